Context: an optimization exercise on an open-source flow, tuned for small area and a short achievable clock period. The choices shown serve that exercise and are no tape-out recipe.
Where RTL was checked, it was by simulation tests only, not by an equivalence proof against the original.
Runs are listed by start time; runs that overlapped did not see each other's results, and the first one shown may already differ from the original design.
The series may have gaps, and a smaller design here may also do less where the tests do not look.
No functional check of the RTL was part of runs 2 to 6, 12, 15, 18 and 22.
The clock input has no modelled driver; a real chip could not lean on it and would need a root buffer or a full tree.

<file path="flow/design.v">
`timescale 1ns / 1ps
module alu(input wire [31:0] a, input wire [31:0] b, input wire [3:0] opcode, output reg [31:0] result,output reg zero_flag,
				output reg carry_flag, output reg sign_flag, output reg overflow_flag
    );
	 reg signed [31:0] multiplicand;
	 reg signed [31:0] multiplier;
	 reg signed [31:0] product_high;
	 reg signed [31:0] product_low;
	 wire [31:0] rst, produ,prods;
	 wire cst;
	 wire [31:0] left_shifted;
	 wire [31:0] right_shifted;
	 wire [31:0] input1;
	 wire [31:0] input2;
	 assign input1 = a;
	 assign input2 = b;
	 Hibrid_adder A(.a(input1), .b(input2), .sum(rst), .cout(cst));
	 array_multiplier M(.a(input1), .b(input2), .y(produ));
	 wire [31:0] input11;
	 wire [31:0] input22;
	 checkBit C(.a(a),.y(input11));
	 checkBit D(.a(b),.y(input22));
	 array_multiplier N(.a(input11), .b(input22), .y(prods));
		always @(*)
		begin
			carry_flag <= 0; 
			zero_flag <= 0;
			sign_flag <= 0;
			overflow_flag <= 0;
			case(opcode)
				4'b0000:
					begin
						result <= rst;
						carry_flag <= cst;  
						zero_flag <= (result == 32'd0)?1:0; 
						sign_flag <= result[31];  
						overflow_flag <= carry_flag^(result[31]^(a[31]^b[31]));  
					end
				4'b0001:
					begin
						result <= ~b+1; 
						zero_flag <= (result == 32'd0)?1:0; 
						sign_flag <= result[31];  
						overflow_flag <= carry_flag^(result[31]^(a[31]^b[31]));  
					end
				4'b0010:
					begin
						result <= produ; 
						zero_flag <= (result == 32'd0)?1:0; 
						sign_flag <= result[31];  
						overflow_flag <= carry_flag^(result[31]^(a[31]^b[31]));  
					end
				4'b0011: 
					begin
						 if(a[31]!=b[31])
						 begin
								result <= ~prods + 1;
								sign_flag <= result[31];
						 end
						 else
						 begin
								result <= prods;
								sign_flag <= result[31]; 
						 end
						 zero_flag <= (result == 32'd0)?1:0; 
						 overflow_flag <= carry_flag^(result[31]^(a[31]^b[31]));  
					end
				4'b0100:
					begin
						result <= rst;
						carry_flag <= cst;  
						zero_flag <= (result == 32'd0)?1:0; 
						sign_flag <= result[31];  
						overflow_flag <= carry_flag^(result[31]^(a[31]^b[31]));  
					end
				4'b0101:
					begin
						result <= ~b+1; 
						zero_flag <= (result == 32'd0)?1:0; 
						sign_flag <= result[31];  
						overflow_flag <= carry_flag^(result[31]^(a[31]^b[31]));  
					end
				4'b0110: result <= a&b; 
				4'b0111: result <= a^b; 
				4'b1010: result <= a<<b; 
				4'b1011: result <= a>>b; 
				4'b1100: result <= a<<b; 
				4'b1101: result <= a>>b; 
				4'b1110: result <= a<<<b; 
				4'b1111: result <= a>>>b; 
				default:
					begin
							result <= 32'd0;  
							zero_flag <= 0;
							sign_flag <= 0;
							overflow_flag <= 0;
							carry_flag <= 0;
					end
			endcase
	end
endmodule
module Hibrid_adder( 
		input [31:0] a,
		input [31:0] b,
		output [31:0] sum,
		output cout
    );
	 wire cin = 0;
	 wire [6:0] c;
	 fourBitAdder Add1(.a(a[3:0]), .b(b[3:0]), .cin(cin) ,.sum(sum[3:0]), .cout(c[0]));
	 fourBitAdder Add2(.a(a[7:4]), .b(b[7:4]), .cin(c[0]) ,.sum(sum[7:4]), .cout(c[1]));
	 fourBitAdder Add3(.a(a[11:8]), .b(b[11:8]), .cin(c[1]) ,.sum(sum[11:8]), .cout(c[2]));
	 fourBitAdder Add4(.a(a[15:12]), .b(b[15:12]), .cin(c[2]) ,.sum(sum[15:12]), .cout(c[3]));
	 fourBitAdder Add5(.a(a[19:16]), .b(b[19:16]), .cin(c[3]) ,.sum(sum[19:16]), .cout(c[4]));
	 fourBitAdder Add6(.a(a[23:20]), .b(b[23:20]), .cin(c[4]) ,.sum(sum[23:20]), .cout(c[5]));
	 fourBitAdder Add7(.a(a[27:24]), .b(b[27:24]), .cin(c[5]) ,.sum(sum[27:24]), .cout(c[6]));
	 fourBitAdder Add8(.a(a[31:28]), .b(b[31:28]), .cin(c[6]) ,.sum(sum[31:28]), .cout(cout));
endmodule
module fourBitAdder(input [3:0] a, input [3:0] b, input cin, output [3:0] sum, output cout);
	 wire [3:0] G,P,C;
	 assign G = a&b;
	 assign P = a^b;
	 assign C[0] = cin;
	 assign C[1] = G[0] + (P[0]&C[0]);
	 assign C[2] = G[1] + (P[1]&G[0]) + (P[1]&P[0]&cin);
	 assign C[3] = G[2] + (P[2]&G[1]) + (P[2]&P[1]&G[0]) +  (P[2]&P[1]&P[0]&cin);
	 assign cout = G[3]+ (P[3]&G[2]) + (P[3]&P[2]&G[1]) +  (P[3]&P[2]&P[1]&G[0]) + (P[3]&P[2]&P[1]&P[0]&cin);	 
	 assign sum = {cout,P^C};
endmodule
module array_multiplier(a, b, y);
		parameter width = 32;
		input [width-1:0] a, b;
		output [2*width-1:0] y;
		wire [width*width-1:0] partials;
		genvar i;
		assign partials[width-1 : 0] = a[0] ? b : 0;
		generate for (i = 1; i < width; i = i+1) 
		begin:gen
			 assign partials[width*(i+1)-1 : width*i] = (a[i] ? b << i : 0) + partials[width*i-1 : width*(i-1)];
		end endgenerate
		assign y = partials[width*width-1 : width*(width-1)];
endmodule
module checkBit(a, y);
		input [31:0] a;
		output reg [31:0] y;
		always @(*)
		begin
			if(a[31] == 1)
			begin
				y <= ~a + 1;
			end
			else
			begin
				y <= a;
			end
		end
endmodule
module alu_top (
    input  wire        clk,
    input  wire [31:0] a,
    input  wire [31:0] b,
    input  wire [3:0]  opcode,
    output reg  [31:0] result,
    output reg         zero_flag,
    output reg         carry_flag,
    output reg         sign_flag,
    output reg         overflow_flag
);
    reg [31:0] a_q, b_q;
    reg [3:0]  op_q;
    wire [31:0] res_w;
    wire        z_w, c_w, s_w, v_w;
    alu u_alu (
        .a(a_q), .b(b_q), .opcode(op_q),
        .result(res_w), .zero_flag(z_w), .carry_flag(c_w),
        .sign_flag(s_w), .overflow_flag(v_w)
    );
    always @(posedge clk) begin
        a_q           <= a;
        b_q           <= b;
        op_q          <= opcode;
        result        <= res_w;
        zero_flag     <= z_w;
        carry_flag    <= c_w;
        sign_flag     <= s_w;
        overflow_flag <= v_w;
    end
endmodule
</file>
<file path="flow/run.sh">
#!/bin/bash
# synth_recipe.tcl (not shown) runs the flow's synth.tcl, then flattens the netlist and writes it again
# the make line also repeats each setting of config.mk as NAME=value (left out here)
make -C /OpenROAD-flow-scripts/flow DESIGN_CONFIG=/design/flow/config.mk WORK_HOME=/design/flow/orfs CLKGATE_MAP_FILE= SYNTH_SCRIPT=/design/flow/synth_recipe.tcl finish
</file>
<file path="flow/config.mk">
export PLATFORM = sky130hd
export DESIGN_NAME = alu_top
export DESIGN_NICKNAME = alu_top
export VERILOG_FILES = /design/flow/design.v
export SDC_FILE = /design/flow/constraint.sdc
export NUM_CORES = 4
export LEC_CHECK = 0
export CAP_MARGIN = 20
export CORE_MARGIN = 2
export CORE_UTILIZATION = 40
export SLEW_MARGIN = 20
</file>
<file path="flow/constraint.sdc">
create_clock -name core_clock -period 12.0 [get_ports {clk}]
set_input_delay 2.4000 -clock core_clock [delete_from_list [all_inputs] [get_ports {clk}]]
set_output_delay 2.4000 -clock core_clock [all_outputs]
set_load 0.01 [all_outputs]
</file>
==> results of run 1 <==
[metal layers]
| metal | vias to the layer above | global-route usage [%] |
|---|---|---|
| li1 | 15100 | - |
| met1 | 18300 | 43.9 |
| met2 | 2135 | 49.0 |
| met3 | 441 | 9.70 |
| met4 | 12 | 14.7 |
| met5 | - | 0 |
[how the worst max path moves through the flow]
stage,startpoint,to,slack (ns),depth (start not counted)
floorplan,b_q[1]$_DFF_P_,zero_flag$_SDFF_PN0_,0.25,44
global placement,b_q[6]$_DFF_P_,zero_flag$_SDFF_PN0_,0.67,40
detailed placement,b_q[6]$_DFF_P_,zero_flag$_SDFF_PN0_,0.40,40
CTS,b_q[6]$_DFF_P_,zero_flag$_SDFF_PN0_,0.36,40
global route,a_q[5]$_DFF_P_,zero_flag$_SDFF_PN0_,0.04,37
finish,a_q[5]$_DFF_P_,zero_flag$_SDFF_PN0_,0.91,37
[kinds of logic after synthesis]
| group | count (synthesis) | share of synthesized area, % |
|---|---|---|
| flops | 104 | 5.09 |
| compound gates | 577 | 9.24 |
| buf+inv | 1118 | 10.4 |
| xor+xnor | 326 | 7.02 |
| simple gates | 1649 | 18.1 |
| mux | 39 | 1.01 |
| fa+ha+maj | 1106 | 49.2 |
[placed cells by master (no fill, tap or decap), types with 23 or more instances in the layout]
cell	Yosys	final
inv_1	803	802
clkdlybuf4s50_1	0	104
xor2_1	84	82
a21oi_1	149	149
nand2_1	890	890
nand3_1	37	37
fa_1	836	836
o31ai_1	29	28
dfxtp_1	104	96
and2_1	209	209
nor2_1	304	303
xnor2_1	241	222
buf_4	2	153
a211oi_1	23	23
nor3_1	39	35
mux2i_1	31	31
ha_1	270	270
o21ai_0	152	151
nand2b_1	27	27
[cell usage after synthesis, drive strengths merged (7+ instances only)]
master     n  area (um2)
xnor2    241        2110
o21ai    155         776
nor2b     10        65.1
mux2i     31         310
nand2b    27         169
nand4      8        50.1
a222oi    21         210
o211ai    17         128
fa       836       16700
clkbuf   250         938
nor4      14        93.8
nand3     37         185
and3      13        81.3
o221ai    13         120
a21oi    149         746
xor2      84         736
dfxtp    104        2080
a221oi    13         114
o41ai      8        70.1
o22ai     14        87.6
mux2       7        78.8
a22oi      9        72.6
nand3b    10        75.1
a211oi    23         173
o31ai     29         218
o21a       7        52.6
or2       14        87.6
ha       270        3380
a21boi    18         135
nor3      39         195
buf       59         241
o2111ai    7        61.3
nor4b      7        61.3
nor2     304        1140
or3       18         113
a31oi     18         113
a21o      16         121
and2     211        1320
inv      803        3010
or4       23         180
nand2    890        3340
[cell type report]
type / instances / area [um2]
Multi-Input combinational cell: 3697 / 34800
Sequential cell: 104 / 2100
Tap cell: 1368 / 1710
Clock buffer: 10 / 229
Antenna cell: 7 / 17.5
Clock inverter: 6 / 62.6
Fill cell: 10300 / 57400
Inverter: 806 / 3030
Timing Repair Buffer: 259 / 2220
[state kept, by name (all words and copies together) (netlist names)]
signal	flops
a_q	32
b_q	32
result	32
op_q	4
carry_flag	1
overflow_flag	1
sign_flag	1
zero_flag	1
[metrics by stage]
| step | utilization [%] | std cells |
|---|---|---|
| after global placement | 43.1 | 6233 |
| after floorplan | - | 4919 |
| final | 43.5 | 6257 |
| after detailed placement | 43.2 | 6234 |
| after global routing | 43.5 | 6254 |
| after CTS | 43.5 | 6250 |
[worst max-delay path, delay by kind of cell, from the launching register on]
kind                     cells  cell delay, ns
adder cells (fa/ha/maj)      9            3.66
AND/OR/NAND/NOR             10            3.35
AO/OA/AOI/OAI               13            3.04
XOR/XNOR                     2            0.47
flip-flops                   1            0.33
buffers and inverters        3            0.15
==> run notes, run 1 <==
clk buf depth 2; share of cells above drive strength 1 5.22%; Synth Net Count 6094; Final period util 92.4%; Post-DP HPWL 134000 um; post_cts resized 0; largest net degree at the start of global routing 95; Worst setup EP type flop; status timing/DRC/antenna clean; first-pass GRT wire length 248000 um; Reg-to-Reg End zero_flag$_SDFF_PN0_; Avg Cell Area, Syn 8.31 um2; # DRC 0; port buffer count 104; WS Path Type reg -> reg; Slew HR 22.9%; total wire length 169000 um; Hold Startpoint op_q[3]$_DFF_P_; maximum clock rate 90.2 MHz; #FFs+latches synth 104; DP Worst Slack 0.401 ns; Worst-path clk slew 0.11 ns; Synth warnings 5; r2r startpoint a_q[5]$_DFF_P_; r2r setup slk 0.91 ns; critical path's largest stage delay 0.72 ns; CTS root buf clkbuf_16; Top cell by count, worst path o21ai_0; post-route ant nets 0; max-cap violation count 0; metal2 WL 71600 um; Via density 5.75; Hold Slack 0.857 ns; GRT Overall Usage 32.8%; clock sinks 104; vias in the first global route 36700; core area 102000 um2; Final nets 6052; Post-CTS Setup Bufs 0; DP Area 43900 um2; worst hold path depth 2; met1 WL 67400 um; Worst path slowest cell or4b_2; die area 105000 um2; gpl congestion 1.04; Die Y 324 um; Final Skew 0.0322 ns; initial antenna violation count 17; CTS tree done; CP Launch Type flop; cts hold-fix bufs 0; Clock Latency Late Sink 0.43 ns; Hold Violations, Final 0; Worst Path Required 12.35 ns; Post-synth EDFFs 0; Seq/Total Area, Yosys 5.09%; die width 324 um; R2R depth 37; setup tns final 0 ns; hold endpoint overflow_flag$_SDFF_PN0_; gr ovfl total 0; DR vias 36000; Top Layer Used met5; effective utilization at floorplan 40.2%; Row Count 117; Main synth FF type dfxtp_1; Cell variety after synth 91; Ports 105; post-synthesis cell count 4919; Avg WL per Cell 27.0 um; Num CTS Buffers 9; H-Tree Depth 3; Worst Hold Class reg -> reg; unrepaired setup endpoints after global routing false; Tightest Pin Transition 1.15 ns; PnR worst setup slack 0.909 ns; Tmin final 11.09 ns; metal3 WL 20600 um; crit-path max FO 21; Area Growth Syn to Fin 8.13%; design area 44200 um2; post-synthesis instance area 40900 um2; # setup viols final 0; asr flop ratio synth 0%; drt pass-1 iters 8; critical path arrival 11.44 ns; Slew Limit Fails 0; Iter 0 DRT Violations 4595
Power of run 1 is left out: the tool's default activity adds up to more than one toggle a clock period on the data nets, which glitch-free logic cannot reach.
==> inputs of run 2 (changes only) <==
==> flow/design.v (replaced) <==
module mul32lo (input wire [31:0] x, input wire [31:0] y, output wire [31:0] p);
  wire neg0 = y[1];
  wire one0 = y[0] ^ 1'b0;
  wire two0 = (y[1] & ~y[0] & ~1'b0) | (~y[1] & y[0] & 1'b0);
  wire neg1 = y[3];
  wire one1 = y[2] ^ y[1];
  wire two1 = (y[3] & ~y[2] & ~y[1]) | (~y[3] & y[2] & y[1]);
  wire neg2 = y[5];
  wire one2 = y[4] ^ y[3];
  wire two2 = (y[5] & ~y[4] & ~y[3]) | (~y[5] & y[4] & y[3]);
  wire neg3 = y[7];
  wire one3 = y[6] ^ y[5];
  wire two3 = (y[7] & ~y[6] & ~y[5]) | (~y[7] & y[6] & y[5]);
  wire neg4 = y[9];
  wire one4 = y[8] ^ y[7];
  wire two4 = (y[9] & ~y[8] & ~y[7]) | (~y[9] & y[8] & y[7]);
  wire neg5 = y[11];
  wire one5 = y[10] ^ y[9];
  wire two5 = (y[11] & ~y[10] & ~y[9]) | (~y[11] & y[10] & y[9]);
  wire neg6 = y[13];
  wire one6 = y[12] ^ y[11];
  wire two6 = (y[13] & ~y[12] & ~y[11]) | (~y[13] & y[12] & y[11]);
  wire neg7 = y[15];
  wire one7 = y[14] ^ y[13];
  wire two7 = (y[15] & ~y[14] & ~y[13]) | (~y[15] & y[14] & y[13]);
  wire neg8 = y[17];
  wire one8 = y[16] ^ y[15];
  wire two8 = (y[17] & ~y[16] & ~y[15]) | (~y[17] & y[16] & y[15]);
  wire neg9 = y[19];
  wire one9 = y[18] ^ y[17];
  wire two9 = (y[19] & ~y[18] & ~y[17]) | (~y[19] & y[18] & y[17]);
  wire neg10 = y[21];
  wire one10 = y[20] ^ y[19];
  wire two10 = (y[21] & ~y[20] & ~y[19]) | (~y[21] & y[20] & y[19]);
  wire neg11 = y[23];
  wire one11 = y[22] ^ y[21];
  wire two11 = (y[23] & ~y[22] & ~y[21]) | (~y[23] & y[22] & y[21]);
  wire neg12 = y[25];
  wire one12 = y[24] ^ y[23];
  wire two12 = (y[25] & ~y[24] & ~y[23]) | (~y[25] & y[24] & y[23]);
  wire neg13 = y[27];
  wire one13 = y[26] ^ y[25];
  wire two13 = (y[27] & ~y[26] & ~y[25]) | (~y[27] & y[26] & y[25]);
  wire neg14 = y[29];
  wire one14 = y[28] ^ y[27];
  wire two14 = (y[29] & ~y[28] & ~y[27]) | (~y[29] & y[28] & y[27]);
  wire neg15 = y[31];
  wire one15 = y[30] ^ y[29];
  wire two15 = (y[31] & ~y[30] & ~y[29]) | (~y[31] & y[30] & y[29]);
  wire pp0_0 = (one0 & x[0]) ^ neg0;
  wire pp0_1 = ((one0 & x[1]) | (two0 & x[0])) ^ neg0;
  wire pp0_2 = ((one0 & x[2]) | (two0 & x[1])) ^ neg0;
  wire pp0_3 = ((one0 & x[3]) | (two0 & x[2])) ^ neg0;
  wire pp0_4 = ((one0 & x[4]) | (two0 & x[3])) ^ neg0;
  wire pp0_5 = ((one0 & x[5]) | (two0 & x[4])) ^ neg0;
  wire pp0_6 = ((one0 & x[6]) | (two0 & x[5])) ^ neg0;
  wire pp0_7 = ((one0 & x[7]) | (two0 & x[6])) ^ neg0;
  wire pp0_8 = ((one0 & x[8]) | (two0 & x[7])) ^ neg0;
  wire pp0_9 = ((one0 & x[9]) | (two0 & x[8])) ^ neg0;
  wire pp0_10 = ((one0 & x[10]) | (two0 & x[9])) ^ neg0;
  wire pp0_11 = ((one0 & x[11]) | (two0 & x[10])) ^ neg0;
  wire pp0_12 = ((one0 & x[12]) | (two0 & x[11])) ^ neg0;
  wire pp0_13 = ((one0 & x[13]) | (two0 & x[12])) ^ neg0;
  wire pp0_14 = ((one0 & x[14]) | (two0 & x[13])) ^ neg0;
  wire pp0_15 = ((one0 & x[15]) | (two0 & x[14])) ^ neg0;
  wire pp0_16 = ((one0 & x[16]) | (two0 & x[15])) ^ neg0;
  wire pp0_17 = ((one0 & x[17]) | (two0 & x[16])) ^ neg0;
  wire pp0_18 = ((one0 & x[18]) | (two0 & x[17])) ^ neg0;
  wire pp0_19 = ((one0 & x[19]) | (two0 & x[18])) ^ neg0;
  wire pp0_20 = ((one0 & x[20]) | (two0 & x[19])) ^ neg0;
  wire pp0_21 = ((one0 & x[21]) | (two0 & x[20])) ^ neg0;
  wire pp0_22 = ((one0 & x[22]) | (two0 & x[21])) ^ neg0;
  wire pp0_23 = ((one0 & x[23]) | (two0 & x[22])) ^ neg0;
  wire pp0_24 = ((one0 & x[24]) | (two0 & x[23])) ^ neg0;
  wire pp0_25 = ((one0 & x[25]) | (two0 & x[24])) ^ neg0;
  wire pp0_26 = ((one0 & x[26]) | (two0 & x[25])) ^ neg0;
  wire pp0_27 = ((one0 & x[27]) | (two0 & x[26])) ^ neg0;
  wire pp0_28 = ((one0 & x[28]) | (two0 & x[27])) ^ neg0;
  wire pp0_29 = ((one0 & x[29]) | (two0 & x[28])) ^ neg0;
  wire pp0_30 = ((one0 & x[30]) | (two0 & x[29])) ^ neg0;
  wire pp0_31 = ((one0 & x[31]) | (two0 & x[30])) ^ neg0;
  wire pp1_0 = (one1 & x[0]) ^ neg1;
  wire pp1_1 = ((one1 & x[1]) | (two1 & x[0])) ^ neg1;
  wire pp1_2 = ((one1 & x[2]) | (two1 & x[1])) ^ neg1;
  wire pp1_3 = ((one1 & x[3]) | (two1 & x[2])) ^ neg1;
  wire pp1_4 = ((one1 & x[4]) | (two1 & x[3])) ^ neg1;
  wire pp1_5 = ((one1 & x[5]) | (two1 & x[4])) ^ neg1;
  wire pp1_6 = ((one1 & x[6]) | (two1 & x[5])) ^ neg1;
  wire pp1_7 = ((one1 & x[7]) | (two1 & x[6])) ^ neg1;
  wire pp1_8 = ((one1 & x[8]) | (two1 & x[7])) ^ neg1;
  wire pp1_9 = ((one1 & x[9]) | (two1 & x[8])) ^ neg1;
  wire pp1_10 = ((one1 & x[10]) | (two1 & x[9])) ^ neg1;
  wire pp1_11 = ((one1 & x[11]) | (two1 & x[10])) ^ neg1;
  wire pp1_12 = ((one1 & x[12]) | (two1 & x[11])) ^ neg1;
  wire pp1_13 = ((one1 & x[13]) | (two1 & x[12])) ^ neg1;
  wire pp1_14 = ((one1 & x[14]) | (two1 & x[13])) ^ neg1;
  wire pp1_15 = ((one1 & x[15]) | (two1 & x[14])) ^ neg1;
  wire pp1_16 = ((one1 & x[16]) | (two1 & x[15])) ^ neg1;
  wire pp1_17 = ((one1 & x[17]) | (two1 & x[16])) ^ neg1;
  wire pp1_18 = ((one1 & x[18]) | (two1 & x[17])) ^ neg1;
  wire pp1_19 = ((one1 & x[19]) | (two1 & x[18])) ^ neg1;
  wire pp1_20 = ((one1 & x[20]) | (two1 & x[19])) ^ neg1;
  wire pp1_21 = ((one1 & x[21]) | (two1 & x[20])) ^ neg1;
  wire pp1_22 = ((one1 & x[22]) | (two1 & x[21])) ^ neg1;
  wire pp1_23 = ((one1 & x[23]) | (two1 & x[22])) ^ neg1;
  wire pp1_24 = ((one1 & x[24]) | (two1 & x[23])) ^ neg1;
  wire pp1_25 = ((one1 & x[25]) | (two1 & x[24])) ^ neg1;
  wire pp1_26 = ((one1 & x[26]) | (two1 & x[25])) ^ neg1;
  wire pp1_27 = ((one1 & x[27]) | (two1 & x[26])) ^ neg1;
  wire pp1_28 = ((one1 & x[28]) | (two1 & x[27])) ^ neg1;
  wire pp1_29 = ((one1 & x[29]) | (two1 & x[28])) ^ neg1;
  wire pp2_0 = (one2 & x[0]) ^ neg2;
  wire pp2_1 = ((one2 & x[1]) | (two2 & x[0])) ^ neg2;
  wire pp2_2 = ((one2 & x[2]) | (two2 & x[1])) ^ neg2;
  wire pp2_3 = ((one2 & x[3]) | (two2 & x[2])) ^ neg2;
  wire pp2_4 = ((one2 & x[4]) | (two2 & x[3])) ^ neg2;
  wire pp2_5 = ((one2 & x[5]) | (two2 & x[4])) ^ neg2;
  wire pp2_6 = ((one2 & x[6]) | (two2 & x[5])) ^ neg2;
  wire pp2_7 = ((one2 & x[7]) | (two2 & x[6])) ^ neg2;
  wire pp2_8 = ((one2 & x[8]) | (two2 & x[7])) ^ neg2;
  wire pp2_9 = ((one2 & x[9]) | (two2 & x[8])) ^ neg2;
  wire pp2_10 = ((one2 & x[10]) | (two2 & x[9])) ^ neg2;
  wire pp2_11 = ((one2 & x[11]) | (two2 & x[10])) ^ neg2;
  wire pp2_12 = ((one2 & x[12]) | (two2 & x[11])) ^ neg2;
  wire pp2_13 = ((one2 & x[13]) | (two2 & x[12])) ^ neg2;
  wire pp2_14 = ((one2 & x[14]) | (two2 & x[13])) ^ neg2;
  wire pp2_15 = ((one2 & x[15]) | (two2 & x[14])) ^ neg2;
  wire pp2_16 = ((one2 & x[16]) | (two2 & x[15])) ^ neg2;
  wire pp2_17 = ((one2 & x[17]) | (two2 & x[16])) ^ neg2;
  wire pp2_18 = ((one2 & x[18]) | (two2 & x[17])) ^ neg2;
  wire pp2_19 = ((one2 & x[19]) | (two2 & x[18])) ^ neg2;
  wire pp2_20 = ((one2 & x[20]) | (two2 & x[19])) ^ neg2;
  wire pp2_21 = ((one2 & x[21]) | (two2 & x[20])) ^ neg2;
  wire pp2_22 = ((one2 & x[22]) | (two2 & x[21])) ^ neg2;
  wire pp2_23 = ((one2 & x[23]) | (two2 & x[22])) ^ neg2;
  wire pp2_24 = ((one2 & x[24]) | (two2 & x[23])) ^ neg2;
  wire pp2_25 = ((one2 & x[25]) | (two2 & x[24])) ^ neg2;
  wire pp2_26 = ((one2 & x[26]) | (two2 & x[25])) ^ neg2;
  wire pp2_27 = ((one2 & x[27]) | (two2 & x[26])) ^ neg2;
  wire pp3_0 = (one3 & x[0]) ^ neg3;
  wire pp3_1 = ((one3 & x[1]) | (two3 & x[0])) ^ neg3;
  wire pp3_2 = ((one3 & x[2]) | (two3 & x[1])) ^ neg3;
  wire pp3_3 = ((one3 & x[3]) | (two3 & x[2])) ^ neg3;
  wire pp3_4 = ((one3 & x[4]) | (two3 & x[3])) ^ neg3;
  wire pp3_5 = ((one3 & x[5]) | (two3 & x[4])) ^ neg3;
  wire pp3_6 = ((one3 & x[6]) | (two3 & x[5])) ^ neg3;
  wire pp3_7 = ((one3 & x[7]) | (two3 & x[6])) ^ neg3;
  wire pp3_8 = ((one3 & x[8]) | (two3 & x[7])) ^ neg3;
  wire pp3_9 = ((one3 & x[9]) | (two3 & x[8])) ^ neg3;
  wire pp3_10 = ((one3 & x[10]) | (two3 & x[9])) ^ neg3;
  wire pp3_11 = ((one3 & x[11]) | (two3 & x[10])) ^ neg3;
  wire pp3_12 = ((one3 & x[12]) | (two3 & x[11])) ^ neg3;
  wire pp3_13 = ((one3 & x[13]) | (two3 & x[12])) ^ neg3;
  wire pp3_14 = ((one3 & x[14]) | (two3 & x[13])) ^ neg3;
  wire pp3_15 = ((one3 & x[15]) | (two3 & x[14])) ^ neg3;
  wire pp3_16 = ((one3 & x[16]) | (two3 & x[15])) ^ neg3;
  wire pp3_17 = ((one3 & x[17]) | (two3 & x[16])) ^ neg3;
  wire pp3_18 = ((one3 & x[18]) | (two3 & x[17])) ^ neg3;
  wire pp3_19 = ((one3 & x[19]) | (two3 & x[18])) ^ neg3;
  wire pp3_20 = ((one3 & x[20]) | (two3 & x[19])) ^ neg3;
  wire pp3_21 = ((one3 & x[21]) | (two3 & x[20])) ^ neg3;
  wire pp3_22 = ((one3 & x[22]) | (two3 & x[21])) ^ neg3;
  wire pp3_23 = ((one3 & x[23]) | (two3 & x[22])) ^ neg3;
  wire pp3_24 = ((one3 & x[24]) | (two3 & x[23])) ^ neg3;
  wire pp3_25 = ((one3 & x[25]) | (two3 & x[24])) ^ neg3;
  wire pp4_0 = (one4 & x[0]) ^ neg4;
  wire pp4_1 = ((one4 & x[1]) | (two4 & x[0])) ^ neg4;
  wire pp4_2 = ((one4 & x[2]) | (two4 & x[1])) ^ neg4;
  wire pp4_3 = ((one4 & x[3]) | (two4 & x[2])) ^ neg4;
  wire pp4_4 = ((one4 & x[4]) | (two4 & x[3])) ^ neg4;
  wire pp4_5 = ((one4 & x[5]) | (two4 & x[4])) ^ neg4;
  wire pp4_6 = ((one4 & x[6]) | (two4 & x[5])) ^ neg4;
  wire pp4_7 = ((one4 & x[7]) | (two4 & x[6])) ^ neg4;
  wire pp4_8 = ((one4 & x[8]) | (two4 & x[7])) ^ neg4;
  wire pp4_9 = ((one4 & x[9]) | (two4 & x[8])) ^ neg4;
  wire pp4_10 = ((one4 & x[10]) | (two4 & x[9])) ^ neg4;
  wire pp4_11 = ((one4 & x[11]) | (two4 & x[10])) ^ neg4;
  wire pp4_12 = ((one4 & x[12]) | (two4 & x[11])) ^ neg4;
  wire pp4_13 = ((one4 & x[13]) | (two4 & x[12])) ^ neg4;
  wire pp4_14 = ((one4 & x[14]) | (two4 & x[13])) ^ neg4;
  wire pp4_15 = ((one4 & x[15]) | (two4 & x[14])) ^ neg4;
  wire pp4_16 = ((one4 & x[16]) | (two4 & x[15])) ^ neg4;
  wire pp4_17 = ((one4 & x[17]) | (two4 & x[16])) ^ neg4;
  wire pp4_18 = ((one4 & x[18]) | (two4 & x[17])) ^ neg4;
  wire pp4_19 = ((one4 & x[19]) | (two4 & x[18])) ^ neg4;
  wire pp4_20 = ((one4 & x[20]) | (two4 & x[19])) ^ neg4;
  wire pp4_21 = ((one4 & x[21]) | (two4 & x[20])) ^ neg4;
  wire pp4_22 = ((one4 & x[22]) | (two4 & x[21])) ^ neg4;
  wire pp4_23 = ((one4 & x[23]) | (two4 & x[22])) ^ neg4;
  wire pp5_0 = (one5 & x[0]) ^ neg5;
  wire pp5_1 = ((one5 & x[1]) | (two5 & x[0])) ^ neg5;
  wire pp5_2 = ((one5 & x[2]) | (two5 & x[1])) ^ neg5;
  wire pp5_3 = ((one5 & x[3]) | (two5 & x[2])) ^ neg5;
  wire pp5_4 = ((one5 & x[4]) | (two5 & x[3])) ^ neg5;
  wire pp5_5 = ((one5 & x[5]) | (two5 & x[4])) ^ neg5;
  wire pp5_6 = ((one5 & x[6]) | (two5 & x[5])) ^ neg5;
  wire pp5_7 = ((one5 & x[7]) | (two5 & x[6])) ^ neg5;
  wire pp5_8 = ((one5 & x[8]) | (two5 & x[7])) ^ neg5;
  wire pp5_9 = ((one5 & x[9]) | (two5 & x[8])) ^ neg5;
  wire pp5_10 = ((one5 & x[10]) | (two5 & x[9])) ^ neg5;
  wire pp5_11 = ((one5 & x[11]) | (two5 & x[10])) ^ neg5;
  wire pp5_12 = ((one5 & x[12]) | (two5 & x[11])) ^ neg5;
  wire pp5_13 = ((one5 & x[13]) | (two5 & x[12])) ^ neg5;
  wire pp5_14 = ((one5 & x[14]) | (two5 & x[13])) ^ neg5;
  wire pp5_15 = ((one5 & x[15]) | (two5 & x[14])) ^ neg5;
  wire pp5_16 = ((one5 & x[16]) | (two5 & x[15])) ^ neg5;
  wire pp5_17 = ((one5 & x[17]) | (two5 & x[16])) ^ neg5;
  wire pp5_18 = ((one5 & x[18]) | (two5 & x[17])) ^ neg5;
  wire pp5_19 = ((one5 & x[19]) | (two5 & x[18])) ^ neg5;
  wire pp5_20 = ((one5 & x[20]) | (two5 & x[19])) ^ neg5;
  wire pp5_21 = ((one5 & x[21]) | (two5 & x[20])) ^ neg5;
  wire pp6_0 = (one6 & x[0]) ^ neg6;
  wire pp6_1 = ((one6 & x[1]) | (two6 & x[0])) ^ neg6;
  wire pp6_2 = ((one6 & x[2]) | (two6 & x[1])) ^ neg6;
  wire pp6_3 = ((one6 & x[3]) | (two6 & x[2])) ^ neg6;
  wire pp6_4 = ((one6 & x[4]) | (two6 & x[3])) ^ neg6;
  wire pp6_5 = ((one6 & x[5]) | (two6 & x[4])) ^ neg6;
  wire pp6_6 = ((one6 & x[6]) | (two6 & x[5])) ^ neg6;
  wire pp6_7 = ((one6 & x[7]) | (two6 & x[6])) ^ neg6;
  wire pp6_8 = ((one6 & x[8]) | (two6 & x[7])) ^ neg6;
  wire pp6_9 = ((one6 & x[9]) | (two6 & x[8])) ^ neg6;
  wire pp6_10 = ((one6 & x[10]) | (two6 & x[9])) ^ neg6;
  wire pp6_11 = ((one6 & x[11]) | (two6 & x[10])) ^ neg6;
  wire pp6_12 = ((one6 & x[12]) | (two6 & x[11])) ^ neg6;
  wire pp6_13 = ((one6 & x[13]) | (two6 & x[12])) ^ neg6;
  wire pp6_14 = ((one6 & x[14]) | (two6 & x[13])) ^ neg6;
  wire pp6_15 = ((one6 & x[15]) | (two6 & x[14])) ^ neg6;
  wire pp6_16 = ((one6 & x[16]) | (two6 & x[15])) ^ neg6;
  wire pp6_17 = ((one6 & x[17]) | (two6 & x[16])) ^ neg6;
  wire pp6_18 = ((one6 & x[18]) | (two6 & x[17])) ^ neg6;
  wire pp6_19 = ((one6 & x[19]) | (two6 & x[18])) ^ neg6;
  wire pp7_0 = (one7 & x[0]) ^ neg7;
  wire pp7_1 = ((one7 & x[1]) | (two7 & x[0])) ^ neg7;
  wire pp7_2 = ((one7 & x[2]) | (two7 & x[1])) ^ neg7;
  wire pp7_3 = ((one7 & x[3]) | (two7 & x[2])) ^ neg7;
  wire pp7_4 = ((one7 & x[4]) | (two7 & x[3])) ^ neg7;
  wire pp7_5 = ((one7 & x[5]) | (two7 & x[4])) ^ neg7;
  wire pp7_6 = ((one7 & x[6]) | (two7 & x[5])) ^ neg7;
  wire pp7_7 = ((one7 & x[7]) | (two7 & x[6])) ^ neg7;
  wire pp7_8 = ((one7 & x[8]) | (two7 & x[7])) ^ neg7;
  wire pp7_9 = ((one7 & x[9]) | (two7 & x[8])) ^ neg7;
  wire pp7_10 = ((one7 & x[10]) | (two7 & x[9])) ^ neg7;
  wire pp7_11 = ((one7 & x[11]) | (two7 & x[10])) ^ neg7;
  wire pp7_12 = ((one7 & x[12]) | (two7 & x[11])) ^ neg7;
  wire pp7_13 = ((one7 & x[13]) | (two7 & x[12])) ^ neg7;
  wire pp7_14 = ((one7 & x[14]) | (two7 & x[13])) ^ neg7;
  wire pp7_15 = ((one7 & x[15]) | (two7 & x[14])) ^ neg7;
  wire pp7_16 = ((one7 & x[16]) | (two7 & x[15])) ^ neg7;
  wire pp7_17 = ((one7 & x[17]) | (two7 & x[16])) ^ neg7;
  wire pp8_0 = (one8 & x[0]) ^ neg8;
  wire pp8_1 = ((one8 & x[1]) | (two8 & x[0])) ^ neg8;
  wire pp8_2 = ((one8 & x[2]) | (two8 & x[1])) ^ neg8;
  wire pp8_3 = ((one8 & x[3]) | (two8 & x[2])) ^ neg8;
  wire pp8_4 = ((one8 & x[4]) | (two8 & x[3])) ^ neg8;
  wire pp8_5 = ((one8 & x[5]) | (two8 & x[4])) ^ neg8;
  wire pp8_6 = ((one8 & x[6]) | (two8 & x[5])) ^ neg8;
  wire pp8_7 = ((one8 & x[7]) | (two8 & x[6])) ^ neg8;
  wire pp8_8 = ((one8 & x[8]) | (two8 & x[7])) ^ neg8;
  wire pp8_9 = ((one8 & x[9]) | (two8 & x[8])) ^ neg8;
  wire pp8_10 = ((one8 & x[10]) | (two8 & x[9])) ^ neg8;
  wire pp8_11 = ((one8 & x[11]) | (two8 & x[10])) ^ neg8;
  wire pp8_12 = ((one8 & x[12]) | (two8 & x[11])) ^ neg8;
  wire pp8_13 = ((one8 & x[13]) | (two8 & x[12])) ^ neg8;
  wire pp8_14 = ((one8 & x[14]) | (two8 & x[13])) ^ neg8;
  wire pp8_15 = ((one8 & x[15]) | (two8 & x[14])) ^ neg8;
  wire pp9_0 = (one9 & x[0]) ^ neg9;
  wire pp9_1 = ((one9 & x[1]) | (two9 & x[0])) ^ neg9;
  wire pp9_2 = ((one9 & x[2]) | (two9 & x[1])) ^ neg9;
  wire pp9_3 = ((one9 & x[3]) | (two9 & x[2])) ^ neg9;
  wire pp9_4 = ((one9 & x[4]) | (two9 & x[3])) ^ neg9;
  wire pp9_5 = ((one9 & x[5]) | (two9 & x[4])) ^ neg9;
  wire pp9_6 = ((one9 & x[6]) | (two9 & x[5])) ^ neg9;
  wire pp9_7 = ((one9 & x[7]) | (two9 & x[6])) ^ neg9;
  wire pp9_8 = ((one9 & x[8]) | (two9 & x[7])) ^ neg9;
  wire pp9_9 = ((one9 & x[9]) | (two9 & x[8])) ^ neg9;
  wire pp9_10 = ((one9 & x[10]) | (two9 & x[9])) ^ neg9;
  wire pp9_11 = ((one9 & x[11]) | (two9 & x[10])) ^ neg9;
  wire pp9_12 = ((one9 & x[12]) | (two9 & x[11])) ^ neg9;
  wire pp9_13 = ((one9 & x[13]) | (two9 & x[12])) ^ neg9;
  wire pp10_0 = (one10 & x[0]) ^ neg10;
  wire pp10_1 = ((one10 & x[1]) | (two10 & x[0])) ^ neg10;
  wire pp10_2 = ((one10 & x[2]) | (two10 & x[1])) ^ neg10;
  wire pp10_3 = ((one10 & x[3]) | (two10 & x[2])) ^ neg10;
  wire pp10_4 = ((one10 & x[4]) | (two10 & x[3])) ^ neg10;
  wire pp10_5 = ((one10 & x[5]) | (two10 & x[4])) ^ neg10;
  wire pp10_6 = ((one10 & x[6]) | (two10 & x[5])) ^ neg10;
  wire pp10_7 = ((one10 & x[7]) | (two10 & x[6])) ^ neg10;
  wire pp10_8 = ((one10 & x[8]) | (two10 & x[7])) ^ neg10;
  wire pp10_9 = ((one10 & x[9]) | (two10 & x[8])) ^ neg10;
  wire pp10_10 = ((one10 & x[10]) | (two10 & x[9])) ^ neg10;
  wire pp10_11 = ((one10 & x[11]) | (two10 & x[10])) ^ neg10;
  wire pp11_0 = (one11 & x[0]) ^ neg11;
  wire pp11_1 = ((one11 & x[1]) | (two11 & x[0])) ^ neg11;
  wire pp11_2 = ((one11 & x[2]) | (two11 & x[1])) ^ neg11;
  wire pp11_3 = ((one11 & x[3]) | (two11 & x[2])) ^ neg11;
  wire pp11_4 = ((one11 & x[4]) | (two11 & x[3])) ^ neg11;
  wire pp11_5 = ((one11 & x[5]) | (two11 & x[4])) ^ neg11;
  wire pp11_6 = ((one11 & x[6]) | (two11 & x[5])) ^ neg11;
  wire pp11_7 = ((one11 & x[7]) | (two11 & x[6])) ^ neg11;
  wire pp11_8 = ((one11 & x[8]) | (two11 & x[7])) ^ neg11;
  wire pp11_9 = ((one11 & x[9]) | (two11 & x[8])) ^ neg11;
  wire pp12_0 = (one12 & x[0]) ^ neg12;
  wire pp12_1 = ((one12 & x[1]) | (two12 & x[0])) ^ neg12;
  wire pp12_2 = ((one12 & x[2]) | (two12 & x[1])) ^ neg12;
  wire pp12_3 = ((one12 & x[3]) | (two12 & x[2])) ^ neg12;
  wire pp12_4 = ((one12 & x[4]) | (two12 & x[3])) ^ neg12;
  wire pp12_5 = ((one12 & x[5]) | (two12 & x[4])) ^ neg12;
  wire pp12_6 = ((one12 & x[6]) | (two12 & x[5])) ^ neg12;
  wire pp12_7 = ((one12 & x[7]) | (two12 & x[6])) ^ neg12;
  wire pp13_0 = (one13 & x[0]) ^ neg13;
  wire pp13_1 = ((one13 & x[1]) | (two13 & x[0])) ^ neg13;
  wire pp13_2 = ((one13 & x[2]) | (two13 & x[1])) ^ neg13;
  wire pp13_3 = ((one13 & x[3]) | (two13 & x[2])) ^ neg13;
  wire pp13_4 = ((one13 & x[4]) | (two13 & x[3])) ^ neg13;
  wire pp13_5 = ((one13 & x[5]) | (two13 & x[4])) ^ neg13;
  wire pp14_0 = (one14 & x[0]) ^ neg14;
  wire pp14_1 = ((one14 & x[1]) | (two14 & x[0])) ^ neg14;
  wire pp14_2 = ((one14 & x[2]) | (two14 & x[1])) ^ neg14;
  wire pp14_3 = ((one14 & x[3]) | (two14 & x[2])) ^ neg14;
  wire r15_0 = one15 & x[0];
  wire r15_1 = (one15 & x[1]) | (two15 & x[0]);
  wire pp15_0 = r15_0;
  wire pp15_1 = r15_1 ^ (neg15 & r15_0);
  wire s1 = neg12 ^ pp0_24;
  wire c2 = neg12 & pp0_24;
  wire s3 = pp0_25 ^ pp10_5;
  wire c4 = pp0_25 & pp10_5;
  wire s5 = neg13 ^ pp0_26 ^ pp10_6;
  wire c6 = (neg13 & pp0_26) | (neg13 & pp10_6) | (pp0_26 & pp10_6);
  wire s7 = pp11_4 ^ pp12_2;
  wire c8 = pp11_4 & pp12_2;
  wire s9 = pp0_27 ^ pp10_7 ^ pp11_5;
  wire c10 = (pp0_27 & pp10_7) | (pp0_27 & pp11_5) | (pp10_7 & pp11_5);
  wire s11 = pp12_3 ^ pp13_1;
  wire c12 = pp12_3 & pp13_1;
  wire s13 = neg14 ^ pp0_28 ^ pp10_8;
  wire c14 = (neg14 & pp0_28) | (neg14 & pp10_8) | (pp0_28 & pp10_8);
  wire s15 = pp11_6 ^ pp12_4 ^ pp13_2;
  wire c16 = (pp11_6 & pp12_4) | (pp11_6 & pp13_2) | (pp12_4 & pp13_2);
  wire s17 = pp14_0 ^ pp1_26;
  wire c18 = pp14_0 & pp1_26;
  wire s19 = pp0_29 ^ pp10_9 ^ pp11_7;
  wire c20 = (pp0_29 & pp10_9) | (pp0_29 & pp11_7) | (pp10_9 & pp11_7);
  wire s21 = pp12_5 ^ pp13_3 ^ pp14_1;
  wire c22 = (pp12_5 & pp13_3) | (pp12_5 & pp14_1) | (pp13_3 & pp14_1);
  wire s23 = pp1_27 ^ pp2_25;
  wire c24 = pp1_27 & pp2_25;
  wire s25 = pp0_30 ^ pp10_10 ^ pp11_8;
  wire c26 = (pp0_30 & pp10_10) | (pp0_30 & pp11_8) | (pp10_10 & pp11_8);
  wire s27 = pp12_6 ^ pp13_4 ^ pp14_2;
  wire c28 = (pp12_6 & pp13_4) | (pp12_6 & pp14_2) | (pp13_4 & pp14_2);
  wire s29 = pp15_0 ^ pp1_28 ^ pp2_26;
  wire c30 = (pp15_0 & pp1_28) | (pp15_0 & pp2_26) | (pp1_28 & pp2_26);
  wire s31 = pp0_31 ^ pp10_11 ^ pp11_9;
  wire s33 = pp12_7 ^ pp13_5 ^ pp14_3;
  wire s35 = pp1_29 ^ pp2_27 ^ pp3_25;
  wire s37 = neg8 ^ pp0_16;
  wire c38 = neg8 & pp0_16;
  wire s39 = pp0_17 ^ pp1_15;
  wire c40 = pp0_17 & pp1_15;
  wire s41 = neg9 ^ pp0_18 ^ pp1_16;
  wire c42 = (neg9 & pp0_18) | (neg9 & pp1_16) | (pp0_18 & pp1_16);
  wire s43 = pp2_14 ^ pp3_12;
  wire c44 = pp2_14 & pp3_12;
  wire s45 = pp0_19 ^ pp1_17 ^ pp2_15;
  wire c46 = (pp0_19 & pp1_17) | (pp0_19 & pp2_15) | (pp1_17 & pp2_15);
  wire s47 = pp3_13 ^ pp4_11;
  wire c48 = pp3_13 & pp4_11;
  wire s49 = neg10 ^ pp0_20 ^ pp10_0;
  wire c50 = (neg10 & pp0_20) | (neg10 & pp10_0) | (pp0_20 & pp10_0);
  wire s51 = pp1_18 ^ pp2_16 ^ pp3_14;
  wire c52 = (pp1_18 & pp2_16) | (pp1_18 & pp3_14) | (pp2_16 & pp3_14);
  wire s53 = pp4_12 ^ pp5_10;
  wire c54 = pp4_12 & pp5_10;
  wire s55 = pp0_21 ^ pp10_1 ^ pp1_19;
  wire c56 = (pp0_21 & pp10_1) | (pp0_21 & pp1_19) | (pp10_1 & pp1_19);
  wire s57 = pp2_17 ^ pp3_15 ^ pp4_13;
  wire c58 = (pp2_17 & pp3_15) | (pp2_17 & pp4_13) | (pp3_15 & pp4_13);
  wire s59 = pp5_11 ^ pp6_9;
  wire c60 = pp5_11 & pp6_9;
  wire s61 = neg11 ^ pp0_22 ^ pp10_2;
  wire c62 = (neg11 & pp0_22) | (neg11 & pp10_2) | (pp0_22 & pp10_2);
  wire s63 = pp11_0 ^ pp1_20 ^ pp2_18;
  wire c64 = (pp11_0 & pp1_20) | (pp11_0 & pp2_18) | (pp1_20 & pp2_18);
  wire s65 = pp3_16 ^ pp4_14 ^ pp5_12;
  wire c66 = (pp3_16 & pp4_14) | (pp3_16 & pp5_12) | (pp4_14 & pp5_12);
  wire s67 = pp6_10 ^ pp7_8;
  wire c68 = pp6_10 & pp7_8;
  wire s69 = pp0_23 ^ pp10_3 ^ pp11_1;
  wire c70 = (pp0_23 & pp10_3) | (pp0_23 & pp11_1) | (pp10_3 & pp11_1);
  wire s71 = pp1_21 ^ pp2_19 ^ pp3_17;
  wire c72 = (pp1_21 & pp2_19) | (pp1_21 & pp3_17) | (pp2_19 & pp3_17);
  wire s73 = pp4_15 ^ pp5_13 ^ pp6_11;
  wire c74 = (pp4_15 & pp5_13) | (pp4_15 & pp6_11) | (pp5_13 & pp6_11);
  wire s75 = pp7_9 ^ pp8_7;
  wire c76 = pp7_9 & pp8_7;
  wire s77 = pp10_4 ^ pp11_2 ^ pp12_0;
  wire c78 = (pp10_4 & pp11_2) | (pp10_4 & pp12_0) | (pp11_2 & pp12_0);
  wire s79 = pp1_22 ^ pp2_20 ^ pp3_18;
  wire c80 = (pp1_22 & pp2_20) | (pp1_22 & pp3_18) | (pp2_20 & pp3_18);
  wire s81 = pp4_16 ^ pp5_14 ^ pp6_12;
  wire c82 = (pp4_16 & pp5_14) | (pp4_16 & pp6_12) | (pp5_14 & pp6_12);
  wire s83 = pp7_10 ^ pp8_8 ^ pp9_6;
  wire c84 = (pp7_10 & pp8_8) | (pp7_10 & pp9_6) | (pp8_8 & pp9_6);
  wire s85 = pp11_3 ^ pp12_1 ^ pp1_23;
  wire c86 = (pp11_3 & pp12_1) | (pp11_3 & pp1_23) | (pp12_1 & pp1_23);
  wire s87 = pp2_21 ^ pp3_19 ^ pp4_17;
  wire c88 = (pp2_21 & pp3_19) | (pp2_21 & pp4_17) | (pp3_19 & pp4_17);
  wire s89 = pp5_15 ^ pp6_13 ^ pp7_11;
  wire c90 = (pp5_15 & pp6_13) | (pp5_15 & pp7_11) | (pp6_13 & pp7_11);
  wire s91 = pp8_9 ^ pp9_7 ^ c2;
  wire c92 = (pp8_9 & pp9_7) | (pp8_9 & c2) | (pp9_7 & c2);
  wire s93 = pp13_0 ^ pp1_24 ^ pp2_22;
  wire c94 = (pp13_0 & pp1_24) | (pp13_0 & pp2_22) | (pp1_24 & pp2_22);
  wire s95 = pp3_20 ^ pp4_18 ^ pp5_16;
  wire c96 = (pp3_20 & pp4_18) | (pp3_20 & pp5_16) | (pp4_18 & pp5_16);
  wire s97 = pp6_14 ^ pp7_12 ^ pp8_10;
  wire c98 = (pp6_14 & pp7_12) | (pp6_14 & pp8_10) | (pp7_12 & pp8_10);
  wire s99 = pp9_8 ^ c4 ^ s7;
  wire c100 = (pp9_8 & c4) | (pp9_8 & s7) | (c4 & s7);
  wire s101 = pp1_25 ^ pp2_23 ^ pp3_21;
  wire c102 = (pp1_25 & pp2_23) | (pp1_25 & pp3_21) | (pp2_23 & pp3_21);
  wire s103 = pp4_19 ^ pp5_17 ^ pp6_15;
  wire c104 = (pp4_19 & pp5_17) | (pp4_19 & pp6_15) | (pp5_17 & pp6_15);
  wire s105 = pp7_13 ^ pp8_11 ^ pp9_9;
  wire c106 = (pp7_13 & pp8_11) | (pp7_13 & pp9_9) | (pp8_11 & pp9_9);
  wire s107 = c8 ^ s11 ^ c6;
  wire c108 = (c8 & s11) | (c8 & c6) | (s11 & c6);
  wire s109 = pp2_24 ^ pp3_22 ^ pp4_20;
  wire c110 = (pp2_24 & pp3_22) | (pp2_24 & pp4_20) | (pp3_22 & pp4_20);
  wire s111 = pp5_18 ^ pp6_16 ^ pp7_14;
  wire c112 = (pp5_18 & pp6_16) | (pp5_18 & pp7_14) | (pp6_16 & pp7_14);
  wire s113 = pp8_12 ^ pp9_10 ^ c12;
  wire c114 = (pp8_12 & pp9_10) | (pp8_12 & c12) | (pp9_10 & c12);
  wire s115 = s17 ^ c10 ^ s13;
  wire c116 = (s17 & c10) | (s17 & s13) | (c10 & s13);
  wire s117 = pp3_23 ^ pp4_21 ^ pp5_19;
  wire c118 = (pp3_23 & pp4_21) | (pp3_23 & pp5_19) | (pp4_21 & pp5_19);
  wire s119 = pp6_17 ^ pp7_15 ^ pp8_13;
  wire c120 = (pp6_17 & pp7_15) | (pp6_17 & pp8_13) | (pp7_15 & pp8_13);
  wire s121 = pp9_11 ^ c18 ^ s23;
  wire c122 = (pp9_11 & c18) | (pp9_11 & s23) | (c18 & s23);
  wire s123 = c14 ^ c16 ^ s19;
  wire c124 = (c14 & c16) | (c14 & s19) | (c16 & s19);
  wire s125 = pp3_24 ^ pp4_22 ^ pp5_20;
  wire c126 = (pp3_24 & pp4_22) | (pp3_24 & pp5_20) | (pp4_22 & pp5_20);
  wire s127 = pp6_18 ^ pp7_16 ^ pp8_14;
  wire c128 = (pp6_18 & pp7_16) | (pp6_18 & pp8_14) | (pp7_16 & pp8_14);
  wire s129 = pp9_12 ^ c24 ^ c20;
  wire c130 = (pp9_12 & c24) | (pp9_12 & c20) | (c24 & c20);
  wire s131 = c22 ^ s25 ^ s27;
  wire c132 = (c22 & s25) | (c22 & s27) | (s25 & s27);
  wire s133 = pp4_23 ^ pp5_21 ^ pp6_19;
  wire s135 = pp7_17 ^ pp8_15 ^ pp9_13;
  wire s137 = pp15_1 ^ c26 ^ c28;
  wire s139 = c30 ^ s31 ^ s33;
  wire s141 = neg5 ^ pp0_10;
  wire c142 = neg5 & pp0_10;
  wire s143 = pp0_11 ^ pp1_9;
  wire c144 = pp0_11 & pp1_9;
  wire s145 = neg6 ^ pp0_12 ^ pp1_10;
  wire c146 = (neg6 & pp0_12) | (neg6 & pp1_10) | (pp0_12 & pp1_10);
  wire s147 = pp2_8 ^ pp3_6;
  wire c148 = pp2_8 & pp3_6;
  wire s149 = pp0_13 ^ pp1_11 ^ pp2_9;
  wire c150 = (pp0_13 & pp1_11) | (pp0_13 & pp2_9) | (pp1_11 & pp2_9);
  wire s151 = pp3_7 ^ pp4_5;
  wire c152 = pp3_7 & pp4_5;
  wire s153 = neg7 ^ pp0_14 ^ pp1_12;
  wire c154 = (neg7 & pp0_14) | (neg7 & pp1_12) | (pp0_14 & pp1_12);
  wire s155 = pp2_10 ^ pp3_8 ^ pp4_6;
  wire c156 = (pp2_10 & pp3_8) | (pp2_10 & pp4_6) | (pp3_8 & pp4_6);
  wire s157 = pp5_4 ^ pp6_2;
  wire c158 = pp5_4 & pp6_2;
  wire s159 = pp0_15 ^ pp1_13 ^ pp2_11;
  wire c160 = (pp0_15 & pp1_13) | (pp0_15 & pp2_11) | (pp1_13 & pp2_11);
  wire s161 = pp3_9 ^ pp4_7 ^ pp5_5;
  wire c162 = (pp3_9 & pp4_7) | (pp3_9 & pp5_5) | (pp4_7 & pp5_5);
  wire s163 = pp6_3 ^ pp7_1;
  wire c164 = pp6_3 & pp7_1;
  wire s165 = pp1_14 ^ pp2_12 ^ pp3_10;
  wire c166 = (pp1_14 & pp2_12) | (pp1_14 & pp3_10) | (pp2_12 & pp3_10);
  wire s167 = pp4_8 ^ pp5_6 ^ pp6_4;
  wire c168 = (pp4_8 & pp5_6) | (pp4_8 & pp6_4) | (pp5_6 & pp6_4);
  wire s169 = pp7_2 ^ pp8_0 ^ s37;
  wire c170 = (pp7_2 & pp8_0) | (pp7_2 & s37) | (pp8_0 & s37);
  wire s171 = pp2_13 ^ pp3_11 ^ pp4_9;
  wire c172 = (pp2_13 & pp3_11) | (pp2_13 & pp4_9) | (pp3_11 & pp4_9);
  wire s173 = pp5_7 ^ pp6_5 ^ pp7_3;
  wire c174 = (pp5_7 & pp6_5) | (pp5_7 & pp7_3) | (pp6_5 & pp7_3);
  wire s175 = pp8_1 ^ c38 ^ s39;
  wire c176 = (pp8_1 & c38) | (pp8_1 & s39) | (c38 & s39);
  wire s177 = pp4_10 ^ pp5_8 ^ pp6_6;
  wire c178 = (pp4_10 & pp5_8) | (pp4_10 & pp6_6) | (pp5_8 & pp6_6);
  wire s179 = pp7_4 ^ pp8_2 ^ pp9_0;
  wire c180 = (pp7_4 & pp8_2) | (pp7_4 & pp9_0) | (pp8_2 & pp9_0);
  wire s181 = c40 ^ s43 ^ s41;
  wire c182 = (c40 & s43) | (c40 & s41) | (s43 & s41);
  wire s183 = pp5_9 ^ pp6_7 ^ pp7_5;
  wire c184 = (pp5_9 & pp6_7) | (pp5_9 & pp7_5) | (pp6_7 & pp7_5);
  wire s185 = pp8_3 ^ pp9_1 ^ c44;
  wire c186 = (pp8_3 & pp9_1) | (pp8_3 & c44) | (pp9_1 & c44);
  wire s187 = s47 ^ c42 ^ s45;
  wire c188 = (s47 & c42) | (s47 & s45) | (c42 & s45);
  wire s189 = pp6_8 ^ pp7_6 ^ pp8_4;
  wire c190 = (pp6_8 & pp7_6) | (pp6_8 & pp8_4) | (pp7_6 & pp8_4);
  wire s191 = pp9_2 ^ c48 ^ s53;
  wire c192 = (pp9_2 & c48) | (pp9_2 & s53) | (c48 & s53);
  wire s193 = c46 ^ s49 ^ s51;
  wire c194 = (c46 & s49) | (c46 & s51) | (s49 & s51);
  wire s195 = pp7_7 ^ pp8_5 ^ pp9_3;
  wire c196 = (pp7_7 & pp8_5) | (pp7_7 & pp9_3) | (pp8_5 & pp9_3);
  wire s197 = c54 ^ s59 ^ c50;
  wire c198 = (c54 & s59) | (c54 & c50) | (s59 & c50);
  wire s199 = c52 ^ s55 ^ s57;
  wire c200 = (c52 & s55) | (c52 & s57) | (s55 & s57);
  wire s201 = pp8_6 ^ pp9_4 ^ c60;
  wire c202 = (pp8_6 & pp9_4) | (pp8_6 & c60) | (pp9_4 & c60);
  wire s203 = s67 ^ c56 ^ c58;
  wire c204 = (s67 & c56) | (s67 & c58) | (c56 & c58);
  wire s205 = s61 ^ s63 ^ s65;
  wire c206 = (s61 & s63) | (s61 & s65) | (s63 & s65);
  wire s207 = pp9_5 ^ c68 ^ s75;
  wire c208 = (pp9_5 & c68) | (pp9_5 & s75) | (c68 & s75);
  wire s209 = c62 ^ c64 ^ c66;
  wire c210 = (c62 & c64) | (c62 & c66) | (c64 & c66);
  wire s211 = s69 ^ s71 ^ s73;
  wire c212 = (s69 & s71) | (s69 & s73) | (s71 & s73);
  wire s213 = c76 ^ s1 ^ c70;
  wire c214 = (c76 & s1) | (c76 & c70) | (s1 & c70);
  wire s215 = c72 ^ c74 ^ s77;
  wire c216 = (c72 & c74) | (c72 & s77) | (c74 & s77);
  wire s217 = s79 ^ s81 ^ s83;
  wire c218 = (s79 & s81) | (s79 & s83) | (s81 & s83);
  wire s219 = s3 ^ c78 ^ c80;
  wire c220 = (s3 & c78) | (s3 & c80) | (c78 & c80);
  wire s221 = c82 ^ c84 ^ s85;
  wire c222 = (c82 & c84) | (c82 & s85) | (c84 & s85);
  wire s223 = s87 ^ s89 ^ s91;
  wire c224 = (s87 & s89) | (s87 & s91) | (s89 & s91);
  wire s225 = c86 ^ c88 ^ c90;
  wire c226 = (c86 & c88) | (c86 & c90) | (c88 & c90);
  wire s227 = s5 ^ s93 ^ s95;
  wire c228 = (s5 & s93) | (s5 & s95) | (s93 & s95);
  wire s229 = s97 ^ c92 ^ s99;
  wire c230 = (s97 & c92) | (s97 & s99) | (c92 & s99);
  wire s231 = c94 ^ c96 ^ c98;
  wire c232 = (c94 & c96) | (c94 & c98) | (c96 & c98);
  wire s233 = s101 ^ s103 ^ s105;
  wire c234 = (s101 & s103) | (s101 & s105) | (s103 & s105);
  wire s235 = s9 ^ c100 ^ s107;
  wire c236 = (s9 & c100) | (s9 & s107) | (c100 & s107);
  wire s237 = c102 ^ c104 ^ c106;
  wire c238 = (c102 & c104) | (c102 & c106) | (c104 & c106);
  wire s239 = s109 ^ s111 ^ s15;
  wire c240 = (s109 & s111) | (s109 & s15) | (s111 & s15);
  wire s241 = s113 ^ c108 ^ s115;
  wire c242 = (s113 & c108) | (s113 & s115) | (c108 & s115);
  wire s243 = c110 ^ c112 ^ s117;
  wire c244 = (c110 & c112) | (c110 & s117) | (c112 & s117);
  wire s245 = s119 ^ s21 ^ c114;
  wire c246 = (s119 & s21) | (s119 & c114) | (s21 & c114);
  wire s247 = s121 ^ c116 ^ s123;
  wire c248 = (s121 & c116) | (s121 & s123) | (c116 & s123);
  wire s249 = c118 ^ c120 ^ s125;
  wire c250 = (c118 & c120) | (c118 & s125) | (c120 & s125);
  wire s251 = s127 ^ s29 ^ c122;
  wire c252 = (s127 & s29) | (s127 & c122) | (s29 & c122);
  wire s253 = c124 ^ s129 ^ s131;
  wire c254 = (c124 & s129) | (c124 & s131) | (s129 & s131);
  wire s255 = c126 ^ c128 ^ s133;
  wire s257 = s135 ^ s35 ^ c130;
  wire s259 = c132 ^ s137 ^ s139;
  wire s261 = neg3 ^ pp0_6;
  wire c262 = neg3 & pp0_6;
  wire s263 = pp0_7 ^ pp1_5;
  wire c264 = pp0_7 & pp1_5;
  wire s265 = neg4 ^ pp0_8 ^ pp1_6;
  wire c266 = (neg4 & pp0_8) | (neg4 & pp1_6) | (pp0_8 & pp1_6);
  wire s267 = pp2_4 ^ pp3_2;
  wire c268 = pp2_4 & pp3_2;
  wire s269 = pp0_9 ^ pp1_7 ^ pp2_5;
  wire c270 = (pp0_9 & pp1_7) | (pp0_9 & pp2_5) | (pp1_7 & pp2_5);
  wire s271 = pp3_3 ^ pp4_1;
  wire c272 = pp3_3 & pp4_1;
  wire s273 = pp1_8 ^ pp2_6 ^ pp3_4;
  wire c274 = (pp1_8 & pp2_6) | (pp1_8 & pp3_4) | (pp2_6 & pp3_4);
  wire s275 = pp4_2 ^ pp5_0 ^ s141;
  wire c276 = (pp4_2 & pp5_0) | (pp4_2 & s141) | (pp5_0 & s141);
  wire s277 = pp2_7 ^ pp3_5 ^ pp4_3;
  wire c278 = (pp2_7 & pp3_5) | (pp2_7 & pp4_3) | (pp3_5 & pp4_3);
  wire s279 = pp5_1 ^ c142 ^ s143;
  wire c280 = (pp5_1 & c142) | (pp5_1 & s143) | (c142 & s143);
  wire s281 = pp4_4 ^ pp5_2 ^ pp6_0;
  wire c282 = (pp4_4 & pp5_2) | (pp4_4 & pp6_0) | (pp5_2 & pp6_0);
  wire s283 = c144 ^ s147 ^ s145;
  wire c284 = (c144 & s147) | (c144 & s145) | (s147 & s145);
  wire s285 = pp5_3 ^ pp6_1 ^ c148;
  wire c286 = (pp5_3 & pp6_1) | (pp5_3 & c148) | (pp6_1 & c148);
  wire s287 = s151 ^ c146 ^ s149;
  wire c288 = (s151 & c146) | (s151 & s149) | (c146 & s149);
  wire s289 = pp7_0 ^ c152 ^ s157;
  wire c290 = (pp7_0 & c152) | (pp7_0 & s157) | (c152 & s157);
  wire s291 = c150 ^ s153 ^ s155;
  wire c292 = (c150 & s153) | (c150 & s155) | (s153 & s155);
  wire s293 = c158 ^ s163 ^ c154;
  wire c294 = (c158 & s163) | (c158 & c154) | (s163 & c154);
  wire s295 = c156 ^ s159 ^ s161;
  wire c296 = (c156 & s159) | (c156 & s161) | (s159 & s161);
  wire s297 = c164 ^ c160 ^ c162;
  wire c298 = (c164 & c160) | (c164 & c162) | (c160 & c162);
  wire s299 = s165 ^ s167 ^ s169;
  wire c300 = (s165 & s167) | (s165 & s169) | (s167 & s169);
  wire s301 = c166 ^ c168 ^ s171;
  wire c302 = (c166 & c168) | (c166 & s171) | (c168 & s171);
  wire s303 = s173 ^ c170 ^ s175;
  wire c304 = (s173 & c170) | (s173 & s175) | (c170 & s175);
  wire s305 = c172 ^ c174 ^ s177;
  wire c306 = (c172 & c174) | (c172 & s177) | (c174 & s177);
  wire s307 = s179 ^ c176 ^ s181;
  wire c308 = (s179 & c176) | (s179 & s181) | (c176 & s181);
  wire s309 = c178 ^ c180 ^ s183;
  wire c310 = (c178 & c180) | (c178 & s183) | (c180 & s183);
  wire s311 = s185 ^ c182 ^ s187;
  wire c312 = (s185 & c182) | (s185 & s187) | (c182 & s187);
  wire s313 = c184 ^ s189 ^ c186;
  wire c314 = (c184 & s189) | (c184 & c186) | (s189 & c186);
  wire s315 = s191 ^ c188 ^ s193;
  wire c316 = (s191 & c188) | (s191 & s193) | (c188 & s193);
  wire s317 = c190 ^ s195 ^ c192;
  wire c318 = (c190 & s195) | (c190 & c192) | (s195 & c192);
  wire s319 = c194 ^ s197 ^ s199;
  wire c320 = (c194 & s197) | (c194 & s199) | (s197 & s199);
  wire s321 = c196 ^ s201 ^ c198;
  wire c322 = (c196 & s201) | (c196 & c198) | (s201 & c198);
  wire s323 = c200 ^ s203 ^ s205;
  wire c324 = (c200 & s203) | (c200 & s205) | (s203 & s205);
  wire s325 = c202 ^ s207 ^ c204;
  wire c326 = (c202 & s207) | (c202 & c204) | (s207 & c204);
  wire s327 = c206 ^ s209 ^ s211;
  wire c328 = (c206 & s209) | (c206 & s211) | (s209 & s211);
  wire s329 = c208 ^ c210 ^ c212;
  wire c330 = (c208 & c210) | (c208 & c212) | (c210 & c212);
  wire s331 = s213 ^ s215 ^ s217;
  wire c332 = (s213 & s215) | (s213 & s217) | (s215 & s217);
  wire s333 = c214 ^ c216 ^ c218;
  wire c334 = (c214 & c216) | (c214 & c218) | (c216 & c218);
  wire s335 = s219 ^ s221 ^ s223;
  wire c336 = (s219 & s221) | (s219 & s223) | (s221 & s223);
  wire s337 = c220 ^ c222 ^ s225;
  wire c338 = (c220 & c222) | (c220 & s225) | (c222 & s225);
  wire s339 = s227 ^ c224 ^ s229;
  wire c340 = (s227 & c224) | (s227 & s229) | (c224 & s229);
  wire s341 = c226 ^ c228 ^ s231;
  wire c342 = (c226 & c228) | (c226 & s231) | (c228 & s231);
  wire s343 = s233 ^ c230 ^ s235;
  wire c344 = (s233 & c230) | (s233 & s235) | (c230 & s235);
  wire s345 = c232 ^ c234 ^ s237;
  wire c346 = (c232 & c234) | (c232 & s237) | (c234 & s237);
  wire s347 = s239 ^ c236 ^ s241;
  wire c348 = (s239 & c236) | (s239 & s241) | (c236 & s241);
  wire s349 = c238 ^ c240 ^ s243;
  wire c350 = (c238 & c240) | (c238 & s243) | (c240 & s243);
  wire s351 = s245 ^ c242 ^ s247;
  wire c352 = (s245 & c242) | (s245 & s247) | (c242 & s247);
  wire s353 = c244 ^ s249 ^ c246;
  wire c354 = (c244 & s249) | (c244 & c246) | (s249 & c246);
  wire s355 = s251 ^ c248 ^ s253;
  wire c356 = (s251 & c248) | (s251 & s253) | (c248 & s253);
  wire s357 = c250 ^ s255 ^ c252;
  wire s359 = s257 ^ c254 ^ s259;
  wire s361 = neg2 ^ pp0_4;
  wire c362 = neg2 & pp0_4;
  wire s363 = pp0_5 ^ pp1_3;
  wire c364 = pp0_5 & pp1_3;
  wire s365 = pp1_4 ^ pp2_2 ^ pp3_0;
  wire c366 = (pp1_4 & pp2_2) | (pp1_4 & pp3_0) | (pp2_2 & pp3_0);
  wire s367 = pp2_3 ^ pp3_1 ^ c262;
  wire c368 = (pp2_3 & pp3_1) | (pp2_3 & c262) | (pp3_1 & c262);
  wire s369 = pp4_0 ^ c264 ^ s267;
  wire c370 = (pp4_0 & c264) | (pp4_0 & s267) | (c264 & s267);
  wire s371 = c268 ^ s271 ^ c266;
  wire c372 = (c268 & s271) | (c268 & c266) | (s271 & c266);
  wire s373 = c272 ^ c270 ^ s273;
  wire c374 = (c272 & c270) | (c272 & s273) | (c270 & s273);
  wire s375 = c274 ^ s277 ^ c276;
  wire c376 = (c274 & s277) | (c274 & c276) | (s277 & c276);
  wire s377 = c278 ^ s281 ^ c280;
  wire c378 = (c278 & s281) | (c278 & c280) | (s281 & c280);
  wire s379 = c282 ^ s285 ^ c284;
  wire c380 = (c282 & s285) | (c282 & c284) | (s285 & c284);
  wire s381 = c286 ^ s289 ^ c288;
  wire c382 = (c286 & s289) | (c286 & c288) | (s289 & c288);
  wire s383 = c290 ^ c292 ^ s293;
  wire c384 = (c290 & c292) | (c290 & s293) | (c292 & s293);
  wire s385 = c294 ^ c296 ^ s297;
  wire c386 = (c294 & c296) | (c294 & s297) | (c296 & s297);
  wire s387 = c298 ^ s301 ^ c300;
  wire c388 = (c298 & s301) | (c298 & c300) | (s301 & c300);
  wire s389 = c302 ^ s305 ^ c304;
  wire c390 = (c302 & s305) | (c302 & c304) | (s305 & c304);
  wire s391 = c306 ^ s309 ^ c308;
  wire c392 = (c306 & s309) | (c306 & c308) | (s309 & c308);
  wire s393 = c310 ^ s313 ^ c312;
  wire c394 = (c310 & s313) | (c310 & c312) | (s313 & c312);
  wire s395 = c314 ^ s317 ^ c316;
  wire c396 = (c314 & s317) | (c314 & c316) | (s317 & c316);
  wire s397 = c318 ^ s321 ^ c320;
  wire c398 = (c318 & s321) | (c318 & c320) | (s321 & c320);
  wire s399 = c322 ^ s325 ^ c324;
  wire c400 = (c322 & s325) | (c322 & c324) | (s325 & c324);
  wire s401 = c326 ^ c328 ^ s329;
  wire c402 = (c326 & c328) | (c326 & s329) | (c328 & s329);
  wire s403 = c330 ^ c332 ^ s333;
  wire c404 = (c330 & c332) | (c330 & s333) | (c332 & s333);
  wire s405 = c334 ^ s337 ^ c336;
  wire c406 = (c334 & s337) | (c334 & c336) | (s337 & c336);
  wire s407 = c338 ^ s341 ^ c340;
  wire c408 = (c338 & s341) | (c338 & c340) | (s341 & c340);
  wire s409 = c342 ^ s345 ^ c344;
  wire c410 = (c342 & s345) | (c342 & c344) | (s345 & c344);
  wire s411 = c346 ^ s349 ^ c348;
  wire c412 = (c346 & s349) | (c346 & c348) | (s349 & c348);
  wire s413 = c350 ^ s353 ^ c352;
  wire c414 = (c350 & s353) | (c350 & c352) | (s353 & c352);
  wire s415 = c354 ^ s357 ^ c356;
  wire s417 = neg1 ^ pp0_2;
  wire c418 = neg1 & pp0_2;
  wire s419 = pp0_3 ^ pp1_1;
  wire c420 = pp0_3 & pp1_1;
  wire s421 = pp1_2 ^ pp2_0 ^ s361;
  wire c422 = (pp1_2 & pp2_0) | (pp1_2 & s361) | (pp2_0 & s361);
  wire s423 = pp2_1 ^ c362 ^ s363;
  wire c424 = (pp2_1 & c362) | (pp2_1 & s363) | (c362 & s363);
  wire s425 = c364 ^ s261 ^ s365;
  wire c426 = (c364 & s261) | (c364 & s365) | (s261 & s365);
  wire s427 = s263 ^ c366 ^ s367;
  wire c428 = (s263 & c366) | (s263 & s367) | (c366 & s367);
  wire s429 = s265 ^ c368 ^ s369;
  wire c430 = (s265 & c368) | (s265 & s369) | (c368 & s369);
  wire s431 = s269 ^ c370 ^ s371;
  wire c432 = (s269 & c370) | (s269 & s371) | (c370 & s371);
  wire s433 = s275 ^ c372 ^ s373;
  wire c434 = (s275 & c372) | (s275 & s373) | (c372 & s373);
  wire s435 = s279 ^ c374 ^ s375;
  wire c436 = (s279 & c374) | (s279 & s375) | (c374 & s375);
  wire s437 = s283 ^ c376 ^ s377;
  wire c438 = (s283 & c376) | (s283 & s377) | (c376 & s377);
  wire s439 = s287 ^ c378 ^ s379;
  wire c440 = (s287 & c378) | (s287 & s379) | (c378 & s379);
  wire s441 = s291 ^ c380 ^ s381;
  wire c442 = (s291 & c380) | (s291 & s381) | (c380 & s381);
  wire s443 = s295 ^ c382 ^ s383;
  wire c444 = (s295 & c382) | (s295 & s383) | (c382 & s383);
  wire s445 = s299 ^ c384 ^ s385;
  wire c446 = (s299 & c384) | (s299 & s385) | (c384 & s385);
  wire s447 = s303 ^ c386 ^ s387;
  wire c448 = (s303 & c386) | (s303 & s387) | (c386 & s387);
  wire s449 = s307 ^ c388 ^ s389;
  wire c450 = (s307 & c388) | (s307 & s389) | (c388 & s389);
  wire s451 = s311 ^ c390 ^ s391;
  wire c452 = (s311 & c390) | (s311 & s391) | (c390 & s391);
  wire s453 = s315 ^ c392 ^ s393;
  wire c454 = (s315 & c392) | (s315 & s393) | (c392 & s393);
  wire s455 = s319 ^ c394 ^ s395;
  wire c456 = (s319 & c394) | (s319 & s395) | (c394 & s395);
  wire s457 = s323 ^ c396 ^ s397;
  wire c458 = (s323 & c396) | (s323 & s397) | (c396 & s397);
  wire s459 = s327 ^ c398 ^ s399;
  wire c460 = (s327 & c398) | (s327 & s399) | (c398 & s399);
  wire s461 = s331 ^ c400 ^ s401;
  wire c462 = (s331 & c400) | (s331 & s401) | (c400 & s401);
  wire s463 = s335 ^ c402 ^ s403;
  wire c464 = (s335 & c402) | (s335 & s403) | (c402 & s403);
  wire s465 = s339 ^ c404 ^ s405;
  wire c466 = (s339 & c404) | (s339 & s405) | (c404 & s405);
  wire s467 = s343 ^ c406 ^ s407;
  wire c468 = (s343 & c406) | (s343 & s407) | (c406 & s407);
  wire s469 = s347 ^ c408 ^ s409;
  wire c470 = (s347 & c408) | (s347 & s409) | (c408 & s409);
  wire s471 = s351 ^ c410 ^ s411;
  wire c472 = (s351 & c410) | (s351 & s411) | (c410 & s411);
  wire s473 = s355 ^ c412 ^ s413;
  wire c474 = (s355 & c412) | (s355 & s413) | (c412 & s413);
  wire s475 = s359 ^ c414 ^ s415;
  wire [31:0] ra = {c474, c472, c470, c468, c466, c464, c462, c460, c458, c456, c454, c452, c450, c448, c446, c444, c442, c440, c438, c436, c434, c432, c430, c428, c426, c424, c422, c420, c418, pp1_0, pp0_1, neg0};
  wire [31:0] rb = {s475, s473, s471, s469, s467, s465, s463, s461, s459, s457, s455, s453, s451, s449, s447, s445, s443, s441, s439, s437, s435, s433, s431, s429, s427, s425, s423, s421, s419, s417, 1'b0, pp0_0};
  assign p = ra + rb;
endmodule
module alu_top (
    input  wire        clk,
    input  wire [31:0] a,
    input  wire [31:0] b,
    input  wire [3:0]  opcode,
    output wire [31:0] result,
    output wire        zero_flag,
    output wire        carry_flag,
    output wire        sign_flag,
    output wire        overflow_flag
);
    wire op_add = ~opcode[3] & ~opcode[1] & ~opcode[0];              
    wire op_neg = ~opcode[3] & ~opcode[1] &  opcode[0];              
    wire op_mul = ~opcode[3] & ~opcode[2] &  opcode[1];              
    wire op_and = ~opcode[3] &  opcode[2] &  opcode[1] & ~opcode[0];  
    wire op_xor = ~opcode[3] &  opcode[2] &  opcode[1] &  opcode[0];  
    wire op_sh  =  opcode[3] & (opcode[2] | opcode[1]);              
    wire op_shl = op_sh & ~opcode[0];
    wire op_shr = op_sh &  opcode[0];
    wire op_ari = ~opcode[3] & ~(opcode[2] & opcode[1]);             
    wire big = |b[31:5];
    wire [31:0] onehot = big ? 32'd0 : (32'd1 << b[4:0]);
    wire [31:0] a_rev;
    genvar i;
    generate for (i = 0; i < 32; i = i + 1) begin : g_ra
        assign a_rev[i] = a[31-i];
    end endgenerate
    wire [31:0] x_d = op_shr ? a_rev : a;
    wire [31:0] y_d = op_sh ? onehot : b;
    reg [31:0] x_q, y_q;
    reg s_add, s_neg, s_mul, s_rev, s_and, s_xor, s_ari;
    always @(posedge clk) begin
        x_q   <= x_d;
        y_q   <= y_d;
        s_add <= op_add;
        s_neg <= op_neg;
        s_mul <= op_mul | op_shl;
        s_rev <= op_shr;
        s_and <= op_and;
        s_xor <= op_xor;
        s_ari <= op_ari;
    end
    wire [32:0] sum = {1'b0, x_q} + {1'b0, y_q};
    wire [31:0] neg = -y_q;
    wire [31:0] prod;
    mul32lo u_mul (.x(x_q), .y(y_q), .p(prod));
    wire [31:0] prod_rev;
    generate for (i = 0; i < 32; i = i + 1) begin : g_rp
        assign prod_rev[i] = prod[31-i];
    end endgenerate
    wire [31:0] res = ({32{s_add}} & sum[31:0])
                    | ({32{s_neg}} & neg)
                    | ({32{s_mul}} & prod)
                    | ({32{s_rev}} & prod_rev)
                    | ({32{s_and}} & (x_q & y_q))
                    | ({32{s_xor}} & (x_q ^ y_q));
    wire cy  = s_add & sum[32];
    wire ovp = s_ari & (cy ^ x_q[31] ^ y_q[31]);
    reg [31:0] res_q;
    reg cy_q, ovp_q, ari_q;
    always @(posedge clk) begin
        res_q <= res;
        cy_q  <= cy;
        ovp_q <= ovp;
        ari_q <= s_ari;
    end
    assign result        = res_q;
    assign carry_flag    = cy_q;
    assign sign_flag     = ari_q & res_q[31];
    assign zero_flag     = ari_q & ~|res_q;
    assign overflow_flag = ovp_q ^ sign_flag;
endmodule
==> run notes, run 2 <==
#FFs+latches synth 106 (+1.9%); CTS tree done; total wire length 74200 um (-56%); asr flop ratio synth 0% (unchanged); effective utilization at floorplan 40.3% (+0.056 points); Avg WL per Cell 26.1 um (-3.3%); WS Path Type reg -> reg; drt pass-1 iters 8 (unchanged); r2r setup slk 3.96 ns (+3.06 ns); cts hold-fix bufs 0 (unchanged); # diodes 0 (-7); Worst path slowest cell clkinv_1; Synth warnings 1 (-4); gr ovfl total 0 (unchanged); area leader, netlist fa_1; post-synthesis instance area 19100 um2 (-53%); Synth Net Count 2626 (-57%); crit path cell chain buf_4 -> clkinv_1 -> ha_1 -> buf_4 -> a22oi_1 -> xnor2_1 -> fa_1 -> fa_1 -> inv_1 -> fa_1 -> fa_1 -> ha_1 -> a211oi_1 -> nor2_1 -> o31ai_1 -> o311ai_4 -> a31oi_4 -> nor2_1 -> a31o_1 -> xor2_1 -> a221o_1; CP top delay family adder cells; Post-CTS Setup Bufs 0 (unchanged); unrepaired setup endpoints after global routing false; top-count cell post-synth xnor2_1; Die Y 223 um (-31%); crit-path max FO 27 (+29%); Iter 0 DRT Violations 2207 (-52%); status timing/DRC/antenna clean; Synth top area share 20.5% (-20 points); commonest cells after routing, fill and taps aside xnor2_1, a22oi_1, inv_1, nand2_1, fa_1; H-Tree Depth 3 (unchanged); top flop regs res_q x32, x_q x32, y_q x32; Seq/Total Area, Yosys 11.1% (+6.0 points); post-synthesis cell count 2253 (-54%); Cell variety after synth 88 (-3.3%); list of most frequent post-synthesis cells xnor2_1, a22oi_1, inv_1; Avg Cell Area, Syn 8.48 um2 (+2.1%); CTS root buf clkbuf_16; commonest non-fill, non-tap cell in the layout xnor2_1; design area 20700 um2 (-53%); Worst-path clk slew 0.07 ns (-0.04 ns); setup tns final 0 ns (unchanged); Ports 105 (unchanged); Main synth FF type dfxtp_1; first-pass GRT wire length 111000 um (-55%); Worst Hold Class reg -> reg; Top cell by count, worst path fa_1; clk buf depth 2 (unchanged); Post-DP HPWL 53300 um (-60%); Worst setup EP type flop; Filler cells 4773 (-53%); post_cts resized 0 (unchanged); Worst Path Required 12.22 ns (-0.13 ns); DR vias 18100 (-50%); CP Launch Type flop; Hold Violations, Final 0 (unchanged); Final Skew 0.00888 ns (-0.0233 ns); maximum clock rate 124 MHz (+38%); # setup viols final 0 (unchanged); Final nets 2593 (-57%); core area 47400 um2 (-53%); Slew Limit Fails 0 (unchanged); Num CTS Buffers 9 (unchanged); Final period util 67.0% (-25 points); DP Area 20400 um2 (-53%); max-cap violation count 0 (unchanged); die width 223 um (-31%); gpl congestion 0.946 (-9.3%); synth top area cells fa_1, xnor2_1, dfxtp_1; GRT Overall Usage 29.4% (-3.5 points); clock sinks 106 (+1.9%); Post-synth EDFFs 0 (unchanged); critical path arrival 8.26 ns (-3.18 ns); port buffer count 104 (unchanged); share of cells above drive strength 1 4.81% (-0.41 points); Tightest Pin Transition 1.11 ns (-0.0360 ns); Tmin final 8.04 ns (-3.06 ns); Slew HR 26.0% (+3.1 points); post-route ant nets 0 (unchanged); Area Growth Syn to Fin 8.39%; die area 49500 um2 (-53%); Via density 6.37 (+11%); vias in the first global route 17700 (-52%); Register Area 2130 um2 (+1.1%); crit path buf inv count 4 (+1); Clock Latency Late Sink 0.36 ns (-0.07 ns); # DRC 0 (unchanged); largest net degree at the start of global routing 45 (-53%); area of the multi-input gates 15200 um2 (-56%); critical path's largest stage delay 1.00 ns (+0.28 ns); Row Count 80 (-32%); initial antenna violation count 1 (-16)
[run 2: changes by cell type in the layout (fill, tap and decap cells not counted), sizes merged, moves of 26 or more]
cell,previous run,this run
a21oi,149,68
a22o,4,36
a22oi,9,244
and2,211,7
buf,155,52
fa,836,196
ha,270,108
inv,806,224
mux2i,31,5
nand2,890,205
nor2,304,54
o21ai,155,51
xnor2,241,328
xor2,84,30
[run 2: kinds of logic after synthesis]
| group | after synthesis | synth area share (%) |
|---|---|---|
| muxes | 5 | 0.281 |
| DFF | 106 | 11.1 |
| buffers and inverters | 428 | 9.17 |
| adders and majority gates | 304 | 27.6 |
| xor gates and xnor gates | 360 | 16.7 |
| AOI/OAI and AO/OA | 626 | 24.4 |
| and+or+nand+nor | 424 | 10.8 |
[run 2: routing by layer]
metal / global-route usage, % / share of wire [%] / vias up
li1: - / - / 7806
met1: 38.9 / 40 / 8938
met2: 47.0 / 45 / 1133
met3: 5.99 / 11 / 200
met4: 11.3 / 4.1 / 0
met5: 0 / 0 / -
[run 2: final timing paths]
kind / cells after the start / startpoint / endpoint
max reg2reg: 21 / y_q[3]$_DFF_P_ / res_q[25]$_DFF_P_
min reg2reg: 0 / s_ari$_DFF_P_ / ari_q$_DFF_P_
min: 0 / s_ari$_DFF_P_ / ari_q$_DFF_P_
max: 21 / y_q[3]$_DFF_P_ / res_q[25]$_DFF_P_
[run 2: metrics by stage]
| step | std cells | util (%) | setup WS [ns] | hold slack [ns] |
|---|---|---|---|---|
| 2_1_floorplan | 2253 | - | 5.00 | 0.323 |
| 3_3_place_gp | 2824 | 43.1 | 4.25 | 0.336 |
| 3_5_place_dp | 2824 | 43.1 | 4.16 | 0.338 |
| 4_1_cts | 2840 | 43.7 | 4.15 | 0.359 |
| 5_1_grt | 2840 | 43.7 | 3.79 | 0.366 |
| 6_report | 2840 | 43.7 | 3.96 | 0.352 |
[run 2: area by class of cell]
cell class | instances | area share [%]
multi-input cells | 1719 | 73.6
inverters | 228 | 4.13
flip-flops and latches | 106 | 10.3
clock inverters | 5 | 0.205
well taps | 615 | 3.71
clock buffers | 11 | 1.17
repair buffers | 156 | 6.91
Power of run 2 is left out for the same reason.
==> inputs of run 3 (changes only) <==
--- a/flow/design.v
+++ b/flow/design.v
@@ -1,52 +1,53 @@
-module mul32lo (input wire [31:0] x, input wire [31:0] y, output wire [31:0] p);
-  wire neg0 = y[1];
-  wire one0 = y[0] ^ 1'b0;
-  wire two0 = (y[1] & ~y[0] & ~1'b0) | (~y[1] & y[0] & 1'b0);
-  wire neg1 = y[3];
-  wire one1 = y[2] ^ y[1];
-  wire two1 = (y[3] & ~y[2] & ~y[1]) | (~y[3] & y[2] & y[1]);
-  wire neg2 = y[5];
-  wire one2 = y[4] ^ y[3];
-  wire two2 = (y[5] & ~y[4] & ~y[3]) | (~y[5] & y[4] & y[3]);
-  wire neg3 = y[7];
-  wire one3 = y[6] ^ y[5];
-  wire two3 = (y[7] & ~y[6] & ~y[5]) | (~y[7] & y[6] & y[5]);
-  wire neg4 = y[9];
-  wire one4 = y[8] ^ y[7];
-  wire two4 = (y[9] & ~y[8] & ~y[7]) | (~y[9] & y[8] & y[7]);
-  wire neg5 = y[11];
-  wire one5 = y[10] ^ y[9];
-  wire two5 = (y[11] & ~y[10] & ~y[9]) | (~y[11] & y[10] & y[9]);
-  wire neg6 = y[13];
-  wire one6 = y[12] ^ y[11];
-  wire two6 = (y[13] & ~y[12] & ~y[11]) | (~y[13] & y[12] & y[11]);
-  wire neg7 = y[15];
-  wire one7 = y[14] ^ y[13];
-  wire two7 = (y[15] & ~y[14] & ~y[13]) | (~y[15] & y[14] & y[13]);
-  wire neg8 = y[17];
-  wire one8 = y[16] ^ y[15];
-  wire two8 = (y[17] & ~y[16] & ~y[15]) | (~y[17] & y[16] & y[15]);
-  wire neg9 = y[19];
-  wire one9 = y[18] ^ y[17];
-  wire two9 = (y[19] & ~y[18] & ~y[17]) | (~y[19] & y[18] & y[17]);
-  wire neg10 = y[21];
-  wire one10 = y[20] ^ y[19];
-  wire two10 = (y[21] & ~y[20] & ~y[19]) | (~y[21] & y[20] & y[19]);
-  wire neg11 = y[23];
-  wire one11 = y[22] ^ y[21];
-  wire two11 = (y[23] & ~y[22] & ~y[21]) | (~y[23] & y[22] & y[21]);
-  wire neg12 = y[25];
-  wire one12 = y[24] ^ y[23];
-  wire two12 = (y[25] & ~y[24] & ~y[23]) | (~y[25] & y[24] & y[23]);
-  wire neg13 = y[27];
-  wire one13 = y[26] ^ y[25];
-  wire two13 = (y[27] & ~y[26] & ~y[25]) | (~y[27] & y[26] & y[25]);
-  wire neg14 = y[29];
-  wire one14 = y[28] ^ y[27];
-  wire two14 = (y[29] & ~y[28] & ~y[27]) | (~y[29] & y[28] & y[27]);
-  wire neg15 = y[31];
-  wire one15 = y[30] ^ y[29];
-  wire two15 = (y[31] & ~y[30] & ~y[29]) | (~y[31] & y[30] & y[29]);
+module mul32lo (input wire [31:0] x, input wire [15:0] one, input wire [15:0] two,
+    input wire [15:0] neg, output wire [31:0] p);
+  wire neg0 = neg[0];
+  wire one0 = one[0];
+  wire two0 = two[0];
+  wire neg1 = neg[1];
+  wire one1 = one[1];
+  wire two1 = two[1];
+  wire neg2 = neg[2];
+  wire one2 = one[2];
+  wire two2 = two[2];
+  wire neg3 = neg[3];
+  wire one3 = one[3];
+  wire two3 = two[3];
+  wire neg4 = neg[4];
+  wire one4 = one[4];
+  wire two4 = two[4];
+  wire neg5 = neg[5];
+  wire one5 = one[5];
+  wire two5 = two[5];
+  wire neg6 = neg[6];
+  wire one6 = one[6];
+  wire two6 = two[6];
+  wire neg7 = neg[7];
+  wire one7 = one[7];
+  wire two7 = two[7];
+  wire neg8 = neg[8];
+  wire one8 = one[8];
+  wire two8 = two[8];
+  wire neg9 = neg[9];
+  wire one9 = one[9];
+  wire two9 = two[9];
+  wire neg10 = neg[10];
+  wire one10 = one[10];
+  wire two10 = two[10];
+  wire neg11 = neg[11];
+  wire one11 = one[11];
+  wire two11 = two[11];
+  wire neg12 = neg[12];
+  wire one12 = one[12];
+  wire two12 = two[12];
+  wire neg13 = neg[13];
+  wire one13 = one[13];
+  wire two13 = two[13];
+  wire neg14 = neg[14];
+  wire one14 = one[14];
+  wire two14 = two[14];
+  wire neg15 = neg[15];
+  wire one15 = one[15];
+  wire two15 = two[15];
   wire pp0_0 = (one0 & x[0]) ^ neg0;
   wire pp0_1 = ((one0 & x[1]) | (two0 & x[0])) ^ neg0;
   wire pp0_2 = ((one0 & x[2]) | (two0 & x[1])) ^ neg0;
@@ -807,6 +808,13 @@
     wire op_shl = op_sh & ~opcode[0];
     wire op_shr = op_sh &  opcode[0];
     wire op_ari = ~opcode[3] & ~(opcode[2] & opcode[1]);             
+    wire [32:0] sum = {1'b0, a} + {1'b0, b};
+    wire [31:0] oth = ({32{op_add}} & sum[31:0])
+                    | ({32{op_neg}} & (-b))
+                    | ({32{op_and}} & (a & b))
+                    | ({32{op_xor}} & (a ^ b));
+    wire cy  = op_add & sum[32];
+    wire ovp = op_ari & (cy ^ a[31] ^ b[31]);
     wire big = |b[31:5];
     wire [31:0] onehot = big ? 32'd0 : (32'd1 << b[4:0]);
     wire [31:0] a_rev;
@@ -816,46 +824,47 @@
     end endgenerate
     wire [31:0] x_d = op_shr ? a_rev : a;
     wire [31:0] y_d = op_sh ? onehot : b;
-    reg [31:0] x_q, y_q;
-    reg s_add, s_neg, s_mul, s_rev, s_and, s_xor, s_ari;
+    wire [32:0] ye = {y_d, 1'b0};
+    wire [15:0] one_d, two_d, neg_d;
+    generate for (i = 0; i < 16; i = i + 1) begin : g_be
+        assign neg_d[i] = ye[2*i+2];
+        assign one_d[i] = ye[2*i+1] ^ ye[2*i];
+        assign two_d[i] = (ye[2*i+2] & ~ye[2*i+1] & ~ye[2*i])
+                        | (~ye[2*i+2] & ye[2*i+1] & ye[2*i]);
+    end endgenerate
+    reg [31:0] x_q, oth_q;
+    reg [15:0] one_q, two_q, neg_q;
+    reg s_mul, s_rev, cy_q, ovp_q, ari_q;
     always @(posedge clk) begin
         x_q   <= x_d;
-        y_q   <= y_d;
-        s_add <= op_add;
-        s_neg <= op_neg;
+        one_q <= one_d;
+        two_q <= two_d;
+        neg_q <= neg_d;
+        oth_q <= oth;
         s_mul <= op_mul | op_shl;
         s_rev <= op_shr;
-        s_and <= op_and;
-        s_xor <= op_xor;
-        s_ari <= op_ari;
+        cy_q  <= cy;
+        ovp_q <= ovp;
+        ari_q <= op_ari;
     end
-    wire [32:0] sum = {1'b0, x_q} + {1'b0, y_q};
-    wire [31:0] neg = -y_q;
     wire [31:0] prod;
-    mul32lo u_mul (.x(x_q), .y(y_q), .p(prod));
+    mul32lo u_mul (.x(x_q), .one(one_q), .two(two_q), .neg(neg_q), .p(prod));
     wire [31:0] prod_rev;
     generate for (i = 0; i < 32; i = i + 1) begin : g_rp
         assign prod_rev[i] = prod[31-i];
     end endgenerate
-    wire [31:0] res = ({32{s_add}} & sum[31:0])
-                    | ({32{s_neg}} & neg)
-                    | ({32{s_mul}} & prod)
-                    | ({32{s_rev}} & prod_rev)
-                    | ({32{s_and}} & (x_q & y_q))
-                    | ({32{s_xor}} & (x_q ^ y_q));
-    wire cy  = s_add & sum[32];
-    wire ovp = s_ari & (cy ^ x_q[31] ^ y_q[31]);
+    wire [31:0] res = oth_q | ({32{s_mul}} & prod) | ({32{s_rev}} & prod_rev);
     reg [31:0] res_q;
-    reg cy_q, ovp_q, ari_q;
+    reg cy_q2, ovp_q2, ari_q2;
     always @(posedge clk) begin
-        res_q <= res;
-        cy_q  <= cy;
-        ovp_q <= ovp;
-        ari_q <= s_ari;
+        res_q  <= res;
+        cy_q2  <= cy_q;
+        ovp_q2 <= ovp_q;
+        ari_q2 <= ari_q;
     end
     assign result        = res_q;
-    assign carry_flag    = cy_q;
-    assign sign_flag     = ari_q & res_q[31];
-    assign zero_flag     = ari_q & ~|res_q;
-    assign overflow_flag = ovp_q ^ sign_flag;
+    assign carry_flag    = cy_q2;
+    assign sign_flag     = ari_q2 & res_q[31];
+    assign zero_flag     = ari_q2 & ~|res_q;
+    assign overflow_flag = ovp_q2 ^ sign_flag;
 endmodule
--- a/flow/config.mk
+++ b/flow/config.mk
@@ -8,4 +8,5 @@
 export CAP_MARGIN = 20
 export CORE_MARGIN = 2
 export CORE_UTILIZATION = 40
+export SETUP_SLACK_MARGIN = 5
 export SLEW_MARGIN = 20
==> run notes, run 3 <==
total wire length 68200 um (-8.2%); initial antenna violation count 1 (unchanged); commonest cells after routing, fill and taps aside a22oi_1, xnor2_1, nand2_1, inv_1, fa_1; Worst Path Required 12.30 ns (+0.08 ns); drt pass-1 iters 9 (+1); largest net degree at the start of global routing 36 (-20%); Hold Violations, Final 0 (unchanged); Post-synth EDFFs 0 (unchanged); commonest non-fill, non-tap cell in the layout a22oi_1; CTS tree done; # diodes 0 (unchanged); die area 49700 um2 (+0.27%); Final nets 2551 (-1.6%); Worst setup EP type flop; top flop regs oth_q x32, res_q x32, x_q x32; setup tns final 0 ns (unchanged); Die Y 223 um (+0.13%); Via density 6.06 (-4.8%); DR vias 17100 (-5.6%); gr ovfl total 0 (unchanged); post_cts resized 0 (unchanged); vias in the first global route 16600 (-6.4%); asr flop ratio synth 0% (unchanged); clock sinks 152 (+43%); # DRC 0 (unchanged); synth top area cells fa_1, dfxtp_1, a22oi_1; post-synthesis cell count 2197 (-2.5%); Synth Net Count 2559 (-2.6%); gpl congestion 0.961 (+1.5%); clk buf depth 2 (unchanged); first-pass GRT wire length 103000 um (-7.2%); Seq/Total Area, Yosys 15.9% (+4.8 points); list of most frequent post-synthesis cells a22oi_1, xnor2_1, nand2_1; post-route ant nets 0 (unchanged); Tightest Pin Transition 1.07 ns (-0.0362 ns); # setup viols final 0 (unchanged); H-Tree Depth 4 (+1); Avg Cell Area, Syn 8.72 um2 (+2.8%); #FFs+latches synth 152 (+43%); WS Path Type reg -> reg; Cell variety after synth 70 (-20%); Num CTS Buffers 17 (+8); Worst-path clk slew 0.08 ns (about the same); cts hold-fix bufs 0 (unchanged); Tmin final 6.42 ns (-1.62 ns); Final period util 53.5% (-13 points); port buffer count 104 (unchanged); maximum clock rate 156 MHz (+25%); r2r setup slk 5.58 ns (+1.62 ns); Iter 0 DRT Violations 1934 (-12%); Area Growth Syn to Fin 10.8%; Worst Hold Class reg -> reg; Clock Latency Late Sink 0.42 ns (+0.06 ns); Slew Limit Fails 0 (unchanged); CTS root buf clkbuf_16; Slew HR 28.2% (+2.2 points); share of cells above drive strength 1 4.72% (-0.086 points); die width 223 um (+0.13%); Synth warnings 1 (unchanged); crit-path max FO 17 (-37%); Avg WL per Cell 24.2 um (-7.4%); Final Skew 0.0198 ns (+0.0109 ns); area leader, netlist fa_1; post-synthesis instance area 19200 um2 (+0.27%); Row Count 80 (unchanged); Post-CTS Setup Bufs 0 (unchanged); top-count cell post-synth a22oi_1; core area 47500 um2 (+0.21%); status timing/DRC/antenna clean; effective utilization at floorplan 40.3% (about the same); Post-DP HPWL 51300 um (-3.9%); Ports 105 (unchanged); critical path arrival 6.72 ns (-1.54 ns); CP Launch Type flop; GRT Overall Usage 27.1% (-2.2 points); Synth top area share 20.5% (-0.056 points); Main synth FF type dfxtp_1; unrepaired setup endpoints after global routing false; max-cap violation count 0 (unchanged)
run 3: changes by cell type after synthesis, sizes merged, moves of 28 or more:
cell and delta:
xor2 +116, a31oi -29, dfxtp +46, a22o -31, a22oi +28, xnor2 -100
run 3: final timing paths:
check / cells after the start / start / endpoint
setup reg to reg: 19 / one_q[1]$_DFF_P_ / res_q[31]$_DFF_P_
setup / recovery: 19 / one_q[1]$_DFF_P_ / res_q[31]$_DFF_P_
hold reg to reg: 0 / ovp_q$_DFF_P_ / ovp_q2$_DFF_P_
hold / removal: 0 / ovp_q$_DFF_P_ / ovp_q2$_DFF_P_
run 3: layer usage:
metal / track usage, % / part of all wire, % / vias up
li1: - / - / 7599
met1: 37.7 / 42 / 8327
met2: 42.5 / 45 / 988
met3: 3.61 / 8.4 / 149
met4: 11.2 / 4.6 / 0
met5: 0 / 0 / -
run 3: logic make-up (layout without fill, tap and decap cells):
kind of cell    after synthesis  count (layout)  synth area share (%)
simple gates                404             404                  10.1
flops                       152             152                  15.9
buf+inv                     378             383                  7.48
mux                           4               4                 0.209
xor+xnor                    375             375                  17.2
fa+ha+maj                   293             293                  26.8
compound gates              591             591                  22.3
run 3: per-stage QoR:
stage	area, um2	utilization, %	hold slack [ns]	std cells	worst slack [ns]
2_1_floorplan	19200	-	0.310	2197	5.81
3_3_place_gp	20700	43.5	0.311	2785	5.67
3_5_place_dp	20700	43.5	0.312	2785	5.62
4_1_cts	21200	44.6	0.329	2817	5.58
5_1_grt	21200	44.7	0.348	2817	5.29
6_report	21200	44.7	0.330	2817	5.58
run 3: critical path: stages (launching register included):
cell	delay (ns)
dfxtp_1	0.72
buf_4	0.36
a22oi_1	0.14
xor2_1	0.20
fa_1	0.53
fa_1	0.44
fa_1	0.42
inv_1	0.09
fa_1	0.42
fa_1	0.45
ha_1	0.37
nand2_1	0.16
o21ai_0	0.15
a221o_1	0.35
a31o_2	0.28
a22o_1	0.22
a211o_1	0.28
a31oi_1	0.21
xnor2_1	0.11
a221o_1	0.36
run 3: final cells by class:
| cell class | instances | area [um2] |
|---|---|---|
| fillers | 4630 | 26300 |
| clock buffers | 18 | 429 |
| flip-flops and latches | 152 | 3050 |
| clock inverters | 14 | 131 |
| multi-input cells | 1667 | 14700 |
| repair buffers | 150 | 1390 |
| well taps | 615 | 769 |
| inverters | 201 | 754 |
Power of run 3 is left out for the same reason.
==> inputs of run 4 (changes only) <==
--- a/flow/config.mk
+++ b/flow/config.mk
@@ -8,5 +8,4 @@
 export CAP_MARGIN = 20
 export CORE_MARGIN = 2
 export CORE_UTILIZATION = 40
-export SETUP_SLACK_MARGIN = 5
 export SLEW_MARGIN = 20
==> run notes, run 4 <==
top-count cell post-synth a22oi_1; post_cts resized 0 (unchanged); Worst setup EP type flop; Hold Violations, Final 0 (unchanged); clock sinks 152 (unchanged); Avg WL per Cell 24.2 um (unchanged); GRT Overall Usage 27.1% (unchanged); core area 47500 um2 (unchanged); Row Count 80 (unchanged); clk buf depth 2 (unchanged); Worst Hold Class reg -> reg; status timing/DRC/antenna clean; effective utilization at floorplan 40.3% (unchanged); Ports 105 (unchanged); Via density 6.06 (unchanged); port buffer count 104 (unchanged); total wire length 68200 um (unchanged); Register Area 3050 um2 (unchanged); setup tns final 0 ns (unchanged); Main synth FF type dfxtp_1; post-synthesis instance area 19200 um2 (unchanged); Worst Path Required 12.30 ns (about the same); CTS root buf clkbuf_16; Die Y 223 um (unchanged); Num CTS Buffers 17 (unchanged); share of cells above drive strength 1 4.72% (unchanged); Filler cells 4630 (unchanged); largest net degree at the start of global routing 36 (unchanged); cts hold-fix bufs 0 (unchanged); Tmin final 6.42 ns (unchanged); Iter 0 DRT Violations 1934 (unchanged); first-pass GRT wire length 103000 um (unchanged); commonest cells after routing, fill and taps aside a22oi_1, xnor2_1, nand2_1, inv_1, fa_1; Synth top area share 20.5% (unchanged); list of most frequent post-synthesis cells a22oi_1, xnor2_1, nand2_1; gr ovfl total 0 (unchanged); Cell variety after synth 70 (unchanged); Synth Net Count 2559 (unchanged); Post-synth EDFFs 0 (unchanged); commonest non-fill, non-tap cell in the layout a22oi_1; crit-path max FO 17 (unchanged); area of the multi-input gates 14700 um2 (unchanged); Worst-path clk slew 0.08 ns (about the same); WS Path Type reg -> reg; die width 223 um (unchanged); synth top area cells fa_1, dfxtp_1, a22oi_1; #FFs+latches synth 152 (unchanged); post-synthesis cell count 2197 (unchanged); Area Growth Syn to Fin 10.8% (unchanged); die area 49700 um2 (unchanged); Avg Cell Area, Syn 8.72 um2 (unchanged); Slew HR 28.2% (unchanged); Hold Startpoint ovp_q$_DFF_P_; # DRC 0 (unchanged); Slew Limit Fails 0 (unchanged); critical path arrival 6.72 ns (about the same); CTS tree done; # setup viols final 0 (unchanged); maximum clock rate 156 MHz (unchanged); Post-CTS Setup Bufs 0 (unchanged); critical path startpoint one_q[1]$_DFF_P_; Final period util 53.5% (unchanged); unrepaired setup endpoints after global routing false; Tightest Pin Transition 1.07 ns (unchanged); # diodes 0 (unchanged); top flop regs oth_q x32, res_q x32, x_q x32; Clock Latency Late Sink 0.42 ns (about the same); Synth warnings 1 (unchanged); drt pass-1 iters 9 (unchanged); vias in the first global route 16600 (unchanged); Final nets 2551 (unchanged); r2r startpoint one_q[1]$_DFF_P_; Seq/Total Area, Yosys 15.9% (unchanged); initial antenna violation count 1 (unchanged); Post-DP HPWL 51300 um (unchanged); asr flop ratio synth 0% (unchanged); DR vias 17100 (unchanged); max-cap violation count 0 (unchanged); gpl congestion 0.961 (unchanged); H-Tree Depth 4 (unchanged); post-route ant nets 0 (unchanged); CP Launch Type flop; Final Skew 0.0198 ns (unchanged); area leader, netlist fa_1
-- run 4: cell counts after synthesis --
Identical to the previous run, type by type.
-- run 4: layout make-up --
type | instances | area share, %
inverter | 201 | 3.55
multi-input combinational | 1667 | 69.3
sequential | 152 | 14.4
clock buffer | 18 | 2.02
tap | 615 | 3.62
clock inverter | 14 | 0.619
timing repair buffer | 150 | 6.53
-- run 4: metrics by stage --
step	worst slack (ns)	cell area, um2	std cells	hold slack [ns]	util (%)
floorplan	5.81	19200	2197	0.310	-
detailed placement	5.62	20700	2785	0.312	43.5
global placement	5.67	20700	2785	0.311	43.5
finish	5.58	21200	2817	0.330	44.7
CTS	5.58	21200	2817	0.329	44.6
global route	5.29	21200	2817	0.348	44.7
-- run 4: final timing paths --
kind	endpoint	slack, ns	depth (start not counted)
setup / recovery	res_q[31]$_DFF_P_	5.58	19
hold / removal	ovp_q2$_DFF_P_	0.33	0
setup reg to reg	res_q[31]$_DFF_P_	5.58	19
hold reg to reg	ovp_q2$_DFF_P_	0.33	0
-- run 4: cells by family (layout without fill, tap and decap cells) --
family / count (synthesis) / in the layout / synth area share (%)
adders and majority gates: 293 / 293 / 26.8
DFF: 152 / 152 / 15.9
muxes: 4 / 4 / 0.209
buffers and inverters: 378 / 383 / 7.48
AOI/OAI and AO/OA: 591 / 591 / 22.3
and+or+nand+nor: 404 / 404 / 10.1
xor gates and xnor gates: 375 / 375 / 17.2
-- run 4: per-layer routing --
layer,routed length [um],share of wire (%),GRT usage (%)
met1,28600,42,37.7
met2,30600,45,42.5
met3,5750,8.4,3.61
met4,3150,4.6,11.2
met5,0,0,0
-- run 4: critical path, stage by stage, from the launching register on --
cell	delay, ns
dfxtp_1	0.72
buf_4	0.36
a22oi_1	0.14
xor2_1	0.20
fa_1	0.53
fa_1	0.44
fa_1	0.42
inv_1	0.09
fa_1	0.42
fa_1	0.45
ha_1	0.37
nand2_1	0.16
o21ai_0	0.15
a221o_1	0.35
a31o_2	0.28
a22o_1	0.22
a211o_1	0.28
a31oi_1	0.21
xnor2_1	0.11
a221o_1	0.36
Power of run 4 is left out for the same reason.
==> inputs of run 5 (changes only) <==
--- a/flow/design.v
+++ b/flow/design.v
@@ -786,7 +786,169 @@
   wire s475 = s359 ^ c414 ^ s415;
   wire [31:0] ra = {c474, c472, c470, c468, c466, c464, c462, c460, c458, c456, c454, c452, c450, c448, c446, c444, c442, c440, c438, c436, c434, c432, c430, c428, c426, c424, c422, c420, c418, pp1_0, pp0_1, neg0};
   wire [31:0] rb = {s475, s473, s471, s469, s467, s465, s463, s461, s459, s457, s455, s453, s451, s449, s447, s445, s443, s441, s439, s437, s435, s433, s431, s429, s427, s425, s423, s421, s419, s417, 1'b0, pp0_0};
-  assign p = ra + rb;
+  wire [31:0] g0 = ra & rb;
+  wire [31:0] p0 = ra ^ rb;
+  wire G1_1 = g0[1] | (p0[1] & g0[0]);
+  wire P1_1 = p0[1] & p0[0];
+  wire G1_3 = g0[3] | (p0[3] & g0[2]);
+  wire P1_3 = p0[3] & p0[2];
+  wire G1_5 = g0[5] | (p0[5] & g0[4]);
+  wire P1_5 = p0[5] & p0[4];
+  wire G1_7 = g0[7] | (p0[7] & g0[6]);
+  wire P1_7 = p0[7] & p0[6];
+  wire G1_9 = g0[9] | (p0[9] & g0[8]);
+  wire P1_9 = p0[9] & p0[8];
+  wire G1_11 = g0[11] | (p0[11] & g0[10]);
+  wire P1_11 = p0[11] & p0[10];
+  wire G1_13 = g0[13] | (p0[13] & g0[12]);
+  wire P1_13 = p0[13] & p0[12];
+  wire G1_15 = g0[15] | (p0[15] & g0[14]);
+  wire P1_15 = p0[15] & p0[14];
+  wire G1_17 = g0[17] | (p0[17] & g0[16]);
+  wire P1_17 = p0[17] & p0[16];
+  wire G1_19 = g0[19] | (p0[19] & g0[18]);
+  wire P1_19 = p0[19] & p0[18];
+  wire G1_21 = g0[21] | (p0[21] & g0[20]);
+  wire P1_21 = p0[21] & p0[20];
+  wire G1_23 = g0[23] | (p0[23] & g0[22]);
+  wire P1_23 = p0[23] & p0[22];
+  wire G1_25 = g0[25] | (p0[25] & g0[24]);
+  wire P1_25 = p0[25] & p0[24];
+  wire G1_27 = g0[27] | (p0[27] & g0[26]);
+  wire P1_27 = p0[27] & p0[26];
+  wire G1_29 = g0[29] | (p0[29] & g0[28]);
+  wire P1_29 = p0[29] & p0[28];
+  wire G1_31 = g0[31] | (p0[31] & g0[30]);
+  wire P1_31 = p0[31] & p0[30];
+  wire G2_2 = g0[2] | (p0[2] & G1_1);
+  wire P2_2 = p0[2] & P1_1;
+  wire G2_3 = G1_3 | (P1_3 & G1_1);
+  wire P2_3 = P1_3 & P1_1;
+  wire G2_6 = g0[6] | (p0[6] & G1_5);
+  wire P2_6 = p0[6] & P1_5;
+  wire G2_7 = G1_7 | (P1_7 & G1_5);
+  wire P2_7 = P1_7 & P1_5;
+  wire G2_10 = g0[10] | (p0[10] & G1_9);
+  wire P2_10 = p0[10] & P1_9;
+  wire G2_11 = G1_11 | (P1_11 & G1_9);
+  wire P2_11 = P1_11 & P1_9;
+  wire G2_14 = g0[14] | (p0[14] & G1_13);
+  wire P2_14 = p0[14] & P1_13;
+  wire G2_15 = G1_15 | (P1_15 & G1_13);
+  wire P2_15 = P1_15 & P1_13;
+  wire G2_18 = g0[18] | (p0[18] & G1_17);
+  wire P2_18 = p0[18] & P1_17;
+  wire G2_19 = G1_19 | (P1_19 & G1_17);
+  wire P2_19 = P1_19 & P1_17;
+  wire G2_22 = g0[22] | (p0[22] & G1_21);
+  wire P2_22 = p0[22] & P1_21;
+  wire G2_23 = G1_23 | (P1_23 & G1_21);
+  wire P2_23 = P1_23 & P1_21;
+  wire G2_26 = g0[26] | (p0[26] & G1_25);
+  wire P2_26 = p0[26] & P1_25;
+  wire G2_27 = G1_27 | (P1_27 & G1_25);
+  wire P2_27 = P1_27 & P1_25;
+  wire G2_30 = g0[30] | (p0[30] & G1_29);
+  wire P2_30 = p0[30] & P1_29;
+  wire G2_31 = G1_31 | (P1_31 & G1_29);
+  wire P2_31 = P1_31 & P1_29;
+  wire G3_4 = g0[4] | (p0[4] & G2_3);
+  wire P3_4 = p0[4] & P2_3;
+  wire G3_5 = G1_5 | (P1_5 & G2_3);
+  wire P3_5 = P1_5 & P2_3;
+  wire G3_6 = G2_6 | (P2_6 & G2_3);
+  wire P3_6 = P2_6 & P2_3;
+  wire G3_7 = G2_7 | (P2_7 & G2_3);
+  wire P3_7 = P2_7 & P2_3;
+  wire G3_12 = g0[12] | (p0[12] & G2_11);
+  wire P3_12 = p0[12] & P2_11;
+  wire G3_13 = G1_13 | (P1_13 & G2_11);
+  wire P3_13 = P1_13 & P2_11;
+  wire G3_14 = G2_14 | (P2_14 & G2_11);
+  wire P3_14 = P2_14 & P2_11;
+  wire G3_15 = G2_15 | (P2_15 & G2_11);
+  wire P3_15 = P2_15 & P2_11;
+  wire G3_20 = g0[20] | (p0[20] & G2_19);
+  wire P3_20 = p0[20] & P2_19;
+  wire G3_21 = G1_21 | (P1_21 & G2_19);
+  wire P3_21 = P1_21 & P2_19;
+  wire G3_22 = G2_22 | (P2_22 & G2_19);
+  wire P3_22 = P2_22 & P2_19;
+  wire G3_23 = G2_23 | (P2_23 & G2_19);
+  wire P3_23 = P2_23 & P2_19;
+  wire G3_28 = g0[28] | (p0[28] & G2_27);
+  wire P3_28 = p0[28] & P2_27;
+  wire G3_29 = G1_29 | (P1_29 & G2_27);
+  wire P3_29 = P1_29 & P2_27;
+  wire G3_30 = G2_30 | (P2_30 & G2_27);
+  wire P3_30 = P2_30 & P2_27;
+  wire G3_31 = G2_31 | (P2_31 & G2_27);
+  wire P3_31 = P2_31 & P2_27;
+  wire G4_8 = g0[8] | (p0[8] & G3_7);
+  wire P4_8 = p0[8] & P3_7;
+  wire G4_9 = G1_9 | (P1_9 & G3_7);
+  wire P4_9 = P1_9 & P3_7;
+  wire G4_10 = G2_10 | (P2_10 & G3_7);
+  wire P4_10 = P2_10 & P3_7;
+  wire G4_11 = G2_11 | (P2_11 & G3_7);
+  wire P4_11 = P2_11 & P3_7;
+  wire G4_12 = G3_12 | (P3_12 & G3_7);
+  wire P4_12 = P3_12 & P3_7;
+  wire G4_13 = G3_13 | (P3_13 & G3_7);
+  wire P4_13 = P3_13 & P3_7;
+  wire G4_14 = G3_14 | (P3_14 & G3_7);
+  wire P4_14 = P3_14 & P3_7;
+  wire G4_15 = G3_15 | (P3_15 & G3_7);
+  wire P4_15 = P3_15 & P3_7;
+  wire G4_24 = g0[24] | (p0[24] & G3_23);
+  wire P4_24 = p0[24] & P3_23;
+  wire G4_25 = G1_25 | (P1_25 & G3_23);
+  wire P4_25 = P1_25 & P3_23;
+  wire G4_26 = G2_26 | (P2_26 & G3_23);
+  wire P4_26 = P2_26 & P3_23;
+  wire G4_27 = G2_27 | (P2_27 & G3_23);
+  wire P4_27 = P2_27 & P3_23;
+  wire G4_28 = G3_28 | (P3_28 & G3_23);
+  wire P4_28 = P3_28 & P3_23;
+  wire G4_29 = G3_29 | (P3_29 & G3_23);
+  wire P4_29 = P3_29 & P3_23;
+  wire G4_30 = G3_30 | (P3_30 & G3_23);
+  wire P4_30 = P3_30 & P3_23;
+  wire G4_31 = G3_31 | (P3_31 & G3_23);
+  wire P4_31 = P3_31 & P3_23;
+  wire G5_16 = g0[16] | (p0[16] & G4_15);
+  wire P5_16 = p0[16] & P4_15;
+  wire G5_17 = G1_17 | (P1_17 & G4_15);
+  wire P5_17 = P1_17 & P4_15;
+  wire G5_18 = G2_18 | (P2_18 & G4_15);
+  wire P5_18 = P2_18 & P4_15;
+  wire G5_19 = G2_19 | (P2_19 & G4_15);
+  wire P5_19 = P2_19 & P4_15;
+  wire G5_20 = G3_20 | (P3_20 & G4_15);
+  wire P5_20 = P3_20 & P4_15;
+  wire G5_21 = G3_21 | (P3_21 & G4_15);
+  wire P5_21 = P3_21 & P4_15;
+  wire G5_22 = G3_22 | (P3_22 & G4_15);
+  wire P5_22 = P3_22 & P4_15;
+  wire G5_23 = G3_23 | (P3_23 & G4_15);
+  wire P5_23 = P3_23 & P4_15;
+  wire G5_24 = G4_24 | (P4_24 & G4_15);
+  wire P5_24 = P4_24 & P4_15;
+  wire G5_25 = G4_25 | (P4_25 & G4_15);
+  wire P5_25 = P4_25 & P4_15;
+  wire G5_26 = G4_26 | (P4_26 & G4_15);
+  wire P5_26 = P4_26 & P4_15;
+  wire G5_27 = G4_27 | (P4_27 & G4_15);
+  wire P5_27 = P4_27 & P4_15;
+  wire G5_28 = G4_28 | (P4_28 & G4_15);
+  wire P5_28 = P4_28 & P4_15;
+  wire G5_29 = G4_29 | (P4_29 & G4_15);
+  wire P5_29 = P4_29 & P4_15;
+  wire G5_30 = G4_30 | (P4_30 & G4_15);
+  wire P5_30 = P4_30 & P4_15;
+  wire G5_31 = G4_31 | (P4_31 & G4_15);
+  wire P5_31 = P4_31 & P4_15;
+  assign p = p0 ^ {G5_30, G5_29, G5_28, G5_27, G5_26, G5_25, G5_24, G5_23, G5_22, G5_21, G5_20, G5_19, G5_18, G5_17, G5_16, G4_15, G4_14, G4_13, G4_12, G4_11, G4_10, G4_9, G4_8, G3_7, G3_6, G3_5, G3_4, G2_3, G2_2, G1_1, g0[0], 1'b0};
 endmodule
 module alu_top (
     input  wire        clk,
==> flow/flow/run.sh (new file) <==
#!/bin/bash
cp standard.sh standard_sh.txt
export SETUP_SLACK_MARGIN=${MARGIN:-7}
bash standard.sh > standard.log 2>&1
==> flow/standard.sh (new file) <==
#!/bin/bash
# synth_recipe.tcl (not shown) runs the flow's synth.tcl, then flattens the netlist and writes it again
# the make line also repeats each setting of config.mk as NAME=value (left out here)
make -C /OpenROAD-flow-scripts/flow DESIGN_CONFIG=/design/flow/config.mk WORK_HOME=/design/flow/orfs CLKGATE_MAP_FILE= SYNTH_SCRIPT=/design/flow/synth_recipe.tcl "${@:-finish}"
removed: flow/run.sh
==> run notes, run 5 <==
WS Path Type reg -> reg; Main synth FF type dfxtp_1; Worst setup EP type flop; Avg WL per Cell 26.5 um (+9.4%); critical path arrival 5.87 ns (-0.85 ns); simple-gate share of the synthesized area 9.33% (-0.77 points); Hold Violations, Final 0 (unchanged); Post-synth EDFFs 0 (unchanged); Worst Path Required 12.31 ns (about the same); core area 46700 um2 (-1.9%); max-cap violation count 0 (unchanged); post-synthesis cell count 2157 (-1.8%); Synth Area in XOR/XNOR 17.0% (-0.18 points); Cell variety after synth 76 (+8.6%); CP Launch Type flop; maximum clock rate 180 MHz (+16%); top-count cell post-synth a22oi_1; die width 222 um (-0.53%); H-Tree Depth 4 (unchanged); post-synthesis instance area 19000 um2 (-1.1%); Slew HR 26.9% (-1.3 points); unrepaired setup endpoints after global routing true; initial antenna violation count 2 (+1); drt pass-1 iters 7 (-2); gr ovfl total 0 (unchanged); area of the multi-input gates 15500 um2 (+5.2%); multiplexer area fraction after synthesis 0.106% (-0.10 points); Final Skew 0.0272 ns (+0.00742 ns); die area 49200 um2 (-1.1%); clk buf depth 2 (unchanged); port buffer count 104 (unchanged); total wire length 75700 um (+11%); first-pass GRT wire length 112000 um (+9.5%); Worst-path clk slew 0.08 ns (about the same); Area Growth Syn to Fin 24.6%; Die Y 222 um (-0.53%); GRT Overall Usage 30.1% (+3.0 points); adder-cell share of the synthesized area 27.5% (+0.67 points); Worst Hold Class reg -> reg; clock sinks 152 (unchanged); area leader, netlist fa_1; top flop regs oth_q x32, res_q x32, x_q x32; commonest non-fill, non-tap cell in the layout a22oi_1; post-route ant nets 0 (unchanged); Register Area 3150 um2 (+3.4%); # setup viols final 0 (unchanged); Synth top area share 21.0% (+0.54 points); Avg Cell Area, Syn 8.79 um2 (+0.76%); Synth warnings 1 (unchanged); Tightest Pin Transition 1.09 ns (+0.0214 ns); Final nets 2605 (+2.1%); status timing/DRC/antenna clean; #FFs+latches synth 152 (unchanged); Synth Net Count 2523 (-1.4%); share of cells above drive strength 1 17.9% (+13 points); Iter 0 DRT Violations 2075 (+7.3%); # DRC 0 (unchanged); Filler cells 4290 (-7.3%); largest net degree at the start of global routing 41 (+14%); main combinational cell family by area after synthesis adder cells; commonest cells after routing, fill and taps aside a22oi_1, xnor2_1, inv_1, nand2_1, fa_1; Clock Latency Late Sink 0.44 ns (+0.02 ns); synth top area cells fa_1, dfxtp_1, a22oi_1; compound-gate portion of the synthesized area 22.1% (-0.25 points); Ports 105 (unchanged); list of most frequent post-synthesis cells a22oi_1, xnor2_1, inv_1; gpl congestion 0.944 (-1.7%); Post-DP HPWL 51200 um (-0.16%); crit-path max FO 8 (-9); CTS tree done; Via density 6.26 (+3.3%); vias in the first global route 17700 (+6.6%); Num CTS Buffers 17 (unchanged); cts hold-fix bufs 0 (unchanged); Final period util 46.3% (-7.2 points); effective utilization at floorplan 40.6% (+0.33 points); Seq/Total Area, Yosys 16.1% (+0.17 points); Tmin final 5.56 ns (-0.863 ns); Slew Limit Fails 0 (unchanged); asr flop ratio synth 0% (unchanged); setup tns final 0 ns (unchanged); Row Count 79 (-1.3%); CTS root buf clkbuf_16; DR vias 17900 (+5.0%)
==> run 5: worst max-delay path, stage by stage, from the launching register on <==
cell and delay [ns]:
dfxtp_4 0.38, buf_12 0.15, buf_4 0.15, a22oi_2 0.15
xor2_1 0.20, fa_1 0.48, fa_2 0.36, fa_1 0.53
inv_2 0.04, fa_1 0.56, fa_1 0.47, ha_4 0.33
a21oi_4 0.07, a21boi_4 0.22, nor3_2 0.07, a2111o_1 0.45
o311ai_4 0.08, o21a_1 0.18, nor2_2 0.06, xnor2_2 0.13
a221o_1 0.33
==> run 5: cell type report <==
class,count,share of cell area (%)
clock inverter,14,0.736
inverter,208,3.34
sequential,152,13.3
clock buffer,18,1.82
tap,607,3.21
multi-input combinational,1611,65.5
antenna,2,0.0212
timing repair buffer,249,12.0
==> run 5: repair_timing <==
item / in CTS / in global routing
cloned: 9 / 0
setup buffers: 70 / 19
pin swaps: 65 / 51
setup endpoints to repair: 89 / 73
resized for setup: 270 / 94
==> run 5: cells by family after synthesis <==
group	Yosys count
AO/OA/AOI/OAI	566
XOR/XNOR	367
adder cells (fa/ha/maj)	297
buffers and inverters	394
flip-flops	152
multiplexers	2
AND/OR/NAND/NOR	379
==> run 5: final timing paths <==
check | from | to | slack, ns | depth (start not counted)
worst min-delay path | ari_q$_DFF_P_ | ari_q2$_DFF_P_ | 0.33 | 0
worst max register to register | x_q[6]$_DFF_P_ | res_q[31]$_DFF_P_ | 6.44 | 20
worst max-delay path | x_q[6]$_DFF_P_ | res_q[31]$_DFF_P_ | 6.44 | 20
worst min register to register | ari_q$_DFF_P_ | ari_q2$_DFF_P_ | 0.33 | 0
==> run 5: metal layers <==
metal	up-vias	part of all wire, %	global-route usage (%)
met3	279	10	7.26
met2	1139	45	47.1
li1	7652	-	-
met1	8840	39	39.4
met4	0	5.6	14.0
met5	-	0	0
==> run 5: metrics by stage <==
stage	util [%]	hold slack [ns]	std cells	setup WS, ns	area [um2]
after floorplan	-	0.310	2157	6.73	19500
after CTS	49.5	0.330	2840	6.45	23100
final	50.6	0.327	2861	6.44	23600
after global routing	50.6	0.334	2859	6.29	23600
after detailed placement	44.2	0.315	2729	5.75	20600
after global placement	44.2	0.313	2729	5.89	20600
Power of run 5 is left out for the same reason.
==> inputs of run 6 (changes only) <==
==> flow/run.sh (new file) <==
#!/bin/bash
# synth_recipe.tcl (not shown) runs the flow's synth.tcl, then flattens the netlist and writes it again
# the make line also repeats each setting of config.mk as NAME=value (left out here)
make -C /OpenROAD-flow-scripts/flow DESIGN_CONFIG=/design/flow/config.mk WORK_HOME=/design/flow/orfs CLKGATE_MAP_FILE= SYNTH_SCRIPT=/design/flow/synth_recipe.tcl finish
removed: flow/flow/run.sh
removed: flow/standard.sh
==> run notes, run 6 <==
WS Path Type reg -> reg; first-pass GRT wire length 105000 um (-6.7%); top-count cell post-synth a22oi_1; core area 46700 um2 (unchanged); maximum clock rate 158 MHz (-12%); Die Y 222 um (unchanged); Seq/Total Area, Yosys 16.1% (unchanged); Cell variety after synth 76 (unchanged); Synth Area in XOR/XNOR 17.0% (unchanged); Hold Slack 0.334 ns (+0.00624 ns); crit-path max FO 17 (+9); Area Growth Syn to Fin 10.6%; worst hold path depth 0 (unchanged); Avg WL per Cell 25.2 um (-4.8%); R2R depth 19 (-5.0%); Synth top area share 21.0% (unchanged); Worst setup EP type flop; share of cells above drive strength 1 4.69% (-13 points); Iter 0 DRT Violations 2079 (+0.19%); Main synth FF type dfxtp_1; setup tns final 0 ns (unchanged); Worst Path Required 12.30 ns (about the same); gpl congestion 0.929 (-1.6%); Worst-path clk slew 0.08 ns (about the same); Tightest Pin Transition 1.11 ns (+0.0107 ns); Synth Net Count 2523 (unchanged); clk buf depth 2 (unchanged); critical path's largest stage delay 0.77 ns (+0.21 ns); CTS tree done; Post-DP HPWL 50400 um (-1.4%); list of most frequent post-synthesis cells a22oi_1, xnor2_1, inv_1; Hold Startpoint cy_q$_DFF_P_; Final period util 52.8% (+6.4 points); GRT Overall Usage 27.9% (-2.3 points); crit path cell chain buf_4 -> a22oi_1 -> xnor2_1 -> ha_1 -> xnor2_1 -> fa_1 -> fa_1 -> inv_1 -> fa_1 -> fa_1 -> ha_1 -> a21o_1 -> a221o_1 -> a31oi_1 -> nand2_1 -> a21oi_1 -> o21ai_0 -> xor2_1 -> a221o_1; clock sinks 152 (unchanged); die width 222 um (unchanged); adder-cell share of the synthesized area 27.5% (unchanged); Reg-to-Reg End res_q[5]$_DFF_P_; Avg Cell Area, Syn 8.79 um2 (unchanged); critical path arrival 6.63 ns (+0.76 ns); port buffer count 104 (unchanged); Synth warnings 1 (unchanged); post-synthesis cell count 2157 (unchanged); Hold Violations, Final 0 (unchanged); CTS root buf clkbuf_16; effective utilization at floorplan 40.6% (unchanged); #FFs+latches synth 152 (unchanged); commonest cells after routing, fill and taps aside a22oi_1, xnor2_1, inv_1, fa_1, nand2_1; max-cap violation count 0 (unchanged); CP Launch Type flop; asr flop ratio synth 0% (unchanged); # setup viols final 0 (unchanged); status timing/DRC/antenna clean; post_cts resized 0 (-100%); DR vias 16900 (-5.5%); H-Tree Depth 4 (unchanged); drt pass-1 iters 6 (-1); synth top area cells fa_1, dfxtp_1, a22oi_1; design area 21000 um2 (-11%); Row Count 79 (unchanged); largest net degree at the start of global routing 41 (unchanged); die area 49200 um2 (unchanged); # diodes 0 (-2); Ports 105 (unchanged); total wire length 69600 um (-8.1%); r2r setup slk 5.67 ns (-0.77 ns); Slew Limit Fails 0 (unchanged); commonest non-fill, non-tap cell in the layout a22oi_1; simple-gate share of the synthesized area 9.33% (unchanged); Clock Latency Late Sink 0.43 ns (about the same); multiplexer area fraction after synthesis 0.106% (unchanged); Post-CTS Setup Bufs 0 (-100%); hold endpoint cy_q2$_DFF_P_; Via density 6.12 (-2.2%); Top cell by count, worst path fa_1; Slew HR 26.2% (-0.72 points); post-synthesis instance area 19000 um2 (unchanged); r2r startpoint one_q[2]$_DFF_P_; unrepaired setup endpoints after global routing false; initial antenna violation count 2 (unchanged); main combinational cell family by area after synthesis adder cells; gr ovfl total 0 (unchanged); Worst Hold Class reg -> reg; Final nets 2508 (-3.7%); cts hold-fix bufs 0 (unchanged); compound-gate portion of the synthesized area 22.1% (unchanged); Tmin final 6.33 ns (+0.773 ns); area leader, netlist fa_1; vias in the first global route 17100 (-3.4%); # DRC 0 (unchanged); final cell count without fillers 2762 (-3.5%); placed instance count 2730 (+0.037%); top flop regs oth_q x32, res_q x32, x_q x32; Num CTS Buffers 17 (unchanged); post-route ant nets 0 (unchanged); Worst path slowest cell dfxtp_1; Post-synth EDFFs 0 (unchanged); Final Skew 0.0192 ns (-0.00802 ns); DP Area 20400 um2 (-0.91%)
run 6: final cells by class:
class	count	area, um2
Clock buffer	18	429
Clock inverter	14	125
Fill cell	4566	25700
Inverter	208	781
Multi-Input combinational cell	1611	14400
Sequential cell	152	3050
Tap cell	607	759
Timing Repair Buffer	152	1400
run 6: worst max-delay path by stage:
stage / endpoint / slack [ns] / from / cells after the start
floorplan: res_q[0]$_DFF_P_ / 5.90 / neg_q[0]$_DFF_P_ / 21
global placement: res_q[0]$_DFF_P_ / 5.66 / two_q[1]$_DFF_P_ / 19
detailed placement: res_q[26]$_DFF_P_ / 5.61 / two_q[1]$_DFF_P_ / 18
CTS: res_q[5]$_DFF_P_ / 5.59 / two_q[1]$_DFF_P_ / 18
global route: res_q[0]$_DFF_P_ / 5.34 / one_q[2]$_DFF_P_ / 20
finish: res_q[5]$_DFF_P_ / 5.67 / one_q[2]$_DFF_P_ / 19
run 6: kinds of logic after synthesis:
logic type               Yosys count
multiplexers                       2
AND/OR/NAND/NOR                  379
buffers and inverters            394
adder cells (fa/ha/maj)          297
AO/OA/AOI/OAI                    566
flip-flops                       152
XOR/XNOR                         367
run 6: metal layers:
metal | up-vias | track usage (%) | routed length [um]
met5 | - | 0 | 16
met4 | 2 | 12.6 | 3220
met3 | 196 | 4.59 | 6120
met2 | 935 | 44.5 | 31800
met1 | 8347 | 37.1 | 28400
li1 | 7437 | - | -
run 6: through the flow:
step	utilization [%]	worst slack, ns
detailed placement	43.8	5.61
CTS	44.9	5.59
global placement	43.8	5.66
floorplan	-	5.90
finish	45.0	5.67
global route	45.0	5.34
run 6: critical path, delay by kind of cell (launching register included):
family / cells / cell delay, ns
flip-flops: 1 / 0.77
buffers and inverters: 2 / 0.44
XOR/XNOR: 3 / 0.62
AND/OR/NAND/NOR: 1 / 0.21
adder cells (fa/ha/maj): 6 / 2.31
AO/OA/AOI/OAI: 7 / 1.86
Power of run 6 is left out for the same reason.
==> inputs of run 7 (changes only) <==
--- a/flow/design.v
+++ b/flow/design.v
@@ -970,13 +970,6 @@
     wire op_shl = op_sh & ~opcode[0];
     wire op_shr = op_sh &  opcode[0];
     wire op_ari = ~opcode[3] & ~(opcode[2] & opcode[1]);             
-    wire [32:0] sum = {1'b0, a} + {1'b0, b};
-    wire [31:0] oth = ({32{op_add}} & sum[31:0])
-                    | ({32{op_neg}} & (-b))
-                    | ({32{op_and}} & (a & b))
-                    | ({32{op_xor}} & (a ^ b));
-    wire cy  = op_add & sum[32];
-    wire ovp = op_ari & (cy ^ a[31] ^ b[31]);
     wire big = |b[31:5];
     wire [31:0] onehot = big ? 32'd0 : (32'd1 << b[4:0]);
     wire [31:0] a_rev;
@@ -994,39 +987,56 @@
         assign two_d[i] = (ye[2*i+2] & ~ye[2*i+1] & ~ye[2*i])
                         | (~ye[2*i+2] & ye[2*i+1] & ye[2*i]);
     end endgenerate
-    reg [31:0] x_q, oth_q;
+    reg [31:0] x_q;
     reg [15:0] one_q, two_q, neg_q;
-    reg s_mul, s_rev, cy_q, ovp_q, ari_q;
+    reg s_add, s_neg, s_and, s_xor, s_mul, s_rev, s_ari;
     always @(posedge clk) begin
         x_q   <= x_d;
         one_q <= one_d;
         two_q <= two_d;
         neg_q <= neg_d;
-        oth_q <= oth;
+        s_add <= op_add;
+        s_neg <= op_neg;
+        s_and <= op_and;
+        s_xor <= op_xor;
         s_mul <= op_mul | op_shl;
         s_rev <= op_shr;
-        cy_q  <= cy;
-        ovp_q <= ovp;
-        ari_q <= op_ari;
+        s_ari <= op_ari;
     end
+    wire [31:0] y_q;
+    generate for (i = 0; i < 16; i = i + 1) begin : g_bd
+        assign y_q[2*i+1] = neg_q[i];
+        if (i == 0) begin : g_lo
+            assign y_q[0] = one_q[0];
+        end else begin : g_hi
+            assign y_q[2*i] = one_q[i] ^ neg_q[i-1];
+        end
+    end endgenerate
+    wire [32:0] sum = {1'b0, x_q} + {1'b0, y_q};
+    wire [31:0] oth = ({32{s_add}} & sum[31:0])
+                    | ({32{s_neg}} & (-y_q))
+                    | ({32{s_and}} & (x_q & y_q))
+                    | ({32{s_xor}} & (x_q ^ y_q));
+    wire cy  = s_add & sum[32];
+    wire ovp = s_ari & (cy ^ x_q[31] ^ y_q[31]);
     wire [31:0] prod;
     mul32lo u_mul (.x(x_q), .one(one_q), .two(two_q), .neg(neg_q), .p(prod));
     wire [31:0] prod_rev;
     generate for (i = 0; i < 32; i = i + 1) begin : g_rp
         assign prod_rev[i] = prod[31-i];
     end endgenerate
-    wire [31:0] res = oth_q | ({32{s_mul}} & prod) | ({32{s_rev}} & prod_rev);
+    wire [31:0] res = oth | ({32{s_mul}} & prod) | ({32{s_rev}} & prod_rev);
     reg [31:0] res_q;
-    reg cy_q2, ovp_q2, ari_q2;
+    reg cy_q, ovp_q, ari_q;
     always @(posedge clk) begin
-        res_q  <= res;
-        cy_q2  <= cy_q;
-        ovp_q2 <= ovp_q;
-        ari_q2 <= ari_q;
+        res_q <= res;
+        cy_q  <= cy;
+        ovp_q <= ovp;
+        ari_q <= s_ari;
     end
     assign result        = res_q;
-    assign carry_flag    = cy_q2;
-    assign sign_flag     = ari_q2 & res_q[31];
-    assign zero_flag     = ari_q2 & ~|res_q;
-    assign overflow_flag = ovp_q2 ^ sign_flag;
+    assign carry_flag    = cy_q;
+    assign sign_flag     = ari_q & res_q[31];
+    assign zero_flag     = ari_q & ~|res_q;
+    assign overflow_flag = ovp_q ^ sign_flag;
 endmodule
==> flow/flow/run.sh (new file) <==
#!/bin/bash
cp standard.sh standard_sh.txt
export SETUP_SLACK_MARGIN=${MARGIN:-7}
bash standard.sh > standard.log 2>&1
==> flow/standard.sh (new file) <==
#!/bin/bash
# synth_recipe.tcl (not shown) runs the flow's synth.tcl, then flattens the netlist and writes it again
# the make line also repeats each setting of config.mk as NAME=value (left out here)
make -C /OpenROAD-flow-scripts/flow DESIGN_CONFIG=/design/flow/config.mk WORK_HOME=/design/flow/orfs CLKGATE_MAP_FILE= SYNTH_SCRIPT=/design/flow/synth_recipe.tcl "${@:-finish}"
removed: flow/run.sh
==> run notes, run 7 <==
status timing/DRC/antenna clean; Worst Hold Class reg -> reg; #FFs+latches synth 122 (-20%); Die Y 221 um (-0.46%); Num CTS Buffers 17 (unchanged); Clock Latency Late Sink 0.48 ns (+0.05 ns); list of most frequent post-synthesis cells xnor2_1, a22oi_1, inv_1; Synth top area share 21.2% (+0.20 points); port buffer count 104 (unchanged); Synth warnings 1 (unchanged); H-Tree Depth 4 (unchanged); Worst-path clk slew 0.07 ns (about the same); Slew HR 50.0% (+24 points); # DRC 0 (unchanged); Avg WL per Cell 28.8 um (+14%); M3 GR Usage 8.22% (+3.6 points); Area Growth Syn to Fin 30.2%; Post-DP HPWL 52800 um (+4.6%); final cell count without fillers 2915 (+5.5%); global routing's busiest layer met2; critical path arrival 5.92 ns (-0.71 ns); top flop regs res_q x32, x_q x32; synth top area cells fa_1, xnor2_1, dfxtp_1; Seq/Total Area, Yosys 13.0% (-3.0 points); post-route ant nets 0 (unchanged); crit-path max FO 7 (-10); # diodes 0 (unchanged); post-synthesis instance area 18800 um2 (-0.92%); Post-synth EDFFs 0 (unchanged); die width 221 um (-0.46%); Cell variety after synth 71 (-6.6%); gr ovfl total 0 (unchanged); clk buf depth 2 (unchanged); Slew Limit Fails 0 (unchanged); Tightest Pin Transition 0.749 ns (-0.356 ns); setup tns final 0 ns (unchanged); Iter 0 DRT Violations 2880 (+39%); effective utilization at floorplan 40.4% (-0.20 points); Final nets 2671 (+6.5%); Final Skew 0.0351 ns (+0.0159 ns); met2 Use GR 50.5% (+5.9 points); share of cells above drive strength 1 23.0% (+18 points); DR vias 18800 (+11%); Avg Cell Area, Syn 8.82 um2 (+0.38%); Worst Path Required 12.34 ns (+0.04 ns); Main synth FF type dfxtp_1; drt pass-1 iters 10 (+4); first-pass GRT wire length 119000 um (+14%); Final Util 52.6% (+7.7 points); initial antenna violation count 0 (-2); commonest non-fill, non-tap cell in the layout xnor2_1; cts hold-fix bufs 0 (unchanged); Via density 6.44 (+5.1%); commonest cells after routing, fill and taps aside xnor2_1, a22oi_1, inv_1, fa_1, buf_4; Ports 105 (unchanged); design area 24500 um2 (+17%); asr flop ratio synth 0% (unchanged); CTS root buf clkbuf_16; met1 Use GR 43.6% (+6.5 points); maximum clock rate 179 MHz (+14%); CTS tree done; unrepaired setup endpoints after global routing true; clock sinks 122 (-20%); largest net degree at the start of global routing 34 (-17%); core area 46500 um2 (-0.42%); area leader, netlist fa_1; Row Count 79 (unchanged); # setup viols final 0 (unchanged); CP Launch Type flop; max-cap violation count 0 (unchanged); WS Path Type reg -> reg; Tmin final 5.58 ns (-0.753 ns); total wire length 84100 um (+21%); Final period util 46.5% (-6.3 points); gpl congestion 0.947 (+1.9%); DP Area 20500 um2 (+0.29%); GRT Overall Usage 33.7% (+5.8 points); Synth Net Count 2505 (-0.71%); vias in the first global route 18400 (+7.5%); Hold Violations, Final 0 (unchanged); Worst setup EP type flop; post-synthesis cell count 2129 (-1.3%); die area 48700 um2 (-0.91%); top-count cell post-synth xnor2_1; placed instance count 2716 (-0.51%)
==> run 7: what timing repair did <==
action,in CTS,in global routing
cloned,18,3
buffers inserted,118,28
gates resized for setup,301,88
setup endpoints to repair,32,30
pin swaps,101,78
==> run 7: cells by family after synthesis <==
group                      count (synthesis)  synth area share, %
buffers and inverters                    408                 8.23
muxes                                     43                 2.51
AOI/OAI and AO/OA                        565                 21.8
DFF                                      122                 13.0
and+or+nand+nor                          300                 8.05
xor gates and xnor gates                 384                 18.0
adders and majority gates                307                 28.4
==> run 7: path summary, 6_finish.rpt <==
path,end,cells after the start,startpoint,slack [ns]
worst max-delay path,res_q[30]$_DFF_P_,20,x_q[17]$_DFF_P_,6.42
worst min register to register,ari_q$_DFF_P_,0,s_ari$_DFF_P_,0.35
worst max register to register,res_q[30]$_DFF_P_,20,x_q[17]$_DFF_P_,6.42
worst min-delay path,ari_q$_DFF_P_,0,s_ari$_DFF_P_,0.35
==> run 7: critical path, stage by stage (launching register included) <==
cell	delay, ns
dfxtp_4	0.41
buf_6	0.14
a22oi_2	0.23
xnor2_2	0.16
fa_2	0.51
fa_1	0.52
fa_2	0.41
inv_2	0.07
fa_1	0.44
fa_1	0.53
ha_4	0.34
and4_4	0.23
buf_6	0.13
nand4_1	0.17
inv_1	0.11
a22oi_2	0.06
o211ai_1	0.16
buf_4	0.23
a21oi_2	0.06
a311o_1	0.29
a221o_1	0.26
==> run 7: layer usage <==
metal	vias to the layer above	part of all wire, %
li1	7778	-
met4	0	7.3
met5	-	0
met1	9072	37
met3	408	13
met2	1512	43
==> run 7: cell type report <==
cell class | count | area, um2
Multi-Input combinational cell | 1599 | 15900
Timing Repair Buffer | 311 | 3610
Inverter | 244 | 976
Clock inverter | 14 | 171
Sequential cell | 122 | 2620
Fill cell | 4160 | 22000
Tap cell | 607 | 759
Clock buffer | 18 | 439
==> run 7: through the flow <==
step | hold slack (ns) | setup WS, ns
after floorplan | 0.323 | 6.74
after CTS | 0.343 | 6.62
after global placement | 0.331 | 5.75
after detailed placement | 0.331 | 5.67
final | 0.345 | 6.42
after global routing | 0.359 | 6.37
Power of run 7 is left out for the same reason.
==> inputs of run 8 (changes only) <==
==> flow/flow/run.sh (replaced) <==
#!/bin/bash
# Standard layout (standard.sh, unchanged synthesis), with
#  - the smallest buffer cell for the port buffers.
# The SDC and the clock period are the standard flow's.
cp standard.sh standard_sh.txt
bash standard.sh SETUP_SLACK_MARGIN=7 "BUFFER_PORTS_ARGS=-buffer_cell sky130_fd_sc_hd__buf_1" finish > standard.log 2>&1
==> run notes, run 8 <==
Avg WL per Cell 28.8 um (about the same); clk buf depth 2 (unchanged); Synth top area share 21.2% (unchanged); commonest cells after routing, fill and taps aside xnor2_1, a22oi_1, inv_1, fa_1, buf_1; crit path cell chain a22oi_2 -> xnor2_1 -> fa_1 -> fa_1 -> fa_2 -> inv_2 -> fa_1 -> fa_1 -> ha_4 -> and4_4 -> a211o_4 -> nor2_4 -> nand3b_1 -> and2_4 -> a311o_1 -> or3b_4; Via density 6.41 (-0.46%); # setup viols final 0 (unchanged); Synth warnings 1 (unchanged); die area 48700 um2 (unchanged); Tightest Pin Transition 0.765 ns (+0.0156 ns); Worst Path Required 12.34 ns (about the same); hold endpoint ari_q$_DFF_P_; Post-DP HPWL 51700 um (-2.1%); Hold Startpoint s_ari$_DFF_P_; vias in the first global route 18300 (-0.071%); Clock Latency Late Sink 0.48 ns (about the same); clock sinks 122 (unchanged); die width 221 um (unchanged); main combinational cell family by area after synthesis adder cells; synth top area cells fa_1, xnor2_1, dfxtp_1; asr flop ratio synth 0% (unchanged); total wire length 83100 um (-1.1%); unrepaired setup endpoints after global routing true; Tmin final 5.56 ns (-0.0197 ns); Slew HR 48.9% (-1.0 points); H-Tree Depth 4 (unchanged); drt pass-1 iters 9 (-1); initial antenna violation count 2 (+2); multiplexer area fraction after synthesis 2.51% (unchanged); Area Growth Syn to Fin 23.9%; share of cells above drive strength 1 20.3% (-2.6 points); crit-path max FO 13 (+6); R2R depth 16 (-20%); Main synth FF type dfxtp_1; Post-synth EDFFs 0 (unchanged); Iter 0 DRT Violations 2704 (-6.1%); first-pass GRT wire length 119000 um (-0.18%); top-count cell post-synth xnor2_1; worst hold path depth 0 (unchanged); post-synthesis cell count 2129 (unchanged); list of most frequent post-synthesis cells xnor2_1, a22oi_1, inv_1; setup tns final 0 ns (unchanged); met1 Use GR 43.5% (-0.12 points); r2r startpoint x_q[20]$_DFF_P_; DR vias 18500 (-1.6%); Seq/Total Area, Yosys 13.0% (unchanged); Hold Violations, Final 0 (unchanged); Top cell by count, worst path fa_1; # DRC 0 (unchanged); compound-gate portion of the synthesized area 21.8% (unchanged); simple-gate share of the synthesized area 8.05% (unchanged); gpl congestion 0.951 (+0.48%); M3 GR Usage 10.4% (+2.2 points); Final nets 2637 (-1.3%); CP top delay family adder cells; post-synthesis instance area 18800 um2 (unchanged); top flop regs res_q x32, x_q x32; WS Path Type reg -> reg; critical path arrival 5.90 ns (-0.02 ns); Hold Slack 0.353 ns (+0.00798 ns); Final period util 46.3% (-0.16 points); core area 46500 um2 (unchanged); Worst-path clk slew 0.06 ns (about the same); Synth Net Count 2505 (unchanged); port buffer count 104 (unchanged); Final Skew 0.0195 ns (-0.0155 ns); adder-cell share of the synthesized area 28.4% (unchanged); effective utilization at floorplan 40.4% (unchanged); Die Y 221 um (unchanged); crit path buf inv count 1 (-4); maximum clock rate 180 MHz (+0.35%); Reg-to-Reg End res_q[28]$_DFF_P_; critical path's largest stage delay 0.68 ns (+0.15 ns); Filler cells 4334 (+4.2%); Num CTS Buffers 17 (unchanged); Slew Limit Fails 0 (unchanged); largest net degree at the start of global routing 34 (unchanged); cts hold-fix bufs 0 (unchanged); Worst path slowest cell dfxtp_2; Avg Cell Area, Syn 8.82 um2 (unchanged); #FFs+latches synth 122 (unchanged); commonest non-fill, non-tap cell in the layout xnor2_1; Cell variety after synth 71 (unchanged); Ports 105 (unchanged); CP Launch Type flop; global routing's busiest layer met2; max-cap violation count 0 (unchanged); CTS root buf clkbuf_16; Worst setup EP type flop; status timing/DRC/antenna clean; gr ovfl total 0 (unchanged); CTS tree done; met2 Use GR 48.9% (-1.6 points); GRT Overall Usage 33.6% (-0.038 points); Worst Hold Class reg -> reg; post-route ant nets 0 (unchanged); Synth Area in XOR/XNOR 18.0% (unchanged); r2r setup slk 6.44 ns (+0.02 ns); area leader, netlist fa_1; Row Count 79 (unchanged)
## run 8: cell counts after synthesis
Identical to the previous run, type by type.
## run 8: worst reg2reg max path, stage by stage, from the launching register on
cell and delay (ns):
dfxtp_2 0.68, a22oi_2 0.14, xnor2_1 0.20, fa_1 0.58
fa_1 0.45, fa_2 0.37, inv_2 0.06, fa_1 0.42
fa_1 0.57, ha_4 0.23, and4_4 0.21, a211o_4 0.36
nor2_4 0.17, nand3b_1 0.13, and2_4 0.17, a311o_1 0.32
or3b_4 0.37
## run 8: cell type report
| class | count | area (um2) | share of cell area [%] |
|---|---|---|---|
| well taps | 607 | 759 | 3.26 |
| clock buffers | 22 | 474 | 2.04 |
| inverters | 244 | 967 | 4.16 |
| clock inverters | 10 | 164 | 0.704 |
| multi-input cells | 1599 | 15700 | 67.6 |
| diodes | 1 | 2.50 | 0.0108 |
| flip-flops and latches | 122 | 2590 | 11.1 |
| repair buffers | 277 | 2590 | 11.1 |
## run 8: logic make-up (layout without fill, tap and decap cells)
| group | Yosys count | after routing |
|---|---|---|
| and+or+nand+nor | 300 | 300 |
| other | 0 | 1 |
| adders and majority gates | 307 | 307 |
| buffers and inverters | 408 | 553 |
| DFF | 122 | 122 |
| xor gates and xnor gates | 384 | 384 |
| muxes | 43 | 43 |
| AOI/OAI and AO/OA | 565 | 565 |
## run 8: worst max-delay path by stage
stage	start	end	slack [ns]	cells after the start
after global routing	two_q[0]$_DFF_P_	res_q[30]$_DFF_P_	6.32	23
after floorplan	x_q[12]$_DFF_P_	res_q[28]$_DFF_P_	6.74	18
after detailed placement	neg_q[7]$_DFF_P_	res_q[30]$_DFF_P_	5.49	15
after CTS	x_q[7]$_DFF_P_	res_q[30]$_DFF_P_	6.49	19
final	x_q[20]$_DFF_P_	res_q[28]$_DFF_P_	6.44	16
after global placement	neg_q[7]$_DFF_P_	res_q[28]$_DFF_P_	5.49	16
## run 8: through the flow
step | util, % | area, um2 | std cells | setup slack, ns
floorplan | - | 19400 | 2129 | 6.74
global placement | 42.7 | 19800 | 2717 | 5.49
detailed placement | 42.7 | 19800 | 2717 | 5.49
CTS | 48.9 | 22700 | 2857 | 6.49
global route | 50.1 | 23300 | 2882 | 6.32
finish | 50.1 | 23300 | 2882 | 6.44
## run 8: layer usage
layer | wire length [um] | up-vias
met4 | 5710 | 0
li1 | - | 7700
met2 | 34900 | 1469
met1 | 30800 | 8954
met5 | 0 | -
met3 | 11700 | 349
## run 8: repair_timing
action | CTS | global route
gates cloned | 13 | 3
setup endpoints to repair | 32 | 29
endpoints found under the hold margin | 0 | 0
resized for setup | 257 | 64
pin swaps | 77 | 49
setup buffers | 95 | 21
Power of run 8 is left out for the same reason.
==> inputs of run 9 (changes only) <==
==> flow/flow/run.sh (replaced) <==
#!/bin/bash
# Standard layout (standard.sh, unchanged synthesis), with
#  - the smallest buffer cell for the port buffers.
# The SDC and the clock period are the standard flow's.
cp standard.sh standard_sh.txt
bash standard.sh SETUP_SLACK_MARGIN=6 "BUFFER_PORTS_ARGS=-buffer_cell sky130_fd_sc_hd__buf_1" finish > standard.log 2>&1
==> run notes, run 9 <==
status timing/DRC/antenna clean; design area 20900 um2 (-10%); Synth Net Count 2505 (unchanged); H-Tree Depth 4 (unchanged); Num CTS Buffers 17 (unchanged); vias in the first global route 17900 (-2.2%); share of cells above drive strength 1 9.22% (-11 points); Hold Violations, Final 0 (unchanged); Worst Hold Class reg -> reg; Area Growth Syn to Fin 11.5%; R2R depth 18 (+2); crit-path max FO 8 (-5); area leader, netlist fa_1; first-pass GRT wire length 112000 um (-6.2%); Synth warnings 1 (unchanged); CP Launch Type flop; setup tns final 0 ns (unchanged); DR vias 17900 (-3.3%); Avg WL per Cell 27.4 um (-5.2%); top-count cell post-synth xnor2_1; WS Path Type reg -> reg; Cell variety after synth 71 (unchanged); top flop regs res_q x32, x_q x32; clk buf depth 2 (unchanged); drt pass-1 iters 9 (unchanged); DP Area 19700 um2 (-0.62%); gr ovfl total 0 (unchanged); die width 221 um (unchanged); post-synthesis instance area 18800 um2 (unchanged); Final Skew 0.0144 ns (-0.00517 ns); Main synth FF type dfxtp_1; Worst-path clk slew 0.07 ns (about the same); max-cap violation count 0 (unchanged); list of most frequent post-synthesis cells xnor2_1, a22oi_1, inv_1; Ports 105 (unchanged); effective utilization at floorplan 40.4% (unchanged); Tightest Pin Transition 0.770 ns (+0.00510 ns); Worst Path Required 12.34 ns (about the same); critical path arrival 6.25 ns (+0.35 ns); Worst setup EP type flop; unrepaired setup endpoints after global routing false; Die Y 221 um (unchanged); #FFs+latches synth 122 (unchanged); CTS tree done; Final nets 2542 (-3.6%); Row Count 79 (unchanged); Post-synth EDFFs 0 (unchanged); worst hold path depth 0 (unchanged); commonest non-fill, non-tap cell in the layout xnor2_1; Iter 0 DRT Violations 2710 (+0.22%); Avg Cell Area, Syn 8.82 um2 (unchanged); Seq/Total Area, Yosys 13.0% (unchanged); die area 48700 um2 (unchanged); Clock Latency Late Sink 0.46 ns (-0.02 ns); # setup viols final 0 (unchanged); Post-DP HPWL 51600 um (-0.19%); gpl congestion 0.952 (about the same); Slew HR 48.6% (-0.35 points); asr flop ratio synth 0% (unchanged); port buffer count 104 (unchanged); synth top area cells fa_1, xnor2_1, dfxtp_1; GRT Overall Usage 31.1% (-2.5 points); cts hold-fix bufs 0 (unchanged); commonest cells after routing, fill and taps aside xnor2_1, a22oi_1, inv_1, fa_1, ha_1; # DRC 0 (unchanged); clock sinks 122 (unchanged); total wire length 76300 um (-8.3%); Tmin final 5.91 ns (+0.350 ns); post-synthesis cell count 2129 (unchanged); maximum clock rate 169 MHz (-5.9%); core area 46500 um2 (unchanged); post-route ant nets 0 (unchanged); initial antenna violation count 0 (-2); largest net degree at the start of global routing 37 (+8.8%); Slew Limit Fails 0 (unchanged); Synth top area share 21.2% (unchanged); CTS root buf clkbuf_16; Final period util 49.2% (+2.9 points); Via density 6.41 (about the same)
==> run 9: cell count changes in the layout (fill, tap and decap cells not counted), sizes merged <==
| cell | before | now |
|---|---|---|
| bufinv | 4 | 1 |
| bufbuf | 13 | 0 |
| diode | 1 | 2 |
| inv | 240 | 249 |
| clkinv | 6 | 5 |
| clkbuf | 25 | 21 |
| buf | 261 | 178 |
==> run 9: final cells by class <==
type                            instances  area [um2]
Fill cell                            4586       25500
Multi-Input combinational cell       1599       14900
Sequential cell                       122        2500
Timing Repair Buffer                  182        1290
Inverter                              244         943
Tap cell                              607         759
Clock buffer                           17         425
Clock inverter                         15         156
Antenna cell                            2        5.00
==> run 9: final timing paths <==
kind,from,to,slack (ns)
setup / recovery,neg_q[1]$_DFF_P_,res_q[28]$_DFF_P_,6.09
hold / removal,s_ari$_DFF_P_,ari_q$_DFF_P_,0.36
setup reg to reg,neg_q[1]$_DFF_P_,res_q[28]$_DFF_P_,6.09
hold reg to reg,s_ari$_DFF_P_,ari_q$_DFF_P_,0.36
==> run 9: stage by stage <==
stage / worst slack, ns / hold slack [ns] / std cells / utilization [%]
after floorplan: 6.03 / 0.323 / 2129 / -
after global placement: 5.56 / 0.330 / 2728 / 42.4
after detailed placement: 5.39 / 0.343 / 2728 / 42.4
after CTS: 5.98 / 0.359 / 2769 / 44.0
after global routing: 5.99 / 0.359 / 2786 / 45.1
final: 6.09 / 0.356 / 2788 / 45.1
==> run 9: per-layer routing <==
metal,track usage [%],part of all wire (%)
met1,40.9,38
met2,47.7,43
met3,7.88,13
met4,14.8,5.6
met5,0,0
==> run 9: kinds of logic after synthesis <==
logic type	after synthesis	share of synthesized area, %
adders and majority gates	307	28.4
DFF	122	13.0
AOI/OAI and AO/OA	565	21.8
and+or+nand+nor	300	8.05
buffers and inverters	408	8.23
xor gates and xnor gates	384	18.0
muxes	43	2.51
==> run 9: timing repair <==
action / CTS / global route
pin swaps: 1 / 2
buffers inserted: 9 / 13
gates cloned: 0 / 4
gates resized for setup: 27 / 96
setup endpoints to repair: 26 / 20
==> run 9: critical path: stages, from the launching register on <==
cell and delay (ns):
dfxtp_4 0.42, buf_12 0.16, buf_4 0.23, xnor2_1 0.17, fa_1 0.48, fa_1 0.50, inv_1 0.05, fa_1 0.36
inv_1 0.10, fa_1 0.43, fa_1 0.48, ha_1 0.36, and4_2 0.32, a211o_4 0.38, nor2_2 0.16, nand3b_1 0.16
and2_1 0.23, a311o_1 0.36, or3b_2 0.43
Power of run 9 is left out for the same reason.
==> inputs of run 10 (changes only) <==
==> flow/design.v (replaced) <==
module mul32lo (input wire [31:0] x, input wire [15:0] one, input wire [15:0] two,
    input wire [15:0] neg, output wire [31:0] p);
  wire pp0_0 = (one[0] & x[0]) ^ neg[0];
  wire pp0_1 = ((one[0] & x[1]) | (two[0] & x[0])) ^ neg[0];
  wire pp0_2 = ((one[0] & x[2]) | (two[0] & x[1])) ^ neg[0];
  wire pp0_3 = ((one[0] & x[3]) | (two[0] & x[2])) ^ neg[0];
  wire pp0_4 = ((one[0] & x[4]) | (two[0] & x[3])) ^ neg[0];
  wire pp0_5 = ((one[0] & x[5]) | (two[0] & x[4])) ^ neg[0];
  wire pp0_6 = ((one[0] & x[6]) | (two[0] & x[5])) ^ neg[0];
  wire pp0_7 = ((one[0] & x[7]) | (two[0] & x[6])) ^ neg[0];
  wire pp0_8 = ((one[0] & x[8]) | (two[0] & x[7])) ^ neg[0];
  wire pp0_9 = ((one[0] & x[9]) | (two[0] & x[8])) ^ neg[0];
  wire pp0_10 = ((one[0] & x[10]) | (two[0] & x[9])) ^ neg[0];
  wire pp0_11 = ((one[0] & x[11]) | (two[0] & x[10])) ^ neg[0];
  wire pp0_12 = ((one[0] & x[12]) | (two[0] & x[11])) ^ neg[0];
  wire pp0_13 = ((one[0] & x[13]) | (two[0] & x[12])) ^ neg[0];
  wire pp0_14 = ((one[0] & x[14]) | (two[0] & x[13])) ^ neg[0];
  wire pp0_15 = ((one[0] & x[15]) | (two[0] & x[14])) ^ neg[0];
  wire pp0_16 = ((one[0] & x[16]) | (two[0] & x[15])) ^ neg[0];
  wire pp0_17 = ((one[0] & x[17]) | (two[0] & x[16])) ^ neg[0];
  wire pp0_18 = ((one[0] & x[18]) | (two[0] & x[17])) ^ neg[0];
  wire pp0_19 = ((one[0] & x[19]) | (two[0] & x[18])) ^ neg[0];
  wire pp0_20 = ((one[0] & x[20]) | (two[0] & x[19])) ^ neg[0];
  wire pp0_21 = ((one[0] & x[21]) | (two[0] & x[20])) ^ neg[0];
  wire pp0_22 = ((one[0] & x[22]) | (two[0] & x[21])) ^ neg[0];
  wire pp0_23 = ((one[0] & x[23]) | (two[0] & x[22])) ^ neg[0];
  wire pp0_24 = ((one[0] & x[24]) | (two[0] & x[23])) ^ neg[0];
  wire pp0_25 = ((one[0] & x[25]) | (two[0] & x[24])) ^ neg[0];
  wire pp0_26 = ((one[0] & x[26]) | (two[0] & x[25])) ^ neg[0];
  wire pp0_27 = ((one[0] & x[27]) | (two[0] & x[26])) ^ neg[0];
  wire pp0_28 = ((one[0] & x[28]) | (two[0] & x[27])) ^ neg[0];
  wire pp0_29 = ((one[0] & x[29]) | (two[0] & x[28])) ^ neg[0];
  wire pp0_30 = ((one[0] & x[30]) | (two[0] & x[29])) ^ neg[0];
  wire pp0_31 = ((one[0] & x[31]) | (two[0] & x[30])) ^ neg[0];
  wire pp1_0 = (one[1] & x[0]) ^ neg[1];
  wire pp1_1 = ((one[1] & x[1]) | (two[1] & x[0])) ^ neg[1];
  wire pp1_2 = ((one[1] & x[2]) | (two[1] & x[1])) ^ neg[1];
  wire pp1_3 = ((one[1] & x[3]) | (two[1] & x[2])) ^ neg[1];
  wire pp1_4 = ((one[1] & x[4]) | (two[1] & x[3])) ^ neg[1];
  wire pp1_5 = ((one[1] & x[5]) | (two[1] & x[4])) ^ neg[1];
  wire pp1_6 = ((one[1] & x[6]) | (two[1] & x[5])) ^ neg[1];
  wire pp1_7 = ((one[1] & x[7]) | (two[1] & x[6])) ^ neg[1];
  wire pp1_8 = ((one[1] & x[8]) | (two[1] & x[7])) ^ neg[1];
  wire pp1_9 = ((one[1] & x[9]) | (two[1] & x[8])) ^ neg[1];
  wire pp1_10 = ((one[1] & x[10]) | (two[1] & x[9])) ^ neg[1];
  wire pp1_11 = ((one[1] & x[11]) | (two[1] & x[10])) ^ neg[1];
  wire pp1_12 = ((one[1] & x[12]) | (two[1] & x[11])) ^ neg[1];
  wire pp1_13 = ((one[1] & x[13]) | (two[1] & x[12])) ^ neg[1];
  wire pp1_14 = ((one[1] & x[14]) | (two[1] & x[13])) ^ neg[1];
  wire pp1_15 = ((one[1] & x[15]) | (two[1] & x[14])) ^ neg[1];
  wire pp1_16 = ((one[1] & x[16]) | (two[1] & x[15])) ^ neg[1];
  wire pp1_17 = ((one[1] & x[17]) | (two[1] & x[16])) ^ neg[1];
  wire pp1_18 = ((one[1] & x[18]) | (two[1] & x[17])) ^ neg[1];
  wire pp1_19 = ((one[1] & x[19]) | (two[1] & x[18])) ^ neg[1];
  wire pp1_20 = ((one[1] & x[20]) | (two[1] & x[19])) ^ neg[1];
  wire pp1_21 = ((one[1] & x[21]) | (two[1] & x[20])) ^ neg[1];
  wire pp1_22 = ((one[1] & x[22]) | (two[1] & x[21])) ^ neg[1];
  wire pp1_23 = ((one[1] & x[23]) | (two[1] & x[22])) ^ neg[1];
  wire pp1_24 = ((one[1] & x[24]) | (two[1] & x[23])) ^ neg[1];
  wire pp1_25 = ((one[1] & x[25]) | (two[1] & x[24])) ^ neg[1];
  wire pp1_26 = ((one[1] & x[26]) | (two[1] & x[25])) ^ neg[1];
  wire pp1_27 = ((one[1] & x[27]) | (two[1] & x[26])) ^ neg[1];
  wire pp1_28 = ((one[1] & x[28]) | (two[1] & x[27])) ^ neg[1];
  wire pp1_29 = ((one[1] & x[29]) | (two[1] & x[28])) ^ neg[1];
  wire pp2_0 = (one[2] & x[0]) ^ neg[2];
  wire pp2_1 = ((one[2] & x[1]) | (two[2] & x[0])) ^ neg[2];
  wire pp2_2 = ((one[2] & x[2]) | (two[2] & x[1])) ^ neg[2];
  wire pp2_3 = ((one[2] & x[3]) | (two[2] & x[2])) ^ neg[2];
  wire pp2_4 = ((one[2] & x[4]) | (two[2] & x[3])) ^ neg[2];
  wire pp2_5 = ((one[2] & x[5]) | (two[2] & x[4])) ^ neg[2];
  wire pp2_6 = ((one[2] & x[6]) | (two[2] & x[5])) ^ neg[2];
  wire pp2_7 = ((one[2] & x[7]) | (two[2] & x[6])) ^ neg[2];
  wire pp2_8 = ((one[2] & x[8]) | (two[2] & x[7])) ^ neg[2];
  wire pp2_9 = ((one[2] & x[9]) | (two[2] & x[8])) ^ neg[2];
  wire pp2_10 = ((one[2] & x[10]) | (two[2] & x[9])) ^ neg[2];
  wire pp2_11 = ((one[2] & x[11]) | (two[2] & x[10])) ^ neg[2];
  wire pp2_12 = ((one[2] & x[12]) | (two[2] & x[11])) ^ neg[2];
  wire pp2_13 = ((one[2] & x[13]) | (two[2] & x[12])) ^ neg[2];
  wire pp2_14 = ((one[2] & x[14]) | (two[2] & x[13])) ^ neg[2];
  wire pp2_15 = ((one[2] & x[15]) | (two[2] & x[14])) ^ neg[2];
  wire pp2_16 = ((one[2] & x[16]) | (two[2] & x[15])) ^ neg[2];
  wire pp2_17 = ((one[2] & x[17]) | (two[2] & x[16])) ^ neg[2];
  wire pp2_18 = ((one[2] & x[18]) | (two[2] & x[17])) ^ neg[2];
  wire pp2_19 = ((one[2] & x[19]) | (two[2] & x[18])) ^ neg[2];
  wire pp2_20 = ((one[2] & x[20]) | (two[2] & x[19])) ^ neg[2];
  wire pp2_21 = ((one[2] & x[21]) | (two[2] & x[20])) ^ neg[2];
  wire pp2_22 = ((one[2] & x[22]) | (two[2] & x[21])) ^ neg[2];
  wire pp2_23 = ((one[2] & x[23]) | (two[2] & x[22])) ^ neg[2];
  wire pp2_24 = ((one[2] & x[24]) | (two[2] & x[23])) ^ neg[2];
  wire pp2_25 = ((one[2] & x[25]) | (two[2] & x[24])) ^ neg[2];
  wire pp2_26 = ((one[2] & x[26]) | (two[2] & x[25])) ^ neg[2];
  wire pp2_27 = ((one[2] & x[27]) | (two[2] & x[26])) ^ neg[2];
  wire pp3_0 = (one[3] & x[0]) ^ neg[3];
  wire pp3_1 = ((one[3] & x[1]) | (two[3] & x[0])) ^ neg[3];
  wire pp3_2 = ((one[3] & x[2]) | (two[3] & x[1])) ^ neg[3];
  wire pp3_3 = ((one[3] & x[3]) | (two[3] & x[2])) ^ neg[3];
  wire pp3_4 = ((one[3] & x[4]) | (two[3] & x[3])) ^ neg[3];
  wire pp3_5 = ((one[3] & x[5]) | (two[3] & x[4])) ^ neg[3];
  wire pp3_6 = ((one[3] & x[6]) | (two[3] & x[5])) ^ neg[3];
  wire pp3_7 = ((one[3] & x[7]) | (two[3] & x[6])) ^ neg[3];
  wire pp3_8 = ((one[3] & x[8]) | (two[3] & x[7])) ^ neg[3];
  wire pp3_9 = ((one[3] & x[9]) | (two[3] & x[8])) ^ neg[3];
  wire pp3_10 = ((one[3] & x[10]) | (two[3] & x[9])) ^ neg[3];
  wire pp3_11 = ((one[3] & x[11]) | (two[3] & x[10])) ^ neg[3];
  wire pp3_12 = ((one[3] & x[12]) | (two[3] & x[11])) ^ neg[3];
  wire pp3_13 = ((one[3] & x[13]) | (two[3] & x[12])) ^ neg[3];
  wire pp3_14 = ((one[3] & x[14]) | (two[3] & x[13])) ^ neg[3];
  wire pp3_15 = ((one[3] & x[15]) | (two[3] & x[14])) ^ neg[3];
  wire pp3_16 = ((one[3] & x[16]) | (two[3] & x[15])) ^ neg[3];
  wire pp3_17 = ((one[3] & x[17]) | (two[3] & x[16])) ^ neg[3];
  wire pp3_18 = ((one[3] & x[18]) | (two[3] & x[17])) ^ neg[3];
  wire pp3_19 = ((one[3] & x[19]) | (two[3] & x[18])) ^ neg[3];
  wire pp3_20 = ((one[3] & x[20]) | (two[3] & x[19])) ^ neg[3];
  wire pp3_21 = ((one[3] & x[21]) | (two[3] & x[20])) ^ neg[3];
  wire pp3_22 = ((one[3] & x[22]) | (two[3] & x[21])) ^ neg[3];
  wire pp3_23 = ((one[3] & x[23]) | (two[3] & x[22])) ^ neg[3];
  wire pp3_24 = ((one[3] & x[24]) | (two[3] & x[23])) ^ neg[3];
  wire pp3_25 = ((one[3] & x[25]) | (two[3] & x[24])) ^ neg[3];
  wire pp4_0 = (one[4] & x[0]) ^ neg[4];
  wire pp4_1 = ((one[4] & x[1]) | (two[4] & x[0])) ^ neg[4];
  wire pp4_2 = ((one[4] & x[2]) | (two[4] & x[1])) ^ neg[4];
  wire pp4_3 = ((one[4] & x[3]) | (two[4] & x[2])) ^ neg[4];
  wire pp4_4 = ((one[4] & x[4]) | (two[4] & x[3])) ^ neg[4];
  wire pp4_5 = ((one[4] & x[5]) | (two[4] & x[4])) ^ neg[4];
  wire pp4_6 = ((one[4] & x[6]) | (two[4] & x[5])) ^ neg[4];
  wire pp4_7 = ((one[4] & x[7]) | (two[4] & x[6])) ^ neg[4];
  wire pp4_8 = ((one[4] & x[8]) | (two[4] & x[7])) ^ neg[4];
  wire pp4_9 = ((one[4] & x[9]) | (two[4] & x[8])) ^ neg[4];
  wire pp4_10 = ((one[4] & x[10]) | (two[4] & x[9])) ^ neg[4];
  wire pp4_11 = ((one[4] & x[11]) | (two[4] & x[10])) ^ neg[4];
  wire pp4_12 = ((one[4] & x[12]) | (two[4] & x[11])) ^ neg[4];
  wire pp4_13 = ((one[4] & x[13]) | (two[4] & x[12])) ^ neg[4];
  wire pp4_14 = ((one[4] & x[14]) | (two[4] & x[13])) ^ neg[4];
  wire pp4_15 = ((one[4] & x[15]) | (two[4] & x[14])) ^ neg[4];
  wire pp4_16 = ((one[4] & x[16]) | (two[4] & x[15])) ^ neg[4];
  wire pp4_17 = ((one[4] & x[17]) | (two[4] & x[16])) ^ neg[4];
  wire pp4_18 = ((one[4] & x[18]) | (two[4] & x[17])) ^ neg[4];
  wire pp4_19 = ((one[4] & x[19]) | (two[4] & x[18])) ^ neg[4];
  wire pp4_20 = ((one[4] & x[20]) | (two[4] & x[19])) ^ neg[4];
  wire pp4_21 = ((one[4] & x[21]) | (two[4] & x[20])) ^ neg[4];
  wire pp4_22 = ((one[4] & x[22]) | (two[4] & x[21])) ^ neg[4];
  wire pp4_23 = ((one[4] & x[23]) | (two[4] & x[22])) ^ neg[4];
  wire pp5_0 = (one[5] & x[0]) ^ neg[5];
  wire pp5_1 = ((one[5] & x[1]) | (two[5] & x[0])) ^ neg[5];
  wire pp5_2 = ((one[5] & x[2]) | (two[5] & x[1])) ^ neg[5];
  wire pp5_3 = ((one[5] & x[3]) | (two[5] & x[2])) ^ neg[5];
  wire pp5_4 = ((one[5] & x[4]) | (two[5] & x[3])) ^ neg[5];
  wire pp5_5 = ((one[5] & x[5]) | (two[5] & x[4])) ^ neg[5];
  wire pp5_6 = ((one[5] & x[6]) | (two[5] & x[5])) ^ neg[5];
  wire pp5_7 = ((one[5] & x[7]) | (two[5] & x[6])) ^ neg[5];
  wire pp5_8 = ((one[5] & x[8]) | (two[5] & x[7])) ^ neg[5];
  wire pp5_9 = ((one[5] & x[9]) | (two[5] & x[8])) ^ neg[5];
  wire pp5_10 = ((one[5] & x[10]) | (two[5] & x[9])) ^ neg[5];
  wire pp5_11 = ((one[5] & x[11]) | (two[5] & x[10])) ^ neg[5];
  wire pp5_12 = ((one[5] & x[12]) | (two[5] & x[11])) ^ neg[5];
  wire pp5_13 = ((one[5] & x[13]) | (two[5] & x[12])) ^ neg[5];
  wire pp5_14 = ((one[5] & x[14]) | (two[5] & x[13])) ^ neg[5];
  wire pp5_15 = ((one[5] & x[15]) | (two[5] & x[14])) ^ neg[5];
  wire pp5_16 = ((one[5] & x[16]) | (two[5] & x[15])) ^ neg[5];
  wire pp5_17 = ((one[5] & x[17]) | (two[5] & x[16])) ^ neg[5];
  wire pp5_18 = ((one[5] & x[18]) | (two[5] & x[17])) ^ neg[5];
  wire pp5_19 = ((one[5] & x[19]) | (two[5] & x[18])) ^ neg[5];
  wire pp5_20 = ((one[5] & x[20]) | (two[5] & x[19])) ^ neg[5];
  wire pp5_21 = ((one[5] & x[21]) | (two[5] & x[20])) ^ neg[5];
  wire pp6_0 = (one[6] & x[0]) ^ neg[6];
  wire pp6_1 = ((one[6] & x[1]) | (two[6] & x[0])) ^ neg[6];
  wire pp6_2 = ((one[6] & x[2]) | (two[6] & x[1])) ^ neg[6];
  wire pp6_3 = ((one[6] & x[3]) | (two[6] & x[2])) ^ neg[6];
  wire pp6_4 = ((one[6] & x[4]) | (two[6] & x[3])) ^ neg[6];
  wire pp6_5 = ((one[6] & x[5]) | (two[6] & x[4])) ^ neg[6];
  wire pp6_6 = ((one[6] & x[6]) | (two[6] & x[5])) ^ neg[6];
  wire pp6_7 = ((one[6] & x[7]) | (two[6] & x[6])) ^ neg[6];
  wire pp6_8 = ((one[6] & x[8]) | (two[6] & x[7])) ^ neg[6];
  wire pp6_9 = ((one[6] & x[9]) | (two[6] & x[8])) ^ neg[6];
  wire pp6_10 = ((one[6] & x[10]) | (two[6] & x[9])) ^ neg[6];
  wire pp6_11 = ((one[6] & x[11]) | (two[6] & x[10])) ^ neg[6];
  wire pp6_12 = ((one[6] & x[12]) | (two[6] & x[11])) ^ neg[6];
  wire pp6_13 = ((one[6] & x[13]) | (two[6] & x[12])) ^ neg[6];
  wire pp6_14 = ((one[6] & x[14]) | (two[6] & x[13])) ^ neg[6];
  wire pp6_15 = ((one[6] & x[15]) | (two[6] & x[14])) ^ neg[6];
  wire pp6_16 = ((one[6] & x[16]) | (two[6] & x[15])) ^ neg[6];
  wire pp6_17 = ((one[6] & x[17]) | (two[6] & x[16])) ^ neg[6];
  wire pp6_18 = ((one[6] & x[18]) | (two[6] & x[17])) ^ neg[6];
  wire pp6_19 = ((one[6] & x[19]) | (two[6] & x[18])) ^ neg[6];
  wire pp7_0 = (one[7] & x[0]) ^ neg[7];
  wire pp7_1 = ((one[7] & x[1]) | (two[7] & x[0])) ^ neg[7];
  wire pp7_2 = ((one[7] & x[2]) | (two[7] & x[1])) ^ neg[7];
  wire pp7_3 = ((one[7] & x[3]) | (two[7] & x[2])) ^ neg[7];
  wire pp7_4 = ((one[7] & x[4]) | (two[7] & x[3])) ^ neg[7];
  wire pp7_5 = ((one[7] & x[5]) | (two[7] & x[4])) ^ neg[7];
  wire pp7_6 = ((one[7] & x[6]) | (two[7] & x[5])) ^ neg[7];
  wire pp7_7 = ((one[7] & x[7]) | (two[7] & x[6])) ^ neg[7];
  wire pp7_8 = ((one[7] & x[8]) | (two[7] & x[7])) ^ neg[7];
  wire pp7_9 = ((one[7] & x[9]) | (two[7] & x[8])) ^ neg[7];
  wire pp7_10 = ((one[7] & x[10]) | (two[7] & x[9])) ^ neg[7];
  wire pp7_11 = ((one[7] & x[11]) | (two[7] & x[10])) ^ neg[7];
  wire pp7_12 = ((one[7] & x[12]) | (two[7] & x[11])) ^ neg[7];
  wire pp7_13 = ((one[7] & x[13]) | (two[7] & x[12])) ^ neg[7];
  wire pp7_14 = ((one[7] & x[14]) | (two[7] & x[13])) ^ neg[7];
  wire pp7_15 = ((one[7] & x[15]) | (two[7] & x[14])) ^ neg[7];
  wire pp7_16 = ((one[7] & x[16]) | (two[7] & x[15])) ^ neg[7];
  wire pp7_17 = ((one[7] & x[17]) | (two[7] & x[16])) ^ neg[7];
  wire pp8_0 = (one[8] & x[0]) ^ neg[8];
  wire pp8_1 = ((one[8] & x[1]) | (two[8] & x[0])) ^ neg[8];
  wire pp8_2 = ((one[8] & x[2]) | (two[8] & x[1])) ^ neg[8];
  wire pp8_3 = ((one[8] & x[3]) | (two[8] & x[2])) ^ neg[8];
  wire pp8_4 = ((one[8] & x[4]) | (two[8] & x[3])) ^ neg[8];
  wire pp8_5 = ((one[8] & x[5]) | (two[8] & x[4])) ^ neg[8];
  wire pp8_6 = ((one[8] & x[6]) | (two[8] & x[5])) ^ neg[8];
  wire pp8_7 = ((one[8] & x[7]) | (two[8] & x[6])) ^ neg[8];
  wire pp8_8 = ((one[8] & x[8]) | (two[8] & x[7])) ^ neg[8];
  wire pp8_9 = ((one[8] & x[9]) | (two[8] & x[8])) ^ neg[8];
  wire pp8_10 = ((one[8] & x[10]) | (two[8] & x[9])) ^ neg[8];
  wire pp8_11 = ((one[8] & x[11]) | (two[8] & x[10])) ^ neg[8];
  wire pp8_12 = ((one[8] & x[12]) | (two[8] & x[11])) ^ neg[8];
  wire pp8_13 = ((one[8] & x[13]) | (two[8] & x[12])) ^ neg[8];
  wire pp8_14 = ((one[8] & x[14]) | (two[8] & x[13])) ^ neg[8];
  wire pp8_15 = ((one[8] & x[15]) | (two[8] & x[14])) ^ neg[8];
  wire pp9_0 = (one[9] & x[0]) ^ neg[9];
  wire pp9_1 = ((one[9] & x[1]) | (two[9] & x[0])) ^ neg[9];
  wire pp9_2 = ((one[9] & x[2]) | (two[9] & x[1])) ^ neg[9];
  wire pp9_3 = ((one[9] & x[3]) | (two[9] & x[2])) ^ neg[9];
  wire pp9_4 = ((one[9] & x[4]) | (two[9] & x[3])) ^ neg[9];
  wire pp9_5 = ((one[9] & x[5]) | (two[9] & x[4])) ^ neg[9];
  wire pp9_6 = ((one[9] & x[6]) | (two[9] & x[5])) ^ neg[9];
  wire pp9_7 = ((one[9] & x[7]) | (two[9] & x[6])) ^ neg[9];
  wire pp9_8 = ((one[9] & x[8]) | (two[9] & x[7])) ^ neg[9];
  wire pp9_9 = ((one[9] & x[9]) | (two[9] & x[8])) ^ neg[9];
  wire pp9_10 = ((one[9] & x[10]) | (two[9] & x[9])) ^ neg[9];
  wire pp9_11 = ((one[9] & x[11]) | (two[9] & x[10])) ^ neg[9];
  wire pp9_12 = ((one[9] & x[12]) | (two[9] & x[11])) ^ neg[9];
  wire pp9_13 = ((one[9] & x[13]) | (two[9] & x[12])) ^ neg[9];
  wire pp10_0 = (one[10] & x[0]) ^ neg[10];
  wire pp10_1 = ((one[10] & x[1]) | (two[10] & x[0])) ^ neg[10];
  wire pp10_2 = ((one[10] & x[2]) | (two[10] & x[1])) ^ neg[10];
  wire pp10_3 = ((one[10] & x[3]) | (two[10] & x[2])) ^ neg[10];
  wire pp10_4 = ((one[10] & x[4]) | (two[10] & x[3])) ^ neg[10];
  wire pp10_5 = ((one[10] & x[5]) | (two[10] & x[4])) ^ neg[10];
  wire pp10_6 = ((one[10] & x[6]) | (two[10] & x[5])) ^ neg[10];
  wire pp10_7 = ((one[10] & x[7]) | (two[10] & x[6])) ^ neg[10];
  wire pp10_8 = ((one[10] & x[8]) | (two[10] & x[7])) ^ neg[10];
  wire pp10_9 = ((one[10] & x[9]) | (two[10] & x[8])) ^ neg[10];
  wire pp10_10 = ((one[10] & x[10]) | (two[10] & x[9])) ^ neg[10];
  wire pp10_11 = ((one[10] & x[11]) | (two[10] & x[10])) ^ neg[10];
  wire pp11_0 = (one[11] & x[0]) ^ neg[11];
  wire pp11_1 = ((one[11] & x[1]) | (two[11] & x[0])) ^ neg[11];
  wire pp11_2 = ((one[11] & x[2]) | (two[11] & x[1])) ^ neg[11];
  wire pp11_3 = ((one[11] & x[3]) | (two[11] & x[2])) ^ neg[11];
  wire pp11_4 = ((one[11] & x[4]) | (two[11] & x[3])) ^ neg[11];
  wire pp11_5 = ((one[11] & x[5]) | (two[11] & x[4])) ^ neg[11];
  wire pp11_6 = ((one[11] & x[6]) | (two[11] & x[5])) ^ neg[11];
  wire pp11_7 = ((one[11] & x[7]) | (two[11] & x[6])) ^ neg[11];
  wire pp11_8 = ((one[11] & x[8]) | (two[11] & x[7])) ^ neg[11];
  wire pp11_9 = ((one[11] & x[9]) | (two[11] & x[8])) ^ neg[11];
  wire pp12_0 = (one[12] & x[0]) ^ neg[12];
  wire pp12_1 = ((one[12] & x[1]) | (two[12] & x[0])) ^ neg[12];
  wire pp12_2 = ((one[12] & x[2]) | (two[12] & x[1])) ^ neg[12];
  wire pp12_3 = ((one[12] & x[3]) | (two[12] & x[2])) ^ neg[12];
  wire pp12_4 = ((one[12] & x[4]) | (two[12] & x[3])) ^ neg[12];
  wire pp12_5 = ((one[12] & x[5]) | (two[12] & x[4])) ^ neg[12];
  wire pp12_6 = ((one[12] & x[6]) | (two[12] & x[5])) ^ neg[12];
  wire pp12_7 = ((one[12] & x[7]) | (two[12] & x[6])) ^ neg[12];
  wire pp13_0 = (one[13] & x[0]) ^ neg[13];
  wire pp13_1 = ((one[13] & x[1]) | (two[13] & x[0])) ^ neg[13];
  wire pp13_2 = ((one[13] & x[2]) | (two[13] & x[1])) ^ neg[13];
  wire pp13_3 = ((one[13] & x[3]) | (two[13] & x[2])) ^ neg[13];
  wire pp13_4 = ((one[13] & x[4]) | (two[13] & x[3])) ^ neg[13];
  wire pp13_5 = ((one[13] & x[5]) | (two[13] & x[4])) ^ neg[13];
  wire pp14_0 = (one[14] & x[0]) ^ neg[14];
  wire pp14_1 = ((one[14] & x[1]) | (two[14] & x[0])) ^ neg[14];
  wire pp14_2 = ((one[14] & x[2]) | (two[14] & x[1])) ^ neg[14];
  wire pp14_3 = ((one[14] & x[3]) | (two[14] & x[2])) ^ neg[14];
  wire r15_0 = one[15] & x[0];
  wire r15_1 = (one[15] & x[1]) | (two[15] & x[0]);
  wire pp15_0 = r15_0;
  wire pp15_1 = r15_1 ^ (neg[15] & r15_0);
  wire s1 = neg[12] ^ pp0_24;
  wire c2 = neg[12] & pp0_24;
  wire s3 = pp0_25 ^ pp10_5;
  wire c4 = pp0_25 & pp10_5;
  wire s5 = neg[13] ^ pp0_26 ^ pp10_6;
  wire c6 = (neg[13] & pp0_26) | (neg[13] & pp10_6) | (pp0_26 & pp10_6);
  wire s7 = pp11_4 ^ pp12_2;
  wire c8 = pp11_4 & pp12_2;
  wire s9 = pp0_27 ^ pp10_7 ^ pp11_5;
  wire c10 = (pp0_27 & pp10_7) | (pp0_27 & pp11_5) | (pp10_7 & pp11_5);
  wire s11 = pp12_3 ^ pp13_1;
  wire c12 = pp12_3 & pp13_1;
  wire s13 = neg[14] ^ pp0_28 ^ pp10_8;
  wire c14 = (neg[14] & pp0_28) | (neg[14] & pp10_8) | (pp0_28 & pp10_8);
  wire s15 = pp11_6 ^ pp12_4 ^ pp13_2;
  wire c16 = (pp11_6 & pp12_4) | (pp11_6 & pp13_2) | (pp12_4 & pp13_2);
  wire s17 = pp14_0 ^ pp1_26;
  wire c18 = pp14_0 & pp1_26;
  wire s19 = pp0_29 ^ pp10_9 ^ pp11_7;
  wire c20 = (pp0_29 & pp10_9) | (pp0_29 & pp11_7) | (pp10_9 & pp11_7);
  wire s21 = pp12_5 ^ pp13_3 ^ pp14_1;
  wire c22 = (pp12_5 & pp13_3) | (pp12_5 & pp14_1) | (pp13_3 & pp14_1);
  wire s23 = pp1_27 ^ pp2_25;
  wire c24 = pp1_27 & pp2_25;
  wire s25 = pp0_30 ^ pp10_10 ^ pp11_8;
  wire c26 = (pp0_30 & pp10_10) | (pp0_30 & pp11_8) | (pp10_10 & pp11_8);
  wire s27 = pp12_6 ^ pp13_4 ^ pp14_2;
  wire c28 = (pp12_6 & pp13_4) | (pp12_6 & pp14_2) | (pp13_4 & pp14_2);
  wire s29 = pp15_0 ^ pp1_28 ^ pp2_26;
  wire c30 = (pp15_0 & pp1_28) | (pp15_0 & pp2_26) | (pp1_28 & pp2_26);
  wire s31 = pp0_31 ^ pp10_11 ^ pp11_9;
  wire s33 = pp12_7 ^ pp13_5 ^ pp14_3;
  wire s35 = pp1_29 ^ pp2_27 ^ pp3_25;
  wire s37 = neg[8] ^ pp0_16;
  wire c38 = neg[8] & pp0_16;
  wire s39 = pp0_17 ^ pp1_15;
  wire c40 = pp0_17 & pp1_15;
  wire s41 = neg[9] ^ pp0_18 ^ pp1_16;
  wire c42 = (neg[9] & pp0_18) | (neg[9] & pp1_16) | (pp0_18 & pp1_16);
  wire s43 = pp2_14 ^ pp3_12;
  wire c44 = pp2_14 & pp3_12;
  wire s45 = pp0_19 ^ pp1_17 ^ pp2_15;
  wire c46 = (pp0_19 & pp1_17) | (pp0_19 & pp2_15) | (pp1_17 & pp2_15);
  wire s47 = pp3_13 ^ pp4_11;
  wire c48 = pp3_13 & pp4_11;
  wire s49 = neg[10] ^ pp0_20 ^ pp10_0;
  wire c50 = (neg[10] & pp0_20) | (neg[10] & pp10_0) | (pp0_20 & pp10_0);
  wire s51 = pp1_18 ^ pp2_16 ^ pp3_14;
  wire c52 = (pp1_18 & pp2_16) | (pp1_18 & pp3_14) | (pp2_16 & pp3_14);
  wire s53 = pp4_12 ^ pp5_10;
  wire c54 = pp4_12 & pp5_10;
  wire s55 = pp0_21 ^ pp10_1 ^ pp1_19;
  wire c56 = (pp0_21 & pp10_1) | (pp0_21 & pp1_19) | (pp10_1 & pp1_19);
  wire s57 = pp2_17 ^ pp3_15 ^ pp4_13;
  wire c58 = (pp2_17 & pp3_15) | (pp2_17 & pp4_13) | (pp3_15 & pp4_13);
  wire s59 = pp5_11 ^ pp6_9;
  wire c60 = pp5_11 & pp6_9;
  wire s61 = neg[11] ^ pp0_22 ^ pp10_2;
  wire c62 = (neg[11] & pp0_22) | (neg[11] & pp10_2) | (pp0_22 & pp10_2);
  wire s63 = pp11_0 ^ pp1_20 ^ pp2_18;
  wire c64 = (pp11_0 & pp1_20) | (pp11_0 & pp2_18) | (pp1_20 & pp2_18);
  wire s65 = pp3_16 ^ pp4_14 ^ pp5_12;
  wire c66 = (pp3_16 & pp4_14) | (pp3_16 & pp5_12) | (pp4_14 & pp5_12);
  wire s67 = pp6_10 ^ pp7_8;
  wire c68 = pp6_10 & pp7_8;
  wire s69 = pp0_23 ^ pp10_3 ^ pp11_1;
  wire c70 = (pp0_23 & pp10_3) | (pp0_23 & pp11_1) | (pp10_3 & pp11_1);
  wire s71 = pp1_21 ^ pp2_19 ^ pp3_17;
  wire c72 = (pp1_21 & pp2_19) | (pp1_21 & pp3_17) | (pp2_19 & pp3_17);
  wire s73 = pp4_15 ^ pp5_13 ^ pp6_11;
  wire c74 = (pp4_15 & pp5_13) | (pp4_15 & pp6_11) | (pp5_13 & pp6_11);
  wire s75 = pp7_9 ^ pp8_7;
  wire c76 = pp7_9 & pp8_7;
  wire s77 = pp10_4 ^ pp11_2 ^ pp12_0;
  wire c78 = (pp10_4 & pp11_2) | (pp10_4 & pp12_0) | (pp11_2 & pp12_0);
  wire s79 = pp1_22 ^ pp2_20 ^ pp3_18;
  wire c80 = (pp1_22 & pp2_20) | (pp1_22 & pp3_18) | (pp2_20 & pp3_18);
  wire s81 = pp4_16 ^ pp5_14 ^ pp6_12;
  wire c82 = (pp4_16 & pp5_14) | (pp4_16 & pp6_12) | (pp5_14 & pp6_12);
  wire s83 = pp7_10 ^ pp8_8 ^ pp9_6;
  wire c84 = (pp7_10 & pp8_8) | (pp7_10 & pp9_6) | (pp8_8 & pp9_6);
  wire s85 = pp11_3 ^ pp12_1 ^ pp1_23;
  wire c86 = (pp11_3 & pp12_1) | (pp11_3 & pp1_23) | (pp12_1 & pp1_23);
  wire s87 = pp2_21 ^ pp3_19 ^ pp4_17;
  wire c88 = (pp2_21 & pp3_19) | (pp2_21 & pp4_17) | (pp3_19 & pp4_17);
  wire s89 = pp5_15 ^ pp6_13 ^ pp7_11;
  wire c90 = (pp5_15 & pp6_13) | (pp5_15 & pp7_11) | (pp6_13 & pp7_11);
  wire s91 = pp8_9 ^ pp9_7 ^ c2;
  wire c92 = (pp8_9 & pp9_7) | (pp8_9 & c2) | (pp9_7 & c2);
  wire s93 = pp13_0 ^ pp1_24 ^ pp2_22;
  wire c94 = (pp13_0 & pp1_24) | (pp13_0 & pp2_22) | (pp1_24 & pp2_22);
  wire s95 = pp3_20 ^ pp4_18 ^ pp5_16;
  wire c96 = (pp3_20 & pp4_18) | (pp3_20 & pp5_16) | (pp4_18 & pp5_16);
  wire s97 = pp6_14 ^ pp7_12 ^ pp8_10;
  wire c98 = (pp6_14 & pp7_12) | (pp6_14 & pp8_10) | (pp7_12 & pp8_10);
  wire s99 = pp9_8 ^ c4 ^ s7;
  wire c100 = (pp9_8 & c4) | (pp9_8 & s7) | (c4 & s7);
  wire s101 = pp1_25 ^ pp2_23 ^ pp3_21;
  wire c102 = (pp1_25 & pp2_23) | (pp1_25 & pp3_21) | (pp2_23 & pp3_21);
  wire s103 = pp4_19 ^ pp5_17 ^ pp6_15;
  wire c104 = (pp4_19 & pp5_17) | (pp4_19 & pp6_15) | (pp5_17 & pp6_15);
  wire s105 = pp7_13 ^ pp8_11 ^ pp9_9;
  wire c106 = (pp7_13 & pp8_11) | (pp7_13 & pp9_9) | (pp8_11 & pp9_9);
  wire s107 = c8 ^ s11 ^ c6;
  wire c108 = (c8 & s11) | (c8 & c6) | (s11 & c6);
  wire s109 = pp2_24 ^ pp3_22 ^ pp4_20;
  wire c110 = (pp2_24 & pp3_22) | (pp2_24 & pp4_20) | (pp3_22 & pp4_20);
  wire s111 = pp5_18 ^ pp6_16 ^ pp7_14;
  wire c112 = (pp5_18 & pp6_16) | (pp5_18 & pp7_14) | (pp6_16 & pp7_14);
  wire s113 = pp8_12 ^ pp9_10 ^ c12;
  wire c114 = (pp8_12 & pp9_10) | (pp8_12 & c12) | (pp9_10 & c12);
  wire s115 = s17 ^ c10 ^ s13;
  wire c116 = (s17 & c10) | (s17 & s13) | (c10 & s13);
  wire s117 = pp3_23 ^ pp4_21 ^ pp5_19;
  wire c118 = (pp3_23 & pp4_21) | (pp3_23 & pp5_19) | (pp4_21 & pp5_19);
  wire s119 = pp6_17 ^ pp7_15 ^ pp8_13;
  wire c120 = (pp6_17 & pp7_15) | (pp6_17 & pp8_13) | (pp7_15 & pp8_13);
  wire s121 = pp9_11 ^ c18 ^ s23;
  wire c122 = (pp9_11 & c18) | (pp9_11 & s23) | (c18 & s23);
  wire s123 = c14 ^ c16 ^ s19;
  wire c124 = (c14 & c16) | (c14 & s19) | (c16 & s19);
  wire s125 = pp3_24 ^ pp4_22 ^ pp5_20;
  wire c126 = (pp3_24 & pp4_22) | (pp3_24 & pp5_20) | (pp4_22 & pp5_20);
  wire s127 = pp6_18 ^ pp7_16 ^ pp8_14;
  wire c128 = (pp6_18 & pp7_16) | (pp6_18 & pp8_14) | (pp7_16 & pp8_14);
  wire s129 = pp9_12 ^ c24 ^ c20;
  wire c130 = (pp9_12 & c24) | (pp9_12 & c20) | (c24 & c20);
  wire s131 = c22 ^ s25 ^ s27;
  wire c132 = (c22 & s25) | (c22 & s27) | (s25 & s27);
  wire s133 = pp4_23 ^ pp5_21 ^ pp6_19;
  wire s135 = pp7_17 ^ pp8_15 ^ pp9_13;
  wire s137 = pp15_1 ^ c26 ^ c28;
  wire s139 = c30 ^ s31 ^ s33;
  wire s141 = neg[5] ^ pp0_10;
  wire c142 = neg[5] & pp0_10;
  wire s143 = pp0_11 ^ pp1_9;
  wire c144 = pp0_11 & pp1_9;
  wire s145 = neg[6] ^ pp0_12 ^ pp1_10;
  wire c146 = (neg[6] & pp0_12) | (neg[6] & pp1_10) | (pp0_12 & pp1_10);
  wire s147 = pp2_8 ^ pp3_6;
  wire c148 = pp2_8 & pp3_6;
  wire s149 = pp0_13 ^ pp1_11 ^ pp2_9;
  wire c150 = (pp0_13 & pp1_11) | (pp0_13 & pp2_9) | (pp1_11 & pp2_9);
  wire s151 = pp3_7 ^ pp4_5;
  wire c152 = pp3_7 & pp4_5;
  wire s153 = neg[7] ^ pp0_14 ^ pp1_12;
  wire c154 = (neg[7] & pp0_14) | (neg[7] & pp1_12) | (pp0_14 & pp1_12);
  wire s155 = pp2_10 ^ pp3_8 ^ pp4_6;
  wire c156 = (pp2_10 & pp3_8) | (pp2_10 & pp4_6) | (pp3_8 & pp4_6);
  wire s157 = pp5_4 ^ pp6_2;
  wire c158 = pp5_4 & pp6_2;
  wire s159 = pp0_15 ^ pp1_13 ^ pp2_11;
  wire c160 = (pp0_15 & pp1_13) | (pp0_15 & pp2_11) | (pp1_13 & pp2_11);
  wire s161 = pp3_9 ^ pp4_7 ^ pp5_5;
  wire c162 = (pp3_9 & pp4_7) | (pp3_9 & pp5_5) | (pp4_7 & pp5_5);
  wire s163 = pp6_3 ^ pp7_1;
  wire c164 = pp6_3 & pp7_1;
  wire s165 = pp1_14 ^ pp2_12 ^ pp3_10;
  wire c166 = (pp1_14 & pp2_12) | (pp1_14 & pp3_10) | (pp2_12 & pp3_10);
  wire s167 = pp4_8 ^ pp5_6 ^ pp6_4;
  wire c168 = (pp4_8 & pp5_6) | (pp4_8 & pp6_4) | (pp5_6 & pp6_4);
  wire s169 = pp7_2 ^ pp8_0 ^ s37;
  wire c170 = (pp7_2 & pp8_0) | (pp7_2 & s37) | (pp8_0 & s37);
  wire s171 = pp2_13 ^ pp3_11 ^ pp4_9;
  wire c172 = (pp2_13 & pp3_11) | (pp2_13 & pp4_9) | (pp3_11 & pp4_9);
  wire s173 = pp5_7 ^ pp6_5 ^ pp7_3;
  wire c174 = (pp5_7 & pp6_5) | (pp5_7 & pp7_3) | (pp6_5 & pp7_3);
  wire s175 = pp8_1 ^ c38 ^ s39;
  wire c176 = (pp8_1 & c38) | (pp8_1 & s39) | (c38 & s39);
  wire s177 = pp4_10 ^ pp5_8 ^ pp6_6;
  wire c178 = (pp4_10 & pp5_8) | (pp4_10 & pp6_6) | (pp5_8 & pp6_6);
  wire s179 = pp7_4 ^ pp8_2 ^ pp9_0;
  wire c180 = (pp7_4 & pp8_2) | (pp7_4 & pp9_0) | (pp8_2 & pp9_0);
  wire s181 = c40 ^ s43 ^ s41;
  wire c182 = (c40 & s43) | (c40 & s41) | (s43 & s41);
  wire s183 = pp5_9 ^ pp6_7 ^ pp7_5;
  wire c184 = (pp5_9 & pp6_7) | (pp5_9 & pp7_5) | (pp6_7 & pp7_5);
  wire s185 = pp8_3 ^ pp9_1 ^ c44;
  wire c186 = (pp8_3 & pp9_1) | (pp8_3 & c44) | (pp9_1 & c44);
  wire s187 = s47 ^ c42 ^ s45;
  wire c188 = (s47 & c42) | (s47 & s45) | (c42 & s45);
  wire s189 = pp6_8 ^ pp7_6 ^ pp8_4;
  wire c190 = (pp6_8 & pp7_6) | (pp6_8 & pp8_4) | (pp7_6 & pp8_4);
  wire s191 = pp9_2 ^ c48 ^ s53;
  wire c192 = (pp9_2 & c48) | (pp9_2 & s53) | (c48 & s53);
  wire s193 = c46 ^ s49 ^ s51;
  wire c194 = (c46 & s49) | (c46 & s51) | (s49 & s51);
  wire s195 = pp7_7 ^ pp8_5 ^ pp9_3;
  wire c196 = (pp7_7 & pp8_5) | (pp7_7 & pp9_3) | (pp8_5 & pp9_3);
  wire s197 = c54 ^ s59 ^ c50;
  wire c198 = (c54 & s59) | (c54 & c50) | (s59 & c50);
  wire s199 = c52 ^ s55 ^ s57;
  wire c200 = (c52 & s55) | (c52 & s57) | (s55 & s57);
  wire s201 = pp8_6 ^ pp9_4 ^ c60;
  wire c202 = (pp8_6 & pp9_4) | (pp8_6 & c60) | (pp9_4 & c60);
  wire s203 = s67 ^ c56 ^ c58;
  wire c204 = (s67 & c56) | (s67 & c58) | (c56 & c58);
  wire s205 = s61 ^ s63 ^ s65;
  wire c206 = (s61 & s63) | (s61 & s65) | (s63 & s65);
  wire s207 = pp9_5 ^ c68 ^ s75;
  wire c208 = (pp9_5 & c68) | (pp9_5 & s75) | (c68 & s75);
  wire s209 = c62 ^ c64 ^ c66;
  wire c210 = (c62 & c64) | (c62 & c66) | (c64 & c66);
  wire s211 = s69 ^ s71 ^ s73;
  wire c212 = (s69 & s71) | (s69 & s73) | (s71 & s73);
  wire s213 = c76 ^ s1 ^ c70;
  wire c214 = (c76 & s1) | (c76 & c70) | (s1 & c70);
  wire s215 = c72 ^ c74 ^ s77;
  wire c216 = (c72 & c74) | (c72 & s77) | (c74 & s77);
  wire s217 = s79 ^ s81 ^ s83;
  wire c218 = (s79 & s81) | (s79 & s83) | (s81 & s83);
  wire s219 = s3 ^ c78 ^ c80;
  wire c220 = (s3 & c78) | (s3 & c80) | (c78 & c80);
  wire s221 = c82 ^ c84 ^ s85;
  wire c222 = (c82 & c84) | (c82 & s85) | (c84 & s85);
  wire s223 = s87 ^ s89 ^ s91;
  wire c224 = (s87 & s89) | (s87 & s91) | (s89 & s91);
  wire s225 = c86 ^ c88 ^ c90;
  wire c226 = (c86 & c88) | (c86 & c90) | (c88 & c90);
  wire s227 = s5 ^ s93 ^ s95;
  wire c228 = (s5 & s93) | (s5 & s95) | (s93 & s95);
  wire s229 = s97 ^ c92 ^ s99;
  wire c230 = (s97 & c92) | (s97 & s99) | (c92 & s99);
  wire s231 = c94 ^ c96 ^ c98;
  wire c232 = (c94 & c96) | (c94 & c98) | (c96 & c98);
  wire s233 = s101 ^ s103 ^ s105;
  wire c234 = (s101 & s103) | (s101 & s105) | (s103 & s105);
  wire s235 = s9 ^ c100 ^ s107;
  wire c236 = (s9 & c100) | (s9 & s107) | (c100 & s107);
  wire s237 = c102 ^ c104 ^ c106;
  wire c238 = (c102 & c104) | (c102 & c106) | (c104 & c106);
  wire s239 = s109 ^ s111 ^ s15;
  wire c240 = (s109 & s111) | (s109 & s15) | (s111 & s15);
  wire s241 = s113 ^ c108 ^ s115;
  wire c242 = (s113 & c108) | (s113 & s115) | (c108 & s115);
  wire s243 = c110 ^ c112 ^ s117;
  wire c244 = (c110 & c112) | (c110 & s117) | (c112 & s117);
  wire s245 = s119 ^ s21 ^ c114;
  wire c246 = (s119 & s21) | (s119 & c114) | (s21 & c114);
  wire s247 = s121 ^ c116 ^ s123;
  wire c248 = (s121 & c116) | (s121 & s123) | (c116 & s123);
  wire s249 = c118 ^ c120 ^ s125;
  wire c250 = (c118 & c120) | (c118 & s125) | (c120 & s125);
  wire s251 = s127 ^ s29 ^ c122;
  wire c252 = (s127 & s29) | (s127 & c122) | (s29 & c122);
  wire s253 = c124 ^ s129 ^ s131;
  wire c254 = (c124 & s129) | (c124 & s131) | (s129 & s131);
  wire s255 = c126 ^ c128 ^ s133;
  wire s257 = s135 ^ s35 ^ c130;
  wire s259 = c132 ^ s137 ^ s139;
  wire s261 = neg[3] ^ pp0_6;
  wire c262 = neg[3] & pp0_6;
  wire s263 = pp0_7 ^ pp1_5;
  wire c264 = pp0_7 & pp1_5;
  wire s265 = neg[4] ^ pp0_8 ^ pp1_6;
  wire c266 = (neg[4] & pp0_8) | (neg[4] & pp1_6) | (pp0_8 & pp1_6);
  wire s267 = pp2_4 ^ pp3_2;
  wire c268 = pp2_4 & pp3_2;
  wire s269 = pp0_9 ^ pp1_7 ^ pp2_5;
  wire c270 = (pp0_9 & pp1_7) | (pp0_9 & pp2_5) | (pp1_7 & pp2_5);
  wire s271 = pp3_3 ^ pp4_1;
  wire c272 = pp3_3 & pp4_1;
  wire s273 = pp1_8 ^ pp2_6 ^ pp3_4;
  wire c274 = (pp1_8 & pp2_6) | (pp1_8 & pp3_4) | (pp2_6 & pp3_4);
  wire s275 = pp4_2 ^ pp5_0 ^ s141;
  wire c276 = (pp4_2 & pp5_0) | (pp4_2 & s141) | (pp5_0 & s141);
  wire s277 = pp2_7 ^ pp3_5 ^ pp4_3;
  wire c278 = (pp2_7 & pp3_5) | (pp2_7 & pp4_3) | (pp3_5 & pp4_3);
  wire s279 = pp5_1 ^ c142 ^ s143;
  wire c280 = (pp5_1 & c142) | (pp5_1 & s143) | (c142 & s143);
  wire s281 = pp4_4 ^ pp5_2 ^ pp6_0;
  wire c282 = (pp4_4 & pp5_2) | (pp4_4 & pp6_0) | (pp5_2 & pp6_0);
  wire s283 = c144 ^ s147 ^ s145;
  wire c284 = (c144 & s147) | (c144 & s145) | (s147 & s145);
  wire s285 = pp5_3 ^ pp6_1 ^ c148;
  wire c286 = (pp5_3 & pp6_1) | (pp5_3 & c148) | (pp6_1 & c148);
  wire s287 = s151 ^ c146 ^ s149;
  wire c288 = (s151 & c146) | (s151 & s149) | (c146 & s149);
  wire s289 = pp7_0 ^ c152 ^ s157;
  wire c290 = (pp7_0 & c152) | (pp7_0 & s157) | (c152 & s157);
  wire s291 = c150 ^ s153 ^ s155;
  wire c292 = (c150 & s153) | (c150 & s155) | (s153 & s155);
  wire s293 = c158 ^ s163 ^ c154;
  wire c294 = (c158 & s163) | (c158 & c154) | (s163 & c154);
  wire s295 = c156 ^ s159 ^ s161;
  wire c296 = (c156 & s159) | (c156 & s161) | (s159 & s161);
  wire s297 = c164 ^ c160 ^ c162;
  wire c298 = (c164 & c160) | (c164 & c162) | (c160 & c162);
  wire s299 = s165 ^ s167 ^ s169;
  wire c300 = (s165 & s167) | (s165 & s169) | (s167 & s169);
  wire s301 = c166 ^ c168 ^ s171;
  wire c302 = (c166 & c168) | (c166 & s171) | (c168 & s171);
  wire s303 = s173 ^ c170 ^ s175;
  wire c304 = (s173 & c170) | (s173 & s175) | (c170 & s175);
  wire s305 = c172 ^ c174 ^ s177;
  wire c306 = (c172 & c174) | (c172 & s177) | (c174 & s177);
  wire s307 = s179 ^ c176 ^ s181;
  wire c308 = (s179 & c176) | (s179 & s181) | (c176 & s181);
  wire s309 = c178 ^ c180 ^ s183;
  wire c310 = (c178 & c180) | (c178 & s183) | (c180 & s183);
  wire s311 = s185 ^ c182 ^ s187;
  wire c312 = (s185 & c182) | (s185 & s187) | (c182 & s187);
  wire s313 = c184 ^ s189 ^ c186;
  wire c314 = (c184 & s189) | (c184 & c186) | (s189 & c186);
  wire s315 = s191 ^ c188 ^ s193;
  wire c316 = (s191 & c188) | (s191 & s193) | (c188 & s193);
  wire s317 = c190 ^ s195 ^ c192;
  wire c318 = (c190 & s195) | (c190 & c192) | (s195 & c192);
  wire s319 = c194 ^ s197 ^ s199;
  wire c320 = (c194 & s197) | (c194 & s199) | (s197 & s199);
  wire s321 = c196 ^ s201 ^ c198;
  wire c322 = (c196 & s201) | (c196 & c198) | (s201 & c198);
  wire s323 = c200 ^ s203 ^ s205;
  wire c324 = (c200 & s203) | (c200 & s205) | (s203 & s205);
  wire s325 = c202 ^ s207 ^ c204;
  wire c326 = (c202 & s207) | (c202 & c204) | (s207 & c204);
  wire s327 = c206 ^ s209 ^ s211;
  wire c328 = (c206 & s209) | (c206 & s211) | (s209 & s211);
  wire s329 = c208 ^ c210 ^ c212;
  wire c330 = (c208 & c210) | (c208 & c212) | (c210 & c212);
  wire s331 = s213 ^ s215 ^ s217;
  wire c332 = (s213 & s215) | (s213 & s217) | (s215 & s217);
  wire s333 = c214 ^ c216 ^ c218;
  wire c334 = (c214 & c216) | (c214 & c218) | (c216 & c218);
  wire s335 = s219 ^ s221 ^ s223;
  wire c336 = (s219 & s221) | (s219 & s223) | (s221 & s223);
  wire s337 = c220 ^ c222 ^ s225;
  wire c338 = (c220 & c222) | (c220 & s225) | (c222 & s225);
  wire s339 = s227 ^ c224 ^ s229;
  wire c340 = (s227 & c224) | (s227 & s229) | (c224 & s229);
  wire s341 = c226 ^ c228 ^ s231;
  wire c342 = (c226 & c228) | (c226 & s231) | (c228 & s231);
  wire s343 = s233 ^ c230 ^ s235;
  wire c344 = (s233 & c230) | (s233 & s235) | (c230 & s235);
  wire s345 = c232 ^ c234 ^ s237;
  wire c346 = (c232 & c234) | (c232 & s237) | (c234 & s237);
  wire s347 = s239 ^ c236 ^ s241;
  wire c348 = (s239 & c236) | (s239 & s241) | (c236 & s241);
  wire s349 = c238 ^ c240 ^ s243;
  wire c350 = (c238 & c240) | (c238 & s243) | (c240 & s243);
  wire s351 = s245 ^ c242 ^ s247;
  wire c352 = (s245 & c242) | (s245 & s247) | (c242 & s247);
  wire s353 = c244 ^ s249 ^ c246;
  wire c354 = (c244 & s249) | (c244 & c246) | (s249 & c246);
  wire s355 = s251 ^ c248 ^ s253;
  wire c356 = (s251 & c248) | (s251 & s253) | (c248 & s253);
  wire s357 = c250 ^ s255 ^ c252;
  wire s359 = s257 ^ c254 ^ s259;
  wire s361 = neg[2] ^ pp0_4;
  wire c362 = neg[2] & pp0_4;
  wire s363 = pp0_5 ^ pp1_3;
  wire c364 = pp0_5 & pp1_3;
  wire s365 = pp1_4 ^ pp2_2 ^ pp3_0;
  wire c366 = (pp1_4 & pp2_2) | (pp1_4 & pp3_0) | (pp2_2 & pp3_0);
  wire s367 = pp2_3 ^ pp3_1 ^ c262;
  wire c368 = (pp2_3 & pp3_1) | (pp2_3 & c262) | (pp3_1 & c262);
  wire s369 = pp4_0 ^ c264 ^ s267;
  wire c370 = (pp4_0 & c264) | (pp4_0 & s267) | (c264 & s267);
  wire s371 = c268 ^ s271 ^ c266;
  wire c372 = (c268 & s271) | (c268 & c266) | (s271 & c266);
  wire s373 = c272 ^ c270 ^ s273;
  wire c374 = (c272 & c270) | (c272 & s273) | (c270 & s273);
  wire s375 = c274 ^ s277 ^ c276;
  wire c376 = (c274 & s277) | (c274 & c276) | (s277 & c276);
  wire s377 = c278 ^ s281 ^ c280;
  wire c378 = (c278 & s281) | (c278 & c280) | (s281 & c280);
  wire s379 = c282 ^ s285 ^ c284;
  wire c380 = (c282 & s285) | (c282 & c284) | (s285 & c284);
  wire s381 = c286 ^ s289 ^ c288;
  wire c382 = (c286 & s289) | (c286 & c288) | (s289 & c288);
  wire s383 = c290 ^ c292 ^ s293;
  wire c384 = (c290 & c292) | (c290 & s293) | (c292 & s293);
  wire s385 = c294 ^ c296 ^ s297;
  wire c386 = (c294 & c296) | (c294 & s297) | (c296 & s297);
  wire s387 = c298 ^ s301 ^ c300;
  wire c388 = (c298 & s301) | (c298 & c300) | (s301 & c300);
  wire s389 = c302 ^ s305 ^ c304;
  wire c390 = (c302 & s305) | (c302 & c304) | (s305 & c304);
  wire s391 = c306 ^ s309 ^ c308;
  wire c392 = (c306 & s309) | (c306 & c308) | (s309 & c308);
  wire s393 = c310 ^ s313 ^ c312;
  wire c394 = (c310 & s313) | (c310 & c312) | (s313 & c312);
  wire s395 = c314 ^ s317 ^ c316;
  wire c396 = (c314 & s317) | (c314 & c316) | (s317 & c316);
  wire s397 = c318 ^ s321 ^ c320;
  wire c398 = (c318 & s321) | (c318 & c320) | (s321 & c320);
  wire s399 = c322 ^ s325 ^ c324;
  wire c400 = (c322 & s325) | (c322 & c324) | (s325 & c324);
  wire s401 = c326 ^ c328 ^ s329;
  wire c402 = (c326 & c328) | (c326 & s329) | (c328 & s329);
  wire s403 = c330 ^ c332 ^ s333;
  wire c404 = (c330 & c332) | (c330 & s333) | (c332 & s333);
  wire s405 = c334 ^ s337 ^ c336;
  wire c406 = (c334 & s337) | (c334 & c336) | (s337 & c336);
  wire s407 = c338 ^ s341 ^ c340;
  wire c408 = (c338 & s341) | (c338 & c340) | (s341 & c340);
  wire s409 = c342 ^ s345 ^ c344;
  wire c410 = (c342 & s345) | (c342 & c344) | (s345 & c344);
  wire s411 = c346 ^ s349 ^ c348;
  wire c412 = (c346 & s349) | (c346 & c348) | (s349 & c348);
  wire s413 = c350 ^ s353 ^ c352;
  wire c414 = (c350 & s353) | (c350 & c352) | (s353 & c352);
  wire s415 = c354 ^ s357 ^ c356;
  wire s417 = neg[1] ^ pp0_2;
  wire c418 = neg[1] & pp0_2;
  wire s419 = pp0_3 ^ pp1_1;
  wire c420 = pp0_3 & pp1_1;
  wire s421 = pp1_2 ^ pp2_0 ^ s361;
  wire c422 = (pp1_2 & pp2_0) | (pp1_2 & s361) | (pp2_0 & s361);
  wire s423 = pp2_1 ^ c362 ^ s363;
  wire c424 = (pp2_1 & c362) | (pp2_1 & s363) | (c362 & s363);
  wire s425 = c364 ^ s261 ^ s365;
  wire c426 = (c364 & s261) | (c364 & s365) | (s261 & s365);
  wire s427 = s263 ^ c366 ^ s367;
  wire c428 = (s263 & c366) | (s263 & s367) | (c366 & s367);
  wire s429 = s265 ^ c368 ^ s369;
  wire c430 = (s265 & c368) | (s265 & s369) | (c368 & s369);
  wire s431 = s269 ^ c370 ^ s371;
  wire c432 = (s269 & c370) | (s269 & s371) | (c370 & s371);
  wire s433 = s275 ^ c372 ^ s373;
  wire c434 = (s275 & c372) | (s275 & s373) | (c372 & s373);
  wire s435 = s279 ^ c374 ^ s375;
  wire c436 = (s279 & c374) | (s279 & s375) | (c374 & s375);
  wire s437 = s283 ^ c376 ^ s377;
  wire c438 = (s283 & c376) | (s283 & s377) | (c376 & s377);
  wire s439 = s287 ^ c378 ^ s379;
  wire c440 = (s287 & c378) | (s287 & s379) | (c378 & s379);
  wire s441 = s291 ^ c380 ^ s381;
  wire c442 = (s291 & c380) | (s291 & s381) | (c380 & s381);
  wire s443 = s295 ^ c382 ^ s383;
  wire c444 = (s295 & c382) | (s295 & s383) | (c382 & s383);
  wire s445 = s299 ^ c384 ^ s385;
  wire c446 = (s299 & c384) | (s299 & s385) | (c384 & s385);
  wire s447 = s303 ^ c386 ^ s387;
  wire c448 = (s303 & c386) | (s303 & s387) | (c386 & s387);
  wire s449 = s307 ^ c388 ^ s389;
  wire c450 = (s307 & c388) | (s307 & s389) | (c388 & s389);
  wire s451 = s311 ^ c390 ^ s391;
  wire c452 = (s311 & c390) | (s311 & s391) | (c390 & s391);
  wire s453 = s315 ^ c392 ^ s393;
  wire c454 = (s315 & c392) | (s315 & s393) | (c392 & s393);
  wire s455 = s319 ^ c394 ^ s395;
  wire c456 = (s319 & c394) | (s319 & s395) | (c394 & s395);
  wire s457 = s323 ^ c396 ^ s397;
  wire c458 = (s323 & c396) | (s323 & s397) | (c396 & s397);
  wire s459 = s327 ^ c398 ^ s399;
  wire c460 = (s327 & c398) | (s327 & s399) | (c398 & s399);
  wire s461 = s331 ^ c400 ^ s401;
  wire c462 = (s331 & c400) | (s331 & s401) | (c400 & s401);
  wire s463 = s335 ^ c402 ^ s403;
  wire c464 = (s335 & c402) | (s335 & s403) | (c402 & s403);
  wire s465 = c404 ^ s339 ^ s405;
  wire c466 = (c404 & s339) | (c404 & s405) | (s339 & s405);
  wire s467 = s343 ^ c406 ^ s407;
  wire c468 = (s343 & c406) | (s343 & s407) | (c406 & s407);
  wire s469 = s347 ^ c408 ^ s409;
  wire c470 = (s347 & c408) | (s347 & s409) | (c408 & s409);
  wire s471 = s351 ^ c410 ^ s411;
  wire c472 = (s351 & c410) | (s351 & s411) | (c410 & s411);
  wire s473 = s355 ^ c412 ^ s413;
  wire c474 = (s355 & c412) | (s355 & s413) | (c412 & s413);
  wire s475 = s359 ^ c414 ^ s415;
  wire [31:0] ma = {c474, c472, c470, c468, c466, c464, c462, c460, c458, c456, c454, c452, c450, c448, c446, c444, c442, c440, c438, c436, c434, c432, c430, c428, c426, c424, c422, c420, c418, pp1_0, pp0_1, neg[0]};
  wire [31:0] mb = {s475, s473, s471, s469, s467, s465, s463, s461, s459, s457, s455, s453, s451, s449, s447, s445, s443, s441, s439, s437, s435, s433, s431, s429, s427, s425, s423, s421, s419, s417, 1'b0, pp0_0};
  wire [31:0] kg0 = ma & mb;
  wire [31:0] kp0 = ma ^ mb;
  wire kG1_1 = kg0[1] | (kp0[1] & kg0[0]);
  wire kP1_1 = kp0[1] & kp0[0];
  wire kG1_3 = kg0[3] | (kp0[3] & kg0[2]);
  wire kP1_3 = kp0[3] & kp0[2];
  wire kG1_5 = kg0[5] | (kp0[5] & kg0[4]);
  wire kP1_5 = kp0[5] & kp0[4];
  wire kG1_7 = kg0[7] | (kp0[7] & kg0[6]);
  wire kP1_7 = kp0[7] & kp0[6];
  wire kG1_9 = kg0[9] | (kp0[9] & kg0[8]);
  wire kP1_9 = kp0[9] & kp0[8];
  wire kG1_11 = kg0[11] | (kp0[11] & kg0[10]);
  wire kP1_11 = kp0[11] & kp0[10];
  wire kG1_13 = kg0[13] | (kp0[13] & kg0[12]);
  wire kP1_13 = kp0[13] & kp0[12];
  wire kG1_15 = kg0[15] | (kp0[15] & kg0[14]);
  wire kP1_15 = kp0[15] & kp0[14];
  wire kG1_17 = kg0[17] | (kp0[17] & kg0[16]);
  wire kP1_17 = kp0[17] & kp0[16];
  wire kG1_19 = kg0[19] | (kp0[19] & kg0[18]);
  wire kP1_19 = kp0[19] & kp0[18];
  wire kG1_21 = kg0[21] | (kp0[21] & kg0[20]);
  wire kP1_21 = kp0[21] & kp0[20];
  wire kG1_23 = kg0[23] | (kp0[23] & kg0[22]);
  wire kP1_23 = kp0[23] & kp0[22];
  wire kG1_25 = kg0[25] | (kp0[25] & kg0[24]);
  wire kP1_25 = kp0[25] & kp0[24];
  wire kG1_27 = kg0[27] | (kp0[27] & kg0[26]);
  wire kP1_27 = kp0[27] & kp0[26];
  wire kG1_29 = kg0[29] | (kp0[29] & kg0[28]);
  wire kP1_29 = kp0[29] & kp0[28];
  wire kG1_31 = kg0[31] | (kp0[31] & kg0[30]);
  wire kP1_31 = kp0[31] & kp0[30];
  wire kG2_2 = kg0[2] | (kp0[2] & kG1_1);
  wire kP2_2 = kp0[2] & kP1_1;
  wire kG2_3 = kG1_3 | (kP1_3 & kG1_1);
  wire kP2_3 = kP1_3 & kP1_1;
  wire kG2_6 = kg0[6] | (kp0[6] & kG1_5);
  wire kP2_6 = kp0[6] & kP1_5;
  wire kG2_7 = kG1_7 | (kP1_7 & kG1_5);
  wire kP2_7 = kP1_7 & kP1_5;
  wire kG2_10 = kg0[10] | (kp0[10] & kG1_9);
  wire kP2_10 = kp0[10] & kP1_9;
  wire kG2_11 = kG1_11 | (kP1_11 & kG1_9);
  wire kP2_11 = kP1_11 & kP1_9;
  wire kG2_14 = kg0[14] | (kp0[14] & kG1_13);
  wire kP2_14 = kp0[14] & kP1_13;
  wire kG2_15 = kG1_15 | (kP1_15 & kG1_13);
  wire kP2_15 = kP1_15 & kP1_13;
  wire kG2_18 = kg0[18] | (kp0[18] & kG1_17);
  wire kP2_18 = kp0[18] & kP1_17;
  wire kG2_19 = kG1_19 | (kP1_19 & kG1_17);
  wire kP2_19 = kP1_19 & kP1_17;
  wire kG2_22 = kg0[22] | (kp0[22] & kG1_21);
  wire kP2_22 = kp0[22] & kP1_21;
  wire kG2_23 = kG1_23 | (kP1_23 & kG1_21);
  wire kP2_23 = kP1_23 & kP1_21;
  wire kG2_26 = kg0[26] | (kp0[26] & kG1_25);
  wire kP2_26 = kp0[26] & kP1_25;
  wire kG2_27 = kG1_27 | (kP1_27 & kG1_25);
  wire kP2_27 = kP1_27 & kP1_25;
  wire kG2_30 = kg0[30] | (kp0[30] & kG1_29);
  wire kP2_30 = kp0[30] & kP1_29;
  wire kG2_31 = kG1_31 | (kP1_31 & kG1_29);
  wire kP2_31 = kP1_31 & kP1_29;
  wire kG3_4 = kg0[4] | (kp0[4] & kG2_3);
  wire kP3_4 = kp0[4] & kP2_3;
  wire kG3_5 = kG1_5 | (kP1_5 & kG2_3);
  wire kP3_5 = kP1_5 & kP2_3;
  wire kG3_6 = kG2_6 | (kP2_6 & kG2_3);
  wire kP3_6 = kP2_6 & kP2_3;
  wire kG3_7 = kG2_7 | (kP2_7 & kG2_3);
  wire kP3_7 = kP2_7 & kP2_3;
  wire kG3_12 = kg0[12] | (kp0[12] & kG2_11);
  wire kP3_12 = kp0[12] & kP2_11;
  wire kG3_13 = kG1_13 | (kP1_13 & kG2_11);
  wire kP3_13 = kP1_13 & kP2_11;
  wire kG3_14 = kG2_14 | (kP2_14 & kG2_11);
  wire kP3_14 = kP2_14 & kP2_11;
  wire kG3_15 = kG2_15 | (kP2_15 & kG2_11);
  wire kP3_15 = kP2_15 & kP2_11;
  wire kG3_20 = kg0[20] | (kp0[20] & kG2_19);
  wire kP3_20 = kp0[20] & kP2_19;
  wire kG3_21 = kG1_21 | (kP1_21 & kG2_19);
  wire kP3_21 = kP1_21 & kP2_19;
  wire kG3_22 = kG2_22 | (kP2_22 & kG2_19);
  wire kP3_22 = kP2_22 & kP2_19;
  wire kG3_23 = kG2_23 | (kP2_23 & kG2_19);
  wire kP3_23 = kP2_23 & kP2_19;
  wire kG3_28 = kg0[28] | (kp0[28] & kG2_27);
  wire kP3_28 = kp0[28] & kP2_27;
  wire kG3_29 = kG1_29 | (kP1_29 & kG2_27);
  wire kP3_29 = kP1_29 & kP2_27;
  wire kG3_30 = kG2_30 | (kP2_30 & kG2_27);
  wire kP3_30 = kP2_30 & kP2_27;
  wire kG3_31 = kG2_31 | (kP2_31 & kG2_27);
  wire kP3_31 = kP2_31 & kP2_27;
  wire kG4_8 = kg0[8] | (kp0[8] & kG3_7);
  wire kP4_8 = kp0[8] & kP3_7;
  wire kG4_9 = kG1_9 | (kP1_9 & kG3_7);
  wire kP4_9 = kP1_9 & kP3_7;
  wire kG4_10 = kG2_10 | (kP2_10 & kG3_7);
  wire kP4_10 = kP2_10 & kP3_7;
  wire kG4_11 = kG2_11 | (kP2_11 & kG3_7);
  wire kP4_11 = kP2_11 & kP3_7;
  wire kG4_12 = kG3_12 | (kP3_12 & kG3_7);
  wire kP4_12 = kP3_12 & kP3_7;
  wire kG4_13 = kG3_13 | (kP3_13 & kG3_7);
  wire kP4_13 = kP3_13 & kP3_7;
  wire kG4_14 = kG3_14 | (kP3_14 & kG3_7);
  wire kP4_14 = kP3_14 & kP3_7;
  wire kG4_15 = kG3_15 | (kP3_15 & kG3_7);
  wire kP4_15 = kP3_15 & kP3_7;
  wire kG4_24 = kg0[24] | (kp0[24] & kG3_23);
  wire kP4_24 = kp0[24] & kP3_23;
  wire kG4_25 = kG1_25 | (kP1_25 & kG3_23);
  wire kP4_25 = kP1_25 & kP3_23;
  wire kG4_26 = kG2_26 | (kP2_26 & kG3_23);
  wire kP4_26 = kP2_26 & kP3_23;
  wire kG4_27 = kG2_27 | (kP2_27 & kG3_23);
  wire kP4_27 = kP2_27 & kP3_23;
  wire kG4_28 = kG3_28 | (kP3_28 & kG3_23);
  wire kP4_28 = kP3_28 & kP3_23;
  wire kG4_29 = kG3_29 | (kP3_29 & kG3_23);
  wire kP4_29 = kP3_29 & kP3_23;
  wire kG4_30 = kG3_30 | (kP3_30 & kG3_23);
  wire kP4_30 = kP3_30 & kP3_23;
  wire kG4_31 = kG3_31 | (kP3_31 & kG3_23);
  wire kP4_31 = kP3_31 & kP3_23;
  wire kG5_16 = kg0[16] | (kp0[16] & kG4_15);
  wire kP5_16 = kp0[16] & kP4_15;
  wire kG5_17 = kG1_17 | (kP1_17 & kG4_15);
  wire kP5_17 = kP1_17 & kP4_15;
  wire kG5_18 = kG2_18 | (kP2_18 & kG4_15);
  wire kP5_18 = kP2_18 & kP4_15;
  wire kG5_19 = kG2_19 | (kP2_19 & kG4_15);
  wire kP5_19 = kP2_19 & kP4_15;
  wire kG5_20 = kG3_20 | (kP3_20 & kG4_15);
  wire kP5_20 = kP3_20 & kP4_15;
  wire kG5_21 = kG3_21 | (kP3_21 & kG4_15);
  wire kP5_21 = kP3_21 & kP4_15;
  wire kG5_22 = kG3_22 | (kP3_22 & kG4_15);
  wire kP5_22 = kP3_22 & kP4_15;
  wire kG5_23 = kG3_23 | (kP3_23 & kG4_15);
  wire kP5_23 = kP3_23 & kP4_15;
  wire kG5_24 = kG4_24 | (kP4_24 & kG4_15);
  wire kP5_24 = kP4_24 & kP4_15;
  wire kG5_25 = kG4_25 | (kP4_25 & kG4_15);
  wire kP5_25 = kP4_25 & kP4_15;
  wire kG5_26 = kG4_26 | (kP4_26 & kG4_15);
  wire kP5_26 = kP4_26 & kP4_15;
  wire kG5_27 = kG4_27 | (kP4_27 & kG4_15);
  wire kP5_27 = kP4_27 & kP4_15;
  wire kG5_28 = kG4_28 | (kP4_28 & kG4_15);
  wire kP5_28 = kP4_28 & kP4_15;
  wire kG5_29 = kG4_29 | (kP4_29 & kG4_15);
  wire kP5_29 = kP4_29 & kP4_15;
  wire kG5_30 = kG4_30 | (kP4_30 & kG4_15);
  wire kP5_30 = kP4_30 & kP4_15;
  wire kG5_31 = kG4_31 | (kP4_31 & kG4_15);
  wire kP5_31 = kP4_31 & kP4_15;
  assign p = kp0 ^ {kG5_30, kG5_29, kG5_28, kG5_27, kG5_26, kG5_25, kG5_24, kG5_23, kG5_22, kG5_21, kG5_20, kG5_19, kG5_18, kG5_17, kG5_16, kG4_15, kG4_14, kG4_13, kG4_12, kG4_11, kG4_10, kG4_9, kG4_8, kG3_7, kG3_6, kG3_5, kG3_4, kG2_3, kG2_2, kG1_1, kg0[0], 1'b0};
endmodule
module add32bk (input wire [31:0] x, input wire [31:0] y, output wire [31:0] s, output wire co);
  wire [31:0] g0 = x & y;
  wire [31:0] p0 = x ^ y;
  wire G1_0 = g0[1] | (p0[1] & g0[0]);
  wire G3_2 = g0[3] | (p0[3] & g0[2]);
  wire P3_2 = p0[3] & p0[2];
  wire G5_4 = g0[5] | (p0[5] & g0[4]);
  wire P5_4 = p0[5] & p0[4];
  wire G7_6 = g0[7] | (p0[7] & g0[6]);
  wire P7_6 = p0[7] & p0[6];
  wire G9_8 = g0[9] | (p0[9] & g0[8]);
  wire P9_8 = p0[9] & p0[8];
  wire G11_10 = g0[11] | (p0[11] & g0[10]);
  wire P11_10 = p0[11] & p0[10];
  wire G13_12 = g0[13] | (p0[13] & g0[12]);
  wire P13_12 = p0[13] & p0[12];
  wire G15_14 = g0[15] | (p0[15] & g0[14]);
  wire P15_14 = p0[15] & p0[14];
  wire G17_16 = g0[17] | (p0[17] & g0[16]);
  wire P17_16 = p0[17] & p0[16];
  wire G19_18 = g0[19] | (p0[19] & g0[18]);
  wire P19_18 = p0[19] & p0[18];
  wire G21_20 = g0[21] | (p0[21] & g0[20]);
  wire P21_20 = p0[21] & p0[20];
  wire G23_22 = g0[23] | (p0[23] & g0[22]);
  wire P23_22 = p0[23] & p0[22];
  wire G25_24 = g0[25] | (p0[25] & g0[24]);
  wire P25_24 = p0[25] & p0[24];
  wire G27_26 = g0[27] | (p0[27] & g0[26]);
  wire P27_26 = p0[27] & p0[26];
  wire G29_28 = g0[29] | (p0[29] & g0[28]);
  wire P29_28 = p0[29] & p0[28];
  wire G31_30 = g0[31] | (p0[31] & g0[30]);
  wire P31_30 = p0[31] & p0[30];
  wire G3_0 = G3_2 | (P3_2 & G1_0);
  wire G7_4 = G7_6 | (P7_6 & G5_4);
  wire P7_4 = P7_6 & P5_4;
  wire G11_8 = G11_10 | (P11_10 & G9_8);
  wire P11_8 = P11_10 & P9_8;
  wire G15_12 = G15_14 | (P15_14 & G13_12);
  wire P15_12 = P15_14 & P13_12;
  wire G19_16 = G19_18 | (P19_18 & G17_16);
  wire P19_16 = P19_18 & P17_16;
  wire G23_20 = G23_22 | (P23_22 & G21_20);
  wire P23_20 = P23_22 & P21_20;
  wire G27_24 = G27_26 | (P27_26 & G25_24);
  wire P27_24 = P27_26 & P25_24;
  wire G31_28 = G31_30 | (P31_30 & G29_28);
  wire P31_28 = P31_30 & P29_28;
  wire G7_0 = G7_4 | (P7_4 & G3_0);
  wire G15_8 = G15_12 | (P15_12 & G11_8);
  wire P15_8 = P15_12 & P11_8;
  wire G23_16 = G23_20 | (P23_20 & G19_16);
  wire P23_16 = P23_20 & P19_16;
  wire G31_24 = G31_28 | (P31_28 & G27_24);
  wire P31_24 = P31_28 & P27_24;
  wire G15_0 = G15_8 | (P15_8 & G7_0);
  wire G31_16 = G31_24 | (P31_24 & G23_16);
  wire P31_16 = P31_24 & P23_16;
  wire G31_0 = G31_16 | (P31_16 & G15_0);
  wire G23_0 = G23_16 | (P23_16 & G15_0);
  wire G11_0 = G11_8 | (P11_8 & G7_0);
  wire G19_0 = G19_16 | (P19_16 & G15_0);
  wire G27_0 = G27_24 | (P27_24 & G23_0);
  wire G5_0 = G5_4 | (P5_4 & G3_0);
  wire G9_0 = G9_8 | (P9_8 & G7_0);
  wire G13_0 = G13_12 | (P13_12 & G11_0);
  wire G17_0 = G17_16 | (P17_16 & G15_0);
  wire G21_0 = G21_20 | (P21_20 & G19_0);
  wire G25_0 = G25_24 | (P25_24 & G23_0);
  wire G29_0 = G29_28 | (P29_28 & G27_0);
  wire G2_0 = g0[2] | (p0[2] & G1_0);
  wire G4_0 = g0[4] | (p0[4] & G3_0);
  wire G6_0 = g0[6] | (p0[6] & G5_0);
  wire G8_0 = g0[8] | (p0[8] & G7_0);
  wire G10_0 = g0[10] | (p0[10] & G9_0);
  wire G12_0 = g0[12] | (p0[12] & G11_0);
  wire G14_0 = g0[14] | (p0[14] & G13_0);
  wire G16_0 = g0[16] | (p0[16] & G15_0);
  wire G18_0 = g0[18] | (p0[18] & G17_0);
  wire G20_0 = g0[20] | (p0[20] & G19_0);
  wire G22_0 = g0[22] | (p0[22] & G21_0);
  wire G24_0 = g0[24] | (p0[24] & G23_0);
  wire G26_0 = g0[26] | (p0[26] & G25_0);
  wire G28_0 = g0[28] | (p0[28] & G27_0);
  wire G30_0 = g0[30] | (p0[30] & G29_0);
  assign s = p0 ^ {G30_0, G29_0, G28_0, G27_0, G26_0, G25_0, G24_0, G23_0, G22_0, G21_0, G20_0, G19_0, G18_0, G17_0, G16_0, G15_0, G14_0, G13_0, G12_0, G11_0, G10_0, G9_0, G8_0, G7_0, G6_0, G5_0, G4_0, G3_0, G2_0, G1_0, g0[0], 1'b0};
  assign co = G31_0;
endmodule
module alu_top (
    input  wire        clk,
    input  wire [31:0] a,
    input  wire [31:0] b,
    input  wire [3:0]  opcode,
    output wire [31:0] result,
    output wire        zero_flag,
    output wire        carry_flag,
    output wire        sign_flag,
    output wire        overflow_flag
);
    wire op_add = ~opcode[3] & ~opcode[1] & ~opcode[0];              
    wire op_neg = ~opcode[3] & ~opcode[1] &  opcode[0];              
    wire op_mul = ~opcode[3] & ~opcode[2] &  opcode[1];              
    wire op_and = ~opcode[3] &  opcode[2] &  opcode[1] & ~opcode[0];  
    wire op_xor = ~opcode[3] &  opcode[2] &  opcode[1] &  opcode[0];  
    wire op_sh  =  opcode[3] & (opcode[2] | opcode[1]);              
    wire op_shl = op_sh & ~opcode[0];
    wire op_shr = op_sh &  opcode[0];
    wire op_ari = ~opcode[3] & ~(opcode[2] & opcode[1]);             
    wire big = |b[31:5];
    wire [31:0] onehot = big ? 32'd0 : (32'd1 << b[4:0]);
    wire [31:0] a_rev;
    genvar i;
    generate for (i = 0; i < 32; i = i + 1) begin : g_ra
        assign a_rev[i] = a[31-i];
    end endgenerate
    wire [31:0] x_d = op_shr ? a_rev : (a | {32{op_neg}});
    wire [31:0] y_d = op_sh ? onehot : b;
    wire [32:0] ye = {y_d, 1'b0};
    wire [15:0] one_d, two_d, neg_d;
    generate for (i = 0; i < 16; i = i + 1) begin : g_be
        assign neg_d[i] = ye[2*i+2];
        assign one_d[i] = ye[2*i+1] ^ ye[2*i];
        assign two_d[i] = (ye[2*i+2] & ~ye[2*i+1] & ~ye[2*i])
                        | (~ye[2*i+2] & ye[2*i+1] & ye[2*i]);
    end endgenerate
    reg [31:0] x_q;
    reg [15:0] one_q, two_q, neg_q;
    reg s_add, s_and, s_xor, s_mul, s_rev, s_ari, axb31;
    always @(posedge clk) begin
        x_q   <= x_d;
        one_q <= one_d;
        two_q <= two_d;
        neg_q <= neg_d;
        s_add <= op_add;
        s_and <= op_and;
        s_xor <= op_xor;
        s_mul <= op_mul | op_shl | op_neg;
        s_rev <= op_shr;
        s_ari <= op_ari;
        axb31 <= a[31] ^ b[31];
    end
    wire [31:0] y_q;
    generate for (i = 0; i < 16; i = i + 1) begin : g_bd
        assign y_q[2*i+1] = neg_q[i];
        if (i == 0) begin : g_lo
            assign y_q[0] = one_q[0];
        end else begin : g_hi
            assign y_q[2*i] = one_q[i] ^ neg_q[i-1];
        end
    end endgenerate
    wire [32:0] sum;
    add32bk u_add (.x(x_q), .y(y_q), .s(sum[31:0]), .co(sum[32]));
    wire [31:0] oth = ({32{s_add}} & sum[31:0])
                    | ({32{s_and}} & (x_q & y_q))
                    | ({32{s_xor}} & (x_q ^ y_q));
    wire cy  = s_add & sum[32];
    wire ovp = s_ari & (cy ^ axb31);
    wire [31:0] prod;
    mul32lo u_mul (.x(x_q), .one(one_q), .two(two_q), .neg(neg_q), .p(prod));
    wire [31:0] prod_rev;
    generate for (i = 0; i < 32; i = i + 1) begin : g_rp
        assign prod_rev[i] = prod[31-i];
    end endgenerate
    wire [31:0] res = oth | ({32{s_mul}} & prod) | ({32{s_rev}} & prod_rev);
    reg [31:0] res_q;
    reg cy_q, ovp_q, ari_q;
    always @(posedge clk) begin
        res_q <= res;
        cy_q  <= cy;
        ovp_q <= ovp;
        ari_q <= s_ari;
    end
    assign result        = res_q;
    assign carry_flag    = cy_q;
    assign sign_flag     = ari_q & res_q[31];
    assign zero_flag     = ari_q & ~|res_q;
    assign overflow_flag = ovp_q ^ sign_flag;
endmodule
==> flow/flow/run.sh (replaced) <==
#!/bin/bash
# The standard layout (standard.sh), with these changes:
#  - synthesis without the early generic "abc -fast" pass, so that the full
#    adders written in the RTL reach extract_fa as written (no inverters
#    between adder cells); registers are unchanged,
#  - the smallest buffer cell for the port buffers.
# The SDC and the clock period are the standard flow's. Each tool's output goes to the
# ORFS logs under orfs/logs; make's own output to standard.log.
cp standard.sh standard_sh.txt
bash standard.sh SYNTH_ARGS=-noabc SETUP_SLACK_MARGIN=${MARGIN:-7} \
  "BUFFER_PORTS_ARGS=-buffer_cell sky130_fd_sc_hd__buf_1" finish > standard.log 2>&1
==> run notes, run 10 <==
Worst-path clk slew 0.06 ns (about the same); Worst setup EP type flop; Num CTS Buffers 17 (unchanged); Die Y 210 um (-5.0%); Final nets 2237 (-12%); drt pass-1 iters 8 (-1); gpl congestion 0.948 (-0.47%); top flop regs res_q x32, x_q x32; Post-DP HPWL 41300 um (-20%); CTS tree done; Area Growth Syn to Fin 24.4%; Filler cells 3731 (-19%); Synth warnings 1 (unchanged); final cell count without fillers 2412 (-13%); area leader, netlist fa_1; Final Util 50.3% (+5.2 points); gr ovfl total 0 (unchanged); Cell variety after synth 68 (-4.2%); # setup viols final 0 (unchanged); Row Count 75 (-5.1%); Ports 105 (unchanged); Register Area 2560 um2 (+2.1%); asr flop ratio synth 0% (unchanged); share of cells above drive strength 1 20.1% (+11 points); area of the multi-input gates 14600 um2 (-2.0%); Hold Slack 0.390 ns (+0.0349 ns); commonest non-fill, non-tap cell in the layout xnor2_1; Hold Violations, Final 0 (unchanged); die area 43900 um2 (-9.8%); Final period util 45.2% (-4.1 points); CTS root buf clkbuf_16; clk buf depth 2 (unchanged); core area 41900 um2 (-9.9%); DR vias 15900 (-11%); Post-synth EDFFs 0 (unchanged); status timing/DRC/antenna clean; Final Skew 0.0122 ns (-0.00223 ns); Seq/Total Area, Yosys 14.4% (+1.4 points); Tmin final 5.42 ns (-0.487 ns); unrepaired setup endpoints after global routing true; Main synth FF type dfxtp_1; list of most frequent post-synthesis cells xnor2_1, a22oi_1, fa_1; die width 210 um (-5.0%); commonest cells after routing, fill and taps aside xnor2_1, a22oi_1, fa_1, buf_1, nand2_1; clock sinks 122 (unchanged); crit-path max FO 15 (+7); # DRC 0 (unchanged); initial antenna violation count 1 (+1); effective utilization at floorplan 40.4% (about the same); critical path arrival 5.73 ns (-0.52 ns); Synth top area share 25.6% (+4.4 points); synth top area cells fa_1, xnor2_1, dfxtp_1; maximum clock rate 184 MHz (+9.0%); max-cap violation count 0 (unchanged); post-synthesis cell count 1770 (-17%); top-count cell post-synth xnor2_1; WS Path Type reg -> reg; Via density 6.60 (+2.9%); Synth Net Count 2148 (-14%); #FFs+latches synth 122 (unchanged); CP Launch Type flop; post-route ant nets 0 (unchanged); Iter 0 DRT Violations 2229 (-18%); Avg Cell Area, Syn 9.55 um2 (+8.3%); post-synthesis instance area 16900 um2 (-10%); first-pass GRT wire length 103000 um (-7.7%); Clock Latency Late Sink 0.44 ns (-0.02 ns); vias in the first global route 16300 (-9.2%); Slew Limit Fails 0 (unchanged); Avg WL per Cell 29.4 um (+7.4%); H-Tree Depth 4 (unchanged); GRT Overall Usage 31.6% (+0.53 points); largest net degree at the start of global routing 66 (+78%); placed instance count 2296 (-16%); Worst Hold Class reg -> reg; total wire length 70900 um (-7.1%); Tightest Pin Transition 0.775 ns (+0.00456 ns); Slew HR 48.3% (-0.30 points); port buffer count 104 (unchanged); cts hold-fix bufs 0 (unchanged); setup tns final 0 ns (unchanged); Worst Path Required 12.31 ns (-0.03 ns)
-- run 10: cell count changes after synthesis, moves of 12 or more --
| cell | change |
|---|---|
| mux2_2 | -31 |
| o21ai_0 | -50 |
| inv_1 | -205 |
| nor2_1 | +28 |
| a21oi_1 | +12 |
| buf_1 | +14 |
| fa_1 | +17 |
| xnor2_1 | -31 |
| a22oi_1 | +12 |
| ha_1 | -15 |
| clkbuf_1 | -13 |
| xor2_1 | +17 |
-- run 10: cells by family (layout without fill, tap and decap cells) --
group | after synthesis | count (layout) | synth area share [%]
AOI/OAI and AO/OA | 491 | 491 | 21.6
xor gates and xnor gates | 369 | 369 | 19.1
adders and majority gates | 309 | 309 | 32.5
and+or+nand+nor | 276 | 276 | 7.49
buffers and inverters | 199 | 301 | 4.59
DFF | 122 | 122 | 14.4
muxes | 4 | 4 | 0.252
other | 0 | 1 | 0
-- run 10: worst max-delay path, stage by stage (launching register included) --
cell and delay [ns]:
dfxtp_1 0.32, buf_6 0.24, ha_1 0.29, inv_1 0.09, fa_1 0.46, fa_1 0.50, fa_2 0.37, fa_1 0.49
fa_1 0.54, ha_4 0.21, a21o_1 0.18, a21oi_4 0.17, o211a_1 0.24, o32ai_2 0.11, a31oi_2 0.25, nand2b_1 0.14
a21oi_2 0.21, xnor2_2 0.10, a221o_1 0.36
-- run 10: through the flow --
step           area, um2  setup WS, ns
2_1_floorplan      17300          6.98
3_3_place_gp       17900          6.37
3_5_place_dp       17900          6.28
4_1_cts            20600          6.73
5_1_grt            21000          6.48
6_report           21000          6.58
-- run 10: final timing paths --
| check | startpoint | endpoint | slack (ns) | cells past startpoint |
|---|---|---|---|---|
| worst min-delay path | s_ari$_DFF_P_ | ari_q$_DFF_P_ | 0.39 | 0 |
| worst max-delay path | neg_q[10]$_DFF_P_ | res_q[29]$_DFF_P_ | 6.58 | 18 |
| worst max register to register | neg_q[10]$_DFF_P_ | res_q[29]$_DFF_P_ | 6.58 | 18 |
| worst min register to register | s_ari$_DFF_P_ | ari_q$_DFF_P_ | 0.39 | 0 |
-- run 10: cell type report --
class / count / area share [%]
repair buffers: 241 / 12.0
well taps: 539 / 3.21
diodes: 1 / 0.0119
clock inverters: 14 / 0.874
flip-flops and latches: 122 / 12.2
clock buffers: 18 / 2.04
multi-input cells: 1449 / 69.2
inverters: 28 / 0.500
-- run 10: layer usage --
metal / wire [um] / track usage, %
met5: 0 / 0.445
met4: 4840 / 19.3
met3: 8830 / 9.01
met2: 31400 / 49.2
met1: 25800 / 38.9
-- run 10: repair_timing --
item | in CTS | in global routing
endpoints found under the setup margin | 31 | 28
cloned | 21 | 1
pin swaps | 67 | 47
setup buffers | 46 | 14
gates resized for setup | 268 | 53
Power of run 10 is left out for the same reason.
==> inputs of run 11 (changes only) <==
==> flow/flow/run.sh (replaced) <==
#!/bin/bash
# The standard layout (standard.sh), with these changes:
#  - synthesis without the early generic "abc -fast" pass, so that the full
#    adders written in the RTL reach extract_fa as written (no inverters
#    between adder cells); registers are unchanged,
#  - after clock tree synthesis, flow/skew.tcl delays the clock of the second
#    register stage (useful skew for the paths between the two stages),
#  - the smallest buffer cell for the port buffers.
# The SDC and the clock period are the standard flow's. Each tool's output goes to the
# ORFS logs under orfs/logs; make's own output to standard.log.
cp standard.sh standard_sh.txt
bash standard.sh SYNTH_ARGS=-noabc SETUP_SLACK_MARGIN=6.8 \
  "BUFFER_PORTS_ARGS=-buffer_cell sky130_fd_sc_hd__buf_1" \
  POST_CTS_TCL=$PWD/flow/skew.tcl \
  "SKEW_CHAIN=sky130_fd_sc_hd__clkdlybuf4s50_1 sky130_fd_sc_hd__clkbuf_4" \
  finish > standard.log 2>&1
==> flow/flow/skew.tcl (new file) <==
# Sourced by ORFS after clock tree synthesis (POST_CTS_TCL).
# Delays the clock of the second register stage (the registers written from
# the multiplier and adder) by a short buffer chain, so that the paths between
# the two register stages get more of the cycle. The registers' clock stays a
# buffered branch of the same clock tree; input and output paths only lose
# time from this.
set stage2_re {^(res_q|cy_q|ovp_q|ari_q)(\[|\$)}
set chain $::env(SKEW_CHAIN)

set db [ord::get_db]
set block [ord::get_db_block]

set groups [dict create]
foreach inst [$block getInsts] {
  if { [regexp $stage2_re [$inst getName]] } {
    set it [$inst findITerm CLK]
    dict lappend groups [[$it getNet] getName] $inst
  }
}

set k 0
dict for {netname insts} $groups {
  set net [$block findNet $netname]
  set sx 0
  set sy 0
  foreach i $insts {
    set loc [$i getLocation]
    set sx [expr { $sx + [lindex $loc 0] }]
    set sy [expr { $sy + [lindex $loc 1] }]
  }
  set n [llength $insts]
  set cx [expr { int($sx / $n) }]
  set cy [expr { int($sy / $n) }]
  set prev $net
  set j 0
  foreach cell $chain {
    set m [$db findMaster $cell]
    set b [odb::dbInst_create $block $m "skewbuf_${k}_${j}"]
    set nn [odb::dbNet_create $block "skewclk_${k}_${j}"]
    $nn setSigType CLOCK
    [$b findITerm A] connect $prev
    [$b findITerm X] connect $nn
    $b setLocation $cx $cy
    $b setPlacementStatus PLACED
    set prev $nn
    incr j
  }
  foreach i $insts {
    set it [$i findITerm CLK]
    $it disconnect
    $it connect $prev
  }
  puts "skew: group $k on $netname: $n registers"
  incr k
}
global_connect

detailed_placement
estimate_parasitics -placement
report_worst_slack -max
report_worst_slack -min
repair_timing_helper
detailed_placement
check_placement -verbose
estimate_parasitics -placement
report_worst_slack -max
report_worst_slack -min
report_checks -from [all_inputs] -to [all_registers -data_pins] -format end
report_checks -from [all_registers -clock_pins] -to [all_registers -data_pins] -format end
report_checks -from [all_registers -clock_pins] -to [all_outputs] -format end
==> run notes, run 11 <==
area leader, netlist fa_1; Hold Slack 0.208 ns (-0.183 ns); DR vias 15700 (-1.6%); drt pass-1 iters 9 (+1); Row Count 75 (unchanged); top flop regs res_q x32, x_q x32; Slew Limit Fails 0 (unchanged); #FFs+latches synth 122 (unchanged); Clock Latency Late Sink 1.10 ns (+0.66 ns); compound-gate portion of the synthesized area 21.6% (unchanged); Filler cells 3773 (+1.1%); Post-DP HPWL 41600 um (+0.76%); synth top area cells fa_1, xnor2_1, dfxtp_1; adder-cell share of the synthesized area 32.5% (unchanged); critical path arrival 5.60 ns (-0.13 ns); Worst setup EP type flop; setup tns final 0 ns (unchanged); Final period util 44.1% (-1.1 points); Final Util 50.1% (-0.20 points); commonest cells after routing, fill and taps aside xnor2_1, a22oi_1, fa_1, buf_1, nand2_1; max-cap violation count 0 (unchanged); Worst Path Required 12.31 ns (about the same); Worst Hold Class reg -> reg; # setup viols final 0 (unchanged); Main synth FF type dfxtp_1; Hold Violations, Final 0 (unchanged); Cell variety after synth 68 (unchanged); post-synthesis instance area 16900 um2 (unchanged); Area Growth Syn to Fin 24.0%; Worst-path clk slew 0.06 ns (about the same); total wire length 68500 um (-3.3%); WS Path Type reg -> reg; Synth top area share 25.6% (unchanged); final cell count without fillers 2414 (+0.083%); simple-gate share of the synthesized area 7.49% (unchanged); Die Y 210 um (unchanged); Final nets 2239 (+0.089%); die area 43900 um2 (unchanged); Slew HR 31.9% (-16 points); maximum clock rate 189 MHz (+2.5%); core area 41900 um2 (unchanged); list of most frequent post-synthesis cells xnor2_1, a22oi_1, fa_1; Tightest Pin Transition 1.02 ns (+0.243 ns); post-synthesis cell count 1770 (unchanged); first-pass GRT wire length 100000 um (-3.0%); Avg Cell Area, Syn 9.55 um2 (unchanged); crit-path max FO 17 (+2); initial antenna violation count 0 (-1); post-route ant nets 0 (unchanged); CTS tree done; Avg WL per Cell 28.4 um (-3.4%); top-count cell post-synth xnor2_1; Synth warnings 1 (unchanged); commonest non-fill, non-tap cell in the layout xnor2_1; vias in the first global route 16000 (-2.0%); effective utilization at floorplan 40.4% (unchanged); gr ovfl total 0 (unchanged); GRT Overall Usage 30.7% (-0.90 points); die width 210 um (unchanged); Iter 0 DRT Violations 2079 (-6.7%); Post-synth EDFFs 0 (unchanged); main combinational cell family by area after synthesis adder cells; Synth Net Count 2148 (unchanged); Ports 105 (unchanged); Synth Area in XOR/XNOR 19.1% (unchanged); Via density 6.48 (-1.7%); largest net degree at the start of global routing 66 (unchanged); status timing/DRC/antenna clean; Seq/Total Area, Yosys 14.4% (unchanged); placed instance count 2297 (+0.044%); share of cells above drive strength 1 20.2% (+0.043 points); Tmin final 5.29 ns (-0.133 ns); CP Launch Type flop; port buffer count 104 (unchanged); asr flop ratio synth 0% (unchanged); clock sinks 122 (unchanged); gpl congestion 0.931 (-1.8%); Final Skew 0.667 ns (+0.655 ns); unrepaired setup endpoints after global routing true; multiplexer area fraction after synthesis 0.252% (unchanged); # DRC 0 (unchanged)
==> run 11: cell counts after synthesis <==
Identical to the previous run, type by type.
==> run 11: routing by layer <==
metal	GRT usage (%)	up-vias	part of all wire [%]
met5	0	-	0
met4	17.0	0	6.6
met3	7.87	283	11
met2	47.8	1130	44
met1	39.1	7782	38
li1	-	6458	-
==> run 11: area by class of cell, clock buffers not listed <==
cell class                      count  area [um2]  share of cell area (%)
Timing Repair Buffer              241        2470                    11.8
Tap cell                          539         674                    3.22
Sequential cell                   122        2570                    12.3
Inverter                           28         105                   0.502
Buffer                              2        17.5                  0.0836
Antenna cell                        2        5.00                  0.0239
Multi-Input combinational cell   1449       14500                    69.2
Clock inverter                     12         163                   0.776
==> run 11: kinds of logic (layout without fill, tap and decap cells) <==
kind of cell | count (synthesis) | count (layout)
AO/OA/AOI/OAI | 491 | 491
XOR/XNOR | 369 | 369
adder cells (fa/ha/maj) | 309 | 309
AND/OR/NAND/NOR | 276 | 276
buffers and inverters | 199 | 302
flip-flops | 122 | 122
multiplexers | 4 | 4
other | 0 | 2
==> run 11: final timing paths <==
check | start | endpoint | slack [ns] | cells after the start
setup / recovery | x_q[16]$_DFF_P_ | res_q[31]$_DFF_P_ | 6.71 | 19
hold reg to reg | x_q[30]$_DFF_P_ | cy_q$_DFF_P_ | 0.21 | 2
hold / removal | x_q[30]$_DFF_P_ | cy_q$_DFF_P_ | 0.21 | 2
setup reg to reg | x_q[16]$_DFF_P_ | res_q[31]$_DFF_P_ | 6.71 | 19
==> run 11: stage by stage <==
stage	setup slack (ns)	area [um2]
global route	6.58	20900
global placement	6.16	17800
floorplan	6.80	17000
detailed placement	6.05	17800
finish	6.71	21000
==> run 11: worst max-delay path, stage by stage (launching register included) <==
cell,delay [ns]
dfxtp_1,0.32
buf_12,0.16
a22oi_2,0.22
xnor2_1,0.13
fa_2,0.60
fa_2,0.44
fa_2,0.36
fa_2,0.56
fa_2,0.47
ha_4,0.33
and3_4,0.21
nor2_2,0.04
o2bb2ai_2,0.12
o32ai_2,0.30
a31oi_2,0.10
buf_4,0.17
a21oi_4,0.16
a21oi_2,0.09
xnor2_2,0.23
o211ai_1,0.13
Power of run 11 is left out for the same reason.
==> inputs of run 12 (changes only) <==
--- a/flow/design.v
+++ b/flow/design.v
@@ -1,5 +1,5 @@
 module mul32lo (input wire [31:0] x, input wire [15:0] one, input wire [15:0] two,
-    input wire [15:0] neg, output wire [31:0] p);
+    input wire [15:0] neg, output wire [31:0] p, output wire z);
   wire pp0_0 = (one[0] & x[0]) ^ neg[0];
   wire pp0_1 = ((one[0] & x[1]) | (two[0] & x[0])) ^ neg[0];
   wire pp0_2 = ((one[0] & x[2]) | (two[0] & x[1])) ^ neg[0];
@@ -901,6 +901,8 @@
   wire kG5_31 = kG4_31 | (kP4_31 & kG4_15);
   wire kP5_31 = kP4_31 & kP4_15;
   assign p = kp0 ^ {kG5_30, kG5_29, kG5_28, kG5_27, kG5_26, kG5_25, kG5_24, kG5_23, kG5_22, kG5_21, kG5_20, kG5_19, kG5_18, kG5_17, kG5_16, kG4_15, kG4_14, kG4_13, kG4_12, kG4_11, kG4_10, kG4_9, kG4_8, kG3_7, kG3_6, kG3_5, kG3_4, kG2_3, kG2_2, kG1_1, kg0[0], 1'b0};
+  wire [31:0] zk = ma | mb;
+  assign z = &(~((ma ^ mb) ^ {zk[30:0], 1'b0}));
 endmodule
 module add32bk (input wire [31:0] x, input wire [31:0] y, output wire [31:0] s, output wire co);
   wire [31:0] g0 = x & y;
@@ -1061,16 +1063,19 @@
     wire cy  = s_add & sum[32];
     wire ovp = s_ari & (cy ^ axb31);
     wire [31:0] prod;
-    mul32lo u_mul (.x(x_q), .one(one_q), .two(two_q), .neg(neg_q), .p(prod));
+    wire        prod_z;
+    mul32lo u_mul (.x(x_q), .one(one_q), .two(two_q), .neg(neg_q), .p(prod), .z(prod_z));
+    wire zf = s_ari & (s_add ? ~|sum[31:0] : prod_z);
     wire [31:0] prod_rev;
     generate for (i = 0; i < 32; i = i + 1) begin : g_rp
         assign prod_rev[i] = prod[31-i];
     end endgenerate
     wire [31:0] res = oth | ({32{s_mul}} & prod) | ({32{s_rev}} & prod_rev);
     reg [31:0] res_q;
-    reg cy_q, ovp_q, ari_q;
+    reg cy_q, ovp_q, ari_q, zf_q;
     always @(posedge clk) begin
         res_q <= res;
+        zf_q  <= zf;
         cy_q  <= cy;
         ovp_q <= ovp;
         ari_q <= s_ari;
@@ -1078,6 +1083,6 @@
     assign result        = res_q;
     assign carry_flag    = cy_q;
     assign sign_flag     = ari_q & res_q[31];
-    assign zero_flag     = ari_q & ~|res_q;
+    assign zero_flag     = zf_q;
     assign overflow_flag = ovp_q ^ sign_flag;
 endmodule
--- a/flow/flow/skew.tcl
+++ b/flow/flow/skew.tcl
@@ -4,7 +4,7 @@
 # the two register stages get more of the cycle. The registers' clock stays a
 # buffered branch of the same clock tree; input and output paths only lose
 # time from this.
-set stage2_re {^(res_q|cy_q|ovp_q|ari_q)(\[|\$)}
+set stage2_re {^(res_q|cy_q|ovp_q|ari_q|zf_q)(\\?\[|\$)}
 set chain $::env(SKEW_CHAIN)
 
 set db [ord::get_db]
==> run notes, run 12 <==
top-count cell post-synth xnor2_1; CP Launch Type flop; gr ovfl total 0 (unchanged); effective utilization at floorplan 40.6% (+0.17 points); Clock Latency Late Sink 1.08 ns (-0.02 ns); Slew Limit Fails 0 (unchanged); Die Y 216 um (+2.9%); Synth top area share 24.1% (-1.5 points); Synth warnings 1 (unchanged); Worst-path clk slew 0.06 ns (about the same); DR vias 16700 (+6.7%); Post-DP HPWL 45000 um (+8.1%); largest net degree at the start of global routing 66 (unchanged); crit-path max FO 29 (+12); r2r startpoint neg_q[3]$_DFF_P_; share of cells above drive strength 1 14.0% (-6.2 points); list of most frequent post-synthesis cells xnor2_1, a22oi_1, fa_1; maximum clock rate 202 MHz (+6.9%); Ports 105 (unchanged); commonest cells after routing, fill and taps aside xnor2_1, a22oi_1, fa_1, nand2_1, ha_1; # setup viols final 0 (unchanged); Area Growth Syn to Fin 19.1%; unrepaired setup endpoints after global routing false; post-synthesis cell count 1937 (+9.4%); Worst setup EP type flop; Avg Cell Area, Syn 9.26 um2 (-3.0%); GRT Overall Usage 31.1% (+0.32 points); gpl congestion 0.962 (+3.4%); critical path startpoint neg_q[3]$_DFF_P_; clock sinks 123 (+0.82%); Final Skew 0.652 ns (-0.0155 ns); multiplexer area fraction after synthesis 0.174% (-0.077 points); main combinational cell family by area after synthesis adder cells; first-pass GRT wire length 107000 um (+7.3%); setup tns final 0 ns (unchanged); post-route ant nets 0 (unchanged); CTS tree done; Iter 0 DRT Violations 2304 (+11%); Worst Path Required 12.92 ns (+0.61 ns); Seq/Total Area, Yosys 13.7% (-0.72 points); Row Count 77 (+2.7%); die width 216 um (+2.9%); Via density 6.39 (-1.5%); Slew HR 30.3% (-1.6 points); Synth Net Count 2345 (+9.2%); initial antenna violation count 0 (unchanged); compound-gate portion of the synthesized area 19.9% (-1.8 points); # diodes 0 (-2); post-synthesis instance area 17900 um2 (+6.1%); Tmin final 4.94 ns (-0.342 ns); asr flop ratio synth 0% (unchanged); Hold Startpoint axb31$_DFF_P_; Final nets 2416 (+7.9%); top flop regs res_q x32, x_q x32; total wire length 73100 um (+6.7%); Tightest Pin Transition 1.04 ns (+0.0236 ns); commonest non-fill, non-tap cell in the layout xnor2_1; simple-gate share of the synthesized area 8.61% (+1.1 points); # DRC 0 (unchanged); Cell variety after synth 64 (-5.9%); status timing/DRC/antenna clean; #FFs+latches synth 123 (+0.82%); die area 46600 um2 (+6.0%); Avg WL per Cell 28.0 um (-1.4%); Main synth FF type dfxtp_1; Synth Area in XOR/XNOR 19.4% (+0.32 points); Hold Violations, Final 0 (unchanged); Post-synth EDFFs 0 (unchanged); port buffer count 104 (unchanged); Worst Hold Class reg -> reg; synth top area cells fa_1, xnor2_1, dfxtp_1; core area 44200 um2 (+5.7%); Final period util 41.2% (-2.9 points); area leader, netlist fa_1; critical path arrival 5.87 ns (+0.27 ns); max-cap violation count 0 (unchanged); vias in the first global route 17000 (+6.5%); WS Path Type reg -> reg; adder-cell share of the synthesized area 32.7% (+0.22 points); drt pass-1 iters 8 (-1)
-- run 12: changes by cell type after synthesis, moves of 12 or more --
cell	change
a22oi_1	-27
ha_1	+30
inv_1	+52
nand2_1	+16
nand2b_1	+18
nand3b_1	+12
o21ai_0	+25
xor2_1	+30
-- run 12: final cells by class, clock buffers not listed --
type	instances	area, um2
sequential	123	2550
tap	592	741
inverter	80	300
timing repair buffer	214	2060
buffer	14	123
fill	4035	22900
multi-input combinational	1558	15000
clock inverter	14	184
-- run 12: final timing paths --
check	to	slack, ns	depth (start not counted)
max	res_q[0]$_DFF_P_	7.06	19
min	ovp_q$_DFF_P_	0.03	2
max reg2reg	res_q[0]$_DFF_P_	7.06	19
min reg2reg	ovp_q$_DFF_P_	0.03	2
-- run 12: critical path, stage by stage (launching register included) --
cell and delay (ns):
dfxtp_2 0.33, buf_8 0.35, xnor2_2 0.14, fa_1 0.62, fa_1 0.47, fa_2 0.36
fa_1 0.46, fa_1 0.56, inv_2 0.05, ha_4 0.22, a21oi_2 0.15, o211ai_1 0.14
a311oi_1 0.32, o21ai_1 0.11, a41o_2 0.30, a221oi_4 0.28, buf_4 0.18, o21ai_2 0.07
xnor2_2 0.19, o211ai_1 0.10
-- run 12: through the flow --
| stage | std cells | cell area (um2) | worst slack (ns) | utilization [%] | hold slack, ns |
|---|---|---|---|---|---|
| after global routing | 2613 | 21400 | 6.82 | 48.3 | 0.0177 |
| after global placement | 2507 | 18900 | 6.01 | 42.8 | 0.483 |
| after floorplan | 1937 | 18400 | 6.63 | - | 0.372 |
| after detailed placement | 2507 | 18900 | 5.91 | 42.8 | 0.492 |
| final | 2613 | 21400 | 7.06 | 48.3 | 0.0303 |
-- run 12: layer usage --
metal | part of all wire, % | track usage [%] | vias to the layer above
met4 | 7.5 | 20.5 | 0
met3 | 12 | 9.06 | 355
met1 | 37 | 38.3 | 8276
li1 | - | - | 6869
met5 | 0 | 0.417 | -
met2 | 44 | 47.1 | 1194
-- run 12: logic make-up (layout without fill, tap and decap cells) --
family,count (synthesis),after routing
AO/OA/AOI/OAI,491,491
buffers and inverters,256,340
flip-flops,123,123
AND/OR/NAND/NOR,327,327
adder cells (fa/ha/maj),339,339
XOR/XNOR,398,398
multiplexers,3,3
Power of run 12 is left out for the same reason.
==> inputs of run 13 (changes only) <==
--- a/flow/design.v
+++ b/flow/design.v
@@ -1,5 +1,5 @@
 module mul32lo (input wire [31:0] x, input wire [15:0] one, input wire [15:0] two,
-    input wire [15:0] neg, output wire [31:0] p, output wire z);
+    input wire [15:0] neg, output wire [31:0] p);
   wire pp0_0 = (one[0] & x[0]) ^ neg[0];
   wire pp0_1 = ((one[0] & x[1]) | (two[0] & x[0])) ^ neg[0];
   wire pp0_2 = ((one[0] & x[2]) | (two[0] & x[1])) ^ neg[0];
@@ -901,8 +901,6 @@
   wire kG5_31 = kG4_31 | (kP4_31 & kG4_15);
   wire kP5_31 = kP4_31 & kP4_15;
   assign p = kp0 ^ {kG5_30, kG5_29, kG5_28, kG5_27, kG5_26, kG5_25, kG5_24, kG5_23, kG5_22, kG5_21, kG5_20, kG5_19, kG5_18, kG5_17, kG5_16, kG4_15, kG4_14, kG4_13, kG4_12, kG4_11, kG4_10, kG4_9, kG4_8, kG3_7, kG3_6, kG3_5, kG3_4, kG2_3, kG2_2, kG1_1, kg0[0], 1'b0};
-  wire [31:0] zk = ma | mb;
-  assign z = &(~((ma ^ mb) ^ {zk[30:0], 1'b0}));
 endmodule
 module add32bk (input wire [31:0] x, input wire [31:0] y, output wire [31:0] s, output wire co);
   wire [31:0] g0 = x & y;
@@ -1063,19 +1061,16 @@
     wire cy  = s_add & sum[32];
     wire ovp = s_ari & (cy ^ axb31);
     wire [31:0] prod;
-    wire        prod_z;
-    mul32lo u_mul (.x(x_q), .one(one_q), .two(two_q), .neg(neg_q), .p(prod), .z(prod_z));
-    wire zf = s_ari & (s_add ? ~|sum[31:0] : prod_z);
+    mul32lo u_mul (.x(x_q), .one(one_q), .two(two_q), .neg(neg_q), .p(prod));
     wire [31:0] prod_rev;
     generate for (i = 0; i < 32; i = i + 1) begin : g_rp
         assign prod_rev[i] = prod[31-i];
     end endgenerate
     wire [31:0] res = oth | ({32{s_mul}} & prod) | ({32{s_rev}} & prod_rev);
     reg [31:0] res_q;
-    reg cy_q, ovp_q, ari_q, zf_q;
+    reg cy_q, ovp_q, ari_q;
     always @(posedge clk) begin
         res_q <= res;
-        zf_q  <= zf;
         cy_q  <= cy;
         ovp_q <= ovp;
         ari_q <= s_ari;
@@ -1083,6 +1078,6 @@
     assign result        = res_q;
     assign carry_flag    = cy_q;
     assign sign_flag     = ari_q & res_q[31];
-    assign zero_flag     = zf_q;
+    assign zero_flag     = ari_q & ~|res_q;
     assign overflow_flag = ovp_q ^ sign_flag;
 endmodule
--- a/flow/flow/skew.tcl
+++ b/flow/flow/skew.tcl
@@ -4,7 +4,7 @@
 # the two register stages get more of the cycle. The registers' clock stays a
 # buffered branch of the same clock tree; input and output paths only lose
 # time from this.
-set stage2_re {^(res_q|cy_q|ovp_q|ari_q|zf_q)(\\?\[|\$)}
+set stage2_re {^(res_q|cy_q|ovp_q|ari_q)(\\?\[|\$)}
 set chain $::env(SKEW_CHAIN)
 
 set db [ord::get_db]
==> run notes, run 13 <==
commonest cells after routing, fill and taps aside xnor2_1, a22oi_1, fa_1, buf_1, nand2_1; core area 41900 um2 (-5.4%); r2r startpoint x_q[14]$_DFF_P_; Avg Cell Area, Syn 9.55 um2 (+3.1%); post-route ant nets 0 (unchanged); WS Path Type reg -> out; die width 210 um (-2.9%); #FFs+latches synth 122 (-0.81%); clock sinks 122 (-0.81%); drt pass-1 iters 8 (unchanged); CTS tree done; Final nets 2223 (-8.0%); synth top area cells fa_1, xnor2_1, dfxtp_1; critical path's largest stage delay 0.61 ns (about the same); Hold Violations, Final 0 (unchanged); list of most frequent post-synthesis cells xnor2_1, a22oi_1, fa_1; max-cap violation count 0 (unchanged); Worst path depth 4 (-15); Worst Hold Class reg -> reg; Synth top area share 25.6% (+1.5 points); Cell variety after synth 68 (+6.3%); DR vias 15300 (-8.3%); gr ovfl total 0 (unchanged); asr flop ratio synth 0% (unchanged); Post-synth EDFFs 0 (unchanged); design area 20300 um2 (-5.2%); Via density 6.38 (about the same); final cell count without fillers 2397 (-8.3%); Final Skew 0.649 ns (-0.00295 ns); Final period util 42.4% (+1.2 points); effective utilization at floorplan 40.4% (-0.17 points); crit path cell chain nor4b_1 -> nand4_1 -> nor3_1 -> buf_1; total wire length 66300 um (-9.3%); critical path arrival 2.68 ns (-3.19 ns); CP top delay family simple AND/OR/NAND/NOR gates; post-synthesis instance area 16900 um2 (-5.8%); largest net degree at the start of global routing 66 (unchanged); setup tns final 0 ns (unchanged); DP Area 17800 um2 (-6.1%); crit path buf inv count 1 (-2); Slew HR 31.0% (+0.70 points); Setup crit end zero_flag; Tightest Pin Transition 1.03 ns (-0.0104 ns); area leader, netlist fa_1; share of cells above drive strength 1 14.8% (+0.86 points); crit-path max FO 2 (-93%); top-count cell post-synth xnor2_1; Seq/Total Area, Yosys 14.4% (+0.72 points); Row Count 75 (-2.6%); placed instance count 2297 (-8.4%); vias in the first global route 15900 (-6.3%); Worst path slowest cell nor4b_1; Filler cells 3849 (-4.6%); Area Growth Syn to Fin 19.8%; Synth Net Count 2148 (-8.4%); Reg-to-Reg End res_q[5]$_DFF_P_; GRT Overall Usage 30.2% (-0.83 points); die area 43900 um2 (-5.6%); Avg WL per Cell 27.6 um (-1.2%); maximum clock rate 197 MHz (-2.7%); R2R depth 18 (-1); gpl congestion 0.931 (-3.3%); port buffer count 104 (unchanged); top flop regs res_q x32, x_q x32; # setup viols final 0 (unchanged); Worst-path clk slew 0.11 ns (+0.05 ns); Tmin final 5.08 ns (+0.139 ns); Post-DP HPWL 41600 um (-7.5%); critical path startpoint res_q[9]$_DFF_P_; CP Launch Type flop; Synth warnings 1 (unchanged); unrepaired setup endpoints after global routing false; Worst Path Required 9.60 ns (-3.32 ns); Final Util 48.4% (+0.080 points); Clock Latency Late Sink 1.08 ns (about the same); commonest non-fill, non-tap cell in the layout xnor2_1; Main synth FF type dfxtp_1; status timing/DRC/antenna clean; Slew Limit Fails 0 (unchanged); # DRC 0 (unchanged); r2r setup slk 7.21 ns (+0.15 ns); post-synthesis cell count 1770 (-8.6%); first-pass GRT wire length 98700 um (-8.0%); Ports 105 (unchanged); initial antenna violation count 1 (+1); Die Y 210 um (-2.9%); Worst setup EP type output port; Iter 0 DRT Violations 1828 (-21%)
[run 13: changes by cell type in the layout (fill, tap and decap cells not counted), sizes merged, moves of 10 or more]
cell / before / now
inv: 86 / 33
o21ai: 64 / 30
ha: 123 / 93
xor2: 84 / 54
a22oi: 269 / 296
nand2b: 25 / 8
nand2: 109 / 93
nand3b: 15 / 3
a21oi: 53 / 63
[run 13: metrics by stage]
| step | hold WS [ns] | setup WS [ns] |
|---|---|---|
| finish | 0.0957 | 6.92 |
| global route | 0.109 | 6.80 |
| detailed placement | 0.367 | 6.05 |
| global placement | 0.362 | 6.16 |
| floorplan | 0.352 | 6.80 |
[run 13: cells by family (layout without fill, tap and decap cells)]
group,after synthesis,after routing,share of synthesized area (%)
buf+inv,199,286,4.59
fa+ha+maj,309,309,32.5
mux,4,4,0.252
xor+xnor,369,369,19.1
flops,122,122,14.4
compound gates,491,491,21.6
other cells,0,1,0
simple gates,276,276,7.49
[run 13: layout make-up, clock buffers not listed]
cell class / instances / area, um2 / area share [%]
repair buffers: 213 / 2100 / 10.4
flip-flops and latches: 122 / 2540 / 12.6
well taps: 539 / 674 / 3.33
plain buffers: 14 / 123 / 0.605
diodes: 1 / 2.50 / 0.0124
clock inverters: 12 / 163 / 0.803
inverters: 28 / 105 / 0.519
multi-input cells: 1449 / 14100 / 69.6
[run 13: worst min path at each step]
| stage | from | end | slack [ns] | cells past startpoint |
|---|---|---|---|---|
| after floorplan | s_ari$_DFF_P_ | ari_q$_DFF_P_ | 0.35 | 0 |
| after global placement | s_ari$_DFF_P_ | ari_q$_DFF_P_ | 0.36 | 0 |
| after detailed placement | s_ari$_DFF_P_ | ari_q$_DFF_P_ | 0.37 | 0 |
| after global routing | s_mul$_DFF_P_ | res_q[15]$_DFF_P_ | 0.11 | 3 |
| final | s_mul$_DFF_P_ | res_q[15]$_DFF_P_ | 0.1 | 3 |
[run 13: tightest hold or removal path, delay by kind of cell, from the launching register on]
| family | cells | cell delay [ns] |
|---|---|---|
| buffers and inverters | 1 | 0.24 |
| flip-flops | 1 | 0.30 |
| AND/OR/NAND/NOR | 2 | 0.15 |
[run 13: per-layer routing]
metal	vias up	wire length [um]	track usage, %
li1	6428	-	-
met1	7663	26100	38.1
met2	990	29900	47.5
met3	219	6850	8.57
met4	2	3410	15.1
met5	-	16	0
Power of run 13 is left out for the same reason.
==> inputs of run 14 (changes only) <==
--- a/flow/flow/run.sh
+++ b/flow/flow/run.sh
@@ -9,7 +9,7 @@
 # The SDC and the clock period are the standard flow's. Each tool's output goes to the
 # ORFS logs under orfs/logs; make's own output to standard.log.
 cp standard.sh standard_sh.txt
-bash standard.sh SYNTH_ARGS=-noabc SETUP_SLACK_MARGIN=6.8 \
+bash standard.sh SYNTH_ARGS=-noabc SETUP_SLACK_MARGIN=7.3 \
   "BUFFER_PORTS_ARGS=-buffer_cell sky130_fd_sc_hd__buf_1" \
   POST_CTS_TCL=$PWD/flow/skew.tcl \
   "SKEW_CHAIN=sky130_fd_sc_hd__clkdlybuf4s50_1 sky130_fd_sc_hd__clkbuf_4" \
==> run notes, run 14 <==
status timing/DRC/antenna clean; Worst-path clk slew 0.07 ns (-0.04 ns); Avg Cell Area, Syn 9.55 um2 (unchanged); Worst setup EP type flop; R2R depth 18 (unchanged); top-count cell post-synth xnor2_1; simple-gate share of the synthesized area 7.49% (unchanged); share of cells above drive strength 1 21.3% (+6.5 points); Tightest Pin Transition 1.06 ns (+0.0311 ns); asr flop ratio synth 0% (unchanged); Iter 0 DRT Violations 2165 (+18%); area leader, netlist fa_1; crit-path max FO 16 (+14); r2r setup slk 7.31 ns (+0.10 ns); worst hold path depth 2 (-1); post-route ant nets 0 (unchanged); unrepaired setup endpoints after global routing true; Area Growth Syn to Fin 25.4%; multiplexer area fraction after synthesis 0.252% (unchanged); #FFs+latches synth 122 (unchanged); CP Launch Type flop; Tmin final 4.69 ns (-0.394 ns); vias in the first global route 16300 (+2.2%); Hold Violations, Final 0 (unchanged); Post-synth EDFFs 0 (unchanged); Final Skew 0.643 ns (-0.00616 ns); hold endpoint ovp_q$_DFF_P_; Cell variety after synth 68 (unchanged); Final nets 2244 (+0.94%); adder-cell share of the synthesized area 32.5% (unchanged); Via density 6.63 (+3.9%); Synth Net Count 2148 (unchanged); total wire length 72700 um (+9.7%); port buffer count 104 (unchanged); GRT Overall Usage 32.5% (+2.3 points); Post-DP HPWL 41000 um (-1.5%); compound-gate portion of the synthesized area 21.6% (unchanged); commonest cells after routing, fill and taps aside xnor2_1, a22oi_1, fa_1, buf_1, nand2_1; critical path arrival 5.62 ns (+2.94 ns); largest net degree at the start of global routing 66 (unchanged); first-pass GRT wire length 105000 um (+6.2%); Synth Area in XOR/XNOR 19.1% (unchanged); top flop regs res_q x32, x_q x32; Slew Limit Fails 0 (unchanged); critical path's largest stage delay 0.57 ns (-0.04 ns); Die Y 210 um (unchanged); gr ovfl total 0 (unchanged); gpl congestion 0.957 (+2.8%); Synth top area share 25.6% (unchanged); setup tns final 0 ns (unchanged); Worst Hold Class reg -> reg; r2r startpoint one_q[0]$_DFF_P_; Worst path slowest cell fa_1; Avg WL per Cell 30.0 um (+8.7%); post-synthesis instance area 16900 um2 (unchanged); synth top area cells fa_1, xnor2_1, dfxtp_1; die area 43900 um2 (unchanged); die width 210 um (unchanged); Filler cells 3720 (-3.4%); Final period util 39.1% (-3.3 points); Clock Latency Late Sink 1.06 ns (-0.02 ns); WS Path Type reg -> reg; main combinational cell family by area after synthesis adder cells; maximum clock rate 213 MHz (+8.4%); Main synth FF type dfxtp_1; Slew HR 29.0% (-2.1 points); commonest non-fill, non-tap cell in the layout xnor2_1; # setup viols final 0 (unchanged); core area 41900 um2 (unchanged); drt pass-1 iters 9 (+1); # DRC 0 (unchanged); Seq/Total Area, Yosys 14.4% (unchanged); effective utilization at floorplan 40.4% (unchanged); Hold Startpoint axb31$_DFF_P_; Synth warnings 1 (unchanged); clock sinks 122 (unchanged); Ports 105 (unchanged); Top cell by count, worst path fa_1; crit path cell chain buf_12 -> a22oi_2 -> xnor2_1 -> fa_2 -> fa_1 -> fa_1 -> fa_1 -> fa_1 -> ha_4 -> and3_1 -> nor2_2 -> o2bb2ai_2 -> nor2_1 -> a21oi_2 -> o21bai_4 -> a21oi_2 -> xnor2_2 -> a221o_1; post-synthesis cell count 1770 (unchanged); Reg-to-Reg End res_q[26]$_DFF_P_; Row Count 75 (unchanged); max-cap violation count 0 (unchanged); DR vias 16000 (+4.9%); initial antenna violation count 1 (unchanged); CTS tree done; list of most frequent post-synthesis cells xnor2_1, a22oi_1, fa_1; Worst Path Required 12.93 ns (+3.33 ns)
run 14: cell types whose count changed in the layout (fill, tap and decap cells not counted), moves of 12 or more:
| cell | previous run | this run |
|---|---|---|
| dfxtp_1 | 84 | 71 |
| fa_1 | 197 | 185 |
| dfxtp_4 | 22 | 34 |
| a22oi_2 | 13 | 57 |
| a22oi_1 | 283 | 239 |
| fa_2 | 19 | 31 |
run 14: per-layer routing:
metal	global-route usage (%)	vias up	part of all wire [%]	wire length [um]
li1	-	6482	-	-
met1	38.7	7959	36	26100
met2	48.6	1242	43	31500
met3	11.7	364	13	9150
met4	23.6	0	8.0	5850
met5	0	-	0	0
run 14: area by class of cell, clock buffers not listed:
type                            count  area (um2)  share of cell area [%]
Multi-Input combinational cell   1449       14600                    68.8
Sequential cell                   122        2590                    12.2
Timing Repair Buffer              234        2480                    11.7
Tap cell                          539         674                    3.18
Clock inverter                     14         209                   0.985
Buffer                             14         123                   0.578
Inverter                           28         109                   0.513
Antenna cell                        2        5.00                  0.0236
run 14: critical path, delay by kind of cell, from the launching register on:
kind,cells,cell delay (ns)
XOR/XNOR,2,0.29
flip-flops,1,0.41
adder cells (fa/ha/maj),6,2.71
buffers and inverters,1,0.20
AO/OA/AOI/OAI,6,1.09
AND/OR/NAND/NOR,3,0.44
run 14: metrics by stage:
stage                     std cells  hold WS [ns]  worst slack, ns  instance area [um2]  utilization (%)
final                          2419        0.0570             7.31                21200             50.7
after global routing           2417        0.0847             7.25                21200             50.7
after detailed placement       2286         0.382             6.23                18000             43.0
after global placement         2286         0.380             6.32                18000             43.0
after floorplan                1770         0.352             7.07                17700                -
run 14: logic make-up after synthesis:
family / Yosys count
AOI/OAI and AO/OA: 491
xor gates and xnor gates: 369
adders and majority gates: 309
and+or+nand+nor: 276
buffers and inverters: 199
DFF: 122
muxes: 4
run 14: worst max path at each step:
stage / end / from / slack, ns / depth (start not counted)
6_report: res_q[26]$_DFF_P_ / one_q[0]$_DFF_P_ / 7.31 / 18
2_1_floorplan: res_q[29]$_DFF_P_ / x_q[0]$_DFF_P_ / 7.07 / 20
5_1_grt: res_q[26]$_DFF_P_ / one_q[1]$_DFF_P_ / 7.25 / 18
3_3_place_gp: res_q[29]$_DFF_P_ / two_q[5]$_DFF_P_ / 6.32 / 16
3_5_place_dp: res_q[29]$_DFF_P_ / two_q[5]$_DFF_P_ / 6.23 / 16
Power of run 14 is left out for the same reason.
==> inputs of run 15 (changes only) <==
--- a/flow/design.v
+++ b/flow/design.v
@@ -1011,23 +1011,34 @@
     wire op_shl = op_sh & ~opcode[0];
     wire op_shr = op_sh &  opcode[0];
     wire op_ari = ~opcode[3] & ~(opcode[2] & opcode[1]);             
-    wire big = |b[31:5];
-    wire [31:0] onehot = big ? 32'd0 : (32'd1 << b[4:0]);
     wire [31:0] a_rev;
     genvar i;
     generate for (i = 0; i < 32; i = i + 1) begin : g_ra
         assign a_rev[i] = a[31-i];
     end endgenerate
     wire [31:0] x_d = op_shr ? a_rev : (a | {32{op_neg}});
-    wire [31:0] y_d = op_sh ? onehot : b;
-    wire [32:0] ye = {y_d, 1'b0};
-    wire [15:0] one_d, two_d, neg_d;
+    wire [32:0] be = {b, 1'b0};
+    wire [15:0] b_one, b_two, b_neg;
     generate for (i = 0; i < 16; i = i + 1) begin : g_be
-        assign neg_d[i] = ye[2*i+2];
-        assign one_d[i] = ye[2*i+1] ^ ye[2*i];
-        assign two_d[i] = (ye[2*i+2] & ~ye[2*i+1] & ~ye[2*i])
-                        | (~ye[2*i+2] & ye[2*i+1] & ye[2*i]);
+        assign b_neg[i] = be[2*i+2];
+        assign b_one[i] = be[2*i+1] ^ be[2*i];
+        assign b_two[i] = (be[2*i+2] & ~be[2*i+1] & ~be[2*i])
+                        | (~be[2*i+2] & be[2*i+1] & be[2*i]);
     end endgenerate
+    wire [31:0] dec = 32'd1 << b[4:0];
+    wire [15:0] s_one, s_two;
+    generate for (i = 0; i < 16; i = i + 1) begin : g_se
+        assign s_two[i] = dec[2*i+1];
+        if (i == 0) begin : g_lo
+            assign s_one[i] = dec[0];
+        end else begin : g_hi
+            assign s_one[i] = dec[2*i] | dec[2*i-1];
+        end
+    end endgenerate
+    wire sh_ok = op_sh & ~|b[31:5];
+    wire [15:0] one_d = ({16{sh_ok}} & s_one) | ({16{~op_sh}} & b_one);
+    wire [15:0] two_d = ({16{sh_ok}} & s_two) | ({16{~op_sh}} & b_two);
+    wire [15:0] neg_d = ({16{sh_ok}} & s_two) | ({16{~op_sh}} & b_neg);
     reg [31:0] x_q;
     reg [15:0] one_q, two_q, neg_q;
     reg s_add, s_and, s_xor, s_mul, s_rev, s_ari, axb31;
==> run notes, run 15 <==
Final nets 2313 (+3.1%); # setup viols final 0 (unchanged); critical path's largest stage delay 0.54 ns (-0.03 ns); WS Path Type reg -> reg; synth top area cells fa_1, xnor2_1, dfxtp_1; CP top delay family adder cells; core area 42900 um2 (+2.5%); R2R depth 18 (unchanged); Synth Area in XOR/XNOR 17.8% (-1.4 points); post-synthesis cell count 1844 (+4.2%); GRT Overall Usage 32.3% (-0.23 points); Post-DP HPWL 43800 um (+6.8%); Worst path depth 18 (unchanged); max-cap violation count 0 (unchanged); Worst Path Required 12.93 ns (about the same); Synth warnings 1 (unchanged); Main synth FF type dfxtp_1; Setup crit end res_q[5]$_DFF_P_; Iter 0 DRT Violations 2519 (+16%); post-route ant nets 0 (unchanged); Slew HR 49.7% (+21 points); Worst setup EP type flop; commonest non-fill, non-tap cell in the layout xnor2_1; Tightest Pin Transition 0.754 ns (-0.308 ns); # DRC 0 (unchanged); Final Skew 0.643 ns (-0.000181 ns); #FFs+latches synth 122 (unchanged); compound-gate portion of the synthesized area 22.1% (+0.45 points); Avg Cell Area, Syn 9.37 um2 (-1.9%); Slew Limit Fails 0 (unchanged); Die Y 212 um (+1.1%); Post-synth EDFFs 0 (unchanged); Worst Hold Class reg -> reg; Row Count 76 (+1.3%); unrepaired setup endpoints after global routing true; die width 212 um (+1.1%); multiplexer area fraction after synthesis 0.355% (+0.10 points); Tmin final 4.69 ns (-0.00255 ns); Ports 105 (unchanged); main combinational cell family by area after synthesis adder cells; Cell variety after synth 71 (+4.4%); vias in the first global route 16700 (+2.4%); total wire length 72600 um (about the same); top-count cell post-synth xnor2_1; crit path cell chain buf_12 -> a22oi_2 -> xnor2_1 -> fa_2 -> fa_2 -> fa_2 -> fa_1 -> fa_1 -> ha_4 -> a21o_1 -> a21o_1 -> a21oi_2 -> nand2_1 -> o21a_1 -> buf_6 -> o21ai_4 -> mux2i_1 -> nand3_1; Filler cells 3858 (+3.7%); Synth Net Count 2235 (+4.1%); r2r setup slk 7.31 ns (about the same); Worst path slowest cell fa_1; status timing/DRC/antenna clean; Via density 6.53 (-1.6%); Clock Latency Late Sink 1.07 ns (about the same); first-pass GRT wire length 106000 um (+0.91%); asr flop ratio synth 0% (unchanged); adder-cell share of the synthesized area 32.7% (+0.23 points); commonest cells after routing, fill and taps aside xnor2_1, a22oi_1, fa_1, buf_1, nor2_1; maximum clock rate 213 MHz (about the same); list of most frequent post-synthesis cells xnor2_1, a22oi_1, fa_1; simple-gate share of the synthesized area 7.99% (+0.50 points); gr ovfl total 0 (unchanged); area leader, netlist fa_1; Synth top area share 25.0% (-0.56 points); gpl congestion 0.929 (-2.9%); post-synthesis instance area 17300 um2 (+2.2%); largest net degree at the start of global routing 66 (unchanged); initial antenna violation count 0 (-1); drt pass-1 iters 10 (+1); critical path arrival 5.61 ns (about the same); Hold Violations, Final 0 (unchanged); crit-path max FO 7 (-9); Worst-path clk slew 0.08 ns (about the same); effective utilization at floorplan 40.3% (-0.092 points); DR vias 16400 (+2.5%); Seq/Total Area, Yosys 14.1% (-0.32 points); CP Launch Type flop; Top cell by count, worst path fa_2; Final period util 39.1% (about the same); port buffer count 104 (unchanged); share of cells above drive strength 1 18.1% (-3.2 points); r2r startpoint one_q[1]$_DFF_P_; crit path buf inv count 2 (+1); clock sinks 122 (unchanged); setup tns final 0 ns (unchanged); CTS tree done; Area Growth Syn to Fin 23.2%; # diodes 0 (-2); Reg-to-Reg End res_q[5]$_DFF_P_; Avg WL per Cell 28.8 um (-4.1%); top flop regs res_q x32, x_q x32; critical path startpoint one_q[1]$_DFF_P_; die area 44900 um2 (+2.2%)
[run 15: worst min path at each step]
stage | start | endpoint | slack (ns) | depth (start not counted)
global placement | s_ari$_DFF_P_ | ari_q$_DFF_P_ | 0.37 | 0
detailed placement | s_ari$_DFF_P_ | ari_q$_DFF_P_ | 0.37 | 0
finish | axb31$_DFF_P_ | ovp_q$_DFF_P_ | 0.08 | 2
global route | s_mul$_DFF_P_ | res_q[7]$_DFF_P_ | 0.09 | 3
floorplan | s_ari$_DFF_P_ | ari_q$_DFF_P_ | 0.35 | 0
[run 15: area by class of cell, clock buffers not listed]
cell class	count	area (um2)	share of cell area (%)
multi-input combinational	1496	14800	69.5
sequential	122	2580	12.1
timing repair buffer	220	2260	10.6
tap	585	732	3.44
inverter	51	191	0.899
clock inverter	14	180	0.846
buffer	14	123	0.576
[run 15: metal layers]
metal / vias to the layer above / track usage (%) / share of wire, %
met1: 8040 / 40.4 / 37
met5: - / 0 / 0
met3: 324 / 9.72 / 13
li1: 6685 / - / -
met2: 1395 / 48.8 / 43
met4: 0 / 20.0 / 6.8
[run 15: tightest hold or removal path, cell delays in order (launching register included)]
cell	delay, ns
dfxtp_1	0.40
nand2b_1	0.12
mux2i_1	0.08
[run 15: cells by family (layout without fill, tap and decap cells)]
kind of cell / Yosys count / count (layout)
DFF: 122 / 122
and+or+nand+nor: 295 / 295
xor gates and xnor gates: 349 / 349
muxes: 6 / 6
AOI/OAI and AO/OA: 524 / 524
adders and majority gates: 322 / 322
buffers and inverters: 226 / 317
[run 15: metrics by stage]
step	hold WS (ns)	util (%)	area [um2]	setup slack (ns)	instances
after floorplan	0.352	-	17900	6.87	1844
after global placement	0.368	42.9	18400	6.24	2406
after detailed placement	0.373	42.9	18400	6.17	2406
after global routing	0.0863	49.6	21300	7.22	2520
final	0.0791	49.6	21300	7.31	2520
Power of run 15 is left out for the same reason.
==> inputs of run 16 (changes only) <==
--- a/flow/design.v
+++ b/flow/design.v
@@ -1011,34 +1011,23 @@
     wire op_shl = op_sh & ~opcode[0];
     wire op_shr = op_sh &  opcode[0];
     wire op_ari = ~opcode[3] & ~(opcode[2] & opcode[1]);             
+    wire big = |b[31:5];
+    wire [31:0] onehot = big ? 32'd0 : (32'd1 << b[4:0]);
     wire [31:0] a_rev;
     genvar i;
     generate for (i = 0; i < 32; i = i + 1) begin : g_ra
         assign a_rev[i] = a[31-i];
     end endgenerate
     wire [31:0] x_d = op_shr ? a_rev : (a | {32{op_neg}});
-    wire [32:0] be = {b, 1'b0};
-    wire [15:0] b_one, b_two, b_neg;
+    wire [31:0] y_d = op_sh ? onehot : b;
+    wire [32:0] ye = {y_d, 1'b0};
+    wire [15:0] one_d, two_d, neg_d;
     generate for (i = 0; i < 16; i = i + 1) begin : g_be
-        assign b_neg[i] = be[2*i+2];
-        assign b_one[i] = be[2*i+1] ^ be[2*i];
-        assign b_two[i] = (be[2*i+2] & ~be[2*i+1] & ~be[2*i])
-                        | (~be[2*i+2] & be[2*i+1] & be[2*i]);
+        assign neg_d[i] = ye[2*i+2];
+        assign one_d[i] = ye[2*i+1] ^ ye[2*i];
+        assign two_d[i] = (ye[2*i+2] & ~ye[2*i+1] & ~ye[2*i])
+                        | (~ye[2*i+2] & ye[2*i+1] & ye[2*i]);
     end endgenerate
-    wire [31:0] dec = 32'd1 << b[4:0];
-    wire [15:0] s_one, s_two;
-    generate for (i = 0; i < 16; i = i + 1) begin : g_se
-        assign s_two[i] = dec[2*i+1];
-        if (i == 0) begin : g_lo
-            assign s_one[i] = dec[0];
-        end else begin : g_hi
-            assign s_one[i] = dec[2*i] | dec[2*i-1];
-        end
-    end endgenerate
-    wire sh_ok = op_sh & ~|b[31:5];
-    wire [15:0] one_d = ({16{sh_ok}} & s_one) | ({16{~op_sh}} & b_one);
-    wire [15:0] two_d = ({16{sh_ok}} & s_two) | ({16{~op_sh}} & b_two);
-    wire [15:0] neg_d = ({16{sh_ok}} & s_two) | ({16{~op_sh}} & b_neg);
     reg [31:0] x_q;
     reg [15:0] one_q, two_q, neg_q;
     reg s_add, s_and, s_xor, s_mul, s_rev, s_ari, axb31;
--- a/flow/flow/run.sh
+++ b/flow/flow/run.sh
@@ -9,8 +9,8 @@
 # The SDC and the clock period are the standard flow's. Each tool's output goes to the
 # ORFS logs under orfs/logs; make's own output to standard.log.
 cp standard.sh standard_sh.txt
-bash standard.sh SYNTH_ARGS=-noabc SETUP_SLACK_MARGIN=7.3 \
+bash standard.sh SYNTH_ARGS=-noabc SETUP_SLACK_MARGIN=7.6 \
   "BUFFER_PORTS_ARGS=-buffer_cell sky130_fd_sc_hd__buf_1" \
   POST_CTS_TCL=$PWD/flow/skew.tcl \
-  "SKEW_CHAIN=sky130_fd_sc_hd__clkdlybuf4s50_1 sky130_fd_sc_hd__clkbuf_4" \
+  "SKEW_CHAIN=sky130_fd_sc_hd__clkdlybuf4s50_1 sky130_fd_sc_hd__clkbuf_2 sky130_fd_sc_hd__clkbuf_4" \
   finish > standard.log 2>&1
==> run notes, run 16 <==
top flop regs res_q x32, x_q x32; unrepaired setup endpoints after global routing true; final cell count without fillers 2437 (-3.3%); # diodes 0 (unchanged); Seq/Total Area, Yosys 14.4% (+0.32 points); Post-DP HPWL 40800 um (-6.9%); core area 41900 um2 (-2.4%); Ports 105 (unchanged); Avg WL per Cell 30.3 um (+5.0%); gr ovfl total 0 (unchanged); DR vias 16100 (-2.4%); Synth Net Count 2148 (-3.9%); Tmin final 4.67 ns (-0.0154 ns); Cell variety after synth 68 (-4.2%); setup tns final 0 ns (unchanged); post-synthesis instance area 16900 um2 (-2.2%); Avg Cell Area, Syn 9.55 um2 (+1.9%); Slew Limit Fails 0 (unchanged); Synth top area share 25.6% (+0.56 points); Worst-path clk slew 0.09 ns (about the same); Final nets 2263 (-2.2%); maximum clock rate 214 MHz (+0.33%); list of most frequent post-synthesis cells xnor2_1, a22oi_1, fa_1; # setup viols final 0 (unchanged); WS Path Type reg -> out; critical path arrival 2.27 ns (-3.34 ns); Hold Slack 0.0140 ns (-0.0652 ns); status timing/DRC/antenna clean; post-synthesis cell count 1770 (-4.0%); commonest cells after routing, fill and taps aside xnor2_1, a22oi_1, fa_1, buf_1, nand2_1; Worst Path Required 9.60 ns (-3.33 ns); met1 WL 26800 um (+0.55%); commonest non-fill, non-tap cell in the layout xnor2_1; design area 21500 um2 (+1.0%); clock sinks 122 (unchanged); metal3 WL 9270 um (-2.6%); DP Area 18000 um2 (-2.1%); # DRC 0 (unchanged); Synth warnings 1 (unchanged); crit-path max FO 2 (-5); Worst setup EP type output port; Die Y 210 um (-1.1%); die area 43900 um2 (-2.1%); Top Layer Used met5; post-route ant nets 0 (unchanged); Area Growth Syn to Fin 27.2%; metal2 WL 31900 um (+1.3%); CP Launch Type flop; largest net degree at the start of global routing 66 (unchanged); #FFs+latches synth 122 (unchanged); CTS tree done; Via density 6.59 (+0.96%); Tightest Pin Transition 1.05 ns (+0.294 ns); die width 210 um (-1.1%); Post-synth EDFFs 0 (unchanged); synth top area cells fa_1, xnor2_1, dfxtp_1; initial antenna violation count 6 (+6); port buffer count 104 (unchanged); Iter 0 DRT Violations 2389 (-5.2%); r2r setup slk 7.35 ns (+0.04 ns); max-cap violation count 0 (unchanged); Main synth FF type dfxtp_1; area leader, netlist fa_1; placed instance count 2285 (-5.0%); top-count cell post-synth xnor2_1; area of the multi-input gates 14800 um2 (-0.16%); effective utilization at floorplan 40.4% (+0.092 points); gpl congestion 0.929 (about the same); total wire length 73800 um (+1.6%); Filler cells 3643 (-5.6%); Clock Latency Late Sink 1.16 ns (+0.09 ns); Hold Violations, Final 0 (unchanged); Final period util 38.9% (-0.13 points); Register Area 2610 um2 (+0.97%); vias in the first global route 16700 (+0.072%); share of cells above drive strength 1 22.7% (+4.6 points); Slew HR 29.9% (-20 points); Row Count 75 (-1.3%); asr flop ratio synth 0% (unchanged); GRT Overall Usage 33.1% (+0.81 points); Worst Hold Class reg -> reg; first-pass GRT wire length 107000 um (+0.75%); drt pass-1 iters 8 (-2); Final Skew 0.738 ns (+0.0954 ns)
run 16: critical path, cell delays in order (launching register included):
cell and delay (ns):
dfxtp_2 0.35, nor4_4 0.34, nand4_1 0.12, nor3_1 0.16, buf_2 0.15
run 16: cell families (layout without fill, tap and decap cells):
kind of cell | Yosys count | in the layout | share of synthesized area [%]
AOI/OAI and AO/OA | 491 | 491 | 21.6
xor gates and xnor gates | 369 | 369 | 19.1
adders and majority gates | 309 | 309 | 32.5
buffers and inverters | 199 | 327 | 4.59
DFF | 122 | 122 | 14.4
muxes | 4 | 4 | 0.252
and+or+nand+nor | 276 | 276 | 7.49
run 16: per-stage QoR:
step           util (%)  setup slack, ns
2_1_floorplan         -             7.07
3_5_place_dp       43.0             6.19
3_3_place_gp       43.0             6.33
5_1_grt            51.4             7.23
6_report           51.4             7.33
run 16: worst paths after layout:
kind	start	to	depth (start not counted)
min reg2reg	s_mul$_DFF_P_	res_q[13]$_DFF_P_	3
max reg2reg	x_q[0]$_DFF_P_	res_q[29]$_DFF_P_	19
max	res_q[10]$_DFF_P_	zero_flag	4
min	s_mul$_DFF_P_	res_q[13]$_DFF_P_	3
run 16: cell type report, clock buffers not listed:
class | instances | area share (%)
multi-input cells | 1449 | 68.6
inverters | 28 | 0.489
plain buffers | 21 | 0.733
flip-flops and latches | 122 | 12.1
well taps | 539 | 3.14
clock inverters | 12 | 0.640
repair buffers | 246 | 12.1
run 16: routing by layer:
metal	up-vias	GRT usage, %
li1	6513	-
met1	7902	39.8
met2	1268	49.5
met3	368	11.3
met4	4	23.8
met5	-	0
Power of run 16 is left out for the same reason.
==> inputs of run 17 (changes only) <==
==> flow/flow/run.sh (replaced) <==
#!/bin/bash
# The standard layout (standard.sh), with these changes:
#  - synthesis without the early generic "abc -fast" pass, so that the full
#    adders written in the RTL reach extract_fa as written (no inverters
#    between adder cells); registers are unchanged,
#  - after clock tree synthesis, flow/skew.tcl delays the clock of the second
#    register stage (useful skew for the paths between the two stages),
#  - the smallest buffer cell for the port buffers,
#  - no gate cloning in timing repair.
# The SDC and the clock period are the standard flow's. Each tool's output goes to the
# ORFS logs under orfs/logs; make's own output to standard.log.
cp standard.sh standard_sh.txt
bash standard.sh SYNTH_ARGS=-noabc SETUP_SLACK_MARGIN=7.3 SKIP_GATE_CLONING=1 \
  "BUFFER_PORTS_ARGS=-buffer_cell sky130_fd_sc_hd__buf_1" \
  POST_CTS_TCL=$PWD/flow/skew.tcl \
  "SKEW_CHAIN=sky130_fd_sc_hd__clkdlybuf4s50_1 sky130_fd_sc_hd__clkbuf_4" \
  finish > standard.log 2>&1
==> run notes, run 17 <==
Post-synth EDFFs 0 (unchanged); Row Count 75 (unchanged); commonest cells after routing, fill and taps aside xnor2_1, a22oi_1, fa_1, buf_1, nand2_1; initial antenna violation count 1 (-5); critical path arrival 5.59 ns (+3.32 ns); core area 41900 um2 (unchanged); post-synthesis cell count 1770 (unchanged); critical path startpoint x_q[1]$_DFF_P_; Worst path slowest cell fa_1; port buffer count 104 (unchanged); Die Y 210 um (unchanged); max-cap violation count 0 (unchanged); first-pass GRT wire length 103000 um (-3.3%); Worst-path clk slew 0.07 ns (-0.02 ns); Worst Path Required 12.95 ns (+3.35 ns); CTS tree done; #FFs+latches synth 122 (unchanged); DP Area 18000 um2 (about the same); asr flop ratio synth 0% (unchanged); Final period util 38.7% (-0.22 points); unrepaired setup endpoints after global routing true; vias in the first global route 16200 (-3.0%); critical path's largest stage delay 0.60 ns (+0.25 ns); Main synth FF type dfxtp_1; Avg Cell Area, Syn 9.55 um2 (unchanged); Tmin final 4.64 ns (-0.0267 ns); Hold Startpoint axb31$_DFF_P_; synth top area cells fa_1, xnor2_1, dfxtp_1; crit path cell chain buf_12 -> buf_4 -> a22oi_2 -> xnor2_2 -> fa_1 -> fa_2 -> fa_2 -> fa_1 -> fa_1 -> ha_4 -> a21o_1 -> a21oi_2 -> o32ai_2 -> a31oi_2 -> nand2b_1 -> a21oi_2 -> xnor2_1 -> a221o_1; # setup viols final 0 (unchanged); Worst Hold Class reg -> reg; r2r startpoint x_q[1]$_DFF_P_; Worst setup EP type flop; CP top delay family adder cells; GRT Overall Usage 31.9% (-1.2 points); setup tns final 0 ns (unchanged); Synth warnings 1 (unchanged); Synth top area share 25.6% (unchanged); design area 21200 um2 (-1.4%); crit-path max FO 6 (+4); largest net degree at the start of global routing 66 (unchanged); DR vias 16000 (-0.11%); commonest non-fill, non-tap cell in the layout xnor2_1; Final Skew 0.643 ns (-0.0953 ns); Tightest Pin Transition 1.08 ns (+0.0312 ns); die width 210 um (unchanged); CP Launch Type flop; Post-DP HPWL 41000 um (+0.56%); gr ovfl total 0 (unchanged); list of most frequent post-synthesis cells xnor2_1, a22oi_1, fa_1; top flop regs res_q x32, x_q x32; Cell variety after synth 68 (unchanged); Slew Limit Fails 0 (unchanged); total wire length 71200 um (-3.5%); post-synthesis instance area 16900 um2 (unchanged); maximum clock rate 215 MHz (+0.58%); WS Path Type reg -> reg; top-count cell post-synth xnor2_1; # DRC 0 (unchanged); drt pass-1 iters 12 (+4); Clock Latency Late Sink 1.07 ns (-0.09 ns); Via density 6.56 (-0.40%); Area Growth Syn to Fin 25.4%; Final nets 2271 (+0.35%); gpl congestion 0.957 (+3.0%); Top cell by count, worst path fa_1; post-route ant nets 0 (unchanged); Hold Violations, Final 0 (unchanged); status timing/DRC/antenna clean; share of cells above drive strength 1 20.9% (-1.7 points); effective utilization at floorplan 40.4% (unchanged); Iter 0 DRT Violations 2330 (-2.5%); # diodes 0 (unchanged); Slew HR 27.8% (-2.1 points); crit path buf inv count 2 (+1); clock sinks 122 (unchanged); Avg WL per Cell 29.1 um (-3.8%); Seq/Total Area, Yosys 14.4% (unchanged); die area 43900 um2 (unchanged); Ports 105 (unchanged); area leader, netlist fa_1; Synth Net Count 2148 (unchanged)
-- run 17: cell counts after synthesis --
No cell type changed its count.
-- run 17: layout make-up, clock buffers not listed --
class / instances / area, um2
Fill cell: 3730 / 20600
Timing Repair Buffer: 261 / 2560
Buffer: 14 / 123
Sequential cell: 122 / 2540
Clock inverter: 14 / 209
Inverter: 28 / 105
Tap cell: 539 / 674
Multi-Input combinational cell: 1449 / 14600
-- run 17: tightest hold or removal path: stages (launching register included) --
cell and delay (ns):
dfxtp_1 0.36, nand2b_1 0.13, mux2i_1 0.09
-- run 17: cell families after synthesis --
| kind of cell | share of synthesized area [%] |
|---|---|
| DFF | 14.4 |
| xor gates and xnor gates | 19.1 |
| and+or+nand+nor | 7.49 |
| muxes | 0.252 |
| buffers and inverters | 4.59 |
| adders and majority gates | 32.5 |
| AOI/OAI and AO/OA | 21.6 |
-- run 17: stage by stage --
step	worst slack (ns)	instances	hold WS, ns	util (%)
after global placement	6.32	2286	0.380	43.0
after detailed placement	6.23	2286	0.382	43.0
final	7.36	2444	0.0295	50.7
after floorplan	7.07	1770	0.352	-
after global routing	7.28	2444	0.0742	50.7
-- run 17: routing by layer --
layer  wire length [um]  GRT usage, %
met2              31400          48.2
met3               8410          9.52
met5                 63             0
met1              25900          39.2
met4               5410          21.9
-- run 17: worst paths after layout --
| kind | endpoint | slack [ns] | depth (start not counted) |
|---|---|---|---|
| max | res_q[29]$_DFF_P_ | 7.36 | 18 |
| min | ovp_q$_DFF_P_ | 0.03 | 2 |
| max reg2reg | res_q[29]$_DFF_P_ | 7.36 | 18 |
| min reg2reg | ovp_q$_DFF_P_ | 0.03 | 2 |
Power of run 17 is left out for the same reason.
==> inputs of run 18 (changes only) <==
--- a/flow/design.v
+++ b/flow/design.v
@@ -274,470 +274,462 @@
   wire r15_1 = (one[15] & x[1]) | (two[15] & x[0]);
   wire pp15_0 = r15_0;
   wire pp15_1 = r15_1 ^ (neg[15] & r15_0);
-  wire s1 = neg[12] ^ pp0_24;
-  wire c2 = neg[12] & pp0_24;
-  wire s3 = pp0_25 ^ pp10_5;
-  wire c4 = pp0_25 & pp10_5;
-  wire s5 = neg[13] ^ pp0_26 ^ pp10_6;
-  wire c6 = (neg[13] & pp0_26) | (neg[13] & pp10_6) | (pp0_26 & pp10_6);
-  wire s7 = pp11_4 ^ pp12_2;
-  wire c8 = pp11_4 & pp12_2;
-  wire s9 = pp0_27 ^ pp10_7 ^ pp11_5;
-  wire c10 = (pp0_27 & pp10_7) | (pp0_27 & pp11_5) | (pp10_7 & pp11_5);
-  wire s11 = pp12_3 ^ pp13_1;
-  wire c12 = pp12_3 & pp13_1;
-  wire s13 = neg[14] ^ pp0_28 ^ pp10_8;
-  wire c14 = (neg[14] & pp0_28) | (neg[14] & pp10_8) | (pp0_28 & pp10_8);
-  wire s15 = pp11_6 ^ pp12_4 ^ pp13_2;
-  wire c16 = (pp11_6 & pp12_4) | (pp11_6 & pp13_2) | (pp12_4 & pp13_2);
-  wire s17 = pp14_0 ^ pp1_26;
-  wire c18 = pp14_0 & pp1_26;
-  wire s19 = pp0_29 ^ pp10_9 ^ pp11_7;
-  wire c20 = (pp0_29 & pp10_9) | (pp0_29 & pp11_7) | (pp10_9 & pp11_7);
-  wire s21 = pp12_5 ^ pp13_3 ^ pp14_1;
-  wire c22 = (pp12_5 & pp13_3) | (pp12_5 & pp14_1) | (pp13_3 & pp14_1);
-  wire s23 = pp1_27 ^ pp2_25;
-  wire c24 = pp1_27 & pp2_25;
-  wire s25 = pp0_30 ^ pp10_10 ^ pp11_8;
-  wire c26 = (pp0_30 & pp10_10) | (pp0_30 & pp11_8) | (pp10_10 & pp11_8);
-  wire s27 = pp12_6 ^ pp13_4 ^ pp14_2;
-  wire c28 = (pp12_6 & pp13_4) | (pp12_6 & pp14_2) | (pp13_4 & pp14_2);
-  wire s29 = pp15_0 ^ pp1_28 ^ pp2_26;
-  wire c30 = (pp15_0 & pp1_28) | (pp15_0 & pp2_26) | (pp1_28 & pp2_26);
-  wire s31 = pp0_31 ^ pp10_11 ^ pp11_9;
-  wire s33 = pp12_7 ^ pp13_5 ^ pp14_3;
-  wire s35 = pp1_29 ^ pp2_27 ^ pp3_25;
-  wire s37 = neg[8] ^ pp0_16;
-  wire c38 = neg[8] & pp0_16;
-  wire s39 = pp0_17 ^ pp1_15;
-  wire c40 = pp0_17 & pp1_15;
-  wire s41 = neg[9] ^ pp0_18 ^ pp1_16;
-  wire c42 = (neg[9] & pp0_18) | (neg[9] & pp1_16) | (pp0_18 & pp1_16);
-  wire s43 = pp2_14 ^ pp3_12;
-  wire c44 = pp2_14 & pp3_12;
-  wire s45 = pp0_19 ^ pp1_17 ^ pp2_15;
-  wire c46 = (pp0_19 & pp1_17) | (pp0_19 & pp2_15) | (pp1_17 & pp2_15);
-  wire s47 = pp3_13 ^ pp4_11;
-  wire c48 = pp3_13 & pp4_11;
-  wire s49 = neg[10] ^ pp0_20 ^ pp10_0;
-  wire c50 = (neg[10] & pp0_20) | (neg[10] & pp10_0) | (pp0_20 & pp10_0);
-  wire s51 = pp1_18 ^ pp2_16 ^ pp3_14;
-  wire c52 = (pp1_18 & pp2_16) | (pp1_18 & pp3_14) | (pp2_16 & pp3_14);
-  wire s53 = pp4_12 ^ pp5_10;
-  wire c54 = pp4_12 & pp5_10;
-  wire s55 = pp0_21 ^ pp10_1 ^ pp1_19;
-  wire c56 = (pp0_21 & pp10_1) | (pp0_21 & pp1_19) | (pp10_1 & pp1_19);
-  wire s57 = pp2_17 ^ pp3_15 ^ pp4_13;
-  wire c58 = (pp2_17 & pp3_15) | (pp2_17 & pp4_13) | (pp3_15 & pp4_13);
-  wire s59 = pp5_11 ^ pp6_9;
-  wire c60 = pp5_11 & pp6_9;
-  wire s61 = neg[11] ^ pp0_22 ^ pp10_2;
-  wire c62 = (neg[11] & pp0_22) | (neg[11] & pp10_2) | (pp0_22 & pp10_2);
-  wire s63 = pp11_0 ^ pp1_20 ^ pp2_18;
-  wire c64 = (pp11_0 & pp1_20) | (pp11_0 & pp2_18) | (pp1_20 & pp2_18);
-  wire s65 = pp3_16 ^ pp4_14 ^ pp5_12;
-  wire c66 = (pp3_16 & pp4_14) | (pp3_16 & pp5_12) | (pp4_14 & pp5_12);
-  wire s67 = pp6_10 ^ pp7_8;
-  wire c68 = pp6_10 & pp7_8;
-  wire s69 = pp0_23 ^ pp10_3 ^ pp11_1;
-  wire c70 = (pp0_23 & pp10_3) | (pp0_23 & pp11_1) | (pp10_3 & pp11_1);
-  wire s71 = pp1_21 ^ pp2_19 ^ pp3_17;
-  wire c72 = (pp1_21 & pp2_19) | (pp1_21 & pp3_17) | (pp2_19 & pp3_17);
-  wire s73 = pp4_15 ^ pp5_13 ^ pp6_11;
-  wire c74 = (pp4_15 & pp5_13) | (pp4_15 & pp6_11) | (pp5_13 & pp6_11);
-  wire s75 = pp7_9 ^ pp8_7;
-  wire c76 = pp7_9 & pp8_7;
-  wire s77 = pp10_4 ^ pp11_2 ^ pp12_0;
-  wire c78 = (pp10_4 & pp11_2) | (pp10_4 & pp12_0) | (pp11_2 & pp12_0);
-  wire s79 = pp1_22 ^ pp2_20 ^ pp3_18;
-  wire c80 = (pp1_22 & pp2_20) | (pp1_22 & pp3_18) | (pp2_20 & pp3_18);
-  wire s81 = pp4_16 ^ pp5_14 ^ pp6_12;
-  wire c82 = (pp4_16 & pp5_14) | (pp4_16 & pp6_12) | (pp5_14 & pp6_12);
-  wire s83 = pp7_10 ^ pp8_8 ^ pp9_6;
-  wire c84 = (pp7_10 & pp8_8) | (pp7_10 & pp9_6) | (pp8_8 & pp9_6);
-  wire s85 = pp11_3 ^ pp12_1 ^ pp1_23;
-  wire c86 = (pp11_3 & pp12_1) | (pp11_3 & pp1_23) | (pp12_1 & pp1_23);
-  wire s87 = pp2_21 ^ pp3_19 ^ pp4_17;
-  wire c88 = (pp2_21 & pp3_19) | (pp2_21 & pp4_17) | (pp3_19 & pp4_17);
-  wire s89 = pp5_15 ^ pp6_13 ^ pp7_11;
-  wire c90 = (pp5_15 & pp6_13) | (pp5_15 & pp7_11) | (pp6_13 & pp7_11);
-  wire s91 = pp8_9 ^ pp9_7 ^ c2;
-  wire c92 = (pp8_9 & pp9_7) | (pp8_9 & c2) | (pp9_7 & c2);
-  wire s93 = pp13_0 ^ pp1_24 ^ pp2_22;
-  wire c94 = (pp13_0 & pp1_24) | (pp13_0 & pp2_22) | (pp1_24 & pp2_22);
-  wire s95 = pp3_20 ^ pp4_18 ^ pp5_16;
-  wire c96 = (pp3_20 & pp4_18) | (pp3_20 & pp5_16) | (pp4_18 & pp5_16);
-  wire s97 = pp6_14 ^ pp7_12 ^ pp8_10;
-  wire c98 = (pp6_14 & pp7_12) | (pp6_14 & pp8_10) | (pp7_12 & pp8_10);
-  wire s99 = pp9_8 ^ c4 ^ s7;
-  wire c100 = (pp9_8 & c4) | (pp9_8 & s7) | (c4 & s7);
-  wire s101 = pp1_25 ^ pp2_23 ^ pp3_21;
-  wire c102 = (pp1_25 & pp2_23) | (pp1_25 & pp3_21) | (pp2_23 & pp3_21);
-  wire s103 = pp4_19 ^ pp5_17 ^ pp6_15;
-  wire c104 = (pp4_19 & pp5_17) | (pp4_19 & pp6_15) | (pp5_17 & pp6_15);
-  wire s105 = pp7_13 ^ pp8_11 ^ pp9_9;
-  wire c106 = (pp7_13 & pp8_11) | (pp7_13 & pp9_9) | (pp8_11 & pp9_9);
-  wire s107 = c8 ^ s11 ^ c6;
-  wire c108 = (c8 & s11) | (c8 & c6) | (s11 & c6);
-  wire s109 = pp2_24 ^ pp3_22 ^ pp4_20;
-  wire c110 = (pp2_24 & pp3_22) | (pp2_24 & pp4_20) | (pp3_22 & pp4_20);
-  wire s111 = pp5_18 ^ pp6_16 ^ pp7_14;
-  wire c112 = (pp5_18 & pp6_16) | (pp5_18 & pp7_14) | (pp6_16 & pp7_14);
-  wire s113 = pp8_12 ^ pp9_10 ^ c12;
-  wire c114 = (pp8_12 & pp9_10) | (pp8_12 & c12) | (pp9_10 & c12);
-  wire s115 = s17 ^ c10 ^ s13;
-  wire c116 = (s17 & c10) | (s17 & s13) | (c10 & s13);
-  wire s117 = pp3_23 ^ pp4_21 ^ pp5_19;
-  wire c118 = (pp3_23 & pp4_21) | (pp3_23 & pp5_19) | (pp4_21 & pp5_19);
-  wire s119 = pp6_17 ^ pp7_15 ^ pp8_13;
-  wire c120 = (pp6_17 & pp7_15) | (pp6_17 & pp8_13) | (pp7_15 & pp8_13);
-  wire s121 = pp9_11 ^ c18 ^ s23;
-  wire c122 = (pp9_11 & c18) | (pp9_11 & s23) | (c18 & s23);
-  wire s123 = c14 ^ c16 ^ s19;
-  wire c124 = (c14 & c16) | (c14 & s19) | (c16 & s19);
-  wire s125 = pp3_24 ^ pp4_22 ^ pp5_20;
-  wire c126 = (pp3_24 & pp4_22) | (pp3_24 & pp5_20) | (pp4_22 & pp5_20);
-  wire s127 = pp6_18 ^ pp7_16 ^ pp8_14;
-  wire c128 = (pp6_18 & pp7_16) | (pp6_18 & pp8_14) | (pp7_16 & pp8_14);
-  wire s129 = pp9_12 ^ c24 ^ c20;
-  wire c130 = (pp9_12 & c24) | (pp9_12 & c20) | (c24 & c20);
-  wire s131 = c22 ^ s25 ^ s27;
-  wire c132 = (c22 & s25) | (c22 & s27) | (s25 & s27);
-  wire s133 = pp4_23 ^ pp5_21 ^ pp6_19;
-  wire s135 = pp7_17 ^ pp8_15 ^ pp9_13;
-  wire s137 = pp15_1 ^ c26 ^ c28;
-  wire s139 = c30 ^ s31 ^ s33;
-  wire s141 = neg[5] ^ pp0_10;
-  wire c142 = neg[5] & pp0_10;
-  wire s143 = pp0_11 ^ pp1_9;
-  wire c144 = pp0_11 & pp1_9;
-  wire s145 = neg[6] ^ pp0_12 ^ pp1_10;
-  wire c146 = (neg[6] & pp0_12) | (neg[6] & pp1_10) | (pp0_12 & pp1_10);
-  wire s147 = pp2_8 ^ pp3_6;
-  wire c148 = pp2_8 & pp3_6;
-  wire s149 = pp0_13 ^ pp1_11 ^ pp2_9;
-  wire c150 = (pp0_13 & pp1_11) | (pp0_13 & pp2_9) | (pp1_11 & pp2_9);
-  wire s151 = pp3_7 ^ pp4_5;
-  wire c152 = pp3_7 & pp4_5;
-  wire s153 = neg[7] ^ pp0_14 ^ pp1_12;
-  wire c154 = (neg[7] & pp0_14) | (neg[7] & pp1_12) | (pp0_14 & pp1_12);
-  wire s155 = pp2_10 ^ pp3_8 ^ pp4_6;
-  wire c156 = (pp2_10 & pp3_8) | (pp2_10 & pp4_6) | (pp3_8 & pp4_6);
-  wire s157 = pp5_4 ^ pp6_2;
-  wire c158 = pp5_4 & pp6_2;
-  wire s159 = pp0_15 ^ pp1_13 ^ pp2_11;
-  wire c160 = (pp0_15 & pp1_13) | (pp0_15 & pp2_11) | (pp1_13 & pp2_11);
-  wire s161 = pp3_9 ^ pp4_7 ^ pp5_5;
-  wire c162 = (pp3_9 & pp4_7) | (pp3_9 & pp5_5) | (pp4_7 & pp5_5);
-  wire s163 = pp6_3 ^ pp7_1;
-  wire c164 = pp6_3 & pp7_1;
-  wire s165 = pp1_14 ^ pp2_12 ^ pp3_10;
-  wire c166 = (pp1_14 & pp2_12) | (pp1_14 & pp3_10) | (pp2_12 & pp3_10);
-  wire s167 = pp4_8 ^ pp5_6 ^ pp6_4;
-  wire c168 = (pp4_8 & pp5_6) | (pp4_8 & pp6_4) | (pp5_6 & pp6_4);
-  wire s169 = pp7_2 ^ pp8_0 ^ s37;
-  wire c170 = (pp7_2 & pp8_0) | (pp7_2 & s37) | (pp8_0 & s37);
-  wire s171 = pp2_13 ^ pp3_11 ^ pp4_9;
-  wire c172 = (pp2_13 & pp3_11) | (pp2_13 & pp4_9) | (pp3_11 & pp4_9);
-  wire s173 = pp5_7 ^ pp6_5 ^ pp7_3;
-  wire c174 = (pp5_7 & pp6_5) | (pp5_7 & pp7_3) | (pp6_5 & pp7_3);
-  wire s175 = pp8_1 ^ c38 ^ s39;
-  wire c176 = (pp8_1 & c38) | (pp8_1 & s39) | (c38 & s39);
-  wire s177 = pp4_10 ^ pp5_8 ^ pp6_6;
-  wire c178 = (pp4_10 & pp5_8) | (pp4_10 & pp6_6) | (pp5_8 & pp6_6);
-  wire s179 = pp7_4 ^ pp8_2 ^ pp9_0;
-  wire c180 = (pp7_4 & pp8_2) | (pp7_4 & pp9_0) | (pp8_2 & pp9_0);
-  wire s181 = c40 ^ s43 ^ s41;
-  wire c182 = (c40 & s43) | (c40 & s41) | (s43 & s41);
-  wire s183 = pp5_9 ^ pp6_7 ^ pp7_5;
-  wire c184 = (pp5_9 & pp6_7) | (pp5_9 & pp7_5) | (pp6_7 & pp7_5);
-  wire s185 = pp8_3 ^ pp9_1 ^ c44;
-  wire c186 = (pp8_3 & pp9_1) | (pp8_3 & c44) | (pp9_1 & c44);
-  wire s187 = s47 ^ c42 ^ s45;
-  wire c188 = (s47 & c42) | (s47 & s45) | (c42 & s45);
-  wire s189 = pp6_8 ^ pp7_6 ^ pp8_4;
-  wire c190 = (pp6_8 & pp7_6) | (pp6_8 & pp8_4) | (pp7_6 & pp8_4);
-  wire s191 = pp9_2 ^ c48 ^ s53;
-  wire c192 = (pp9_2 & c48) | (pp9_2 & s53) | (c48 & s53);
-  wire s193 = c46 ^ s49 ^ s51;
-  wire c194 = (c46 & s49) | (c46 & s51) | (s49 & s51);
-  wire s195 = pp7_7 ^ pp8_5 ^ pp9_3;
-  wire c196 = (pp7_7 & pp8_5) | (pp7_7 & pp9_3) | (pp8_5 & pp9_3);
-  wire s197 = c54 ^ s59 ^ c50;
-  wire c198 = (c54 & s59) | (c54 & c50) | (s59 & c50);
-  wire s199 = c52 ^ s55 ^ s57;
-  wire c200 = (c52 & s55) | (c52 & s57) | (s55 & s57);
-  wire s201 = pp8_6 ^ pp9_4 ^ c60;
-  wire c202 = (pp8_6 & pp9_4) | (pp8_6 & c60) | (pp9_4 & c60);
-  wire s203 = s67 ^ c56 ^ c58;
-  wire c204 = (s67 & c56) | (s67 & c58) | (c56 & c58);
-  wire s205 = s61 ^ s63 ^ s65;
-  wire c206 = (s61 & s63) | (s61 & s65) | (s63 & s65);
-  wire s207 = pp9_5 ^ c68 ^ s75;
-  wire c208 = (pp9_5 & c68) | (pp9_5 & s75) | (c68 & s75);
-  wire s209 = c62 ^ c64 ^ c66;
-  wire c210 = (c62 & c64) | (c62 & c66) | (c64 & c66);
-  wire s211 = s69 ^ s71 ^ s73;
-  wire c212 = (s69 & s71) | (s69 & s73) | (s71 & s73);
-  wire s213 = c76 ^ s1 ^ c70;
-  wire c214 = (c76 & s1) | (c76 & c70) | (s1 & c70);
-  wire s215 = c72 ^ c74 ^ s77;
-  wire c216 = (c72 & c74) | (c72 & s77) | (c74 & s77);
-  wire s217 = s79 ^ s81 ^ s83;
-  wire c218 = (s79 & s81) | (s79 & s83) | (s81 & s83);
-  wire s219 = s3 ^ c78 ^ c80;
-  wire c220 = (s3 & c78) | (s3 & c80) | (c78 & c80);
-  wire s221 = c82 ^ c84 ^ s85;
-  wire c222 = (c82 & c84) | (c82 & s85) | (c84 & s85);
-  wire s223 = s87 ^ s89 ^ s91;
-  wire c224 = (s87 & s89) | (s87 & s91) | (s89 & s91);
-  wire s225 = c86 ^ c88 ^ c90;
-  wire c226 = (c86 & c88) | (c86 & c90) | (c88 & c90);
-  wire s227 = s5 ^ s93 ^ s95;
-  wire c228 = (s5 & s93) | (s5 & s95) | (s93 & s95);
-  wire s229 = s97 ^ c92 ^ s99;
-  wire c230 = (s97 & c92) | (s97 & s99) | (c92 & s99);
-  wire s231 = c94 ^ c96 ^ c98;
-  wire c232 = (c94 & c96) | (c94 & c98) | (c96 & c98);
-  wire s233 = s101 ^ s103 ^ s105;
-  wire c234 = (s101 & s103) | (s101 & s105) | (s103 & s105);
-  wire s235 = s9 ^ c100 ^ s107;
-  wire c236 = (s9 & c100) | (s9 & s107) | (c100 & s107);
-  wire s237 = c102 ^ c104 ^ c106;
-  wire c238 = (c102 & c104) | (c102 & c106) | (c104 & c106);
-  wire s239 = s109 ^ s111 ^ s15;
-  wire c240 = (s109 & s111) | (s109 & s15) | (s111 & s15);
-  wire s241 = s113 ^ c108 ^ s115;
-  wire c242 = (s113 & c108) | (s113 & s115) | (c108 & s115);
-  wire s243 = c110 ^ c112 ^ s117;
-  wire c244 = (c110 & c112) | (c110 & s117) | (c112 & s117);
-  wire s245 = s119 ^ s21 ^ c114;
-  wire c246 = (s119 & s21) | (s119 & c114) | (s21 & c114);
-  wire s247 = s121 ^ c116 ^ s123;
-  wire c248 = (s121 & c116) | (s121 & s123) | (c116 & s123);
-  wire s249 = c118 ^ c120 ^ s125;
-  wire c250 = (c118 & c120) | (c118 & s125) | (c120 & s125);
-  wire s251 = s127 ^ s29 ^ c122;
-  wire c252 = (s127 & s29) | (s127 & c122) | (s29 & c122);
-  wire s253 = c124 ^ s129 ^ s131;
-  wire c254 = (c124 & s129) | (c124 & s131) | (s129 & s131);
-  wire s255 = c126 ^ c128 ^ s133;
-  wire s257 = s135 ^ s35 ^ c130;
-  wire s259 = c132 ^ s137 ^ s139;
-  wire s261 = neg[3] ^ pp0_6;
-  wire c262 = neg[3] & pp0_6;
-  wire s263 = pp0_7 ^ pp1_5;
-  wire c264 = pp0_7 & pp1_5;
-  wire s265 = neg[4] ^ pp0_8 ^ pp1_6;
-  wire c266 = (neg[4] & pp0_8) | (neg[4] & pp1_6) | (pp0_8 & pp1_6);
-  wire s267 = pp2_4 ^ pp3_2;
-  wire c268 = pp2_4 & pp3_2;
-  wire s269 = pp0_9 ^ pp1_7 ^ pp2_5;
-  wire c270 = (pp0_9 & pp1_7) | (pp0_9 & pp2_5) | (pp1_7 & pp2_5);
-  wire s271 = pp3_3 ^ pp4_1;
-  wire c272 = pp3_3 & pp4_1;
-  wire s273 = pp1_8 ^ pp2_6 ^ pp3_4;
-  wire c274 = (pp1_8 & pp2_6) | (pp1_8 & pp3_4) | (pp2_6 & pp3_4);
-  wire s275 = pp4_2 ^ pp5_0 ^ s141;
-  wire c276 = (pp4_2 & pp5_0) | (pp4_2 & s141) | (pp5_0 & s141);
-  wire s277 = pp2_7 ^ pp3_5 ^ pp4_3;
-  wire c278 = (pp2_7 & pp3_5) | (pp2_7 & pp4_3) | (pp3_5 & pp4_3);
-  wire s279 = pp5_1 ^ c142 ^ s143;
-  wire c280 = (pp5_1 & c142) | (pp5_1 & s143) | (c142 & s143);
-  wire s281 = pp4_4 ^ pp5_2 ^ pp6_0;
-  wire c282 = (pp4_4 & pp5_2) | (pp4_4 & pp6_0) | (pp5_2 & pp6_0);
-  wire s283 = c144 ^ s147 ^ s145;
-  wire c284 = (c144 & s147) | (c144 & s145) | (s147 & s145);
-  wire s285 = pp5_3 ^ pp6_1 ^ c148;
-  wire c286 = (pp5_3 & pp6_1) | (pp5_3 & c148) | (pp6_1 & c148);
-  wire s287 = s151 ^ c146 ^ s149;
-  wire c288 = (s151 & c146) | (s151 & s149) | (c146 & s149);
-  wire s289 = pp7_0 ^ c152 ^ s157;
-  wire c290 = (pp7_0 & c152) | (pp7_0 & s157) | (c152 & s157);
-  wire s291 = c150 ^ s153 ^ s155;
-  wire c292 = (c150 & s153) | (c150 & s155) | (s153 & s155);
-  wire s293 = c158 ^ s163 ^ c154;
-  wire c294 = (c158 & s163) | (c158 & c154) | (s163 & c154);
-  wire s295 = c156 ^ s159 ^ s161;
-  wire c296 = (c156 & s159) | (c156 & s161) | (s159 & s161);
-  wire s297 = c164 ^ c160 ^ c162;
-  wire c298 = (c164 & c160) | (c164 & c162) | (c160 & c162);
-  wire s299 = s165 ^ s167 ^ s169;
-  wire c300 = (s165 & s167) | (s165 & s169) | (s167 & s169);
-  wire s301 = c166 ^ c168 ^ s171;
-  wire c302 = (c166 & c168) | (c166 & s171) | (c168 & s171);
-  wire s303 = s173 ^ c170 ^ s175;
-  wire c304 = (s173 & c170) | (s173 & s175) | (c170 & s175);
-  wire s305 = c172 ^ c174 ^ s177;
-  wire c306 = (c172 & c174) | (c172 & s177) | (c174 & s177);
-  wire s307 = s179 ^ c176 ^ s181;
-  wire c308 = (s179 & c176) | (s179 & s181) | (c176 & s181);
-  wire s309 = c178 ^ c180 ^ s183;
-  wire c310 = (c178 & c180) | (c178 & s183) | (c180 & s183);
-  wire s311 = s185 ^ c182 ^ s187;
-  wire c312 = (s185 & c182) | (s185 & s187) | (c182 & s187);
-  wire s313 = c184 ^ s189 ^ c186;
-  wire c314 = (c184 & s189) | (c184 & c186) | (s189 & c186);
-  wire s315 = s191 ^ c188 ^ s193;
-  wire c316 = (s191 & c188) | (s191 & s193) | (c188 & s193);
-  wire s317 = c190 ^ s195 ^ c192;
-  wire c318 = (c190 & s195) | (c190 & c192) | (s195 & c192);
-  wire s319 = c194 ^ s197 ^ s199;
-  wire c320 = (c194 & s197) | (c194 & s199) | (s197 & s199);
-  wire s321 = c196 ^ s201 ^ c198;
-  wire c322 = (c196 & s201) | (c196 & c198) | (s201 & c198);
-  wire s323 = c200 ^ s203 ^ s205;
-  wire c324 = (c200 & s203) | (c200 & s205) | (s203 & s205);
-  wire s325 = c202 ^ s207 ^ c204;
-  wire c326 = (c202 & s207) | (c202 & c204) | (s207 & c204);
-  wire s327 = c206 ^ s209 ^ s211;
-  wire c328 = (c206 & s209) | (c206 & s211) | (s209 & s211);
-  wire s329 = c208 ^ c210 ^ c212;
-  wire c330 = (c208 & c210) | (c208 & c212) | (c210 & c212);
-  wire s331 = s213 ^ s215 ^ s217;
-  wire c332 = (s213 & s215) | (s213 & s217) | (s215 & s217);
-  wire s333 = c214 ^ c216 ^ c218;
-  wire c334 = (c214 & c216) | (c214 & c218) | (c216 & c218);
-  wire s335 = s219 ^ s221 ^ s223;
-  wire c336 = (s219 & s221) | (s219 & s223) | (s221 & s223);
-  wire s337 = c220 ^ c222 ^ s225;
-  wire c338 = (c220 & c222) | (c220 & s225) | (c222 & s225);
-  wire s339 = s227 ^ c224 ^ s229;
-  wire c340 = (s227 & c224) | (s227 & s229) | (c224 & s229);
-  wire s341 = c226 ^ c228 ^ s231;
-  wire c342 = (c226 & c228) | (c226 & s231) | (c228 & s231);
-  wire s343 = s233 ^ c230 ^ s235;
-  wire c344 = (s233 & c230) | (s233 & s235) | (c230 & s235);
-  wire s345 = c232 ^ c234 ^ s237;
-  wire c346 = (c232 & c234) | (c232 & s237) | (c234 & s237);
-  wire s347 = s239 ^ c236 ^ s241;
-  wire c348 = (s239 & c236) | (s239 & s241) | (c236 & s241);
-  wire s349 = c238 ^ c240 ^ s243;
-  wire c350 = (c238 & c240) | (c238 & s243) | (c240 & s243);
-  wire s351 = s245 ^ c242 ^ s247;
-  wire c352 = (s245 & c242) | (s245 & s247) | (c242 & s247);
-  wire s353 = c244 ^ s249 ^ c246;
-  wire c354 = (c244 & s249) | (c244 & c246) | (s249 & c246);
-  wire s355 = s251 ^ c248 ^ s253;
-  wire c356 = (s251 & c248) | (s251 & s253) | (c248 & s253);
-  wire s357 = c250 ^ s255 ^ c252;
-  wire s359 = s257 ^ c254 ^ s259;
-  wire s361 = neg[2] ^ pp0_4;
-  wire c362 = neg[2] & pp0_4;
-  wire s363 = pp0_5 ^ pp1_3;
-  wire c364 = pp0_5 & pp1_3;
-  wire s365 = pp1_4 ^ pp2_2 ^ pp3_0;
-  wire c366 = (pp1_4 & pp2_2) | (pp1_4 & pp3_0) | (pp2_2 & pp3_0);
-  wire s367 = pp2_3 ^ pp3_1 ^ c262;
-  wire c368 = (pp2_3 & pp3_1) | (pp2_3 & c262) | (pp3_1 & c262);
-  wire s369 = pp4_0 ^ c264 ^ s267;
-  wire c370 = (pp4_0 & c264) | (pp4_0 & s267) | (c264 & s267);
-  wire s371 = c268 ^ s271 ^ c266;
-  wire c372 = (c268 & s271) | (c268 & c266) | (s271 & c266);
-  wire s373 = c272 ^ c270 ^ s273;
-  wire c374 = (c272 & c270) | (c272 & s273) | (c270 & s273);
-  wire s375 = c274 ^ s277 ^ c276;
-  wire c376 = (c274 & s277) | (c274 & c276) | (s277 & c276);
-  wire s377 = c278 ^ s281 ^ c280;
-  wire c378 = (c278 & s281) | (c278 & c280) | (s281 & c280);
-  wire s379 = c282 ^ s285 ^ c284;
-  wire c380 = (c282 & s285) | (c282 & c284) | (s285 & c284);
-  wire s381 = c286 ^ s289 ^ c288;
-  wire c382 = (c286 & s289) | (c286 & c288) | (s289 & c288);
-  wire s383 = c290 ^ c292 ^ s293;
-  wire c384 = (c290 & c292) | (c290 & s293) | (c292 & s293);
-  wire s385 = c294 ^ c296 ^ s297;
-  wire c386 = (c294 & c296) | (c294 & s297) | (c296 & s297);
-  wire s387 = c298 ^ s301 ^ c300;
-  wire c388 = (c298 & s301) | (c298 & c300) | (s301 & c300);
-  wire s389 = c302 ^ s305 ^ c304;
-  wire c390 = (c302 & s305) | (c302 & c304) | (s305 & c304);
-  wire s391 = c306 ^ s309 ^ c308;
-  wire c392 = (c306 & s309) | (c306 & c308) | (s309 & c308);
-  wire s393 = c310 ^ s313 ^ c312;
-  wire c394 = (c310 & s313) | (c310 & c312) | (s313 & c312);
-  wire s395 = c314 ^ s317 ^ c316;
-  wire c396 = (c314 & s317) | (c314 & c316) | (s317 & c316);
-  wire s397 = c318 ^ s321 ^ c320;
-  wire c398 = (c318 & s321) | (c318 & c320) | (s321 & c320);
-  wire s399 = c322 ^ s325 ^ c324;
-  wire c400 = (c322 & s325) | (c322 & c324) | (s325 & c324);
-  wire s401 = c326 ^ c328 ^ s329;
-  wire c402 = (c326 & c328) | (c326 & s329) | (c328 & s329);
-  wire s403 = c330 ^ c332 ^ s333;
-  wire c404 = (c330 & c332) | (c330 & s333) | (c332 & s333);
-  wire s405 = c334 ^ s337 ^ c336;
-  wire c406 = (c334 & s337) | (c334 & c336) | (s337 & c336);
-  wire s407 = c338 ^ s341 ^ c340;
-  wire c408 = (c338 & s341) | (c338 & c340) | (s341 & c340);
-  wire s409 = c342 ^ s345 ^ c344;
-  wire c410 = (c342 & s345) | (c342 & c344) | (s345 & c344);
-  wire s411 = c346 ^ s349 ^ c348;
-  wire c412 = (c346 & s349) | (c346 & c348) | (s349 & c348);
-  wire s413 = c350 ^ s353 ^ c352;
-  wire c414 = (c350 & s353) | (c350 & c352) | (s353 & c352);
-  wire s415 = c354 ^ s357 ^ c356;
-  wire s417 = neg[1] ^ pp0_2;
-  wire c418 = neg[1] & pp0_2;
-  wire s419 = pp0_3 ^ pp1_1;
-  wire c420 = pp0_3 & pp1_1;
-  wire s421 = pp1_2 ^ pp2_0 ^ s361;
-  wire c422 = (pp1_2 & pp2_0) | (pp1_2 & s361) | (pp2_0 & s361);
-  wire s423 = pp2_1 ^ c362 ^ s363;
-  wire c424 = (pp2_1 & c362) | (pp2_1 & s363) | (c362 & s363);
-  wire s425 = c364 ^ s261 ^ s365;
-  wire c426 = (c364 & s261) | (c364 & s365) | (s261 & s365);
-  wire s427 = s263 ^ c366 ^ s367;
-  wire c428 = (s263 & c366) | (s263 & s367) | (c366 & s367);
-  wire s429 = s265 ^ c368 ^ s369;
-  wire c430 = (s265 & c368) | (s265 & s369) | (c368 & s369);
-  wire s431 = s269 ^ c370 ^ s371;
-  wire c432 = (s269 & c370) | (s269 & s371) | (c370 & s371);
-  wire s433 = s275 ^ c372 ^ s373;
-  wire c434 = (s275 & c372) | (s275 & s373) | (c372 & s373);
-  wire s435 = s279 ^ c374 ^ s375;
-  wire c436 = (s279 & c374) | (s279 & s375) | (c374 & s375);
-  wire s437 = s283 ^ c376 ^ s377;
-  wire c438 = (s283 & c376) | (s283 & s377) | (c376 & s377);
-  wire s439 = s287 ^ c378 ^ s379;
-  wire c440 = (s287 & c378) | (s287 & s379) | (c378 & s379);
-  wire s441 = s291 ^ c380 ^ s381;
-  wire c442 = (s291 & c380) | (s291 & s381) | (c380 & s381);
-  wire s443 = s295 ^ c382 ^ s383;
-  wire c444 = (s295 & c382) | (s295 & s383) | (c382 & s383);
-  wire s445 = s299 ^ c384 ^ s385;
-  wire c446 = (s299 & c384) | (s299 & s385) | (c384 & s385);
-  wire s447 = s303 ^ c386 ^ s387;
-  wire c448 = (s303 & c386) | (s303 & s387) | (c386 & s387);
-  wire s449 = s307 ^ c388 ^ s389;
-  wire c450 = (s307 & c388) | (s307 & s389) | (c388 & s389);
-  wire s451 = s311 ^ c390 ^ s391;
-  wire c452 = (s311 & c390) | (s311 & s391) | (c390 & s391);
-  wire s453 = s315 ^ c392 ^ s393;
-  wire c454 = (s315 & c392) | (s315 & s393) | (c392 & s393);
-  wire s455 = s319 ^ c394 ^ s395;
-  wire c456 = (s319 & c394) | (s319 & s395) | (c394 & s395);
-  wire s457 = s323 ^ c396 ^ s397;
-  wire c458 = (s323 & c396) | (s323 & s397) | (c396 & s397);
-  wire s459 = s327 ^ c398 ^ s399;
-  wire c460 = (s327 & c398) | (s327 & s399) | (c398 & s399);
-  wire s461 = s331 ^ c400 ^ s401;
-  wire c462 = (s331 & c400) | (s331 & s401) | (c400 & s401);
-  wire s463 = s335 ^ c402 ^ s403;
-  wire c464 = (s335 & c402) | (s335 & s403) | (c402 & s403);
-  wire s465 = c404 ^ s339 ^ s405;
-  wire c466 = (c404 & s339) | (c404 & s405) | (s339 & s405);
-  wire s467 = s343 ^ c406 ^ s407;
-  wire c468 = (s343 & c406) | (s343 & s407) | (c406 & s407);
-  wire s469 = s347 ^ c408 ^ s409;
-  wire c470 = (s347 & c408) | (s347 & s409) | (c408 & s409);
-  wire s471 = s351 ^ c410 ^ s411;
-  wire c472 = (s351 & c410) | (s351 & s411) | (c410 & s411);
-  wire s473 = s355 ^ c412 ^ s413;
-  wire c474 = (s355 & c412) | (s355 & s413) | (c412 & s413);
-  wire s475 = s359 ^ c414 ^ s415;
-  wire [31:0] ma = {c474, c472, c470, c468, c466, c464, c462, c460, c458, c456, c454, c452, c450, c448, c446, c444, c442, c440, c438, c436, c434, c432, c430, c428, c426, c424, c422, c420, c418, pp1_0, pp0_1, neg[0]};
-  wire [31:0] mb = {s475, s473, s471, s469, s467, s465, s463, s461, s459, s457, s455, s453, s451, s449, s447, s445, s443, s441, s439, s437, s435, s433, s431, s429, s427, s425, s423, s421, s419, s417, 1'b0, pp0_0};
+  wire s1 = neg[14] ^ pp13_2;
+  wire c2 = neg[14] & pp13_2;
+  wire s3 = pp13_3 ^ pp14_1;
+  wire c4 = pp13_3 & pp14_1;
+  wire s5 = pp13_4 ^ pp14_2 ^ pp15_0;
+  wire c6 = (pp13_4 & pp14_2) | (pp13_4 & pp15_0) | (pp14_2 & pp15_0);
+  wire s7 = pp13_5 ^ pp14_3 ^ pp15_1;
+  wire [5:0] ta = {c6, c4, c2, pp14_0, pp13_1, neg[13]};
+  wire [5:0] tb = {s7, s5, s3, s1, 1'b0, pp13_0};
+  wire [5:0] tsum = ta + tb;
+  wire s9 = neg[1] ^ pp0_2;
+  wire c10 = neg[1] & pp0_2;
+  wire s11 = pp0_3 ^ pp1_1;
+  wire c12 = pp0_3 & pp1_1;
+  wire s13 = neg[2] ^ pp0_4 ^ pp1_2;
+  wire c14 = (neg[2] & pp0_4) | (neg[2] & pp1_2) | (pp0_4 & pp1_2);
+  wire s15 = pp2_0 ^ c12;
+  wire c16 = pp2_0 & c12;
+  wire s17 = pp0_5 ^ pp1_3 ^ pp2_1;
+  wire c18 = (pp0_5 & pp1_3) | (pp0_5 & pp2_1) | (pp1_3 & pp2_1);
+  wire s19 = c14 ^ c16;
+  wire c20 = c14 & c16;
+  wire s21 = neg[3] ^ pp0_6 ^ pp1_4;
+  wire c22 = (neg[3] & pp0_6) | (neg[3] & pp1_4) | (pp0_6 & pp1_4);
+  wire s23 = pp2_2 ^ pp3_0 ^ c18;
+  wire c24 = (pp2_2 & pp3_0) | (pp2_2 & c18) | (pp3_0 & c18);
+  wire s25 = s21 ^ c20;
+  wire c26 = s21 & c20;
+  wire s27 = pp0_7 ^ pp1_5 ^ pp2_3;
+  wire c28 = (pp0_7 & pp1_5) | (pp0_7 & pp2_3) | (pp1_5 & pp2_3);
+  wire s29 = pp3_1 ^ c22 ^ s27;
+  wire c30 = (pp3_1 & c22) | (pp3_1 & s27) | (c22 & s27);
+  wire s31 = c24 ^ c26;
+  wire c32 = c24 & c26;
+  wire s33 = neg[4] ^ pp0_8 ^ pp1_6;
+  wire c34 = (neg[4] & pp0_8) | (neg[4] & pp1_6) | (pp0_8 & pp1_6);
+  wire s35 = pp2_4 ^ pp3_2 ^ pp4_0;
+  wire c36 = (pp2_4 & pp3_2) | (pp2_4 & pp4_0) | (pp3_2 & pp4_0);
+  wire s37 = c28 ^ s33 ^ s35;
+  wire c38 = (c28 & s33) | (c28 & s35) | (s33 & s35);
+  wire s39 = c30 ^ s37;
+  wire c40 = c30 & s37;
+  wire s41 = pp0_9 ^ pp1_7 ^ pp2_5;
+  wire c42 = (pp0_9 & pp1_7) | (pp0_9 & pp2_5) | (pp1_7 & pp2_5);
+  wire s43 = pp3_3 ^ pp4_1 ^ c34;
+  wire c44 = (pp3_3 & pp4_1) | (pp3_3 & c34) | (pp4_1 & c34);
+  wire s45 = c36 ^ s41 ^ c38;
+  wire c46 = (c36 & s41) | (c36 & c38) | (s41 & c38);
+  wire s47 = s43 ^ c40;
+  wire c48 = s43 & c40;
+  wire s49 = neg[5] ^ pp0_10 ^ pp1_8;
+  wire c50 = (neg[5] & pp0_10) | (neg[5] & pp1_8) | (pp0_10 & pp1_8);
+  wire s51 = pp2_6 ^ pp3_4 ^ pp4_2;
+  wire c52 = (pp2_6 & pp3_4) | (pp2_6 & pp4_2) | (pp3_4 & pp4_2);
+  wire s53 = pp5_0 ^ c42 ^ s49;
+  wire c54 = (pp5_0 & c42) | (pp5_0 & s49) | (c42 & s49);
+  wire s55 = s51 ^ c44 ^ s53;
+  wire c56 = (s51 & c44) | (s51 & s53) | (c44 & s53);
+  wire s57 = c46 ^ c48;
+  wire c58 = c46 & c48;
+  wire s59 = pp0_11 ^ pp1_9 ^ pp2_7;
+  wire c60 = (pp0_11 & pp1_9) | (pp0_11 & pp2_7) | (pp1_9 & pp2_7);
+  wire s61 = pp3_5 ^ pp4_3 ^ pp5_1;
+  wire c62 = (pp3_5 & pp4_3) | (pp3_5 & pp5_1) | (pp4_3 & pp5_1);
+  wire s63 = c50 ^ c52 ^ s59;
+  wire c64 = (c50 & c52) | (c50 & s59) | (c52 & s59);
+  wire s65 = s61 ^ c54 ^ s63;
+  wire c66 = (s61 & c54) | (s61 & s63) | (c54 & s63);
+  wire s67 = c56 ^ s65;
+  wire c68 = c56 & s65;
+  wire s69 = neg[6] ^ pp0_12 ^ pp1_10;
+  wire c70 = (neg[6] & pp0_12) | (neg[6] & pp1_10) | (pp0_12 & pp1_10);
+  wire s71 = pp2_8 ^ pp3_6 ^ pp4_4;
+  wire c72 = (pp2_8 & pp3_6) | (pp2_8 & pp4_4) | (pp3_6 & pp4_4);
+  wire s73 = pp5_2 ^ pp6_0 ^ c60;
+  wire c74 = (pp5_2 & pp6_0) | (pp5_2 & c60) | (pp6_0 & c60);
+  wire s75 = c62 ^ s69 ^ s71;
+  wire c76 = (c62 & s69) | (c62 & s71) | (s69 & s71);
+  wire s77 = c64 ^ s73 ^ s75;
+  wire c78 = (c64 & s73) | (c64 & s75) | (s73 & s75);
+  wire s79 = c66 ^ s77;
+  wire c80 = c66 & s77;
+  wire s81 = pp0_13 ^ pp1_11 ^ pp2_9;
+  wire c82 = (pp0_13 & pp1_11) | (pp0_13 & pp2_9) | (pp1_11 & pp2_9);
+  wire s83 = pp3_7 ^ pp4_5 ^ pp5_3;
+  wire c84 = (pp3_7 & pp4_5) | (pp3_7 & pp5_3) | (pp4_5 & pp5_3);
+  wire s85 = pp6_1 ^ c70 ^ c72;
+  wire c86 = (pp6_1 & c70) | (pp6_1 & c72) | (c70 & c72);
+  wire s87 = s81 ^ s83 ^ c74;
+  wire c88 = (s81 & s83) | (s81 & c74) | (s83 & c74);
+  wire s89 = c76 ^ s85 ^ s87;
+  wire c90 = (c76 & s85) | (c76 & s87) | (s85 & s87);
+  wire s91 = c78 ^ c80;
+  wire c92 = c78 & c80;
+  wire s93 = neg[7] ^ pp0_14 ^ pp1_12;
+  wire c94 = (neg[7] & pp0_14) | (neg[7] & pp1_12) | (pp0_14 & pp1_12);
+  wire s95 = pp2_10 ^ pp3_8 ^ pp4_6;
+  wire c96 = (pp2_10 & pp3_8) | (pp2_10 & pp4_6) | (pp3_8 & pp4_6);
+  wire s97 = pp5_4 ^ pp6_2 ^ pp7_0;
+  wire c98 = (pp5_4 & pp6_2) | (pp5_4 & pp7_0) | (pp6_2 & pp7_0);
+  wire s99 = c82 ^ c84 ^ s93;
+  wire c100 = (c82 & c84) | (c82 & s93) | (c84 & s93);
+  wire s101 = s95 ^ s97 ^ c86;
+  wire c102 = (s95 & s97) | (s95 & c86) | (s97 & c86);
+  wire s103 = s99 ^ c88 ^ s101;
+  wire c104 = (s99 & c88) | (s99 & s101) | (c88 & s101);
+  wire s105 = c90 ^ s103;
+  wire c106 = c90 & s103;
+  wire s107 = pp0_15 ^ pp1_13 ^ pp2_11;
+  wire c108 = (pp0_15 & pp1_13) | (pp0_15 & pp2_11) | (pp1_13 & pp2_11);
+  wire s109 = pp3_9 ^ pp4_7 ^ pp5_5;
+  wire c110 = (pp3_9 & pp4_7) | (pp3_9 & pp5_5) | (pp4_7 & pp5_5);
+  wire s111 = pp6_3 ^ pp7_1 ^ c94;
+  wire c112 = (pp6_3 & pp7_1) | (pp6_3 & c94) | (pp7_1 & c94);
+  wire s113 = c96 ^ c98 ^ s107;
+  wire c114 = (c96 & c98) | (c96 & s107) | (c98 & s107);
+  wire s115 = s109 ^ c100 ^ s111;
+  wire c116 = (s109 & c100) | (s109 & s111) | (c100 & s111);
+  wire s117 = s113 ^ c102 ^ s115;
+  wire c118 = (s113 & c102) | (s113 & s115) | (c102 & s115);
+  wire s119 = c104 ^ s117;
+  wire c120 = c104 & s117;
+  wire s121 = neg[8] ^ pp0_16 ^ pp1_14;
+  wire c122 = (neg[8] & pp0_16) | (neg[8] & pp1_14) | (pp0_16 & pp1_14);
+  wire s123 = pp2_12 ^ pp3_10 ^ pp4_8;
+  wire c124 = (pp2_12 & pp3_10) | (pp2_12 & pp4_8) | (pp3_10 & pp4_8);
+  wire s125 = pp5_6 ^ pp6_4 ^ pp7_2;
+  wire c126 = (pp5_6 & pp6_4) | (pp5_6 & pp7_2) | (pp6_4 & pp7_2);
+  wire s127 = pp8_0 ^ c108 ^ c110;
+  wire c128 = (pp8_0 & c108) | (pp8_0 & c110) | (c108 & c110);
+  wire s129 = s121 ^ s123 ^ s125;
+  wire c130 = (s121 & s123) | (s121 & s125) | (s123 & s125);
+  wire s131 = c112 ^ c114 ^ s127;
+  wire c132 = (c112 & c114) | (c112 & s127) | (c114 & s127);
+  wire s133 = s129 ^ c116 ^ s131;
+  wire c134 = (s129 & c116) | (s129 & s131) | (c116 & s131);
+  wire s135 = c118 ^ s133;
+  wire c136 = c118 & s133;
+  wire s137 = pp0_17 ^ pp1_15 ^ pp2_13;
+  wire c138 = (pp0_17 & pp1_15) | (pp0_17 & pp2_13) | (pp1_15 & pp2_13);
+  wire s139 = pp3_11 ^ pp4_9 ^ pp5_7;
+  wire c140 = (pp3_11 & pp4_9) | (pp3_11 & pp5_7) | (pp4_9 & pp5_7);
+  wire s141 = pp6_5 ^ pp7_3 ^ pp8_1;
+  wire c142 = (pp6_5 & pp7_3) | (pp6_5 & pp8_1) | (pp7_3 & pp8_1);
+  wire s143 = c122 ^ c124 ^ c126;
+  wire c144 = (c122 & c124) | (c122 & c126) | (c124 & c126);
+  wire s145 = s137 ^ s139 ^ s141;
+  wire c146 = (s137 & s139) | (s137 & s141) | (s139 & s141);
+  wire s147 = c128 ^ c130 ^ s143;
+  wire c148 = (c128 & c130) | (c128 & s143) | (c130 & s143);
+  wire s149 = s145 ^ c132 ^ s147;
+  wire c150 = (s145 & c132) | (s145 & s147) | (c132 & s147);
+  wire s151 = c134 ^ s149;
+  wire c152 = c134 & s149;
+  wire s153 = neg[9] ^ pp0_18 ^ pp1_16;
+  wire c154 = (neg[9] & pp0_18) | (neg[9] & pp1_16) | (pp0_18 & pp1_16);
+  wire s155 = pp2_14 ^ pp3_12 ^ pp4_10;
+  wire c156 = (pp2_14 & pp3_12) | (pp2_14 & pp4_10) | (pp3_12 & pp4_10);
+  wire s157 = pp5_8 ^ pp6_6 ^ pp7_4;
+  wire c158 = (pp5_8 & pp6_6) | (pp5_8 & pp7_4) | (pp6_6 & pp7_4);
+  wire s159 = pp8_2 ^ pp9_0 ^ c138;
+  wire c160 = (pp8_2 & pp9_0) | (pp8_2 & c138) | (pp9_0 & c138);
+  wire s161 = c140 ^ c142 ^ s153;
+  wire c162 = (c140 & c142) | (c140 & s153) | (c142 & s153);
+  wire s163 = s155 ^ s157 ^ c144;
+  wire c164 = (s155 & s157) | (s155 & c144) | (s157 & c144);
+  wire s165 = c146 ^ s159 ^ s161;
+  wire c166 = (c146 & s159) | (c146 & s161) | (s159 & s161);
+  wire s167 = c148 ^ s163 ^ s165;
+  wire c168 = (c148 & s163) | (c148 & s165) | (s163 & s165);
+  wire s169 = c150 ^ s167;
+  wire c170 = c150 & s167;
+  wire s171 = pp0_19 ^ pp1_17 ^ pp2_15;
+  wire c172 = (pp0_19 & pp1_17) | (pp0_19 & pp2_15) | (pp1_17 & pp2_15);
+  wire s173 = pp3_13 ^ pp4_11 ^ pp5_9;
+  wire c174 = (pp3_13 & pp4_11) | (pp3_13 & pp5_9) | (pp4_11 & pp5_9);
+  wire s175 = pp6_7 ^ pp7_5 ^ pp8_3;
+  wire c176 = (pp6_7 & pp7_5) | (pp6_7 & pp8_3) | (pp7_5 & pp8_3);
+  wire s177 = pp9_1 ^ c154 ^ c156;
+  wire c178 = (pp9_1 & c154) | (pp9_1 & c156) | (c154 & c156);
+  wire s179 = c158 ^ s171 ^ s173;
+  wire c180 = (c158 & s171) | (c158 & s173) | (s171 & s173);
+  wire s181 = s175 ^ c160 ^ c162;
+  wire c182 = (s175 & c160) | (s175 & c162) | (c160 & c162);
+  wire s183 = s177 ^ s179 ^ c164;
+  wire c184 = (s177 & s179) | (s177 & c164) | (s179 & c164);
+  wire s185 = c166 ^ s181 ^ s183;
+  wire c186 = (c166 & s181) | (c166 & s183) | (s181 & s183);
+  wire s187 = c168 ^ s185;
+  wire c188 = c168 & s185;
+  wire s189 = neg[10] ^ pp0_20 ^ pp10_0;
+  wire c190 = (neg[10] & pp0_20) | (neg[10] & pp10_0) | (pp0_20 & pp10_0);
+  wire s191 = pp1_18 ^ pp2_16 ^ pp3_14;
+  wire c192 = (pp1_18 & pp2_16) | (pp1_18 & pp3_14) | (pp2_16 & pp3_14);
+  wire s193 = pp4_12 ^ pp5_10 ^ pp6_8;
+  wire c194 = (pp4_12 & pp5_10) | (pp4_12 & pp6_8) | (pp5_10 & pp6_8);
+  wire s195 = pp7_6 ^ pp8_4 ^ pp9_2;
+  wire c196 = (pp7_6 & pp8_4) | (pp7_6 & pp9_2) | (pp8_4 & pp9_2);
+  wire s197 = c172 ^ c174 ^ c176;
+  wire c198 = (c172 & c174) | (c172 & c176) | (c174 & c176);
+  wire s199 = s189 ^ s191 ^ s193;
+  wire c200 = (s189 & s191) | (s189 & s193) | (s191 & s193);
+  wire s201 = s195 ^ c178 ^ c180;
+  wire c202 = (s195 & c178) | (s195 & c180) | (c178 & c180);
+  wire s203 = s197 ^ s199 ^ c182;
+  wire c204 = (s197 & s199) | (s197 & c182) | (s199 & c182);
+  wire s205 = s201 ^ c184 ^ s203;
+  wire c206 = (s201 & c184) | (s201 & s203) | (c184 & s203);
+  wire s207 = c186 ^ s205;
+  wire c208 = c186 & s205;
+  wire s209 = pp0_21 ^ pp10_1 ^ pp1_19;
+  wire c210 = (pp0_21 & pp10_1) | (pp0_21 & pp1_19) | (pp10_1 & pp1_19);
+  wire s211 = pp2_17 ^ pp3_15 ^ pp4_13;
+  wire c212 = (pp2_17 & pp3_15) | (pp2_17 & pp4_13) | (pp3_15 & pp4_13);
+  wire s213 = pp5_11 ^ pp6_9 ^ pp7_7;
+  wire c214 = (pp5_11 & pp6_9) | (pp5_11 & pp7_7) | (pp6_9 & pp7_7);
+  wire s215 = pp8_5 ^ pp9_3 ^ c190;
+  wire c216 = (pp8_5 & pp9_3) | (pp8_5 & c190) | (pp9_3 & c190);
+  wire s217 = c192 ^ c194 ^ c196;
+  wire c218 = (c192 & c194) | (c192 & c196) | (c194 & c196);
+  wire s219 = s209 ^ s211 ^ s213;
+  wire c220 = (s209 & s211) | (s209 & s213) | (s211 & s213);
+  wire s221 = c198 ^ c200 ^ s215;
+  wire c222 = (c198 & c200) | (c198 & s215) | (c200 & s215);
+  wire s223 = s217 ^ s219 ^ c202;
+  wire c224 = (s217 & s219) | (s217 & c202) | (s219 & c202);
+  wire s225 = s221 ^ c204 ^ s223;
+  wire c226 = (s221 & c204) | (s221 & s223) | (c204 & s223);
+  wire s227 = c206 ^ s225;
+  wire c228 = c206 & s225;
+  wire s229 = neg[11] ^ pp0_22 ^ pp10_2;
+  wire c230 = (neg[11] & pp0_22) | (neg[11] & pp10_2) | (pp0_22 & pp10_2);
+  wire s231 = pp11_0 ^ pp1_20 ^ pp2_18;
+  wire c232 = (pp11_0 & pp1_20) | (pp11_0 & pp2_18) | (pp1_20 & pp2_18);
+  wire s233 = pp3_16 ^ pp4_14 ^ pp5_12;
+  wire c234 = (pp3_16 & pp4_14) | (pp3_16 & pp5_12) | (pp4_14 & pp5_12);
+  wire s235 = pp6_10 ^ pp7_8 ^ pp8_6;
+  wire c236 = (pp6_10 & pp7_8) | (pp6_10 & pp8_6) | (pp7_8 & pp8_6);
+  wire s237 = pp9_4 ^ c210 ^ c212;
+  wire c238 = (pp9_4 & c210) | (pp9_4 & c212) | (c210 & c212);
+  wire s239 = c214 ^ s229 ^ s231;
+  wire c240 = (c214 & s229) | (c214 & s231) | (s229 & s231);
+  wire s241 = s233 ^ s235 ^ c216;
+  wire c242 = (s233 & s235) | (s233 & c216) | (s235 & c216);
+  wire s243 = c218 ^ c220 ^ s237;
+  wire c244 = (c218 & c220) | (c218 & s237) | (c220 & s237);
+  wire s245 = s239 ^ c222 ^ s241;
+  wire c246 = (s239 & c222) | (s239 & s241) | (c222 & s241);
+  wire s247 = s243 ^ c224 ^ s245;
+  wire c248 = (s243 & c224) | (s243 & s245) | (c224 & s245);
+  wire s249 = c226 ^ s247;
+  wire c250 = c226 & s247;
+  wire s251 = pp0_23 ^ pp10_3 ^ pp11_1;
+  wire c252 = (pp0_23 & pp10_3) | (pp0_23 & pp11_1) | (pp10_3 & pp11_1);
+  wire s253 = pp1_21 ^ pp2_19 ^ pp3_17;
+  wire c254 = (pp1_21 & pp2_19) | (pp1_21 & pp3_17) | (pp2_19 & pp3_17);
+  wire s255 = pp4_15 ^ pp5_13 ^ pp6_11;
+  wire c256 = (pp4_15 & pp5_13) | (pp4_15 & pp6_11) | (pp5_13 & pp6_11);
+  wire s257 = pp7_9 ^ pp8_7 ^ pp9_5;
+  wire c258 = (pp7_9 & pp8_7) | (pp7_9 & pp9_5) | (pp8_7 & pp9_5);
+  wire s259 = c230 ^ c232 ^ c234;
+  wire c260 = (c230 & c232) | (c230 & c234) | (c232 & c234);
+  wire s261 = c236 ^ s251 ^ s253;
+  wire c262 = (c236 & s251) | (c236 & s253) | (s251 & s253);
+  wire s263 = s255 ^ s257 ^ c238;
+  wire c264 = (s255 & s257) | (s255 & c238) | (s257 & c238);
+  wire s265 = c240 ^ s259 ^ s261;
+  wire c266 = (c240 & s259) | (c240 & s261) | (s259 & s261);
+  wire s267 = c242 ^ c244 ^ s263;
+  wire c268 = (c242 & c244) | (c242 & s263) | (c244 & s263);
+  wire s269 = s265 ^ c246 ^ s267;
+  wire c270 = (s265 & c246) | (s265 & s267) | (c246 & s267);
+  wire s271 = c248 ^ s269;
+  wire c272 = c248 & s269;
+  wire s273 = neg[12] ^ pp0_24 ^ pp10_4;
+  wire c274 = (neg[12] & pp0_24) | (neg[12] & pp10_4) | (pp0_24 & pp10_4);
+  wire s275 = pp11_2 ^ pp12_0 ^ pp1_22;
+  wire c276 = (pp11_2 & pp12_0) | (pp11_2 & pp1_22) | (pp12_0 & pp1_22);
+  wire s277 = pp2_20 ^ pp3_18 ^ pp4_16;
+  wire c278 = (pp2_20 & pp3_18) | (pp2_20 & pp4_16) | (pp3_18 & pp4_16);
+  wire s279 = pp5_14 ^ pp6_12 ^ pp7_10;
+  wire c280 = (pp5_14 & pp6_12) | (pp5_14 & pp7_10) | (pp6_12 & pp7_10);
+  wire s281 = pp8_8 ^ pp9_6 ^ c252;
+  wire c282 = (pp8_8 & pp9_6) | (pp8_8 & c252) | (pp9_6 & c252);
+  wire s283 = c254 ^ c256 ^ c258;
+  wire c284 = (c254 & c256) | (c254 & c258) | (c256 & c258);
+  wire s285 = s273 ^ s275 ^ s277;
+  wire c286 = (s273 & s275) | (s273 & s277) | (s275 & s277);
+  wire s287 = s279 ^ c260 ^ c262;
+  wire c288 = (s279 & c260) | (s279 & c262) | (c260 & c262);
+  wire s289 = s281 ^ s283 ^ s285;
+  wire c290 = (s281 & s283) | (s281 & s285) | (s283 & s285);
+  wire s291 = c264 ^ c266 ^ s287;
+  wire c292 = (c264 & c266) | (c264 & s287) | (c266 & s287);
+  wire s293 = s289 ^ c268 ^ s291;
+  wire c294 = (s289 & c268) | (s289 & s291) | (c268 & s291);
+  wire s295 = c270 ^ s293;
+  wire c296 = c270 & s293;
+  wire s297 = pp0_25 ^ pp10_5 ^ pp11_3;
+  wire c298 = (pp0_25 & pp10_5) | (pp0_25 & pp11_3) | (pp10_5 & pp11_3);
+  wire s299 = pp12_1 ^ pp1_23 ^ pp2_21;
+  wire c300 = (pp12_1 & pp1_23) | (pp12_1 & pp2_21) | (pp1_23 & pp2_21);
+  wire s301 = pp3_19 ^ pp4_17 ^ pp5_15;
+  wire c302 = (pp3_19 & pp4_17) | (pp3_19 & pp5_15) | (pp4_17 & pp5_15);
+  wire s303 = pp6_13 ^ pp7_11 ^ pp8_9;
+  wire c304 = (pp6_13 & pp7_11) | (pp6_13 & pp8_9) | (pp7_11 & pp8_9);
+  wire s305 = pp9_7 ^ c274 ^ c276;
+  wire c306 = (pp9_7 & c274) | (pp9_7 & c276) | (c274 & c276);
+  wire s307 = c278 ^ c280 ^ s297;
+  wire c308 = (c278 & c280) | (c278 & s297) | (c280 & s297);
+  wire s309 = s299 ^ s301 ^ s303;
+  wire c310 = (s299 & s301) | (s299 & s303) | (s301 & s303);
+  wire s311 = c282 ^ c284 ^ c286;
+  wire c312 = (c282 & c284) | (c282 & c286) | (c284 & c286);
+  wire s313 = s305 ^ s307 ^ s309;
+  wire c314 = (s305 & s307) | (s305 & s309) | (s307 & s309);
+  wire s315 = c288 ^ c290 ^ s311;
+  wire c316 = (c288 & c290) | (c288 & s311) | (c290 & s311);
+  wire s317 = s313 ^ c292 ^ s315;
+  wire c318 = (s313 & c292) | (s313 & s315) | (c292 & s315);
+  wire s319 = c294 ^ s317;
+  wire c320 = c294 & s317;
+  wire s321 = pp0_26 ^ pp10_6 ^ pp11_4;
+  wire c322 = (pp0_26 & pp10_6) | (pp0_26 & pp11_4) | (pp10_6 & pp11_4);
+  wire s323 = pp12_2 ^ pp1_24 ^ pp2_22;
+  wire c324 = (pp12_2 & pp1_24) | (pp12_2 & pp2_22) | (pp1_24 & pp2_22);
+  wire s325 = pp3_20 ^ pp4_18 ^ pp5_16;
+  wire c326 = (pp3_20 & pp4_18) | (pp3_20 & pp5_16) | (pp4_18 & pp5_16);
+  wire s327 = pp6_14 ^ pp7_12 ^ pp8_10;
+  wire c328 = (pp6_14 & pp7_12) | (pp6_14 & pp8_10) | (pp7_12 & pp8_10);
+  wire s329 = pp9_8 ^ c298 ^ c300;
+  wire c330 = (pp9_8 & c298) | (pp9_8 & c300) | (c298 & c300);
+  wire s331 = c302 ^ c304 ^ s321;
+  wire c332 = (c302 & c304) | (c302 & s321) | (c304 & s321);
+  wire s333 = s323 ^ s325 ^ s327;
+  wire c334 = (s323 & s325) | (s323 & s327) | (s325 & s327);
+  wire s335 = c306 ^ c308 ^ c310;
+  wire c336 = (c306 & c308) | (c306 & c310) | (c308 & c310);
+  wire s337 = s329 ^ s331 ^ s333;
+  wire c338 = (s329 & s331) | (s329 & s333) | (s331 & s333);
+  wire s339 = tsum[0] ^ c312 ^ c314;
+  wire c340 = (tsum[0] & c312) | (tsum[0] & c314) | (c312 & c314);
+  wire s341 = s335 ^ s337 ^ c316;
+  wire c342 = (s335 & s337) | (s335 & c316) | (s337 & c316);
+  wire s343 = s339 ^ c318 ^ s341;
+  wire c344 = (s339 & c318) | (s339 & s341) | (c318 & s341);
+  wire s345 = pp0_27 ^ pp10_7 ^ pp11_5;
+  wire c346 = (pp0_27 & pp10_7) | (pp0_27 & pp11_5) | (pp10_7 & pp11_5);
+  wire s347 = pp12_3 ^ pp1_25 ^ pp2_23;
+  wire c348 = (pp12_3 & pp1_25) | (pp12_3 & pp2_23) | (pp1_25 & pp2_23);
+  wire s349 = pp3_21 ^ pp4_19 ^ pp5_17;
+  wire c350 = (pp3_21 & pp4_19) | (pp3_21 & pp5_17) | (pp4_19 & pp5_17);
+  wire s351 = pp6_15 ^ pp7_13 ^ pp8_11;
+  wire c352 = (pp6_15 & pp7_13) | (pp6_15 & pp8_11) | (pp7_13 & pp8_11);
+  wire s353 = pp9_9 ^ c322 ^ c324;
+  wire c354 = (pp9_9 & c322) | (pp9_9 & c324) | (c322 & c324);
+  wire s355 = c326 ^ c328 ^ s345;
+  wire c356 = (c326 & c328) | (c326 & s345) | (c328 & s345);
+  wire s357 = s347 ^ s349 ^ s351;
+  wire c358 = (s347 & s349) | (s347 & s351) | (s349 & s351);
+  wire s359 = c330 ^ c332 ^ c334;
+  wire c360 = (c330 & c332) | (c330 & c334) | (c332 & c334);
+  wire s361 = s353 ^ s355 ^ s357;
+  wire c362 = (s353 & s355) | (s353 & s357) | (s355 & s357);
+  wire s363 = tsum[1] ^ c336 ^ c338;
+  wire c364 = (tsum[1] & c336) | (tsum[1] & c338) | (c336 & c338);
+  wire s365 = s359 ^ s361 ^ c340;
+  wire c366 = (s359 & s361) | (s359 & c340) | (s361 & c340);
+  wire s367 = s363 ^ c342 ^ s365;
+  wire c368 = (s363 & c342) | (s363 & s365) | (c342 & s365);
+  wire s369 = pp0_28 ^ pp10_8 ^ pp11_6;
+  wire c370 = (pp0_28 & pp10_8) | (pp0_28 & pp11_6) | (pp10_8 & pp11_6);
+  wire s371 = pp12_4 ^ pp1_26 ^ pp2_24;
+  wire c372 = (pp12_4 & pp1_26) | (pp12_4 & pp2_24) | (pp1_26 & pp2_24);
+  wire s373 = pp3_22 ^ pp4_20 ^ pp5_18;
+  wire c374 = (pp3_22 & pp4_20) | (pp3_22 & pp5_18) | (pp4_20 & pp5_18);
+  wire s375 = pp6_16 ^ pp7_14 ^ pp8_12;
+  wire c376 = (pp6_16 & pp7_14) | (pp6_16 & pp8_12) | (pp7_14 & pp8_12);
+  wire s377 = pp9_10 ^ c346 ^ c348;
+  wire c378 = (pp9_10 & c346) | (pp9_10 & c348) | (c346 & c348);
+  wire s379 = c350 ^ c352 ^ s369;
+  wire c380 = (c350 & c352) | (c350 & s369) | (c352 & s369);
+  wire s381 = s371 ^ s373 ^ s375;
+  wire c382 = (s371 & s373) | (s371 & s375) | (s373 & s375);
+  wire s383 = c354 ^ c356 ^ c358;
+  wire c384 = (c354 & c356) | (c354 & c358) | (c356 & c358);
+  wire s385 = s377 ^ s379 ^ s381;
+  wire c386 = (s377 & s379) | (s377 & s381) | (s379 & s381);
+  wire s387 = tsum[2] ^ c360 ^ c362;
+  wire c388 = (tsum[2] & c360) | (tsum[2] & c362) | (c360 & c362);
+  wire s389 = s383 ^ s385 ^ c364;
+  wire c390 = (s383 & s385) | (s383 & c364) | (s385 & c364);
+  wire s391 = s387 ^ c366 ^ s389;
+  wire c392 = (s387 & c366) | (s387 & s389) | (c366 & s389);
+  wire s393 = pp0_29 ^ pp10_9 ^ pp11_7;
+  wire c394 = (pp0_29 & pp10_9) | (pp0_29 & pp11_7) | (pp10_9 & pp11_7);
+  wire s395 = pp12_5 ^ pp1_27 ^ pp2_25;
+  wire c396 = (pp12_5 & pp1_27) | (pp12_5 & pp2_25) | (pp1_27 & pp2_25);
+  wire s397 = pp3_23 ^ pp4_21 ^ pp5_19;
+  wire c398 = (pp3_23 & pp4_21) | (pp3_23 & pp5_19) | (pp4_21 & pp5_19);
+  wire s399 = pp6_17 ^ pp7_15 ^ pp8_13;
+  wire c400 = (pp6_17 & pp7_15) | (pp6_17 & pp8_13) | (pp7_15 & pp8_13);
+  wire s401 = pp9_11 ^ c370 ^ c372;
+  wire c402 = (pp9_11 & c370) | (pp9_11 & c372) | (c370 & c372);
+  wire s403 = c374 ^ c376 ^ s393;
+  wire c404 = (c374 & c376) | (c374 & s393) | (c376 & s393);
+  wire s405 = s395 ^ s397 ^ s399;
+  wire c406 = (s395 & s397) | (s395 & s399) | (s397 & s399);
+  wire s407 = c378 ^ c380 ^ c382;
+  wire c408 = (c378 & c380) | (c378 & c382) | (c380 & c382);
+  wire s409 = s401 ^ s403 ^ s405;
+  wire c410 = (s401 & s403) | (s401 & s405) | (s403 & s405);
+  wire s411 = tsum[3] ^ c384 ^ c386;
+  wire c412 = (tsum[3] & c384) | (tsum[3] & c386) | (c384 & c386);
+  wire s413 = s407 ^ s409 ^ c388;
+  wire c414 = (s407 & s409) | (s407 & c388) | (s409 & c388);
+  wire s415 = s411 ^ c390 ^ s413;
+  wire c416 = (s411 & c390) | (s411 & s413) | (c390 & s413);
+  wire s417 = pp0_30 ^ pp10_10 ^ pp11_8;
+  wire c418 = (pp0_30 & pp10_10) | (pp0_30 & pp11_8) | (pp10_10 & pp11_8);
+  wire s419 = pp12_6 ^ pp1_28 ^ pp2_26;
+  wire c420 = (pp12_6 & pp1_28) | (pp12_6 & pp2_26) | (pp1_28 & pp2_26);
+  wire s421 = pp3_24 ^ pp4_22 ^ pp5_20;
+  wire c422 = (pp3_24 & pp4_22) | (pp3_24 & pp5_20) | (pp4_22 & pp5_20);
+  wire s423 = pp6_18 ^ pp7_16 ^ pp8_14;
+  wire c424 = (pp6_18 & pp7_16) | (pp6_18 & pp8_14) | (pp7_16 & pp8_14);
+  wire s425 = pp9_12 ^ c394 ^ c396;
+  wire c426 = (pp9_12 & c394) | (pp9_12 & c396) | (c394 & c396);
+  wire s427 = c398 ^ c400 ^ s417;
+  wire c428 = (c398 & c400) | (c398 & s417) | (c400 & s417);
+  wire s429 = s419 ^ s421 ^ s423;
+  wire c430 = (s419 & s421) | (s419 & s423) | (s421 & s423);
+  wire s431 = c402 ^ c404 ^ c406;
+  wire c432 = (c402 & c404) | (c402 & c406) | (c404 & c406);
+  wire s433 = s425 ^ s427 ^ s429;
+  wire c434 = (s425 & s427) | (s425 & s429) | (s427 & s429);
+  wire s435 = tsum[4] ^ c408 ^ c410;
+  wire c436 = (tsum[4] & c408) | (tsum[4] & c410) | (c408 & c410);
+  wire s437 = s431 ^ s433 ^ c412;
+  wire c438 = (s431 & s433) | (s431 & c412) | (s433 & c412);
+  wire s439 = s435 ^ c414 ^ s437;
+  wire c440 = (s435 & c414) | (s435 & s437) | (c414 & s437);
+  wire s441 = pp0_31 ^ pp10_11 ^ pp11_9;
+  wire s443 = pp12_7 ^ pp1_29 ^ pp2_27;
+  wire s445 = pp3_25 ^ pp4_23 ^ pp5_21;
+  wire s447 = pp6_19 ^ pp7_17 ^ pp8_15;
+  wire s449 = pp9_13 ^ c418 ^ c420;
+  wire s451 = c422 ^ c424 ^ s441;
+  wire s453 = s443 ^ s445 ^ s447;
+  wire s455 = c426 ^ c428 ^ c430;
+  wire s457 = s449 ^ s451 ^ s453;
+  wire s459 = tsum[5] ^ c432 ^ c434;
+  wire s461 = s455 ^ s457 ^ c436;
+  wire s463 = s459 ^ c438 ^ s461;
+  wire [31:0] ma = {c440, c416, c392, c368, c344, c320, c296, c272, c250, c228, c208, c188, c170, c152, c136, c120, c106, c92, s89, c68, c58, s55, s45, c32, s29, s23, s17, s13, c10, pp1_0, pp0_1, neg[0]};
+  wire [31:0] mb = {s463, s439, s415, s391, s367, s343, s319, s295, s271, s249, s227, s207, s187, s169, s151, s135, s119, s105, s91, s79, s67, s57, s47, s39, s31, s25, s19, s15, s11, s9, 1'b0, pp0_0};
   wire [31:0] kg0 = ma & mb;
   wire [31:0] kp0 = ma ^ mb;
   wire kG1_1 = kg0[1] | (kp0[1] & kg0[0]);
==> run notes, run 18 <==
critical path arrival 5.78 ns (+0.19 ns); Clock Latency Late Sink 1.08 ns (about the same); critical path's largest stage delay 0.65 ns (+0.05 ns); Slew HR 46.7% (+19 points); Top cell by count, worst path xnor2_1; gr ovfl total 0 (unchanged); WS Path Type reg -> reg; Cell variety after synth 68 (unchanged); Post-DP HPWL 42000 um (+2.6%); Row Count 75 (unchanged); Avg Cell Area, Syn 9.35 um2 (-2.1%); Synth warnings 1 (unchanged); Worst Hold Class reg -> reg; CP top delay family adder cells; largest net degree at the start of global routing 66 (unchanged); total wire length 74200 um (+4.2%); DP Area 18200 um2 (+1.2%); DP Worst Slack 5.90 ns (-0.331 ns); commonest non-fill, non-tap cell in the layout xnor2_1; gpl congestion 0.939 (-1.9%); asr flop ratio synth 0% (unchanged); list of most frequent post-synthesis cells xnor2_1, a22oi_1, fa_1; Final Skew 0.657 ns (+0.0144 ns); core area 42000 um2 (+0.45%); design area 22200 um2 (+4.7%); post-synthesis cell count 1825 (+3.1%); Seq/Total Area, Yosys 14.3% (-0.13 points); # DRC 0 (unchanged); Iter 0 DRT Violations 2241 (-3.8%); Main synth FF type dfxtp_1; Hold Violations, Final 0 (unchanged); die width 211 um (+0.44%); Worst Path Required 12.94 ns (about the same); Via density 6.52 (-0.57%); # setup viols final 0 (unchanged); Worst-path clk slew 0.07 ns (about the same); Slew Limit Fails 0 (unchanged); top-count cell post-synth xnor2_1; PnR worst setup slack 7.15 ns (-0.201 ns); Ports 105 (unchanged); CP Launch Type flop; GRT Overall Usage 33.4% (+1.5 points); vias in the first global route 16500 (+2.2%); post-route ant nets 0 (unchanged); Synth top area share 25.0% (-0.58 points); Synth Net Count 2204 (+2.6%); clock sinks 122 (unchanged); effective utilization at floorplan 40.6% (+0.18 points); Area Growth Syn to Fin 30.1%; post-synthesis instance area 17100 um2 (+0.90%); first-pass GRT wire length 108000 um (+4.6%); drt pass-1 iters 9 (-3); #FFs+latches synth 122 (unchanged); share of cells above drive strength 1 25.3% (+4.3 points); Worst path slowest cell fa_1; top flop regs res_q x32, x_q x32; Tightest Pin Transition 0.797 ns (-0.282 ns); synth top area cells fa_1, xnor2_1, dfxtp_1; Worst setup EP type flop; crit path cell chain buf_12 -> buf_16 -> a22oi_1 -> xnor2_1 -> fa_1 -> fa_1 -> fa_1 -> fa_1 -> fa_2 -> xnor2_2 -> xnor2_2 -> xnor2_1 -> xnor2_1 -> xnor2_1 -> xnor2_1 -> xnor3_1 -> nand2_1 -> nand3_1; Final nets 2359 (+3.9%); port buffer count 104 (unchanged); status timing/DRC/antenna clean; Final period util 40.4% (+1.7 points); setup tns final 0 ns (unchanged); maximum clock rate 206 MHz (-4.2%); unrepaired setup endpoints after global routing true; initial antenna violation count 3 (+2); Avg WL per Cell 29.3 um (+0.53%); commonest cells after routing, fill and taps aside xnor2_1, a22oi_1, fa_1, buf_1, nand2_1; Post-synth EDFFs 0 (unchanged); max-cap violation count 0 (unchanged); DR vias 16500 (+3.1%); area leader, netlist fa_1; Tmin final 4.85 ns (+0.201 ns); Die Y 211 um (+0.44%); crit-path max FO 14 (+8); die area 44300 um2 (+0.88%); crit path buf inv count 2 (unchanged); CTS tree done
-- run 18: per-stage QoR --
step	util (%)	hold WS (ns)	cells
floorplan	-	0.343	1825
global placement	43.3	0.367	2333
detailed placement	43.3	0.371	2333
global route	52.8	0.110	2533
finish	52.8	0.121	2534
-- run 18: path summary, 6_finish.rpt --
kind	slack, ns	depth (start not counted)	end	from
worst max register to register	7.15	18	res_q[0]$_DFF_P_	x_q[6]$_DFF_P_
worst max-delay path	7.15	18	res_q[0]$_DFF_P_	x_q[6]$_DFF_P_
worst min register to register	0.12	3	res_q[31]$_DFF_P_	s_mul$_DFF_P_
worst min-delay path	0.12	3	res_q[31]$_DFF_P_	s_mul$_DFF_P_
-- run 18: per-layer routing --
layer | global-route usage [%] | vias up | share of wire, %
met1 | 40.9 | 8206 | 37
met2 | 51.4 | 1195 | 44
met5 | 0 | - | 0.036
li1 | - | 6776 | -
met4 | 20.8 | 4 | 6.8
met3 | 10.4 | 352 | 12
-- run 18: worst register-to-register path, cell delays in order (launching register included) --
cell and delay [ns]:
dfxtp_4 0.47, buf_12 0.15, buf_16 0.18, a22oi_1 0.14, xnor2_1 0.18, fa_1 0.65
fa_1 0.47, fa_1 0.56, fa_1 0.52, fa_2 0.37, xnor2_2 0.23, xnor2_2 0.14
xnor2_1 0.15, xnor2_1 0.17, xnor2_1 0.17, xnor2_1 0.17, xnor3_1 0.45, nand2_1 0.08
nand3_1 0.08
-- run 18: area by class of cell, clock buffers not listed --
class	count	area, um2
clock inverter	15	213
antenna	2	5.00
tap	539	674
sequential	122	2570
inverter	30	113
multi-input combinational	1499	15100
timing repair buffer	298	3030
fill	3653	19800
buffer	12	105
-- run 18: cells by family (layout without fill, tap and decap cells) --
group / after synthesis / after routing / share of synthesized area, %
compound gates: 492 / 492 / 20.9
xor+xnor: 365 / 365 / 18.8
simple gates: 329 / 329 / 9.07
fa+ha+maj: 310 / 310 / 32.1
buf+inv: 204 / 372 / 4.59
flops: 122 / 122 / 14.3
mux: 3 / 3 / 0.176
other cells: 0 / 2 / 0
Power of run 18 is left out for the same reason.
==> inputs of run 19 (changes only) <==
==> flow/design.v: back to that of run 10 <==
--- a/flow/flow/run.sh
+++ b/flow/flow/run.sh
@@ -6,12 +6,14 @@
 #  - after clock tree synthesis, flow/skew.tcl delays the clock of the second
 #    register stage (useful skew for the paths between the two stages),
 #  - the smallest buffer cell for the port buffers,
-#  - no gate cloning in timing repair.
+#  - no gate cloning in timing repair,
+#  - no dummy loads in clock tree synthesis.
 # The SDC and the clock period are the standard flow's. Each tool's output goes to the
 # ORFS logs under orfs/logs; make's own output to standard.log.
 cp standard.sh standard_sh.txt
 bash standard.sh SYNTH_ARGS=-noabc SETUP_SLACK_MARGIN=7.3 SKIP_GATE_CLONING=1 \
   "BUFFER_PORTS_ARGS=-buffer_cell sky130_fd_sc_hd__buf_1" \
+  "CTS_ARGS=-sink_clustering_enable -repair_clock_nets -dont_use_dummy_load" \
   POST_CTS_TCL=$PWD/flow/skew.tcl \
   "SKEW_CHAIN=sky130_fd_sc_hd__clkdlybuf4s50_1 sky130_fd_sc_hd__clkbuf_4" \
   finish > standard.log 2>&1
==> flow/config.mk (replaced) <==
export PLATFORM = sky130hd
export DESIGN_NAME = alu_top
export DESIGN_NICKNAME = alu_top
export VERILOG_FILES = /design/flow/design.v
export SDC_FILE = /design/flow/constraint.sdc
export NUM_CORES = 4
export LEC_CHECK = 0
export CAP_MARGIN = 0
export CORE_MARGIN = 2
export CORE_UTILIZATION = 55
export SLEW_MARGIN = 0
==> run notes, run 19 <==
status timing/DRC/antenna clean; effective utilization at floorplan 55.6% (+15 points); gpl congestion 0.947 (+0.85%); Iter 0 DRT Violations 2345 (+4.6%); area leader, netlist fa_1; initial antenna violation count 2 (-1); hold endpoint res_q[3]$_DFF_P_; Seq/Total Area, Yosys 14.4% (+0.13 points); CTS tree done; r2r startpoint x_q[9]$_DFF_P_; Synth Net Count 2148 (-2.5%); Row Count 64 (-15%); Slew Limit Fails 0 (unchanged); Post-synth EDFFs 0 (unchanged); setup tns final 0 ns (unchanged); commonest cells after routing, fill and taps aside xnor2_1, a22oi_1, fa_1, buf_1, nand2_1; # DRC 0 (unchanged); final cell count without fillers 2286 (-9.8%); Hold Violations, Final 0 (unchanged); Hold Startpoint s_mul$_DFF_P_; worst hold path depth 3 (unchanged); Via density 7.04 (+7.9%); Worst setup EP type flop; Area Growth Syn to Fin 22.2%; GRT Overall Usage 44.4% (+11 points); max-cap violation count 0 (unchanged); Worst Hold Class reg -> reg; clock sinks 122 (unchanged); #FFs+latches synth 122 (unchanged); unrepaired setup endpoints after global routing true; # setup viols final 0 (unchanged); synth top area cells fa_1, xnor2_1, dfxtp_1; Cell variety after synth 68 (unchanged); die area 32200 um2 (-27%); Final nets 2269 (-3.8%); Register Area 2550 um2 (-1.1%); top flop regs res_q x32, x_q x32; drt pass-1 iters 8 (-1); Avg Cell Area, Syn 9.55 um2 (+2.2%); total wire length 71100 um (-4.1%); CP Launch Type flop; list of most frequent post-synthesis cells xnor2_1, a22oi_1, fa_1; Slew HR 11.9% (-35 points); core area 30400 um2 (-28%); WS Path Type reg -> reg; r2r setup slk 7.29 ns (+0.14 ns); Worst Path Required 12.87 ns (-0.07 ns); Filler cells 2441 (-33%); maximum clock rate 213 MHz (+3.0%); largest net degree at the start of global routing 66 (unchanged); first-pass GRT wire length 102000 um (-5.7%); Final period util 39.2% (-1.2 points); PnR worst setup slack 7.29 ns (+0.141 ns); placed instance count 2142 (-8.2%); Die Y 179 um (-15%); Tightest Pin Transition 1.32 ns (+0.522 ns); gr ovfl total 0 (unchanged); Main synth FF type dfxtp_1; crit-path max FO 13 (-1); area of the multi-input gates 14400 um2 (-4.2%); Ports 105 (unchanged); Avg WL per Cell 31.1 um (+6.3%); vias in the first global route 15800 (-4.3%); Reg-to-Reg End res_q[31]$_DFF_P_; Tmin final 4.71 ns (-0.141 ns); DP Worst Slack 6.28 ns (+0.376 ns); share of cells above drive strength 1 19.4% (-5.9 points); post-synthesis instance area 16900 um2 (-0.89%); top-count cell post-synth xnor2_1; Synth warnings 1 (unchanged); commonest non-fill, non-tap cell in the layout xnor2_1; asr flop ratio synth 0% (unchanged); die width 179 um (-15%); Clock Latency Late Sink 1.04 ns (-0.04 ns); port buffer count 104 (unchanged); Worst-path clk slew 0.07 ns (about the same); DR vias 16100 (-2.7%); R2R depth 16 (-2); post-synthesis cell count 1770 (-3.0%); post-route ant nets 0 (unchanged); critical path arrival 5.58 ns (-0.20 ns); Synth top area share 25.6% (+0.58 points); Post-DP HPWL 41400 um (-1.5%); Final Skew 0.638 ns (-0.0190 ns)
run 19: cell types whose count changed after synthesis, moves of 5 or more:
cell      delta
nand2_1      -9
o21ai_1     -28
or3_1        -5
o21ai_0     +13
a22oi_1     +12
nand2b_1     -6
clkbuf_1    -17
buf_2        +7
xor2_1       +5
nor2_1      -10
buf_1        +7
run 19: metrics by stage:
step           utilization, %  instance area, um2  hold slack (ns)
2_1_floorplan               -               17700            0.352
3_3_place_gp             58.5               17800            0.429
3_5_place_dp             58.5               17800            0.432
5_1_grt                  67.9               20700            0.103
6_report                 67.9               20700           0.0912
run 19: cells by family (layout without fill, tap and decap cells):
kind of cell	after synthesis	in the layout	synth area share [%]
xor gates and xnor gates	369	369	19.1
adders and majority gates	309	309	32.5
buffers and inverters	199	318	4.59
and+or+nand+nor	276	276	7.49
muxes	4	4	0.252
DFF	122	122	14.4
other	0	1	0
AOI/OAI and AO/OA	491	491	21.6
run 19: critical path, cell delays in order, from the launching register on:
cell and delay, ns:
dfxtp_1 0.33, buf_12 0.18, a22oi_1 0.28, xnor2_1 0.19, fa_1 0.48, fa_1 0.59, fa_2 0.49, fa_1 0.44
fa_1 0.48, fa_2 0.41, xnor2_2 0.16, xnor2_2 0.16, xnor2_1 0.15, xnor2_1 0.32, xnor2_1 0.22, xnor2_2 0.17
o211ai_1 0.10
run 19: worst max path at each step:
stage	from	to	cells past startpoint
after global placement	x_q[4]$_DFF_P_	res_q[31]$_DFF_P_	16
after floorplan	x_q[0]$_DFF_P_	res_q[29]$_DFF_P_	20
final	x_q[9]$_DFF_P_	res_q[31]$_DFF_P_	16
after global routing	two_q[1]$_DFF_P_	res_q[26]$_DFF_P_	18
after detailed placement	two_q[6]$_DFF_P_	res_q[29]$_DFF_P_	16
run 19: cell type report, clock buffers not listed:
| type | instances | area share [%] |
|---|---|---|
| inverter | 28 | 0.509 |
| sequential | 122 | 12.3 |
| buffer | 14 | 0.594 |
| timing repair buffer | 259 | 12.2 |
| tap | 396 | 2.40 |
| multi-input combinational | 1449 | 69.9 |
| antenna | 1 | 0.0121 |
run 19: metal layers:
| layer | routed length, um | track usage [%] |
|---|---|---|
| met3 | 9040 | 15.9 |
| met2 | 30900 | 67.0 |
| met1 | 25500 | 53.8 |
| met5 | 73 | 0 |
| met4 | 5610 | 28.5 |
Power of run 19 is left out for the same reason.
==> inputs of run 20 (changes only) <==
==> flow/flow/run.sh (replaced) <==
#!/bin/bash
# The standard layout (standard.sh), with these changes:
#  - synthesis without the early generic "abc -fast" pass, so that the full
#    adders written in the RTL reach extract_fa as written (no inverters
#    between adder cells); registers are unchanged,
#  - after clock tree synthesis, flow/skew.tcl delays the clock of the second
#    register stage (useful skew for the paths between the two stages),
#  - the smallest buffer cell for the port buffers.
# The SDC and the clock period are the standard flow's. Each tool's output goes to the
# ORFS logs under orfs/logs; make's own output to standard.log.
cp standard.sh standard_sh.txt
bash standard.sh SYNTH_ARGS=-noabc SETUP_SLACK_MARGIN=7.3 \
  "BUFFER_PORTS_ARGS=-buffer_cell sky130_fd_sc_hd__buf_1" \
  POST_CTS_TCL=$PWD/flow/skew.tcl \
  "SKEW_CHAIN=sky130_fd_sc_hd__clkdlybuf4s50_1 sky130_fd_sc_hd__clkbuf_4" \
  finish > standard.log 2>&1
==> flow/config.mk (replaced) <==
export PLATFORM = sky130hd
export DESIGN_NAME = alu_top
export DESIGN_NICKNAME = alu_top
export VERILOG_FILES = /design/flow/design.v
export SDC_FILE = /design/flow/constraint.sdc
export NUM_CORES = 4
export LEC_CHECK = 0
export CAP_MARGIN = 20
export CORE_MARGIN = 2
export CORE_UTILIZATION = 60
export SLEW_MARGIN = 20
==> run notes, run 20 <==
Via density 7.17 (+1.9%); GRT Overall Usage 47.9% (+3.5 points); Die Y 172 um (-4.2%); effective utilization at floorplan 60.8% (+5.3 points); Area Growth Syn to Fin 22.6%; CP Launch Type flop; Main synth FF type dfxtp_1; post-route ant nets 0 (unchanged); top flop regs res_q x32, x_q x32; Tmin final 4.67 ns (-0.0362 ns); Clock Latency Late Sink 1.07 ns (+0.03 ns); Worst-path clk slew 0.09 ns (+0.02 ns); core area 27800 um2 (-8.7%); crit path buf inv count 1 (unchanged); PnR worst setup slack 7.33 ns (+0.0362 ns); post-synthesis instance area 16900 um2 (unchanged); crit-path max FO 6 (-7); gr ovfl total 0 (unchanged); critical path's largest stage delay 0.54 ns (-0.05 ns); design area 20700 um2 (+0.33%); maximum clock rate 214 MHz (+0.77%); Worst Hold Class reg -> reg; area leader, netlist fa_1; Final nets 2237 (-1.4%); initial antenna violation count 2 (unchanged); die area 29500 um2 (-8.1%); CTS tree done; gpl congestion 0.983 (+3.8%); list of most frequent post-synthesis cells xnor2_1, a22oi_1, fa_1; post-synthesis cell count 1770 (unchanged); Tightest Pin Transition 0.865 ns (-0.455 ns); Synth Net Count 2148 (unchanged); die width 172 um (-4.2%); Filler cells 2002 (-18%); Slew Limit Fails 0 (unchanged); Synth top area share 25.6% (unchanged); # setup viols final 0 (unchanged); CP top delay family adder cells; #FFs+latches synth 122 (unchanged); Avg Cell Area, Syn 9.55 um2 (unchanged); DP Area 17800 um2 (about the same); Worst Path Required 12.92 ns (+0.05 ns); top-count cell post-synth xnor2_1; Cell variety after synth 68 (unchanged); Slew HR 42.4% (+30 points); commonest cells after routing, fill and taps aside xnor2_1, a22oi_1, fa_1, buf_1, nand2_1; Final period util 38.9% (-0.30 points); # DRC 0 (unchanged); critical path arrival 5.59 ns (about the same); Final Skew 0.662 ns (+0.0237 ns); Seq/Total Area, Yosys 14.4% (unchanged); port buffer count 104 (unchanged); Top cell by count, worst path fa_1; largest net degree at the start of global routing 66 (unchanged); Row Count 61 (-4.7%); synth top area cells fa_1, xnor2_1, dfxtp_1; Hold Violations, Final 0 (unchanged); DR vias 16100 (+0.30%); clock sinks 122 (unchanged); unrepaired setup endpoints after global routing true; Avg WL per Cell 31.3 um (+0.58%); commonest non-fill, non-tap cell in the layout xnor2_1; share of cells above drive strength 1 19.3% (-0.038 points); Worst path slowest cell fa_1; Ports 105 (unchanged); setup tns final 0 ns (unchanged); Post-synth EDFFs 0 (unchanged); max-cap violation count 0 (unchanged); Iter 0 DRT Violations 2294 (-2.2%); DP Worst Slack 6.33 ns (+0.0566 ns); drt pass-1 iters 13 (+5); status timing/DRC/antenna clean; first-pass GRT wire length 102000 um (-0.26%); crit path cell chain clkbuf_16 -> a22oi_1 -> xnor2_1 -> ha_1 -> fa_1 -> fa_1 -> fa_1 -> fa_1 -> ha_4 -> nand2_1 -> a211oi_4 -> nand2b_4 -> a21oi_1 -> o21ai_1 -> xor2_2 -> a221o_1; Worst setup EP type flop; WS Path Type reg -> reg; asr flop ratio synth 0% (unchanged); Synth warnings 1 (unchanged); Post-DP HPWL 41800 um (+1.0%); total wire length 70500 um (-0.96%); vias in the first global route 16100 (+2.0%); Hold Slack 0.0684 ns (-0.0228 ns)
[run 20: path summary, 6_finish.rpt]
kind         cells past startpoint  slack [ns]        startpoint                 to
min                              3        0.07     s_mul$_DFF_P_  res_q[11]$_DFF_P_
max                             16        7.33  one_q[1]$_DFF_P_  res_q[23]$_DFF_P_
min reg2reg                      3        0.07     s_mul$_DFF_P_  res_q[11]$_DFF_P_
max reg2reg                     16        7.33  one_q[1]$_DFF_P_  res_q[23]$_DFF_P_
[run 20: tightest hold or removal path: cells and delay by family (launching register included)]
family / cells / cell delay [ns]
flip-flops: 1 / 0.29
buffers and inverters: 1 / 0.23
AND/OR/NAND/NOR: 2 / 0.15
[run 20: per-layer routing]
layer	GRT usage (%)	part of all wire [%]
met1	55.3	34
met2	71.6	42
met3	18.7	14
met4	36.2	9.9
met5	1.39	0.088
[run 20: cells by family (layout without fill, tap and decap cells)]
family	after synthesis	in the layout	synth area share (%)
flip-flops	122	122	14.4
other	0	1	0
buffers and inverters	199	301	4.59
AO/OA/AOI/OAI	491	491	21.6
AND/OR/NAND/NOR	276	276	7.49
multiplexers	4	4	0.252
adder cells (fa/ha/maj)	309	309	32.5
XOR/XNOR	369	369	19.1
[run 20: cell type report, clock buffers not listed]
type,count,area [um2],share of cell area [%]
multi-input combinational,1449,14500,69.8
sequential,122,2590,12.5
timing repair buffer,227,2350,11.3
tap,378,473,2.28
clock inverter,15,198,0.954
buffer,14,123,0.592
inverter,28,105,0.507
antenna,1,2.50,0.0121
[run 20: through the flow]
stage,cells,utilization (%)
floorplan,1770,-
global placement,2128,64.1
detailed placement,2128,64.1
global route,2250,74.6
finish,2251,74.6
Power of run 20 is left out for the same reason.
==> inputs of run 21 (changes only) <==
--- a/flow/config.mk
+++ b/flow/config.mk
@@ -8,4 +8,5 @@
 export CAP_MARGIN = 20
 export CORE_MARGIN = 2
 export CORE_UTILIZATION = 60
+export GPL_TIMING_DRIVEN = 0
 export SLEW_MARGIN = 20
==> run notes, run 21 <==
gpl congestion 1.10 (+12%); post-route ant nets 0 (unchanged); Worst setup EP type flop; Worst path slowest cell a211oi_4; Iter 0 DRT Violations 3261 (+42%); top flop regs res_q x32, x_q x32; Tightest Pin Transition 0.719 ns (-0.146 ns); CTS tree done; Area Growth Syn to Fin 27.5%; commonest cells after routing, fill and taps aside xnor2_1, a22oi_1, fa_1, buf_1, nand2_1; commonest non-fill, non-tap cell in the layout xnor2_1; max-cap violation count 0 (unchanged); setup tns final 0 ns (unchanged); share of cells above drive strength 1 24.0% (+4.7 points); status timing/DRC/antenna clean; Worst Path Required 12.90 ns (-0.02 ns); PnR worst setup slack 6.55 ns (-0.782 ns); Slew HR 52.1% (+9.7 points); Cell variety after synth 68 (unchanged); Final nets 2358 (+5.4%); vias in the first global route 16500 (+2.1%); synth top area cells fa_1, xnor2_1, dfxtp_1; Avg WL per Cell 30.3 um (-3.3%); # DRC 0 (unchanged); Clock Latency Late Sink 1.07 ns (about the same); CP top delay family adder cells; Slew Limit Fails 0 (unchanged); area leader, netlist fa_1; Tmin final 5.45 ns (+0.782 ns); Synth Net Count 2148 (unchanged); Post-synth EDFFs 0 (unchanged); Row Count 61 (unchanged); crit path cell chain clkbuf_8 -> a22oi_1 -> xnor2_1 -> fa_1 -> fa_1 -> fa_1 -> fa_1 -> ha_4 -> buf_4 -> nand2_1 -> a211oi_4 -> buf_4 -> a31oi_2 -> buf_6 -> nand2b_4 -> a21oi_4 -> xnor2_4 -> a221o_1; crit path buf inv count 4 (+3); post-synthesis cell count 1770 (unchanged); Main synth FF type dfxtp_1; GRT Overall Usage 48.1% (+0.25 points); #FFs+latches synth 122 (unchanged); Seq/Total Area, Yosys 14.4% (unchanged); Synth warnings 1 (unchanged); core area 27800 um2 (unchanged); die area 29500 um2 (unchanged); Avg Cell Area, Syn 9.55 um2 (unchanged); largest net degree at the start of global routing 17 (-74%); initial antenna violation count 0 (-2); clock sinks 122 (unchanged); Final period util 45.4% (+6.5 points); die width 172 um (unchanged); top-count cell post-synth xnor2_1; first-pass GRT wire length 103000 um (+1.0%); DR vias 16800 (+4.3%); total wire length 71800 um (+1.9%); Worst Hold Class reg -> reg; Die Y 172 um (unchanged); Post-DP HPWL 51600 um (+23%); list of most frequent post-synthesis cells xnor2_1, a22oi_1, fa_1; Ports 105 (unchanged); maximum clock rate 183 MHz (-14%); Worst-path clk slew 0.07 ns (-0.02 ns); asr flop ratio synth 0% (unchanged); crit-path max FO 10 (+4); DP Worst Slack 5.43 ns (-0.905 ns); port buffer count 102 (-1.9%); Top cell by count, worst path fa_1; drt pass-1 iters 11 (-2); critical path arrival 6.35 ns (+0.76 ns); effective utilization at floorplan 60.8% (unchanged); WS Path Type reg -> reg; # setup viols final 0 (unchanged); gr ovfl total 0 (unchanged); Via density 7.10 (-1.0%); CP Launch Type flop; Final Skew 0.672 ns (+0.0103 ns); critical path's largest stage delay 0.59 ns (+0.05 ns); Filler cells 1879 (-6.1%); Synth top area share 25.6% (unchanged); Hold Violations, Final 0 (unchanged); post-synthesis instance area 16900 um2 (unchanged); unrepaired setup endpoints after global routing true
## run 21: cell counts after synthesis
Identical to the previous run, type by type.
## run 21: area by class of cell, clock buffers not listed
type / count / area [um2] / area share [%]
Buffer: 183 / 1880 / 8.72
Sequential cell: 122 / 2560 / 11.9
Multi-Input combinational cell: 1449 / 14800 / 68.7
Clock inverter: 14 / 213 / 0.987
Inverter: 28 / 105 / 0.488
Timing Repair Buffer: 179 / 1080 / 5.03
Tap cell: 378 / 473 / 2.19
Antenna cell: 2 / 5.00 / 0.0232
## run 21: worst paths after layout
kind | start | end | slack, ns | cells after the start
setup / recovery | x_q[11]$_DFF_P_ | res_q[29]$_DFF_P_ | 6.55 | 18
hold / removal | neg_q[0]$_DFF_P_ | res_q[1]$_DFF_P_ | 0.14 | 3
setup reg to reg | x_q[11]$_DFF_P_ | res_q[29]$_DFF_P_ | 6.55 | 18
hold reg to reg | neg_q[0]$_DFF_P_ | res_q[1]$_DFF_P_ | 0.14 | 3
## run 21: kinds of logic (layout without fill, tap and decap cells)
family                     after synthesis  after routing  synth area share [%]
AOI/OAI and AO/OA                      491            491                  21.6
xor gates and xnor gates               369            369                  19.1
adders and majority gates              309            309                  32.5
buffers and inverters                  199            421                  4.59
DFF                                    122            122                  14.4
muxes                                    4              4                 0.252
other                                    0              2                     0
and+or+nand+nor                        276            276                  7.49
## run 21: routing by layer
layer	share of wire, %	vias up	global-route usage, %
met2	41	1552	69.5
li1	-	6700	-
met5	0	-	1.22
met1	35	8141	59.8
met4	8.0	0	29.7
met3	15	440	19.8
## run 21: worst min-delay path, stage by stage (launching register included)
cell and delay (ns):
dfxtp_4 0.39, fa_1 0.17, a22oi_1 0.07, nand3_2 0.08
## run 21: metrics by stage
step / utilization [%] / cell area, um2 / hold WS [ns] / instances
global placement: 66.9 / 18600 / 0.413 / 2250
finish: 77.6 / 21600 / 0.142 / 2372
detailed placement: 66.9 / 18600 / 0.425 / 2250
floorplan: - / 17700 / 0.352 / 1770
global route: 77.6 / 21500 / 0.144 / 2370
Power of run 21 is left out for the same reason.
==> inputs of run 22 (changes only) <==
--- a/flow/design.v
+++ b/flow/design.v
@@ -1,5 +1,5 @@
 module mul32lo (input wire [31:0] x, input wire [15:0] one, input wire [15:0] two,
-    input wire [15:0] neg, output wire [31:0] p);
+    input wire [15:0] neg, output wire [31:0] p, output wire z);
   wire pp0_0 = (one[0] & x[0]) ^ neg[0];
   wire pp0_1 = ((one[0] & x[1]) | (two[0] & x[0])) ^ neg[0];
   wire pp0_2 = ((one[0] & x[2]) | (two[0] & x[1])) ^ neg[0];
@@ -901,6 +901,8 @@
   wire kG5_31 = kG4_31 | (kP4_31 & kG4_15);
   wire kP5_31 = kP4_31 & kP4_15;
   assign p = kp0 ^ {kG5_30, kG5_29, kG5_28, kG5_27, kG5_26, kG5_25, kG5_24, kG5_23, kG5_22, kG5_21, kG5_20, kG5_19, kG5_18, kG5_17, kG5_16, kG4_15, kG4_14, kG4_13, kG4_12, kG4_11, kG4_10, kG4_9, kG4_8, kG3_7, kG3_6, kG3_5, kG3_4, kG2_3, kG2_2, kG1_1, kg0[0], 1'b0};
+  wire [31:0] zk = ma | mb;
+  assign z = &(~((ma ^ mb) ^ {zk[30:0], 1'b0}));
 endmodule
 module add32bk (input wire [31:0] x, input wire [31:0] y, output wire [31:0] s, output wire co);
   wire [31:0] g0 = x & y;
@@ -1061,16 +1063,19 @@
     wire cy  = s_add & sum[32];
     wire ovp = s_ari & (cy ^ axb31);
     wire [31:0] prod;
-    mul32lo u_mul (.x(x_q), .one(one_q), .two(two_q), .neg(neg_q), .p(prod));
+    wire        prod_z;
+    mul32lo u_mul (.x(x_q), .one(one_q), .two(two_q), .neg(neg_q), .p(prod), .z(prod_z));
+    wire zf = s_ari & (s_add ? ~|sum[31:0] : prod_z);
     wire [31:0] prod_rev;
     generate for (i = 0; i < 32; i = i + 1) begin : g_rp
         assign prod_rev[i] = prod[31-i];
     end endgenerate
     wire [31:0] res = oth | ({32{s_mul}} & prod) | ({32{s_rev}} & prod_rev);
     reg [31:0] res_q;
-    reg cy_q, ovp_q, ari_q;
+    reg cy_q, ovp_q, ari_q, zf_q;
     always @(posedge clk) begin
         res_q <= res;
+        zf_q  <= zf;
         cy_q  <= cy;
         ovp_q <= ovp;
         ari_q <= s_ari;
@@ -1078,6 +1083,6 @@
     assign result        = res_q;
     assign carry_flag    = cy_q;
     assign sign_flag     = ari_q & res_q[31];
-    assign zero_flag     = ari_q & ~|res_q;
+    assign zero_flag     = zf_q;
     assign overflow_flag = ovp_q ^ sign_flag;
 endmodule
==> flow/flow/run.sh (replaced) <==
#!/bin/bash
# The standard layout (standard.sh), with these changes:
#  - synthesis without the early generic "abc -fast" pass, so that the full
#    adders written in the RTL reach extract_fa as written (no inverters
#    between adder cells); registers are unchanged,
#  - after clock tree synthesis, flow/skew.tcl delays the clock of the second
#    register stage (useful skew for the paths between the two stages),
#  - the smallest buffer cell for the port buffers,
#  - no gate cloning in timing repair,
#  - no dummy loads in clock tree synthesis.
# The SDC and the clock period are the standard flow's. Each tool's output goes to the
# ORFS logs under orfs/logs; make's own output to standard.log.
cp standard.sh standard_sh.txt
bash standard.sh SYNTH_ARGS=-noabc SETUP_SLACK_MARGIN=7.3 SKIP_GATE_CLONING=1 \
  "BUFFER_PORTS_ARGS=-buffer_cell sky130_fd_sc_hd__buf_1" \
  "CTS_ARGS=-sink_clustering_enable -repair_clock_nets -dont_use_dummy_load" \
  POST_CTS_TCL=$PWD/flow/skew.tcl \
  "SKEW_CHAIN=sky130_fd_sc_hd__clkdlybuf4s50_1 sky130_fd_sc_hd__clkdlybuf4s25_1 sky130_fd_sc_hd__clkbuf_4" \
  finish > standard.log 2>&1
--- a/flow/flow/skew.tcl
+++ b/flow/flow/skew.tcl
@@ -4,7 +4,7 @@
 # the two register stages get more of the cycle. The registers' clock stays a
 # buffered branch of the same clock tree; input and output paths only lose
 # time from this.
-set stage2_re {^(res_q|cy_q|ovp_q|ari_q)(\\?\[|\$)}
+set stage2_re {^(res_q|cy_q|ovp_q|ari_q|zf_q)(\\?\[|\$)}
 set chain $::env(SKEW_CHAIN)
 
 set db [ord::get_db]
--- a/flow/config.mk
+++ b/flow/config.mk
@@ -8,5 +8,4 @@
 export CAP_MARGIN = 20
 export CORE_MARGIN = 2
 export CORE_UTILIZATION = 60
-export GPL_TIMING_DRIVEN = 0
 export SLEW_MARGIN = 20
==> run notes, run 22 <==
share of cells above drive strength 1 15.5% (-8.5 points); crit-path max FO 20 (+10); Via density 6.99 (-1.5%); Die Y 177 um (+2.9%); status timing/DRC/antenna clean; top flop regs res_q x32, x_q x32; CTS tree done; Clock Latency Late Sink 1.32 ns (+0.25 ns); Avg WL per Cell 29.7 um (-2.0%); Post-synth EDFFs 0 (unchanged); Area Growth Syn to Fin 17.8%; Main synth FF type dfxtp_1; Ports 105 (unchanged); critical path startpoint x_q[14]$_DFF_P_; drt pass-1 iters 7 (-4); Row Count 63 (+3.3%); Synth Net Count 2345 (+9.2%); die area 31300 um2 (+6.0%); gpl congestion 1.02 (-7.4%); Final Skew 0.919 ns (+0.247 ns); Synth top area share 24.1% (-1.5 points); Worst setup EP type flop; area leader, netlist fa_1; Post-DP HPWL 44900 um (-13%); Final period util 38.8% (-6.6 points); top-count cell post-synth xnor2_1; DR vias 16900 (+0.11%); clock sinks 123 (+0.82%); list of most frequent post-synthesis cells xnor2_1, a22oi_1, fa_1; max-cap violation count 0 (unchanged); maximum clock rate 215 MHz (+17%); total wire length 71500 um (-0.37%); Tightest Pin Transition 1.06 ns (+0.344 ns); asr flop ratio synth 0% (unchanged); commonest cells after routing, fill and taps aside xnor2_1, a22oi_1, fa_1, nand2_1, buf_1; post-synthesis instance area 17900 um2 (+6.1%); Iter 0 DRT Violations 2484 (-24%); die width 177 um (+2.9%); # DRC 0 (unchanged); initial antenna violation count 1 (+1); Seq/Total Area, Yosys 13.7% (-0.72 points); WS Path Type reg -> reg; post-route ant nets 0 (unchanged); #FFs+latches synth 123 (+0.82%); effective utilization at floorplan 60.7% (-0.17 points); Avg Cell Area, Syn 9.26 um2 (-3.0%); synth top area cells fa_1, xnor2_1, dfxtp_1; Hold Violations, Final 0 (unchanged); Worst Hold Class reg -> reg; # setup viols final 0 (unchanged); Tmin final 4.66 ns (-0.790 ns); Synth warnings 1 (unchanged); critical path arrival 5.87 ns (-0.48 ns); Cell variety after synth 64 (-5.9%); post-synthesis cell count 1937 (+9.4%); CP Launch Type flop; Slew HR 28.9% (-23 points); commonest non-fill, non-tap cell in the layout xnor2_1; setup tns final 0 ns (unchanged); largest net degree at the start of global routing 66 (+49); port buffer count 104 (+2.0%); core area 29600 um2 (+6.4%); unrepaired setup endpoints after global routing true; r2r startpoint x_q[14]$_DFF_P_; first-pass GRT wire length 104000 um (+1.6%); GRT Overall Usage 45.6% (-2.6 points); Hold Startpoint neg_q[15]$_DFF_P_; Final nets 2430 (+3.1%); Slew Limit Fails 0 (unchanged); Worst Path Required 13.21 ns (+0.31 ns); gr ovfl total 0 (unchanged); vias in the first global route 16900 (+2.7%); Worst-path clk slew 0.08 ns (about the same)
-- run 22: cell type report, clock buffers not listed --
cell class	instances	area (um2)
multi-input cells	1558	15200
fillers	2246	8420
flip-flops and latches	123	2570
repair buffers	224	1980
well taps	390	488
inverters	80	300
plain buffers	18	165
diodes	1	2.50
-- run 22: cells by family (layout without fill, tap and decap cells) --
logic type | Yosys count | in the layout | synth area share [%]
AO/OA/AOI/OAI | 491 | 491 | 19.9
XOR/XNOR | 398 | 398 | 19.4
adder cells (fa/ha/maj) | 339 | 339 | 32.7
buffers and inverters | 256 | 339 | 5.48
flip-flops | 123 | 123 | 13.7
multiplexers | 3 | 3 | 0.174
other | 0 | 1 | 0
AND/OR/NAND/NOR | 327 | 327 | 8.61
-- run 22: critical path: stages, from the launching register on --
cell	delay (ns)
dfxtp_1	0.33
buf_6	0.26
a22oi_2	0.13
xnor2_1	0.17
fa_1	0.49
fa_1	0.52
fa_2	0.36
fa_1	0.47
fa_1	0.54
inv_2	0.05
ha_4	0.21
a21oi_2	0.16
o211ai_1	0.14
a311oi_1	0.30
o21ai_1	0.11
a41o_2	0.30
a221oi_4	0.34
o21bai_2	0.11
xor2_1	0.16
a221o_1	0.30
-- run 22: per-layer routing --
metal	track usage (%)	vias up	wire length [um]
met4	30.4	0	5800
met3	13.5	429	9040
met5	0	-	0
li1	-	6884	-
met2	72.5	1456	32000
met1	53.4	8083	24600
-- run 22: per-stage QoR --
stage                     setup slack [ns]  instances  utilization, %  area [um2]  hold slack (ns)
after floorplan                       6.63       1937               -       18500            0.372
after global placement                5.73       2294            63.1       18600            0.432
after detailed placement              5.78       2294            63.1       18700            0.436
after global routing                  7.22       2410            71.5       21100           0.0432
final                                 7.34       2411            71.5       21100           0.0591
-- run 22: path summary, 6_finish.rpt --
| check | slack, ns | depth (start not counted) | end |
|---|---|---|---|
| min | 0.06 | 4 | res_q[31]$_DFF_P_ |
| max reg2reg | 7.34 | 19 | res_q[29]$_DFF_P_ |
| max | 7.34 | 19 | res_q[29]$_DFF_P_ |
| min reg2reg | 0.06 | 4 | res_q[31]$_DFF_P_ |
Power of run 22 is left out for the same reason.
==> inputs of run 23 (changes only) <==
--- a/flow/design.v
+++ b/flow/design.v
@@ -1,5 +1,5 @@
 module mul32lo (input wire [31:0] x, input wire [15:0] one, input wire [15:0] two,
-    input wire [15:0] neg, output wire [31:0] p, output wire z);
+    input wire [15:0] neg, output wire [31:0] p);
   wire pp0_0 = (one[0] & x[0]) ^ neg[0];
   wire pp0_1 = ((one[0] & x[1]) | (two[0] & x[0])) ^ neg[0];
   wire pp0_2 = ((one[0] & x[2]) | (two[0] & x[1])) ^ neg[0];
@@ -901,8 +901,6 @@
   wire kG5_31 = kG4_31 | (kP4_31 & kG4_15);
   wire kP5_31 = kP4_31 & kP4_15;
   assign p = kp0 ^ {kG5_30, kG5_29, kG5_28, kG5_27, kG5_26, kG5_25, kG5_24, kG5_23, kG5_22, kG5_21, kG5_20, kG5_19, kG5_18, kG5_17, kG5_16, kG4_15, kG4_14, kG4_13, kG4_12, kG4_11, kG4_10, kG4_9, kG4_8, kG3_7, kG3_6, kG3_5, kG3_4, kG2_3, kG2_2, kG1_1, kg0[0], 1'b0};
-  wire [31:0] zk = ma | mb;
-  assign z = &(~((ma ^ mb) ^ {zk[30:0], 1'b0}));
 endmodule
 module add32bk (input wire [31:0] x, input wire [31:0] y, output wire [31:0] s, output wire co);
   wire [31:0] g0 = x & y;
@@ -1063,19 +1061,16 @@
     wire cy  = s_add & sum[32];
     wire ovp = s_ari & (cy ^ axb31);
     wire [31:0] prod;
-    wire        prod_z;
-    mul32lo u_mul (.x(x_q), .one(one_q), .two(two_q), .neg(neg_q), .p(prod), .z(prod_z));
-    wire zf = s_ari & (s_add ? ~|sum[31:0] : prod_z);
+    mul32lo u_mul (.x(x_q), .one(one_q), .two(two_q), .neg(neg_q), .p(prod));
     wire [31:0] prod_rev;
     generate for (i = 0; i < 32; i = i + 1) begin : g_rp
         assign prod_rev[i] = prod[31-i];
     end endgenerate
     wire [31:0] res = oth | ({32{s_mul}} & prod) | ({32{s_rev}} & prod_rev);
     reg [31:0] res_q;
-    reg cy_q, ovp_q, ari_q, zf_q;
+    reg cy_q, ovp_q, ari_q;
     always @(posedge clk) begin
         res_q <= res;
-        zf_q  <= zf;
         cy_q  <= cy;
         ovp_q <= ovp;
         ari_q <= s_ari;
@@ -1083,6 +1078,6 @@
     assign result        = res_q;
     assign carry_flag    = cy_q;
     assign sign_flag     = ari_q & res_q[31];
-    assign zero_flag     = zf_q;
+    assign zero_flag     = ari_q & ~|res_q;
     assign overflow_flag = ovp_q ^ sign_flag;
 endmodule
==> flow/flow/run.sh (replaced) <==
#!/bin/bash
# The standard layout (standard.sh), with these changes:
#  - synthesis without the early generic "abc -fast" pass, so that the full
#    adders written in the RTL reach extract_fa as written (no inverters
#    between adder cells); registers are unchanged,
#  - after clock tree synthesis, flow/skew.tcl delays the clock of the second
#    register stage (useful skew for the paths between the two stages),
#  - the smallest buffer cell for the port buffers.
# The SDC and the clock period are the standard flow's. Each tool's output goes to the
# ORFS logs under orfs/logs; make's own output to standard.log.
cp standard.sh standard_sh.txt
bash standard.sh SYNTH_ARGS=-noabc SETUP_SLACK_MARGIN=7.1 \
  "BUFFER_PORTS_ARGS=-buffer_cell sky130_fd_sc_hd__buf_1" \
  POST_CTS_TCL=$PWD/flow/skew.tcl \
  "SKEW_CHAIN=sky130_fd_sc_hd__clkdlybuf4s50_1 sky130_fd_sc_hd__clkbuf_4" \
  finish > standard.log 2>&1
--- a/flow/flow/skew.tcl
+++ b/flow/flow/skew.tcl
@@ -4,7 +4,7 @@
 # the two register stages get more of the cycle. The registers' clock stays a
 # buffered branch of the same clock tree; input and output paths only lose
 # time from this.
-set stage2_re {^(res_q|cy_q|ovp_q|ari_q|zf_q)(\\?\[|\$)}
+set stage2_re {^(res_q|cy_q|ovp_q|ari_q)(\\?\[|\$)}
 set chain $::env(SKEW_CHAIN)
 
 set db [ord::get_db]
==> run notes, run 23 <==
Worst setup EP type output port; # setup viols final 0 (unchanged); Slew HR 29.0% (+0.068 points); DR vias 16200 (-3.7%); effective utilization at floorplan 60.8% (+0.17 points); Hold Violations, Final 0 (unchanged); Row Count 61 (-3.2%); Die Y 172 um (-2.9%); initial antenna violation count 1 (unchanged); Worst-path clk slew 0.08 ns (about the same); simple-gate share of the synthesized area 7.49% (-1.1 points); top-count cell post-synth xnor2_1; Area Growth Syn to Fin 21.4%; first-pass GRT wire length 101000 um (-2.8%); GRT Overall Usage 47.5% (+2.0 points); WS Path Type reg -> out; gr ovfl total 0 (unchanged); adder-cell share of the synthesized area 32.5% (-0.22 points); Post-DP HPWL 41000 um (-8.7%); crit-path max FO 2 (-90%); Tightest Pin Transition 1.06 ns (-0.00102 ns); largest net degree at the start of global routing 66 (unchanged); gpl congestion 0.975 (-4.1%); clock sinks 122 (-0.81%); die width 172 um (-2.9%); Final nets 2230 (-8.2%); # DRC 0 (unchanged); setup tns final 0 ns (unchanged); Synth Area in XOR/XNOR 19.1% (-0.32 points); status timing/DRC/antenna clean; #FFs+latches synth 122 (-0.81%); max-cap violation count 0 (unchanged); main combinational cell family by area after synthesis adder cells; Synth Net Count 2148 (-8.4%); Via density 7.23 (+3.4%); Worst Hold Class reg -> reg; Ports 105 (unchanged); Avg WL per Cell 31.2 um (+5.1%); share of cells above drive strength 1 19.1% (+3.6 points); port buffer count 104 (unchanged); Avg Cell Area, Syn 9.55 um2 (+3.1%); vias in the first global route 16100 (-4.6%); CP Launch Type flop; asr flop ratio synth 0% (unchanged); post-route ant nets 0 (unchanged); Tmin final 4.72 ns (+0.0550 ns); CTS tree done; Iter 0 DRT Violations 2515 (+1.2%); drt pass-1 iters 8 (+1); Synth top area share 25.6% (+1.5 points); Worst Path Required 9.60 ns (-3.61 ns); commonest cells after routing, fill and taps aside xnor2_1, a22oi_1, fa_1, buf_1, nand2_1; total wire length 70000 um (-2.1%); compound-gate portion of the synthesized area 21.6% (+1.8 points); Final period util 39.3% (+0.46 points); Final Skew 0.640 ns (-0.279 ns); Cell variety after synth 68 (+6.3%); die area 29500 um2 (-5.6%); Main synth FF type dfxtp_1; Synth warnings 1 (unchanged); critical path arrival 2.32 ns (-3.55 ns); post-synthesis instance area 16900 um2 (-5.8%); Filler cells 2053 (-8.6%); multiplexer area fraction after synthesis 0.252% (+0.077 points); area of the multi-input gates 14400 um2 (-5.4%); Seq/Total Area, Yosys 14.4% (+0.72 points); Register Area 2580 um2 (+0.39%); Post-synth EDFFs 0 (unchanged); synth top area cells fa_1, xnor2_1, dfxtp_1; Clock Latency Late Sink 1.05 ns (-0.27 ns); commonest non-fill, non-tap cell in the layout xnor2_1; core area 27800 um2 (-6.0%); post-synthesis cell count 1770 (-8.6%); Slew Limit Fails 0 (unchanged); area leader, netlist fa_1; unrepaired setup endpoints after global routing false; list of most frequent post-synthesis cells xnor2_1, a22oi_1, fa_1; maximum clock rate 212 MHz (-1.2%); top flop regs res_q x32, x_q x32
-- run 23: cell count changes after synthesis, sizes merged, moves of 17 or more --
cell,before,now
nand2b,25,8
xor2,84,54
ha,123,93
inv,80,28
o21ai,64,30
a22oi,269,296
-- run 23: cell type report, clock buffers not listed --
type,count,area share [%]
multi-input cells,1449,70.1
flip-flops and latches,122,12.6
well taps,378,2.30
inverters,28,0.512
diodes,1,0.0122
clock inverters,15,0.750
repair buffers,222,11.2
plain buffers,12,0.512
-- run 23: layer usage --
layer  wire length [um]  vias to the layer above  track usage (%)
met2              30200                     1384             71.1
met5                 40                        -                0
li1                   -                     6444                -
met4               6360                        2             37.0
met3               9080                      434             16.5
met1              24300                     7959             55.9
-- run 23: logic make-up after synthesis --
group | count (synthesis)
fa+ha+maj | 309
simple gates | 276
mux | 4
xor+xnor | 369
compound gates | 491
buf+inv | 199
flops | 122
-- run 23: final timing paths --
path              cells past startpoint                end  slack (ns)              from
setup / recovery                      4          zero_flag        7.28  res_q[2]$_DFF_P_
setup reg to reg                     16  res_q[29]$_DFF_P_        7.33  two_q[4]$_DFF_P_
hold reg to reg                       3   res_q[3]$_DFF_P_        0.11     s_mul$_DFF_P_
hold / removal                        3   res_q[3]$_DFF_P_        0.11     s_mul$_DFF_P_
-- run 23: critical path: stages, from the launching register on --
cell and delay (ns):
dfxtp_1 0.38, nor4b_2 0.38, nand4_1 0.15, nor3_1 0.18, buf_1 0.17
-- run 23: through the flow --
stage	cells	utilization, %	area, um2	setup slack, ns	hold WS [ns]
6_report	2244	73.9	20500	7.28	0.113
2_1_floorplan	1770	-	17500	7.07	0.352
3_3_place_gp	2128	63.8	17700	6.34	0.368
5_1_grt	2243	73.9	20500	7.14	0.120
3_5_place_dp	2128	63.8	17700	6.28	0.369
Power of run 23 is left out for the same reason.
==> inputs of run 24 (changes only) <==
--- a/flow/flow/run.sh
+++ b/flow/flow/run.sh
@@ -9,7 +9,7 @@
 # The SDC and the clock period are the standard flow's. Each tool's output goes to the
 # ORFS logs under orfs/logs; make's own output to standard.log.
 cp standard.sh standard_sh.txt
-bash standard.sh SYNTH_ARGS=-noabc SETUP_SLACK_MARGIN=7.1 \
+bash standard.sh SYNTH_ARGS=-noabc SETUP_SLACK_MARGIN=7.5 \
   "BUFFER_PORTS_ARGS=-buffer_cell sky130_fd_sc_hd__buf_1" \
   POST_CTS_TCL=$PWD/flow/skew.tcl \
   "SKEW_CHAIN=sky130_fd_sc_hd__clkdlybuf4s50_1 sky130_fd_sc_hd__clkbuf_4" \
==> run notes, run 24 <==
status timing/DRC/antenna clean; clock sinks 122 (unchanged); GRT Overall Usage 49.2% (+1.7 points); area of the multi-input gates 14800 um2 (+2.6%); first-pass GRT wire length 104000 um (+3.2%); die area 29500 um2 (unchanged); unrepaired setup endpoints after global routing true; Worst-path clk slew 0.10 ns (+0.02 ns); Worst Hold Class reg -> reg; crit-path max FO 7 (+5); core area 27800 um2 (unchanged); post-route ant nets 0 (unchanged); drt pass-1 iters 13 (+5); Final Skew 0.647 ns (+0.00652 ns); post-synthesis cell count 1770 (unchanged); Final period util 42.1% (+2.8 points); top-count cell post-synth xnor2_1; Cell variety after synth 68 (unchanged); top flop regs res_q x32, x_q x32; gpl congestion 0.992 (+1.8%); Via density 7.27 (+0.59%); Hold Violations, Final 0 (unchanged); Hold Slack 0.139 ns (+0.0257 ns); area leader, netlist fa_1; # setup viols final 0 (unchanged); vias in the first global route 16600 (+3.1%); # DRC 0 (unchanged); Avg Cell Area, Syn 9.55 um2 (unchanged); adder-cell share of the synthesized area 32.5% (unchanged); multiplexer area fraction after synthesis 0.252% (unchanged); DR vias 16700 (+2.8%); largest net degree at the start of global routing 66 (unchanged); list of most frequent post-synthesis cells xnor2_1, a22oi_1, fa_1; Final nets 2279 (+2.2%); Iter 0 DRT Violations 2719 (+8.1%); Synth warnings 1 (unchanged); commonest cells after routing, fill and taps aside xnor2_1, a22oi_1, fa_1, buf_1, nand2_1; Register Area 2590 um2 (+0.24%); max-cap violation count 0 (unchanged); Avg WL per Cell 32.3 um (+3.5%); #FFs+latches synth 122 (unchanged); Slew Limit Fails 0 (unchanged); maximum clock rate 198 MHz (-6.7%); setup tns final 0 ns (unchanged); compound-gate portion of the synthesized area 21.6% (unchanged); Post-DP HPWL 41000 um (-0.11%); effective utilization at floorplan 60.8% (unchanged); Ports 105 (unchanged); Slew HR 25.7% (-3.3 points); initial antenna violation count 5 (+4); Synth top area share 25.6% (unchanged); port buffer count 104 (unchanged); Row Count 61 (unchanged); Synth Area in XOR/XNOR 19.1% (unchanged); Tightest Pin Transition 1.11 ns (+0.0516 ns); Tmin final 5.05 ns (+0.337 ns); Die Y 172 um (unchanged); main combinational cell family by area after synthesis adder cells; Worst Path Required 12.94 ns (+3.34 ns); asr flop ratio synth 0% (unchanged); post-synthesis instance area 16900 um2 (unchanged); Post-synth EDFFs 0 (unchanged); synth top area cells fa_1, xnor2_1, dfxtp_1; Clock Latency Late Sink 1.05 ns (about the same); simple-gate share of the synthesized area 7.49% (unchanged); Worst setup EP type flop; gr ovfl total 0 (unchanged); CP Launch Type flop; WS Path Type reg -> reg; Seq/Total Area, Yosys 14.4% (unchanged); share of cells above drive strength 1 24.0% (+4.9 points); Filler cells 1889 (-8.0%); critical path arrival 5.99 ns (+3.67 ns); Main synth FF type dfxtp_1; die width 172 um (unchanged); Synth Net Count 2148 (unchanged); total wire length 74100 um (+5.8%); CTS tree done; Area Growth Syn to Fin 26.8%; commonest non-fill, non-tap cell in the layout xnor2_1
## run 24: cell type report, clock buffers not listed
type	instances	share of cell area, %
antenna	2	0.0233
buffer	14	0.572
clock inverter	14	0.974
tap	378	2.21
timing repair buffer	269	12.8
multi-input combinational	1449	68.8
inverter	28	0.490
sequential	122	12.1
## run 24: cell families after synthesis
group / Yosys count
buffers and inverters: 199
muxes: 4
DFF: 122
AOI/OAI and AO/OA: 491
and+or+nand+nor: 276
xor gates and xnor gates: 369
adders and majority gates: 309
## run 24: worst max-delay path, cell delays in order, from the launching register on
cell,delay (ns)
dfxtp_4,0.37
buf_4,0.16
buf_16,0.15
a22oi_1,0.23
xnor2_1,0.17
fa_1,0.60
fa_1,0.45
fa_2,0.35
fa_1,0.51
fa_1,0.47
ha_4,0.28
and3_4,0.19
nor2_2,0.11
o2bb2ai_2,0.17
o32ai_4,0.12
a31oi_4,0.43
nand2b_1,0.20
a21oi_2,0.17
xnor2_1,0.11
a221o_1,0.32
## run 24: worst paths after layout
check	from	endpoint	slack [ns]	depth (start not counted)
min reg2reg	s_rev$_DFF_P_	res_q[10]$_DFF_P_	0.14	3
max	one_q[0]$_DFF_P_	res_q[29]$_DFF_P_	6.95	19
min	s_rev$_DFF_P_	res_q[10]$_DFF_P_	0.14	3
max reg2reg	one_q[0]$_DFF_P_	res_q[29]$_DFF_P_	6.95	19
## run 24: through the flow
stage	area, um2	util [%]	worst slack (ns)	cells
global route	21400	77.2	6.93	2292
floorplan	17700	-	7.07	1770
finish	21400	77.2	6.95	2294
detailed placement	17800	64.0	6.04	2124
global placement	17800	64.0	6.14	2124
## run 24: per-layer routing
metal | part of all wire [%] | global-route usage [%]
met1 | 33 | 55.1
met2 | 43 | 71.5
met3 | 14 | 22.5
met4 | 9.8 | 40.6
met5 | 0.034 | 0.348
Power of run 24 is left out for the same reason.
==> inputs of run 25 (changes only) <==
==> flow/flow/run.sh (replaced) <==
#!/bin/bash
# The standard layout (standard.sh), with these changes:
#  - synthesis without the early generic "abc -fast" pass, so that the full
#    adders written in the RTL reach extract_fa as written (no inverters
#    between adder cells); registers are unchanged,
#  - after clock tree synthesis, flow/skew.tcl clocks the second register
#    stage later and the first earlier (useful skew for the paths between
#    the two stages),
#  - the smallest buffer cell for the port buffers,
#  - no dummy loads in clock tree synthesis.
# The SDC and the clock period are the standard flow's. Each tool's output goes to the
# ORFS logs under orfs/logs; make's own output to standard.log.
cp standard.sh standard_sh.txt
bash standard.sh SYNTH_ARGS=-noabc SETUP_SLACK_MARGIN=7.4 \
  "BUFFER_PORTS_ARGS=-buffer_cell sky130_fd_sc_hd__buf_1" \
  "CTS_ARGS=-sink_clustering_enable -repair_clock_nets -dont_use_dummy_load" \
  POST_CTS_TCL=$PWD/flow/skew.tcl \
  "SKEW_CHAIN=sky130_fd_sc_hd__clkdlybuf4s50_1 sky130_fd_sc_hd__clkbuf_4" \
  SKEW_EARLY_CELL=sky130_fd_sc_hd__clkbuf_16 SKEW_EARLY_GROUPS=3 \
  finish > standard.log 2>&1
==> flow/flow/skew.tcl (replaced) <==
# Sourced by ORFS after clock tree synthesis (POST_CTS_TCL).
# Useful skew for the paths between the two register stages:
#  - the second stage (registers written from the multiplier and adder) gets
#    its clock through an extra buffer chain, so it is clocked later;
set stage2_re {^(res_q|cy_q|ovp_q|ari_q)(\\?\[|\$)}
set stage1_re {^((x_q|one_q|two_q|neg_q)\\?\[|(s_add|s_and|s_xor|s_mul|s_rev|s_ari|axb31)\$)}
set chain $::env(SKEW_CHAIN)
set early_cell $::env(SKEW_EARLY_CELL)
set n_early $::env(SKEW_EARLY_GROUPS)

set db [ord::get_db]
set block [ord::get_db_block]

proc centroid { insts } {
  set sx 0
  set sy 0
  foreach i $insts {
    set loc [$i getLocation]
    set sx [expr { $sx + [lindex $loc 0] }]
    set sy [expr { $sy + [lindex $loc 1] }]
  }
  set n [llength $insts]
  return [list [expr { int($sx / $n) }] [expr { int($sy / $n) }]]
}

# ---- second stage: later clock
set groups [dict create]
set stage1 {}
foreach inst [$block getInsts] {
  set name [$inst getName]
  if { [regexp $stage2_re $name] } {
    set it [$inst findITerm CLK]
    dict lappend groups [[$it getNet] getName] $inst
  } elseif { [regexp $stage1_re $name] } {
    lappend stage1 $inst
  }
}
set k 0
dict for {netname insts} $groups {
  set net [$block findNet $netname]
  lassign [centroid $insts] cx cy
  set prev $net
  set j 0
  foreach cell $chain {
    set b [odb::dbInst_create $block [$db findMaster $cell] "skewbuf_${k}_${j}"]
    set nn [odb::dbNet_create $block "skewclk_${k}_${j}"]
    $nn setSigType CLOCK
    [$b findITerm A] connect $prev
    [$b findITerm X] connect $nn
    $b setLocation $cx $cy
    $b setPlacementStatus PLACED
    set prev $nn
    incr j
  }
  foreach i $insts {
    set it [$i findITerm CLK]
    $it disconnect
    $it connect $prev
  }
  puts "skew: late group $k on $netname: [llength $insts] registers"
  incr k
}

# ---- first stage: earlier clock, straight from the clock port's net
set portnet [[$block findBTerm clk] getNet]
set stage1 [lsort -command { apply {{a b} {
  expr { [lindex [$a getLocation] 0] - [lindex [$b getLocation] 0] } } } } $stage1]
set n [llength $stage1]
for {set g 0} {$g < $n_early} {incr g} {
  set lo [expr { $g * $n / $n_early }]
  set hi [expr { ($g + 1) * $n / $n_early - 1 }]
  set insts [lrange $stage1 $lo $hi]
  lassign [centroid $insts] cx cy
  set b [odb::dbInst_create $block [$db findMaster $early_cell] "earlybuf_$g"]
  set nn [odb::dbNet_create $block "earlyclk_$g"]
  $nn setSigType CLOCK
  [$b findITerm A] connect $portnet
  [$b findITerm X] connect $nn
  $b setLocation $cx $cy
  $b setPlacementStatus PLACED
  foreach i $insts {
    set it [$i findITerm CLK]
    $it disconnect
    $it connect $nn
  }
  puts "skew: early group $g: [llength $insts] registers"
}

# ---- remove clock buffers left without loads
set changed 1
while { $changed } {
  set changed 0
  foreach inst [$block getInsts] {
    set m [[$inst getMaster] getName]
    if { ![string match "sky130_fd_sc_hd__clkbuf*" $m] } { continue }
    set out [$inst findITerm X]
    set net [$out getNet]
    if { $net eq "NULL" || $net eq "" } { continue }
    set loads 0
    foreach it [$net getITerms] {
      if { [$it isInputSignal] } { incr loads }
    }
    if { $loads == 0 && [llength [$net getBTerms]] == 0 } {
      puts "skew: removing unloaded [$inst getName]"
      odb::dbInst_destroy $inst
      odb::dbNet_destroy $net
      set changed 1
      break
    }
  }
}
global_connect

detailed_placement
estimate_parasitics -placement
report_worst_slack -max
report_worst_slack -min
repair_timing_helper
detailed_placement
check_placement -verbose
estimate_parasitics -placement
report_worst_slack -max
report_worst_slack -min
report_checks -from [all_inputs] -to [all_registers -data_pins] -format end
report_checks -from [all_registers -clock_pins] -to [all_registers -data_pins] -format end
report_checks -from [all_registers -clock_pins] -to [all_outputs] -format end
==> run notes, run 25 <==
r2r startpoint x_q[9]$_DFF_P_; Main synth FF type dfxtp_1; commonest non-fill, non-tap cell in the layout xnor2_1; compound-gate portion of the synthesized area 21.6% (unchanged); synth top area cells fa_1, xnor2_1, dfxtp_1; Seq/Total Area, Yosys 14.4% (unchanged); critical path arrival 5.41 ns (-0.58 ns); main combinational cell family by area after synthesis adder cells; adder-cell share of the synthesized area 32.5% (unchanged); list of most frequent post-synthesis cells xnor2_1, a22oi_1, fa_1; status timing/DRC/antenna clean; CP top delay family adder cells; effective utilization at floorplan 60.8% (unchanged); DP Area 17800 um2 (about the same); GRT Overall Usage 46.6% (-2.6 points); area leader, netlist fa_1; Final nets 2237 (-1.8%); Area Growth Syn to Fin 21.4%; CP Launch Type flop; # diodes 0 (-2); crit-path max FO 12 (+5); commonest cells after routing, fill and taps aside xnor2_1, a22oi_1, fa_1, buf_1, nand2_1; port buffer count 104 (unchanged); critical path's largest stage delay 0.60 ns (about the same); top flop regs res_q x32, x_q x32; WS Path Type reg -> reg; Post-DP HPWL 40900 um (-0.18%); unrepaired setup endpoints after global routing true; die area 29500 um2 (unchanged); Synth Net Count 2148 (unchanged); Worst setup EP type flop; top-count cell post-synth xnor2_1; largest net degree at the start of global routing 66 (unchanged); crit path cell chain bufbuf_16 -> a22oi_1 -> xnor2_1 -> ha_1 -> fa_1 -> fa_1 -> fa_1 -> fa_1 -> ha_2 -> nor2_2 -> o2bb2ai_4 -> o32ai_2 -> a31oi_1 -> buf_4 -> a21oi_2 -> a21oi_1 -> xnor2_1 -> o211ai_1; maximum clock rate 214 MHz (+8.4%); Worst path slowest cell fa_1; Final period util 38.9% (-3.3 points); clock sinks 122 (unchanged); Row Count 61 (unchanged); Avg Cell Area, Syn 9.55 um2 (unchanged); Synth warnings 1 (unchanged); # setup viols final 0 (unchanged); Post-synth EDFFs 0 (unchanged); Top cell by count, worst path fa_1; post-synthesis cell count 1770 (unchanged); total wire length 69700 um (-5.9%); Final Util 73.8% (-3.3 points); design area 20500 um2 (-4.3%); post-synthesis instance area 16900 um2 (unchanged); Synth Area in XOR/XNOR 19.1% (unchanged); Cell variety after synth 68 (unchanged); die width 172 um (unchanged); critical path startpoint x_q[9]$_DFF_P_; Avg WL per Cell 31.2 um (-3.4%); first-pass GRT wire length 99400 um (-4.8%); DR vias 16100 (-3.8%); Tmin final 4.66 ns (-0.391 ns); initial antenna violation count 1 (-4); post-route ant nets 0 (unchanged); #FFs+latches synth 122 (unchanged); # DRC 0 (unchanged); gr ovfl total 0 (unchanged); gpl congestion 0.974 (-1.8%); Slew Limit Fails 0 (unchanged); core area 27800 um2 (unchanged); Via density 7.18 (-1.2%); multiplexer area fraction after synthesis 0.252% (unchanged); share of cells above drive strength 1 20.0% (-4.0 points); Worst Hold Class reg -> reg; Tightest Pin Transition 1.07 ns (-0.0457 ns); Worst Path Required 12.75 ns (-0.19 ns); Hold Startpoint x_q[31]$_DFF_P_; Final Skew 0.783 ns (+0.136 ns); Clock Latency Late Sink 0.94 ns (-0.11 ns); Hold Violations, Final 0 (unchanged); setup tns final 0 ns (unchanged); Worst-path clk slew 0.11 ns (about the same); Synth top area share 25.6% (unchanged); simple-gate share of the synthesized area 7.49% (unchanged); Die Y 172 um (unchanged); vias in the first global route 16100 (-3.0%); Ports 105 (unchanged); Slew HR 28.6% (+2.9 points); Iter 0 DRT Violations 2474 (-9.0%); max-cap violation count 0 (unchanged); asr flop ratio synth 0% (unchanged); crit path buf inv count 2 (unchanged); drt pass-1 iters 9 (-4)
run 25: cell families (layout without fill, tap and decap cells):
kind of cell | after synthesis | count (layout)
xor gates and xnor gates | 369 | 369
muxes | 4 | 4
adders and majority gates | 309 | 309
AOI/OAI and AO/OA | 491 | 491
and+or+nand+nor | 276 | 276
DFF | 122 | 122
buffers and inverters | 199 | 286
run 25: worst reg2reg max path: cells and delay by family, from the launching register on:
| kind | cells | cell delay, ns |
|---|---|---|
| XOR/XNOR | 2 | 0.36 |
| buffers and inverters | 2 | 0.50 |
| AND/OR/NAND/NOR | 1 | 0.08 |
| adder cells (fa/ha/maj) | 6 | 2.81 |
| flip-flops | 1 | 0.40 |
| AO/OA/AOI/OAI | 7 | 1.09 |
run 25: metal layers:
metal  GRT usage, %  part of all wire [%]
met3           17.1                    14
met4           36.2                   9.9
met5           1.57                 0.088
met2           69.0                    43
met1           54.6                    34
run 25: layout make-up, clock buffers not listed:
class | count | area, um2
Multi-Input combinational cell | 1449 | 14600
Timing Repair Buffer | 233 | 2340
Sequential cell | 122 | 2600
Inverter | 28 | 105
Buffer | 17 | 198
Tap cell | 378 | 473
Fill cell | 1970 | 7270
run 25: worst paths after layout:
check | end | slack (ns) | cells after the start
max | res_q[31]$_DFF_P_ | 7.34 | 18
min | res_q[31]$_DFF_P_ | 0.07 | 3
max reg2reg | res_q[31]$_DFF_P_ | 7.34 | 18
min reg2reg | res_q[31]$_DFF_P_ | 0.07 | 3
run 25: through the flow:
step           worst slack [ns]  std cells  hold slack [ns]
3_3_place_gp               6.21       2126            0.361
2_1_floorplan              7.07       1770            0.352
3_5_place_dp               6.15       2126            0.368
6_report                   7.34       2235           0.0682
5_1_grt                    7.31       2235           0.0803
Power of run 25 is left out for the same reason.
==> inputs of run 26 (changes only) <==
--- a/flow/flow/run.sh
+++ b/flow/flow/run.sh
@@ -15,6 +15,6 @@
   "BUFFER_PORTS_ARGS=-buffer_cell sky130_fd_sc_hd__buf_1" \
   "CTS_ARGS=-sink_clustering_enable -repair_clock_nets -dont_use_dummy_load" \
   POST_CTS_TCL=$PWD/flow/skew.tcl \
-  "SKEW_CHAIN=sky130_fd_sc_hd__clkdlybuf4s50_1 sky130_fd_sc_hd__clkbuf_4" \
+  "SKEW_CHAIN=sky130_fd_sc_hd__clkdlybuf4s50_1 sky130_fd_sc_hd__clkbuf_2 sky130_fd_sc_hd__clkbuf_4" \
   SKEW_EARLY_CELL=sky130_fd_sc_hd__clkbuf_16 SKEW_EARLY_GROUPS=3 \
   finish > standard.log 2>&1
==> run notes, run 26 <==
status timing/DRC/antenna clean; Post-DP HPWL 40900 um (unchanged); post-synthesis cell count 1770 (unchanged); Synth Net Count 2148 (unchanged); die width 172 um (unchanged); r2r setup slk 7.37 ns (+0.03 ns); Final period util 38.6% (-0.29 points); Main synth FF type dfxtp_1; Synth warnings 1 (unchanged); CP Launch Type flop; Ports 105 (unchanged); Hold Violations, Final 0 (unchanged); Post-synth EDFFs 0 (unchanged); Reg-to-Reg End res_q[31]$_DFF_P_; Setup crit end res_q[31]$_DFF_P_; DR vias 16100 (+0.34%); Worst path slowest cell dfxtp_2; R2R depth 18 (unchanged); synth top area cells fa_1, xnor2_1, dfxtp_1; commonest cells after routing, fill and taps aside xnor2_1, a22oi_1, fa_1, buf_1, nand2_1; gr ovfl total 0 (unchanged); Cell variety after synth 68 (unchanged); Worst Path Required 12.82 ns (+0.07 ns); commonest non-fill, non-tap cell in the layout xnor2_1; Worst Hold Class reg -> reg; Row Count 61 (unchanged); die area 29500 um2 (unchanged); crit path cell chain a22oi_1 -> xnor2_1 -> fa_1 -> fa_1 -> fa_2 -> fa_1 -> fa_2 -> ha_4 -> and3_4 -> nor2_2 -> o2bb2ai_2 -> o32ai_2 -> a31oi_1 -> buf_4 -> a21oi_2 -> a21oi_1 -> xnor2_1 -> o211ai_1; asr flop ratio synth 0% (unchanged); WS Path Type reg -> reg; crit-path max FO 11 (-1); initial antenna violation count 2 (+1); Tmin final 4.63 ns (-0.0342 ns); list of most frequent post-synthesis cells xnor2_1, a22oi_1, fa_1; final cell count without fillers 2249 (+0.63%); core area 27800 um2 (unchanged); Area Growth Syn to Fin 20.9%; Clock Latency Late Sink 1.04 ns (+0.10 ns); setup tns final 0 ns (unchanged); port buffer count 104 (unchanged); Final nets 2248 (+0.49%); gpl congestion 0.974 (unchanged); maximum clock rate 216 MHz (+0.74%); vias in the first global route 16300 (+0.95%); # setup viols final 0 (unchanged); max-cap violation count 0 (unchanged); placed instance count 2126 (unchanged); Die Y 172 um (unchanged); Via density 7.16 (-0.29%); clock sinks 122 (unchanged); Worst setup EP type flop; area of the multi-input gates 14500 um2 (-0.69%); Tightest Pin Transition 1.05 ns (-0.0180 ns); Filler cells 1997 (+1.4%); critical path arrival 5.45 ns (+0.04 ns); GRT Overall Usage 46.7% (+0.074 points); top flop regs res_q x32, x_q x32; first-pass GRT wire length 99600 um (+0.23%); effective utilization at floorplan 60.8% (unchanged); Avg Cell Area, Syn 9.55 um2 (unchanged); # DRC 0 (unchanged); unrepaired setup endpoints after global routing true; share of cells above drive strength 1 19.2% (-0.87 points); largest net degree at the start of global routing 66 (unchanged); #FFs+latches synth 122 (unchanged); drt pass-1 iters 10 (+1); Synth top area share 25.6% (unchanged); Register Area 2590 um2 (-0.24%); top-count cell post-synth xnor2_1; Final Skew 0.877 ns (+0.0940 ns); Iter 0 DRT Violations 2463 (-0.44%); Top cell by count, worst path fa_1; critical path startpoint two_q[10]$_DFF_P_; post-route ant nets 0 (unchanged); Seq/Total Area, Yosys 14.4% (unchanged); Slew Limit Fails 0 (unchanged); Slew HR 29.8% (+1.2 points); Worst-path clk slew 0.11 ns (about the same); r2r startpoint two_q[10]$_DFF_P_; post-synthesis instance area 16900 um2 (unchanged); critical path's largest stage delay 0.55 ns (-0.05 ns); total wire length 69200 um (-0.66%); Avg WL per Cell 30.8 um (-1.3%); area leader, netlist fa_1
run 26: cell counts after synthesis:
Identical to the previous run, type by type.
run 26: metal layers:
| layer | track usage, % | wire, um | up-vias |
|---|---|---|---|
| li1 | - | - | 6470 |
| met1 | 54.3 | 23700 | 7748 |
| met2 | 69.0 | 29800 | 1435 |
| met3 | 18.0 | 9430 | 454 |
| met4 | 36.6 | 6310 | 0 |
| met5 | 0 | 0 | - |
run 26: area by class of cell, clock buffers not listed:
| cell class | instances | share of cell area (%) |
|---|---|---|
| multi-input combinational | 1449 | 70.9 |
| sequential | 122 | 12.7 |
| timing repair buffer | 237 | 11.4 |
| tap | 378 | 2.31 |
| buffer | 24 | 1.14 |
| inverter | 28 | 0.514 |
| antenna | 3 | 0.0367 |
run 26: critical path, delay by kind of cell, from the launching register on:
family                   cells  cell delay [ns]
XOR/XNOR                     2             0.57
buffers and inverters        1             0.18
adder cells (fa/ha/maj)      6             2.67
AND/OR/NAND/NOR              2             0.27
AO/OA/AOI/OAI                7             1.04
flip-flops                   1             0.55
run 26: logic make-up after synthesis:
group,synth area share [%]
simple gates,7.49
flops,14.4
compound gates,21.6
fa+ha+maj,32.5
buf+inv,4.59
xor+xnor,19.1
mux,0.252
run 26: worst min-delay path by stage:
| stage | to | slack (ns) | cells after the start | startpoint |
|---|---|---|---|---|
| floorplan | ari_q$_DFF_P_ | 0.35 | 0 | s_ari$_DFF_P_ |
| global placement | ari_q$_DFF_P_ | 0.36 | 0 | s_ari$_DFF_P_ |
| detailed placement | ari_q$_DFF_P_ | 0.37 | 0 | s_ari$_DFF_P_ |
| global route | res_q[12]$_DFF_P_ | 0.07 | 4 | x_q[12]$_DFF_P_ |
| finish | res_q[30]$_DFF_P_ | 0.03 | 3 | x_q[30]$_DFF_P_ |
run 26: per-stage QoR:
step	instance area [um2]	hold slack (ns)	util [%]	setup WS (ns)
floorplan	17700	0.352	-	7.07
global placement	17800	0.361	64.1	6.21
detailed placement	17800	0.368	64.1	6.15
global route	20400	0.0748	73.5	7.32
finish	20400	0.0345	73.6	7.37
Power of run 26 is left out for the same reason.

==> separate check: timing with driven ports <==
How much do the figures lean on ideal ports? The routed layouts below were timed once more, with nothing changed but the port constraints. Step 1, drivers: a clkbuf_16 drives clk and a buf_2 each remaining input, both assumed. Step 2, shift: input delay + t, output delay - t, t = (earliest + latest rising clock arrival at the registers) / 2. This alone moves slack from input paths to output paths. a / b / c = ideal / step 1 / step 2; a / b = the first two.
| run | t (ns) | slack for setup (ns) | latest minus earliest clock arrival (ns) | cell pins on the clock port's net |
|---|---|---|---|---|
| run 1 | 0.466 | 0.909 / 0.909 / 0.909 | 0.033 / 0.032 | 1 |
| run 2 | 0.395 | 3.964 / 3.964 / 3.964 | 0.009 / 0.009 | 1 |
| run 3 | 0.466 | 5.580 / 5.580 / 5.580 | 0.020 / 0.020 | 1 |
| run 4 | 0.466 | 5.580 / 5.580 / 5.580 | 0.020 / 0.020 | 1 |
| run 5 | 0.479 | 6.443 / 6.443 / 6.443 | 0.027 / 0.027 | 1 |
| run 6 | 0.470 | 5.670 / 5.670 / 5.670 | 0.019 / 0.019 | 1 |
| run 7 | 0.522 | 6.423 / 6.423 / 6.423 | 0.035 / 0.035 | 1 |
| run 8 | 0.509 | 6.442 / 6.442 / 6.442 | 0.029 / 0.028 | 1 |
| run 9 | 0.505 | 6.093 / 6.093 / 6.093 | 0.016 / 0.016 | 1 |
| run 10 | 0.487 | 6.580 / 6.580 / 6.580 | 0.012 / 0.012 | 1 |
| run 11 | 0.819 | 6.713 / 6.713 / 6.713 | 0.669 / 0.669 | 1 |
| run 12 | 0.807 | 7.055 / 7.055 / 6.820 | 0.651 / 0.652 | 1 |
| run 13 | 0.808 | 6.916 / 6.861 / 6.710 | 0.649 / 0.649 | 1 |
| run 14 | 0.793 | 7.311 / 7.311 / 6.901 | 0.643 / 0.642 | 1 |
| run 15 | 0.803 | 7.313 / 7.313 / 6.728 | 0.642 / 0.642 | 1 |
| run 16 | 0.842 | 7.329 / 7.275 / 6.986 | 0.738 / 0.738 | 1 |
| run 17 | 0.800 | 7.355 / 7.312 / 6.859 | 0.643 / 0.643 | 1 |
| run 18 | 0.808 | 7.154 / 7.154 / 6.726 | 0.658 / 0.657 | 1 |
| run 19 | 0.768 | 7.295 / 7.295 / 6.867 | 0.638 / 0.638 | 1 |
| run 20 | 0.786 | 7.331 / 7.312 / 6.736 | 0.662 / 0.662 | 1 |
| run 21 | 0.787 | 6.549 / 6.549 / 6.549 | 0.672 / 0.672 | 1 |
| run 22 | 0.912 | 7.339 / 7.339 / 6.584 | 0.919 / 0.920 | 1 |
| run 23 | 0.776 | 7.284 / 7.238 / 6.904 | 0.640 / 0.641 | 1 |
| run 24 | 0.769 | 6.946 / 6.946 / 6.946 | 0.647 / 0.647 | 1 |
| run 25 | 0.627 | 7.337 / 7.337 / 7.114 | 0.783 / 0.783 | 4 |
| run 26 | 0.676 | 7.371 / 7.350 / 7.061 | 0.876 / 0.877 | 4 |
In 16 of these runs the clock reaches the registers at very different times; t lies between them, and the last value is a rough guide only. For run 22, which loses most, drivers alone change the setup slack by 0.000 ns; drivers and shift together by -0.755 ns.
